What follows belongs to an exercise in optimizing a design on an open flow for small area; a production flow would make more cautious choices. At most, simulation tests tie the RTL to the original design; equivalence was not proved. Runs are listed by start time; runs that overlapped did not see each other's results, and the first one shown may already differ from the original design. Some runs may be left out. An edit can pass the tests and still lose a function that they never use. Function not checked in runs 2 to 4: the RTL went through the layout flow alone. No activity file was given, so power comes from the tool's default toggle rates.

==> flow/design.v <==
module dsp_x9(
	output	[17:0]	p,
	input	[8:0]	a,
	input	[8:0]	b,
	input			cea,
	input			ceb,
	input			cepd,
	input			clk,
	input			rstan,
	input			rstbn,
	input			rstpdn
);
reg	signed	[8:0]	ra;
reg	signed	[8:0]	rb;
reg	signed	[17:0]	rp;
always @(posedge clk or negedge rstan)
	if(~rstan)
		ra	<=	9'd0;
	else if(cea)
		ra	<=	a;
always @(posedge clk or negedge rstbn)
	if(~rstbn)
		rb	<=	9'd0;
	else if(ceb)
		rb	<=	b;
always @(posedge clk or negedge rstpdn)
	if(~rstpdn)
		rp	<=	18'd0;
	else if(cepd)
		rp	<=	ra * rb;
assign	p	=	rp;
endmodule
module ccm(
	input			clk,
	input			reset_n,
	input	[8:0]	i_ccm_1m1,	 
	input	[8:0]	i_ccm_1m2,
	input	[8:0]	i_ccm_1m3,
	input	[8:0]	i_ccm_2m1,
	input	[8:0]	i_ccm_2m2,
	input	[8:0]	i_ccm_2m3,
	input	[8:0]	i_ccm_3m1,
	input	[8:0]	i_ccm_3m2,
	input	[8:0]	i_ccm_3m3,
	input	[2:0]	i_video_syn,
	input	[23:0]	i_data,
	output	[2:0]	o_video_sync,
	output	[23:0]	o_data
);
reg			[8:0]	ccm_1m1,ccm_1m2,ccm_1m3,ccm_2m1,ccm_2m2,ccm_2m3,ccm_3m1,ccm_3m2,ccm_3m3;
always @(posedge clk)
	{ccm_1m1,	ccm_1m2,	ccm_1m3,
	ccm_2m1,	ccm_2m2,	ccm_2m3,
	ccm_3m1,	ccm_3m2,	ccm_3m3}	<=	{i_ccm_1m1,		i_ccm_1m2,	i_ccm_1m3,
											i_ccm_2m1,		i_ccm_2m2,	i_ccm_2m3,
											i_ccm_3m1,		i_ccm_3m2,	i_ccm_3m3};
reg		[3:0]		syn_v,syn_h,syn_d;
always @(posedge clk or negedge reset_n)
	if(~reset_n) begin
		syn_v	<=	0;
		syn_h	<=	0;
		syn_d	<=	0;
	end else begin
		syn_v	<=	{syn_v[2:0],	i_video_syn[2]};
		syn_d	<=	{syn_d[2:0],	i_video_syn[1]};
		syn_h	<=	{syn_h[2:0],	i_video_syn[0]};
	end																					
reg		[7:0]	r0,g0,b0;		 
always @(posedge clk)
	{r0,g0,b0}	<=	i_data;		 
wire signed	[17:0]	mul_ccm1_1,mul_ccm1_2,mul_ccm1_3,
				mul_ccm2_1,mul_ccm2_2,mul_ccm2_3,
				mul_ccm3_1,mul_ccm3_2,mul_ccm3_3;
dsp_x9 u_dsp_x9_cmm1_1(
	.p			(mul_ccm1_1		),
	.a			({1'b0,r0}		),
	.b			(ccm_1m1		), 
	.cea		(syn_d[0]		), 
	.ceb		(syn_d[0]		), 
	.cepd		(1'b1			),
	.clk		(clk			), 
	.rstan		(reset_n		), 
	.rstbn		(reset_n		), 
	.rstpdn		(reset_n		) 
);
dsp_x9 u_dsp_x9_cmm1_2(
	.p			(mul_ccm1_2		),
	.a			({1'b0,g0}		),
	.b			(ccm_1m2		), 
	.cea		(syn_d[0]		), 
	.ceb		(syn_d[0]		), 
	.cepd		(1'b1			),
	.clk		(clk			), 
	.rstan		(reset_n		), 
	.rstbn		(reset_n		), 
	.rstpdn		(reset_n		) 
);
dsp_x9 u_dsp_x9_cmm1_3(
	.p			(mul_ccm1_3		),
	.a			({1'b0,b0}		),
	.b			(ccm_1m3		), 
	.cea		(syn_d[0]		), 
	.ceb		(syn_d[0]		), 
	.cepd		(1'b1			),
	.clk		(clk			), 
	.rstan		(reset_n		), 
	.rstbn		(reset_n		), 
	.rstpdn		(reset_n		) 
);
dsp_x9 u_dsp_x9_cmm2_1(
	.p			(mul_ccm2_1		),
	.a			({1'b0,r0}		),
	.b			(ccm_2m1		), 
	.cea		(syn_d[0]		), 
	.ceb		(syn_d[0]		), 
	.cepd		(1'b1			),
	.clk		(clk			), 
	.rstan		(reset_n		), 
	.rstbn		(reset_n		), 
	.rstpdn		(reset_n		) 
);
dsp_x9 u_dsp_x9_cmm2_2(
	.p			(mul_ccm2_2		),
	.a			({1'b0,g0}		),
	.b			(ccm_2m2		), 
	.cea		(syn_d[0]		), 
	.ceb		(syn_d[0]		), 
	.cepd		(1'b1			),
	.clk		(clk			), 
	.rstan		(reset_n		), 
	.rstbn		(reset_n		), 
	.rstpdn		(reset_n		) 
);
dsp_x9 u_dsp_x9_cmm2_3(
	.p			(mul_ccm2_3		),
	.a			({1'b0,b0}		),
	.b			(ccm_2m3		), 
	.cea		(syn_d[0]		), 
	.ceb		(syn_d[0]		), 
	.cepd		(1'b1			),
	.clk		(clk			), 
	.rstan		(reset_n		), 
	.rstbn		(reset_n		), 
	.rstpdn		(reset_n		) 
);
dsp_x9 u_dsp_x9_cmm3_1(
	.p			(mul_ccm3_1		),
	.a			({1'b0,r0}		),
	.b			(ccm_3m1		), 
	.cea		(syn_d[0]		), 
	.ceb		(syn_d[0]		), 
	.cepd		(1'b1			),
	.clk		(clk			), 
	.rstan		(reset_n		), 
	.rstbn		(reset_n		), 
	.rstpdn		(reset_n		) 
);
dsp_x9 u_dsp_x9_cmm3_2(
	.p			(mul_ccm3_2		),
	.a			({1'b0,g0}		),
	.b			(ccm_3m2		), 
	.cea		(syn_d[0]		), 
	.ceb		(syn_d[0]		), 
	.cepd		(1'b1			),
	.clk		(clk			), 
	.rstan		(reset_n		), 
	.rstbn		(reset_n		), 
	.rstpdn		(reset_n		) 
);
dsp_x9 u_dsp_x9_cmm3_3(
	.p			(mul_ccm3_3		),
	.a			({1'b0,b0}		),
	.b			(ccm_3m3		), 
	.cea		(syn_d[0]		), 
	.ceb		(syn_d[0]		), 
	.cepd		(1'b1			),
	.clk		(clk			), 
	.rstan		(reset_n		), 
	.rstbn		(reset_n		), 
	.rstpdn		(reset_n		) 
);
reg			[7:0]	o_r0,	o_g0,	o_b0;
wire signed	[19:0]	o_r0_d,	o_g0_d,	o_b0_d;
assign			o_r0_d	=	mul_ccm1_1 +mul_ccm1_2	+mul_ccm1_3;
assign			o_g0_d	=	mul_ccm2_1 +mul_ccm2_2	+mul_ccm2_3;
assign			o_b0_d	=	mul_ccm3_1 +mul_ccm3_2	+mul_ccm3_3;
always @(posedge clk)
	o_r0		<=	(o_r0_d[19]	==	1'b1		)	?	8'b0:
					(o_r0_d[18:15] != 0			)	?	8'b1111_1111	:o_r0_d[14:7];
always @(posedge clk)
	o_g0		<=	(o_g0_d[19]	==	1'b1		)	?	8'b0:
					(o_g0_d[18:15] != 0			)	?	8'b1111_1111	:o_g0_d[14:7];
always @(posedge clk)
	o_b0		<=	(o_b0_d[19]	==	1'b1		)	?	8'b0:
					(o_b0_d[18:15] != 0			)	?	8'b1111_1111	:o_b0_d[14:7];
assign			o_data			=	{o_r0,	o_g0	,o_b0	};
assign			o_video_sync	=	{syn_v[3],syn_d[3],syn_h[3]};
endmodule
==> flow/run.sh <==
#!/bin/bash
# synth_recipe.tcl (not shown) runs the flow's synth.tcl, then flattens the netlist and writes it again
# the make line also repeats each setting of config.mk as NAME=value (left out here)
make -C /OpenROAD-flow-scripts/flow DESIGN_CONFIG=/design/flow/config.mk WORK_HOME=/design/flow/orfs CLKGATE_MAP_FILE= SYNTH_SCRIPT=/design/flow/synth_recipe.tcl finish
==> flow/config.mk <==
export PLATFORM = sky130hd
export DESIGN_NAME = ccm
export DESIGN_NICKNAME = ccm
export VERILOG_FILES = /design/flow/design.v
export SDC_FILE = /design/flow/constraint.sdc
export NUM_CORES = 4
export LEC_CHECK = 0
export CAP_MARGIN = 20
export CORE_MARGIN = 2
export CORE_UTILIZATION = 40
export SLEW_MARGIN = 20
==> flow/constraint.sdc <==
create_clock -name core_clock -period 7.0 [get_ports {clk}]
set_input_delay 1.4000 -clock core_clock [delete_from_list [all_inputs] [get_ports {clk}]]
set_output_delay 1.4000 -clock core_clock [all_outputs]
set_load 0.01 [all_outputs]
==> report_table.html, run 1 <==
<table>
<tr><th>Metric</th><th>Value</th></tr>
<tr><th colspan="2">Place</th></tr>
<tr><td>Number of buffers added on ports</td><td>~140</td></tr>
<tr><td>Post-detailed-placement half-perimeter wirelength</td><td>59600 um</td></tr>
<tr><td>Placer Congestion</td><td>0.847</td></tr>
<tr><td>Placement Setup Slack</td><td>between 1.5 and 2 ns</td></tr>
<tr><td>Instance count after placement with tap cells included</td><td>between 4k and 5k</td></tr>
<tr><th colspan="2">Layout</th></tr>
<tr><td>Total Nets Final</td><td>roughly 4.5k</td></tr>
<tr><td>Fillers</td><td>8320</td></tr>
<tr><td>Share of post-route cells with drive strength above 1</td><td>0.0712</td></tr>
<tr><td>Cell Count, Final, Fillers Out</td><td>4672</td></tr>
<tr><td>Relative area change from synthesis to final layout</td><td>12.2%</td></tr>
<tr><td>Commonest non-fill, non-tap cells in the layout</td><td>sky130_fd_sc_hd__ha_1, sky130_fd_sc_hd__inv_1, sky130_fd_sc_hd__fa_1</td></tr>
<tr><td>Most common cell after layout, fill and taps aside</td><td>sky130_fd_sc_hd__ha_1</td></tr>
<tr><th colspan="2">STA</th></tr>
<tr><td>Post-route setup TNS</td><td>0 ns</td></tr>
<tr><td>Min Hold Slack</td><td>roughly 0.34 ns</td></tr>
<tr><td>Final count of negative-setup-slack endpoints</td><td>0</td></tr>
<tr><td>RSZ-0062 raised after global routing</td><td>false</td></tr>
<tr><td>Post-route worst setup slack</td><td>roughly 1.5 ns</td></tr>
<tr><td>F_max</td><td>~0.18 GHz</td></tr>
<tr><td>Max-slew violation count</td><td>0</td></tr>
<tr><td>Final critical delay including setup and external delays</td><td>5.46 ns</td></tr>
<tr><td>Period utilization</td><td>0.780</td></tr>
<tr><td>Remaining max-slew budget at the tightest pin</td><td>0.329</td></tr>
<tr><td>Final hold violation count</td><td>0</td></tr>
<tr><td>Actual transition at the worst max-transition pin</td><td>~1.0 ns</td></tr>
<tr><td>Clock skew</td><td>between 0.02 and 0.025 ns</td></tr>
<tr><th colspan="2">Detailed routing</th></tr>
<tr><td>TritonRoute pass-1 iters</td><td>5</td></tr>
<tr><td>Via-per-instance ratio</td><td>around 4.8</td></tr>
<tr><td>Post-route DRC</td><td>0</td></tr>
<tr><td>Aggregate routed wire length</td><td>around 76000 um</td></tr>
<tr><td>Routed length per placed instance</td><td>approximately 16 um</td></tr>
<tr><td>Violation count after the first detailed-routing iteration</td><td>a little over 1k</td></tr>
<tr><td>Number of nets still failing antenna checks after routing</td><td>0</td></tr>
<tr><td>Via count of the routed design</td><td>roughly 23k</td></tr>
<tr><th colspan="2">Floorplan</th></tr>
<tr><td>Vertical die dimension</td><td>slightly above 300 um</td></tr>
<tr><td>Area of the die</td><td>a little over 0.09 mm^2</td></tr>
<tr><td>Die Width</td><td>approximately 300 um</td></tr>
<tr><td>Std cell rows</td><td>110</td></tr>
<tr><td>Total core area</td><td>0.0896 mm^2</td></tr>
<tr><td>I/O pin count</td><td>about 140</td></tr>
<tr><td>Starting Density</td><td>0.402</td></tr>
<tr><th colspan="2">Worst setup path</th></tr>
<tr><td>Cells on worst reg2reg path</td><td>20</td></tr>
<tr><td>Delay of the slowest critical-path stage</td><td>0.88 ns</td></tr>
<tr><td>Cell chain of the critical path</td><td>buf_4 &gt; nand2_1 &gt; fa_1 &gt; inv_1 &gt; fa_1 &gt; ha_1 &gt; inv_1 &gt; fa_1 &gt; inv_1 &gt; ha_1 &gt; ha_1 &gt; fa_1 &gt; a21o_1 &gt; a21oi_1 &gt; nor2b_1 &gt; o211ai_1 &gt; nand2_1 &gt; a41oi_1 &gt; nor2b_1 &gt; xnor2_1</td></tr>
<tr><td>Data arrival time at the worst-slack endpoint</td><td>5.98 ns</td></tr>
<tr><td>CP Max Fanout</td><td>23</td></tr>
<tr><td>Library cell appearing most often on the critical path</td><td>sky130_fd_sc_hd__fa_1</td></tr>
<tr><td>Critical Path Start Type</td><td>flop</td></tr>
<tr><td>WP data required</td><td>around 7.5 ns</td></tr>
<tr><td>Critical-path top delay cell</td><td>sky130_fd_sc_hd__dfrtp_1</td></tr>
<tr><td>Critical path capture point type</td><td>flop</td></tr>
<tr><td>Crit path kind</td><td>reg2reg</td></tr>
<tr><th colspan="2">Synthesis</th></tr>
<tr><td>Number of warnings issued by yosys</td><td>2</td></tr>
<tr><td>Combinational family with the most area after synthesis</td><td>adder cells</td></tr>
<tr><td>Arithmetic-cell share of the synthesized area counting full adders, half adders and majority gates</td><td>0.428</td></tr>
<tr><td>Top-area cell type share of the netlist area</td><td>0.244</td></tr>
<tr><td>Multiplexer fraction of the synthesized cell area</td><td>0.0340</td></tr>
<tr><td>Fraction of synthesis flops using an asynchronous set or reset pin</td><td>0.684</td></tr>
<tr><td>Complex-gate fraction of the synthesized area</td><td>0.0509</td></tr>
<tr><td>Sequential fraction of the synthesis area</td><td>0.266</td></tr>
<tr><td>Synthesized-area fraction occupied by xor and xnor cells</td><td>0.0338</td></tr>
<tr><td>EDFF count, synth</td><td>0</td></tr>
<tr><td>Mean area per synthesized cell</td><td>approximately 11 um^2</td></tr>
<tr><td>Library cell occupying the most area in the post-synthesis netlist</td><td>sky130_fd_sc_hd__fa_1</td></tr>
<tr><td>Top flip-flop cell by instance count after synthesis</td><td>sky130_fd_sc_hd__dfrtp_1</td></tr>
<tr><td>Synth Area in Simple Gates</td><td>0.129</td></tr>
<tr><td>Largest cells by area after synthesis</td><td>sky130_fd_sc_hd__fa_1, sky130_fd_sc_hd__dfrtp_1, sky130_fd_sc_hd__ha_1, sky130_fd_sc_hd__dfxtp_1, sky130_fd_sc_hd__and2_1</td></tr>
<tr><td>Net count of the mapped netlist</td><td>around 4.4k</td></tr>
<tr><td>Synth Register Bits</td><td>between 400 and 500</td></tr>
<tr><td>Gate Count Post-Synth</td><td>~3.3k</td></tr>
<tr><td>Distinct cells, synth</td><td>65</td></tr>
<tr><td>Synthesized cell area</td><td>0.0360 mm^2</td></tr>
<tr><th colspan="2">CTS</th></tr>
<tr><td>Post-CTS setup repair buffer count</td><td>0</td></tr>
<tr><td>Clock-pin transition on the worst setup and hold timing paths</td><td>0.06 ns</td></tr>
<tr><td>Bufs on Longest Clock Path</td><td>3</td></tr>
<tr><td>Resized Gates After CTS</td><td>0</td></tr>
<tr><td>Later-pin clock latency in the skew report</td><td>0.61 ns</td></tr>
<tr><td>Clock Sink Count</td><td>408</td></tr>
<tr><td>TritonCTS Buffers</td><td>50</td></tr>
<tr><td>CTS H-tree lvls</td><td>2</td></tr>
<tr><td>Number of hold-repair buffers added at the cts stage</td><td>0</td></tr>
<tr><td>TritonCTS clock tree</td><td>yes</td></tr>
<tr><td>CTS root buffer</td><td>sky130_fd_sc_hd__clkbuf_16</td></tr>
<tr><th colspan="2">GRT</th></tr>
<tr><td>Wire length of the first global-routing pass</td><td>about 130000 um</td></tr>
<tr><td>Number of antenna violations at the first check in global routing</td><td>3</td></tr>
<tr><td>Maximum number of pins on one net before global-route repair</td><td>120</td></tr>
<tr><td>Overall fraction of global-route tracks in use</td><td>0.173</td></tr>
<tr><td>Number of global-route vias before repair</td><td>approximately 24k</td></tr>
<tr><td>GRT Residual Overflow</td><td>0</td></tr>
<tr><th colspan="2">Worst hold path</th></tr>
<tr><td>Worst hold path stage count</td><td>0</td></tr>
<tr><td>Class of the tightest hold or removal check</td><td>reg2reg</td></tr>
<tr><th colspan="2">Outcome</th></tr>
<tr><td>Outcome</td><td>timing/DRC/antenna clean</td></tr>
<tr><th colspan="2">Job</th></tr>
<tr><td># Max-Cap Violations</td><td>0</td></tr>
</table>
final timing paths:
check	start	endpoint	slack, ns
worst min-delay path	syn_h[1]$_DFF_PN0_	syn_h[2]$_DFF_PN0_	0.34
max in group asynchronous	reset_n	u_dsp_x9_cmm1_2.rb[8]$_DFFE_PN0P_	5.02
min in group asynchronous	reset_n	syn_d[3]$_DFF_PN0_	0.76
worst min register to register	syn_h[1]$_DFF_PN0_	syn_h[2]$_DFF_PN0_	0.34
worst max register to register	u_dsp_x9_cmm1_2.ra[5]$_DFFE_PN0P_	u_dsp_x9_cmm3_2.rp[15]$_DFF_PN0_	1.54
worst max-delay path	u_dsp_x9_cmm1_2.ra[5]$_DFFE_PN0P_	u_dsp_x9_cmm3_2.rp[15]$_DFF_PN0_	1.54
critical path, delay by kind of cell (launching register included):
| kind | cells | cell delay, ns |
|---|---|---|
| AOI/OAI and AO/OA | 4 | 0.81 |
| xor gates and xnor gates | 1 | 0.12 |
| adders and majority gates | 7 | 2.72 |
| buffers and inverters | 4 | 0.40 |
| DFF | 1 | 0.88 |
| and+or+nand+nor | 4 | 0.45 |
metrics by stage:
stage	cell area, um^2	utilization
after floorplan	36000	-
after global placement	38600	0.431
after detailed placement	38600	0.431
after CTS	40400	0.451
after global routing	40400	0.451
final	40400	0.451
layer usage:
layer | global-route usage | share of wire | up-vias
met5 | 0 | 0 | -
met4 | 0.0443 | 0.023 | 0
met3 | 0.0213 | 0.032 | 85
met2 | 0.284 | 0.46 | 302
met1 | 0.243 | 0.48 | 11200
li1 | - | - | 10900
cell usage after synthesis, drive strengths merged, types with 3 or more instances:
library cell    n
a211o           3
a21o           28
a21oi         117
a311oi          4
a31oi           4
a41oi          13
and2          345
buf            13
clkbuf         95
dfrtp         279
dfxtp         129
fa            438
ha            531
inv           451
mux2          107
nand2         298
nand2b         26
nand3          31
nand3b          3
nand4           7
nor2           40
nor2b          83
nor3           24
o211ai         18
o21a           21
o21ai          33
o21bai          8
o31a            7
o31ai           5
o41ai           4
or2             7
or3             8
xnor2          98
xor2           41
cell type report:
type                            instances  area (um^2)  share of cell area
Antenna cell                            1         2.50           0.0000619
Timing Repair Buffer                  163         1580              0.0391
Tap cell                             1176         1470              0.0364
Clock inverter                         24          194             0.00480
Sequential cell                       408         9570               0.237
Clock buffer                           70         1570              0.0387
Multi-Input combinational cell       2379        24300               0.602
Inverter                              451         1690              0.0419
cell families (layout without fill, tap and decap cells):
kind of cell    count (synthesis)  count (layout)
fa+ha+maj                     969             969
simple gates                  882             882
buf+inv                       559             708
flops                         408             408
compound gates                280             280
xor+xnor                      139             139
mux                           109             109
other cells                     0               1
Power of run 1 is not shown: the default activity estimate is doubtful for this run.
==> run 2: changes to the inputs <==
==> flow/design.v (replaced) <==
module ccm_fa(input a, input b, input ci, output s, output co);
assign s = a ^ b ^ ci;
assign co = (a & b) | (a & ci) | (b & ci);
endmodule
module ccm_tree(
	input	[7:0]	x0, x1, x2,
	input	[8:0]	m0, m1, m2,
	output	[18:0]	cs
);
	wire p1 = ~(x0[0] & m0[0]);
	wire p2 = ~(x0[0] & m0[1]);
	wire p3 = ~(x0[0] & m0[2]);
	wire p4 = ~(x0[0] & m0[3]);
	wire p5 = ~(x0[0] & m0[4]);
	wire p6 = ~(x0[0] & m0[5]);
	wire p7 = ~(x0[0] & m0[6]);
	wire p8 = ~(x0[0] & m0[7]);
	wire p9 = x0[0] & m0[8];
	wire p10 = ~(x0[1] & m0[0]);
	wire p11 = ~(x0[1] & m0[1]);
	wire p12 = ~(x0[1] & m0[2]);
	wire p13 = ~(x0[1] & m0[3]);
	wire p14 = ~(x0[1] & m0[4]);
	wire p15 = ~(x0[1] & m0[5]);
	wire p16 = ~(x0[1] & m0[6]);
	wire p17 = ~(x0[1] & m0[7]);
	wire p18 = x0[1] & m0[8];
	wire p19 = ~(x0[2] & m0[0]);
	wire p20 = ~(x0[2] & m0[1]);
	wire p21 = ~(x0[2] & m0[2]);
	wire p22 = ~(x0[2] & m0[3]);
	wire p23 = ~(x0[2] & m0[4]);
	wire p24 = ~(x0[2] & m0[5]);
	wire p25 = ~(x0[2] & m0[6]);
	wire p26 = ~(x0[2] & m0[7]);
	wire p27 = x0[2] & m0[8];
	wire p28 = ~(x0[3] & m0[0]);
	wire p29 = ~(x0[3] & m0[1]);
	wire p30 = ~(x0[3] & m0[2]);
	wire p31 = ~(x0[3] & m0[3]);
	wire p32 = ~(x0[3] & m0[4]);
	wire p33 = ~(x0[3] & m0[5]);
	wire p34 = ~(x0[3] & m0[6]);
	wire p35 = ~(x0[3] & m0[7]);
	wire p36 = x0[3] & m0[8];
	wire p37 = ~(x0[4] & m0[0]);
	wire p38 = ~(x0[4] & m0[1]);
	wire p39 = ~(x0[4] & m0[2]);
	wire p40 = ~(x0[4] & m0[3]);
	wire p41 = ~(x0[4] & m0[4]);
	wire p42 = ~(x0[4] & m0[5]);
	wire p43 = ~(x0[4] & m0[6]);
	wire p44 = ~(x0[4] & m0[7]);
	wire p45 = x0[4] & m0[8];
	wire p46 = ~(x0[5] & m0[0]);
	wire p47 = ~(x0[5] & m0[1]);
	wire p48 = ~(x0[5] & m0[2]);
	wire p49 = ~(x0[5] & m0[3]);
	wire p50 = ~(x0[5] & m0[4]);
	wire p51 = ~(x0[5] & m0[5]);
	wire p52 = ~(x0[5] & m0[6]);
	wire p53 = ~(x0[5] & m0[7]);
	wire p54 = x0[5] & m0[8];
	wire p55 = ~(x0[6] & m0[0]);
	wire p56 = ~(x0[6] & m0[1]);
	wire p57 = ~(x0[6] & m0[2]);
	wire p58 = ~(x0[6] & m0[3]);
	wire p59 = ~(x0[6] & m0[4]);
	wire p60 = ~(x0[6] & m0[5]);
	wire p61 = ~(x0[6] & m0[6]);
	wire p62 = ~(x0[6] & m0[7]);
	wire p63 = x0[6] & m0[8];
	wire p64 = ~(x0[7] & m0[0]);
	wire p65 = ~(x0[7] & m0[1]);
	wire p66 = ~(x0[7] & m0[2]);
	wire p67 = ~(x0[7] & m0[3]);
	wire p68 = ~(x0[7] & m0[4]);
	wire p69 = ~(x0[7] & m0[5]);
	wire p70 = ~(x0[7] & m0[6]);
	wire p71 = ~(x0[7] & m0[7]);
	wire p72 = x0[7] & m0[8];
	wire p73 = ~(x1[0] & m1[0]);
	wire p74 = ~(x1[0] & m1[1]);
	wire p75 = ~(x1[0] & m1[2]);
	wire p76 = ~(x1[0] & m1[3]);
	wire p77 = ~(x1[0] & m1[4]);
	wire p78 = ~(x1[0] & m1[5]);
	wire p79 = ~(x1[0] & m1[6]);
	wire p80 = ~(x1[0] & m1[7]);
	wire p81 = x1[0] & m1[8];
	wire p82 = ~(x1[1] & m1[0]);
	wire p83 = ~(x1[1] & m1[1]);
	wire p84 = ~(x1[1] & m1[2]);
	wire p85 = ~(x1[1] & m1[3]);
	wire p86 = ~(x1[1] & m1[4]);
	wire p87 = ~(x1[1] & m1[5]);
	wire p88 = ~(x1[1] & m1[6]);
	wire p89 = ~(x1[1] & m1[7]);
	wire p90 = x1[1] & m1[8];
	wire p91 = ~(x1[2] & m1[0]);
	wire p92 = ~(x1[2] & m1[1]);
	wire p93 = ~(x1[2] & m1[2]);
	wire p94 = ~(x1[2] & m1[3]);
	wire p95 = ~(x1[2] & m1[4]);
	wire p96 = ~(x1[2] & m1[5]);
	wire p97 = ~(x1[2] & m1[6]);
	wire p98 = ~(x1[2] & m1[7]);
	wire p99 = x1[2] & m1[8];
	wire p100 = ~(x1[3] & m1[0]);
	wire p101 = ~(x1[3] & m1[1]);
	wire p102 = ~(x1[3] & m1[2]);
	wire p103 = ~(x1[3] & m1[3]);
	wire p104 = ~(x1[3] & m1[4]);
	wire p105 = ~(x1[3] & m1[5]);
	wire p106 = ~(x1[3] & m1[6]);
	wire p107 = ~(x1[3] & m1[7]);
	wire p108 = x1[3] & m1[8];
	wire p109 = ~(x1[4] & m1[0]);
	wire p110 = ~(x1[4] & m1[1]);
	wire p111 = ~(x1[4] & m1[2]);
	wire p112 = ~(x1[4] & m1[3]);
	wire p113 = ~(x1[4] & m1[4]);
	wire p114 = ~(x1[4] & m1[5]);
	wire p115 = ~(x1[4] & m1[6]);
	wire p116 = ~(x1[4] & m1[7]);
	wire p117 = x1[4] & m1[8];
	wire p118 = ~(x1[5] & m1[0]);
	wire p119 = ~(x1[5] & m1[1]);
	wire p120 = ~(x1[5] & m1[2]);
	wire p121 = ~(x1[5] & m1[3]);
	wire p122 = ~(x1[5] & m1[4]);
	wire p123 = ~(x1[5] & m1[5]);
	wire p124 = ~(x1[5] & m1[6]);
	wire p125 = ~(x1[5] & m1[7]);
	wire p126 = x1[5] & m1[8];
	wire p127 = ~(x1[6] & m1[0]);
	wire p128 = ~(x1[6] & m1[1]);
	wire p129 = ~(x1[6] & m1[2]);
	wire p130 = ~(x1[6] & m1[3]);
	wire p131 = ~(x1[6] & m1[4]);
	wire p132 = ~(x1[6] & m1[5]);
	wire p133 = ~(x1[6] & m1[6]);
	wire p134 = ~(x1[6] & m1[7]);
	wire p135 = x1[6] & m1[8];
	wire p136 = ~(x1[7] & m1[0]);
	wire p137 = ~(x1[7] & m1[1]);
	wire p138 = ~(x1[7] & m1[2]);
	wire p139 = ~(x1[7] & m1[3]);
	wire p140 = ~(x1[7] & m1[4]);
	wire p141 = ~(x1[7] & m1[5]);
	wire p142 = ~(x1[7] & m1[6]);
	wire p143 = ~(x1[7] & m1[7]);
	wire p144 = x1[7] & m1[8];
	wire p145 = ~(x2[0] & m2[0]);
	wire p146 = ~(x2[0] & m2[1]);
	wire p147 = ~(x2[0] & m2[2]);
	wire p148 = ~(x2[0] & m2[3]);
	wire p149 = ~(x2[0] & m2[4]);
	wire p150 = ~(x2[0] & m2[5]);
	wire p151 = ~(x2[0] & m2[6]);
	wire p152 = ~(x2[0] & m2[7]);
	wire p153 = x2[0] & m2[8];
	wire p154 = ~(x2[1] & m2[0]);
	wire p155 = ~(x2[1] & m2[1]);
	wire p156 = ~(x2[1] & m2[2]);
	wire p157 = ~(x2[1] & m2[3]);
	wire p158 = ~(x2[1] & m2[4]);
	wire p159 = ~(x2[1] & m2[5]);
	wire p160 = ~(x2[1] & m2[6]);
	wire p161 = ~(x2[1] & m2[7]);
	wire p162 = x2[1] & m2[8];
	wire p163 = ~(x2[2] & m2[0]);
	wire p164 = ~(x2[2] & m2[1]);
	wire p165 = ~(x2[2] & m2[2]);
	wire p166 = ~(x2[2] & m2[3]);
	wire p167 = ~(x2[2] & m2[4]);
	wire p168 = ~(x2[2] & m2[5]);
	wire p169 = ~(x2[2] & m2[6]);
	wire p170 = ~(x2[2] & m2[7]);
	wire p171 = x2[2] & m2[8];
	wire p172 = ~(x2[3] & m2[0]);
	wire p173 = ~(x2[3] & m2[1]);
	wire p174 = ~(x2[3] & m2[2]);
	wire p175 = ~(x2[3] & m2[3]);
	wire p176 = ~(x2[3] & m2[4]);
	wire p177 = ~(x2[3] & m2[5]);
	wire p178 = ~(x2[3] & m2[6]);
	wire p179 = ~(x2[3] & m2[7]);
	wire p180 = x2[3] & m2[8];
	wire p181 = ~(x2[4] & m2[0]);
	wire p182 = ~(x2[4] & m2[1]);
	wire p183 = ~(x2[4] & m2[2]);
	wire p184 = ~(x2[4] & m2[3]);
	wire p185 = ~(x2[4] & m2[4]);
	wire p186 = ~(x2[4] & m2[5]);
	wire p187 = ~(x2[4] & m2[6]);
	wire p188 = ~(x2[4] & m2[7]);
	wire p189 = x2[4] & m2[8];
	wire p190 = ~(x2[5] & m2[0]);
	wire p191 = ~(x2[5] & m2[1]);
	wire p192 = ~(x2[5] & m2[2]);
	wire p193 = ~(x2[5] & m2[3]);
	wire p194 = ~(x2[5] & m2[4]);
	wire p195 = ~(x2[5] & m2[5]);
	wire p196 = ~(x2[5] & m2[6]);
	wire p197 = ~(x2[5] & m2[7]);
	wire p198 = x2[5] & m2[8];
	wire p199 = ~(x2[6] & m2[0]);
	wire p200 = ~(x2[6] & m2[1]);
	wire p201 = ~(x2[6] & m2[2]);
	wire p202 = ~(x2[6] & m2[3]);
	wire p203 = ~(x2[6] & m2[4]);
	wire p204 = ~(x2[6] & m2[5]);
	wire p205 = ~(x2[6] & m2[6]);
	wire p206 = ~(x2[6] & m2[7]);
	wire p207 = x2[6] & m2[8];
	wire p208 = ~(x2[7] & m2[0]);
	wire p209 = ~(x2[7] & m2[1]);
	wire p210 = ~(x2[7] & m2[2]);
	wire p211 = ~(x2[7] & m2[3]);
	wire p212 = ~(x2[7] & m2[4]);
	wire p213 = ~(x2[7] & m2[5]);
	wire p214 = ~(x2[7] & m2[6]);
	wire p215 = ~(x2[7] & m2[7]);
	wire p216 = x2[7] & m2[8];
	wire c218 = (p1 & p73) | (p1 & p145) | (p73 & p145);
	wire s219, c220;
	ccm_fa u_s219 (.a(p2), .b(p10), .ci(p74), .s(s219), .co(c220));
	wire s221, c222;
	ccm_fa u_s221 (.a(p82), .b(p146), .ci(p154), .s(s221), .co(c222));
	wire c224 = (c218 & s219) | (c218 & s221) | (s219 & s221);
	wire s225, c226;
	ccm_fa u_s225 (.a(p3), .b(p11), .ci(p19), .s(s225), .co(c226));
	wire s227, c228;
	ccm_fa u_s227 (.a(p75), .b(p83), .ci(p91), .s(s227), .co(c228));
	wire s229, c230;
	ccm_fa u_s229 (.a(p147), .b(p155), .ci(p163), .s(s229), .co(c230));
	wire s231, c232;
	ccm_fa u_s231 (.a(c220), .b(c222), .ci(s225), .s(s231), .co(c232));
	wire s233, c234;
	ccm_fa u_s233 (.a(s227), .b(s229), .ci(c224), .s(s233), .co(c234));
	wire c235 = s231 | s233;
	wire s236, c237;
	ccm_fa u_s236 (.a(p4), .b(p12), .ci(p20), .s(s236), .co(c237));
	wire s238, c239;
	ccm_fa u_s238 (.a(p28), .b(p76), .ci(p84), .s(s238), .co(c239));
	wire s240, c241;
	ccm_fa u_s240 (.a(p92), .b(p100), .ci(p148), .s(s240), .co(c241));
	wire s242, c243;
	ccm_fa u_s242 (.a(p156), .b(p164), .ci(p172), .s(s242), .co(c243));
	wire s244, c245;
	ccm_fa u_s244 (.a(c226), .b(c228), .ci(c230), .s(s244), .co(c245));
	wire s246, c247;
	ccm_fa u_s246 (.a(s236), .b(s238), .ci(s240), .s(s246), .co(c247));
	wire s248, c249;
	ccm_fa u_s248 (.a(s242), .b(c232), .ci(s244), .s(s248), .co(c249));
	wire s250, c251;
	ccm_fa u_s250 (.a(s246), .b(c234), .ci(s248), .s(s250), .co(c251));
	wire c252 = c235 | s250;
	wire s253, c254;
	ccm_fa u_s253 (.a(p5), .b(p13), .ci(p21), .s(s253), .co(c254));
	wire s255, c256;
	ccm_fa u_s255 (.a(p29), .b(p37), .ci(p77), .s(s255), .co(c256));
	wire s257, c258;
	ccm_fa u_s257 (.a(p85), .b(p93), .ci(p101), .s(s257), .co(c258));
	wire s259, c260;
	ccm_fa u_s259 (.a(p109), .b(p149), .ci(p157), .s(s259), .co(c260));
	wire s261, c262;
	ccm_fa u_s261 (.a(p165), .b(p173), .ci(p181), .s(s261), .co(c262));
	wire s263, c264;
	ccm_fa u_s263 (.a(c237), .b(c239), .ci(c241), .s(s263), .co(c264));
	wire s265, c266;
	ccm_fa u_s265 (.a(c243), .b(s253), .ci(s255), .s(s265), .co(c266));
	wire s267, c268;
	ccm_fa u_s267 (.a(s257), .b(s259), .ci(s261), .s(s267), .co(c268));
	wire s269, c270;
	ccm_fa u_s269 (.a(c245), .b(c247), .ci(s263), .s(s269), .co(c270));
	wire s271, c272;
	ccm_fa u_s271 (.a(s265), .b(s267), .ci(c249), .s(s271), .co(c272));
	wire s273, c274;
	ccm_fa u_s273 (.a(s269), .b(c251), .ci(s271), .s(s273), .co(c274));
	wire c275 = c252 | s273;
	wire s276, c277;
	ccm_fa u_s276 (.a(p6), .b(p14), .ci(p22), .s(s276), .co(c277));
	wire s278, c279;
	ccm_fa u_s278 (.a(p30), .b(p38), .ci(p46), .s(s278), .co(c279));
	wire s280, c281;
	ccm_fa u_s280 (.a(p78), .b(p86), .ci(p94), .s(s280), .co(c281));
	wire s282, c283;
	ccm_fa u_s282 (.a(p102), .b(p110), .ci(p118), .s(s282), .co(c283));
	wire s284, c285;
	ccm_fa u_s284 (.a(p150), .b(p158), .ci(p166), .s(s284), .co(c285));
	wire s286, c287;
	ccm_fa u_s286 (.a(p174), .b(p182), .ci(p190), .s(s286), .co(c287));
	wire s288, c289;
	ccm_fa u_s288 (.a(c254), .b(c256), .ci(c258), .s(s288), .co(c289));
	wire s290, c291;
	ccm_fa u_s290 (.a(c260), .b(c262), .ci(s276), .s(s290), .co(c291));
	wire s292, c293;
	ccm_fa u_s292 (.a(s278), .b(s280), .ci(s282), .s(s292), .co(c293));
	wire s294, c295;
	ccm_fa u_s294 (.a(s284), .b(s286), .ci(c264), .s(s294), .co(c295));
	wire s296, c297;
	ccm_fa u_s296 (.a(c266), .b(c268), .ci(s288), .s(s296), .co(c297));
	wire s298, c299;
	ccm_fa u_s298 (.a(s290), .b(s292), .ci(c270), .s(s298), .co(c299));
	wire s300, c301;
	ccm_fa u_s300 (.a(s294), .b(s296), .ci(c272), .s(s300), .co(c301));
	wire s302, c303;
	ccm_fa u_s302 (.a(s298), .b(s300), .ci(c274), .s(s302), .co(c303));
	wire c304 = c275 | s302;
	wire s305, c306;
	ccm_fa u_s305 (.a(p7), .b(p15), .ci(p23), .s(s305), .co(c306));
	wire s307, c308;
	ccm_fa u_s307 (.a(p31), .b(p39), .ci(p47), .s(s307), .co(c308));
	wire s309, c310;
	ccm_fa u_s309 (.a(p55), .b(p79), .ci(p87), .s(s309), .co(c310));
	wire s311, c312;
	ccm_fa u_s311 (.a(p95), .b(p103), .ci(p111), .s(s311), .co(c312));
	wire s313, c314;
	ccm_fa u_s313 (.a(p119), .b(p127), .ci(p151), .s(s313), .co(c314));
	wire s315, c316;
	ccm_fa u_s315 (.a(p159), .b(p167), .ci(p175), .s(s315), .co(c316));
	wire s317, c318;
	ccm_fa u_s317 (.a(p183), .b(p191), .ci(p199), .s(s317), .co(c318));
	wire s319, c320;
	ccm_fa u_s319 (.a(c277), .b(c279), .ci(c281), .s(s319), .co(c320));
	wire s321, c322;
	ccm_fa u_s321 (.a(c283), .b(c285), .ci(c287), .s(s321), .co(c322));
	wire s323, c324;
	ccm_fa u_s323 (.a(s305), .b(s307), .ci(s309), .s(s323), .co(c324));
	wire s325, c326;
	ccm_fa u_s325 (.a(s311), .b(s313), .ci(s315), .s(s325), .co(c326));
	wire s327, c328;
	ccm_fa u_s327 (.a(s317), .b(c289), .ci(c291), .s(s327), .co(c328));
	wire s329, c330;
	ccm_fa u_s329 (.a(c293), .b(s319), .ci(s321), .s(s329), .co(c330));
	wire s331, c332;
	ccm_fa u_s331 (.a(s323), .b(s325), .ci(c295), .s(s331), .co(c332));
	wire s333, c334;
	ccm_fa u_s333 (.a(c297), .b(s327), .ci(s329), .s(s333), .co(c334));
	wire s335, c336;
	ccm_fa u_s335 (.a(c299), .b(s331), .ci(s333), .s(s335), .co(c336));
	wire s337, c338;
	ccm_fa u_s337 (.a(c301), .b(s335), .ci(c303), .s(s337), .co(c338));
	wire c339 = c304 | s337;
	wire s340, c341;
	ccm_fa u_s340 (.a(p8), .b(p16), .ci(p24), .s(s340), .co(c341));
	wire s342, c343;
	ccm_fa u_s342 (.a(p32), .b(p40), .ci(p48), .s(s342), .co(c343));
	wire s344, c345;
	ccm_fa u_s344 (.a(p56), .b(p64), .ci(p80), .s(s344), .co(c345));
	wire s346, c347;
	ccm_fa u_s346 (.a(p88), .b(p96), .ci(p104), .s(s346), .co(c347));
	wire s348, c349;
	ccm_fa u_s348 (.a(p112), .b(p120), .ci(p128), .s(s348), .co(c349));
	wire s350, c351;
	ccm_fa u_s350 (.a(p136), .b(p152), .ci(p160), .s(s350), .co(c351));
	wire s352, c353;
	ccm_fa u_s352 (.a(p168), .b(p176), .ci(p184), .s(s352), .co(c353));
	wire s354, c355;
	ccm_fa u_s354 (.a(p192), .b(p200), .ci(p208), .s(s354), .co(c355));
	wire s356, c357;
	ccm_fa u_s356 (.a(c306), .b(c308), .ci(c310), .s(s356), .co(c357));
	wire s358, c359;
	ccm_fa u_s358 (.a(c312), .b(c314), .ci(c316), .s(s358), .co(c359));
	wire s360, c361;
	ccm_fa u_s360 (.a(c318), .b(s340), .ci(s342), .s(s360), .co(c361));
	wire s362, c363;
	ccm_fa u_s362 (.a(s344), .b(s346), .ci(s348), .s(s362), .co(c363));
	wire s364, c365;
	ccm_fa u_s364 (.a(s350), .b(s352), .ci(s354), .s(s364), .co(c365));
	wire s366, c367;
	ccm_fa u_s366 (.a(c320), .b(c322), .ci(c324), .s(s366), .co(c367));
	wire s368, c369;
	ccm_fa u_s368 (.a(c326), .b(s356), .ci(s358), .s(s368), .co(c369));
	wire s370, c371;
	ccm_fa u_s370 (.a(s360), .b(s362), .ci(s364), .s(s370), .co(c371));
	wire s372, c373;
	ccm_fa u_s372 (.a(c328), .b(c330), .ci(s366), .s(s372), .co(c373));
	wire s374, c375;
	ccm_fa u_s374 (.a(s368), .b(s370), .ci(c332), .s(s374), .co(c375));
	wire s376, c377;
	ccm_fa u_s376 (.a(c334), .b(s372), .ci(s374), .s(s376), .co(c377));
	wire s378, c379;
	ccm_fa u_s378 (.a(c336), .b(s376), .ci(c338), .s(s378), .co(c379));
	wire s380 = p17 ^ p25;
	wire c381 = p17 & p25;
	wire s382, c383;
	ccm_fa u_s382 (.a(p33), .b(p41), .ci(p49), .s(s382), .co(c383));
	wire s384, c385;
	ccm_fa u_s384 (.a(p57), .b(p65), .ci(p89), .s(s384), .co(c385));
	wire s386, c387;
	ccm_fa u_s386 (.a(p97), .b(p105), .ci(p113), .s(s386), .co(c387));
	wire s388, c389;
	ccm_fa u_s388 (.a(p121), .b(p129), .ci(p137), .s(s388), .co(c389));
	wire s390, c391;
	ccm_fa u_s390 (.a(p161), .b(p169), .ci(p177), .s(s390), .co(c391));
	wire s392, c393;
	ccm_fa u_s392 (.a(p185), .b(p193), .ci(p201), .s(s392), .co(c393));
	wire s394, c395;
	ccm_fa u_s394 (.a(p209), .b(p9), .ci(p81), .s(s394), .co(c395));
	wire s396, c397;
	ccm_fa u_s396 (.a(p153), .b(c341), .ci(c343), .s(s396), .co(c397));
	wire s398, c399;
	ccm_fa u_s398 (.a(c345), .b(c347), .ci(c349), .s(s398), .co(c399));
	wire s400, c401;
	ccm_fa u_s400 (.a(c351), .b(c353), .ci(c355), .s(s400), .co(c401));
	wire s402, c403;
	ccm_fa u_s402 (.a(s380), .b(s382), .ci(s384), .s(s402), .co(c403));
	wire s404, c405;
	ccm_fa u_s404 (.a(s386), .b(s388), .ci(s390), .s(s404), .co(c405));
	wire s406, c407;
	ccm_fa u_s406 (.a(s392), .b(s394), .ci(c357), .s(s406), .co(c407));
	wire s408, c409;
	ccm_fa u_s408 (.a(c359), .b(c361), .ci(c363), .s(s408), .co(c409));
	wire s410, c411;
	ccm_fa u_s410 (.a(c365), .b(s396), .ci(s398), .s(s410), .co(c411));
	wire s412, c413;
	ccm_fa u_s412 (.a(s400), .b(s402), .ci(s404), .s(s412), .co(c413));
	wire s414, c415;
	ccm_fa u_s414 (.a(c367), .b(c369), .ci(s406), .s(s414), .co(c415));
	wire s416, c417;
	ccm_fa u_s416 (.a(c371), .b(s408), .ci(s410), .s(s416), .co(c417));
	wire s418, c419;
	ccm_fa u_s418 (.a(s412), .b(c373), .ci(s414), .s(s418), .co(c419));
	wire s420, c421;
	ccm_fa u_s420 (.a(s416), .b(c375), .ci(s418), .s(s420), .co(c421));
	wire s422, c423;
	ccm_fa u_s422 (.a(c377), .b(s420), .ci(c379), .s(s422), .co(c423));
	wire s424 = p26 ^ p34;
	wire c425 = p26 & p34;
	wire s426, c427;
	ccm_fa u_s426 (.a(p42), .b(p50), .ci(p58), .s(s426), .co(c427));
	wire s428, c429;
	ccm_fa u_s428 (.a(p66), .b(p98), .ci(p106), .s(s428), .co(c429));
	wire s430, c431;
	ccm_fa u_s430 (.a(p114), .b(p122), .ci(p130), .s(s430), .co(c431));
	wire s432, c433;
	ccm_fa u_s432 (.a(p138), .b(p170), .ci(p178), .s(s432), .co(c433));
	wire s434, c435;
	ccm_fa u_s434 (.a(p186), .b(p194), .ci(p202), .s(s434), .co(c435));
	wire s436, c437;
	ccm_fa u_s436 (.a(p210), .b(p18), .ci(p90), .s(s436), .co(c437));
	wire s438, c439;
	ccm_fa u_s438 (.a(p162), .b(c381), .ci(c383), .s(s438), .co(c439));
	wire s440, c441;
	ccm_fa u_s440 (.a(c385), .b(c387), .ci(c389), .s(s440), .co(c441));
	wire s442, c443;
	ccm_fa u_s442 (.a(c391), .b(c393), .ci(c395), .s(s442), .co(c443));
	wire s444, c445;
	ccm_fa u_s444 (.a(s424), .b(s426), .ci(s428), .s(s444), .co(c445));
	wire s446, c447;
	ccm_fa u_s446 (.a(s430), .b(s432), .ci(s434), .s(s446), .co(c447));
	wire s448, c449;
	ccm_fa u_s448 (.a(s436), .b(c397), .ci(c399), .s(s448), .co(c449));
	wire s450, c451;
	ccm_fa u_s450 (.a(c401), .b(c403), .ci(c405), .s(s450), .co(c451));
	wire s452, c453;
	ccm_fa u_s452 (.a(s438), .b(s440), .ci(s442), .s(s452), .co(c453));
	wire s454, c455;
	ccm_fa u_s454 (.a(s444), .b(s446), .ci(c407), .s(s454), .co(c455));
	wire s456, c457;
	ccm_fa u_s456 (.a(c409), .b(c411), .ci(s448), .s(s456), .co(c457));
	wire s458, c459;
	ccm_fa u_s458 (.a(c413), .b(s450), .ci(s452), .s(s458), .co(c459));
	wire s460, c461;
	ccm_fa u_s460 (.a(c415), .b(s454), .ci(c417), .s(s460), .co(c461));
	wire s462, c463;
	ccm_fa u_s462 (.a(s456), .b(s458), .ci(c419), .s(s462), .co(c463));
	wire s464, c465;
	ccm_fa u_s464 (.a(s460), .b(c421), .ci(s462), .s(s464), .co(c465));
	wire s466, c467;
	ccm_fa u_s466 (.a(p35), .b(p43), .ci(p51), .s(s466), .co(c467));
	wire s468, c469;
	ccm_fa u_s468 (.a(p59), .b(p67), .ci(p107), .s(s468), .co(c469));
	wire s470, c471;
	ccm_fa u_s470 (.a(p115), .b(p123), .ci(p131), .s(s470), .co(c471));
	wire s472, c473;
	ccm_fa u_s472 (.a(p139), .b(p179), .ci(p187), .s(s472), .co(c473));
	wire s474, c475;
	ccm_fa u_s474 (.a(p195), .b(p203), .ci(p211), .s(s474), .co(c475));
	wire s476, c477;
	ccm_fa u_s476 (.a(p27), .b(p99), .ci(p171), .s(s476), .co(c477));
	wire s478, c479;
	ccm_fa u_s478 (.a(c425), .b(c427), .ci(c429), .s(s478), .co(c479));
	wire s480, c481;
	ccm_fa u_s480 (.a(c431), .b(c433), .ci(c435), .s(s480), .co(c481));
	wire s482, c483;
	ccm_fa u_s482 (.a(c437), .b(s466), .ci(s468), .s(s482), .co(c483));
	wire s484, c485;
	ccm_fa u_s484 (.a(s470), .b(s472), .ci(s474), .s(s484), .co(c485));
	wire s486, c487;
	ccm_fa u_s486 (.a(s476), .b(c439), .ci(c441), .s(s486), .co(c487));
	wire s488, c489;
	ccm_fa u_s488 (.a(c443), .b(c445), .ci(c447), .s(s488), .co(c489));
	wire s490, c491;
	ccm_fa u_s490 (.a(s478), .b(s480), .ci(s482), .s(s490), .co(c491));
	wire s492, c493;
	ccm_fa u_s492 (.a(s484), .b(c449), .ci(c451), .s(s492), .co(c493));
	wire s494, c495;
	ccm_fa u_s494 (.a(s486), .b(c453), .ci(s488), .s(s494), .co(c495));
	wire s496, c497;
	ccm_fa u_s496 (.a(s490), .b(c455), .ci(c457), .s(s496), .co(c497));
	wire s498, c499;
	ccm_fa u_s498 (.a(s492), .b(c459), .ci(s494), .s(s498), .co(c499));
	wire s500, c501;
	ccm_fa u_s500 (.a(s496), .b(c461), .ci(s498), .s(s500), .co(c501));
	wire s502, c503;
	ccm_fa u_s502 (.a(c463), .b(s500), .ci(c465), .s(s502), .co(c503));
	wire s504, c505;
	ccm_fa u_s504 (.a(p44), .b(p52), .ci(p60), .s(s504), .co(c505));
	wire s506, c507;
	ccm_fa u_s506 (.a(p68), .b(p116), .ci(p124), .s(s506), .co(c507));
	wire s508, c509;
	ccm_fa u_s508 (.a(p132), .b(p140), .ci(p188), .s(s508), .co(c509));
	wire s510, c511;
	ccm_fa u_s510 (.a(p196), .b(p204), .ci(p212), .s(s510), .co(c511));
	wire s512, c513;
	ccm_fa u_s512 (.a(p36), .b(p108), .ci(p180), .s(s512), .co(c513));
	wire s514, c515;
	ccm_fa u_s514 (.a(c467), .b(c469), .ci(c471), .s(s514), .co(c515));
	wire s516, c517;
	ccm_fa u_s516 (.a(c473), .b(c475), .ci(c477), .s(s516), .co(c517));
	wire s518, c519;
	ccm_fa u_s518 (.a(s504), .b(s506), .ci(s508), .s(s518), .co(c519));
	wire s520, c521;
	ccm_fa u_s520 (.a(s510), .b(s512), .ci(c479), .s(s520), .co(c521));
	wire s522, c523;
	ccm_fa u_s522 (.a(c481), .b(c483), .ci(c485), .s(s522), .co(c523));
	wire s524, c525;
	ccm_fa u_s524 (.a(s514), .b(s516), .ci(s518), .s(s524), .co(c525));
	wire s526, c527;
	ccm_fa u_s526 (.a(c487), .b(c489), .ci(s520), .s(s526), .co(c527));
	wire s528, c529;
	ccm_fa u_s528 (.a(c491), .b(s522), .ci(s524), .s(s528), .co(c529));
	wire s530, c531;
	ccm_fa u_s530 (.a(c493), .b(c495), .ci(s526), .s(s530), .co(c531));
	wire s532, c533;
	ccm_fa u_s532 (.a(s528), .b(c497), .ci(c499), .s(s532), .co(c533));
	wire s534, c535;
	ccm_fa u_s534 (.a(s530), .b(s532), .ci(c501), .s(s534), .co(c535));
	wire s536, c537;
	ccm_fa u_s536 (.a(p53), .b(p61), .ci(p69), .s(s536), .co(c537));
	wire s538, c539;
	ccm_fa u_s538 (.a(p125), .b(p133), .ci(p141), .s(s538), .co(c539));
	wire s540, c541;
	ccm_fa u_s540 (.a(p197), .b(p205), .ci(p213), .s(s540), .co(c541));
	wire s542, c543;
	ccm_fa u_s542 (.a(p45), .b(p117), .ci(p189), .s(s542), .co(c543));
	wire s544, c545;
	ccm_fa u_s544 (.a(c505), .b(c507), .ci(c509), .s(s544), .co(c545));
	wire s546, c547;
	ccm_fa u_s546 (.a(c511), .b(c513), .ci(s536), .s(s546), .co(c547));
	wire s548, c549;
	ccm_fa u_s548 (.a(s538), .b(s540), .ci(s542), .s(s548), .co(c549));
	wire s550, c551;
	ccm_fa u_s550 (.a(c515), .b(c517), .ci(c519), .s(s550), .co(c551));
	wire s552, c553;
	ccm_fa u_s552 (.a(s544), .b(s546), .ci(s548), .s(s552), .co(c553));
	wire s554, c555;
	ccm_fa u_s554 (.a(c521), .b(c523), .ci(c525), .s(s554), .co(c555));
	wire s556, c557;
	ccm_fa u_s556 (.a(s550), .b(s552), .ci(c527), .s(s556), .co(c557));
	wire s558, c559;
	ccm_fa u_s558 (.a(c529), .b(s554), .ci(s556), .s(s558), .co(c559));
	wire s560, c561;
	ccm_fa u_s560 (.a(c531), .b(s558), .ci(c533), .s(s560), .co(c561));
	wire s562, c563;
	ccm_fa u_s562 (.a(p62), .b(p70), .ci(p134), .s(s562), .co(c563));
	wire s564, c565;
	ccm_fa u_s564 (.a(p142), .b(p206), .ci(p214), .s(s564), .co(c565));
	wire s566, c567;
	ccm_fa u_s566 (.a(p54), .b(p126), .ci(p198), .s(s566), .co(c567));
	wire s568, c569;
	ccm_fa u_s568 (.a(c537), .b(c539), .ci(c541), .s(s568), .co(c569));
	wire s570, c571;
	ccm_fa u_s570 (.a(c543), .b(s562), .ci(s564), .s(s570), .co(c571));
	wire s572, c573;
	ccm_fa u_s572 (.a(s566), .b(c545), .ci(c547), .s(s572), .co(c573));
	wire s574, c575;
	ccm_fa u_s574 (.a(s568), .b(c549), .ci(s570), .s(s574), .co(c575));
	wire s576, c577;
	ccm_fa u_s576 (.a(c551), .b(s572), .ci(c553), .s(s576), .co(c577));
	wire s578, c579;
	ccm_fa u_s578 (.a(s574), .b(c555), .ci(s576), .s(s578), .co(c579));
	wire s580, c581;
	ccm_fa u_s580 (.a(c557), .b(s578), .ci(c559), .s(s580), .co(c581));
	wire s582, c583;
	ccm_fa u_s582 (.a(p71), .b(p143), .ci(p215), .s(s582), .co(c583));
	wire s584, c585;
	ccm_fa u_s584 (.a(p63), .b(p135), .ci(p207), .s(s584), .co(c585));
	wire s586, c587;
	ccm_fa u_s586 (.a(c563), .b(c565), .ci(c567), .s(s586), .co(c587));
	wire s588, c589;
	ccm_fa u_s588 (.a(s582), .b(s584), .ci(c569), .s(s588), .co(c589));
	wire s590, c591;
	ccm_fa u_s590 (.a(c571), .b(s586), .ci(c573), .s(s590), .co(c591));
	wire s592, c593;
	ccm_fa u_s592 (.a(s588), .b(c575), .ci(s590), .s(s592), .co(c593));
	wire s594, c595;
	ccm_fa u_s594 (.a(c577), .b(s592), .ci(c579), .s(s594), .co(c595));
	wire s596, c597;
	ccm_fa u_s596 (.a(p72), .b(p144), .ci(p216), .s(s596), .co(c597));
	wire s598, c599;
	ccm_fa u_s598 (.a(c583), .b(c585), .ci(s596), .s(s598), .co(c599));
	wire s600, c601;
	ccm_fa u_s600 (.a(c587), .b(s598), .ci(c589), .s(s600), .co(c601));
	wire s602, c603;
	ccm_fa u_s602 (.a(c591), .b(s600), .ci(c593), .s(s602), .co(c603));
	wire s604 = c597 ^ c599;
	wire c605 = c597 & c599;
	wire s606, c607;
	ccm_fa u_s606 (.a(s604), .b(c601), .ci(c603), .s(s606), .co(c607));
	assign cs = {c607, c605, s606, c595, s602, c581, s594, c561, s580, c535, s560, c503, s534, s502, c423, s464, s422, s378, c339};
endmodule
module ccm_fin(
	input	[18:0]	cs,
	output	[7:0]	y
);
	wire [11:0] ta = ~{1'b0, cs[17], cs[16], cs[14], cs[12], cs[10], cs[8], cs[6], cs[5], cs[3], cs[2], cs[0]};
	wire [11:0] tb = ~{1'b1, cs[18], 1'b1, cs[15], cs[13], cs[11], cs[9], cs[7], 1'b1, cs[4], 1'b1, cs[1]};
	wire tc = ~1'b1;
	wire [11:0] p = ta ^ tb;
	wire [11:0] g = ta & tb;
	wire G608 = g[0] | (p[0] & tc);
	wire G609 = g[1] | (p[1] & G608);
	wire P610 = p[1] & p[0];
	wire G611 = g[2] | (p[2] & g[1]);
	wire P612 = p[2] & p[1];
	wire G613 = g[3] | (p[3] & g[2]);
	wire P614 = p[3] & p[2];
	wire G615 = g[4] | (p[4] & g[3]);
	wire P616 = p[4] & p[3];
	wire G617 = g[5] | (p[5] & g[4]);
	wire P618 = p[5] & p[4];
	wire G619 = g[6] | (p[6] & g[5]);
	wire P620 = p[6] & p[5];
	wire G621 = g[7] | (p[7] & g[6]);
	wire P622 = p[7] & p[6];
	wire G623 = g[8] | (p[8] & g[7]);
	wire P624 = p[8] & p[7];
	wire G625 = g[9] | (p[9] & g[8]);
	wire P626 = p[9] & p[8];
	wire G627 = g[10] | (p[10] & g[9]);
	wire P628 = p[10] & p[9];
	wire G629 = g[11] | (p[11] & g[10]);
	wire P630 = p[11] & p[10];
	wire G631 = G611 | (P612 & G608);
	wire P632 = P612 & p[0];
	wire G633 = G613 | (P614 & G609);
	wire P634 = P614 & P610;
	wire G635 = G615 | (P616 & G611);
	wire P636 = P616 & P612;
	wire G637 = G617 | (P618 & G613);
	wire P638 = P618 & P614;
	wire G639 = G619 | (P620 & G615);
	wire P640 = P620 & P616;
	wire G641 = G621 | (P622 & G617);
	wire P642 = P622 & P618;
	wire G643 = G623 | (P624 & G619);
	wire P644 = P624 & P620;
	wire G645 = G625 | (P626 & G621);
	wire P646 = P626 & P622;
	wire G647 = G627 | (P628 & G623);
	wire P648 = P628 & P624;
	wire G649 = G629 | (P630 & G625);
	wire P650 = P630 & P626;
	wire G651 = G635 | (P636 & G608);
	wire P652 = P636 & p[0];
	wire G653 = G637 | (P638 & G609);
	wire P654 = P638 & P610;
	wire G655 = G639 | (P640 & G631);
	wire P656 = P640 & P632;
	wire G657 = G641 | (P642 & G633);
	wire P658 = P642 & P634;
	wire G659 = G643 | (P644 & G635);
	wire P660 = P644 & P636;
	wire G661 = G645 | (P646 & G637);
	wire P662 = P646 & P638;
	wire G663 = G647 | (P648 & G639);
	wire P664 = P648 & P640;
	wire G665 = G649 | (P650 & G641);
	wire P666 = P650 & P642;
	wire G667 = G659 | (P660 & G608);
	wire P668 = P660 & p[0];
	wire G669 = G661 | (P662 & G609);
	wire P670 = P662 & P610;
	wire G671 = G663 | (P664 & G631);
	wire P672 = P664 & P632;
	wire G673 = G665 | (P666 & G633);
	wire P674 = P666 & P634;
	wire [11:0] cy = {G671, G669, G667, G657, G655, G653, G651, G633, G631, G609, G608, tc};
	wire [11:0] sum = p ^ cy;
	wire neg = sum[11];
	wire ovf = |sum[10:8];
	assign y = neg ? 8'd0 : ovf ? 8'd255 : sum[7:0];
endmodule
module ccm_row(
	input	[7:0]	x0, x1, x2,
	input	[8:0]	m0, m1, m2,
	output	[7:0]	y
);
wire	[18:0]	cs;
ccm_tree u_tree(.x0(x0), .x1(x1), .x2(x2), .m0(m0), .m1(m1), .m2(m2), .cs(cs));
ccm_fin u_fin(.cs(cs), .y(y));
endmodule
module ccm(
	input			clk,
	input			reset_n,
	input	[8:0]	i_ccm_1m1,	 
	input	[8:0]	i_ccm_1m2,
	input	[8:0]	i_ccm_1m3,
	input	[8:0]	i_ccm_2m1,
	input	[8:0]	i_ccm_2m2,
	input	[8:0]	i_ccm_2m3,
	input	[8:0]	i_ccm_3m1,
	input	[8:0]	i_ccm_3m2,
	input	[8:0]	i_ccm_3m3,
	input	[2:0]	i_video_syn,
	input	[23:0]	i_data,
	output	[2:0]	o_video_sync,
	output	[23:0]	o_data
);
reg		[3:0]		syn_v,syn_h,syn_d;
always @(posedge clk or negedge reset_n)
	if(~reset_n) begin
		syn_v	<=	0;
		syn_h	<=	0;
		syn_d	<=	0;
	end else begin
		syn_v	<=	{syn_v[2:0],	i_video_syn[2]};
		syn_d	<=	{syn_d[2:0],	i_video_syn[1]};
		syn_h	<=	{syn_h[2:0],	i_video_syn[0]};
	end
wire	[7:0]	r_new, g_new, b_new;
ccm_row u_row_r(
	.x0	(i_data[23:16]), .x1 (i_data[15:8]), .x2 (i_data[7:0]),
	.m0	(i_ccm_1m1), .m1 (i_ccm_1m2), .m2 (i_ccm_1m3),
	.y	(r_new)
);
ccm_row u_row_g(
	.x0	(i_data[23:16]), .x1 (i_data[15:8]), .x2 (i_data[7:0]),
	.m0	(i_ccm_2m1), .m1 (i_ccm_2m2), .m2 (i_ccm_2m3),
	.y	(g_new)
);
ccm_row u_row_b(
	.x0	(i_data[23:16]), .x1 (i_data[15:8]), .x2 (i_data[7:0]),
	.m0	(i_ccm_3m1), .m1 (i_ccm_3m2), .m2 (i_ccm_3m3),
	.y	(b_new)
);
reg		[23:0]	d1, d2, d3, d4;
always @(posedge clk) begin
	d1	<=	{r_new, g_new, b_new};
	d2	<=	d1;
	d3	<=	d2;
	d4	<=	d3;
end
assign			o_data			=	d4;
assign			o_video_sync	=	{syn_v[3],syn_d[3],syn_h[3]};
endmodule
--- a/flow/config.mk
+++ b/flow/config.mk
@@ -11 +11,3 @@
 export SLEW_MARGIN = 20
+export SYNTH_HIERARCHICAL = 1
+export SYNTH_MINIMUM_KEEP_SIZE = 0
==> report_table.html, run 2 <==
<table>
<tr><th>Metric</th><th>Value</th></tr>
<tr><th colspan="2">Synthesis</th></tr>
<tr><td>Distinct cells, synth</td><td>34 (was 65)</td></tr>
<tr><td>Synthesized cell area</td><td>0.0191 mm^2 (was 0.0360 mm^2)</td></tr>
<tr><td>Top flip-flop cell by instance count after synthesis</td><td>sky130_fd_sc_hd__dfxtp_1 (was sky130_fd_sc_hd__dfrtp_1)</td></tr>
<tr><td>Mean area per synthesized cell</td><td>10.7 um^2 (was 10.8 um^2)</td></tr>
<tr><td>Largest cells by area after synthesis</td><td>sky130_fd_sc_hd__fa_1, sky130_fd_sc_hd__nand2_1, sky130_fd_sc_hd__dfxtp_1, sky130_fd_sc_hd__buf_4, sky130_fd_sc_hd__clkbuf_1 (was sky130_fd_sc_hd__fa_1, sky130_fd_sc_hd__dfrtp_1, sky130_fd_sc_hd__ha_1, sky130_fd_sc_hd__dfxtp_1, sky130_fd_sc_hd__and2_1)</td></tr>
<tr><td>Number of warnings issued by yosys</td><td>7 (was 2)</td></tr>
<tr><td>Fraction of synthesis flops using an asynchronous set or reset pin</td><td>0.111 (was 0.684)</td></tr>
<tr><td>Top-area cell type share of the netlist area</td><td>0.591 (was 0.244)</td></tr>
<tr><td>Synth Register Bits</td><td>108 (was 408)</td></tr>
<tr><td>Top cells by count, synth</td><td>sky130_fd_sc_hd__nand2_1, sky130_fd_sc_hd__fa_1, sky130_fd_sc_hd__clkbuf_1 (was sky130_fd_sc_hd__ha_1, sky130_fd_sc_hd__inv_1, sky130_fd_sc_hd__fa_1)</td></tr>
<tr><td>EDFF count, synth</td><td>0 (unchanged)</td></tr>
<tr><td>Library cell occupying the most area in the post-synthesis netlist</td><td>sky130_fd_sc_hd__fa_1 (unchanged)</td></tr>
<tr><td>Dominant cell by count in the synthesized netlist</td><td>sky130_fd_sc_hd__nand2_1 (was sky130_fd_sc_hd__ha_1)</td></tr>
<tr><td>Sequential fraction of the synthesis area</td><td>0.116 (was 0.266)</td></tr>
<tr><td>Net count of the mapped netlist</td><td>2498 (was 4425)</td></tr>
<tr><td>Gate Count Post-Synth</td><td>1788 (was 3346)</td></tr>
<tr><th colspan="2">Place</th></tr>
<tr><td>Number of buffers added on ports</td><td>136 (unchanged)</td></tr>
<tr><td>Post-detailed-placement half-perimeter wirelength</td><td>46900 um (was 59600 um)</td></tr>
<tr><td>Area of placed instances</td><td>0.0223 mm^2 (was 0.0386 mm^2)</td></tr>
<tr><td>Placer Congestion</td><td>0.948 (was 0.847)</td></tr>
<tr><th colspan="2">CTS</th></tr>
<tr><td>Clock-pin transition on the worst setup and hold timing paths</td><td>0.10 ns (was 0.06 ns)</td></tr>
<tr><td>CTS root buffer</td><td>sky130_fd_sc_hd__clkbuf_16 (unchanged)</td></tr>
<tr><td>Clock Sink Count</td><td>108 (was 408)</td></tr>
<tr><td>TritonCTS Buffers</td><td>9 (was 50)</td></tr>
<tr><td>Number of hold-repair buffers added at the cts stage</td><td>0 (unchanged)</td></tr>
<tr><td>CTS H-tree lvls</td><td>3 (was 2)</td></tr>
<tr><td>Later-pin clock latency in the skew report</td><td>0.41 ns (was 0.61 ns)</td></tr>
<tr><td>TritonCTS clock tree</td><td>yes (unchanged)</td></tr>
<tr><td>Bufs on Longest Clock Path</td><td>2 (was 3)</td></tr>
<tr><th colspan="2">GRT</th></tr>
<tr><td>Met2 track utilization from global routing</td><td>0.390 (was 0.284)</td></tr>
<tr><td>GRT Residual Overflow</td><td>0 (unchanged)</td></tr>
<tr><td>Maximum number of pins on one net before global-route repair</td><td>23 (was 120)</td></tr>
<tr><td>Wire length of the first global-routing pass</td><td>89500 um (was 129000 um)</td></tr>
<tr><td>GRT met1 Usage</td><td>0.321 (was 0.243)</td></tr>
<tr><td>Highest-utilization routing layer at the global route stage</td><td>met2 (unchanged)</td></tr>
<tr><td>Overall fraction of global-route tracks in use</td><td>0.242 (was 0.173)</td></tr>
<tr><td>Global-route track usage on met3</td><td>0.0553 (was 0.0213)</td></tr>
<tr><td>Number of global-route vias before repair</td><td>15.9k (was 24.2k)</td></tr>
<tr><td>Number of antenna violations at the first check in global routing</td><td>3 (unchanged)</td></tr>
<tr><th colspan="2">Worst hold path</th></tr>
<tr><td>Class of the tightest hold or removal check</td><td>reg2reg (unchanged)</td></tr>
<tr><td>Worst hold path stage count</td><td>0 (unchanged)</td></tr>
<tr><th colspan="2">Floorplan</th></tr>
<tr><td>Area of the die</td><td>0.0495 mm^2 (was 0.0924 mm^2)</td></tr>
<tr><td>Total core area</td><td>0.0474 mm^2 (was 0.0896 mm^2)</td></tr>
<tr><td>Die Width</td><td>223 um (was 304 um)</td></tr>
<tr><td>Vertical die dimension</td><td>223 um (was 304 um)</td></tr>
<tr><td>Std cell rows</td><td>80 (was 110)</td></tr>
<tr><td>Starting Density</td><td>0.403 (was 0.402)</td></tr>
<tr><td>I/O pin count</td><td>137 (unchanged)</td></tr>
<tr><th colspan="2">Worst setup path</th></tr>
<tr><td>Critical path capture point type</td><td>flop (unchanged)</td></tr>
<tr><td>CP Max Fanout</td><td>8 (was 23)</td></tr>
<tr><td>Crit path kind</td><td>in2reg (was reg2reg)</td></tr>
<tr><td>Critical-path top delay cell</td><td>sky130_fd_sc_hd__fa_1 (was sky130_fd_sc_hd__dfrtp_1)</td></tr>
<tr><td>Cells on worst reg2reg path</td><td>0 (was 20)</td></tr>
<tr><td>Delay of the slowest critical-path stage</td><td>0.55 ns (was 0.88 ns)</td></tr>
<tr><td>Data arrival time at the worst-slack endpoint</td><td>7.20 ns (was 5.98 ns)</td></tr>
<tr><td>WP data required</td><td>7.28 ns (was 7.52 ns)</td></tr>
<tr><td>Cell count along the critical path</td><td>19 (was 20)</td></tr>
<tr><td>Critical Path Start Type</td><td>input pin (was flop)</td></tr>
<tr><td>Crit path buffers/inverters</td><td>4 (unchanged)</td></tr>
<tr><td>Library cell appearing most often on the critical path</td><td>sky130_fd_sc_hd__fa_1 (unchanged)</td></tr>
<tr><td>Cell chain of the critical path</td><td>clkdlybuf4s50_1 &gt; nand2_1 &gt; fa_1 &gt; fa_1 &gt; fa_1 &gt; fa_1 &gt; fa_1 &gt; fa_2 &gt; fa_2 &gt; fa_1 &gt; inv_2 &gt; ha_4 &gt; a21oi_4 &gt; o211a_1 &gt; a211oi_2 &gt; buf_4 &gt; o41ai_4 &gt; buf_4 &gt; o22ai_1 (was buf_4 &gt; nand2_1 &gt; fa_1 &gt; inv_1 &gt; fa_1 &gt; ha_1 &gt; inv_1 &gt; fa_1 &gt; inv_1 &gt; ha_1 &gt; ha_1 &gt; fa_1 &gt; a21o_1 &gt; a21oi_1 &gt; nor2b_1 &gt; o211ai_1 &gt; nand2_1 &gt; a41oi_1 &gt; nor2b_1 &gt; xnor2_1)</td></tr>
<tr><td>CP top delay family</td><td>adder cells (unchanged)</td></tr>
<tr><th colspan="2">Layout</th></tr>
<tr><td>Total Nets Final</td><td>2729 (was 4532)</td></tr>
<tr><td>Share of post-route cells with drive strength above 1</td><td>0.233 (was 0.0712)</td></tr>
<tr><td>Total non-filler cell area in the finished layout</td><td>0.0236 mm^2 (was 0.0404 mm^2)</td></tr>
<tr><td>Most common cell after layout, fill and taps aside</td><td>sky130_fd_sc_hd__nand2_1 (was sky130_fd_sc_hd__ha_1)</td></tr>
<tr><td>Diodes inserted</td><td>0 (was 1)</td></tr>
<tr><td>Relative area change from synthesis to final layout</td><td>23.7% (was 12.2%)</td></tr>
<tr><td>Commonest non-fill, non-tap cells in the layout</td><td>sky130_fd_sc_hd__nand2_1, sky130_fd_sc_hd__fa_1, sky130_fd_sc_hd__buf_4 (was sky130_fd_sc_hd__ha_1, sky130_fd_sc_hd__inv_1, sky130_fd_sc_hd__fa_1)</td></tr>
<tr><th colspan="2">STA</th></tr>
<tr><td>Final hold violation count</td><td>0 (unchanged)</td></tr>
<tr><td>Remaining max-slew budget at the tightest pin</td><td>0.660 (was 0.329)</td></tr>
<tr><td>RSZ-0062 raised after global routing</td><td>true (was false)</td></tr>
<tr><td>F_max</td><td>0.144 GHz (was 0.183 GHz)</td></tr>
<tr><td>Clock skew</td><td>0.0222 ns (was 0.0229 ns)</td></tr>
<tr><td>Final critical delay including setup and external delays</td><td>6.93 ns (was 5.46 ns)</td></tr>
<tr><td>Actual transition at the worst max-transition pin</td><td>0.509 ns (was 1.01 ns)</td></tr>
<tr><td>Final count of negative-setup-slack endpoints</td><td>0 (unchanged)</td></tr>
<tr><td>Period utilization</td><td>0.990 (was 0.780)</td></tr>
<tr><td>Post-route setup TNS</td><td>0 ns (unchanged)</td></tr>
<tr><td>Max-slew violation count</td><td>0 (unchanged)</td></tr>
<tr><th colspan="2">Detailed routing</th></tr>
<tr><td>Number of nets still failing antenna checks after routing</td><td>0 (unchanged)</td></tr>
<tr><td>Post-route DRC</td><td>0 (unchanged)</td></tr>
<tr><td>Aggregate routed wire length</td><td>57600 um (was 75700 um)</td></tr>
<tr><td>Via-per-instance ratio</td><td>5.31 (was 4.83)</td></tr>
<tr><td>Routed length per placed instance</td><td>21.8 um (was 16.2 um)</td></tr>
<tr><td>Via count of the routed design</td><td>14.0k (was 22.5k)</td></tr>
<tr><td>TritonRoute pass-1 iters</td><td>6 (was 5)</td></tr>
<tr><td>Violation count after the first detailed-routing iteration</td><td>1219 (was 1006)</td></tr>
<tr><th colspan="2">Job</th></tr>
<tr><td># Max-Cap Violations</td><td>0 (unchanged)</td></tr>
<tr><th colspan="2">Outcome</th></tr>
<tr><td>Outcome</td><td>timing/DRC/antenna clean (unchanged)</td></tr>
</table>
run 2: changes by cell type after synthesis, sizes merged, moves of 126 or more:
cell	previous run	this run
nand2	298	588
ha	531	36
fa	438	564
inv	451	63
dfrtp	279	12
and2	345	72
run 2: final cells by class:
type                            count  area [um^2]
Clock buffer                        9          225
Fill cell                        4250        23800
Sequential cell                   108         2220
Timing Repair Buffer              424         4120
Clock inverter                      7         91.3
Multi-Input combinational cell   1413        16000
Tap cell                          615          769
Inverter                           63          236
run 2: path summary, 6_finish.rpt:
check / startpoint / endpoint / slack, ns
max in group asynchronous: reset_n / syn_v[0]$_DFF_PN0_ / 5.32
min in group asynchronous: reset_n / syn_h[3]$_DFF_PN0_ / 1.32
min: d2[10]$_DFF_P_ / d3[10]$_DFF_P_ / 0.31
max: i_ccm_1m3[5] / d1[16]$_DFF_P_ / 0.07
max reg2reg: syn_d[0]$_DFF_PN0_ / syn_d[1]$_DFF_PN0_ / 6.51
min reg2reg: d2[10]$_DFF_P_ / d3[10]$_DFF_P_ / 0.31
run 2: logic make-up (layout without fill, tap and decap cells):
kind of cell,after synthesis,after routing,synth area share
buf+inv,267,503,0.0690
xor+xnor,15,15,0.00688
simple gates,708,708,0.155
compound gates,84,84,0.0348
flops,108,108,0.116
fa+ha+maj,606,606,0.618
run 2: per-module statistics from Yosys, one instance, submodules excluded, a selection:
| module | flops+latches | area (um^2) | cells inside | times used |
|---|---|---|---|---|
| ccm_tree | 0 | 1310 | 291 | 3 |
| ccm_fin | 0 | 544 | 80 | 3 |
| ccm | 108 | 2240 | 111 | 1 |
| ccm_fa | 0 | 20.0 | 1 | 564 |
run 2: through the flow:
stage | util | cells | worst slack [ns] | hold slack [ns]
final | 0.498 | 2639 | 0.0719 | 0.308
after global routing | 0.498 | 2639 | -0.0615 | 0.323
after detailed placement | 0.470 | 2587 | -0.955 | 0.312
after global placement | 0.470 | 2587 | -0.811 | 0.311
after CTS | 0.490 | 2634 | -0.00976 | 0.308
after floorplan | - | 1788 | 0.00732 | 0.310
run 2: routing by layer:
metal | up-vias | part of all wire | wire length, um
met1 | 7370 | 0.40 | 22900
met2 | 712 | 0.47 | 27300
met4 | 6 | 0.034 | 1950
met3 | 115 | 0.095 | 5450
li1 | 5805 | - | -
met5 | - | 0.00071 | 41
run 2: what timing repair did:
| action | 4_1_cts | 5_1_grt |
|---|---|---|
| gates resized for setup | 124 | 122 |
| buffers inserted | 24 | 9 |
| endpoints found under the setup margin | 24 | 24 |
| pin swaps | 39 | 45 |
| gates cloned | 7 | 3 |
Power of run 2 is not shown: default switching activity piles up to over one toggle a cycle in this logic, so the estimate is an artifact.
==> run 3: changes to the inputs <==
--- a/flow/design.v
+++ b/flow/design.v
@@ -628,67 +628,41 @@
 	wire P610 = p[1] & p[0];
-	wire G611 = g[2] | (p[2] & g[1]);
-	wire P612 = p[2] & p[1];
-	wire G613 = g[3] | (p[3] & g[2]);
-	wire P614 = p[3] & p[2];
-	wire G615 = g[4] | (p[4] & g[3]);
-	wire P616 = p[4] & p[3];
-	wire G617 = g[5] | (p[5] & g[4]);
-	wire P618 = p[5] & p[4];
-	wire G619 = g[6] | (p[6] & g[5]);
-	wire P620 = p[6] & p[5];
-	wire G621 = g[7] | (p[7] & g[6]);
-	wire P622 = p[7] & p[6];
-	wire G623 = g[8] | (p[8] & g[7]);
-	wire P624 = p[8] & p[7];
-	wire G625 = g[9] | (p[9] & g[8]);
-	wire P626 = p[9] & p[8];
-	wire G627 = g[10] | (p[10] & g[9]);
-	wire P628 = p[10] & p[9];
-	wire G629 = g[11] | (p[11] & g[10]);
-	wire P630 = p[11] & p[10];
-	wire G631 = G611 | (P612 & G608);
-	wire P632 = P612 & p[0];
-	wire G633 = G613 | (P614 & G609);
-	wire P634 = P614 & P610;
-	wire G635 = G615 | (P616 & G611);
-	wire P636 = P616 & P612;
-	wire G637 = G617 | (P618 & G613);
-	wire P638 = P618 & P614;
-	wire G639 = G619 | (P620 & G615);
-	wire P640 = P620 & P616;
-	wire G641 = G621 | (P622 & G617);
-	wire P642 = P622 & P618;
-	wire G643 = G623 | (P624 & G619);
-	wire P644 = P624 & P620;
-	wire G645 = G625 | (P626 & G621);
-	wire P646 = P626 & P622;
-	wire G647 = G627 | (P628 & G623);
-	wire P648 = P628 & P624;
-	wire G649 = G629 | (P630 & G625);
-	wire P650 = P630 & P626;
-	wire G651 = G635 | (P636 & G608);
-	wire P652 = P636 & p[0];
-	wire G653 = G637 | (P638 & G609);
-	wire P654 = P638 & P610;
-	wire G655 = G639 | (P640 & G631);
-	wire P656 = P640 & P632;
-	wire G657 = G641 | (P642 & G633);
-	wire P658 = P642 & P634;
-	wire G659 = G643 | (P644 & G635);
-	wire P660 = P644 & P636;
-	wire G661 = G645 | (P646 & G637);
-	wire P662 = P646 & P638;
-	wire G663 = G647 | (P648 & G639);
-	wire P664 = P648 & P640;
-	wire G665 = G649 | (P650 & G641);
-	wire P666 = P650 & P642;
-	wire G667 = G659 | (P660 & G608);
-	wire P668 = P660 & p[0];
-	wire G669 = G661 | (P662 & G609);
-	wire P670 = P662 & P610;
-	wire G671 = G663 | (P664 & G631);
-	wire P672 = P664 & P632;
-	wire G673 = G665 | (P666 & G633);
-	wire P674 = P666 & P634;
-	wire [11:0] cy = {G671, G669, G667, G657, G655, G653, G651, G633, G631, G609, G608, tc};
+	wire G611 = g[3] | (p[3] & g[2]);
+	wire P612 = p[3] & p[2];
+	wire G613 = g[5] | (p[5] & g[4]);
+	wire P614 = p[5] & p[4];
+	wire G615 = g[7] | (p[7] & g[6]);
+	wire P616 = p[7] & p[6];
+	wire G617 = g[9] | (p[9] & g[8]);
+	wire P618 = p[9] & p[8];
+	wire G619 = g[11] | (p[11] & g[10]);
+	wire P620 = p[11] & p[10];
+	wire G621 = g[2] | (p[2] & G609);
+	wire P622 = p[2] & P610;
+	wire G623 = G611 | (P612 & G609);
+	wire P624 = P612 & P610;
+	wire G625 = g[6] | (p[6] & G613);
+	wire P626 = p[6] & P614;
+	wire G627 = G615 | (P616 & G613);
+	wire P628 = P616 & P614;
+	wire G629 = g[10] | (p[10] & G617);
+	wire P630 = p[10] & P618;
+	wire G631 = G619 | (P620 & G617);
+	wire P632 = P620 & P618;
+	wire G633 = g[4] | (p[4] & G623);
+	wire P634 = p[4] & P624;
+	wire G635 = G613 | (P614 & G623);
+	wire P636 = P614 & P624;
+	wire G637 = G625 | (P626 & G623);
+	wire P638 = P626 & P624;
+	wire G639 = G627 | (P628 & G623);
+	wire P640 = P628 & P624;
+	wire G641 = g[8] | (p[8] & G639);
+	wire P642 = p[8] & P640;
+	wire G643 = G617 | (P618 & G639);
+	wire P644 = P618 & P640;
+	wire G645 = G629 | (P630 & G639);
+	wire P646 = P630 & P640;
+	wire G647 = G631 | (P632 & G639);
+	wire P648 = P632 & P640;
+	wire [11:0] cy = {G645, G643, G641, G639, G637, G635, G633, G623, G621, G609, G608, tc};
 	wire [11:0] sum = p ^ cy;
@@ -698,11 +672,2 @@
 endmodule
-module ccm_row(
-	input	[7:0]	x0, x1, x2,
-	input	[8:0]	m0, m1, m2,
-	output	[7:0]	y
-);
-wire	[18:0]	cs;
-ccm_tree u_tree(.x0(x0), .x1(x1), .x2(x2), .m0(m0), .m1(m1), .m2(m2), .cs(cs));
-ccm_fin u_fin(.cs(cs), .y(y));
-endmodule
 module ccm(
@@ -735,22 +700,31 @@
 	end
-wire	[7:0]	r_new, g_new, b_new;
-ccm_row u_row_r(
+wire	[18:0]	cs_r, cs_g, cs_b;
+ccm_tree u_tree_r(
 	.x0	(i_data[23:16]), .x1 (i_data[15:8]), .x2 (i_data[7:0]),
 	.m0	(i_ccm_1m1), .m1 (i_ccm_1m2), .m2 (i_ccm_1m3),
-	.y	(r_new)
+	.cs	(cs_r)
 );
-ccm_row u_row_g(
+ccm_tree u_tree_g(
 	.x0	(i_data[23:16]), .x1 (i_data[15:8]), .x2 (i_data[7:0]),
 	.m0	(i_ccm_2m1), .m1 (i_ccm_2m2), .m2 (i_ccm_2m3),
-	.y	(g_new)
+	.cs	(cs_g)
 );
-ccm_row u_row_b(
+ccm_tree u_tree_b(
 	.x0	(i_data[23:16]), .x1 (i_data[15:8]), .x2 (i_data[7:0]),
 	.m0	(i_ccm_3m1), .m1 (i_ccm_3m2), .m2 (i_ccm_3m3),
-	.y	(b_new)
+	.cs	(cs_b)
 );
-reg		[23:0]	d1, d2, d3, d4;
+reg		[18:0]	c1_r, c1_g, c1_b;
+always @(posedge clk) begin
+	c1_r	<=	cs_r;
+	c1_g	<=	cs_g;
+	c1_b	<=	cs_b;
+end
+wire	[7:0]	r_new, g_new, b_new;
+ccm_fin u_fin_r(.cs(c1_r), .y(r_new));
+ccm_fin u_fin_g(.cs(c1_g), .y(g_new));
+ccm_fin u_fin_b(.cs(c1_b), .y(b_new));
+reg		[23:0]	d2, d3, d4;
 always @(posedge clk) begin
-	d1	<=	{r_new, g_new, b_new};
-	d2	<=	d1;
+	d2	<=	{r_new, g_new, b_new};
 	d3	<=	d2;
==> report_table.html, run 3 <==
<table>
<tr><th>Metric</th><th>Value</th></tr>
<tr><th colspan="2">Outcome</th></tr>
<tr><td>Outcome</td><td>timing/DRC/antenna clean (unchanged)</td></tr>
<tr><th colspan="2">STA</th></tr>
<tr><td>Max-slew violation count</td><td>0 (unchanged)</td></tr>
<tr><td>Post-route worst setup slack</td><td>0.896 ns (was 0.0719 ns)</td></tr>
<tr><td>Clock skew</td><td>0.0191 ns (was 0.0222 ns)</td></tr>
<tr><td>Period utilization</td><td>0.872 (was 0.990)</td></tr>
<tr><td>Min Hold Slack</td><td>0.324 ns (was 0.308 ns)</td></tr>
<tr><td>Final count of negative-setup-slack endpoints</td><td>0 (unchanged)</td></tr>
<tr><td>F_max</td><td>0.164 GHz (was 0.144 GHz)</td></tr>
<tr><td>Actual transition at the worst max-transition pin</td><td>0.852 ns (was 0.509 ns)</td></tr>
<tr><td>RSZ-0062 raised after global routing</td><td>false (was true)</td></tr>
<tr><td>Final critical delay including setup and external delays</td><td>6.10 ns (was 6.93 ns)</td></tr>
<tr><td>Remaining max-slew budget at the tightest pin</td><td>0.430 (was 0.660)</td></tr>
<tr><td>Final hold violation count</td><td>0 (unchanged)</td></tr>
<tr><td>Post-route setup TNS</td><td>0 ns (unchanged)</td></tr>
<tr><th colspan="2">Synthesis</th></tr>
<tr><td>Fraction of synthesis flops using an asynchronous set or reset pin</td><td>0.0851 (was 0.111)</td></tr>
<tr><td>Complex-gate fraction of the synthesized area</td><td>0.0243 (was 0.0348)</td></tr>
<tr><td>Number of warnings issued by yosys</td><td>7 (unchanged)</td></tr>
<tr><td>Synth Register Bits</td><td>141 (was 108)</td></tr>
<tr><td>Largest cells by area after synthesis</td><td>sky130_fd_sc_hd__fa_1, sky130_fd_sc_hd__dfxtp_1, sky130_fd_sc_hd__nand2_1, sky130_fd_sc_hd__buf_4, sky130_fd_sc_hd__clkbuf_1 (was sky130_fd_sc_hd__fa_1, sky130_fd_sc_hd__nand2_1, sky130_fd_sc_hd__dfxtp_1, sky130_fd_sc_hd__buf_4, sky130_fd_sc_hd__clkbuf_1)</td></tr>
<tr><td>Synth Area in Simple Gates</td><td>0.157 (was 0.155)</td></tr>
<tr><td>Library cell occupying the most area in the post-synthesis netlist</td><td>sky130_fd_sc_hd__fa_1 (unchanged)</td></tr>
<tr><td>Net count of the mapped netlist</td><td>2531 (was 2498)</td></tr>
<tr><td>Mean area per synthesized cell</td><td>11.0 um^2 (was 10.7 um^2)</td></tr>
<tr><td>Multiplexer fraction of the synthesized cell area</td><td>0.00150 (was 0)</td></tr>
<tr><td>Arithmetic-cell share of the synthesized area counting full adders, half adders and majority gates</td><td>0.601 (was 0.618)</td></tr>
<tr><td>Combinational family with the most area after synthesis</td><td>adder cells (unchanged)</td></tr>
<tr><td>Dominant cell by count in the synthesized netlist</td><td>sky130_fd_sc_hd__nand2_1 (unchanged)</td></tr>
<tr><td>Top cells by count, synth</td><td>sky130_fd_sc_hd__nand2_1, sky130_fd_sc_hd__fa_1, sky130_fd_sc_hd__dfxtp_1 (was sky130_fd_sc_hd__nand2_1, sky130_fd_sc_hd__fa_1, sky130_fd_sc_hd__clkbuf_1)</td></tr>
<tr><td>Top-area cell type share of the netlist area</td><td>0.575 (was 0.591)</td></tr>
<tr><td>EDFF count, synth</td><td>0 (unchanged)</td></tr>
<tr><td>Top flip-flop cell by instance count after synthesis</td><td>sky130_fd_sc_hd__dfxtp_1 (unchanged)</td></tr>
<tr><td>Distinct cells, synth</td><td>38 (was 34)</td></tr>
<tr><td>Synthesized cell area</td><td>0.0200 mm^2 (was 0.0191 mm^2)</td></tr>
<tr><td>Gate Count Post-Synth</td><td>1812 (was 1788)</td></tr>
<tr><td>Sequential fraction of the synthesis area</td><td>0.144 (was 0.116)</td></tr>
<tr><td>Synthesized-area fraction occupied by xor and xnor cells</td><td>0.00658 (was 0.00688)</td></tr>
<tr><th colspan="2">GRT</th></tr>
<tr><td>GRT Residual Overflow</td><td>0 (unchanged)</td></tr>
<tr><td>Overall fraction of global-route tracks in use</td><td>0.235 (was 0.242)</td></tr>
<tr><td>Wire length of the first global-routing pass</td><td>88700 um (was 89500 um)</td></tr>
<tr><td>Number of global-route vias before repair</td><td>15.3k (was 15.9k)</td></tr>
<tr><td>Maximum number of pins on one net before global-route repair</td><td>28 (was 23)</td></tr>
<tr><td>Number of antenna violations at the first check in global routing</td><td>6 (was 3)</td></tr>
<tr><th colspan="2">Place</th></tr>
<tr><td>Post-detailed-placement half-perimeter wirelength</td><td>45700 um (was 46900 um)</td></tr>
<tr><td>Placer Congestion</td><td>0.920 (was 0.948)</td></tr>
<tr><td>Number of buffers added on ports</td><td>136 (unchanged)</td></tr>
<tr><td>Placement Setup Slack</td><td>0.426 ns (was -0.955 ns)</td></tr>
<tr><th colspan="2">Floorplan</th></tr>
<tr><td>Vertical die dimension</td><td>227 um (was 223 um)</td></tr>
<tr><td>Area of the die</td><td>0.0517 mm^2 (was 0.0495 mm^2)</td></tr>
<tr><td>Starting Density</td><td>0.407 (was 0.403)</td></tr>
<tr><td>I/O pin count</td><td>137 (unchanged)</td></tr>
<tr><td>Total core area</td><td>0.0491 mm^2 (was 0.0474 mm^2)</td></tr>
<tr><td>Die Width</td><td>227 um (was 223 um)</td></tr>
<tr><td>Std cell rows</td><td>81 (was 80)</td></tr>
<tr><th colspan="2">Job</th></tr>
<tr><td># Max-Cap Violations</td><td>0 (unchanged)</td></tr>
<tr><th colspan="2">Worst setup path</th></tr>
<tr><td>CP top delay family</td><td>adder cells (unchanged)</td></tr>
<tr><td>Delay of the slowest critical-path stage</td><td>1.03 ns (was 0.55 ns)</td></tr>
<tr><td>Cell chain of the critical path</td><td>clkdlybuf4s50_1 &gt; nand2_1 &gt; fa_1 &gt; fa_1 &gt; fa_1 &gt; fa_1 &gt; fa_1 &gt; fa_1 &gt; fa_1 &gt; fa_1 &gt; fa_1 (was clkdlybuf4s50_1 &gt; nand2_1 &gt; fa_1 &gt; fa_1 &gt; fa_1 &gt; fa_1 &gt; fa_1 &gt; fa_2 &gt; fa_2 &gt; fa_1 &gt; inv_2 &gt; ha_4 &gt; a21oi_4 &gt; o211a_1 &gt; a211oi_2 &gt; buf_4 &gt; o41ai_4 &gt; buf_4 &gt; o22ai_1)</td></tr>
<tr><td>Critical Path Start Type</td><td>input pin (unchanged)</td></tr>
<tr><td>Library cell appearing most often on the critical path</td><td>sky130_fd_sc_hd__fa_1 (unchanged)</td></tr>
<tr><td>Critical-path top delay cell</td><td>sky130_fd_sc_hd__clkdlybuf4s50_1 (was sky130_fd_sc_hd__fa_1)</td></tr>
<tr><td>Data arrival time at the worst-slack endpoint</td><td>6.48 ns (was 7.20 ns)</td></tr>
<tr><td>WP data required</td><td>7.37 ns (was 7.28 ns)</td></tr>
<tr><td>Crit path buffers/inverters</td><td>1 (was 4)</td></tr>
<tr><td>Crit path kind</td><td>in2reg (unchanged)</td></tr>
<tr><td>CP Max Fanout</td><td>15 (was 8)</td></tr>
<tr><td>Critical path capture point type</td><td>flop (unchanged)</td></tr>
<tr><th colspan="2">Layout</th></tr>
<tr><td>Relative area change from synthesis to final layout</td><td>12.0% (was 23.7%)</td></tr>
<tr><td>Share of post-route cells with drive strength above 1</td><td>0.0914 (was 0.233)</td></tr>
<tr><td>Total Nets Final</td><td>2566 (was 2729)</td></tr>
<tr><td>Regs by FF count</td><td>d2: 24 flops, d3: 24 flops, d4: 24 flops</td></tr>
<tr><td>Commonest non-fill, non-tap cells in the layout</td><td>sky130_fd_sc_hd__nand2_1, sky130_fd_sc_hd__fa_1, sky130_fd_sc_hd__clkdlybuf4s50_1 (was sky130_fd_sc_hd__nand2_1, sky130_fd_sc_hd__fa_1, sky130_fd_sc_hd__buf_4)</td></tr>
<tr><td>Most common cell after layout, fill and taps aside</td><td>sky130_fd_sc_hd__nand2_1 (unchanged)</td></tr>
<tr><th colspan="2">Detailed routing</th></tr>
<tr><td>Violation count after the first detailed-routing iteration</td><td>1253 (was 1219)</td></tr>
<tr><td>Number of nets still failing antenna checks after routing</td><td>0 (unchanged)</td></tr>
<tr><td>Post-route DRC</td><td>0 (unchanged)</td></tr>
<tr><td>Via-per-instance ratio</td><td>5.28 (was 5.31)</td></tr>
<tr><td>Routed length per placed instance</td><td>22.5 um (was 21.8 um)</td></tr>
<tr><td>Via count of the routed design</td><td>13.4k (was 14.0k)</td></tr>
<tr><td>Aggregate routed wire length</td><td>56800 um (was 57600 um)</td></tr>
<tr><td>TritonRoute pass-1 iters</td><td>5 (was 6)</td></tr>
<tr><th colspan="2">CTS</th></tr>
<tr><td>Number of hold-repair buffers added at the cts stage</td><td>0 (unchanged)</td></tr>
<tr><td>Bufs on Longest Clock Path</td><td>2 (unchanged)</td></tr>
<tr><td>CTS H-tree lvls</td><td>4 (was 3)</td></tr>
<tr><td>TritonCTS Buffers</td><td>17 (was 9)</td></tr>
<tr><td>Post-CTS setup repair buffer count</td><td>0 (was 24)</td></tr>
<tr><td>Resized Gates After CTS</td><td>0 (was 124)</td></tr>
<tr><td>CTS root buffer</td><td>sky130_fd_sc_hd__clkbuf_16 (unchanged)</td></tr>
<tr><td>Clock Sink Count</td><td>141 (was 108)</td></tr>
<tr><td>Later-pin clock latency in the skew report</td><td>0.49 ns (was 0.41 ns)</td></tr>
<tr><td>Clock-pin transition on the worst setup and hold timing paths</td><td>0.07 ns (was 0.10 ns)</td></tr>
<tr><td>TritonCTS clock tree</td><td>yes (unchanged)</td></tr>
<tr><th colspan="2">Power and ir drop</th></tr>
<tr><td>Total power</td><td>about 8.5 mW</td></tr>
<tr><td>Worst IR Drop VDD</td><td>about 0.23 mV</td></tr>
<tr><td>Static Leakage</td><td>8.29 nW</td></tr>
<tr><td>Power per Cell Area</td><td>between 300 and 400 mW/mm^2</td></tr>
<tr><th colspan="2">Worst hold path</th></tr>
<tr><td>Class of the tightest hold or removal check</td><td>reg2reg (unchanged)</td></tr>
</table>
-- run 3: cell count changes after synthesis, sizes merged, moves of 9 or more --
cell,change
nor3,+9
o21a,-12
dfxtp,+33
a31oi,+9
a221oi,+15
nor2,+9
o22ai,-24
fa,+9
-- run 3: layout make-up --
cell class / instances / area (um^2)
clock buffer: 17 / 425
multi-input combinational: 1410 / 15800
timing repair buffer: 220 / 2030
sequential: 141 / 2880
antenna: 5 / 12.5
fill: 4564 / 26700
tap: 664 / 831
inverter: 57 / 214
clock inverter: 15 / 181
-- run 3: final timing paths --
check / start / endpoint / slack [ns] / depth (start not counted)
max in group asynchronous: reset_n / syn_d[3]$_DFF_PN0_ / 5.40 / 1
setup / recovery: i_data[1] / c1_g[2]$_DFF_P_ / 0.90 / 11
setup reg to reg: c1_r[0]$_DFF_P_ / d2[21]$_DFF_P_ / 4.06 / 12
hold / removal: d2[15]$_DFF_P_ / d3[15]$_DFF_P_ / 0.32 / 0
hold reg to reg: d2[15]$_DFF_P_ / d3[15]$_DFF_P_ / 0.32 / 0
min in group asynchronous: reset_n / syn_v[0]$_DFF_PN0_ / 1.26 / 1
-- run 3: cell families after synthesis --
logic type / Yosys count
AO/OA/AOI/OAI: 45
XOR/XNOR: 15
adder cells (fa/ha/maj): 615
buffers and inverters: 261
flip-flops: 141
multiplexers: 3
AND/OR/NAND/NOR: 732
-- run 3: layer usage --
| metal | vias up | routed length (um) | global-route usage |
|---|---|---|---|
| met5 | - | 17 | 0 |
| met4 | 2 | 2190 | 0.104 |
| met3 | 142 | 5060 | 0.0568 |
| met2 | 721 | 27300 | 0.377 |
| met1 | 7030 | 22300 | 0.303 |
| li1 | 5456 | - | - |
-- run 3: power by group --
| group | switching (mW) | leakage, nW | internal (mW) | total, mW |
|---|---|---|---|---|
| clock | 0.465 | 0.297 | 0.484 | 0.950 |
| combinational | 3.25 | 6.77 | 2.79 | 6.05 |
| sequential | 0.143 | 1.22 | 1.33 | 1.48 |
-- run 3: per-stage QoR --
| stage | utilization | cells | cell area, um^2 |
|---|---|---|---|
| 6_report | 0.456 | 2529 | 22400 |
| 5_1_grt | 0.456 | 2529 | 22400 |
| 4_1_cts | 0.455 | 2524 | 22300 |
| 3_5_place_dp | 0.443 | 2492 | 21700 |
| 3_3_place_gp | 0.443 | 2492 | 21700 |
| 2_1_floorplan | - | 1812 | 20000 |
-- run 3: per-module statistics from Yosys (local to each module, per instance) --
module | cell area [um^2] | cells | flops+latches | times used
ccm_tree | 1310 | 291 | 0 | 3
ccm | 2910 | 144 | 141 | 1
ccm_fin | 609 | 77 | 0 | 3
ccm_fa | 20.0 | 1 | 0 | 564
==> run 4: changes to the inputs <==
--- a/flow/design.v
+++ b/flow/design.v
@@ -623,47 +623,27 @@
 	wire tc = ~1'b1;
-	wire [11:0] p = ta ^ tb;
-	wire [11:0] g = ta & tb;
-	wire G608 = g[0] | (p[0] & tc);
-	wire G609 = g[1] | (p[1] & G608);
-	wire P610 = p[1] & p[0];
-	wire G611 = g[3] | (p[3] & g[2]);
-	wire P612 = p[3] & p[2];
-	wire G613 = g[5] | (p[5] & g[4]);
-	wire P614 = p[5] & p[4];
-	wire G615 = g[7] | (p[7] & g[6]);
-	wire P616 = p[7] & p[6];
-	wire G617 = g[9] | (p[9] & g[8]);
-	wire P618 = p[9] & p[8];
-	wire G619 = g[11] | (p[11] & g[10]);
-	wire P620 = p[11] & p[10];
-	wire G621 = g[2] | (p[2] & G609);
-	wire P622 = p[2] & P610;
-	wire G623 = G611 | (P612 & G609);
-	wire P624 = P612 & P610;
-	wire G625 = g[6] | (p[6] & G613);
-	wire P626 = p[6] & P614;
-	wire G627 = G615 | (P616 & G613);
-	wire P628 = P616 & P614;
-	wire G629 = g[10] | (p[10] & G617);
-	wire P630 = p[10] & P618;
-	wire G631 = G619 | (P620 & G617);
-	wire P632 = P620 & P618;
-	wire G633 = g[4] | (p[4] & G623);
-	wire P634 = p[4] & P624;
-	wire G635 = G613 | (P614 & G623);
-	wire P636 = P614 & P624;
-	wire G637 = G625 | (P626 & G623);
-	wire P638 = P626 & P624;
-	wire G639 = G627 | (P628 & G623);
-	wire P640 = P628 & P624;
-	wire G641 = g[8] | (p[8] & G639);
-	wire P642 = p[8] & P640;
-	wire G643 = G617 | (P618 & G639);
-	wire P644 = P618 & P640;
-	wire G645 = G629 | (P630 & G639);
-	wire P646 = P630 & P640;
-	wire G647 = G631 | (P632 & G639);
-	wire P648 = P632 & P640;
-	wire [11:0] cy = {G645, G643, G641, G639, G637, G635, G633, G623, G621, G609, G608, tc};
-	wire [11:0] sum = p ^ cy;
+	wire [11:0] ns;
+	assign ns[0] = cs[0] ^ cs[1] ^ 1'b1;
+	wire k608 = (cs[0] & cs[1]) | (cs[0] & 1'b1) | (cs[1] & 1'b1);
+	assign ns[1] = cs[2] ^ 1'b1 ^ k608;
+	wire k609 = (cs[2] & 1'b1) | (cs[2] & k608) | (1'b1 & k608);
+	wire k610;
+	ccm_fa u_k610 (.a(cs[3]), .b(cs[4]), .ci(k609), .s(ns[2]), .co(k610));
+	assign ns[3] = cs[5] ^ 1'b1 ^ k610;
+	wire k611 = (cs[5] & 1'b1) | (cs[5] & k610) | (1'b1 & k610);
+	wire k612;
+	ccm_fa u_k612 (.a(cs[6]), .b(cs[7]), .ci(k611), .s(ns[4]), .co(k612));
+	wire k613;
+	ccm_fa u_k613 (.a(cs[8]), .b(cs[9]), .ci(k612), .s(ns[5]), .co(k613));
+	wire k614;
+	ccm_fa u_k614 (.a(cs[10]), .b(cs[11]), .ci(k613), .s(ns[6]), .co(k614));
+	wire k615;
+	ccm_fa u_k615 (.a(cs[12]), .b(cs[13]), .ci(k614), .s(ns[7]), .co(k615));
+	wire k616;
+	ccm_fa u_k616 (.a(cs[14]), .b(cs[15]), .ci(k615), .s(ns[8]), .co(k616));
+	assign ns[9] = cs[16] ^ 1'b1 ^ k616;
+	wire k617 = (cs[16] & 1'b1) | (cs[16] & k616) | (1'b1 & k616);
+	wire k618;
+	ccm_fa u_k618 (.a(cs[17]), .b(cs[18]), .ci(k617), .s(ns[10]), .co(k618));
+	assign ns[11] = 1'b0 ^ 1'b1 ^ k618;
+	wire [11:0] sum = ~ns;
 	wire neg = sum[11];
==> report_table.html, run 4 <==
<table>
<tr><th>Metric</th><th>Value</th></tr>
<tr><th colspan="2">Synthesis</th></tr>
<tr><td>Dominant cell by count in the synthesized netlist</td><td>sky130_fd_sc_hd__fa_1 (was sky130_fd_sc_hd__nand2_1)</td></tr>
<tr><td>EDFF count, synth</td><td>0 (unchanged)</td></tr>
<tr><td>Largest cells by area after synthesis</td><td>sky130_fd_sc_hd__fa_1, sky130_fd_sc_hd__dfxtp_1, sky130_fd_sc_hd__nand2_1, sky130_fd_sc_hd__buf_4, sky130_fd_sc_hd__clkbuf_1 (unchanged)</td></tr>
<tr><td>Distinct cells, synth</td><td>17 (was 38)</td></tr>
<tr><td>Gate Count Post-Synth</td><td>1686 (was 1812)</td></tr>
<tr><td>Mean area per synthesized cell</td><td>11.3 um^2 (was 11.0 um^2)</td></tr>
<tr><td>Top flip-flop cell by instance count after synthesis</td><td>sky130_fd_sc_hd__dfxtp_1 (unchanged)</td></tr>
<tr><td>Number of warnings issued by yosys</td><td>7 (unchanged)</td></tr>
<tr><td>Synthesized cell area</td><td>0.0191 mm^2 (was 0.0200 mm^2)</td></tr>
<tr><td>Synth Register Bits</td><td>141 (unchanged)</td></tr>
<tr><td>Top cells by count, synth</td><td>sky130_fd_sc_hd__fa_1, sky130_fd_sc_hd__nand2_1, sky130_fd_sc_hd__clkbuf_1, sky130_fd_sc_hd__dfxtp_1 (was sky130_fd_sc_hd__nand2_1, sky130_fd_sc_hd__fa_1, sky130_fd_sc_hd__dfxtp_1)</td></tr>
<tr><td>Library cell occupying the most area in the post-synthesis netlist</td><td>sky130_fd_sc_hd__fa_1 (unchanged)</td></tr>
<tr><td>Fraction of synthesis flops using an asynchronous set or reset pin</td><td>0.0851 (unchanged)</td></tr>
<tr><td>Sequential fraction of the synthesis area</td><td>0.151 (was 0.144)</td></tr>
<tr><td>Net count of the mapped netlist</td><td>2402 (was 2531)</td></tr>
<tr><td>Top-area cell type share of the netlist area</td><td>0.612 (was 0.575)</td></tr>
<tr><th colspan="2">GRT</th></tr>
<tr><td>GRT Residual Overflow</td><td>0 (unchanged)</td></tr>
<tr><td>Wire length of the first global-routing pass</td><td>84400 um (was 88700 um)</td></tr>
<tr><td>Number of global-route vias before repair</td><td>14.5k (was 15.3k)</td></tr>
<tr><td>Number of antenna violations at the first check in global routing</td><td>2 (was 6)</td></tr>
<tr><td>Overall fraction of global-route tracks in use</td><td>0.232 (was 0.235)</td></tr>
<tr><td>Maximum number of pins on one net before global-route repair</td><td>28 (unchanged)</td></tr>
<tr><th colspan="2">STA</th></tr>
<tr><td>Final count of negative-setup-slack endpoints</td><td>0 (unchanged)</td></tr>
<tr><td>Final critical delay including setup and external delays</td><td>5.97 ns (was 6.10 ns)</td></tr>
<tr><td>Post-route worst setup slack</td><td>1.03 ns (was 0.896 ns)</td></tr>
<tr><td>Remaining max-slew budget at the tightest pin</td><td>0.387 (was 0.430)</td></tr>
<tr><td>Max-slew violation count</td><td>0 (unchanged)</td></tr>
<tr><td>Final hold violation count</td><td>0 (unchanged)</td></tr>
<tr><td>Clock skew</td><td>0.00852 ns (was 0.0191 ns)</td></tr>
<tr><td>Actual transition at the worst max-transition pin</td><td>0.917 ns (was 0.852 ns)</td></tr>
<tr><td>RSZ-0062 raised after global routing</td><td>false (unchanged)</td></tr>
<tr><td>Post-route setup TNS</td><td>0 ns (unchanged)</td></tr>
<tr><td>Period utilization</td><td>0.853 (was 0.872)</td></tr>
<tr><td>F_max</td><td>0.168 GHz (was 0.164 GHz)</td></tr>
<tr><th colspan="2">Worst setup path</th></tr>
<tr><td>Library cell appearing most often on the critical path</td><td>sky130_fd_sc_hd__fa_1 (unchanged)</td></tr>
<tr><td>Start point of the critical path</td><td>i_data[18] (was i_data[1])</td></tr>
<tr><td>Data arrival time at the worst-slack endpoint</td><td>6.29 ns (was 6.48 ns)</td></tr>
<tr><td>Cell count along the critical path</td><td>11 (unchanged)</td></tr>
<tr><td>Crit path buffers/inverters</td><td>2 (was 1)</td></tr>
<tr><td>Start of the worst register-to-register path</td><td>c1_b[0]$_DFF_P_ (was c1_r[0]$_DFF_P_)</td></tr>
<tr><td>Cells on worst reg2reg path</td><td>19 (was 12)</td></tr>
<tr><td>CP Max Fanout</td><td>12 (was 15)</td></tr>
<tr><td>Critical Path Start Type</td><td>input pin (unchanged)</td></tr>
<tr><td>Worst reg-to-reg setup slack</td><td>2.26 ns (was 4.06 ns)</td></tr>
<tr><td>WP data required</td><td>7.32 ns (was 7.37 ns)</td></tr>
<tr><td>Critical-path top delay cell</td><td>sky130_fd_sc_hd__clkdlybuf4s50_1 (unchanged)</td></tr>
<tr><td>Crit path kind</td><td>in2reg (unchanged)</td></tr>
<tr><td>Cell chain of the critical path</td><td>clkdlybuf4s50_1 &gt; buf_4 &gt; nand2_1 &gt; fa_1 &gt; fa_1 &gt; fa_1 &gt; fa_1 &gt; fa_1 &gt; fa_1 &gt; fa_1 &gt; fa_1 (was clkdlybuf4s50_1 &gt; nand2_1 &gt; fa_1 &gt; fa_1 &gt; fa_1 &gt; fa_1 &gt; fa_1 &gt; fa_1 &gt; fa_1 &gt; fa_1 &gt; fa_1)</td></tr>
<tr><td>CP top delay family</td><td>adder cells (unchanged)</td></tr>
<tr><td>Delay of the slowest critical-path stage</td><td>0.85 ns (was 1.03 ns)</td></tr>
<tr><td>Critical path capture point type</td><td>flop (unchanged)</td></tr>
<tr><th colspan="2">Floorplan</th></tr>
<tr><td>Std cell rows</td><td>80 (was 81)</td></tr>
<tr><td>Total core area</td><td>0.0474 mm^2 (was 0.0491 mm^2)</td></tr>
<tr><td>Vertical die dimension</td><td>223 um (was 227 um)</td></tr>
<tr><td>Starting Density</td><td>0.403 (was 0.407)</td></tr>
<tr><td>Die Width</td><td>223 um (was 227 um)</td></tr>
<tr><td>Area of the die</td><td>0.0496 mm^2 (was 0.0517 mm^2)</td></tr>
<tr><td>I/O pin count</td><td>137 (unchanged)</td></tr>
<tr><th colspan="2">Detailed routing</th></tr>
<tr><td>Post-route DRC</td><td>0 (unchanged)</td></tr>
<tr><td>Aggregate routed wire length</td><td>54200 um (was 56800 um)</td></tr>
<tr><td>Number of nets still failing antenna checks after routing</td><td>0 (unchanged)</td></tr>
<tr><td>Via-per-instance ratio</td><td>5.38 (was 5.28)</td></tr>
<tr><td>Violation count after the first detailed-routing iteration</td><td>857 (was 1253)</td></tr>
<tr><td>Routed length per placed instance</td><td>23.4 um (was 22.5 um)</td></tr>
<tr><td>TritonRoute pass-1 iters</td><td>5 (unchanged)</td></tr>
<tr><td>Via count of the routed design</td><td>12.4k (was 13.4k)</td></tr>
<tr><th colspan="2">Layout</th></tr>
<tr><td>Total Nets Final</td><td>2402 (was 2566)</td></tr>
<tr><td>Utilization of the core after routing</td><td>0.450 (was 0.456)</td></tr>
<tr><td>Fillers</td><td>4405 (was 4564)</td></tr>
<tr><td>Area of the multi-input gates</td><td>0.0150 mm^2 (was 0.0158 mm^2)</td></tr>
<tr><td>Most common cell after layout, fill and taps aside</td><td>sky130_fd_sc_hd__fa_1 (was sky130_fd_sc_hd__nand2_1)</td></tr>
<tr><td>Area used by sequential logic in the layout</td><td>0.00288 mm^2 (unchanged)</td></tr>
<tr><td>Relative area change from synthesis to final layout</td><td>11.7% (was 12.0%)</td></tr>
<tr><td>Diodes inserted</td><td>0 (was 5)</td></tr>
<tr><td>Commonest non-fill, non-tap cells in the layout</td><td>sky130_fd_sc_hd__fa_1, sky130_fd_sc_hd__nand2_1, sky130_fd_sc_hd__clkdlybuf4s50_1 (was sky130_fd_sc_hd__nand2_1, sky130_fd_sc_hd__fa_1, sky130_fd_sc_hd__clkdlybuf4s50_1)</td></tr>
<tr><td>Share of post-route cells with drive strength above 1</td><td>0.0742 (was 0.0914)</td></tr>
<tr><td>Regs by FF count</td><td>d2: 24 flops, d3: 24 flops, d4: 24 flops (unchanged)</td></tr>
<tr><th colspan="2">CTS</th></tr>
<tr><td>Clock Sink Count</td><td>141 (unchanged)</td></tr>
<tr><td>Number of hold-repair buffers added at the cts stage</td><td>0 (unchanged)</td></tr>
<tr><td>Resized Gates After CTS</td><td>0 (unchanged)</td></tr>
<tr><td>Bufs on Longest Clock Path</td><td>2 (unchanged)</td></tr>
<tr><td>CTS root buffer</td><td>sky130_fd_sc_hd__clkbuf_16 (unchanged)</td></tr>
<tr><td>TritonCTS Buffers</td><td>17 (unchanged)</td></tr>
<tr><td>CTS H-tree lvls</td><td>4 (unchanged)</td></tr>
<tr><td>Clock-pin transition on the worst setup and hold timing paths</td><td>0.06 ns (was 0.07 ns)</td></tr>
<tr><td>Later-pin clock latency in the skew report</td><td>0.45 ns (was 0.49 ns)</td></tr>
<tr><td>Post-CTS setup repair buffer count</td><td>0 (unchanged)</td></tr>
<tr><td>TritonCTS clock tree</td><td>yes (unchanged)</td></tr>
<tr><th colspan="2">Place</th></tr>
<tr><td>Placement Setup Slack</td><td>0.616 ns (was 0.426 ns)</td></tr>
<tr><td>Post-detailed-placement half-perimeter wirelength</td><td>42000 um (was 45700 um)</td></tr>
<tr><td>Number of buffers added on ports</td><td>136 (unchanged)</td></tr>
<tr><td>Placer Congestion</td><td>0.898 (was 0.920)</td></tr>
<tr><th colspan="2">Worst hold path</th></tr>
<tr><td>Worst hold start</td><td>d2[13]$_DFF_P_ (was d2[15]$_DFF_P_)</td></tr>
<tr><td>Class of the tightest hold or removal check</td><td>reg2reg (unchanged)</td></tr>
<tr><td>Worst hold path stage count</td><td>0 (unchanged)</td></tr>
<tr><th colspan="2">Outcome</th></tr>
<tr><td>Outcome</td><td>timing/DRC/antenna clean (unchanged)</td></tr>
<tr><th colspan="2">Power and ir drop</th></tr>
<tr><td>Static Leakage</td><td>7.79 nW (was 8.29 nW)</td></tr>
<tr><td>Worst IR Drop VDD</td><td>0.217 mV (was 0.235 mV)</td></tr>
<tr><td>Total power</td><td>7.87 mW (was 8.47 mW)</td></tr>
<tr><td>Power per Cell Area</td><td>368 mW/mm^2 (was 379 mW/mm^2)</td></tr>
<tr><th colspan="2">Job</th></tr>
<tr><td># Max-Cap Violations</td><td>0 (unchanged)</td></tr>
</table>
run 4: cell count changes after synthesis, moves of 6 or more:
cell | previous run | this run
sky130_fd_sc_hd__nor2_1 | 27 | 3
sky130_fd_sc_hd__a21oi_2 | 3 | 24
sky130_fd_sc_hd__ha_1 | 36 | 21
sky130_fd_sc_hd__inv_1 | 54 | 39
sky130_fd_sc_hd__a221oi_1 | 12 | 0
sky130_fd_sc_hd__fa_1 | 573 | 585
sky130_fd_sc_hd__nor3_1 | 12 | 0
sky130_fd_sc_hd__a31oi_1 | 9 | 0
sky130_fd_sc_hd__nand2_1 | 579 | 570
sky130_fd_sc_hd__xnor2_1 | 9 | 0
sky130_fd_sc_hd__nand3_1 | 6 | 0
sky130_fd_sc_hd__xor2_1 | 6 | 0
run 4: per-stage QoR:
stage	instance area (um^2)	cells	hold WS, ns
finish	21400	2314	0.326
global placement	20700	2282	0.310
CTS	21400	2314	0.328
global route	21400	2314	0.332
floorplan	19100	1686	0.310
detailed placement	20700	2282	0.312
run 4: per-module statistics from Yosys (local to each module, per instance):
module / times used / flip-flops and latches / area, um^2 / cells
ccm_fin: 3 / 0 / 193 / 28
ccm: 1 / 141 / 2910 / 144
ccm_fa: 585 / 0 / 20.0 / 1
ccm_tree: 3 / 0 / 1310 / 291
run 4: logic make-up (layout without fill, tap and decap cells):
group                    Yosys count  after routing  share of synthesized area
buffers and inverters            249            262                     0.0665
AND/OR/NAND/NOR                  660            660                      0.142
adder cells (fa/ha/maj)          612            612                      0.630
AO/OA/AOI/OAI                     24             24                     0.0110
flip-flops                       141            141                      0.151
run 4: layer usage:
metal,vias to the layer above,global-route usage,part of all wire
li1,4895,-,-
met1,6626,0.291,0.38
met2,789,0.371,0.47
met3,133,0.0754,0.10
met4,2,0.0950,0.041
met5,-,0,0.00022
run 4: area by class of cell:
class | count | area share
Multi-Input combinational cell | 1296 | 0.701
Inverter | 39 | 0.00685
Clock inverter | 14 | 0.00937
Sequential cell | 141 | 0.135
Tap cell | 615 | 0.0360
Timing Repair Buffer | 191 | 0.0912
Clock buffer | 18 | 0.0211
run 4: path summary, 6_finish.rpt:
| kind | to |
|---|---|
| worst min-delay path | d3[13]$_DFF_P_ |
| worst max register to register | d2[2]$_DFF_P_ |
| min in group asynchronous | syn_v[3]$_DFF_PN0_ |
| worst max-delay path | c1_r[2]$_DFF_P_ |
| max in group asynchronous | syn_h[1]$_DFF_PN0_ |
| worst min register to register | d3[13]$_DFF_P_ |
run 4: report_power, final:
part           switching [mW]  total [mW]  internal, mW  leakage, nW
combinational            2.84        5.39          2.55         6.25
clock                   0.370       0.992         0.622        0.310
sequential              0.143        1.49          1.34         1.23
==> run 5: changes to the inputs <==
==> flow/design.v (replaced) <==
module ccm_fa(input a, input b, input ci, output s, output co);
assign s = a ^ b ^ ci;
assign co = (a & b) | (a & ci) | (b & ci);
endmodule
module ccm_tree(
	input	[7:0]	x0, x1, x2,
	input	[8:0]	m0, m1, m2,
	input	[9:0]	t0, t1, t2,	 
	output	[20:0]	cs
);
	wire e1 = m0[0] & ~m0[1], e2 = ~m0[0] & m0[1], e3 = m0[0] & m0[1];
	wire p4 = ~((m0[0] & x0[0]));
	wire p5;
	ccm_sel u_p5 (.s1(e1), .s2(e2), .s3(e3), .a(x0[1]), .b(x0[0]), .c(t0[1]), .y(p5));
	wire p6;
	ccm_sel u_p6 (.s1(e1), .s2(e2), .s3(e3), .a(x0[2]), .b(x0[1]), .c(t0[2]), .y(p6));
	wire p7;
	ccm_sel u_p7 (.s1(e1), .s2(e2), .s3(e3), .a(x0[3]), .b(x0[2]), .c(t0[3]), .y(p7));
	wire p8;
	ccm_sel u_p8 (.s1(e1), .s2(e2), .s3(e3), .a(x0[4]), .b(x0[3]), .c(t0[4]), .y(p8));
	wire p9;
	ccm_sel u_p9 (.s1(e1), .s2(e2), .s3(e3), .a(x0[5]), .b(x0[4]), .c(t0[5]), .y(p9));
	wire p10;
	ccm_sel u_p10 (.s1(e1), .s2(e2), .s3(e3), .a(x0[6]), .b(x0[5]), .c(t0[6]), .y(p10));
	wire p11;
	ccm_sel u_p11 (.s1(e1), .s2(e2), .s3(e3), .a(x0[7]), .b(x0[6]), .c(t0[7]), .y(p11));
	wire p12;
	ccm_sel2 u_p12 (.s2(e2), .s3(e3), .b(x0[7]), .c(t0[8]), .y(p12));
	wire p13 = ~((e3 & t0[9]));
	wire e14 = m0[2] & ~m0[3], e15 = ~m0[2] & m0[3], e16 = m0[2] & m0[3];
	wire p17 = ~((m0[2] & x0[0]));
	wire p18;
	ccm_sel u_p18 (.s1(e14), .s2(e15), .s3(e16), .a(x0[1]), .b(x0[0]), .c(t0[1]), .y(p18));
	wire p19;
	ccm_sel u_p19 (.s1(e14), .s2(e15), .s3(e16), .a(x0[2]), .b(x0[1]), .c(t0[2]), .y(p19));
	wire p20;
	ccm_sel u_p20 (.s1(e14), .s2(e15), .s3(e16), .a(x0[3]), .b(x0[2]), .c(t0[3]), .y(p20));
	wire p21;
	ccm_sel u_p21 (.s1(e14), .s2(e15), .s3(e16), .a(x0[4]), .b(x0[3]), .c(t0[4]), .y(p21));
	wire p22;
	ccm_sel u_p22 (.s1(e14), .s2(e15), .s3(e16), .a(x0[5]), .b(x0[4]), .c(t0[5]), .y(p22));
	wire p23;
	ccm_sel u_p23 (.s1(e14), .s2(e15), .s3(e16), .a(x0[6]), .b(x0[5]), .c(t0[6]), .y(p23));
	wire p24;
	ccm_sel u_p24 (.s1(e14), .s2(e15), .s3(e16), .a(x0[7]), .b(x0[6]), .c(t0[7]), .y(p24));
	wire p25;
	ccm_sel2 u_p25 (.s2(e15), .s3(e16), .b(x0[7]), .c(t0[8]), .y(p25));
	wire p26 = ~((e16 & t0[9]));
	wire e27 = m0[4] & ~m0[5], e28 = ~m0[4] & m0[5], e29 = m0[4] & m0[5];
	wire p30 = ~((m0[4] & x0[0]));
	wire p31;
	ccm_sel u_p31 (.s1(e27), .s2(e28), .s3(e29), .a(x0[1]), .b(x0[0]), .c(t0[1]), .y(p31));
	wire p32;
	ccm_sel u_p32 (.s1(e27), .s2(e28), .s3(e29), .a(x0[2]), .b(x0[1]), .c(t0[2]), .y(p32));
	wire p33;
	ccm_sel u_p33 (.s1(e27), .s2(e28), .s3(e29), .a(x0[3]), .b(x0[2]), .c(t0[3]), .y(p33));
	wire p34;
	ccm_sel u_p34 (.s1(e27), .s2(e28), .s3(e29), .a(x0[4]), .b(x0[3]), .c(t0[4]), .y(p34));
	wire p35;
	ccm_sel u_p35 (.s1(e27), .s2(e28), .s3(e29), .a(x0[5]), .b(x0[4]), .c(t0[5]), .y(p35));
	wire p36;
	ccm_sel u_p36 (.s1(e27), .s2(e28), .s3(e29), .a(x0[6]), .b(x0[5]), .c(t0[6]), .y(p36));
	wire p37;
	ccm_sel u_p37 (.s1(e27), .s2(e28), .s3(e29), .a(x0[7]), .b(x0[6]), .c(t0[7]), .y(p37));
	wire p38;
	ccm_sel2 u_p38 (.s2(e28), .s3(e29), .b(x0[7]), .c(t0[8]), .y(p38));
	wire p39 = ~((e29 & t0[9]));
	wire e40 = m0[6] & ~m0[7], e41 = ~m0[6] & m0[7], e42 = m0[6] & m0[7];
	wire p43 = ~((m0[6] & x0[0]));
	wire p44;
	ccm_sel u_p44 (.s1(e40), .s2(e41), .s3(e42), .a(x0[1]), .b(x0[0]), .c(t0[1]), .y(p44));
	wire p45;
	ccm_sel u_p45 (.s1(e40), .s2(e41), .s3(e42), .a(x0[2]), .b(x0[1]), .c(t0[2]), .y(p45));
	wire p46;
	ccm_sel u_p46 (.s1(e40), .s2(e41), .s3(e42), .a(x0[3]), .b(x0[2]), .c(t0[3]), .y(p46));
	wire p47;
	ccm_sel u_p47 (.s1(e40), .s2(e41), .s3(e42), .a(x0[4]), .b(x0[3]), .c(t0[4]), .y(p47));
	wire p48;
	ccm_sel u_p48 (.s1(e40), .s2(e41), .s3(e42), .a(x0[5]), .b(x0[4]), .c(t0[5]), .y(p48));
	wire p49;
	ccm_sel u_p49 (.s1(e40), .s2(e41), .s3(e42), .a(x0[6]), .b(x0[5]), .c(t0[6]), .y(p49));
	wire p50;
	ccm_sel u_p50 (.s1(e40), .s2(e41), .s3(e42), .a(x0[7]), .b(x0[6]), .c(t0[7]), .y(p50));
	wire p51;
	ccm_sel2 u_p51 (.s2(e41), .s3(e42), .b(x0[7]), .c(t0[8]), .y(p51));
	wire p52 = ~((e42 & t0[9]));
	wire p53 = x0[0] & m0[8];
	wire p54 = x0[1] & m0[8];
	wire p55 = x0[2] & m0[8];
	wire p56 = x0[3] & m0[8];
	wire p57 = x0[4] & m0[8];
	wire p58 = x0[5] & m0[8];
	wire p59 = x0[6] & m0[8];
	wire p60 = x0[7] & m0[8];
	wire e61 = m1[0] & ~m1[1], e62 = ~m1[0] & m1[1], e63 = m1[0] & m1[1];
	wire p64 = ~((m1[0] & x1[0]));
	wire p65;
	ccm_sel u_p65 (.s1(e61), .s2(e62), .s3(e63), .a(x1[1]), .b(x1[0]), .c(t1[1]), .y(p65));
	wire p66;
	ccm_sel u_p66 (.s1(e61), .s2(e62), .s3(e63), .a(x1[2]), .b(x1[1]), .c(t1[2]), .y(p66));
	wire p67;
	ccm_sel u_p67 (.s1(e61), .s2(e62), .s3(e63), .a(x1[3]), .b(x1[2]), .c(t1[3]), .y(p67));
	wire p68;
	ccm_sel u_p68 (.s1(e61), .s2(e62), .s3(e63), .a(x1[4]), .b(x1[3]), .c(t1[4]), .y(p68));
	wire p69;
	ccm_sel u_p69 (.s1(e61), .s2(e62), .s3(e63), .a(x1[5]), .b(x1[4]), .c(t1[5]), .y(p69));
	wire p70;
	ccm_sel u_p70 (.s1(e61), .s2(e62), .s3(e63), .a(x1[6]), .b(x1[5]), .c(t1[6]), .y(p70));
	wire p71;
	ccm_sel u_p71 (.s1(e61), .s2(e62), .s3(e63), .a(x1[7]), .b(x1[6]), .c(t1[7]), .y(p71));
	wire p72;
	ccm_sel2 u_p72 (.s2(e62), .s3(e63), .b(x1[7]), .c(t1[8]), .y(p72));
	wire p73 = ~((e63 & t1[9]));
	wire e74 = m1[2] & ~m1[3], e75 = ~m1[2] & m1[3], e76 = m1[2] & m1[3];
	wire p77 = ~((m1[2] & x1[0]));
	wire p78;
	ccm_sel u_p78 (.s1(e74), .s2(e75), .s3(e76), .a(x1[1]), .b(x1[0]), .c(t1[1]), .y(p78));
	wire p79;
	ccm_sel u_p79 (.s1(e74), .s2(e75), .s3(e76), .a(x1[2]), .b(x1[1]), .c(t1[2]), .y(p79));
	wire p80;
	ccm_sel u_p80 (.s1(e74), .s2(e75), .s3(e76), .a(x1[3]), .b(x1[2]), .c(t1[3]), .y(p80));
	wire p81;
	ccm_sel u_p81 (.s1(e74), .s2(e75), .s3(e76), .a(x1[4]), .b(x1[3]), .c(t1[4]), .y(p81));
	wire p82;
	ccm_sel u_p82 (.s1(e74), .s2(e75), .s3(e76), .a(x1[5]), .b(x1[4]), .c(t1[5]), .y(p82));
	wire p83;
	ccm_sel u_p83 (.s1(e74), .s2(e75), .s3(e76), .a(x1[6]), .b(x1[5]), .c(t1[6]), .y(p83));
	wire p84;
	ccm_sel u_p84 (.s1(e74), .s2(e75), .s3(e76), .a(x1[7]), .b(x1[6]), .c(t1[7]), .y(p84));
	wire p85;
	ccm_sel2 u_p85 (.s2(e75), .s3(e76), .b(x1[7]), .c(t1[8]), .y(p85));
	wire p86 = ~((e76 & t1[9]));
	wire e87 = m1[4] & ~m1[5], e88 = ~m1[4] & m1[5], e89 = m1[4] & m1[5];
	wire p90 = ~((m1[4] & x1[0]));
	wire p91;
	ccm_sel u_p91 (.s1(e87), .s2(e88), .s3(e89), .a(x1[1]), .b(x1[0]), .c(t1[1]), .y(p91));
	wire p92;
	ccm_sel u_p92 (.s1(e87), .s2(e88), .s3(e89), .a(x1[2]), .b(x1[1]), .c(t1[2]), .y(p92));
	wire p93;
	ccm_sel u_p93 (.s1(e87), .s2(e88), .s3(e89), .a(x1[3]), .b(x1[2]), .c(t1[3]), .y(p93));
	wire p94;
	ccm_sel u_p94 (.s1(e87), .s2(e88), .s3(e89), .a(x1[4]), .b(x1[3]), .c(t1[4]), .y(p94));
	wire p95;
	ccm_sel u_p95 (.s1(e87), .s2(e88), .s3(e89), .a(x1[5]), .b(x1[4]), .c(t1[5]), .y(p95));
	wire p96;
	ccm_sel u_p96 (.s1(e87), .s2(e88), .s3(e89), .a(x1[6]), .b(x1[5]), .c(t1[6]), .y(p96));
	wire p97;
	ccm_sel u_p97 (.s1(e87), .s2(e88), .s3(e89), .a(x1[7]), .b(x1[6]), .c(t1[7]), .y(p97));
	wire p98;
	ccm_sel2 u_p98 (.s2(e88), .s3(e89), .b(x1[7]), .c(t1[8]), .y(p98));
	wire p99 = ~((e89 & t1[9]));
	wire e100 = m1[6] & ~m1[7], e101 = ~m1[6] & m1[7], e102 = m1[6] & m1[7];
	wire p103 = ~((m1[6] & x1[0]));
	wire p104;
	ccm_sel u_p104 (.s1(e100), .s2(e101), .s3(e102), .a(x1[1]), .b(x1[0]), .c(t1[1]), .y(p104));
	wire p105;
	ccm_sel u_p105 (.s1(e100), .s2(e101), .s3(e102), .a(x1[2]), .b(x1[1]), .c(t1[2]), .y(p105));
	wire p106;
	ccm_sel u_p106 (.s1(e100), .s2(e101), .s3(e102), .a(x1[3]), .b(x1[2]), .c(t1[3]), .y(p106));
	wire p107;
	ccm_sel u_p107 (.s1(e100), .s2(e101), .s3(e102), .a(x1[4]), .b(x1[3]), .c(t1[4]), .y(p107));
	wire p108;
	ccm_sel u_p108 (.s1(e100), .s2(e101), .s3(e102), .a(x1[5]), .b(x1[4]), .c(t1[5]), .y(p108));
	wire p109;
	ccm_sel u_p109 (.s1(e100), .s2(e101), .s3(e102), .a(x1[6]), .b(x1[5]), .c(t1[6]), .y(p109));
	wire p110;
	ccm_sel u_p110 (.s1(e100), .s2(e101), .s3(e102), .a(x1[7]), .b(x1[6]), .c(t1[7]), .y(p110));
	wire p111;
	ccm_sel2 u_p111 (.s2(e101), .s3(e102), .b(x1[7]), .c(t1[8]), .y(p111));
	wire p112 = ~((e102 & t1[9]));
	wire p113 = x1[0] & m1[8];
	wire p114 = x1[1] & m1[8];
	wire p115 = x1[2] & m1[8];
	wire p116 = x1[3] & m1[8];
	wire p117 = x1[4] & m1[8];
	wire p118 = x1[5] & m1[8];
	wire p119 = x1[6] & m1[8];
	wire p120 = x1[7] & m1[8];
	wire e121 = m2[0] & ~m2[1], e122 = ~m2[0] & m2[1], e123 = m2[0] & m2[1];
	wire p124 = ~((m2[0] & x2[0]));
	wire p125;
	ccm_sel u_p125 (.s1(e121), .s2(e122), .s3(e123), .a(x2[1]), .b(x2[0]), .c(t2[1]), .y(p125));
	wire p126;
	ccm_sel u_p126 (.s1(e121), .s2(e122), .s3(e123), .a(x2[2]), .b(x2[1]), .c(t2[2]), .y(p126));
	wire p127;
	ccm_sel u_p127 (.s1(e121), .s2(e122), .s3(e123), .a(x2[3]), .b(x2[2]), .c(t2[3]), .y(p127));
	wire p128;
	ccm_sel u_p128 (.s1(e121), .s2(e122), .s3(e123), .a(x2[4]), .b(x2[3]), .c(t2[4]), .y(p128));
	wire p129;
	ccm_sel u_p129 (.s1(e121), .s2(e122), .s3(e123), .a(x2[5]), .b(x2[4]), .c(t2[5]), .y(p129));
	wire p130;
	ccm_sel u_p130 (.s1(e121), .s2(e122), .s3(e123), .a(x2[6]), .b(x2[5]), .c(t2[6]), .y(p130));
	wire p131;
	ccm_sel u_p131 (.s1(e121), .s2(e122), .s3(e123), .a(x2[7]), .b(x2[6]), .c(t2[7]), .y(p131));
	wire p132;
	ccm_sel2 u_p132 (.s2(e122), .s3(e123), .b(x2[7]), .c(t2[8]), .y(p132));
	wire p133 = ~((e123 & t2[9]));
	wire e134 = m2[2] & ~m2[3], e135 = ~m2[2] & m2[3], e136 = m2[2] & m2[3];
	wire p137 = ~((m2[2] & x2[0]));
	wire p138;
	ccm_sel u_p138 (.s1(e134), .s2(e135), .s3(e136), .a(x2[1]), .b(x2[0]), .c(t2[1]), .y(p138));
	wire p139;
	ccm_sel u_p139 (.s1(e134), .s2(e135), .s3(e136), .a(x2[2]), .b(x2[1]), .c(t2[2]), .y(p139));
	wire p140;
	ccm_sel u_p140 (.s1(e134), .s2(e135), .s3(e136), .a(x2[3]), .b(x2[2]), .c(t2[3]), .y(p140));
	wire p141;
	ccm_sel u_p141 (.s1(e134), .s2(e135), .s3(e136), .a(x2[4]), .b(x2[3]), .c(t2[4]), .y(p141));
	wire p142;
	ccm_sel u_p142 (.s1(e134), .s2(e135), .s3(e136), .a(x2[5]), .b(x2[4]), .c(t2[5]), .y(p142));
	wire p143;
	ccm_sel u_p143 (.s1(e134), .s2(e135), .s3(e136), .a(x2[6]), .b(x2[5]), .c(t2[6]), .y(p143));
	wire p144;
	ccm_sel u_p144 (.s1(e134), .s2(e135), .s3(e136), .a(x2[7]), .b(x2[6]), .c(t2[7]), .y(p144));
	wire p145;
	ccm_sel2 u_p145 (.s2(e135), .s3(e136), .b(x2[7]), .c(t2[8]), .y(p145));
	wire p146 = ~((e136 & t2[9]));
	wire e147 = m2[4] & ~m2[5], e148 = ~m2[4] & m2[5], e149 = m2[4] & m2[5];
	wire p150 = ~((m2[4] & x2[0]));
	wire p151;
	ccm_sel u_p151 (.s1(e147), .s2(e148), .s3(e149), .a(x2[1]), .b(x2[0]), .c(t2[1]), .y(p151));
	wire p152;
	ccm_sel u_p152 (.s1(e147), .s2(e148), .s3(e149), .a(x2[2]), .b(x2[1]), .c(t2[2]), .y(p152));
	wire p153;
	ccm_sel u_p153 (.s1(e147), .s2(e148), .s3(e149), .a(x2[3]), .b(x2[2]), .c(t2[3]), .y(p153));
	wire p154;
	ccm_sel u_p154 (.s1(e147), .s2(e148), .s3(e149), .a(x2[4]), .b(x2[3]), .c(t2[4]), .y(p154));
	wire p155;
	ccm_sel u_p155 (.s1(e147), .s2(e148), .s3(e149), .a(x2[5]), .b(x2[4]), .c(t2[5]), .y(p155));
	wire p156;
	ccm_sel u_p156 (.s1(e147), .s2(e148), .s3(e149), .a(x2[6]), .b(x2[5]), .c(t2[6]), .y(p156));
	wire p157;
	ccm_sel u_p157 (.s1(e147), .s2(e148), .s3(e149), .a(x2[7]), .b(x2[6]), .c(t2[7]), .y(p157));
	wire p158;
	ccm_sel2 u_p158 (.s2(e148), .s3(e149), .b(x2[7]), .c(t2[8]), .y(p158));
	wire p159 = ~((e149 & t2[9]));
	wire e160 = m2[6] & ~m2[7], e161 = ~m2[6] & m2[7], e162 = m2[6] & m2[7];
	wire p163 = ~((m2[6] & x2[0]));
	wire p164;
	ccm_sel u_p164 (.s1(e160), .s2(e161), .s3(e162), .a(x2[1]), .b(x2[0]), .c(t2[1]), .y(p164));
	wire p165;
	ccm_sel u_p165 (.s1(e160), .s2(e161), .s3(e162), .a(x2[2]), .b(x2[1]), .c(t2[2]), .y(p165));
	wire p166;
	ccm_sel u_p166 (.s1(e160), .s2(e161), .s3(e162), .a(x2[3]), .b(x2[2]), .c(t2[3]), .y(p166));
	wire p167;
	ccm_sel u_p167 (.s1(e160), .s2(e161), .s3(e162), .a(x2[4]), .b(x2[3]), .c(t2[4]), .y(p167));
	wire p168;
	ccm_sel u_p168 (.s1(e160), .s2(e161), .s3(e162), .a(x2[5]), .b(x2[4]), .c(t2[5]), .y(p168));
	wire p169;
	ccm_sel u_p169 (.s1(e160), .s2(e161), .s3(e162), .a(x2[6]), .b(x2[5]), .c(t2[6]), .y(p169));
	wire p170;
	ccm_sel u_p170 (.s1(e160), .s2(e161), .s3(e162), .a(x2[7]), .b(x2[6]), .c(t2[7]), .y(p170));
	wire p171;
	ccm_sel2 u_p171 (.s2(e161), .s3(e162), .b(x2[7]), .c(t2[8]), .y(p171));
	wire p172 = ~((e162 & t2[9]));
	wire p173 = x2[0] & m2[8];
	wire p174 = x2[1] & m2[8];
	wire p175 = x2[2] & m2[8];
	wire p176 = x2[3] & m2[8];
	wire p177 = x2[4] & m2[8];
	wire p178 = x2[5] & m2[8];
	wire p179 = x2[6] & m2[8];
	wire p180 = x2[7] & m2[8];
	wire c182 = (p4 & p64) | (p4 & p124) | (p64 & p124);
	wire s183, c184;
	ccm_fa u_s183 (.a(c182), .b(p5), .ci(p65), .s(s183), .co(c184));
	wire c185 = p125 | s183;
	wire s186, c187;
	ccm_fa u_s186 (.a(p17), .b(p77), .ci(p137), .s(s186), .co(c187));
	wire s188, c189;
	ccm_fa u_s188 (.a(s186), .b(p6), .ci(p66), .s(s188), .co(c189));
	wire s190, c191;
	ccm_fa u_s190 (.a(p126), .b(c184), .ci(s188), .s(s190), .co(c191));
	wire c192 = c185 | s190;
	wire s193, c194;
	ccm_fa u_s193 (.a(c187), .b(p7), .ci(p18), .s(s193), .co(c194));
	wire s195, c196;
	ccm_fa u_s195 (.a(p67), .b(p78), .ci(p127), .s(s195), .co(c196));
	wire s197, c198;
	ccm_fa u_s197 (.a(p138), .b(c189), .ci(s193), .s(s197), .co(c198));
	wire s199, c200;
	ccm_fa u_s199 (.a(s195), .b(c191), .ci(s197), .s(s199), .co(c200));
	wire c201 = c192 | s199;
	wire s202, c203;
	ccm_fa u_s202 (.a(p30), .b(p90), .ci(p150), .s(s202), .co(c203));
	wire s204, c205;
	ccm_fa u_s204 (.a(s202), .b(p8), .ci(p19), .s(s204), .co(c205));
	wire s206, c207;
	ccm_fa u_s206 (.a(p68), .b(p79), .ci(p128), .s(s206), .co(c207));
	wire s208, c209;
	ccm_fa u_s208 (.a(p139), .b(c194), .ci(c196), .s(s208), .co(c209));
	wire s210, c211;
	ccm_fa u_s210 (.a(s204), .b(s206), .ci(s208), .s(s210), .co(c211));
	wire s212, c213;
	ccm_fa u_s212 (.a(c198), .b(s210), .ci(c200), .s(s212), .co(c213));
	wire c214 = c201 | s212;
	wire s215, c216;
	ccm_fa u_s215 (.a(c203), .b(p9), .ci(p20), .s(s215), .co(c216));
	wire s217, c218;
	ccm_fa u_s217 (.a(p31), .b(p69), .ci(p80), .s(s217), .co(c218));
	wire s219, c220;
	ccm_fa u_s219 (.a(p91), .b(p129), .ci(p140), .s(s219), .co(c220));
	wire s221, c222;
	ccm_fa u_s221 (.a(p151), .b(c205), .ci(c207), .s(s221), .co(c222));
	wire s223, c224;
	ccm_fa u_s223 (.a(s215), .b(s217), .ci(s219), .s(s223), .co(c224));
	wire s225, c226;
	ccm_fa u_s225 (.a(c209), .b(s221), .ci(s223), .s(s225), .co(c226));
	wire s227, c228;
	ccm_fa u_s227 (.a(c211), .b(s225), .ci(c213), .s(s227), .co(c228));
	wire c229 = c214 | s227;
	wire s230, c231;
	ccm_fa u_s230 (.a(p43), .b(p103), .ci(p163), .s(s230), .co(c231));
	wire s232, c233;
	ccm_fa u_s232 (.a(s230), .b(p10), .ci(p21), .s(s232), .co(c233));
	wire s234, c235;
	ccm_fa u_s234 (.a(p32), .b(p70), .ci(p81), .s(s234), .co(c235));
	wire s236, c237;
	ccm_fa u_s236 (.a(p92), .b(p130), .ci(p141), .s(s236), .co(c237));
	wire s238, c239;
	ccm_fa u_s238 (.a(p152), .b(c216), .ci(c218), .s(s238), .co(c239));
	wire s240, c241;
	ccm_fa u_s240 (.a(c220), .b(s232), .ci(s234), .s(s240), .co(c241));
	wire s242, c243;
	ccm_fa u_s242 (.a(s236), .b(c222), .ci(s238), .s(s242), .co(c243));
	wire s244, c245;
	ccm_fa u_s244 (.a(c224), .b(s240), .ci(s242), .s(s244), .co(c245));
	wire s246, c247;
	ccm_fa u_s246 (.a(c226), .b(s244), .ci(c228), .s(s246), .co(c247));
	wire c248 = c229 | s246;
	wire s249, c250;
	ccm_fa u_s249 (.a(c231), .b(p11), .ci(p22), .s(s249), .co(c250));
	wire s251, c252;
	ccm_fa u_s251 (.a(p33), .b(p44), .ci(p71), .s(s251), .co(c252));
	wire s253, c254;
	ccm_fa u_s253 (.a(p82), .b(p93), .ci(p104), .s(s253), .co(c254));
	wire s255, c256;
	ccm_fa u_s255 (.a(p131), .b(p142), .ci(p153), .s(s255), .co(c256));
	wire s257, c258;
	ccm_fa u_s257 (.a(p164), .b(c233), .ci(c235), .s(s257), .co(c258));
	wire s259, c260;
	ccm_fa u_s259 (.a(c237), .b(s249), .ci(s251), .s(s259), .co(c260));
	wire s261, c262;
	ccm_fa u_s261 (.a(s253), .b(s255), .ci(c239), .s(s261), .co(c262));
	wire s263, c264;
	ccm_fa u_s263 (.a(s257), .b(c241), .ci(s259), .s(s263), .co(c264));
	wire s265, c266;
	ccm_fa u_s265 (.a(c243), .b(s261), .ci(s263), .s(s265), .co(c266));
	wire s267, c268;
	ccm_fa u_s267 (.a(c245), .b(s265), .ci(c247), .s(s267), .co(c268));
	wire s269 = p53 ^ p113;
	wire c270 = p53 & p113;
	wire s271, c272;
	ccm_fa u_s271 (.a(p173), .b(s269), .ci(p12), .s(s271), .co(c272));
	wire s273, c274;
	ccm_fa u_s273 (.a(p23), .b(p34), .ci(p45), .s(s273), .co(c274));
	wire s275, c276;
	ccm_fa u_s275 (.a(p72), .b(p83), .ci(p94), .s(s275), .co(c276));
	wire s277, c278;
	ccm_fa u_s277 (.a(p105), .b(p132), .ci(p143), .s(s277), .co(c278));
	wire s279, c280;
	ccm_fa u_s279 (.a(p154), .b(p165), .ci(c250), .s(s279), .co(c280));
	wire s281, c282;
	ccm_fa u_s281 (.a(c252), .b(c254), .ci(c256), .s(s281), .co(c282));
	wire s283, c284;
	ccm_fa u_s283 (.a(s271), .b(s273), .ci(s275), .s(s283), .co(c284));
	wire s285, c286;
	ccm_fa u_s285 (.a(s277), .b(c258), .ci(s279), .s(s285), .co(c286));
	wire s287, c288;
	ccm_fa u_s287 (.a(s281), .b(c260), .ci(s283), .s(s287), .co(c288));
	wire s289, c290;
	ccm_fa u_s289 (.a(c262), .b(s285), .ci(c264), .s(s289), .co(c290));
	wire s291, c292;
	ccm_fa u_s291 (.a(s287), .b(c266), .ci(s289), .s(s291), .co(c292));
	wire s293 = p54 ^ p114;
	wire c294 = p54 & p114;
	wire s295, c296;
	ccm_fa u_s295 (.a(p174), .b(c270), .ci(s293), .s(s295), .co(c296));
	wire s297, c298;
	ccm_fa u_s297 (.a(s295), .b(p13), .ci(p24), .s(s297), .co(c298));
	wire s299, c300;
	ccm_fa u_s299 (.a(p35), .b(p46), .ci(p73), .s(s299), .co(c300));
	wire s301, c302;
	ccm_fa u_s301 (.a(p84), .b(p95), .ci(p106), .s(s301), .co(c302));
	wire s303, c304;
	ccm_fa u_s303 (.a(p133), .b(p144), .ci(p155), .s(s303), .co(c304));
	wire s305, c306;
	ccm_fa u_s305 (.a(p166), .b(c272), .ci(c274), .s(s305), .co(c306));
	wire s307, c308;
	ccm_fa u_s307 (.a(c276), .b(c278), .ci(s297), .s(s307), .co(c308));
	wire s309, c310;
	ccm_fa u_s309 (.a(s299), .b(s301), .ci(s303), .s(s309), .co(c310));
	wire s311, c312;
	ccm_fa u_s311 (.a(c280), .b(c282), .ci(s305), .s(s311), .co(c312));
	wire s313, c314;
	ccm_fa u_s313 (.a(c284), .b(s307), .ci(s309), .s(s313), .co(c314));
	wire s315, c316;
	ccm_fa u_s315 (.a(c286), .b(s311), .ci(c288), .s(s315), .co(c316));
	wire s317, c318;
	ccm_fa u_s317 (.a(s313), .b(c290), .ci(s315), .s(s317), .co(c318));
	wire s319, c320;
	ccm_fa u_s319 (.a(p55), .b(p115), .ci(p175), .s(s319), .co(c320));
	wire s321, c322;
	ccm_fa u_s321 (.a(c294), .b(s319), .ci(c296), .s(s321), .co(c322));
	wire s323, c324;
	ccm_fa u_s323 (.a(p25), .b(p36), .ci(p47), .s(s323), .co(c324));
	wire s325, c326;
	ccm_fa u_s325 (.a(p85), .b(p96), .ci(p107), .s(s325), .co(c326));
	wire s327, c328;
	ccm_fa u_s327 (.a(p145), .b(p156), .ci(p167), .s(s327), .co(c328));
	wire s329, c330;
	ccm_fa u_s329 (.a(s321), .b(c298), .ci(c300), .s(s329), .co(c330));
	wire s331, c332;
	ccm_fa u_s331 (.a(c302), .b(c304), .ci(s323), .s(s331), .co(c332));
	wire s333, c334;
	ccm_fa u_s333 (.a(s325), .b(s327), .ci(c306), .s(s333), .co(c334));
	wire s335, c336;
	ccm_fa u_s335 (.a(s329), .b(c308), .ci(c310), .s(s335), .co(c336));
	wire s337, c338;
	ccm_fa u_s337 (.a(s331), .b(c312), .ci(s333), .s(s337), .co(c338));
	wire s339, c340;
	ccm_fa u_s339 (.a(c314), .b(s335), .ci(s337), .s(s339), .co(c340));
	wire s341, c342;
	ccm_fa u_s341 (.a(c316), .b(s339), .ci(c318), .s(s341), .co(c342));
	wire s343, c344;
	ccm_fa u_s343 (.a(p56), .b(p116), .ci(p176), .s(s343), .co(c344));
	wire s345, c346;
	ccm_fa u_s345 (.a(c320), .b(s343), .ci(p26), .s(s345), .co(c346));
	wire s347, c348;
	ccm_fa u_s347 (.a(p37), .b(p48), .ci(p86), .s(s347), .co(c348));
	wire s349, c350;
	ccm_fa u_s349 (.a(p97), .b(p108), .ci(p146), .s(s349), .co(c350));
	wire s351, c352;
	ccm_fa u_s351 (.a(p157), .b(p168), .ci(c322), .s(s351), .co(c352));
	wire s353, c354;
	ccm_fa u_s353 (.a(c324), .b(c326), .ci(c328), .s(s353), .co(c354));
	wire s355, c356;
	ccm_fa u_s355 (.a(s345), .b(s347), .ci(s349), .s(s355), .co(c356));
	wire s357, c358;
	ccm_fa u_s357 (.a(s351), .b(c330), .ci(s353), .s(s357), .co(c358));
	wire s359, c360;
	ccm_fa u_s359 (.a(c332), .b(s355), .ci(c334), .s(s359), .co(c360));
	wire s361, c362;
	ccm_fa u_s361 (.a(c336), .b(s357), .ci(c338), .s(s361), .co(c362));
	wire s363, c364;
	ccm_fa u_s363 (.a(s359), .b(c340), .ci(s361), .s(s363), .co(c364));
	wire s365, c366;
	ccm_fa u_s365 (.a(p57), .b(p117), .ci(p177), .s(s365), .co(c366));
	wire s367, c368;
	ccm_fa u_s367 (.a(c344), .b(s365), .ci(p38), .s(s367), .co(c368));
	wire s369, c370;
	ccm_fa u_s369 (.a(p49), .b(p98), .ci(p109), .s(s369), .co(c370));
	wire s371, c372;
	ccm_fa u_s371 (.a(p158), .b(p169), .ci(c346), .s(s371), .co(c372));
	wire s373, c374;
	ccm_fa u_s373 (.a(c348), .b(c350), .ci(s367), .s(s373), .co(c374));
	wire s375, c376;
	ccm_fa u_s375 (.a(s369), .b(c352), .ci(c354), .s(s375), .co(c376));
	wire s377, c378;
	ccm_fa u_s377 (.a(s371), .b(c356), .ci(s373), .s(s377), .co(c378));
	wire s379, c380;
	ccm_fa u_s379 (.a(c358), .b(s375), .ci(s377), .s(s379), .co(c380));
	wire s381, c382;
	ccm_fa u_s381 (.a(c360), .b(s379), .ci(c362), .s(s381), .co(c382));
	wire s383, c384;
	ccm_fa u_s383 (.a(p58), .b(p118), .ci(p178), .s(s383), .co(c384));
	wire s385, c386;
	ccm_fa u_s385 (.a(c366), .b(s383), .ci(p39), .s(s385), .co(c386));
	wire s387, c388;
	ccm_fa u_s387 (.a(p50), .b(p99), .ci(p110), .s(s387), .co(c388));
	wire s389, c390;
	ccm_fa u_s389 (.a(p159), .b(p170), .ci(c368), .s(s389), .co(c390));
	wire s391, c392;
	ccm_fa u_s391 (.a(c370), .b(s385), .ci(s387), .s(s391), .co(c392));
	wire s393, c394;
	ccm_fa u_s393 (.a(c372), .b(s389), .ci(c374), .s(s393), .co(c394));
	wire s395, c396;
	ccm_fa u_s395 (.a(s391), .b(c376), .ci(c378), .s(s395), .co(c396));
	wire s397, c398;
	ccm_fa u_s397 (.a(s393), .b(c380), .ci(s395), .s(s397), .co(c398));
	wire s399, c400;
	ccm_fa u_s399 (.a(p59), .b(p119), .ci(p179), .s(s399), .co(c400));
	wire s401, c402;
	ccm_fa u_s401 (.a(c384), .b(s399), .ci(p51), .s(s401), .co(c402));
	wire s403, c404;
	ccm_fa u_s403 (.a(p111), .b(p171), .ci(c386), .s(s403), .co(c404));
	wire s405, c406;
	ccm_fa u_s405 (.a(c388), .b(s401), .ci(c390), .s(s405), .co(c406));
	wire s407, c408;
	ccm_fa u_s407 (.a(s403), .b(c392), .ci(s405), .s(s407), .co(c408));
	wire s409, c410;
	ccm_fa u_s409 (.a(c394), .b(s407), .ci(c396), .s(s409), .co(c410));
	wire s411, c412;
	ccm_fa u_s411 (.a(p60), .b(p120), .ci(p180), .s(s411), .co(c412));
	wire s413, c414;
	ccm_fa u_s413 (.a(c400), .b(s411), .ci(p52), .s(s413), .co(c414));
	wire s415, c416;
	ccm_fa u_s415 (.a(p112), .b(p172), .ci(c402), .s(s415), .co(c416));
	wire s417, c418;
	ccm_fa u_s417 (.a(s413), .b(c404), .ci(s415), .s(s417), .co(c418));
	wire s419, c420;
	ccm_fa u_s419 (.a(c406), .b(s417), .ci(c408), .s(s419), .co(c420));
	wire s421 = c412 ^ c414;
	wire c422 = c412 & c414;
	wire s423, c424;
	ccm_fa u_s423 (.a(c416), .b(s421), .ci(c418), .s(s423), .co(c424));
	assign cs = {c424, c422, c420, s423, c410, s419, s409, c398, c382, s397, s381, c364, s363, c342, s341, s317, c292, c268, s291, s267, c248};
endmodule
module ccm_fin(
	input	[20:0]	cs,
	output	[7:0]	y
);
	wire [11:0] ta = ~{1'b0, cs[19], cs[17], cs[15], cs[13], cs[11], cs[9], cs[7], cs[6], cs[4], cs[2], cs[0]};
	wire [11:0] tb = ~{1'b1, cs[20], cs[18], cs[16], cs[14], cs[12], cs[10], cs[8], 1'b1, cs[5], cs[3], cs[1]};
	wire tc = ~1'b1;
	wire [11:0] ns;
	assign ns[0] = cs[0] ^ cs[1] ^ 1'b1;
	wire k425 = (cs[0] & cs[1]) | (cs[0] & 1'b1) | (cs[1] & 1'b1);
	wire k426;
	ccm_fa u_k426 (.a(cs[2]), .b(cs[3]), .ci(k425), .s(ns[1]), .co(k426));
	wire k427;
	ccm_fa u_k427 (.a(cs[4]), .b(cs[5]), .ci(k426), .s(ns[2]), .co(k427));
	assign ns[3] = cs[6] ^ 1'b1 ^ k427;
	wire k428 = (cs[6] & 1'b1) | (cs[6] & k427) | (1'b1 & k427);
	wire k429;
	ccm_fa u_k429 (.a(cs[7]), .b(cs[8]), .ci(k428), .s(ns[4]), .co(k429));
	wire k430;
	ccm_fa u_k430 (.a(cs[9]), .b(cs[10]), .ci(k429), .s(ns[5]), .co(k430));
	wire k431;
	ccm_fa u_k431 (.a(cs[11]), .b(cs[12]), .ci(k430), .s(ns[6]), .co(k431));
	wire k432;
	ccm_fa u_k432 (.a(cs[13]), .b(cs[14]), .ci(k431), .s(ns[7]), .co(k432));
	wire k433;
	ccm_fa u_k433 (.a(cs[15]), .b(cs[16]), .ci(k432), .s(ns[8]), .co(k433));
	wire k434;
	ccm_fa u_k434 (.a(cs[17]), .b(cs[18]), .ci(k433), .s(ns[9]), .co(k434));
	wire k435;
	ccm_fa u_k435 (.a(cs[19]), .b(cs[20]), .ci(k434), .s(ns[10]), .co(k435));
	assign ns[11] = 1'b0 ^ 1'b1 ^ k435;
	wire [11:0] sum = ~ns;
	wire neg = sum[11];
	wire ovf = |sum[10:8];
	assign y = neg ? 8'd0 : ovf ? 8'd255 : sum[7:0];
endmodule
module ccm_x3(
	input	[7:0]	x,
	output	[9:0]	t
);
wire [7:1] g = x[7:1] & x[6:0];
wire [7:1] p = x[7:1] ^ x[6:0];
wire G1 = g[2] | (p[2] & g[1]);
wire P1 = p[2] & p[1];
wire G2 = g[4] | (p[4] & g[3]);
wire P2 = p[4] & p[3];
wire G3 = g[6] | (p[6] & g[5]);
wire P3 = p[6] & p[5];
wire G4 = g[3] | (p[3] & G1);
wire P4 = p[3] & P1;
wire G5 = G2 | (P2 & G1);
wire P5 = P2 & P1;
wire G6 = g[7] | (p[7] & G3);
wire P6 = p[7] & P3;
wire G7 = g[5] | (p[5] & G5);
wire P7 = p[5] & P5;
wire G8 = G3 | (P3 & G5);
wire P8 = P3 & P5;
wire G9 = G6 | (P6 & G5);
wire P9 = P6 & P5;
assign t[0] = x[0];
assign t[1] = p[1];
assign t[2] = p[2] ^ g[1];
assign t[3] = p[3] ^ G1;
assign t[4] = p[4] ^ G4;
assign t[5] = p[5] ^ G5;
assign t[6] = p[6] ^ G7;
assign t[7] = p[7] ^ G8;
assign t[8] = x[7] ^ G9;
assign t[9] = x[7] & G9;
endmodule
module ccm_sel(input s1, input s2, input s3, input a, input b, input c, output y);
assign y = ~((s1 & a) | (s2 & b) | (s3 & c));
endmodule
module ccm_sel2(input s2, input s3, input b, input c, output y);
assign y = ~((s2 & b) | (s3 & c));
endmodule
module ccm(
	input			clk,
	input			reset_n,
	input	[8:0]	i_ccm_1m1,	 
	input	[8:0]	i_ccm_1m2,
	input	[8:0]	i_ccm_1m3,
	input	[8:0]	i_ccm_2m1,
	input	[8:0]	i_ccm_2m2,
	input	[8:0]	i_ccm_2m3,
	input	[8:0]	i_ccm_3m1,
	input	[8:0]	i_ccm_3m2,
	input	[8:0]	i_ccm_3m3,
	input	[2:0]	i_video_syn,
	input	[23:0]	i_data,
	output	[2:0]	o_video_sync,
	output	[23:0]	o_data
);
reg		[3:0]		syn_v,syn_h,syn_d;
always @(posedge clk or negedge reset_n)
	if(~reset_n) begin
		syn_v	<=	0;
		syn_h	<=	0;
		syn_d	<=	0;
	end else begin
		syn_v	<=	{syn_v[2:0],	i_video_syn[2]};
		syn_d	<=	{syn_d[2:0],	i_video_syn[1]};
		syn_h	<=	{syn_h[2:0],	i_video_syn[0]};
	end
wire	[9:0]	t_r, t_g, t_b;
ccm_x3 u_x3_r(.x(i_data[23:16]), .t(t_r));
ccm_x3 u_x3_g(.x(i_data[15:8]), .t(t_g));
ccm_x3 u_x3_b(.x(i_data[7:0]), .t(t_b));
wire	[20:0]	cs_r, cs_g, cs_b;
ccm_tree u_tree_r(
	.x0	(i_data[23:16]), .x1 (i_data[15:8]), .x2 (i_data[7:0]),
	.t0	(t_r), .t1 (t_g), .t2 (t_b),
	.m0	(i_ccm_1m1), .m1 (i_ccm_1m2), .m2 (i_ccm_1m3),
	.cs	(cs_r)
);
ccm_tree u_tree_g(
	.x0	(i_data[23:16]), .x1 (i_data[15:8]), .x2 (i_data[7:0]),
	.t0	(t_r), .t1 (t_g), .t2 (t_b),
	.m0	(i_ccm_2m1), .m1 (i_ccm_2m2), .m2 (i_ccm_2m3),
	.cs	(cs_g)
);
ccm_tree u_tree_b(
	.x0	(i_data[23:16]), .x1 (i_data[15:8]), .x2 (i_data[7:0]),
	.t0	(t_r), .t1 (t_g), .t2 (t_b),
	.m0	(i_ccm_3m1), .m1 (i_ccm_3m2), .m2 (i_ccm_3m3),
	.cs	(cs_b)
);
reg		[20:0]	c1_r, c1_g, c1_b;
always @(posedge clk) begin
	c1_r	<=	cs_r;
	c1_g	<=	cs_g;
	c1_b	<=	cs_b;
end
wire	[7:0]	r_new, g_new, b_new;
ccm_fin u_fin_r(.cs(c1_r), .y(r_new));
ccm_fin u_fin_g(.cs(c1_g), .y(g_new));
ccm_fin u_fin_b(.cs(c1_b), .y(b_new));
reg		[23:0]	d2, d3, d4;
always @(posedge clk) begin
	d2	<=	{r_new, g_new, b_new};
	d3	<=	d2;
	d4	<=	d3;
end
assign			o_data			=	d4;
assign			o_video_sync	=	{syn_v[3],syn_d[3],syn_h[3]};
endmodule
==> report_table.html, run 5 <==
<table>
<tr><th>Metric</th><th>Value</th></tr>
<tr><th colspan="2">Detailed routing</th></tr>
<tr><td>Number of nets still failing antenna checks after routing</td><td>0 (unchanged)</td></tr>
<tr><td>Post-route DRC</td><td>0 (unchanged)</td></tr>
<tr><td>Via-per-instance ratio</td><td>6.74 (was 5.38)</td></tr>
<tr><td>Via count of the routed design</td><td>13.5k (was 12.4k)</td></tr>
<tr><td>Routed length per placed instance</td><td>29.6 um (was 23.4 um)</td></tr>
<tr><td>Violation count after the first detailed-routing iteration</td><td>3311 (was 857)</td></tr>
<tr><td>TritonRoute pass-1 iters</td><td>14 (was 5)</td></tr>
<tr><td>Aggregate routed wire length</td><td>59200 um (was 54200 um)</td></tr>
<tr><th colspan="2">Power and ir drop</th></tr>
<tr><td>Net switching fraction of the power</td><td>0.432 (was 0.426)</td></tr>
<tr><td>Static Leakage</td><td>6.79 nW (was 7.79 nW)</td></tr>
<tr><td>Total power</td><td>6.97 mW (was 7.87 mW)</td></tr>
<tr><td>Sequential power share</td><td>0.210 (was 0.189)</td></tr>
<tr><td>Worst IR Drop VDD</td><td>0.161 mV (was 0.217 mV)</td></tr>
<tr><td>Total net switching power</td><td>3.01 mW (was 3.35 mW)</td></tr>
<tr><td>Internal portion of total power</td><td>3.96 mW (was 4.52 mW)</td></tr>
<tr><td>Clock power share</td><td>0.144 (was 0.126)</td></tr>
<tr><td>Power per Cell Area</td><td>358 mW/mm^2 (was 368 mW/mm^2)</td></tr>
<tr><td>Part of the total power dissipated in combinational logic</td><td>0.646 (was 0.685)</td></tr>
<tr><th colspan="2">GRT</th></tr>
<tr><td>Number of antenna violations at the first check in global routing</td><td>1 (was 2)</td></tr>
<tr><td>Maximum number of pins on one net before global-route repair</td><td>29 (was 28)</td></tr>
<tr><td>Overall fraction of global-route tracks in use</td><td>0.279 (was 0.232)</td></tr>
<tr><td>GRT Residual Overflow</td><td>0 (unchanged)</td></tr>
<tr><td>Wire length of the first global-routing pass</td><td>89400 um (was 84400 um)</td></tr>
<tr><td>Number of global-route vias before repair</td><td>14.5k (about the same)</td></tr>
<tr><th colspan="2">CTS</th></tr>
<tr><td>TritonCTS Buffers</td><td>17 (unchanged)</td></tr>
<tr><td>Number of hold-repair buffers added at the cts stage</td><td>0 (unchanged)</td></tr>
<tr><td>Bufs on Longest Clock Path</td><td>2 (unchanged)</td></tr>
<tr><td>Clock-pin transition on the worst setup and hold timing paths</td><td>0.07 ns (was 0.06 ns)</td></tr>
<tr><td>CTS root buffer</td><td>sky130_fd_sc_hd__clkbuf_16 (unchanged)</td></tr>
<tr><td>TritonCTS clock tree</td><td>yes (unchanged)</td></tr>
<tr><td>CTS H-tree lvls</td><td>4 (unchanged)</td></tr>
<tr><td>Resized Gates After CTS</td><td>0 (unchanged)</td></tr>
<tr><td>Post-CTS setup repair buffer count</td><td>0 (unchanged)</td></tr>
<tr><td>Later-pin clock latency in the skew report</td><td>0.48 ns (was 0.45 ns)</td></tr>
<tr><td>Clock Sink Count</td><td>147 (was 141)</td></tr>
<tr><th colspan="2">STA</th></tr>
<tr><td>Post-route setup TNS</td><td>0 ns (unchanged)</td></tr>
<tr><td>Final count of negative-setup-slack endpoints</td><td>0 (unchanged)</td></tr>
<tr><td>Post-route worst setup slack</td><td>0.482 ns (was 1.03 ns)</td></tr>
<tr><td>Final critical delay including setup and external delays</td><td>6.52 ns (was 5.97 ns)</td></tr>
<tr><td>Actual transition at the worst max-transition pin</td><td>1.19 ns (was 0.917 ns)</td></tr>
<tr><td>Final hold violation count</td><td>0 (unchanged)</td></tr>
<tr><td>Clock skew</td><td>0.0220 ns (was 0.00852 ns)</td></tr>
<tr><td>F_max</td><td>0.153 GHz (was 0.168 GHz)</td></tr>
<tr><td>RSZ-0062 raised after global routing</td><td>false (unchanged)</td></tr>
<tr><td>Max-slew violation count</td><td>0 (unchanged)</td></tr>
<tr><td>Min Hold Slack</td><td>0.324 ns (was 0.326 ns)</td></tr>
<tr><td>Period utilization</td><td>0.931 (was 0.853)</td></tr>
<tr><td>Remaining max-slew budget at the tightest pin</td><td>0.203 (was 0.387)</td></tr>
<tr><th colspan="2">Place</th></tr>
<tr><td>Post-detailed-placement half-perimeter wirelength</td><td>45600 um (was 42000 um)</td></tr>
<tr><td>Placer Congestion</td><td>0.985 (was 0.898)</td></tr>
<tr><td>Number of buffers added on ports</td><td>136 (unchanged)</td></tr>
<tr><td>Placement Setup Slack</td><td>0.0669 ns (was 0.616 ns)</td></tr>
<tr><th colspan="2">Worst setup path</th></tr>
<tr><td>Data arrival time at the worst-slack endpoint</td><td>6.86 ns (was 6.29 ns)</td></tr>
<tr><td>Critical-path top delay cell</td><td>sky130_fd_sc_hd__fa_1 (was sky130_fd_sc_hd__clkdlybuf4s50_1)</td></tr>
<tr><td>Crit path kind</td><td>in2reg (unchanged)</td></tr>
<tr><td>Worst reg-to-reg setup slack</td><td>1.79 ns (was 2.26 ns)</td></tr>
<tr><td>Cell count along the critical path</td><td>16 (was 11)</td></tr>
<tr><td>Cell chain of the critical path</td><td>clkdlybuf4s50_1 &gt; ha_1 &gt; fa_1 &gt; a21oi_2 &gt; inv_1 &gt; a21oi_1 &gt; fa_1 &gt; inv_1 &gt; buf_4 &gt; a222oi_1 &gt; fa_1 &gt; fa_1 &gt; fa_1 &gt; fa_1 &gt; fa_1 &gt; fa_1 (was clkdlybuf4s50_1 &gt; buf_4 &gt; nand2_1 &gt; fa_1 &gt; fa_1 &gt; fa_1 &gt; fa_1 &gt; fa_1 &gt; fa_1 &gt; fa_1 &gt; fa_1)</td></tr>
<tr><td>Cells on worst reg2reg path</td><td>17 (was 19)</td></tr>
<tr><td>Library cell appearing most often on the critical path</td><td>sky130_fd_sc_hd__fa_1 (unchanged)</td></tr>
<tr><td>Critical path capture point type</td><td>flop (unchanged)</td></tr>
<tr><td>Delay of the slowest critical-path stage</td><td>0.57 ns (was 0.85 ns)</td></tr>
<tr><td>Critical Path Start Type</td><td>input pin (unchanged)</td></tr>
<tr><td>CP Max Fanout</td><td>6 (was 12)</td></tr>
<tr><td>WP data required</td><td>7.34 ns (was 7.32 ns)</td></tr>
<tr><td>CP top delay family</td><td>adder cells (unchanged)</td></tr>
<tr><td>Crit path buffers/inverters</td><td>4 (was 2)</td></tr>
<tr><th colspan="2">Synthesis</th></tr>
<tr><td>Synthesized cell area</td><td>0.0167 mm^2 (was 0.0191 mm^2)</td></tr>
<tr><td>Mean area per synthesized cell</td><td>12.9 um^2 (was 11.3 um^2)</td></tr>
<tr><td>Number of warnings issued by yosys</td><td>7 (unchanged)</td></tr>
<tr><td>Net count of the mapped netlist</td><td>1820 (was 2402)</td></tr>
<tr><td>Gate Count Post-Synth</td><td>1293 (was 1686)</td></tr>
<tr><th colspan="2">Layout</th></tr>
<tr><td>Most common cell after layout, fill and taps aside</td><td>sky130_fd_sc_hd__fa_1 (unchanged)</td></tr>
<tr><td>Share of post-route cells with drive strength above 1</td><td>0.126 (was 0.0742)</td></tr>
<tr><td>Utilization of the core after routing</td><td>0.474 (was 0.450)</td></tr>
<tr><td>Commonest non-fill, non-tap cells in the layout</td><td>sky130_fd_sc_hd__fa_1, sky130_fd_sc_hd__a222oi_1, sky130_fd_sc_hd__clkdlybuf4s50_1 (was sky130_fd_sc_hd__fa_1, sky130_fd_sc_hd__nand2_1, sky130_fd_sc_hd__clkdlybuf4s50_1)</td></tr>
<tr><td>Regs by FF count</td><td>d2: 24 flops, d3: 24 flops, d4: 24 flops (unchanged)</td></tr>
<tr><td>Fillers</td><td>3737 (was 4405)</td></tr>
<tr><td>Relative area change from synthesis to final layout</td><td>16.3% (was 11.7%)</td></tr>
<tr><td>Total Nets Final</td><td>1980 (was 2402)</td></tr>
<tr><th colspan="2">Outcome</th></tr>
<tr><td>Outcome</td><td>timing/DRC/antenna clean (unchanged)</td></tr>
<tr><th colspan="2">Worst hold path</th></tr>
<tr><td>Worst hold path stage count</td><td>0 (unchanged)</td></tr>
<tr><td>Class of the tightest hold or removal check</td><td>reg2reg (unchanged)</td></tr>
<tr><th colspan="2">Job</th></tr>
<tr><td># Max-Cap Violations</td><td>0 (unchanged)</td></tr>
<tr><th colspan="2">Floorplan</th></tr>
<tr><td>Vertical die dimension</td><td>208 um (was 223 um)</td></tr>
<tr><td>Std cell rows</td><td>74 (was 80)</td></tr>
<tr><td>Total core area</td><td>0.0410 mm^2 (was 0.0474 mm^2)</td></tr>
<tr><td>Starting Density</td><td>0.408 (was 0.403)</td></tr>
<tr><td>Area of the die</td><td>0.0434 mm^2 (was 0.0496 mm^2)</td></tr>
<tr><td>Die Width</td><td>208 um (was 223 um)</td></tr>
<tr><td>I/O pin count</td><td>137 (unchanged)</td></tr>
</table>
-- run 5: layout make-up --
class | instances | area [um^2] | area share
multi-input combinational | 1026 | 13000 | 0.668
sequential | 147 | 3000 | 0.154
timing repair buffer | 213 | 1960 | 0.101
tap | 532 | 666 | 0.0342
clock buffer | 18 | 450 | 0.0232
clock inverter | 14 | 181 | 0.00933
inverter | 48 | 180 | 0.00927
antenna | 1 | 2.50 | 0.000129
-- run 5: final timing paths --
path,from,endpoint
max,i_data[17],c1_g[1]$_DFF_P_
min,d2[17]$_DFF_P_,d3[17]$_DFF_P_
max reg2reg,c1_g[0]$_DFF_P_,d2[8]$_DFF_P_
min reg2reg,d2[17]$_DFF_P_,d3[17]$_DFF_P_
max in group asynchronous,reset_n,syn_d[0]$_DFF_PN0_
min in group asynchronous,reset_n,syn_h[3]$_DFF_PN0_
-- run 5: stage by stage --
| stage | area, um^2 | std cells |
|---|---|---|
| after global placement | 18800 | 1966 |
| after floorplan | 16700 | 1293 |
| after global routing | 19400 | 1998 |
| after detailed placement | 18800 | 1966 |
| after CTS | 19400 | 1998 |
| final | 19400 | 1999 |
-- run 5: worst reg2reg max path, delay by kind of cell, from the launching register on --
family                   cells  cell delay, ns
AO/OA/AOI/OAI                1            0.14
adder cells (fa/ha/maj)     11            3.90
buffers and inverters        4            0.22
flip-flops                   1            0.30
AND/OR/NAND/NOR              1            0.52
-- run 5: power by group through the flow --
| stage | Combinational, mW | Sequential [mW] | Clock (mW) |
|---|---|---|---|
| 2_1_floorplan | 4.51 | 1.51 | 0 |
| 3_3_place_gp | 4.46 | 1.48 | 0 |
| 3_5_place_dp | 4.57 | 1.49 | 0 |
| 4_1_cts | 4.58 | 1.47 | 1.03 |
| 5_1_grt | 5.16 | 1.51 | 1.06 |
| 6_report | 4.50 | 1.46 | 1.00 |
-- run 5: metal layers --
layer | part of all wire | global-route usage | up-vias
met5 | 0.00022 | 0 | -
met2 | 0.45 | 0.431 | 1136
met4 | 0.045 | 0.133 | 2
li1 | - | - | 5286
met1 | 0.38 | 0.362 | 6859
met3 | 0.13 | 0.0797 | 182
==> run 6: changes to the inputs <==
--- a/flow/config.mk
+++ b/flow/config.mk
@@ -9,3 +9,3 @@
 export CORE_MARGIN = 2
-export CORE_UTILIZATION = 40
+export CORE_UTILIZATION = 30
 export SLEW_MARGIN = 20
==> report_table.html, run 6 <==
<table>
<tr><th>Metric</th><th>Value</th></tr>
<tr><th colspan="2">Power and ir drop</th></tr>
<tr><td>Worst IR Drop VDD</td><td>0.262 mV (was 0.161 mV)</td></tr>
<tr><td>Static Leakage</td><td>6.78 nW (was 6.79 nW)</td></tr>
<tr><td>Power per Cell Area</td><td>349 mW/mm^2 (was 358 mW/mm^2)</td></tr>
<tr><th colspan="2">Layout</th></tr>
<tr><td>Relative area change from synthesis to final layout</td><td>17.8% (was 16.3%)</td></tr>
<tr><td>Total Nets Final</td><td>1984 (was 1980)</td></tr>
<tr><td>Cell Count, Final, Fillers Out</td><td>2218 (was 1999)</td></tr>
<tr><td>Commonest non-fill, non-tap cells in the layout</td><td>sky130_fd_sc_hd__fa_1, sky130_fd_sc_hd__a222oi_1, sky130_fd_sc_hd__clkdlybuf4s50_1 (unchanged)</td></tr>
<tr><td>Fillers</td><td>5456 (was 3737)</td></tr>
<tr><td>Most common cell after layout, fill and taps aside</td><td>sky130_fd_sc_hd__fa_1 (unchanged)</td></tr>
<tr><td>Diodes inserted</td><td>0 (was 1)</td></tr>
<tr><td>Regs by FF count</td><td>d2: 24 flops, d3: 24 flops, d4: 24 flops (unchanged)</td></tr>
<tr><td>Share of post-route cells with drive strength above 1</td><td>0.127 (was 0.126)</td></tr>
<tr><th colspan="2">CTS</th></tr>
<tr><td>Resized Gates After CTS</td><td>0 (unchanged)</td></tr>
<tr><td>Bufs on Longest Clock Path</td><td>2 (unchanged)</td></tr>
<tr><td>CTS root buffer</td><td>sky130_fd_sc_hd__clkbuf_16 (unchanged)</td></tr>
<tr><td>Clock-pin transition on the worst setup and hold timing paths</td><td>0.06 ns (was 0.07 ns)</td></tr>
<tr><td>TritonCTS clock tree</td><td>yes (unchanged)</td></tr>
<tr><td>Clock Sink Count</td><td>147 (unchanged)</td></tr>
<tr><td>Later-pin clock latency in the skew report</td><td>0.47 ns (was 0.48 ns)</td></tr>
<tr><td>CTS H-tree lvls</td><td>4 (unchanged)</td></tr>
<tr><td>Post-CTS setup repair buffer count</td><td>0 (unchanged)</td></tr>
<tr><td>TritonCTS Buffers</td><td>17 (unchanged)</td></tr>
<tr><td>Number of hold-repair buffers added at the cts stage</td><td>0 (unchanged)</td></tr>
<tr><th colspan="2">Detailed routing</th></tr>
<tr><td>Aggregate routed wire length</td><td>60900 um (was 59200 um)</td></tr>
<tr><td>Number of nets still failing antenna checks after routing</td><td>0 (unchanged)</td></tr>
<tr><td>TritonRoute pass-1 iters</td><td>13 (was 14)</td></tr>
<tr><td>Violation count after the first detailed-routing iteration</td><td>3709 (was 3311)</td></tr>
<tr><td>Post-route DRC</td><td>0 (unchanged)</td></tr>
<tr><td>Via-per-instance ratio</td><td>6.07 (was 6.74)</td></tr>
<tr><td>Via count of the routed design</td><td>13.5k (about the same)</td></tr>
<tr><td>Routed length per placed instance</td><td>27.4 um (was 29.6 um)</td></tr>
<tr><th colspan="2">Place</th></tr>
<tr><td>Instance count after placement with tap cells included</td><td>2186 (was 1966)</td></tr>
<tr><td>Placer Congestion</td><td>0.958 (was 0.985)</td></tr>
<tr><td>Post-detailed-placement half-perimeter wirelength</td><td>47800 um (was 45600 um)</td></tr>
<tr><td>Number of buffers added on ports</td><td>136 (unchanged)</td></tr>
<tr><th colspan="2">GRT</th></tr>
<tr><td>Number of global-route vias before repair</td><td>14.4k (was 14.5k)</td></tr>
<tr><td>Overall fraction of global-route tracks in use</td><td>0.214 (was 0.279)</td></tr>
<tr><td>Maximum number of pins on one net before global-route repair</td><td>29 (unchanged)</td></tr>
<tr><td>Number of antenna violations at the first check in global routing</td><td>0 (was 1)</td></tr>
<tr><td>GRT Residual Overflow</td><td>0 (unchanged)</td></tr>
<tr><td>Wire length of the first global-routing pass</td><td>89700 um (was 89400 um)</td></tr>
<tr><th colspan="2">Worst setup path</th></tr>
<tr><td>Critical path capture point type</td><td>flop (unchanged)</td></tr>
<tr><td>Cell chain of the critical path</td><td>clkdlybuf4s50_1 &gt; buf_4 &gt; fa_1 &gt; a21oi_2 &gt; buf_4 &gt; o21ai_2 &gt; xor2_1 &gt; a222oi_1 &gt; fa_1 &gt; fa_1 &gt; fa_1 &gt; fa_1 &gt; fa_1 &gt; fa_1 (was clkdlybuf4s50_1 &gt; ha_1 &gt; fa_1 &gt; a21oi_2 &gt; inv_1 &gt; a21oi_1 &gt; fa_1 &gt; inv_1 &gt; buf_4 &gt; a222oi_1 &gt; fa_1 &gt; fa_1 &gt; fa_1 &gt; fa_1 &gt; fa_1 &gt; fa_1)</td></tr>
<tr><td>Delay of the slowest critical-path stage</td><td>0.91 ns (was 0.57 ns)</td></tr>
<tr><td>Critical Path Start Type</td><td>input pin (unchanged)</td></tr>
<tr><td>Data arrival time at the worst-slack endpoint</td><td>7.15 ns (was 6.86 ns)</td></tr>
<tr><td>Crit path kind</td><td>in2reg (unchanged)</td></tr>
<tr><td>CP Max Fanout</td><td>8 (was 6)</td></tr>
<tr><td>Critical-path top delay cell</td><td>sky130_fd_sc_hd__xor2_1 (was sky130_fd_sc_hd__fa_1)</td></tr>
<tr><td>WP data required</td><td>7.34 ns (about the same)</td></tr>
<tr><td>Cells on worst reg2reg path</td><td>17 (unchanged)</td></tr>
<tr><td>Library cell appearing most often on the critical path</td><td>sky130_fd_sc_hd__fa_1 (unchanged)</td></tr>
<tr><th colspan="2">Worst hold path</th></tr>
<tr><td>Worst hold path stage count</td><td>0 (unchanged)</td></tr>
<tr><td>Class of the tightest hold or removal check</td><td>reg2reg (unchanged)</td></tr>
<tr><th colspan="2">STA</th></tr>
<tr><td>Post-route setup TNS</td><td>0 ns (unchanged)</td></tr>
<tr><td>RSZ-0062 raised after global routing</td><td>false (unchanged)</td></tr>
<tr><td>F_max</td><td>0.147 GHz (was 0.153 GHz)</td></tr>
<tr><td>Remaining max-slew budget at the tightest pin</td><td>0.210 (was 0.203)</td></tr>
<tr><td>Period utilization</td><td>0.972 (was 0.931)</td></tr>
<tr><td>Final critical delay including setup and external delays</td><td>6.80 ns (was 6.52 ns)</td></tr>
<tr><td>Final count of negative-setup-slack endpoints</td><td>0 (unchanged)</td></tr>
<tr><td>Max-slew violation count</td><td>0 (unchanged)</td></tr>
<tr><td>Actual transition at the worst max-transition pin</td><td>1.18 ns (was 1.19 ns)</td></tr>
<tr><td>Final hold violation count</td><td>0 (unchanged)</td></tr>
<tr><td>Clock skew</td><td>0.00607 ns (was 0.0220 ns)</td></tr>
<tr><th colspan="2">Synthesis</th></tr>
<tr><td>Number of warnings issued by yosys</td><td>7 (unchanged)</td></tr>
<tr><td>Mean area per synthesized cell</td><td>12.9 um^2 (unchanged)</td></tr>
<tr><td>Synthesized cell area</td><td>0.0167 mm^2 (unchanged)</td></tr>
<tr><td>Gate Count Post-Synth</td><td>1293 (unchanged)</td></tr>
<tr><td>Net count of the mapped netlist</td><td>1820 (unchanged)</td></tr>
<tr><th colspan="2">Floorplan</th></tr>
<tr><td>Die Width</td><td>240 um (was 208 um)</td></tr>
<tr><td>Total core area</td><td>0.0551 mm^2 (was 0.0410 mm^2)</td></tr>
<tr><td>I/O pin count</td><td>137 (unchanged)</td></tr>
<tr><td>Vertical die dimension</td><td>240 um (was 208 um)</td></tr>
<tr><td>Std cell rows</td><td>86 (was 74)</td></tr>
<tr><td>Starting Density</td><td>0.303 (was 0.408)</td></tr>
<tr><td>Area of the die</td><td>0.0576 mm^2 (was 0.0434 mm^2)</td></tr>
<tr><th colspan="2">Job</th></tr>
<tr><td># Max-Cap Violations</td><td>0 (unchanged)</td></tr>
<tr><th colspan="2">Outcome</th></tr>
<tr><td>Outcome</td><td>timing/DRC/antenna clean (unchanged)</td></tr>
</table>
-- run 6: final cells by class --
| cell class | count | area, um^2 | area share |
|---|---|---|---|
| inverters | 48 | 180 | 0.00915 |
| repair buffers | 217 | 1990 | 0.101 |
| clock inverters | 13 | 149 | 0.00756 |
| multi-input cells | 1026 | 13000 | 0.660 |
| flip-flops and latches | 147 | 3000 | 0.152 |
| well taps | 748 | 936 | 0.0475 |
| clock buffers | 19 | 443 | 0.0225 |
-- run 6: critical path, delay by kind of cell --
kind / cells / cell delay, ns
xor+xnor: 1 / 0.91
fa+ha+maj: 7 / 3.31
buf+inv: 3 / 0.92
compound gates: 3 / 0.59
-- run 6: final timing paths --
path / slack, ns / end / start
hold reg to reg: 0.32 / d4[22]$_DFF_P_ / d3[22]$_DFF_P_
max in group asynchronous: 5.39 / syn_v[3]$_DFF_PN0_ / reset_n
min in group asynchronous: 1.27 / syn_v[2]$_DFF_PN0_ / reset_n
hold / removal: 0.32 / d4[22]$_DFF_P_ / d3[22]$_DFF_P_
setup reg to reg: 1.84 / d2[12]$_DFF_P_ / c1_g[0]$_DFF_P_
setup / recovery: 0.20 / c1_g[6]$_DFF_P_ / i_data[9]
-- run 6: metal layers --
| layer | part of all wire | GRT usage |
|---|---|---|
| met4 | 0.041 | 0.0905 |
| met1 | 0.39 | 0.284 |
| met2 | 0.44 | 0.318 |
| met3 | 0.13 | 0.0708 |
| met5 | 0 | 0 |
-- run 6: power by group --
part | internal, mW | switching [mW] | leakage [nW] | total (mW)
Clock | 0.537 | 0.378 | 0.286 | 0.915
Sequential | 1.33 | 0.134 | 1.28 | 1.47
Combinational | 2.06 | 2.43 | 5.22 | 4.49
Total | 3.93 | 2.94 | 6.78 | 6.87
-- run 6: per-stage QoR --
| stage | hold WS (ns) | instance area [um^2] | setup slack (ns) | util | total power, mW |
|---|---|---|---|---|---|
| floorplan | 0.310 | 16700 | 0.921 | - | 6.02 |
| global placement | 0.311 | 19100 | 0.0155 | 0.347 | 5.94 |
| detailed placement | 0.313 | 19100 | -0.0956 | 0.347 | 6.04 |
| CTS | 0.326 | 19700 | 0.404 | 0.358 | 7.00 |
| global route | 0.328 | 19700 | 0.126 | 0.358 | 7.69 |
| finish | 0.323 | 19700 | 0.196 | 0.358 | 6.87 |
==> run 7: changes to the inputs <==
==> flow/flow/run.sh (new file) <==
#!/bin/bash
# The standard layout (standard.sh: ORFS with the standard synthesis),
# with one change: the buffer that buffer_ports puts on every input and output
# port is the smallest buffer, sky130_fd_sc_hd__buf_1.
# make's full output goes to flow_make.log; ORFS keeps each step's log under orfs/logs.
set -euo pipefail
bash standard.sh BUFFER_PORTS_ARGS="-buffer_cell sky130_fd_sc_hd__buf_1" finish > flow_make.log 2>&1
==> flow/standard.sh (new file) <==
#!/bin/bash
# synth_recipe.tcl (not shown) runs the flow's synth.tcl, then flattens the netlist and writes it again
# the make line also repeats each setting of config.mk as NAME=value (left out here)
make -C /OpenROAD-flow-scripts/flow DESIGN_CONFIG=/design/flow/config.mk WORK_HOME=/design/flow/orfs CLKGATE_MAP_FILE= SYNTH_SCRIPT=/design/flow/synth_recipe.tcl "${@:-finish}"
--- a/flow/config.mk
+++ b/flow/config.mk
@@ -9,3 +9,3 @@
 export CORE_MARGIN = 2
-export CORE_UTILIZATION = 30
+export CORE_UTILIZATION = 40
 export SLEW_MARGIN = 20
removed: flow/run.sh
==> report_table.html, run 7 <==
<table>
<tr><th>Metric</th><th>Value</th></tr>
<tr><th colspan="2">Layout</th></tr>
<tr><td>Commonest non-fill, non-tap cells in the layout</td><td>sky130_fd_sc_hd__fa_1, sky130_fd_sc_hd__a222oi_1, sky130_fd_sc_hd__dfxtp_1, sky130_fd_sc_hd__buf_1, sky130_fd_sc_hd__and2_1 (was sky130_fd_sc_hd__fa_1, sky130_fd_sc_hd__a222oi_1, sky130_fd_sc_hd__clkdlybuf4s50_1)</td></tr>
<tr><td>Total Nets Final</td><td>1963 (was 1984)</td></tr>
<tr><td>Diodes inserted</td><td>0 (unchanged)</td></tr>
<tr><td>Utilization of the core after routing</td><td>0.449 (was 0.358)</td></tr>
<tr><td>Relative area change from synthesis to final layout</td><td>10.2% (was 17.8%)</td></tr>
<tr><td>Share of post-route cells with drive strength above 1</td><td>0.115 (was 0.127)</td></tr>
<tr><td>Regs by FF count</td><td>d2: 24 flops, d3: 24 flops, d4: 24 flops (unchanged)</td></tr>
<tr><td>Most common cell after layout, fill and taps aside</td><td>sky130_fd_sc_hd__fa_1 (unchanged)</td></tr>
<tr><td>Fillers</td><td>3780 (was 5456)</td></tr>
<tr><th colspan="2">Detailed routing</th></tr>
<tr><td>Post-route DRC</td><td>0 (unchanged)</td></tr>
<tr><td>TritonRoute pass-1 iters</td><td>17 (was 13)</td></tr>
<tr><td>Aggregate routed wire length</td><td>57600 um (was 60900 um)</td></tr>
<tr><td>Via-per-instance ratio</td><td>6.77 (was 6.07)</td></tr>
<tr><td>Violation count after the first detailed-routing iteration</td><td>3501 (was 3709)</td></tr>
<tr><td>Routed length per placed instance</td><td>29.1 um (was 27.4 um)</td></tr>
<tr><td>Via count of the routed design</td><td>13.4k (was 13.5k)</td></tr>
<tr><td>Number of nets still failing antenna checks after routing</td><td>0 (unchanged)</td></tr>
<tr><th colspan="2">CTS</th></tr>
<tr><td>TritonCTS clock tree</td><td>yes (unchanged)</td></tr>
<tr><td>Resized Gates After CTS</td><td>0 (unchanged)</td></tr>
<tr><td>Clock Sink Count</td><td>147 (unchanged)</td></tr>
<tr><td>TritonCTS Buffers</td><td>17 (unchanged)</td></tr>
<tr><td>Clock-pin transition on the worst setup and hold timing paths</td><td>0.08 ns (was 0.06 ns)</td></tr>
<tr><td>Later-pin clock latency in the skew report</td><td>0.47 ns (about the same)</td></tr>
<tr><td>Bufs on Longest Clock Path</td><td>2 (unchanged)</td></tr>
<tr><td>Number of hold-repair buffers added at the cts stage</td><td>0 (unchanged)</td></tr>
<tr><td>CTS root buffer</td><td>sky130_fd_sc_hd__clkbuf_16 (unchanged)</td></tr>
<tr><td>CTS H-tree lvls</td><td>4 (unchanged)</td></tr>
<tr><td>Post-CTS setup repair buffer count</td><td>0 (unchanged)</td></tr>
<tr><th colspan="2">Synthesis</th></tr>
<tr><td>Gate Count Post-Synth</td><td>1293 (unchanged)</td></tr>
<tr><td>Mean area per synthesized cell</td><td>12.9 um^2 (unchanged)</td></tr>
<tr><td>Synthesized cell area</td><td>0.0167 mm^2 (unchanged)</td></tr>
<tr><td>Number of warnings issued by yosys</td><td>7 (unchanged)</td></tr>
<tr><td>Net count of the mapped netlist</td><td>1820 (unchanged)</td></tr>
<tr><th colspan="2">Floorplan</th></tr>
<tr><td>Starting Density</td><td>0.408 (was 0.303)</td></tr>
<tr><td>Area of the die</td><td>0.0434 mm^2 (was 0.0576 mm^2)</td></tr>
<tr><td>Die Width</td><td>208 um (was 240 um)</td></tr>
<tr><td>Std cell rows</td><td>74 (was 86)</td></tr>
<tr><td>Total core area</td><td>0.0410 mm^2 (was 0.0551 mm^2)</td></tr>
<tr><td>Vertical die dimension</td><td>208 um (was 240 um)</td></tr>
<tr><td>I/O pin count</td><td>137 (unchanged)</td></tr>
<tr><th colspan="2">Place</th></tr>
<tr><td>Placer Congestion</td><td>0.956 (was 0.958)</td></tr>
<tr><td>Number of buffers added on ports</td><td>136 (unchanged)</td></tr>
<tr><td>Post-detailed-placement half-perimeter wirelength</td><td>44300 um (was 47800 um)</td></tr>
<tr><th colspan="2">STA</th></tr>
<tr><td>Final hold violation count</td><td>0 (unchanged)</td></tr>
<tr><td>Actual transition at the worst max-transition pin</td><td>0.872 ns (was 1.18 ns)</td></tr>
<tr><td>Clock skew</td><td>0.0199 ns (was 0.00607 ns)</td></tr>
<tr><td>Post-route setup TNS</td><td>0 ns (unchanged)</td></tr>
<tr><td>Final count of negative-setup-slack endpoints</td><td>0 (unchanged)</td></tr>
<tr><td>RSZ-0062 raised after global routing</td><td>false (unchanged)</td></tr>
<tr><td>Remaining max-slew budget at the tightest pin</td><td>0.419 (was 0.210)</td></tr>
<tr><td>Max-slew violation count</td><td>0 (unchanged)</td></tr>
<tr><td>Period utilization</td><td>0.916 (was 0.972)</td></tr>
<tr><td>F_max</td><td>0.156 GHz (was 0.147 GHz)</td></tr>
<tr><td>Final critical delay including setup and external delays</td><td>6.41 ns (was 6.80 ns)</td></tr>
<tr><th colspan="2">Worst setup path</th></tr>
<tr><td>CP Max Fanout</td><td>12 (was 8)</td></tr>
<tr><td>WP data required</td><td>7.33 ns (was 7.34 ns)</td></tr>
<tr><td>Critical path capture point type</td><td>flop (unchanged)</td></tr>
<tr><td>Data arrival time at the worst-slack endpoint</td><td>6.75 ns (was 7.15 ns)</td></tr>
<tr><td>Crit path kind</td><td>in2reg (unchanged)</td></tr>
<tr><td>Critical Path Start Type</td><td>input pin (unchanged)</td></tr>
<tr><th colspan="2">Power and ir drop</th></tr>
<tr><td>Power per Cell Area</td><td>364 mW/mm^2 (was 349 mW/mm^2)</td></tr>
<tr><td>Worst IR Drop VDD</td><td>0.175 mV (was 0.262 mV)</td></tr>
<tr><td>Static Leakage</td><td>6.31 nW (was 6.78 nW)</td></tr>
<tr><th colspan="2">GRT</th></tr>
<tr><td>Number of global-route vias before repair</td><td>14.0k (was 14.4k)</td></tr>
<tr><td>GRT Residual Overflow</td><td>0 (unchanged)</td></tr>
<tr><td>Number of antenna violations at the first check in global routing</td><td>1 (was 0)</td></tr>
<tr><td>Wire length of the first global-routing pass</td><td>85900 um (was 89700 um)</td></tr>
<tr><td>Maximum number of pins on one net before global-route repair</td><td>29 (unchanged)</td></tr>
<tr><td>Overall fraction of global-route tracks in use</td><td>0.268 (was 0.214)</td></tr>
<tr><th colspan="2">Worst hold path</th></tr>
<tr><td>Class of the tightest hold or removal check</td><td>reg2reg (unchanged)</td></tr>
<tr><th colspan="2">Outcome</th></tr>
<tr><td>Outcome</td><td>timing/DRC/antenna clean (unchanged)</td></tr>
<tr><th colspan="2">Job</th></tr>
<tr><td># Max-Cap Violations</td><td>0 (unchanged)</td></tr>
</table>
==> run 7: power breakdown <==
group	total, mW	internal (mW)	switching, mW
combinational	4.28	1.89	2.39
clock	0.968	0.557	0.410
sequential	1.47	1.33	0.132
==> run 7: cell type report <==
type                            count  area (um^2)  share of cell area
Sequential cell                   147         3000               0.163
Inverter                           48          180             0.00978
Clock buffer                       19          454              0.0247
Timing Repair Buffer              196          962              0.0522
Clock inverter                     13          161             0.00876
Tap cell                          532          666              0.0361
Multi-Input combinational cell   1026        13000               0.705
==> run 7: layer usage <==
metal | vias up | share of wire | GRT usage
li1 | 5254 | - | -
met1 | 6771 | 0.37 | 0.344
met2 | 1186 | 0.46 | 0.420
met3 | 193 | 0.13 | 0.0871
met4 | 2 | 0.045 | 0.108
met5 | - | 0.00028 | 0
==> run 7: per-stage QoR <==
stage	cells	hold slack (ns)	instance area (um^2)	setup slack, ns	total power [mW]
after floorplan	1293	0.310	16700	0.921	6.02
after global placement	1949	0.311	17800	0.248	5.70
after detailed placement	1949	0.312	17800	0.193	5.82
after CTS	1981	0.322	18400	0.685	6.82
after global routing	1981	0.329	18400	0.404	7.53
final	1981	0.313	18400	0.585	6.71
==> run 7: path summary, 6_finish.rpt <==
| check | slack (ns) | from | cells past startpoint | endpoint |
|---|---|---|---|---|
| setup / recovery | 0.59 | i_data[9] | 15 | c1_r[6]$_DFF_P_ |
| hold / removal | 0.31 | d3[9]$_DFF_P_ | 0 | d4[9]$_DFF_P_ |
| setup reg to reg | 1.85 | c1_g[0]$_DFF_P_ | 17 | d2[8]$_DFF_P_ |
| hold reg to reg | 0.31 | d3[9]$_DFF_P_ | 0 | d4[9]$_DFF_P_ |
| max in group asynchronous | 5.68 | reset_n | 1 | syn_v[0]$_DFF_PN0_ |
| min in group asynchronous | 0.92 | reset_n | 1 | syn_d[2]$_DFF_PN0_ |
==> run 7: worst max-delay path, stage by stage <==
cell	delay (ns)
sky130_fd_sc_hd__buf_1	0.13
sky130_fd_sc_hd__ha_1	0.21
sky130_fd_sc_hd__fa_1	0.49
sky130_fd_sc_hd__a21oi_2	0.22
sky130_fd_sc_hd__inv_1	0.05
sky130_fd_sc_hd__a21oi_1	0.17
sky130_fd_sc_hd__fa_1	0.43
sky130_fd_sc_hd__inv_1	0.58
sky130_fd_sc_hd__a222oi_1	0.24
sky130_fd_sc_hd__fa_1	0.52
sky130_fd_sc_hd__fa_1	0.43
sky130_fd_sc_hd__fa_1	0.43
sky130_fd_sc_hd__fa_1	0.53
sky130_fd_sc_hd__fa_1	0.44
sky130_fd_sc_hd__fa_1	0.46
==> run 8: changes to the inputs <==
--- a/flow/design.v
+++ b/flow/design.v
@@ -7,3 +7,3 @@
 	input	[8:0]	m0, m1, m2,
-	input	[9:0]	t0, t1, t2,	 
+	input	[8:0]	t0, t1, t2,	 
 	output	[20:0]	cs
@@ -11,3 +11,3 @@
 	wire e1 = m0[0] & ~m0[1], e2 = ~m0[0] & m0[1], e3 = m0[0] & m0[1];
-	wire p4 = ~((m0[0] & x0[0]));
+	wire p4 = ~(m0[0] & x0[0]);
 	wire p5;
@@ -26,7 +26,6 @@
 	ccm_sel u_p11 (.s1(e1), .s2(e2), .s3(e3), .a(x0[7]), .b(x0[6]), .c(t0[7]), .y(p11));
-	wire p12;
-	ccm_sel2 u_p12 (.s2(e2), .s3(e3), .b(x0[7]), .c(t0[8]), .y(p12));
-	wire p13 = ~((e3 & t0[9]));
+	wire p12 = ~(m0[1] & x0[7]);
+	wire p13 = ~(e3 & t0[8]);
 	wire e14 = m0[2] & ~m0[3], e15 = ~m0[2] & m0[3], e16 = m0[2] & m0[3];
-	wire p17 = ~((m0[2] & x0[0]));
+	wire p17 = ~(m0[2] & x0[0]);
 	wire p18;
@@ -45,7 +44,6 @@
 	ccm_sel u_p24 (.s1(e14), .s2(e15), .s3(e16), .a(x0[7]), .b(x0[6]), .c(t0[7]), .y(p24));
-	wire p25;
-	ccm_sel2 u_p25 (.s2(e15), .s3(e16), .b(x0[7]), .c(t0[8]), .y(p25));
-	wire p26 = ~((e16 & t0[9]));
+	wire p25 = ~(m0[3] & x0[7]);
+	wire p26 = ~(e16 & t0[8]);
 	wire e27 = m0[4] & ~m0[5], e28 = ~m0[4] & m0[5], e29 = m0[4] & m0[5];
-	wire p30 = ~((m0[4] & x0[0]));
+	wire p30 = ~(m0[4] & x0[0]);
 	wire p31;
@@ -64,7 +62,6 @@
 	ccm_sel u_p37 (.s1(e27), .s2(e28), .s3(e29), .a(x0[7]), .b(x0[6]), .c(t0[7]), .y(p37));
-	wire p38;
-	ccm_sel2 u_p38 (.s2(e28), .s3(e29), .b(x0[7]), .c(t0[8]), .y(p38));
-	wire p39 = ~((e29 & t0[9]));
+	wire p38 = ~(m0[5] & x0[7]);
+	wire p39 = ~(e29 & t0[8]);
 	wire e40 = m0[6] & ~m0[7], e41 = ~m0[6] & m0[7], e42 = m0[6] & m0[7];
-	wire p43 = ~((m0[6] & x0[0]));
+	wire p43 = ~(m0[6] & x0[0]);
 	wire p44;
@@ -83,5 +80,4 @@
 	ccm_sel u_p50 (.s1(e40), .s2(e41), .s3(e42), .a(x0[7]), .b(x0[6]), .c(t0[7]), .y(p50));
-	wire p51;
-	ccm_sel2 u_p51 (.s2(e41), .s3(e42), .b(x0[7]), .c(t0[8]), .y(p51));
-	wire p52 = ~((e42 & t0[9]));
+	wire p51 = ~(m0[7] & x0[7]);
+	wire p52 = ~(e42 & t0[8]);
 	wire p53 = x0[0] & m0[8];
@@ -95,3 +91,3 @@
 	wire e61 = m1[0] & ~m1[1], e62 = ~m1[0] & m1[1], e63 = m1[0] & m1[1];
-	wire p64 = ~((m1[0] & x1[0]));
+	wire p64 = ~(m1[0] & x1[0]);
 	wire p65;
@@ -110,7 +106,6 @@
 	ccm_sel u_p71 (.s1(e61), .s2(e62), .s3(e63), .a(x1[7]), .b(x1[6]), .c(t1[7]), .y(p71));
-	wire p72;
-	ccm_sel2 u_p72 (.s2(e62), .s3(e63), .b(x1[7]), .c(t1[8]), .y(p72));
-	wire p73 = ~((e63 & t1[9]));
+	wire p72 = ~(m1[1] & x1[7]);
+	wire p73 = ~(e63 & t1[8]);
 	wire e74 = m1[2] & ~m1[3], e75 = ~m1[2] & m1[3], e76 = m1[2] & m1[3];
-	wire p77 = ~((m1[2] & x1[0]));
+	wire p77 = ~(m1[2] & x1[0]);
 	wire p78;
@@ -129,7 +124,6 @@
 	ccm_sel u_p84 (.s1(e74), .s2(e75), .s3(e76), .a(x1[7]), .b(x1[6]), .c(t1[7]), .y(p84));
-	wire p85;
-	ccm_sel2 u_p85 (.s2(e75), .s3(e76), .b(x1[7]), .c(t1[8]), .y(p85));
-	wire p86 = ~((e76 & t1[9]));
+	wire p85 = ~(m1[3] & x1[7]);
+	wire p86 = ~(e76 & t1[8]);
 	wire e87 = m1[4] & ~m1[5], e88 = ~m1[4] & m1[5], e89 = m1[4] & m1[5];
-	wire p90 = ~((m1[4] & x1[0]));
+	wire p90 = ~(m1[4] & x1[0]);
 	wire p91;
@@ -148,7 +142,6 @@
 	ccm_sel u_p97 (.s1(e87), .s2(e88), .s3(e89), .a(x1[7]), .b(x1[6]), .c(t1[7]), .y(p97));
-	wire p98;
-	ccm_sel2 u_p98 (.s2(e88), .s3(e89), .b(x1[7]), .c(t1[8]), .y(p98));
-	wire p99 = ~((e89 & t1[9]));
+	wire p98 = ~(m1[5] & x1[7]);
+	wire p99 = ~(e89 & t1[8]);
 	wire e100 = m1[6] & ~m1[7], e101 = ~m1[6] & m1[7], e102 = m1[6] & m1[7];
-	wire p103 = ~((m1[6] & x1[0]));
+	wire p103 = ~(m1[6] & x1[0]);
 	wire p104;
@@ -167,5 +160,4 @@
 	ccm_sel u_p110 (.s1(e100), .s2(e101), .s3(e102), .a(x1[7]), .b(x1[6]), .c(t1[7]), .y(p110));
-	wire p111;
-	ccm_sel2 u_p111 (.s2(e101), .s3(e102), .b(x1[7]), .c(t1[8]), .y(p111));
-	wire p112 = ~((e102 & t1[9]));
+	wire p111 = ~(m1[7] & x1[7]);
+	wire p112 = ~(e102 & t1[8]);
 	wire p113 = x1[0] & m1[8];
@@ -179,3 +171,3 @@
 	wire e121 = m2[0] & ~m2[1], e122 = ~m2[0] & m2[1], e123 = m2[0] & m2[1];
-	wire p124 = ~((m2[0] & x2[0]));
+	wire p124 = ~(m2[0] & x2[0]);
 	wire p125;
@@ -194,7 +186,6 @@
 	ccm_sel u_p131 (.s1(e121), .s2(e122), .s3(e123), .a(x2[7]), .b(x2[6]), .c(t2[7]), .y(p131));
-	wire p132;
-	ccm_sel2 u_p132 (.s2(e122), .s3(e123), .b(x2[7]), .c(t2[8]), .y(p132));
-	wire p133 = ~((e123 & t2[9]));
+	wire p132 = ~(m2[1] & x2[7]);
+	wire p133 = ~(e123 & t2[8]);
 	wire e134 = m2[2] & ~m2[3], e135 = ~m2[2] & m2[3], e136 = m2[2] & m2[3];
-	wire p137 = ~((m2[2] & x2[0]));
+	wire p137 = ~(m2[2] & x2[0]);
 	wire p138;
@@ -213,7 +204,6 @@
 	ccm_sel u_p144 (.s1(e134), .s2(e135), .s3(e136), .a(x2[7]), .b(x2[6]), .c(t2[7]), .y(p144));
-	wire p145;
-	ccm_sel2 u_p145 (.s2(e135), .s3(e136), .b(x2[7]), .c(t2[8]), .y(p145));
-	wire p146 = ~((e136 & t2[9]));
+	wire p145 = ~(m2[3] & x2[7]);
+	wire p146 = ~(e136 & t2[8]);
 	wire e147 = m2[4] & ~m2[5], e148 = ~m2[4] & m2[5], e149 = m2[4] & m2[5];
-	wire p150 = ~((m2[4] & x2[0]));
+	wire p150 = ~(m2[4] & x2[0]);
 	wire p151;
@@ -232,7 +222,6 @@
 	ccm_sel u_p157 (.s1(e147), .s2(e148), .s3(e149), .a(x2[7]), .b(x2[6]), .c(t2[7]), .y(p157));
-	wire p158;
-	ccm_sel2 u_p158 (.s2(e148), .s3(e149), .b(x2[7]), .c(t2[8]), .y(p158));
-	wire p159 = ~((e149 & t2[9]));
+	wire p158 = ~(m2[5] & x2[7]);
+	wire p159 = ~(e149 & t2[8]);
 	wire e160 = m2[6] & ~m2[7], e161 = ~m2[6] & m2[7], e162 = m2[6] & m2[7];
-	wire p163 = ~((m2[6] & x2[0]));
+	wire p163 = ~(m2[6] & x2[0]);
 	wire p164;
@@ -251,5 +240,4 @@
 	ccm_sel u_p170 (.s1(e160), .s2(e161), .s3(e162), .a(x2[7]), .b(x2[6]), .c(t2[7]), .y(p170));
-	wire p171;
-	ccm_sel2 u_p171 (.s2(e161), .s3(e162), .b(x2[7]), .c(t2[8]), .y(p171));
-	wire p172 = ~((e162 & t2[9]));
+	wire p171 = ~(m2[7] & x2[7]);
+	wire p172 = ~(e162 & t2[8]);
 	wire p173 = x2[0] & m2[8];
@@ -291,5 +279,5 @@
 	wire s210, c211;
-	ccm_fa u_s210 (.a(s204), .b(s206), .ci(s208), .s(s210), .co(c211));
+	ccm_fa u_s210 (.a(s204), .b(s206), .ci(c198), .s(s210), .co(c211));
 	wire s212, c213;
-	ccm_fa u_s212 (.a(c198), .b(s210), .ci(c200), .s(s212), .co(c213));
+	ccm_fa u_s212 (.a(s208), .b(c200), .ci(s210), .s(s212), .co(c213));
 	wire c214 = c201 | s212;
@@ -323,7 +311,7 @@
 	wire s242, c243;
-	ccm_fa u_s242 (.a(s236), .b(c222), .ci(s238), .s(s242), .co(c243));
+	ccm_fa u_s242 (.a(s236), .b(c222), .ci(c224), .s(s242), .co(c243));
 	wire s244, c245;
-	ccm_fa u_s244 (.a(c224), .b(s240), .ci(s242), .s(s244), .co(c245));
+	ccm_fa u_s244 (.a(s238), .b(s240), .ci(c226), .s(s244), .co(c245));
 	wire s246, c247;
-	ccm_fa u_s246 (.a(c226), .b(s244), .ci(c228), .s(s246), .co(c247));
+	ccm_fa u_s246 (.a(s242), .b(s244), .ci(c228), .s(s246), .co(c247));
 	wire c248 = c229 | s246;
@@ -344,3 +332,3 @@
 	wire s263, c264;
-	ccm_fa u_s263 (.a(s257), .b(c241), .ci(s259), .s(s263), .co(c264));
+	ccm_fa u_s263 (.a(c241), .b(s257), .ci(s259), .s(s263), .co(c264));
 	wire s265, c266;
@@ -349,54 +337,54 @@
 	ccm_fa u_s267 (.a(c245), .b(s265), .ci(c247), .s(s267), .co(c268));
-	wire s269 = p53 ^ p113;
-	wire c270 = p53 & p113;
+	wire s269 = p12 ^ p72;
+	wire c270 = p12 & p72;
 	wire s271, c272;
-	ccm_fa u_s271 (.a(p173), .b(s269), .ci(p12), .s(s271), .co(c272));
+	ccm_fa u_s271 (.a(p132), .b(p53), .ci(p113), .s(s271), .co(c272));
 	wire s273, c274;
-	ccm_fa u_s273 (.a(p23), .b(p34), .ci(p45), .s(s273), .co(c274));
+	ccm_fa u_s273 (.a(p173), .b(s269), .ci(s271), .s(s273), .co(c274));
 	wire s275, c276;
-	ccm_fa u_s275 (.a(p72), .b(p83), .ci(p94), .s(s275), .co(c276));
+	ccm_fa u_s275 (.a(s273), .b(p13), .ci(p73), .s(s275), .co(c276));
 	wire s277, c278;
-	ccm_fa u_s277 (.a(p105), .b(p132), .ci(p143), .s(s277), .co(c278));
+	ccm_fa u_s277 (.a(p133), .b(p23), .ci(p34), .s(s277), .co(c278));
 	wire s279, c280;
-	ccm_fa u_s279 (.a(p154), .b(p165), .ci(c250), .s(s279), .co(c280));
+	ccm_fa u_s279 (.a(p45), .b(p83), .ci(p94), .s(s279), .co(c280));
 	wire s281, c282;
-	ccm_fa u_s281 (.a(c252), .b(c254), .ci(c256), .s(s281), .co(c282));
+	ccm_fa u_s281 (.a(p105), .b(p143), .ci(p154), .s(s281), .co(c282));
 	wire s283, c284;
-	ccm_fa u_s283 (.a(s271), .b(s273), .ci(s275), .s(s283), .co(c284));
+	ccm_fa u_s283 (.a(p165), .b(c250), .ci(c252), .s(s283), .co(c284));
 	wire s285, c286;
-	ccm_fa u_s285 (.a(s277), .b(c258), .ci(s279), .s(s285), .co(c286));
+	ccm_fa u_s285 (.a(c254), .b(c256), .ci(s275), .s(s285), .co(c286));
 	wire s287, c288;
-	ccm_fa u_s287 (.a(s281), .b(c260), .ci(s283), .s(s287), .co(c288));
+	ccm_fa u_s287 (.a(s277), .b(s279), .ci(s281), .s(s287), .co(c288));
 	wire s289, c290;
-	ccm_fa u_s289 (.a(c262), .b(s285), .ci(c264), .s(s289), .co(c290));
+	ccm_fa u_s289 (.a(c258), .b(c260), .ci(s283), .s(s289), .co(c290));
 	wire s291, c292;
-	ccm_fa u_s291 (.a(s287), .b(c266), .ci(s289), .s(s291), .co(c292));
-	wire s293 = p54 ^ p114;
-	wire c294 = p54 & p114;
-	wire s295, c296;
-	ccm_fa u_s295 (.a(p174), .b(c270), .ci(s293), .s(s295), .co(c296));
-	wire s297, c298;
-	ccm_fa u_s297 (.a(s295), .b(p13), .ci(p24), .s(s297), .co(c298));
+	ccm_fa u_s291 (.a(s285), .b(s287), .ci(c262), .s(s291), .co(c292));
+	wire s293, c294;
+	ccm_fa u_s293 (.a(c264), .b(s289), .ci(s291), .s(s293), .co(c294));
+	wire s295 = ~(c266 ^ s293);
+	wire c296 = c266 | s293;
+	wire s297 = p54 ^ p114;
+	wire c298 = p54 & p114;
 	wire s299, c300;
-	ccm_fa u_s299 (.a(p35), .b(p46), .ci(p73), .s(s299), .co(c300));
+	ccm_fa u_s299 (.a(p174), .b(c270), .ci(c272), .s(s299), .co(c300));
 	wire s301, c302;
-	ccm_fa u_s301 (.a(p84), .b(p95), .ci(p106), .s(s301), .co(c302));
+	ccm_fa u_s301 (.a(s297), .b(c274), .ci(s299), .s(s301), .co(c302));
 	wire s303, c304;
-	ccm_fa u_s303 (.a(p133), .b(p144), .ci(p155), .s(s303), .co(c304));
+	ccm_fa u_s303 (.a(s301), .b(p24), .ci(p35), .s(s303), .co(c304));
 	wire s305, c306;
-	ccm_fa u_s305 (.a(p166), .b(c272), .ci(c274), .s(s305), .co(c306));
+	ccm_fa u_s305 (.a(p46), .b(p84), .ci(p95), .s(s305), .co(c306));
 	wire s307, c308;
-	ccm_fa u_s307 (.a(c276), .b(c278), .ci(s297), .s(s307), .co(c308));
+	ccm_fa u_s307 (.a(p106), .b(p144), .ci(p155), .s(s307), .co(c308));
 	wire s309, c310;
-	ccm_fa u_s309 (.a(s299), .b(s301), .ci(s303), .s(s309), .co(c310));
+	ccm_fa u_s309 (.a(p166), .b(c276), .ci(c278), .s(s309), .co(c310));
 	wire s311, c312;
-	ccm_fa u_s311 (.a(c280), .b(c282), .ci(s305), .s(s311), .co(c312));
+	ccm_fa u_s311 (.a(c280), .b(c282), .ci(s303), .s(s311), .co(c312));
 	wire s313, c314;
-	ccm_fa u_s313 (.a(c284), .b(s307), .ci(s309), .s(s313), .co(c314));
+	ccm_fa u_s313 (.a(s305), .b(s307), .ci(c284), .s(s313), .co(c314));
 	wire s315, c316;
-	ccm_fa u_s315 (.a(c286), .b(s311), .ci(c288), .s(s315), .co(c316));
+	ccm_fa u_s315 (.a(c286), .b(c288), .ci(s309), .s(s315), .co(c316));
 	wire s317, c318;
-	ccm_fa u_s317 (.a(s313), .b(c290), .ci(s315), .s(s317), .co(c318));
+	ccm_fa u_s317 (.a(s311), .b(c290), .ci(s313), .s(s317), .co(c318));
 	wire s319, c320;
-	ccm_fa u_s319 (.a(p55), .b(p115), .ci(p175), .s(s319), .co(c320));
+	ccm_fa u_s319 (.a(s315), .b(c292), .ci(s317), .s(s319), .co(c320));
 	wire s321, c322;
@@ -404,104 +392,108 @@
 	wire s323, c324;
-	ccm_fa u_s323 (.a(p25), .b(p36), .ci(p47), .s(s323), .co(c324));
+	ccm_fa u_s323 (.a(p25), .b(p85), .ci(p145), .s(s323), .co(c324));
 	wire s325, c326;
-	ccm_fa u_s325 (.a(p85), .b(p96), .ci(p107), .s(s325), .co(c326));
+	ccm_fa u_s325 (.a(p55), .b(p115), .ci(p175), .s(s325), .co(c326));
 	wire s327, c328;
-	ccm_fa u_s327 (.a(p145), .b(p156), .ci(p167), .s(s327), .co(c328));
+	ccm_fa u_s327 (.a(c298), .b(s323), .ci(s325), .s(s327), .co(c328));
 	wire s329, c330;
-	ccm_fa u_s329 (.a(s321), .b(c298), .ci(c300), .s(s329), .co(c330));
+	ccm_fa u_s329 (.a(c300), .b(s327), .ci(c302), .s(s329), .co(c330));
 	wire s331, c332;
-	ccm_fa u_s331 (.a(c302), .b(c304), .ci(s323), .s(s331), .co(c332));
+	ccm_fa u_s331 (.a(s329), .b(p26), .ci(p86), .s(s331), .co(c332));
 	wire s333, c334;
-	ccm_fa u_s333 (.a(s325), .b(s327), .ci(c306), .s(s333), .co(c334));
+	ccm_fa u_s333 (.a(p146), .b(p36), .ci(p47), .s(s333), .co(c334));
 	wire s335, c336;
-	ccm_fa u_s335 (.a(s329), .b(c308), .ci(c310), .s(s335), .co(c336));
+	ccm_fa u_s335 (.a(p96), .b(p107), .ci(p156), .s(s335), .co(c336));
 	wire s337, c338;
-	ccm_fa u_s337 (.a(s331), .b(c312), .ci(s333), .s(s337), .co(c338));
+	ccm_fa u_s337 (.a(p167), .b(c304), .ci(c306), .s(s337), .co(c338));
 	wire s339, c340;
-	ccm_fa u_s339 (.a(c314), .b(s335), .ci(s337), .s(s339), .co(c340));
+	ccm_fa u_s339 (.a(c308), .b(s331), .ci(s333), .s(s339), .co(c340));
 	wire s341, c342;
-	ccm_fa u_s341 (.a(c316), .b(s339), .ci(c318), .s(s341), .co(c342));
+	ccm_fa u_s341 (.a(s335), .b(c310), .ci(c312), .s(s341), .co(c342));
 	wire s343, c344;
-	ccm_fa u_s343 (.a(p56), .b(p116), .ci(p176), .s(s343), .co(c344));
+	ccm_fa u_s343 (.a(s337), .b(s339), .ci(c314), .s(s343), .co(c344));
 	wire s345, c346;
-	ccm_fa u_s345 (.a(c320), .b(s343), .ci(p26), .s(s345), .co(c346));
+	ccm_fa u_s345 (.a(c316), .b(s341), .ci(c318), .s(s345), .co(c346));
 	wire s347, c348;
-	ccm_fa u_s347 (.a(p37), .b(p48), .ci(p86), .s(s347), .co(c348));
+	ccm_fa u_s347 (.a(s343), .b(s345), .ci(c320), .s(s347), .co(c348));
 	wire s349, c350;
-	ccm_fa u_s349 (.a(p97), .b(p108), .ci(p146), .s(s349), .co(c350));
+	ccm_fa u_s349 (.a(p56), .b(p116), .ci(p176), .s(s349), .co(c350));
 	wire s351, c352;
-	ccm_fa u_s351 (.a(p157), .b(p168), .ci(c322), .s(s351), .co(c352));
+	ccm_fa u_s351 (.a(c324), .b(c326), .ci(s349), .s(s351), .co(c352));
 	wire s353, c354;
-	ccm_fa u_s353 (.a(c324), .b(c326), .ci(c328), .s(s353), .co(c354));
+	ccm_fa u_s353 (.a(c328), .b(s351), .ci(c330), .s(s353), .co(c354));
 	wire s355, c356;
-	ccm_fa u_s355 (.a(s345), .b(s347), .ci(s349), .s(s355), .co(c356));
+	ccm_fa u_s355 (.a(p37), .b(p48), .ci(p97), .s(s355), .co(c356));
 	wire s357, c358;
-	ccm_fa u_s357 (.a(s351), .b(c330), .ci(s353), .s(s357), .co(c358));
+	ccm_fa u_s357 (.a(p108), .b(p157), .ci(p168), .s(s357), .co(c358));
 	wire s359, c360;
-	ccm_fa u_s359 (.a(c332), .b(s355), .ci(c334), .s(s359), .co(c360));
+	ccm_fa u_s359 (.a(s353), .b(c332), .ci(c334), .s(s359), .co(c360));
 	wire s361, c362;
-	ccm_fa u_s361 (.a(c336), .b(s357), .ci(c338), .s(s361), .co(c362));
+	ccm_fa u_s361 (.a(c336), .b(s355), .ci(s357), .s(s361), .co(c362));
 	wire s363, c364;
-	ccm_fa u_s363 (.a(s359), .b(c340), .ci(s361), .s(s363), .co(c364));
+	ccm_fa u_s363 (.a(c338), .b(c340), .ci(s359), .s(s363), .co(c364));
 	wire s365, c366;
-	ccm_fa u_s365 (.a(p57), .b(p117), .ci(p177), .s(s365), .co(c366));
+	ccm_fa u_s365 (.a(s361), .b(c342), .ci(s363), .s(s365), .co(c366));
 	wire s367, c368;
-	ccm_fa u_s367 (.a(c344), .b(s365), .ci(p38), .s(s367), .co(c368));
+	ccm_fa u_s367 (.a(c344), .b(s365), .ci(c346), .s(s367), .co(c368));
 	wire s369, c370;
-	ccm_fa u_s369 (.a(p49), .b(p98), .ci(p109), .s(s369), .co(c370));
+	ccm_fa u_s369 (.a(p38), .b(p98), .ci(p158), .s(s369), .co(c370));
 	wire s371, c372;
-	ccm_fa u_s371 (.a(p158), .b(p169), .ci(c346), .s(s371), .co(c372));
+	ccm_fa u_s371 (.a(p57), .b(p117), .ci(p177), .s(s371), .co(c372));
 	wire s373, c374;
-	ccm_fa u_s373 (.a(c348), .b(c350), .ci(s367), .s(s373), .co(c374));
+	ccm_fa u_s373 (.a(c350), .b(s369), .ci(s371), .s(s373), .co(c374));
 	wire s375, c376;
-	ccm_fa u_s375 (.a(s369), .b(c352), .ci(c354), .s(s375), .co(c376));
+	ccm_fa u_s375 (.a(c352), .b(s373), .ci(p39), .s(s375), .co(c376));
 	wire s377, c378;
-	ccm_fa u_s377 (.a(s371), .b(c356), .ci(s373), .s(s377), .co(c378));
+	ccm_fa u_s377 (.a(p99), .b(p159), .ci(c354), .s(s377), .co(c378));
 	wire s379, c380;
-	ccm_fa u_s379 (.a(c358), .b(s375), .ci(s377), .s(s379), .co(c380));
+	ccm_fa u_s379 (.a(p49), .b(p109), .ci(p169), .s(s379), .co(c380));
 	wire s381, c382;
-	ccm_fa u_s381 (.a(c360), .b(s379), .ci(c362), .s(s381), .co(c382));
+	ccm_fa u_s381 (.a(c356), .b(c358), .ci(s375), .s(s381), .co(c382));
 	wire s383, c384;
-	ccm_fa u_s383 (.a(p58), .b(p118), .ci(p178), .s(s383), .co(c384));
+	ccm_fa u_s383 (.a(s377), .b(s379), .ci(c360), .s(s383), .co(c384));
 	wire s385, c386;
-	ccm_fa u_s385 (.a(c366), .b(s383), .ci(p39), .s(s385), .co(c386));
+	ccm_fa u_s385 (.a(c362), .b(s381), .ci(c364), .s(s385), .co(c386));
 	wire s387, c388;
-	ccm_fa u_s387 (.a(p50), .b(p99), .ci(p110), .s(s387), .co(c388));
+	ccm_fa u_s387 (.a(s383), .b(c366), .ci(s385), .s(s387), .co(c388));
 	wire s389, c390;
-	ccm_fa u_s389 (.a(p159), .b(p170), .ci(c368), .s(s389), .co(c390));
+	ccm_fa u_s389 (.a(p58), .b(p118), .ci(p178), .s(s389), .co(c390));
 	wire s391, c392;
-	ccm_fa u_s391 (.a(c370), .b(s385), .ci(s387), .s(s391), .co(c392));
+	ccm_fa u_s391 (.a(c370), .b(c372), .ci(s389), .s(s391), .co(c392));
 	wire s393, c394;
-	ccm_fa u_s393 (.a(c372), .b(s389), .ci(c374), .s(s393), .co(c394));
+	ccm_fa u_s393 (.a(c374), .b(s391), .ci(p50), .s(s393), .co(c394));
 	wire s395, c396;
-	ccm_fa u_s395 (.a(s391), .b(c376), .ci(c378), .s(s395), .co(c396));
+	ccm_fa u_s395 (.a(p110), .b(p170), .ci(c376), .s(s395), .co(c396));
 	wire s397, c398;
-	ccm_fa u_s397 (.a(s393), .b(c380), .ci(s395), .s(s397), .co(c398));
+	ccm_fa u_s397 (.a(c378), .b(c380), .ci(s393), .s(s397), .co(c398));
 	wire s399, c400;
-	ccm_fa u_s399 (.a(p59), .b(p119), .ci(p179), .s(s399), .co(c400));
+	ccm_fa u_s399 (.a(c382), .b(s395), .ci(s397), .s(s399), .co(c400));
 	wire s401, c402;
-	ccm_fa u_s401 (.a(c384), .b(s399), .ci(p51), .s(s401), .co(c402));
+	ccm_fa u_s401 (.a(c384), .b(s399), .ci(c386), .s(s401), .co(c402));
 	wire s403, c404;
-	ccm_fa u_s403 (.a(p111), .b(p171), .ci(c386), .s(s403), .co(c404));
+	ccm_fa u_s403 (.a(p51), .b(p111), .ci(p171), .s(s403), .co(c404));
 	wire s405, c406;
-	ccm_fa u_s405 (.a(c388), .b(s401), .ci(c390), .s(s405), .co(c406));
+	ccm_fa u_s405 (.a(p59), .b(p119), .ci(p179), .s(s405), .co(c406));
 	wire s407, c408;
-	ccm_fa u_s407 (.a(s403), .b(c392), .ci(s405), .s(s407), .co(c408));
+	ccm_fa u_s407 (.a(c390), .b(s403), .ci(s405), .s(s407), .co(c408));
 	wire s409, c410;
-	ccm_fa u_s409 (.a(c394), .b(s407), .ci(c396), .s(s409), .co(c410));
+	ccm_fa u_s409 (.a(c392), .b(s407), .ci(p52), .s(s409), .co(c410));
 	wire s411, c412;
-	ccm_fa u_s411 (.a(p60), .b(p120), .ci(p180), .s(s411), .co(c412));
+	ccm_fa u_s411 (.a(p112), .b(p172), .ci(c394), .s(s411), .co(c412));
 	wire s413, c414;
-	ccm_fa u_s413 (.a(c400), .b(s411), .ci(p52), .s(s413), .co(c414));
+	ccm_fa u_s413 (.a(s409), .b(c396), .ci(c398), .s(s413), .co(c414));
 	wire s415, c416;
-	ccm_fa u_s415 (.a(p112), .b(p172), .ci(c402), .s(s415), .co(c416));
+	ccm_fa u_s415 (.a(s411), .b(c400), .ci(s413), .s(s415), .co(c416));
 	wire s417, c418;
-	ccm_fa u_s417 (.a(s413), .b(c404), .ci(s415), .s(s417), .co(c418));
+	ccm_fa u_s417 (.a(p60), .b(p120), .ci(p180), .s(s417), .co(c418));
 	wire s419, c420;
-	ccm_fa u_s419 (.a(c406), .b(s417), .ci(c408), .s(s419), .co(c420));
-	wire s421 = c412 ^ c414;
-	wire c422 = c412 & c414;
+	ccm_fa u_s419 (.a(c404), .b(c406), .ci(s417), .s(s419), .co(c420));
+	wire s421, c422;
+	ccm_fa u_s421 (.a(c408), .b(s419), .ci(c410), .s(s421), .co(c422));
 	wire s423, c424;
-	ccm_fa u_s423 (.a(c416), .b(s421), .ci(c418), .s(s423), .co(c424));
-	assign cs = {c424, c422, c420, s423, c410, s419, s409, c398, c382, s397, s381, c364, s363, c342, s341, s317, c292, c268, s291, s267, c248};
+	ccm_fa u_s423 (.a(c412), .b(s421), .ci(c414), .s(s423), .co(c424));
+	wire s425 = c418 ^ c420;
+	wire c426 = c418 & c420;
+	wire s427 = ~(s425 ^ c422);
+	wire c428 = s425 | c422;
+	assign cs = {c428, c426, c424, s427, s423, c416, c402, s415, c388, s401, c368, s387, c348, s367, c322, s347, s321, c268, s295, s267, c248};
 endmodule
@@ -511,4 +503,4 @@
 );
-	wire [11:0] ta = ~{1'b0, cs[19], cs[17], cs[15], cs[13], cs[11], cs[9], cs[7], cs[6], cs[4], cs[2], cs[0]};
-	wire [11:0] tb = ~{1'b1, cs[20], cs[18], cs[16], cs[14], cs[12], cs[10], cs[8], 1'b1, cs[5], cs[3], cs[1]};
+	wire [11:0] ta = ~{1'b0, cs[19], cs[17], cs[15], cs[13], cs[11], cs[9], cs[7], cs[5], cs[4], cs[2], cs[0]};
+	wire [11:0] tb = ~{1'b1, cs[20], cs[18], cs[16], cs[14], cs[12], cs[10], cs[8], cs[6], 1'b1, cs[3], cs[1]};
 	wire tc = ~1'b1;
@@ -516,24 +508,24 @@
 	assign ns[0] = cs[0] ^ cs[1] ^ 1'b1;
-	wire k425 = (cs[0] & cs[1]) | (cs[0] & 1'b1) | (cs[1] & 1'b1);
-	wire k426;
-	ccm_fa u_k426 (.a(cs[2]), .b(cs[3]), .ci(k425), .s(ns[1]), .co(k426));
-	wire k427;
-	ccm_fa u_k427 (.a(cs[4]), .b(cs[5]), .ci(k426), .s(ns[2]), .co(k427));
-	assign ns[3] = cs[6] ^ 1'b1 ^ k427;
-	wire k428 = (cs[6] & 1'b1) | (cs[6] & k427) | (1'b1 & k427);
-	wire k429;
-	ccm_fa u_k429 (.a(cs[7]), .b(cs[8]), .ci(k428), .s(ns[4]), .co(k429));
+	wire k429 = (cs[0] & cs[1]) | (cs[0] & 1'b1) | (cs[1] & 1'b1);
 	wire k430;
-	ccm_fa u_k430 (.a(cs[9]), .b(cs[10]), .ci(k429), .s(ns[5]), .co(k430));
-	wire k431;
-	ccm_fa u_k431 (.a(cs[11]), .b(cs[12]), .ci(k430), .s(ns[6]), .co(k431));
+	ccm_fa u_k430 (.a(cs[2]), .b(cs[3]), .ci(k429), .s(ns[1]), .co(k430));
+	assign ns[2] = cs[4] ^ 1'b1 ^ k430;
+	wire k431 = (cs[4] & 1'b1) | (cs[4] & k430) | (1'b1 & k430);
 	wire k432;
-	ccm_fa u_k432 (.a(cs[13]), .b(cs[14]), .ci(k431), .s(ns[7]), .co(k432));
+	ccm_fa u_k432 (.a(cs[5]), .b(cs[6]), .ci(k431), .s(ns[3]), .co(k432));
 	wire k433;
-	ccm_fa u_k433 (.a(cs[15]), .b(cs[16]), .ci(k432), .s(ns[8]), .co(k433));
+	ccm_fa u_k433 (.a(cs[7]), .b(cs[8]), .ci(k432), .s(ns[4]), .co(k433));
 	wire k434;
-	ccm_fa u_k434 (.a(cs[17]), .b(cs[18]), .ci(k433), .s(ns[9]), .co(k434));
+	ccm_fa u_k434 (.a(cs[9]), .b(cs[10]), .ci(k433), .s(ns[5]), .co(k434));
 	wire k435;
-	ccm_fa u_k435 (.a(cs[19]), .b(cs[20]), .ci(k434), .s(ns[10]), .co(k435));
-	assign ns[11] = 1'b0 ^ 1'b1 ^ k435;
+	ccm_fa u_k435 (.a(cs[11]), .b(cs[12]), .ci(k434), .s(ns[6]), .co(k435));
+	wire k436;
+	ccm_fa u_k436 (.a(cs[13]), .b(cs[14]), .ci(k435), .s(ns[7]), .co(k436));
+	wire k437;
+	ccm_fa u_k437 (.a(cs[15]), .b(cs[16]), .ci(k436), .s(ns[8]), .co(k437));
+	wire k438;
+	ccm_fa u_k438 (.a(cs[17]), .b(cs[18]), .ci(k437), .s(ns[9]), .co(k438));
+	wire k439;
+	ccm_fa u_k439 (.a(cs[19]), .b(cs[20]), .ci(k438), .s(ns[10]), .co(k439));
+	assign ns[11] = 1'b0 ^ 1'b1 ^ k439;
 	wire [11:0] sum = ~ns;
@@ -545,3 +537,3 @@
 	input	[7:0]	x,
-	output	[9:0]	t
+	output	[8:0]	t
 );
@@ -549,19 +541,27 @@
 wire [7:1] p = x[7:1] ^ x[6:0];
-wire G1 = g[2] | (p[2] & g[1]);
-wire P1 = p[2] & p[1];
-wire G2 = g[4] | (p[4] & g[3]);
+wire G1;
+ccm_ao u_ao1 (.g(g[2]), .p(p[2]), .c(g[1]), .y(G1));
+wire G2;
+ccm_ao u_ao2 (.g(g[4]), .p(p[4]), .c(g[3]), .y(G2));
 wire P2 = p[4] & p[3];
-wire G3 = g[6] | (p[6] & g[5]);
+wire G3;
+ccm_ao u_ao3 (.g(g[6]), .p(p[6]), .c(g[5]), .y(G3));
 wire P3 = p[6] & p[5];
-wire G4 = g[3] | (p[3] & G1);
-wire P4 = p[3] & P1;
-wire G5 = G2 | (P2 & G1);
-wire P5 = P2 & P1;
-wire G6 = g[7] | (p[7] & G3);
+wire G4;
+ccm_ao u_ao4 (.g(g[3]), .p(p[3]), .c(G1), .y(G4));
+wire P4 = p[3] & p[2];
+wire G5;
+ccm_ao u_ao5 (.g(G2), .p(P2), .c(G1), .y(G5));
+wire P5 = P2 & p[2];
+wire G6;
+ccm_ao u_ao6 (.g(g[7]), .p(p[7]), .c(G3), .y(G6));
 wire P6 = p[7] & P3;
-wire G7 = g[5] | (p[5] & G5);
+wire G7;
+ccm_ao u_ao7 (.g(g[5]), .p(p[5]), .c(G5), .y(G7));
 wire P7 = p[5] & P5;
-wire G8 = G3 | (P3 & G5);
+wire G8;
+ccm_ao u_ao8 (.g(G3), .p(P3), .c(G5), .y(G8));
 wire P8 = P3 & P5;
-wire G9 = G6 | (P6 & G5);
+wire G9;
+ccm_ao u_ao9 (.g(G6), .p(P6), .c(G5), .y(G9));
 wire P9 = P6 & P5;
@@ -575,4 +575,6 @@
 assign t[7] = p[7] ^ G8;
-assign t[8] = x[7] ^ G9;
-assign t[9] = x[7] & G9;
+assign t[8] = G9;
+endmodule
+module ccm_ao(input g, input p, input c, output y);
+assign y = g | (p & c);
 endmodule
@@ -581,5 +583,2 @@
 endmodule
-module ccm_sel2(input s2, input s3, input b, input c, output y);
-assign y = ~((s2 & b) | (s3 & c));
-endmodule
 module ccm(
@@ -612,3 +611,3 @@
 	end
-wire	[9:0]	t_r, t_g, t_b;
+wire	[8:0]	t_r, t_g, t_b;
 ccm_x3 u_x3_r(.x(i_data[23:16]), .t(t_r));
==> flow/flow/run.sh (replaced) <==
#!/bin/bash
# The standard layout (standard.sh: ORFS with the standard synthesis),
# with two changes to how the layout is made:
#  - buffer_ports puts the smallest buffer, sky130_fd_sc_hd__buf_1, on every
#    input and output port;
#  - clock tree synthesis uses sky130_fd_sc_hd__clkbuf_8 and adds no dummy
#    loads.
# make's full output goes to flow_make.log; ORFS keeps each step's log under orfs/logs.
set -euo pipefail
bash standard.sh \
  BUFFER_PORTS_ARGS="-buffer_cell sky130_fd_sc_hd__buf_1" \
  CTS_ARGS="-sink_clustering_enable -repair_clock_nets -buf_list sky130_fd_sc_hd__clkbuf_8 -dont_use_dummy_load" \
  finish > flow_make.log 2>&1
--- a/flow/config.mk
+++ b/flow/config.mk
@@ -8,4 +8,6 @@
 export CAP_MARGIN = 20
+export CELL_PAD_IN_SITES_DETAIL_PLACEMENT = 1
 export CORE_MARGIN = 2
 export CORE_UTILIZATION = 40
+export GPL_TIMING_DRIVEN = 0
 export SLEW_MARGIN = 20
==> report_table.html, run 8 <==
<table>
<tr><th>Metric</th><th>Value</th></tr>
<tr><th colspan="2">Worst hold path</th></tr>
<tr><td>Worst hold start</td><td>d2[23]$_DFF_P_ (was d3[9]$_DFF_P_)</td></tr>
<tr><td>Class of the tightest hold or removal check</td><td>reg2reg (unchanged)</td></tr>
<tr><th colspan="2">STA</th></tr>
<tr><td>Remaining max-slew budget at the tightest pin</td><td>0.379 (was 0.419)</td></tr>
<tr><td>Max-slew violation count</td><td>0 (unchanged)</td></tr>
<tr><td>RSZ-0062 raised after global routing</td><td>false (unchanged)</td></tr>
<tr><td>Final hold violation count</td><td>0 (unchanged)</td></tr>
<tr><td>Period utilization</td><td>0.953 (was 0.916)</td></tr>
<tr><td>Final critical delay including setup and external delays</td><td>6.67 ns (was 6.41 ns)</td></tr>
<tr><td>Clock skew</td><td>0.0334 ns (was 0.0199 ns)</td></tr>
<tr><td>Final count of negative-setup-slack endpoints</td><td>0 (unchanged)</td></tr>
<tr><td>F_max</td><td>0.150 GHz (was 0.156 GHz)</td></tr>
<tr><td>Post-route setup TNS</td><td>0 ns (unchanged)</td></tr>
<tr><td>Post-route worst setup slack</td><td>0.327 ns (was 0.585 ns)</td></tr>
<tr><td>Actual transition at the worst max-transition pin</td><td>0.931 ns (was 0.872 ns)</td></tr>
<tr><th colspan="2">GRT</th></tr>
<tr><td>Maximum number of pins on one net before global-route repair</td><td>30 (was 29)</td></tr>
<tr><td>Number of antenna violations at the first check in global routing</td><td>3 (was 1)</td></tr>
<tr><td>Overall fraction of global-route tracks in use</td><td>0.279 (was 0.268)</td></tr>
<tr><td>GRT Residual Overflow</td><td>0 (unchanged)</td></tr>
<tr><td>Wire length of the first global-routing pass</td><td>89300 um (was 85900 um)</td></tr>
<tr><td>Number of global-route vias before repair</td><td>15.0k (was 14.0k)</td></tr>
<tr><th colspan="2">Layout</th></tr>
<tr><td>Share of post-route cells with drive strength above 1</td><td>0.129 (was 0.115)</td></tr>
<tr><td>Total Nets Final</td><td>2018 (was 1963)</td></tr>
<tr><td>Relative area change from synthesis to final layout</td><td>11.4% (was 10.2%)</td></tr>
<tr><td>Regs by FF count</td><td>d2: 24 flops, d3: 24 flops, d4: 24 flops (unchanged)</td></tr>
<tr><td>Area of the multi-input gates</td><td>0.0129 mm^2 (was 0.0130 mm^2)</td></tr>
<tr><td>Area used by sequential logic in the layout</td><td>0.00300 mm^2 (unchanged)</td></tr>
<tr><td>Commonest non-fill, non-tap cells in the layout</td><td>sky130_fd_sc_hd__fa_1, sky130_fd_sc_hd__a222oi_1, sky130_fd_sc_hd__dfxtp_1 (was sky130_fd_sc_hd__fa_1, sky130_fd_sc_hd__a222oi_1, sky130_fd_sc_hd__dfxtp_1, sky130_fd_sc_hd__buf_1, sky130_fd_sc_hd__and2_1)</td></tr>
<tr><td>Fillers</td><td>4322 (was 3780)</td></tr>
<tr><td>Most common cell after layout, fill and taps aside</td><td>sky130_fd_sc_hd__fa_1 (unchanged)</td></tr>
<tr><td>Total non-filler cell area in the finished layout</td><td>0.0184 mm^2 (about the same)</td></tr>
<tr><th colspan="2">Worst setup path</th></tr>
<tr><td>Critical Path Start Type</td><td>input pin (unchanged)</td></tr>
<tr><td>Crit path kind</td><td>in2reg (unchanged)</td></tr>
<tr><td>Worst reg-to-reg setup slack</td><td>2.10 ns (was 1.85 ns)</td></tr>
<tr><td>Worst Setup EP</td><td>c1_g[4]$_DFF_P_ (was c1_r[6]$_DFF_P_)</td></tr>
<tr><td>CP Max Fanout</td><td>29 (was 12)</td></tr>
<tr><td>Data arrival time at the worst-slack endpoint</td><td>7.10 ns (was 6.75 ns)</td></tr>
<tr><td>Terminus of the critical flop-to-flop path</td><td>d2[22]$_DFF_P_ (was d2[8]$_DFF_P_)</td></tr>
<tr><td>Critical path capture point type</td><td>flop (unchanged)</td></tr>
<tr><td>Start point of the critical path</td><td>i_data[10] (was i_data[9])</td></tr>
<tr><td>Start of the worst register-to-register path</td><td>c1_r[0]$_DFF_P_ (was c1_g[0]$_DFF_P_)</td></tr>
<tr><td>Cells on worst reg2reg path</td><td>18 (was 17)</td></tr>
<tr><td>WP data required</td><td>7.43 ns (was 7.33 ns)</td></tr>
<tr><th colspan="2">Synthesis</th></tr>
<tr><td>Number of warnings issued by yosys</td><td>7 (unchanged)</td></tr>
<tr><td>Net count of the mapped netlist</td><td>1844 (was 1820)</td></tr>
<tr><td>Gate Count Post-Synth</td><td>1320 (was 1293)</td></tr>
<tr><td>Mean area per synthesized cell</td><td>12.5 um^2 (was 12.9 um^2)</td></tr>
<tr><td>Synthesized cell area</td><td>0.0165 mm^2 (was 0.0167 mm^2)</td></tr>
<tr><th colspan="2">CTS</th></tr>
<tr><td>Resized Gates After CTS</td><td>0 (unchanged)</td></tr>
<tr><td>Post-CTS setup repair buffer count</td><td>0 (unchanged)</td></tr>
<tr><td>Later-pin clock latency in the skew report</td><td>0.53 ns (was 0.47 ns)</td></tr>
<tr><td>CTS H-tree lvls</td><td>4 (unchanged)</td></tr>
<tr><td>TritonCTS Buffers</td><td>17 (unchanged)</td></tr>
<tr><td>TritonCTS clock tree</td><td>yes (unchanged)</td></tr>
<tr><td>Number of hold-repair buffers added at the cts stage</td><td>0 (unchanged)</td></tr>
<tr><td>CTS root buffer</td><td>sky130_fd_sc_hd__clkbuf_8 (was sky130_fd_sc_hd__clkbuf_16)</td></tr>
<tr><td>Clock-pin transition on the worst setup and hold timing paths</td><td>0.08 ns (about the same)</td></tr>
<tr><td>Bufs on Longest Clock Path</td><td>2 (unchanged)</td></tr>
<tr><td>Clock Sink Count</td><td>147 (unchanged)</td></tr>
<tr><th colspan="2">Detailed routing</th></tr>
<tr><td>Number of nets still failing antenna checks after routing</td><td>0 (unchanged)</td></tr>
<tr><td>Aggregate routed wire length</td><td>59200 um (was 57600 um)</td></tr>
<tr><td>Violation count after the first detailed-routing iteration</td><td>3678 (was 3501)</td></tr>
<tr><td>Via-per-instance ratio</td><td>6.73 (was 6.77)</td></tr>
<tr><td>Routed length per placed instance</td><td>29.2 um (was 29.1 um)</td></tr>
<tr><td>TritonRoute pass-1 iters</td><td>15 (was 17)</td></tr>
<tr><td>Post-route DRC</td><td>0 (unchanged)</td></tr>
<tr><td>Via count of the routed design</td><td>13.6k (was 13.4k)</td></tr>
<tr><th colspan="2">Floorplan</th></tr>
<tr><td>Starting Density</td><td>0.405 (was 0.408)</td></tr>
<tr><td>I/O pin count</td><td>137 (unchanged)</td></tr>
<tr><td>Die Width</td><td>207 um (was 208 um)</td></tr>
<tr><td>Total core area</td><td>0.0408 mm^2 (was 0.0410 mm^2)</td></tr>
<tr><td>Std cell rows</td><td>74 (unchanged)</td></tr>
<tr><td>Vertical die dimension</td><td>207 um (was 208 um)</td></tr>
<tr><td>Area of the die</td><td>0.0430 mm^2 (was 0.0434 mm^2)</td></tr>
<tr><th colspan="2">Power and ir drop</th></tr>
<tr><td>Worst IR Drop VDD</td><td>0.278 mV (was 0.175 mV)</td></tr>
<tr><td>Static Leakage</td><td>6.69 nW (was 6.31 nW)</td></tr>
<tr><td>Power per Cell Area</td><td>459 mW/mm^2 (was 364 mW/mm^2)</td></tr>
<tr><th colspan="2">Place</th></tr>
<tr><td>Placer Congestion</td><td>0.922 (was 0.956)</td></tr>
<tr><td>Post-detailed-placement half-perimeter wirelength</td><td>44400 um (was 44300 um)</td></tr>
<tr><td>Number of buffers added on ports</td><td>136 (unchanged)</td></tr>
<tr><td>Placement Setup Slack</td><td>-0.0599 ns (was 0.193 ns)</td></tr>
<tr><td>Area of placed instances</td><td>0.0182 mm^2 (was 0.0178 mm^2)</td></tr>
<tr><th colspan="2">Outcome</th></tr>
<tr><td>Outcome</td><td>timing/DRC/antenna clean (unchanged)</td></tr>
<tr><th colspan="2">Job</th></tr>
<tr><td># Max-Cap Violations</td><td>0 (unchanged)</td></tr>
</table>
run 8: critical path, cell delays in order:
cell	delay, ns
sky130_fd_sc_hd__buf_2	0.61
sky130_fd_sc_hd__ha_1	0.41
sky130_fd_sc_hd__a21o_1	0.25
sky130_fd_sc_hd__a21o_1	0.24
sky130_fd_sc_hd__a21o_1	0.20
sky130_fd_sc_hd__xor2_2	0.24
sky130_fd_sc_hd__buf_8	0.23
sky130_fd_sc_hd__a222oi_1	0.48
sky130_fd_sc_hd__fa_1	0.54
sky130_fd_sc_hd__fa_1	0.40
sky130_fd_sc_hd__fa_1	0.47
sky130_fd_sc_hd__fa_1	0.55
sky130_fd_sc_hd__fa_1	0.45
sky130_fd_sc_hd__fa_1	0.46
sky130_fd_sc_hd__buf_4	0.13
run 8: stage by stage:
step                      hold WS, ns  std cells  utilization  total power [mW]
after floorplan                 0.310       1320            -              6.45
after global placement          0.312       1988        0.434              7.67
after detailed placement        0.313       2007        0.445              8.05
after CTS                       0.317       2024        0.451              8.61
after global routing            0.322       2025        0.451              9.47
final                           0.316       2027        0.451              8.46
run 8: worst min path at each step:
stage	end	slack, ns	cells after the start
finish	d3[23]$_DFF_P_	0.32	0
global route	d3[23]$_DFF_P_	0.32	0
CTS	d4[3]$_DFF_P_	0.32	0
detailed placement	d3[19]$_DFF_P_	0.31	0
global placement	d3[21]$_DFF_P_	0.31	0
floorplan	d3[0]$_DFF_P_	0.31	0
run 8: power breakdown:
part           internal (mW)  total, mW  switching, mW  leakage, nW
clock network          0.213      0.517          0.304        0.122
logic                   3.48       6.45           2.97         5.29
registers               1.36       1.49          0.134         1.28
run 8: area by class of cell:
type,instances,share of cell area
multi-input cells,1047,0.700
flip-flops and latches,147,0.163
repair buffers,155,0.0458
plain buffers,78,0.0320
clock buffers,17,0.0127
diodes,3,0.000408
inverters,48,0.00978
well taps,532,0.0361
run 8: per-layer routing:
layer | part of all wire | vias to the layer above | global-route usage
li1 | - | 5292 | -
met1 | 0.35 | 6891 | 0.347
met2 | 0.45 | 1243 | 0.432
met3 | 0.14 | 209 | 0.0968
met4 | 0.051 | 0 | 0.140
met5 | 0 | - | 0
==> run 9: changes to the inputs <==
--- a/flow/config.mk
+++ b/flow/config.mk
@@ -11,3 +11,2 @@
 export CORE_UTILIZATION = 40
-export GPL_TIMING_DRIVEN = 0
 export SLEW_MARGIN = 20
==> report_table.html, run 9 <==
<table>
<tr><th>Metric</th><th>Value</th></tr>
<tr><th colspan="2">Worst setup path</th></tr>
<tr><td>Data arrival time at the worst-slack endpoint</td><td>6.70 ns (was 7.10 ns)</td></tr>
<tr><td>WP data required</td><td>7.39 ns (was 7.43 ns)</td></tr>
<tr><td>Cells on worst reg2reg path</td><td>17 (was 18)</td></tr>
<tr><td>CP Max Fanout</td><td>12 (was 29)</td></tr>
<tr><td>Start of the worst register-to-register path</td><td>c1_g[1]$_DFF_P_ (was c1_r[0]$_DFF_P_)</td></tr>
<tr><td>Critical path capture point type</td><td>flop (unchanged)</td></tr>
<tr><td>Critical Path Start Type</td><td>input pin (unchanged)</td></tr>
<tr><td>Terminus of the critical flop-to-flop path</td><td>d2[12]$_DFF_P_ (was d2[22]$_DFF_P_)</td></tr>
<tr><td>Crit path kind</td><td>in2reg (unchanged)</td></tr>
<tr><td>Worst reg-to-reg setup slack</td><td>1.71 ns (was 2.10 ns)</td></tr>
<tr><th colspan="2">STA</th></tr>
<tr><td>Actual transition at the worst max-transition pin</td><td>1.00 ns (was 0.931 ns)</td></tr>
<tr><td>Final critical delay including setup and external delays</td><td>6.31 ns (was 6.67 ns)</td></tr>
<tr><td>Period utilization</td><td>0.902 (was 0.953)</td></tr>
<tr><td>Post-route worst setup slack</td><td>0.686 ns (was 0.327 ns)</td></tr>
<tr><td>F_max</td><td>0.158 GHz (was 0.150 GHz)</td></tr>
<tr><td>Remaining max-slew budget at the tightest pin</td><td>0.330 (was 0.379)</td></tr>
<tr><td>Final hold violation count</td><td>0 (unchanged)</td></tr>
<tr><td>Final count of negative-setup-slack endpoints</td><td>0 (unchanged)</td></tr>
<tr><td>RSZ-0062 raised after global routing</td><td>false (unchanged)</td></tr>
<tr><td>Clock skew</td><td>0.0376 ns (was 0.0334 ns)</td></tr>
<tr><td>Max-slew violation count</td><td>0 (unchanged)</td></tr>
<tr><th colspan="2">CTS</th></tr>
<tr><td>CTS root buffer</td><td>sky130_fd_sc_hd__clkbuf_8 (unchanged)</td></tr>
<tr><td>Bufs on Longest Clock Path</td><td>2 (unchanged)</td></tr>
<tr><td>TritonCTS Buffers</td><td>17 (unchanged)</td></tr>
<tr><td>Resized Gates After CTS</td><td>0 (unchanged)</td></tr>
<tr><td>Clock-pin transition on the worst setup and hold timing paths</td><td>0.08 ns (about the same)</td></tr>
<tr><td>TritonCTS clock tree</td><td>yes (unchanged)</td></tr>
<tr><td>Later-pin clock latency in the skew report</td><td>0.52 ns (was 0.53 ns)</td></tr>
<tr><td>CTS H-tree lvls</td><td>4 (unchanged)</td></tr>
<tr><td>Clock Sink Count</td><td>147 (unchanged)</td></tr>
<tr><td>Post-CTS setup repair buffer count</td><td>0 (unchanged)</td></tr>
<tr><td>Number of hold-repair buffers added at the cts stage</td><td>0 (unchanged)</td></tr>
<tr><th colspan="2">Detailed routing</th></tr>
<tr><td>TritonRoute pass-1 iters</td><td>20 (was 15)</td></tr>
<tr><td>Violation count after the first detailed-routing iteration</td><td>3401 (was 3678)</td></tr>
<tr><td>Post-route DRC</td><td>0 (unchanged)</td></tr>
<tr><td>Number of nets still failing antenna checks after routing</td><td>0 (unchanged)</td></tr>
<tr><td>Via-per-instance ratio</td><td>6.75 (was 6.73)</td></tr>
<tr><td>Aggregate routed wire length</td><td>58800 um (was 59200 um)</td></tr>
<tr><td>Routed length per placed instance</td><td>29.4 um (was 29.2 um)</td></tr>
<tr><td>Via count of the routed design</td><td>13.5k (was 13.6k)</td></tr>
<tr><th colspan="2">Synthesis</th></tr>
<tr><td>Net count of the mapped netlist</td><td>1844 (unchanged)</td></tr>
<tr><td>Gate Count Post-Synth</td><td>1320 (unchanged)</td></tr>
<tr><td>Mean area per synthesized cell</td><td>12.5 um^2 (unchanged)</td></tr>
<tr><td>Synthesized cell area</td><td>0.0165 mm^2 (unchanged)</td></tr>
<tr><td>Number of warnings issued by yosys</td><td>7 (unchanged)</td></tr>
<tr><th colspan="2">Layout</th></tr>
<tr><td>Most common cell after layout, fill and taps aside</td><td>sky130_fd_sc_hd__fa_1 (unchanged)</td></tr>
<tr><td>Total non-filler cell area in the finished layout</td><td>0.0179 mm^2 (was 0.0184 mm^2)</td></tr>
<tr><td>Area used by sequential logic in the layout</td><td>0.00300 mm^2 (unchanged)</td></tr>
<tr><td>Share of post-route cells with drive strength above 1</td><td>0.0866 (was 0.129)</td></tr>
<tr><td>Utilization of the core after routing</td><td>0.440 (was 0.451)</td></tr>
<tr><td>Commonest non-fill, non-tap cells in the layout</td><td>sky130_fd_sc_hd__fa_1, sky130_fd_sc_hd__a222oi_1, sky130_fd_sc_hd__buf_1 (was sky130_fd_sc_hd__fa_1, sky130_fd_sc_hd__a222oi_1, sky130_fd_sc_hd__dfxtp_1)</td></tr>
<tr><td>Total Nets Final</td><td>1992 (was 2018)</td></tr>
<tr><td>Regs by FF count</td><td>d2: 24 flops, d3: 24 flops, d4: 24 flops (unchanged)</td></tr>
<tr><td>Area of the multi-input gates</td><td>0.0128 mm^2 (was 0.0129 mm^2)</td></tr>
<tr><td>Relative area change from synthesis to final layout</td><td>8.54% (was 11.4%)</td></tr>
<tr><td>Fillers</td><td>4401 (was 4322)</td></tr>
<tr><th colspan="2">Floorplan</th></tr>
<tr><td>Starting Density</td><td>0.405 (unchanged)</td></tr>
<tr><td>Total core area</td><td>0.0408 mm^2 (unchanged)</td></tr>
<tr><td>Vertical die dimension</td><td>207 um (unchanged)</td></tr>
<tr><td>Die Width</td><td>207 um (unchanged)</td></tr>
<tr><td>I/O pin count</td><td>137 (unchanged)</td></tr>
<tr><td>Std cell rows</td><td>74 (unchanged)</td></tr>
<tr><td>Area of the die</td><td>0.0430 mm^2 (unchanged)</td></tr>
<tr><th colspan="2">GRT</th></tr>
<tr><td>Global-route track usage on met3</td><td>0.0909 (was 0.0968)</td></tr>
<tr><td>Highest-utilization routing layer at the global route stage</td><td>met2 (unchanged)</td></tr>
<tr><td>GRT Residual Overflow</td><td>0 (unchanged)</td></tr>
<tr><td>Wire length of the first global-routing pass</td><td>88800 um (was 89300 um)</td></tr>
<tr><td>Overall fraction of global-route tracks in use</td><td>0.277 (was 0.279)</td></tr>
<tr><td>Met2 track utilization from global routing</td><td>0.427 (was 0.432)</td></tr>
<tr><td>Maximum number of pins on one net before global-route repair</td><td>29 (was 30)</td></tr>
<tr><td>Number of antenna violations at the first check in global routing</td><td>5 (was 3)</td></tr>
<tr><td>Number of global-route vias before repair</td><td>14.6k (was 15.0k)</td></tr>
<tr><td>GRT met1 Usage</td><td>0.357 (was 0.347)</td></tr>
<tr><th colspan="2">Power and ir drop</th></tr>
<tr><td>Power per Cell Area</td><td>373 mW/mm^2 (was 459 mW/mm^2)</td></tr>
<tr><td>Worst IR Drop VDD</td><td>0.202 mV (was 0.278 mV)</td></tr>
<tr><td>Total power</td><td>6.69 mW (was 8.46 mW)</td></tr>
<tr><td>Static Leakage</td><td>6.43 nW (was 6.69 nW)</td></tr>
<tr><th colspan="2">Place</th></tr>
<tr><td>Area of placed instances</td><td>0.0177 mm^2 (was 0.0182 mm^2)</td></tr>
<tr><td>Placer Congestion</td><td>0.983 (was 0.922)</td></tr>
<tr><td>Number of buffers added on ports</td><td>136 (unchanged)</td></tr>
<tr><td>Post-detailed-placement half-perimeter wirelength</td><td>46500 um (was 44400 um)</td></tr>
<tr><td>Placement Setup Slack</td><td>0.221 ns (was -0.0599 ns)</td></tr>
<tr><th colspan="2">Job</th></tr>
<tr><td># Max-Cap Violations</td><td>0 (unchanged)</td></tr>
<tr><th colspan="2">Worst hold path</th></tr>
<tr><td>Min-Delay Endpoint</td><td>d3[12]$_DFF_P_ (was d3[23]$_DFF_P_)</td></tr>
<tr><td>Class of the tightest hold or removal check</td><td>reg2reg (unchanged)</td></tr>
<tr><td>Worst hold path stage count</td><td>0 (unchanged)</td></tr>
<tr><td>Worst hold start</td><td>d2[12]$_DFF_P_ (was d2[23]$_DFF_P_)</td></tr>
<tr><th colspan="2">Outcome</th></tr>
<tr><td>Outcome</td><td>timing/DRC/antenna clean (unchanged)</td></tr>
</table>
-- run 9: cell count changes in the layout (fill, tap and decap cells not counted), sizes merged --
cell and delta:
diode +1, clkbuf -3, buf -23
-- run 9: worst max-delay path: stages --
cell and delay (ns):
sky130_fd_sc_hd__buf_1 0.34, sky130_fd_sc_hd__buf_4 0.26, sky130_fd_sc_hd__ha_1 0.19, sky130_fd_sc_hd__a21o_1 0.19
sky130_fd_sc_hd__a21o_1 0.20, sky130_fd_sc_hd__a21o_1 0.16, sky130_fd_sc_hd__xor2_2 0.74, sky130_fd_sc_hd__a222oi_1 0.35
sky130_fd_sc_hd__fa_1 0.56, sky130_fd_sc_hd__fa_1 0.44, sky130_fd_sc_hd__fa_1 0.42, sky130_fd_sc_hd__fa_1 0.53
sky130_fd_sc_hd__fa_1 0.44, sky130_fd_sc_hd__fa_1 0.45
-- run 9: area by class of cell --
type / count / share of cell area
timing repair buffer: 207 / 0.0595
antenna: 4 / 0.000558
tap: 532 / 0.0371
multi-input combinational: 1047 / 0.712
sequential: 147 / 0.167
clock buffer: 17 / 0.0130
inverter: 48 / 0.0100
-- run 9: where the power goes --
group          switching (mW)  internal, mW  total, mW  leakage, nW
clock network           0.281         0.212      0.493        0.122
logic                    2.62          2.08       4.71         5.04
registers               0.134          1.35       1.48         1.28
-- run 9: layer usage --
layer  up-vias  wire length [um]
met5         -                 9
met4         2              2550
met3       193              8170
met2      1224             26300
met1      6838             21700
li1       5258                 -
-- run 9: stage by stage --
stage / setup TNS (ns) / hold slack, ns / cells
after global placement: -0.0253 / 0.310 / 1981
final: 0 / 0.305 / 2002
after detailed placement: 0 / 0.313 / 1981
after CTS: 0 / 0.313 / 1998
after global routing: 0 / 0.317 / 2000
after floorplan: 0 / 0.310 / 1320
-- run 9: worst max-delay path by stage --
stage / from / to / slack (ns)
after global routing: i_data[17] / c1_g[4]$_DFF_P_ / 0.61
final: i_data[17] / c1_r[4]$_DFF_P_ / 0.69
after detailed placement: i_data[0] / c1_r[4]$_DFF_P_ / 0.22
after global placement: i_data[17] / c1_r[4]$_DFF_P_ / -0.02
after floorplan: i_data[17] / c1_b[4]$_DFF_P_ / 1.06
after CTS: i_data[2] / c1_r[4]$_DFF_P_ / 0.80
==> run 10: changes to the inputs <==
--- a/flow/design.v
+++ b/flow/design.v
@@ -533,3 +533,11 @@
 	wire ovf = |sum[10:8];
-	assign y = neg ? 8'd0 : ovf ? 8'd255 : sum[7:0];
+	wire nok = ~ovf;
+	ccm_sat u_sat0 (.neg(neg), .nok(nok), .n(ns[0]), .y(y[0]));
+	ccm_sat u_sat1 (.neg(neg), .nok(nok), .n(ns[1]), .y(y[1]));
+	ccm_sat u_sat2 (.neg(neg), .nok(nok), .n(ns[2]), .y(y[2]));
+	ccm_sat u_sat3 (.neg(neg), .nok(nok), .n(ns[3]), .y(y[3]));
+	ccm_sat u_sat4 (.neg(neg), .nok(nok), .n(ns[4]), .y(y[4]));
+	ccm_sat u_sat5 (.neg(neg), .nok(nok), .n(ns[5]), .y(y[5]));
+	ccm_sat u_sat6 (.neg(neg), .nok(nok), .n(ns[6]), .y(y[6]));
+	ccm_sat u_sat7 (.neg(neg), .nok(nok), .n(ns[7]), .y(y[7]));
 endmodule
@@ -577,2 +585,5 @@
 endmodule
+module ccm_sat(input neg, input nok, input n, output y);
+assign y = ~(neg | (nok & n));
+endmodule
 module ccm_ao(input g, input p, input c, output y);
--- a/flow/flow/run.sh
+++ b/flow/flow/run.sh
@@ -5,3 +5,3 @@
 #    input and output port;
-#  - clock tree synthesis uses sky130_fd_sc_hd__clkbuf_8 and adds no dummy
+#  - clock tree synthesis uses sky130_fd_sc_hd__clkbuf_8, clusters of up to 25 sinks, and adds no dummy
 #    loads.
@@ -11,3 +11,3 @@
   BUFFER_PORTS_ARGS="-buffer_cell sky130_fd_sc_hd__buf_1" \
-  CTS_ARGS="-sink_clustering_enable -repair_clock_nets -buf_list sky130_fd_sc_hd__clkbuf_8 -dont_use_dummy_load" \
+  CTS_ARGS="-sink_clustering_enable -repair_clock_nets -buf_list sky130_fd_sc_hd__clkbuf_8 -dont_use_dummy_load -sink_clustering_size 25" \
   finish > flow_make.log 2>&1
==> report_table.html, run 10 <==
<table>
<tr><th>Metric</th><th>Value</th></tr>
<tr><th colspan="2">STA</th></tr>
<tr><td>Clock skew</td><td>0.0317 ns (was 0.0376 ns)</td></tr>
<tr><td>Actual transition at the worst max-transition pin</td><td>1.09 ns (was 1.00 ns)</td></tr>
<tr><td>RSZ-0062 raised after global routing</td><td>false (unchanged)</td></tr>
<tr><td>Max-slew violation count</td><td>0 (unchanged)</td></tr>
<tr><td>Final count of negative-setup-slack endpoints</td><td>0 (unchanged)</td></tr>
<tr><td>Post-route setup TNS</td><td>0 ns (unchanged)</td></tr>
<tr><td>Final critical delay including setup and external delays</td><td>6.18 ns (was 6.31 ns)</td></tr>
<tr><td>Period utilization</td><td>0.883 (was 0.902)</td></tr>
<tr><td>F_max</td><td>0.162 GHz (was 0.158 GHz)</td></tr>
<tr><td>Remaining max-slew budget at the tightest pin</td><td>0.271 (was 0.330)</td></tr>
<tr><td>Final hold violation count</td><td>0 (unchanged)</td></tr>
<tr><th colspan="2">GRT</th></tr>
<tr><td>Number of global-route vias before repair</td><td>14.3k (was 14.6k)</td></tr>
<tr><td>Maximum number of pins on one net before global-route repair</td><td>28 (was 29)</td></tr>
<tr><td>GRT Residual Overflow</td><td>0 (unchanged)</td></tr>
<tr><td>Wire length of the first global-routing pass</td><td>92500 um (was 88800 um)</td></tr>
<tr><td>Overall fraction of global-route tracks in use</td><td>0.293 (was 0.277)</td></tr>
<tr><td>Highest-utilization routing layer at the global route stage</td><td>met2 (unchanged)</td></tr>
<tr><td>Met2 track utilization from global routing</td><td>0.426 (was 0.427)</td></tr>
<tr><td>Number of antenna violations at the first check in global routing</td><td>4 (was 5)</td></tr>
<tr><td>Global-route track usage on met3</td><td>0.105 (was 0.0909)</td></tr>
<tr><td>GRT met1 Usage</td><td>0.400 (was 0.357)</td></tr>
<tr><th colspan="2">Synthesis</th></tr>
<tr><td>Number of warnings issued by yosys</td><td>7 (unchanged)</td></tr>
<tr><td>Synthesized cell area</td><td>0.0165 mm^2 (about the same)</td></tr>
<tr><td>Net count of the mapped netlist</td><td>1838 (was 1844)</td></tr>
<tr><td>Mean area per synthesized cell</td><td>12.5 um^2 (about the same)</td></tr>
<tr><td>Gate Count Post-Synth</td><td>1314 (was 1320)</td></tr>
<tr><th colspan="2">Detailed routing</th></tr>
<tr><td>Aggregate routed wire length</td><td>62800 um (was 58800 um)</td></tr>
<tr><td>Via-per-instance ratio</td><td>6.71 (was 6.75)</td></tr>
<tr><td>Number of nets still failing antenna checks after routing</td><td>0 (unchanged)</td></tr>
<tr><td>Post-route DRC</td><td>0 (unchanged)</td></tr>
<tr><td>Violation count after the first detailed-routing iteration</td><td>3106 (was 3401)</td></tr>
<tr><td>Via count of the routed design</td><td>13.4k (was 13.5k)</td></tr>
<tr><td>TritonRoute pass-1 iters</td><td>12 (was 20)</td></tr>
<tr><td>Routed length per placed instance</td><td>31.4 um (was 29.4 um)</td></tr>
<tr><th colspan="2">Layout</th></tr>
<tr><td>Most common cell after layout, fill and taps aside</td><td>sky130_fd_sc_hd__fa_1 (unchanged)</td></tr>
<tr><td>Total non-filler cell area in the finished layout</td><td>0.0179 mm^2 (about the same)</td></tr>
<tr><td>Relative area change from synthesis to final layout</td><td>8.68% (was 8.54%)</td></tr>
<tr><td>Regs by FF count</td><td>d2: 24 flops, d3: 24 flops, d4: 24 flops (unchanged)</td></tr>
<tr><td>Commonest non-fill, non-tap cells in the layout</td><td>sky130_fd_sc_hd__fa_1, sky130_fd_sc_hd__a222oi_1, sky130_fd_sc_hd__dfxtp_1 (was sky130_fd_sc_hd__fa_1, sky130_fd_sc_hd__a222oi_1, sky130_fd_sc_hd__buf_1)</td></tr>
<tr><td>Share of post-route cells with drive strength above 1</td><td>0.0886 (was 0.0866)</td></tr>
<tr><td>Fillers</td><td>4412 (was 4401)</td></tr>
<tr><td>Area of the multi-input gates</td><td>0.0128 mm^2 (about the same)</td></tr>
<tr><td>Total Nets Final</td><td>1994 (was 1992)</td></tr>
<tr><td>Area used by sequential logic in the layout</td><td>0.00300 mm^2 (unchanged)</td></tr>
<tr><th colspan="2">Power and ir drop</th></tr>
<tr><td>Static Leakage</td><td>6.44 nW (was 6.43 nW)</td></tr>
<tr><td>Power per Cell Area</td><td>386 mW/mm^2 (was 373 mW/mm^2)</td></tr>
<tr><td>Worst IR Drop VDD</td><td>0.204 mV (was 0.202 mV)</td></tr>
<tr><th colspan="2">Worst hold path</th></tr>
<tr><td>Class of the tightest hold or removal check</td><td>reg2reg (unchanged)</td></tr>
<tr><td>Worst hold path stage count</td><td>0 (unchanged)</td></tr>
<tr><td>Worst hold start</td><td>d2[4]$_DFF_P_ (was d2[12]$_DFF_P_)</td></tr>
<tr><td>Min-Delay Endpoint</td><td>d3[4]$_DFF_P_ (was d3[12]$_DFF_P_)</td></tr>
<tr><th colspan="2">Floorplan</th></tr>
<tr><td>Vertical die dimension</td><td>207 um (about the same)</td></tr>
<tr><td>Total core area</td><td>0.0407 mm^2 (was 0.0408 mm^2)</td></tr>
<tr><td>Std cell rows</td><td>74 (unchanged)</td></tr>
<tr><td>Area of the die</td><td>0.0429 mm^2 (was 0.0430 mm^2)</td></tr>
<tr><td>Die Width</td><td>207 um (about the same)</td></tr>
<tr><td>Starting Density</td><td>0.405 (about the same)</td></tr>
<tr><td>I/O pin count</td><td>137 (unchanged)</td></tr>
<tr><th colspan="2">Place</th></tr>
<tr><td>Post-detailed-placement half-perimeter wirelength</td><td>48000 um (was 46500 um)</td></tr>
<tr><td>Area of placed instances</td><td>0.0177 mm^2 (about the same)</td></tr>
<tr><td>Placer Congestion</td><td>0.976 (was 0.983)</td></tr>
<tr><td>Number of buffers added on ports</td><td>136 (unchanged)</td></tr>
<tr><th colspan="2">Worst setup path</th></tr>
<tr><td>CP Max Fanout</td><td>12 (unchanged)</td></tr>
<tr><td>Worst reg-to-reg setup slack</td><td>1.58 ns (was 1.71 ns)</td></tr>
<tr><td>Critical Path Start Type</td><td>input pin (unchanged)</td></tr>
<tr><td>WP data required</td><td>7.40 ns (was 7.39 ns)</td></tr>
<tr><td>Start of the worst register-to-register path</td><td>c1_g[0]$_DFF_P_ (was c1_g[1]$_DFF_P_)</td></tr>
<tr><td>Terminus of the critical flop-to-flop path</td><td>d2[15]$_DFF_P_ (was d2[12]$_DFF_P_)</td></tr>
<tr><td>Data arrival time at the worst-slack endpoint</td><td>6.58 ns (was 6.70 ns)</td></tr>
<tr><td>Critical path capture point type</td><td>flop (unchanged)</td></tr>
<tr><td>Crit path kind</td><td>in2reg (unchanged)</td></tr>
<tr><td>Cells on worst reg2reg path</td><td>17 (unchanged)</td></tr>
<tr><th colspan="2">Outcome</th></tr>
<tr><td>Outcome</td><td>timing/DRC/antenna clean (unchanged)</td></tr>
<tr><th colspan="2">CTS</th></tr>
<tr><td>Later-pin clock latency in the skew report</td><td>0.53 ns (was 0.52 ns)</td></tr>
<tr><td>CTS root buffer</td><td>sky130_fd_sc_hd__clkbuf_8 (unchanged)</td></tr>
<tr><td>Clock-pin transition on the worst setup and hold timing paths</td><td>0.08 ns (about the same)</td></tr>
<tr><td>Number of hold-repair buffers added at the cts stage</td><td>0 (unchanged)</td></tr>
<tr><td>Post-CTS setup repair buffer count</td><td>0 (unchanged)</td></tr>
<tr><td>Bufs on Longest Clock Path</td><td>2 (unchanged)</td></tr>
<tr><td>TritonCTS clock tree</td><td>yes (unchanged)</td></tr>
<tr><td>Resized Gates After CTS</td><td>0 (unchanged)</td></tr>
<tr><td>TritonCTS Buffers</td><td>17 (unchanged)</td></tr>
<tr><td>Clock Sink Count</td><td>147 (unchanged)</td></tr>
<tr><td>CTS H-tree lvls</td><td>4 (unchanged)</td></tr>
<tr><th colspan="2">Job</th></tr>
<tr><td># Max-Cap Violations</td><td>0 (unchanged)</td></tr>
</table>
==> run 10: report_power, final <==
part / switching, mW / internal (mW) / leakage [nW] / total (mW)
clock: 0.315 / 0.213 / 0.122 / 0.528
combinational: 2.76 / 2.14 / 5.04 / 4.90
sequential: 0.141 / 1.35 / 1.28 / 1.49
total: 3.22 / 3.70 / 6.44 / 6.92
==> run 10: worst max-delay path, stage by stage <==
cell	delay, ns
sky130_fd_sc_hd__buf_1	0.79
sky130_fd_sc_hd__nand2_1	0.23
sky130_fd_sc_hd__ha_1	0.36
sky130_fd_sc_hd__fa_1	0.43
sky130_fd_sc_hd__fa_1	0.46
sky130_fd_sc_hd__fa_1	0.48
sky130_fd_sc_hd__fa_1	0.53
sky130_fd_sc_hd__fa_1	0.46
sky130_fd_sc_hd__fa_1	0.54
sky130_fd_sc_hd__fa_1	0.44
sky130_fd_sc_hd__fa_1	0.46
==> run 10: final cells by class <==
type	instances	area share
Antenna cell	1	0.000140
Clock buffer	17	0.0131
Inverter	48	0.0101
Multi-Input combinational cell	1047	0.713
Sequential cell	147	0.168
Tap cell	532	0.0372
Timing Repair Buffer	209	0.0593
==> run 10: layer usage <==
| metal | wire [um] | vias up | part of all wire |
|---|---|---|---|
| met5 | 40 | - | 0.00064 |
| met4 | 2220 | 6 | 0.035 |
| met3 | 8730 | 144 | 0.14 |
| met2 | 27000 | 1100 | 0.43 |
| li1 | - | 5267 | - |
| met1 | 24800 | 6919 | 0.40 |
==> run 10: worst max-delay path by stage <==
stage	endpoint	cells past startpoint	slack, ns	start
3_5_place_dp	c1_g[4]$_DFF_P_	13	0.14	i_data[17]
4_1_cts	c1_r[4]$_DFF_P_	13	0.70	i_data[17]
3_3_place_gp	c1_r[4]$_DFF_P_	13	0.15	i_data[17]
5_1_grt	c1_r[7]$_DFF_P_	11	0.74	i_data[15]
6_report	c1_b[7]$_DFF_P_	11	0.82	i_data[15]
2_1_floorplan	c1_b[4]$_DFF_P_	13	1.06	i_data[17]
==> run 10: stage by stage <==
step / power [mW] / worst slack, ns / util / std cells / hold WS, ns
detailed placement: 6.44 / 0.137 / 0.434 / 1983 / 0.313
finish: 6.92 / 0.819 / 0.440 / 2001 / 0.311
CTS: 7.00 / 0.705 / 0.440 / 2000 / 0.311
global route: 7.76 / 0.738 / 0.440 / 2001 / 0.325
floorplan: 6.41 / 1.06 / - / 1314 / 0.310
global placement: 6.19 / 0.150 / 0.434 / 1983 / 0.310
==> run 11: changes to the inputs <==
==> flow/flow/run.sh (replaced) <==
#!/bin/bash
# The standard layout (standard.sh: ORFS with the standard synthesis),
# with two changes to how the layout is made:
#  - buffer_ports puts the smallest buffer, sky130_fd_sc_hd__buf_1, on every
#    input and output port;
#  - clock tree synthesis uses sky130_fd_sc_hd__clkbuf_8 and adds no dummy
#    loads.
# make's full output goes to flow_make.log; ORFS keeps each step's log under orfs/logs.
set -euo pipefail
bash standard.sh \
  BUFFER_PORTS_ARGS="-buffer_cell sky130_fd_sc_hd__buf_1" \
  CTS_ARGS="-sink_clustering_enable -repair_clock_nets -buf_list sky130_fd_sc_hd__clkbuf_8 -dont_use_dummy_load" \
  finish > flow_make.log 2>&1
==> report_table.html, run 11 <==
<table>
<tr><th>Metric</th><th>Value</th></tr>
<tr><th colspan="2">Worst setup path</th></tr>
<tr><td>CP Max Fanout</td><td>12 (unchanged)</td></tr>
<tr><td>Crit path buffers/inverters</td><td>1 (unchanged)</td></tr>
<tr><td>WP data required</td><td>7.40 ns (about the same)</td></tr>
<tr><td>Data arrival time at the worst-slack endpoint</td><td>6.58 ns (about the same)</td></tr>
<tr><td>Crit path kind</td><td>in2reg (unchanged)</td></tr>
<tr><td>CP top delay family</td><td>adder cells (unchanged)</td></tr>
<tr><td>Critical path capture point type</td><td>flop (unchanged)</td></tr>
<tr><td>Cell chain of the critical path</td><td>buf_1 &gt; nand2_1 &gt; ha_1 &gt; fa_1 &gt; fa_1 &gt; fa_1 &gt; fa_1 &gt; fa_1 &gt; fa_1 &gt; fa_1 &gt; fa_1 (unchanged)</td></tr>
<tr><td>Library cell appearing most often on the critical path</td><td>sky130_fd_sc_hd__fa_1 (unchanged)</td></tr>
<tr><td>Critical Path Start Type</td><td>input pin (unchanged)</td></tr>
<tr><td>Critical-path top delay cell</td><td>sky130_fd_sc_hd__buf_1 (unchanged)</td></tr>
<tr><td>Delay of the slowest critical-path stage</td><td>0.79 ns (about the same)</td></tr>
<tr><th colspan="2">Power and ir drop</th></tr>
<tr><td>Clock power share</td><td>0.076 (about the same)</td></tr>
<tr><td>Static Leakage</td><td>6.44 nW (unchanged)</td></tr>
<tr><td>Part of the total power dissipated in combinational logic</td><td>0.708 (about the same)</td></tr>
<tr><td>Total power</td><td>6.92 mW (unchanged)</td></tr>
<tr><td>Net switching fraction of the power</td><td>0.465 (unchanged)</td></tr>
<tr><td>Sequential power share</td><td>0.216 (about the same)</td></tr>
<tr><td>Power per Cell Area</td><td>386 mW/mm^2 (unchanged)</td></tr>
<tr><td>Worst IR Drop VDD</td><td>0.204 mV (unchanged)</td></tr>
<tr><td>Total net switching power</td><td>3.22 mW (unchanged)</td></tr>
<tr><td>Internal portion of total power</td><td>3.70 mW (unchanged)</td></tr>
<tr><th colspan="2">Place</th></tr>
<tr><td>Placer Congestion</td><td>0.976 (unchanged)</td></tr>
<tr><td>Number of buffers added on ports</td><td>136 (unchanged)</td></tr>
<tr><td>Post-detailed-placement half-perimeter wirelength</td><td>48000 um (unchanged)</td></tr>
<tr><td>Instance count after placement with tap cells included</td><td>1983 (unchanged)</td></tr>
<tr><th colspan="2">Floorplan</th></tr>
<tr><td>Vertical die dimension</td><td>207 um (unchanged)</td></tr>
<tr><td>Total core area</td><td>0.0407 mm^2 (unchanged)</td></tr>
<tr><td>Die Width</td><td>207 um (unchanged)</td></tr>
<tr><td>Area of the die</td><td>0.0429 mm^2 (unchanged)</td></tr>
<tr><td>Starting Density</td><td>0.405 (unchanged)</td></tr>
<tr><td>Std cell rows</td><td>74 (unchanged)</td></tr>
<tr><td>I/O pin count</td><td>137 (unchanged)</td></tr>
<tr><th colspan="2">STA</th></tr>
<tr><td>Final critical delay including setup and external delays</td><td>6.18 ns (unchanged)</td></tr>
<tr><td>F_max</td><td>0.162 GHz (unchanged)</td></tr>
<tr><td>Period utilization</td><td>0.883 (unchanged)</td></tr>
<tr><td>Post-route setup TNS</td><td>0 ns (unchanged)</td></tr>
<tr><td>Final count of negative-setup-slack endpoints</td><td>0 (unchanged)</td></tr>
<tr><td>Max-slew violation count</td><td>0 (unchanged)</td></tr>
<tr><td>Actual transition at the worst max-transition pin</td><td>1.09 ns (unchanged)</td></tr>
<tr><td>Remaining max-slew budget at the tightest pin</td><td>0.271 (unchanged)</td></tr>
<tr><td>RSZ-0062 raised after global routing</td><td>false (unchanged)</td></tr>
<tr><td>Final hold violation count</td><td>0 (unchanged)</td></tr>
<tr><td>Clock skew</td><td>0.0317 ns (unchanged)</td></tr>
<tr><td>Min Hold Slack</td><td>0.311 ns (unchanged)</td></tr>
<tr><th colspan="2">Layout</th></tr>
<tr><td>Regs by FF count</td><td>d2: 24 flops, d3: 24 flops, d4: 24 flops (unchanged)</td></tr>
<tr><td>Share of post-route cells with drive strength above 1</td><td>0.0886 (unchanged)</td></tr>
<tr><td>Most common cell after layout, fill and taps aside</td><td>sky130_fd_sc_hd__fa_1 (unchanged)</td></tr>
<tr><td>Cell Count, Final, Fillers Out</td><td>2001 (unchanged)</td></tr>
<tr><td>Relative area change from synthesis to final layout</td><td>8.68% (unchanged)</td></tr>
<tr><td>Fillers</td><td>4412 (unchanged)</td></tr>
<tr><td>Commonest non-fill, non-tap cells in the layout</td><td>sky130_fd_sc_hd__fa_1, sky130_fd_sc_hd__a222oi_1, sky130_fd_sc_hd__dfxtp_1 (unchanged)</td></tr>
<tr><td>Total Nets Final</td><td>1994 (unchanged)</td></tr>
<tr><th colspan="2">GRT</th></tr>
<tr><td>Wire length of the first global-routing pass</td><td>92500 um (unchanged)</td></tr>
<tr><td>Overall fraction of global-route tracks in use</td><td>0.293 (unchanged)</td></tr>
<tr><td>Number of antenna violations at the first check in global routing</td><td>4 (unchanged)</td></tr>
<tr><td>Number of global-route vias before repair</td><td>14.3k (unchanged)</td></tr>
<tr><td>GRT Residual Overflow</td><td>0 (unchanged)</td></tr>
<tr><td>Maximum number of pins on one net before global-route repair</td><td>28 (unchanged)</td></tr>
<tr><th colspan="2">Synthesis</th></tr>
<tr><td>Number of warnings issued by yosys</td><td>7 (unchanged)</td></tr>
<tr><td>Synthesized cell area</td><td>0.0165 mm^2 (unchanged)</td></tr>
<tr><td>Gate Count Post-Synth</td><td>1314 (unchanged)</td></tr>
<tr><td>Net count of the mapped netlist</td><td>1838 (unchanged)</td></tr>
<tr><td>Mean area per synthesized cell</td><td>12.5 um^2 (unchanged)</td></tr>
<tr><th colspan="2">Detailed routing</th></tr>
<tr><td>Number of nets still failing antenna checks after routing</td><td>0 (unchanged)</td></tr>
<tr><td>TritonRoute pass-1 iters</td><td>12 (unchanged)</td></tr>
<tr><td>Via-per-instance ratio</td><td>6.71 (unchanged)</td></tr>
<tr><td>Post-route DRC</td><td>0 (unchanged)</td></tr>
<tr><td>Routed length per placed instance</td><td>31.4 um (unchanged)</td></tr>
<tr><td>Aggregate routed wire length</td><td>62800 um (unchanged)</td></tr>
<tr><td>Violation count after the first detailed-routing iteration</td><td>3106 (unchanged)</td></tr>
<tr><td>Via count of the routed design</td><td>13.4k (unchanged)</td></tr>
<tr><th colspan="2">CTS</th></tr>
<tr><td>TritonCTS clock tree</td><td>yes (unchanged)</td></tr>
<tr><td>CTS root buffer</td><td>sky130_fd_sc_hd__clkbuf_8 (unchanged)</td></tr>
<tr><td>Clock-pin transition on the worst setup and hold timing paths</td><td>0.08 ns (about the same)</td></tr>
<tr><td>Bufs on Longest Clock Path</td><td>2 (unchanged)</td></tr>
<tr><td>Post-CTS setup repair buffer count</td><td>0 (unchanged)</td></tr>
<tr><td>Clock Sink Count</td><td>147 (unchanged)</td></tr>
<tr><td>Later-pin clock latency in the skew report</td><td>0.53 ns (about the same)</td></tr>
<tr><td>TritonCTS Buffers</td><td>17 (unchanged)</td></tr>
<tr><td>Number of hold-repair buffers added at the cts stage</td><td>0 (unchanged)</td></tr>
<tr><td>CTS H-tree lvls</td><td>4 (unchanged)</td></tr>
<tr><td>Resized Gates After CTS</td><td>0 (unchanged)</td></tr>
<tr><th colspan="2">Outcome</th></tr>
<tr><td>Outcome</td><td>timing/DRC/antenna clean (unchanged)</td></tr>
<tr><th colspan="2">Job</th></tr>
<tr><td># Max-Cap Violations</td><td>0 (unchanged)</td></tr>
<tr><th colspan="2">Worst hold path</th></tr>
<tr><td>Class of the tightest hold or removal check</td><td>reg2reg (unchanged)</td></tr>
</table>
==> run 11: cell counts in the layout (fill, tap and decap cells not counted) <==
No cell type changed its count.
==> run 11: final cells by class <==
cell class / instances / area, um^2 / share of cell area
repair buffers: 209 / 1060 / 0.0593
inverters: 48 / 180 / 0.0101
well taps: 532 / 666 / 0.0372
clock buffers: 17 / 234 / 0.0131
diodes: 1 / 2.50 / 0.000140
multi-input cells: 1047 / 12800 / 0.713
flip-flops and latches: 147 / 3000 / 0.168
==> run 11: path summary, 6_finish.rpt <==
path | start | endpoint | slack (ns) | cells after the start
max in group asynchronous | reset_n | syn_v[1]$_DFF_PN0_ | 5.74 | 1
worst min-delay path | d2[4]$_DFF_P_ | d3[4]$_DFF_P_ | 0.31 | 0
worst max-delay path | i_data[15] | c1_b[7]$_DFF_P_ | 0.82 | 11
min in group asynchronous | reset_n | syn_d[1]$_DFF_PN0_ | 0.84 | 1
worst max register to register | c1_g[0]$_DFF_P_ | d2[15]$_DFF_P_ | 1.58 | 17
worst min register to register | d2[4]$_DFF_P_ | d3[4]$_DFF_P_ | 0.31 | 0
==> run 11: worst reg2reg max path, stage by stage (launching register included) <==
cell	delay (ns)
sky130_fd_sc_hd__dfxtp_1	0.32
sky130_fd_sc_hd__inv_1	0.06
sky130_fd_sc_hd__ha_1	0.14
sky130_fd_sc_hd__inv_1	0.05
sky130_fd_sc_hd__fa_1	0.35
sky130_fd_sc_hd__inv_1	0.07
sky130_fd_sc_hd__ha_1	0.13
sky130_fd_sc_hd__inv_1	0.05
sky130_fd_sc_hd__fa_1	0.39
sky130_fd_sc_hd__fa_1	0.39
sky130_fd_sc_hd__fa_1	0.45
sky130_fd_sc_hd__fa_1	0.45
sky130_fd_sc_hd__fa_1	0.42
sky130_fd_sc_hd__fa_1	0.39
sky130_fd_sc_hd__fa_1	0.39
sky130_fd_sc_hd__fa_1	0.49
sky130_fd_sc_hd__and3_1	0.61
sky130_fd_sc_hd__a21oi_2	0.14
==> run 11: routing by layer <==
layer	global-route usage	wire length [um]	up-vias
met2	0.426	27000	1100
met4	0.110	2220	6
li1	-	-	5267
met1	0.400	24800	6919
met5	0	40	-
met3	0.105	8730	144
==> run 11: stage by stage <==
stage / util / cell area [um^2] / worst slack [ns]
2_1_floorplan: - / 16500 / 1.06
3_3_place_gp: 0.434 / 17700 / 0.150
3_5_place_dp: 0.434 / 17700 / 0.137
4_1_cts: 0.440 / 17900 / 0.705
5_1_grt: 0.440 / 17900 / 0.738
6_report: 0.440 / 17900 / 0.819
==> run 11: power by group through the flow <==
stage          Clock [mW]  Sequential (mW)  Combinational [mW]
5_1_grt             0.588             1.54                5.63
3_5_place_dp            0             1.52                4.92
3_3_place_gp            0             1.50                4.69
6_report            0.528             1.49                4.90
4_1_cts             0.550             1.50                4.94
2_1_floorplan           0             1.53                4.88
==> run 12: changes to the inputs <==
--- a/flow/config.mk
+++ b/flow/config.mk
@@ -10,3 +10,3 @@
 export CORE_MARGIN = 2
-export CORE_UTILIZATION = 40
+export CORE_UTILIZATION = 55
 export SLEW_MARGIN = 20
==> report_table.html, run 12 <==
<table>
<tr><th>Metric</th><th>Value</th></tr>
<tr><th colspan="2">Layout</th></tr>
<tr><td>Area of the multi-input gates</td><td>0.0128 mm^2 (about the same)</td></tr>
<tr><td>Commonest non-fill, non-tap cells in the layout</td><td>sky130_fd_sc_hd__fa_1, sky130_fd_sc_hd__a222oi_1, sky130_fd_sc_hd__buf_1 (was sky130_fd_sc_hd__fa_1, sky130_fd_sc_hd__a222oi_1, sky130_fd_sc_hd__dfxtp_1)</td></tr>
<tr><td>Share of post-route cells with drive strength above 1</td><td>0.0822 (was 0.0886)</td></tr>
<tr><td>Total Nets Final</td><td>1986 (was 1994)</td></tr>
<tr><td>Cell Count, Final, Fillers Out</td><td>1851 (was 2001)</td></tr>
<tr><td>Relative area change from synthesis to final layout</td><td>7.41% (was 8.68%)</td></tr>
<tr><td>Total non-filler cell area in the finished layout</td><td>0.0177 mm^2 (was 0.0179 mm^2)</td></tr>
<tr><td>Area used by sequential logic in the layout</td><td>0.00300 mm^2 (unchanged)</td></tr>
<tr><td>Fillers</td><td>3026 (was 4412)</td></tr>
<tr><td>Regs by FF count</td><td>d2: 24 flops, d3: 24 flops, d4: 24 flops (unchanged)</td></tr>
<tr><td>Most common cell after layout, fill and taps aside</td><td>sky130_fd_sc_hd__fa_1 (unchanged)</td></tr>
<tr><td>Utilization of the core after routing</td><td>0.599 (was 0.440)</td></tr>
<tr><th colspan="2">STA</th></tr>
<tr><td>RSZ-0062 raised after global routing</td><td>false (unchanged)</td></tr>
<tr><td>Post-route setup TNS</td><td>0 ns (unchanged)</td></tr>
<tr><td>Clock skew</td><td>0.0361 ns (was 0.0317 ns)</td></tr>
<tr><td>Min Hold Slack</td><td>0.308 ns (was 0.311 ns)</td></tr>
<tr><td>F_max</td><td>0.154 GHz (was 0.162 GHz)</td></tr>
<tr><td>Final count of negative-setup-slack endpoints</td><td>0 (unchanged)</td></tr>
<tr><td>Final hold violation count</td><td>0 (unchanged)</td></tr>
<tr><td>Post-route worst setup slack</td><td>0.507 ns (was 0.819 ns)</td></tr>
<tr><td>Final critical delay including setup and external delays</td><td>6.49 ns (was 6.18 ns)</td></tr>
<tr><td>Max-slew violation count</td><td>0 (unchanged)</td></tr>
<tr><td>Actual transition at the worst max-transition pin</td><td>1.19 ns (was 1.09 ns)</td></tr>
<tr><td>Remaining max-slew budget at the tightest pin</td><td>0.202 (was 0.271)</td></tr>
<tr><td>Period utilization</td><td>0.928 (was 0.883)</td></tr>
<tr><th colspan="2">Detailed routing</th></tr>
<tr><td>Routed length per placed instance</td><td>33.2 um (was 31.4 um)</td></tr>
<tr><td>Via-per-instance ratio</td><td>7.46 (was 6.71)</td></tr>
<tr><td>Via count of the routed design</td><td>13.8k (was 13.4k)</td></tr>
<tr><td>Aggregate routed wire length</td><td>61400 um (was 62800 um)</td></tr>
<tr><td>Post-route DRC</td><td>0 (unchanged)</td></tr>
<tr><td>TritonRoute pass-1 iters</td><td>17 (was 12)</td></tr>
<tr><td>Violation count after the first detailed-routing iteration</td><td>3389 (was 3106)</td></tr>
<tr><td>Number of nets still failing antenna checks after routing</td><td>0 (unchanged)</td></tr>
<tr><th colspan="2">Worst setup path</th></tr>
<tr><td>Critical path capture point type</td><td>flop (unchanged)</td></tr>
<tr><td>WP data required</td><td>7.36 ns (was 7.40 ns)</td></tr>
<tr><td>Crit path buffers/inverters</td><td>1 (unchanged)</td></tr>
<tr><td>Delay of the slowest critical-path stage</td><td>0.91 ns (was 0.79 ns)</td></tr>
<tr><td>Worst reg-to-reg setup slack</td><td>1.65 ns (was 1.58 ns)</td></tr>
<tr><td>Data arrival time at the worst-slack endpoint</td><td>6.86 ns (was 6.58 ns)</td></tr>
<tr><td>CP top delay family</td><td>adder cells (unchanged)</td></tr>
<tr><td>Cell count along the critical path</td><td>13 (was 11)</td></tr>
<tr><td>Library cell appearing most often on the critical path</td><td>sky130_fd_sc_hd__fa_1 (unchanged)</td></tr>
<tr><td>Crit path kind</td><td>in2reg (unchanged)</td></tr>
<tr><td>Start of the worst register-to-register path</td><td>c1_b[1]$_DFF_P_ (was c1_g[0]$_DFF_P_)</td></tr>
<tr><td>Start point of the critical path</td><td>i_data[17] (was i_data[15])</td></tr>
<tr><td>Worst Setup EP</td><td>c1_g[4]$_DFF_P_ (was c1_b[7]$_DFF_P_)</td></tr>
<tr><td>Terminus of the critical flop-to-flop path</td><td>d2[5]$_DFF_P_ (was d2[15]$_DFF_P_)</td></tr>
<tr><td>Critical-path top delay cell</td><td>sky130_fd_sc_hd__xor2_1 (was sky130_fd_sc_hd__buf_1)</td></tr>
<tr><td>CP Max Fanout</td><td>9 (was 12)</td></tr>
<tr><td>Critical Path Start Type</td><td>input pin (unchanged)</td></tr>
<tr><td>Cells on worst reg2reg path</td><td>17 (unchanged)</td></tr>
<tr><td>Cell chain of the critical path</td><td>buf_1 &gt; ha_1 &gt; a21o_1 &gt; a21o_1 &gt; a21o_1 &gt; xor2_1 &gt; a222oi_1 &gt; fa_1 &gt; fa_1 &gt; fa_1 &gt; fa_1 &gt; fa_1 &gt; fa_1 (was buf_1 &gt; nand2_1 &gt; ha_1 &gt; fa_1 &gt; fa_1 &gt; fa_1 &gt; fa_1 &gt; fa_1 &gt; fa_1 &gt; fa_1 &gt; fa_1)</td></tr>
<tr><th colspan="2">CTS</th></tr>
<tr><td>Clock Sink Count</td><td>147 (unchanged)</td></tr>
<tr><td>Bufs on Longest Clock Path</td><td>2 (unchanged)</td></tr>
<tr><td>Clock-pin transition on the worst setup and hold timing paths</td><td>0.09 ns (was 0.08 ns)</td></tr>
<tr><td>Post-CTS setup repair buffer count</td><td>0 (unchanged)</td></tr>
<tr><td>CTS H-tree lvls</td><td>4 (unchanged)</td></tr>
<tr><td>TritonCTS Buffers</td><td>17 (unchanged)</td></tr>
<tr><td>Later-pin clock latency in the skew report</td><td>0.49 ns (was 0.53 ns)</td></tr>
<tr><td>Resized Gates After CTS</td><td>0 (unchanged)</td></tr>
<tr><td>CTS root buffer</td><td>sky130_fd_sc_hd__clkbuf_8 (unchanged)</td></tr>
<tr><td>Number of hold-repair buffers added at the cts stage</td><td>0 (unchanged)</td></tr>
<tr><td>TritonCTS clock tree</td><td>yes (unchanged)</td></tr>
<tr><th colspan="2">GRT</th></tr>
<tr><td>Number of antenna violations at the first check in global routing</td><td>0 (was 4)</td></tr>
<tr><td>Number of global-route vias before repair</td><td>15.4k (was 14.3k)</td></tr>
<tr><td>GRT Residual Overflow</td><td>0 (unchanged)</td></tr>
<tr><td>Wire length of the first global-routing pass</td><td>91500 um (was 92500 um)</td></tr>
<tr><td>Maximum number of pins on one net before global-route repair</td><td>29 (was 28)</td></tr>
<tr><td>Overall fraction of global-route tracks in use</td><td>0.403 (was 0.293)</td></tr>
<tr><th colspan="2">Outcome</th></tr>
<tr><td>Outcome</td><td>timing/DRC/antenna clean (unchanged)</td></tr>
<tr><th colspan="2">Place</th></tr>
<tr><td>Instance count after placement with tap cells included</td><td>1833 (was 1983)</td></tr>
<tr><td>Area of placed instances</td><td>0.0175 mm^2 (was 0.0177 mm^2)</td></tr>
<tr><td>Post-detailed-placement half-perimeter wirelength</td><td>46900 um (was 48000 um)</td></tr>
<tr><td>Placement Setup Slack</td><td>-0.00357 ns (was 0.137 ns)</td></tr>
<tr><td>Number of buffers added on ports</td><td>136 (unchanged)</td></tr>
<tr><td>Placer Congestion</td><td>0.987 (was 0.976)</td></tr>
<tr><th colspan="2">Power and ir drop</th></tr>
<tr><td>Worst IR Drop VDD</td><td>0.432 mV (was 0.204 mV)</td></tr>
<tr><td>Sequential power share</td><td>0.210 (was 0.216)</td></tr>
<tr><td>Total power</td><td>7.13 mW (was 6.92 mW)</td></tr>
<tr><td>Internal portion of total power</td><td>3.78 mW (was 3.70 mW)</td></tr>
<tr><td>Power per Cell Area</td><td>403 mW/mm^2 (was 386 mW/mm^2)</td></tr>
<tr><td>Clock power share</td><td>0.075 (was 0.076)</td></tr>
<tr><td>Net switching fraction of the power</td><td>0.470 (was 0.465)</td></tr>
<tr><td>Static Leakage</td><td>6.40 nW (was 6.44 nW)</td></tr>
<tr><td>Total net switching power</td><td>3.35 mW (was 3.22 mW)</td></tr>
<tr><td>Part of the total power dissipated in combinational logic</td><td>0.714 (was 0.708)</td></tr>
<tr><th colspan="2">Floorplan</th></tr>
<tr><td>Total core area</td><td>0.0296 mm^2 (was 0.0407 mm^2)</td></tr>
<tr><td>Starting Density</td><td>0.558 (was 0.405)</td></tr>
<tr><td>I/O pin count</td><td>137 (unchanged)</td></tr>
<tr><td>Std cell rows</td><td>63 (was 74)</td></tr>
<tr><td>Die Width</td><td>177 um (was 207 um)</td></tr>
<tr><td>Vertical die dimension</td><td>177 um (was 207 um)</td></tr>
<tr><td>Area of the die</td><td>0.0314 mm^2 (was 0.0429 mm^2)</td></tr>
<tr><th colspan="2">Synthesis</th></tr>
<tr><td>Mean area per synthesized cell</td><td>12.5 um^2 (unchanged)</td></tr>
<tr><td>Number of warnings issued by yosys</td><td>7 (unchanged)</td></tr>
<tr><td>Synthesized cell area</td><td>0.0165 mm^2 (unchanged)</td></tr>
<tr><td>Net count of the mapped netlist</td><td>1838 (unchanged)</td></tr>
<tr><td>Gate Count Post-Synth</td><td>1314 (unchanged)</td></tr>
<tr><th colspan="2">Job</th></tr>
<tr><td># Max-Cap Violations</td><td>0 (unchanged)</td></tr>
<tr><th colspan="2">Worst hold path</th></tr>
<tr><td>Class of the tightest hold or removal check</td><td>reg2reg (unchanged)</td></tr>
</table>
## run 12: layout make-up
cell class | count | area share
Multi-Input combinational cell | 1047 | 0.722
Sequential cell | 147 | 0.170
Timing Repair Buffer | 201 | 0.0578
Tap cell | 390 | 0.0276
Clock buffer | 17 | 0.0132
Inverter | 48 | 0.0102
Antenna cell | 1 | 0.000141
## run 12: power by group through the flow
stage	Sequential (mW)	Combinational (mW)	Clock, mW
global route	1.55	5.74	0.584
floorplan	1.53	4.88	0
detailed placement	1.53	5.07	0
global placement	1.50	4.68	0
finish	1.50	5.09	0.536
CTS	1.51	5.11	0.557
## run 12: per-layer routing
layer	global-route usage	part of all wire	vias to the layer above
li1	-	-	5256
met1	0.509	0.35	6997
met2	0.618	0.45	1308
met3	0.143	0.15	250
met4	0.199	0.053	0
met5	0	0	-
## run 12: how the worst min path moves through the flow
stage | from | end | slack [ns] | cells after the start
after floorplan | d2[0]$_DFF_P_ | d3[0]$_DFF_P_ | 0.31 | 0
after global routing | d3[18]$_DFF_P_ | d4[18]$_DFF_P_ | 0.32 | 0
after CTS | d3[18]$_DFF_P_ | d4[18]$_DFF_P_ | 0.31 | 0
final | d3[18]$_DFF_P_ | d4[18]$_DFF_P_ | 0.31 | 0
after global placement | d2[4]$_DFF_P_ | d3[4]$_DFF_P_ | 0.31 | 0
after detailed placement | d2[23]$_DFF_P_ | d3[23]$_DFF_P_ | 0.31 | 0
==> run 13: changes to the inputs <==
--- a/flow/config.mk
+++ b/flow/config.mk
@@ -7,7 +7,7 @@
 export LEC_CHECK = 0
-export CAP_MARGIN = 20
+export CAP_MARGIN = 0
 export CELL_PAD_IN_SITES_DETAIL_PLACEMENT = 1
 export CORE_MARGIN = 2
-export CORE_UTILIZATION = 55
-export SLEW_MARGIN = 20
+export CORE_UTILIZATION = 40
+export SLEW_MARGIN = 0
 export SYNTH_HIERARCHICAL = 1
==> report_table.html, run 13 <==
<table>
<tr><th>Metric</th><th>Value</th></tr>
<tr><th colspan="2">Outcome</th></tr>
<tr><td>Outcome</td><td>timing/DRC/antenna clean (unchanged)</td></tr>
<tr><th colspan="2">CTS</th></tr>
<tr><td>Clock Sink Count</td><td>147 (unchanged)</td></tr>
<tr><td>Post-CTS setup repair buffer count</td><td>0 (unchanged)</td></tr>
<tr><td>CTS root buffer</td><td>sky130_fd_sc_hd__clkbuf_8 (unchanged)</td></tr>
<tr><td>Later-pin clock latency in the skew report</td><td>0.53 ns (was 0.49 ns)</td></tr>
<tr><td>TritonCTS Buffers</td><td>17 (unchanged)</td></tr>
<tr><td>Number of hold-repair buffers added at the cts stage</td><td>0 (unchanged)</td></tr>
<tr><td>Clock-pin transition on the worst setup and hold timing paths</td><td>0.09 ns (about the same)</td></tr>
<tr><td>Bufs on Longest Clock Path</td><td>2 (unchanged)</td></tr>
<tr><td>TritonCTS clock tree</td><td>yes (unchanged)</td></tr>
<tr><td>CTS H-tree lvls</td><td>4 (unchanged)</td></tr>
<tr><td>Resized Gates After CTS</td><td>0 (unchanged)</td></tr>
<tr><th colspan="2">Detailed routing</th></tr>
<tr><td>Via count of the routed design</td><td>13.5k (was 13.8k)</td></tr>
<tr><td>Via-per-instance ratio</td><td>6.74 (was 7.46)</td></tr>
<tr><td>Post-route DRC</td><td>0 (unchanged)</td></tr>
<tr><td>Routed length per placed instance</td><td>31.4 um (was 33.2 um)</td></tr>
<tr><td>Aggregate routed wire length</td><td>62900 um (was 61400 um)</td></tr>
<tr><td>TritonRoute pass-1 iters</td><td>15 (was 17)</td></tr>
<tr><td>Violation count after the first detailed-routing iteration</td><td>3244 (was 3389)</td></tr>
<tr><td>Number of nets still failing antenna checks after routing</td><td>0 (unchanged)</td></tr>
<tr><th colspan="2">Place</th></tr>
<tr><td>Post-detailed-placement half-perimeter wirelength</td><td>48000 um (was 46900 um)</td></tr>
<tr><td>Placer Congestion</td><td>0.976 (was 0.987)</td></tr>
<tr><td>Number of buffers added on ports</td><td>136 (unchanged)</td></tr>
<tr><td>Placement Setup Slack</td><td>0.137 ns (was -0.00357 ns)</td></tr>
<tr><td>Instance count after placement with tap cells included</td><td>1983 (was 1833)</td></tr>
<tr><td>Area of placed instances</td><td>0.0177 mm^2 (was 0.0175 mm^2)</td></tr>
<tr><th colspan="2">Floorplan</th></tr>
<tr><td>Vertical die dimension</td><td>207 um (was 177 um)</td></tr>
<tr><td>I/O pin count</td><td>137 (unchanged)</td></tr>
<tr><td>Die Width</td><td>207 um (was 177 um)</td></tr>
<tr><td>Std cell rows</td><td>74 (was 63)</td></tr>
<tr><td>Starting Density</td><td>0.405 (was 0.558)</td></tr>
<tr><td>Area of the die</td><td>0.0429 mm^2 (was 0.0314 mm^2)</td></tr>
<tr><td>Total core area</td><td>0.0407 mm^2 (was 0.0296 mm^2)</td></tr>
<tr><th colspan="2">Layout</th></tr>
<tr><td>Relative area change from synthesis to final layout</td><td>8.64% (was 7.41%)</td></tr>
<tr><td>Utilization of the core after routing</td><td>0.440 (was 0.599)</td></tr>
<tr><td>Most common cell after layout, fill and taps aside</td><td>sky130_fd_sc_hd__fa_1 (unchanged)</td></tr>
<tr><td>Total non-filler cell area in the finished layout</td><td>0.0179 mm^2 (was 0.0177 mm^2)</td></tr>
<tr><td>Share of post-route cells with drive strength above 1</td><td>0.0879 (was 0.0822)</td></tr>
<tr><td>Regs by FF count</td><td>d2: 24 flops, d3: 24 flops, d4: 24 flops (unchanged)</td></tr>
<tr><td>Fillers</td><td>4416 (was 3026)</td></tr>
<tr><td>Commonest non-fill, non-tap cells in the layout</td><td>sky130_fd_sc_hd__fa_1, sky130_fd_sc_hd__a222oi_1, sky130_fd_sc_hd__dfxtp_1 (was sky130_fd_sc_hd__fa_1, sky130_fd_sc_hd__a222oi_1, sky130_fd_sc_hd__buf_1)</td></tr>
<tr><td>Total Nets Final</td><td>1994 (was 1986)</td></tr>
<tr><td>Cell Count, Final, Fillers Out</td><td>2001 (was 1851)</td></tr>
<tr><th colspan="2">STA</th></tr>
<tr><td>Min Hold Slack</td><td>0.311 ns (was 0.308 ns)</td></tr>
<tr><td>Remaining max-slew budget at the tightest pin</td><td>0.190 (was 0.202)</td></tr>
<tr><td>Final critical delay including setup and external delays</td><td>6.40 ns (was 6.49 ns)</td></tr>
<tr><td>Final count of negative-setup-slack endpoints</td><td>0 (unchanged)</td></tr>
<tr><td>Post-route setup TNS</td><td>0 ns (unchanged)</td></tr>
<tr><td>RSZ-0062 raised after global routing</td><td>false (unchanged)</td></tr>
<tr><td>Actual transition at the worst max-transition pin</td><td>1.21 ns (was 1.19 ns)</td></tr>
<tr><td>Final hold violation count</td><td>0 (unchanged)</td></tr>
<tr><td>Max-slew violation count</td><td>0 (unchanged)</td></tr>
<tr><td>Post-route worst setup slack</td><td>0.598 ns (was 0.507 ns)</td></tr>
<tr><td>F_max</td><td>0.156 GHz (was 0.154 GHz)</td></tr>
<tr><td>Clock skew</td><td>0.0324 ns (was 0.0361 ns)</td></tr>
<tr><td>Period utilization</td><td>0.915 (was 0.928)</td></tr>
<tr><th colspan="2">GRT</th></tr>
<tr><td>Number of global-route vias before repair</td><td>14.3k (was 15.4k)</td></tr>
<tr><td>GRT Residual Overflow</td><td>0 (unchanged)</td></tr>
<tr><td>Wire length of the first global-routing pass</td><td>92500 um (was 91500 um)</td></tr>
<tr><td>Maximum number of pins on one net before global-route repair</td><td>28 (was 29)</td></tr>
<tr><td>Overall fraction of global-route tracks in use</td><td>0.293 (was 0.403)</td></tr>
<tr><td>Number of antenna violations at the first check in global routing</td><td>4 (was 0)</td></tr>
<tr><th colspan="2">Power and ir drop</th></tr>
<tr><td>Total net switching power</td><td>3.21 mW (was 3.35 mW)</td></tr>
<tr><td>Part of the total power dissipated in combinational logic</td><td>0.708 (was 0.714)</td></tr>
<tr><td>Static Leakage</td><td>6.44 nW (was 6.40 nW)</td></tr>
<tr><td>Net switching fraction of the power</td><td>0.465 (was 0.470)</td></tr>
<tr><td>Total power</td><td>6.91 mW (was 7.13 mW)</td></tr>
<tr><td>Sequential power share</td><td>0.216 (was 0.210)</td></tr>
<tr><td>Power per Cell Area</td><td>386 mW/mm^2 (was 403 mW/mm^2)</td></tr>
<tr><td>Clock power share</td><td>0.076 (was 0.075)</td></tr>
<tr><td>Worst IR Drop VDD</td><td>0.196 mV (was 0.432 mV)</td></tr>
<tr><td>Internal portion of total power</td><td>3.70 mW (was 3.78 mW)</td></tr>
<tr><th colspan="2">Worst setup path</th></tr>
<tr><td>WP data required</td><td>7.40 ns (was 7.36 ns)</td></tr>
<tr><td>CP Max Fanout</td><td>7 (was 9)</td></tr>
<tr><td>Data arrival time at the worst-slack endpoint</td><td>6.80 ns (was 6.86 ns)</td></tr>
<tr><td>Crit path kind</td><td>in2reg (unchanged)</td></tr>
<tr><td>Critical Path Start Type</td><td>input pin (unchanged)</td></tr>
<tr><td>Critical path capture point type</td><td>flop (unchanged)</td></tr>
<tr><th colspan="2">Synthesis</th></tr>
<tr><td>Number of warnings issued by yosys</td><td>7 (unchanged)</td></tr>
<tr><td>Gate Count Post-Synth</td><td>1314 (unchanged)</td></tr>
<tr><td>Net count of the mapped netlist</td><td>1838 (unchanged)</td></tr>
<tr><td>Synthesized cell area</td><td>0.0165 mm^2 (unchanged)</td></tr>
<tr><td>Mean area per synthesized cell</td><td>12.5 um^2 (unchanged)</td></tr>
<tr><th colspan="2">Worst hold path</th></tr>
<tr><td>Class of the tightest hold or removal check</td><td>reg2reg (unchanged)</td></tr>
<tr><th colspan="2">Job</th></tr>
<tr><td># Max-Cap Violations</td><td>0 (unchanged)</td></tr>
</table>
## run 13: power by group through the flow
stage	Combinational (mW)	Sequential, mW	Clock, mW
after floorplan	4.88	1.53	0
final	4.89	1.49	0.528
after global routing	5.63	1.54	0.588
after global placement	4.69	1.50	0
after detailed placement	4.92	1.52	0
after CTS	4.94	1.50	0.550
## run 13: path summary, 6_finish.rpt
kind / endpoint / depth (start not counted) / startpoint / slack (ns)
max: c1_g[4]$_DFF_P_ / 13 / i_data[17] / 0.60
min: d3[4]$_DFF_P_ / 0 / d2[4]$_DFF_P_ / 0.31
max reg2reg: d2[15]$_DFF_P_ / 17 / c1_g[0]$_DFF_P_ / 1.57
min reg2reg: d3[4]$_DFF_P_ / 0 / d2[4]$_DFF_P_ / 0.31
max in group asynchronous: syn_v[1]$_DFF_PN0_ / 1 / reset_n / 5.74
min in group asynchronous: syn_d[1]$_DFF_PN0_ / 1 / reset_n / 0.84
## run 13: critical path: stages
cell	delay, ns
sky130_fd_sc_hd__buf_1	0.28
sky130_fd_sc_hd__ha_1	0.32
sky130_fd_sc_hd__a21o_1	0.23
sky130_fd_sc_hd__a21o_1	0.21
sky130_fd_sc_hd__a21o_1	0.17
sky130_fd_sc_hd__xor2_1	0.93
sky130_fd_sc_hd__a222oi_1	0.32
sky130_fd_sc_hd__fa_1	0.60
sky130_fd_sc_hd__fa_1	0.46
sky130_fd_sc_hd__fa_1	0.43
sky130_fd_sc_hd__fa_1	0.54
sky130_fd_sc_hd__fa_1	0.44
sky130_fd_sc_hd__fa_1	0.46
## run 13: routing by layer
| metal | part of all wire | vias to the layer above | wire [um] | global-route usage |
|---|---|---|---|---|
| li1 | - | 5264 | - | - |
| met1 | 0.39 | 6880 | 24700 | 0.400 |
| met3 | 0.14 | 144 | 9020 | 0.105 |
| met4 | 0.035 | 6 | 2210 | 0.110 |
| met2 | 0.43 | 1192 | 26900 | 0.426 |
| met5 | 0.00064 | - | 40 | 0 |
## run 13: area by class of cell
class | count | area [um^2] | share of cell area
inverters | 48 | 180 | 0.0101
flip-flops and latches | 147 | 3000 | 0.168
diodes | 1 | 2.50 | 0.000140
repair buffers | 209 | 1060 | 0.0593
well taps | 532 | 666 | 0.0372
clock buffers | 17 | 234 | 0.0131
multi-input cells | 1047 | 12800 | 0.713

## re-timing with driven ports
The results above use ideal ports. As a check the final layouts listed here were re-extracted and re-timed, cells and wires unchanged.
Step 1 sets driving cells, clkbuf_16 on the clock port and buf_2 on the other inputs (assumed; they add their load-dependent delay and slew).
Step 2 also shifts input and output timing later by t, the mid clock arrival at the registers, as if the neighbouring blocks saw the same clock.
a / b / c = no drivers / after step 1 / after step 2; a / b = the first two.
run | t, ns | setup WS [ns] | hold WS [ns] | pins driven straight from the clock port
run 1 | 0.660 | 1.540 / 1.540 / 1.540 | 0.344 / 0.344 / 0.344 | 1
run 2 | 0.461 | 0.072 / 0.101 / -0.359 | 0.308 / 0.308 / 0.308 | 1
run 3 | 0.538 | 0.896 / 0.925 / 0.387 | 0.324 / 0.324 / 0.324 | 1
run 4 | 0.502 | 1.032 / 1.058 / 0.556 | 0.326 / 0.326 / 0.326 | 1
run 5 | 0.519 | 0.482 / 0.503 / -0.016 | 0.324 / 0.324 / 0.324 | 1
run 6 | 0.520 | 0.196 / 0.226 / -0.294 | 0.323 / 0.323 / 0.323 | 1
run 7 | 0.513 | 0.585 / 0.616 / 0.103 | 0.313 / 0.313 / 0.313 | 1
run 8 | 0.568 | 0.327 / 0.348 / -0.220 | 0.316 / 0.316 / 0.316 | 1
run 9 | 0.560 | 0.686 / 0.714 / 0.153 | 0.305 / 0.305 / 0.305 | 1
run 10 | 0.559 | 0.819 / 0.836 / 0.277 | 0.311 / 0.311 / 0.311 | 1
run 11 | 0.559 | 0.819 / 0.836 / 0.277 | 0.311 / 0.311 / 0.311 | 1
run 12 | 0.530 | 0.507 / 0.535 / 0.005 | 0.308 / 0.308 / 0.308 | 1
run 13 | 0.556 | 0.598 / 0.605 / 0.048 | 0.311 / 0.311 / 0.311 | 1
With both steps, setup timing fails in run 2, run 5, run 6 and run 8, where it was met with ideal ports. For run 13, which loses most, drivers alone change the setup slack by +0.007 ns; drivers and shift together by -0.550 ns.
